From an optimization exercise on the open Yosys and OpenROAD flow, aimed at small area and a short achievable clock period; shortcuts taken in it are not production practice.
Where RTL was checked, it was by simulation tests only, not by an equivalence proof against the original.
The runs stand in the order in which they began. Some may have run side by side, so a run need not build on the results above it, and the first need not be the original design.
Some runs may be left out. An edit can pass the tests and still lose a function that they never use.
For runs 2 to 5, 7, 8, 11 to 13, 15 and 17, only the layout was checked, not whether the RTL still works.

==> flow/design.v <==
module mul_acc_32x16 (input wire [31:0] a, input wire [15:0] b, input wire [31:0] c, output wire [47:0] p);
    wire pp0_0 = a[0] & b[0];
    wire pp0_1 = a[1] & b[0];
    wire pp0_2 = a[2] & b[0];
    wire pp0_3 = a[3] & b[0];
    wire pp0_4 = a[4] & b[0];
    wire pp0_5 = a[5] & b[0];
    wire pp0_6 = a[6] & b[0];
    wire pp0_7 = a[7] & b[0];
    wire pp0_8 = a[8] & b[0];
    wire pp0_9 = a[9] & b[0];
    wire pp0_10 = a[10] & b[0];
    wire pp0_11 = a[11] & b[0];
    wire pp0_12 = a[12] & b[0];
    wire pp0_13 = a[13] & b[0];
    wire pp0_14 = a[14] & b[0];
    wire pp0_15 = a[15] & b[0];
    wire pp0_16 = a[16] & b[0];
    wire pp0_17 = a[17] & b[0];
    wire pp0_18 = a[18] & b[0];
    wire pp0_19 = a[19] & b[0];
    wire pp0_20 = a[20] & b[0];
    wire pp0_21 = a[21] & b[0];
    wire pp0_22 = a[22] & b[0];
    wire pp0_23 = a[23] & b[0];
    wire pp0_24 = a[24] & b[0];
    wire pp0_25 = a[25] & b[0];
    wire pp0_26 = a[26] & b[0];
    wire pp0_27 = a[27] & b[0];
    wire pp0_28 = a[28] & b[0];
    wire pp0_29 = a[29] & b[0];
    wire pp0_30 = a[30] & b[0];
    wire pp0_31 = a[31] & b[0];
    wire pp1_0 = a[0] & b[1];
    wire pp1_1 = a[1] & b[1];
    wire pp1_2 = a[2] & b[1];
    wire pp1_3 = a[3] & b[1];
    wire pp1_4 = a[4] & b[1];
    wire pp1_5 = a[5] & b[1];
    wire pp1_6 = a[6] & b[1];
    wire pp1_7 = a[7] & b[1];
    wire pp1_8 = a[8] & b[1];
    wire pp1_9 = a[9] & b[1];
    wire pp1_10 = a[10] & b[1];
    wire pp1_11 = a[11] & b[1];
    wire pp1_12 = a[12] & b[1];
    wire pp1_13 = a[13] & b[1];
    wire pp1_14 = a[14] & b[1];
    wire pp1_15 = a[15] & b[1];
    wire pp1_16 = a[16] & b[1];
    wire pp1_17 = a[17] & b[1];
    wire pp1_18 = a[18] & b[1];
    wire pp1_19 = a[19] & b[1];
    wire pp1_20 = a[20] & b[1];
    wire pp1_21 = a[21] & b[1];
    wire pp1_22 = a[22] & b[1];
    wire pp1_23 = a[23] & b[1];
    wire pp1_24 = a[24] & b[1];
    wire pp1_25 = a[25] & b[1];
    wire pp1_26 = a[26] & b[1];
    wire pp1_27 = a[27] & b[1];
    wire pp1_28 = a[28] & b[1];
    wire pp1_29 = a[29] & b[1];
    wire pp1_30 = a[30] & b[1];
    wire pp1_31 = a[31] & b[1];
    wire pp2_0 = a[0] & b[2];
    wire pp2_1 = a[1] & b[2];
    wire pp2_2 = a[2] & b[2];
    wire pp2_3 = a[3] & b[2];
    wire pp2_4 = a[4] & b[2];
    wire pp2_5 = a[5] & b[2];
    wire pp2_6 = a[6] & b[2];
    wire pp2_7 = a[7] & b[2];
    wire pp2_8 = a[8] & b[2];
    wire pp2_9 = a[9] & b[2];
    wire pp2_10 = a[10] & b[2];
    wire pp2_11 = a[11] & b[2];
    wire pp2_12 = a[12] & b[2];
    wire pp2_13 = a[13] & b[2];
    wire pp2_14 = a[14] & b[2];
    wire pp2_15 = a[15] & b[2];
    wire pp2_16 = a[16] & b[2];
    wire pp2_17 = a[17] & b[2];
    wire pp2_18 = a[18] & b[2];
    wire pp2_19 = a[19] & b[2];
    wire pp2_20 = a[20] & b[2];
    wire pp2_21 = a[21] & b[2];
    wire pp2_22 = a[22] & b[2];
    wire pp2_23 = a[23] & b[2];
    wire pp2_24 = a[24] & b[2];
    wire pp2_25 = a[25] & b[2];
    wire pp2_26 = a[26] & b[2];
    wire pp2_27 = a[27] & b[2];
    wire pp2_28 = a[28] & b[2];
    wire pp2_29 = a[29] & b[2];
    wire pp2_30 = a[30] & b[2];
    wire pp2_31 = a[31] & b[2];
    wire pp3_0 = a[0] & b[3];
    wire pp3_1 = a[1] & b[3];
    wire pp3_2 = a[2] & b[3];
    wire pp3_3 = a[3] & b[3];
    wire pp3_4 = a[4] & b[3];
    wire pp3_5 = a[5] & b[3];
    wire pp3_6 = a[6] & b[3];
    wire pp3_7 = a[7] & b[3];
    wire pp3_8 = a[8] & b[3];
    wire pp3_9 = a[9] & b[3];
    wire pp3_10 = a[10] & b[3];
    wire pp3_11 = a[11] & b[3];
    wire pp3_12 = a[12] & b[3];
    wire pp3_13 = a[13] & b[3];
    wire pp3_14 = a[14] & b[3];
    wire pp3_15 = a[15] & b[3];
    wire pp3_16 = a[16] & b[3];
    wire pp3_17 = a[17] & b[3];
    wire pp3_18 = a[18] & b[3];
    wire pp3_19 = a[19] & b[3];
    wire pp3_20 = a[20] & b[3];
    wire pp3_21 = a[21] & b[3];
    wire pp3_22 = a[22] & b[3];
    wire pp3_23 = a[23] & b[3];
    wire pp3_24 = a[24] & b[3];
    wire pp3_25 = a[25] & b[3];
    wire pp3_26 = a[26] & b[3];
    wire pp3_27 = a[27] & b[3];
    wire pp3_28 = a[28] & b[3];
    wire pp3_29 = a[29] & b[3];
    wire pp3_30 = a[30] & b[3];
    wire pp3_31 = a[31] & b[3];
    wire pp4_0 = a[0] & b[4];
    wire pp4_1 = a[1] & b[4];
    wire pp4_2 = a[2] & b[4];
    wire pp4_3 = a[3] & b[4];
    wire pp4_4 = a[4] & b[4];
    wire pp4_5 = a[5] & b[4];
    wire pp4_6 = a[6] & b[4];
    wire pp4_7 = a[7] & b[4];
    wire pp4_8 = a[8] & b[4];
    wire pp4_9 = a[9] & b[4];
    wire pp4_10 = a[10] & b[4];
    wire pp4_11 = a[11] & b[4];
    wire pp4_12 = a[12] & b[4];
    wire pp4_13 = a[13] & b[4];
    wire pp4_14 = a[14] & b[4];
    wire pp4_15 = a[15] & b[4];
    wire pp4_16 = a[16] & b[4];
    wire pp4_17 = a[17] & b[4];
    wire pp4_18 = a[18] & b[4];
    wire pp4_19 = a[19] & b[4];
    wire pp4_20 = a[20] & b[4];
    wire pp4_21 = a[21] & b[4];
    wire pp4_22 = a[22] & b[4];
    wire pp4_23 = a[23] & b[4];
    wire pp4_24 = a[24] & b[4];
    wire pp4_25 = a[25] & b[4];
    wire pp4_26 = a[26] & b[4];
    wire pp4_27 = a[27] & b[4];
    wire pp4_28 = a[28] & b[4];
    wire pp4_29 = a[29] & b[4];
    wire pp4_30 = a[30] & b[4];
    wire pp4_31 = a[31] & b[4];
    wire pp5_0 = a[0] & b[5];
    wire pp5_1 = a[1] & b[5];
    wire pp5_2 = a[2] & b[5];
    wire pp5_3 = a[3] & b[5];
    wire pp5_4 = a[4] & b[5];
    wire pp5_5 = a[5] & b[5];
    wire pp5_6 = a[6] & b[5];
    wire pp5_7 = a[7] & b[5];
    wire pp5_8 = a[8] & b[5];
    wire pp5_9 = a[9] & b[5];
    wire pp5_10 = a[10] & b[5];
    wire pp5_11 = a[11] & b[5];
    wire pp5_12 = a[12] & b[5];
    wire pp5_13 = a[13] & b[5];
    wire pp5_14 = a[14] & b[5];
    wire pp5_15 = a[15] & b[5];
    wire pp5_16 = a[16] & b[5];
    wire pp5_17 = a[17] & b[5];
    wire pp5_18 = a[18] & b[5];
    wire pp5_19 = a[19] & b[5];
    wire pp5_20 = a[20] & b[5];
    wire pp5_21 = a[21] & b[5];
    wire pp5_22 = a[22] & b[5];
    wire pp5_23 = a[23] & b[5];
    wire pp5_24 = a[24] & b[5];
    wire pp5_25 = a[25] & b[5];
    wire pp5_26 = a[26] & b[5];
    wire pp5_27 = a[27] & b[5];
    wire pp5_28 = a[28] & b[5];
    wire pp5_29 = a[29] & b[5];
    wire pp5_30 = a[30] & b[5];
    wire pp5_31 = a[31] & b[5];
    wire pp6_0 = a[0] & b[6];
    wire pp6_1 = a[1] & b[6];
    wire pp6_2 = a[2] & b[6];
    wire pp6_3 = a[3] & b[6];
    wire pp6_4 = a[4] & b[6];
    wire pp6_5 = a[5] & b[6];
    wire pp6_6 = a[6] & b[6];
    wire pp6_7 = a[7] & b[6];
    wire pp6_8 = a[8] & b[6];
    wire pp6_9 = a[9] & b[6];
    wire pp6_10 = a[10] & b[6];
    wire pp6_11 = a[11] & b[6];
    wire pp6_12 = a[12] & b[6];
    wire pp6_13 = a[13] & b[6];
    wire pp6_14 = a[14] & b[6];
    wire pp6_15 = a[15] & b[6];
    wire pp6_16 = a[16] & b[6];
    wire pp6_17 = a[17] & b[6];
    wire pp6_18 = a[18] & b[6];
    wire pp6_19 = a[19] & b[6];
    wire pp6_20 = a[20] & b[6];
    wire pp6_21 = a[21] & b[6];
    wire pp6_22 = a[22] & b[6];
    wire pp6_23 = a[23] & b[6];
    wire pp6_24 = a[24] & b[6];
    wire pp6_25 = a[25] & b[6];
    wire pp6_26 = a[26] & b[6];
    wire pp6_27 = a[27] & b[6];
    wire pp6_28 = a[28] & b[6];
    wire pp6_29 = a[29] & b[6];
    wire pp6_30 = a[30] & b[6];
    wire pp6_31 = a[31] & b[6];
    wire pp7_0 = a[0] & b[7];
    wire pp7_1 = a[1] & b[7];
    wire pp7_2 = a[2] & b[7];
    wire pp7_3 = a[3] & b[7];
    wire pp7_4 = a[4] & b[7];
    wire pp7_5 = a[5] & b[7];
    wire pp7_6 = a[6] & b[7];
    wire pp7_7 = a[7] & b[7];
    wire pp7_8 = a[8] & b[7];
    wire pp7_9 = a[9] & b[7];
    wire pp7_10 = a[10] & b[7];
    wire pp7_11 = a[11] & b[7];
    wire pp7_12 = a[12] & b[7];
    wire pp7_13 = a[13] & b[7];
    wire pp7_14 = a[14] & b[7];
    wire pp7_15 = a[15] & b[7];
    wire pp7_16 = a[16] & b[7];
    wire pp7_17 = a[17] & b[7];
    wire pp7_18 = a[18] & b[7];
    wire pp7_19 = a[19] & b[7];
    wire pp7_20 = a[20] & b[7];
    wire pp7_21 = a[21] & b[7];
    wire pp7_22 = a[22] & b[7];
    wire pp7_23 = a[23] & b[7];
    wire pp7_24 = a[24] & b[7];
    wire pp7_25 = a[25] & b[7];
    wire pp7_26 = a[26] & b[7];
    wire pp7_27 = a[27] & b[7];
    wire pp7_28 = a[28] & b[7];
    wire pp7_29 = a[29] & b[7];
    wire pp7_30 = a[30] & b[7];
    wire pp7_31 = a[31] & b[7];
    wire pp8_0 = a[0] & b[8];
    wire pp8_1 = a[1] & b[8];
    wire pp8_2 = a[2] & b[8];
    wire pp8_3 = a[3] & b[8];
    wire pp8_4 = a[4] & b[8];
    wire pp8_5 = a[5] & b[8];
    wire pp8_6 = a[6] & b[8];
    wire pp8_7 = a[7] & b[8];
    wire pp8_8 = a[8] & b[8];
    wire pp8_9 = a[9] & b[8];
    wire pp8_10 = a[10] & b[8];
    wire pp8_11 = a[11] & b[8];
    wire pp8_12 = a[12] & b[8];
    wire pp8_13 = a[13] & b[8];
    wire pp8_14 = a[14] & b[8];
    wire pp8_15 = a[15] & b[8];
    wire pp8_16 = a[16] & b[8];
    wire pp8_17 = a[17] & b[8];
    wire pp8_18 = a[18] & b[8];
    wire pp8_19 = a[19] & b[8];
    wire pp8_20 = a[20] & b[8];
    wire pp8_21 = a[21] & b[8];
    wire pp8_22 = a[22] & b[8];
    wire pp8_23 = a[23] & b[8];
    wire pp8_24 = a[24] & b[8];
    wire pp8_25 = a[25] & b[8];
    wire pp8_26 = a[26] & b[8];
    wire pp8_27 = a[27] & b[8];
    wire pp8_28 = a[28] & b[8];
    wire pp8_29 = a[29] & b[8];
    wire pp8_30 = a[30] & b[8];
    wire pp8_31 = a[31] & b[8];
    wire pp9_0 = a[0] & b[9];
    wire pp9_1 = a[1] & b[9];
    wire pp9_2 = a[2] & b[9];
    wire pp9_3 = a[3] & b[9];
    wire pp9_4 = a[4] & b[9];
    wire pp9_5 = a[5] & b[9];
    wire pp9_6 = a[6] & b[9];
    wire pp9_7 = a[7] & b[9];
    wire pp9_8 = a[8] & b[9];
    wire pp9_9 = a[9] & b[9];
    wire pp9_10 = a[10] & b[9];
    wire pp9_11 = a[11] & b[9];
    wire pp9_12 = a[12] & b[9];
    wire pp9_13 = a[13] & b[9];
    wire pp9_14 = a[14] & b[9];
    wire pp9_15 = a[15] & b[9];
    wire pp9_16 = a[16] & b[9];
    wire pp9_17 = a[17] & b[9];
    wire pp9_18 = a[18] & b[9];
    wire pp9_19 = a[19] & b[9];
    wire pp9_20 = a[20] & b[9];
    wire pp9_21 = a[21] & b[9];
    wire pp9_22 = a[22] & b[9];
    wire pp9_23 = a[23] & b[9];
    wire pp9_24 = a[24] & b[9];
    wire pp9_25 = a[25] & b[9];
    wire pp9_26 = a[26] & b[9];
    wire pp9_27 = a[27] & b[9];
    wire pp9_28 = a[28] & b[9];
    wire pp9_29 = a[29] & b[9];
    wire pp9_30 = a[30] & b[9];
    wire pp9_31 = a[31] & b[9];
    wire pp10_0 = a[0] & b[10];
    wire pp10_1 = a[1] & b[10];
    wire pp10_2 = a[2] & b[10];
    wire pp10_3 = a[3] & b[10];
    wire pp10_4 = a[4] & b[10];
    wire pp10_5 = a[5] & b[10];
    wire pp10_6 = a[6] & b[10];
    wire pp10_7 = a[7] & b[10];
    wire pp10_8 = a[8] & b[10];
    wire pp10_9 = a[9] & b[10];
    wire pp10_10 = a[10] & b[10];
    wire pp10_11 = a[11] & b[10];
    wire pp10_12 = a[12] & b[10];
    wire pp10_13 = a[13] & b[10];
    wire pp10_14 = a[14] & b[10];
    wire pp10_15 = a[15] & b[10];
    wire pp10_16 = a[16] & b[10];
    wire pp10_17 = a[17] & b[10];
    wire pp10_18 = a[18] & b[10];
    wire pp10_19 = a[19] & b[10];
    wire pp10_20 = a[20] & b[10];
    wire pp10_21 = a[21] & b[10];
    wire pp10_22 = a[22] & b[10];
    wire pp10_23 = a[23] & b[10];
    wire pp10_24 = a[24] & b[10];
    wire pp10_25 = a[25] & b[10];
    wire pp10_26 = a[26] & b[10];
    wire pp10_27 = a[27] & b[10];
    wire pp10_28 = a[28] & b[10];
    wire pp10_29 = a[29] & b[10];
    wire pp10_30 = a[30] & b[10];
    wire pp10_31 = a[31] & b[10];
    wire pp11_0 = a[0] & b[11];
    wire pp11_1 = a[1] & b[11];
    wire pp11_2 = a[2] & b[11];
    wire pp11_3 = a[3] & b[11];
    wire pp11_4 = a[4] & b[11];
    wire pp11_5 = a[5] & b[11];
    wire pp11_6 = a[6] & b[11];
    wire pp11_7 = a[7] & b[11];
    wire pp11_8 = a[8] & b[11];
    wire pp11_9 = a[9] & b[11];
    wire pp11_10 = a[10] & b[11];
    wire pp11_11 = a[11] & b[11];
    wire pp11_12 = a[12] & b[11];
    wire pp11_13 = a[13] & b[11];
    wire pp11_14 = a[14] & b[11];
    wire pp11_15 = a[15] & b[11];
    wire pp11_16 = a[16] & b[11];
    wire pp11_17 = a[17] & b[11];
    wire pp11_18 = a[18] & b[11];
    wire pp11_19 = a[19] & b[11];
    wire pp11_20 = a[20] & b[11];
    wire pp11_21 = a[21] & b[11];
    wire pp11_22 = a[22] & b[11];
    wire pp11_23 = a[23] & b[11];
    wire pp11_24 = a[24] & b[11];
    wire pp11_25 = a[25] & b[11];
    wire pp11_26 = a[26] & b[11];
    wire pp11_27 = a[27] & b[11];
    wire pp11_28 = a[28] & b[11];
    wire pp11_29 = a[29] & b[11];
    wire pp11_30 = a[30] & b[11];
    wire pp11_31 = a[31] & b[11];
    wire pp12_0 = a[0] & b[12];
    wire pp12_1 = a[1] & b[12];
    wire pp12_2 = a[2] & b[12];
    wire pp12_3 = a[3] & b[12];
    wire pp12_4 = a[4] & b[12];
    wire pp12_5 = a[5] & b[12];
    wire pp12_6 = a[6] & b[12];
    wire pp12_7 = a[7] & b[12];
    wire pp12_8 = a[8] & b[12];
    wire pp12_9 = a[9] & b[12];
    wire pp12_10 = a[10] & b[12];
    wire pp12_11 = a[11] & b[12];
    wire pp12_12 = a[12] & b[12];
    wire pp12_13 = a[13] & b[12];
    wire pp12_14 = a[14] & b[12];
    wire pp12_15 = a[15] & b[12];
    wire pp12_16 = a[16] & b[12];
    wire pp12_17 = a[17] & b[12];
    wire pp12_18 = a[18] & b[12];
    wire pp12_19 = a[19] & b[12];
    wire pp12_20 = a[20] & b[12];
    wire pp12_21 = a[21] & b[12];
    wire pp12_22 = a[22] & b[12];
    wire pp12_23 = a[23] & b[12];
    wire pp12_24 = a[24] & b[12];
    wire pp12_25 = a[25] & b[12];
    wire pp12_26 = a[26] & b[12];
    wire pp12_27 = a[27] & b[12];
    wire pp12_28 = a[28] & b[12];
    wire pp12_29 = a[29] & b[12];
    wire pp12_30 = a[30] & b[12];
    wire pp12_31 = a[31] & b[12];
    wire pp13_0 = a[0] & b[13];
    wire pp13_1 = a[1] & b[13];
    wire pp13_2 = a[2] & b[13];
    wire pp13_3 = a[3] & b[13];
    wire pp13_4 = a[4] & b[13];
    wire pp13_5 = a[5] & b[13];
    wire pp13_6 = a[6] & b[13];
    wire pp13_7 = a[7] & b[13];
    wire pp13_8 = a[8] & b[13];
    wire pp13_9 = a[9] & b[13];
    wire pp13_10 = a[10] & b[13];
    wire pp13_11 = a[11] & b[13];
    wire pp13_12 = a[12] & b[13];
    wire pp13_13 = a[13] & b[13];
    wire pp13_14 = a[14] & b[13];
    wire pp13_15 = a[15] & b[13];
    wire pp13_16 = a[16] & b[13];
    wire pp13_17 = a[17] & b[13];
    wire pp13_18 = a[18] & b[13];
    wire pp13_19 = a[19] & b[13];
    wire pp13_20 = a[20] & b[13];
    wire pp13_21 = a[21] & b[13];
    wire pp13_22 = a[22] & b[13];
    wire pp13_23 = a[23] & b[13];
    wire pp13_24 = a[24] & b[13];
    wire pp13_25 = a[25] & b[13];
    wire pp13_26 = a[26] & b[13];
    wire pp13_27 = a[27] & b[13];
    wire pp13_28 = a[28] & b[13];
    wire pp13_29 = a[29] & b[13];
    wire pp13_30 = a[30] & b[13];
    wire pp13_31 = a[31] & b[13];
    wire pp14_0 = a[0] & b[14];
    wire pp14_1 = a[1] & b[14];
    wire pp14_2 = a[2] & b[14];
    wire pp14_3 = a[3] & b[14];
    wire pp14_4 = a[4] & b[14];
    wire pp14_5 = a[5] & b[14];
    wire pp14_6 = a[6] & b[14];
    wire pp14_7 = a[7] & b[14];
    wire pp14_8 = a[8] & b[14];
    wire pp14_9 = a[9] & b[14];
    wire pp14_10 = a[10] & b[14];
    wire pp14_11 = a[11] & b[14];
    wire pp14_12 = a[12] & b[14];
    wire pp14_13 = a[13] & b[14];
    wire pp14_14 = a[14] & b[14];
    wire pp14_15 = a[15] & b[14];
    wire pp14_16 = a[16] & b[14];
    wire pp14_17 = a[17] & b[14];
    wire pp14_18 = a[18] & b[14];
    wire pp14_19 = a[19] & b[14];
    wire pp14_20 = a[20] & b[14];
    wire pp14_21 = a[21] & b[14];
    wire pp14_22 = a[22] & b[14];
    wire pp14_23 = a[23] & b[14];
    wire pp14_24 = a[24] & b[14];
    wire pp14_25 = a[25] & b[14];
    wire pp14_26 = a[26] & b[14];
    wire pp14_27 = a[27] & b[14];
    wire pp14_28 = a[28] & b[14];
    wire pp14_29 = a[29] & b[14];
    wire pp14_30 = a[30] & b[14];
    wire pp14_31 = a[31] & b[14];
    wire pp15_0 = a[0] & b[15];
    wire pp15_1 = a[1] & b[15];
    wire pp15_2 = a[2] & b[15];
    wire pp15_3 = a[3] & b[15];
    wire pp15_4 = a[4] & b[15];
    wire pp15_5 = a[5] & b[15];
    wire pp15_6 = a[6] & b[15];
    wire pp15_7 = a[7] & b[15];
    wire pp15_8 = a[8] & b[15];
    wire pp15_9 = a[9] & b[15];
    wire pp15_10 = a[10] & b[15];
    wire pp15_11 = a[11] & b[15];
    wire pp15_12 = a[12] & b[15];
    wire pp15_13 = a[13] & b[15];
    wire pp15_14 = a[14] & b[15];
    wire pp15_15 = a[15] & b[15];
    wire pp15_16 = a[16] & b[15];
    wire pp15_17 = a[17] & b[15];
    wire pp15_18 = a[18] & b[15];
    wire pp15_19 = a[19] & b[15];
    wire pp15_20 = a[20] & b[15];
    wire pp15_21 = a[21] & b[15];
    wire pp15_22 = a[22] & b[15];
    wire pp15_23 = a[23] & b[15];
    wire pp15_24 = a[24] & b[15];
    wire pp15_25 = a[25] & b[15];
    wire pp15_26 = a[26] & b[15];
    wire pp15_27 = a[27] & b[15];
    wire pp15_28 = a[28] & b[15];
    wire pp15_29 = a[29] & b[15];
    wire pp15_30 = a[30] & b[15];
    wire pp15_31 = a[31] & b[15];
    wire t1 = pp0_12 ^ pp1_11;
    wire t2 = pp0_12 & pp1_11;
    wire t3 = pp0_13 ^ pp1_12 ^ pp2_11;
    wire t4 = (pp0_13 & pp1_12) | (pp0_13 & pp2_11) | (pp1_12 & pp2_11);
    wire t5 = pp3_10 ^ pp4_9;
    wire t6 = pp3_10 & pp4_9;
    wire t7 = pp0_14 ^ pp1_13 ^ pp2_12;
    wire t8 = (pp0_14 & pp1_13) | (pp0_14 & pp2_12) | (pp1_13 & pp2_12);
    wire t9 = pp3_11 ^ pp4_10 ^ pp5_9;
    wire t10 = (pp3_11 & pp4_10) | (pp3_11 & pp5_9) | (pp4_10 & pp5_9);
    wire t11 = pp6_8 ^ pp7_7;
    wire t12 = pp6_8 & pp7_7;
    wire t13 = pp0_15 ^ pp1_14 ^ pp2_13;
    wire t14 = (pp0_15 & pp1_14) | (pp0_15 & pp2_13) | (pp1_14 & pp2_13);
    wire t15 = pp3_12 ^ pp4_11 ^ pp5_10;
    wire t16 = (pp3_12 & pp4_11) | (pp3_12 & pp5_10) | (pp4_11 & pp5_10);
    wire t17 = pp6_9 ^ pp7_8 ^ pp8_7;
    wire t18 = (pp6_9 & pp7_8) | (pp6_9 & pp8_7) | (pp7_8 & pp8_7);
    wire t19 = pp9_6 ^ pp10_5;
    wire t20 = pp9_6 & pp10_5;
    wire t21 = pp0_16 ^ pp1_15 ^ pp2_14;
    wire t22 = (pp0_16 & pp1_15) | (pp0_16 & pp2_14) | (pp1_15 & pp2_14);
    wire t23 = pp3_13 ^ pp4_12 ^ pp5_11;
    wire t24 = (pp3_13 & pp4_12) | (pp3_13 & pp5_11) | (pp4_12 & pp5_11);
    wire t25 = pp6_10 ^ pp7_9 ^ pp8_8;
    wire t26 = (pp6_10 & pp7_9) | (pp6_10 & pp8_8) | (pp7_9 & pp8_8);
    wire t27 = pp9_7 ^ pp10_6 ^ pp11_5;
    wire t28 = (pp9_7 & pp10_6) | (pp9_7 & pp11_5) | (pp10_6 & pp11_5);
    wire t29 = pp0_17 ^ pp1_16 ^ pp2_15;
    wire t30 = (pp0_17 & pp1_16) | (pp0_17 & pp2_15) | (pp1_16 & pp2_15);
    wire t31 = pp3_14 ^ pp4_13 ^ pp5_12;
    wire t32 = (pp3_14 & pp4_13) | (pp3_14 & pp5_12) | (pp4_13 & pp5_12);
    wire t33 = pp6_11 ^ pp7_10 ^ pp8_9;
    wire t34 = (pp6_11 & pp7_10) | (pp6_11 & pp8_9) | (pp7_10 & pp8_9);
    wire t35 = pp9_8 ^ pp10_7 ^ pp11_6;
    wire t36 = (pp9_8 & pp10_7) | (pp9_8 & pp11_6) | (pp10_7 & pp11_6);
    wire t37 = pp0_18 ^ pp1_17 ^ pp2_16;
    wire t38 = (pp0_18 & pp1_17) | (pp0_18 & pp2_16) | (pp1_17 & pp2_16);
    wire t39 = pp3_15 ^ pp4_14 ^ pp5_13;
    wire t40 = (pp3_15 & pp4_14) | (pp3_15 & pp5_13) | (pp4_14 & pp5_13);
    wire t41 = pp6_12 ^ pp7_11 ^ pp8_10;
    wire t42 = (pp6_12 & pp7_11) | (pp6_12 & pp8_10) | (pp7_11 & pp8_10);
    wire t43 = pp9_9 ^ pp10_8 ^ pp11_7;
    wire t44 = (pp9_9 & pp10_8) | (pp9_9 & pp11_7) | (pp10_8 & pp11_7);
    wire t45 = pp0_19 ^ pp1_18 ^ pp2_17;
    wire t46 = (pp0_19 & pp1_18) | (pp0_19 & pp2_17) | (pp1_18 & pp2_17);
    wire t47 = pp3_16 ^ pp4_15 ^ pp5_14;
    wire t48 = (pp3_16 & pp4_15) | (pp3_16 & pp5_14) | (pp4_15 & pp5_14);
    wire t49 = pp6_13 ^ pp7_12 ^ pp8_11;
    wire t50 = (pp6_13 & pp7_12) | (pp6_13 & pp8_11) | (pp7_12 & pp8_11);
    wire t51 = pp9_10 ^ pp10_9 ^ pp11_8;
    wire t52 = (pp9_10 & pp10_9) | (pp9_10 & pp11_8) | (pp10_9 & pp11_8);
    wire t53 = pp0_20 ^ pp1_19 ^ pp2_18;
    wire t54 = (pp0_20 & pp1_19) | (pp0_20 & pp2_18) | (pp1_19 & pp2_18);
    wire t55 = pp3_17 ^ pp4_16 ^ pp5_15;
    wire t56 = (pp3_17 & pp4_16) | (pp3_17 & pp5_15) | (pp4_16 & pp5_15);
    wire t57 = pp6_14 ^ pp7_13 ^ pp8_12;
    wire t58 = (pp6_14 & pp7_13) | (pp6_14 & pp8_12) | (pp7_13 & pp8_12);
    wire t59 = pp9_11 ^ pp10_10 ^ pp11_9;
    wire t60 = (pp9_11 & pp10_10) | (pp9_11 & pp11_9) | (pp10_10 & pp11_9);
    wire t61 = pp0_21 ^ pp1_20 ^ pp2_19;
    wire t62 = (pp0_21 & pp1_20) | (pp0_21 & pp2_19) | (pp1_20 & pp2_19);
    wire t63 = pp3_18 ^ pp4_17 ^ pp5_16;
    wire t64 = (pp3_18 & pp4_17) | (pp3_18 & pp5_16) | (pp4_17 & pp5_16);
    wire t65 = pp6_15 ^ pp7_14 ^ pp8_13;
    wire t66 = (pp6_15 & pp7_14) | (pp6_15 & pp8_13) | (pp7_14 & pp8_13);
    wire t67 = pp9_12 ^ pp10_11 ^ pp11_10;
    wire t68 = (pp9_12 & pp10_11) | (pp9_12 & pp11_10) | (pp10_11 & pp11_10);
    wire t69 = pp0_22 ^ pp1_21 ^ pp2_20;
    wire t70 = (pp0_22 & pp1_21) | (pp0_22 & pp2_20) | (pp1_21 & pp2_20);
    wire t71 = pp3_19 ^ pp4_18 ^ pp5_17;
    wire t72 = (pp3_19 & pp4_18) | (pp3_19 & pp5_17) | (pp4_18 & pp5_17);
    wire t73 = pp6_16 ^ pp7_15 ^ pp8_14;
    wire t74 = (pp6_16 & pp7_15) | (pp6_16 & pp8_14) | (pp7_15 & pp8_14);
    wire t75 = pp9_13 ^ pp10_12 ^ pp11_11;
    wire t76 = (pp9_13 & pp10_12) | (pp9_13 & pp11_11) | (pp10_12 & pp11_11);
    wire t77 = pp0_23 ^ pp1_22 ^ pp2_21;
    wire t78 = (pp0_23 & pp1_22) | (pp0_23 & pp2_21) | (pp1_22 & pp2_21);
    wire t79 = pp3_20 ^ pp4_19 ^ pp5_18;
    wire t80 = (pp3_20 & pp4_19) | (pp3_20 & pp5_18) | (pp4_19 & pp5_18);
    wire t81 = pp6_17 ^ pp7_16 ^ pp8_15;
    wire t82 = (pp6_17 & pp7_16) | (pp6_17 & pp8_15) | (pp7_16 & pp8_15);
    wire t83 = pp9_14 ^ pp10_13 ^ pp11_12;
    wire t84 = (pp9_14 & pp10_13) | (pp9_14 & pp11_12) | (pp10_13 & pp11_12);
    wire t85 = pp0_24 ^ pp1_23 ^ pp2_22;
    wire t86 = (pp0_24 & pp1_23) | (pp0_24 & pp2_22) | (pp1_23 & pp2_22);
    wire t87 = pp3_21 ^ pp4_20 ^ pp5_19;
    wire t88 = (pp3_21 & pp4_20) | (pp3_21 & pp5_19) | (pp4_20 & pp5_19);
    wire t89 = pp6_18 ^ pp7_17 ^ pp8_16;
    wire t90 = (pp6_18 & pp7_17) | (pp6_18 & pp8_16) | (pp7_17 & pp8_16);
    wire t91 = pp9_15 ^ pp10_14 ^ pp11_13;
    wire t92 = (pp9_15 & pp10_14) | (pp9_15 & pp11_13) | (pp10_14 & pp11_13);
    wire t93 = pp0_25 ^ pp1_24 ^ pp2_23;
    wire t94 = (pp0_25 & pp1_24) | (pp0_25 & pp2_23) | (pp1_24 & pp2_23);
    wire t95 = pp3_22 ^ pp4_21 ^ pp5_20;
    wire t96 = (pp3_22 & pp4_21) | (pp3_22 & pp5_20) | (pp4_21 & pp5_20);
    wire t97 = pp6_19 ^ pp7_18 ^ pp8_17;
    wire t98 = (pp6_19 & pp7_18) | (pp6_19 & pp8_17) | (pp7_18 & pp8_17);
    wire t99 = pp9_16 ^ pp10_15 ^ pp11_14;
    wire t100 = (pp9_16 & pp10_15) | (pp9_16 & pp11_14) | (pp10_15 & pp11_14);
    wire t101 = pp0_26 ^ pp1_25 ^ pp2_24;
    wire t102 = (pp0_26 & pp1_25) | (pp0_26 & pp2_24) | (pp1_25 & pp2_24);
    wire t103 = pp3_23 ^ pp4_22 ^ pp5_21;
    wire t104 = (pp3_23 & pp4_22) | (pp3_23 & pp5_21) | (pp4_22 & pp5_21);
    wire t105 = pp6_20 ^ pp7_19 ^ pp8_18;
    wire t106 = (pp6_20 & pp7_19) | (pp6_20 & pp8_18) | (pp7_19 & pp8_18);
    wire t107 = pp9_17 ^ pp10_16 ^ pp11_15;
    wire t108 = (pp9_17 & pp10_16) | (pp9_17 & pp11_15) | (pp10_16 & pp11_15);
    wire t109 = pp0_27 ^ pp1_26 ^ pp2_25;
    wire t110 = (pp0_27 & pp1_26) | (pp0_27 & pp2_25) | (pp1_26 & pp2_25);
    wire t111 = pp3_24 ^ pp4_23 ^ pp5_22;
    wire t112 = (pp3_24 & pp4_23) | (pp3_24 & pp5_22) | (pp4_23 & pp5_22);
    wire t113 = pp6_21 ^ pp7_20 ^ pp8_19;
    wire t114 = (pp6_21 & pp7_20) | (pp6_21 & pp8_19) | (pp7_20 & pp8_19);
    wire t115 = pp9_18 ^ pp10_17 ^ pp11_16;
    wire t116 = (pp9_18 & pp10_17) | (pp9_18 & pp11_16) | (pp10_17 & pp11_16);
    wire t117 = pp0_28 ^ pp1_27 ^ pp2_26;
    wire t118 = (pp0_28 & pp1_27) | (pp0_28 & pp2_26) | (pp1_27 & pp2_26);
    wire t119 = pp3_25 ^ pp4_24 ^ pp5_23;
    wire t120 = (pp3_25 & pp4_24) | (pp3_25 & pp5_23) | (pp4_24 & pp5_23);
    wire t121 = pp6_22 ^ pp7_21 ^ pp8_20;
    wire t122 = (pp6_22 & pp7_21) | (pp6_22 & pp8_20) | (pp7_21 & pp8_20);
    wire t123 = pp9_19 ^ pp10_18 ^ pp11_17;
    wire t124 = (pp9_19 & pp10_18) | (pp9_19 & pp11_17) | (pp10_18 & pp11_17);
    wire t125 = pp0_29 ^ pp1_28 ^ pp2_27;
    wire t126 = (pp0_29 & pp1_28) | (pp0_29 & pp2_27) | (pp1_28 & pp2_27);
    wire t127 = pp3_26 ^ pp4_25 ^ pp5_24;
    wire t128 = (pp3_26 & pp4_25) | (pp3_26 & pp5_24) | (pp4_25 & pp5_24);
    wire t129 = pp6_23 ^ pp7_22 ^ pp8_21;
    wire t130 = (pp6_23 & pp7_22) | (pp6_23 & pp8_21) | (pp7_22 & pp8_21);
    wire t131 = pp9_20 ^ pp10_19 ^ pp11_18;
    wire t132 = (pp9_20 & pp10_19) | (pp9_20 & pp11_18) | (pp10_19 & pp11_18);
    wire t133 = pp0_30 ^ pp1_29 ^ pp2_28;
    wire t134 = (pp0_30 & pp1_29) | (pp0_30 & pp2_28) | (pp1_29 & pp2_28);
    wire t135 = pp3_27 ^ pp4_26 ^ pp5_25;
    wire t136 = (pp3_27 & pp4_26) | (pp3_27 & pp5_25) | (pp4_26 & pp5_25);
    wire t137 = pp6_24 ^ pp7_23 ^ pp8_22;
    wire t138 = (pp6_24 & pp7_23) | (pp6_24 & pp8_22) | (pp7_23 & pp8_22);
    wire t139 = pp9_21 ^ pp10_20 ^ pp11_19;
    wire t140 = (pp9_21 & pp10_20) | (pp9_21 & pp11_19) | (pp10_20 & pp11_19);
    wire t141 = pp0_31 ^ pp1_30 ^ pp2_29;
    wire t142 = (pp0_31 & pp1_30) | (pp0_31 & pp2_29) | (pp1_30 & pp2_29);
    wire t143 = pp3_28 ^ pp4_27 ^ pp5_26;
    wire t144 = (pp3_28 & pp4_27) | (pp3_28 & pp5_26) | (pp4_27 & pp5_26);
    wire t145 = pp6_25 ^ pp7_24 ^ pp8_23;
    wire t146 = (pp6_25 & pp7_24) | (pp6_25 & pp8_23) | (pp7_24 & pp8_23);
    wire t147 = pp9_22 ^ pp10_21 ^ pp11_20;
    wire t148 = (pp9_22 & pp10_21) | (pp9_22 & pp11_20) | (pp10_21 & pp11_20);
    wire t149 = pp1_31 ^ pp2_30 ^ pp3_29;
    wire t150 = (pp1_31 & pp2_30) | (pp1_31 & pp3_29) | (pp2_30 & pp3_29);
    wire t151 = pp4_28 ^ pp5_27 ^ pp6_26;
    wire t152 = (pp4_28 & pp5_27) | (pp4_28 & pp6_26) | (pp5_27 & pp6_26);
    wire t153 = pp7_25 ^ pp8_24 ^ pp9_23;
    wire t154 = (pp7_25 & pp8_24) | (pp7_25 & pp9_23) | (pp8_24 & pp9_23);
    wire t155 = pp2_31 ^ pp3_30 ^ pp4_29;
    wire t156 = (pp2_31 & pp3_30) | (pp2_31 & pp4_29) | (pp3_30 & pp4_29);
    wire t157 = pp5_28 ^ pp6_27 ^ pp7_26;
    wire t158 = (pp5_28 & pp6_27) | (pp5_28 & pp7_26) | (pp6_27 & pp7_26);
    wire t159 = pp3_31 ^ pp4_30 ^ pp5_29;
    wire t160 = (pp3_31 & pp4_30) | (pp3_31 & pp5_29) | (pp4_30 & pp5_29);
    wire t161 = pp0_8 ^ pp1_7;
    wire t162 = pp0_8 & pp1_7;
    wire t163 = pp0_9 ^ pp1_8 ^ pp2_7;
    wire t164 = (pp0_9 & pp1_8) | (pp0_9 & pp2_7) | (pp1_8 & pp2_7);
    wire t165 = pp3_6 ^ pp4_5;
    wire t166 = pp3_6 & pp4_5;
    wire t167 = pp0_10 ^ pp1_9 ^ pp2_8;
    wire t168 = (pp0_10 & pp1_9) | (pp0_10 & pp2_8) | (pp1_9 & pp2_8);
    wire t169 = pp3_7 ^ pp4_6 ^ pp5_5;
    wire t170 = (pp3_7 & pp4_6) | (pp3_7 & pp5_5) | (pp4_6 & pp5_5);
    wire t171 = pp6_4 ^ pp7_3;
    wire t172 = pp6_4 & pp7_3;
    wire t173 = pp0_11 ^ pp1_10 ^ pp2_9;
    wire t174 = (pp0_11 & pp1_10) | (pp0_11 & pp2_9) | (pp1_10 & pp2_9);
    wire t175 = pp3_8 ^ pp4_7 ^ pp5_6;
    wire t176 = (pp3_8 & pp4_7) | (pp3_8 & pp5_6) | (pp4_7 & pp5_6);
    wire t177 = pp6_5 ^ pp7_4 ^ pp8_3;
    wire t178 = (pp6_5 & pp7_4) | (pp6_5 & pp8_3) | (pp7_4 & pp8_3);
    wire t179 = pp9_2 ^ pp10_1;
    wire t180 = pp9_2 & pp10_1;
    wire t181 = pp2_10 ^ pp3_9 ^ pp4_8;
    wire t182 = (pp2_10 & pp3_9) | (pp2_10 & pp4_8) | (pp3_9 & pp4_8);
    wire t183 = pp5_7 ^ pp6_6 ^ pp7_5;
    wire t184 = (pp5_7 & pp6_6) | (pp5_7 & pp7_5) | (pp6_6 & pp7_5);
    wire t185 = pp8_4 ^ pp9_3 ^ pp10_2;
    wire t186 = (pp8_4 & pp9_3) | (pp8_4 & pp10_2) | (pp9_3 & pp10_2);
    wire t187 = pp11_1 ^ pp12_0 ^ c[12];
    wire t188 = (pp11_1 & pp12_0) | (pp11_1 & c[12]) | (pp12_0 & c[12]);
    wire t189 = pp5_8 ^ pp6_7 ^ pp7_6;
    wire t190 = (pp5_8 & pp6_7) | (pp5_8 & pp7_6) | (pp6_7 & pp7_6);
    wire t191 = pp8_5 ^ pp9_4 ^ pp10_3;
    wire t192 = (pp8_5 & pp9_4) | (pp8_5 & pp10_3) | (pp9_4 & pp10_3);
    wire t193 = pp11_2 ^ pp12_1 ^ pp13_0;
    wire t194 = (pp11_2 & pp12_1) | (pp11_2 & pp13_0) | (pp12_1 & pp13_0);
    wire t195 = c[13] ^ t3 ^ t5;
    wire t196 = (c[13] & t3) | (c[13] & t5) | (t3 & t5);
    wire t197 = pp8_6 ^ pp9_5 ^ pp10_4;
    wire t198 = (pp8_6 & pp9_5) | (pp8_6 & pp10_4) | (pp9_5 & pp10_4);
    wire t199 = pp11_3 ^ pp12_2 ^ pp13_1;
    wire t200 = (pp11_3 & pp12_2) | (pp11_3 & pp13_1) | (pp12_2 & pp13_1);
    wire t201 = pp14_0 ^ c[14] ^ t7;
    wire t202 = (pp14_0 & c[14]) | (pp14_0 & t7) | (c[14] & t7);
    wire t203 = t9 ^ t11 ^ t4;
    wire t204 = (t9 & t11) | (t9 & t4) | (t11 & t4);
    wire t205 = pp11_4 ^ pp12_3 ^ pp13_2;
    wire t206 = (pp11_4 & pp12_3) | (pp11_4 & pp13_2) | (pp12_3 & pp13_2);
    wire t207 = pp14_1 ^ pp15_0 ^ c[15];
    wire t208 = (pp14_1 & pp15_0) | (pp14_1 & c[15]) | (pp15_0 & c[15]);
    wire t209 = t13 ^ t15 ^ t17;
    wire t210 = (t13 & t15) | (t13 & t17) | (t15 & t17);
    wire t211 = t19 ^ t8 ^ t10;
    wire t212 = (t19 & t8) | (t19 & t10) | (t8 & t10);
    wire t213 = pp12_4 ^ pp13_3 ^ pp14_2;
    wire t214 = (pp12_4 & pp13_3) | (pp12_4 & pp14_2) | (pp13_3 & pp14_2);
    wire t215 = pp15_1 ^ c[16] ^ t21;
    wire t216 = (pp15_1 & c[16]) | (pp15_1 & t21) | (c[16] & t21);
    wire t217 = t23 ^ t25 ^ t27;
    wire t218 = (t23 & t25) | (t23 & t27) | (t25 & t27);
    wire t219 = t14 ^ t16 ^ t18;
    wire t220 = (t14 & t16) | (t14 & t18) | (t16 & t18);
    wire t221 = pp12_5 ^ pp13_4 ^ pp14_3;
    wire t222 = (pp12_5 & pp13_4) | (pp12_5 & pp14_3) | (pp13_4 & pp14_3);
    wire t223 = pp15_2 ^ c[17] ^ t29;
    wire t224 = (pp15_2 & c[17]) | (pp15_2 & t29) | (c[17] & t29);
    wire t225 = t31 ^ t33 ^ t35;
    wire t226 = (t31 & t33) | (t31 & t35) | (t33 & t35);
    wire t227 = t22 ^ t24 ^ t26;
    wire t228 = (t22 & t24) | (t22 & t26) | (t24 & t26);
    wire t229 = pp12_6 ^ pp13_5 ^ pp14_4;
    wire t230 = (pp12_6 & pp13_5) | (pp12_6 & pp14_4) | (pp13_5 & pp14_4);
    wire t231 = pp15_3 ^ c[18] ^ t37;
    wire t232 = (pp15_3 & c[18]) | (pp15_3 & t37) | (c[18] & t37);
    wire t233 = t39 ^ t41 ^ t43;
    wire t234 = (t39 & t41) | (t39 & t43) | (t41 & t43);
    wire t235 = t30 ^ t32 ^ t34;
    wire t236 = (t30 & t32) | (t30 & t34) | (t32 & t34);
    wire t237 = pp12_7 ^ pp13_6 ^ pp14_5;
    wire t238 = (pp12_7 & pp13_6) | (pp12_7 & pp14_5) | (pp13_6 & pp14_5);
    wire t239 = pp15_4 ^ c[19] ^ t45;
    wire t240 = (pp15_4 & c[19]) | (pp15_4 & t45) | (c[19] & t45);
    wire t241 = t47 ^ t49 ^ t51;
    wire t242 = (t47 & t49) | (t47 & t51) | (t49 & t51);
    wire t243 = t38 ^ t40 ^ t42;
    wire t244 = (t38 & t40) | (t38 & t42) | (t40 & t42);
    wire t245 = pp12_8 ^ pp13_7 ^ pp14_6;
    wire t246 = (pp12_8 & pp13_7) | (pp12_8 & pp14_6) | (pp13_7 & pp14_6);
    wire t247 = pp15_5 ^ c[20] ^ t53;
    wire t248 = (pp15_5 & c[20]) | (pp15_5 & t53) | (c[20] & t53);
    wire t249 = t55 ^ t57 ^ t59;
    wire t250 = (t55 & t57) | (t55 & t59) | (t57 & t59);
    wire t251 = t46 ^ t48 ^ t50;
    wire t252 = (t46 & t48) | (t46 & t50) | (t48 & t50);
    wire t253 = pp12_9 ^ pp13_8 ^ pp14_7;
    wire t254 = (pp12_9 & pp13_8) | (pp12_9 & pp14_7) | (pp13_8 & pp14_7);
    wire t255 = pp15_6 ^ c[21] ^ t61;
    wire t256 = (pp15_6 & c[21]) | (pp15_6 & t61) | (c[21] & t61);
    wire t257 = t63 ^ t65 ^ t67;
    wire t258 = (t63 & t65) | (t63 & t67) | (t65 & t67);
    wire t259 = t54 ^ t56 ^ t58;
    wire t260 = (t54 & t56) | (t54 & t58) | (t56 & t58);
    wire t261 = pp12_10 ^ pp13_9 ^ pp14_8;
    wire t262 = (pp12_10 & pp13_9) | (pp12_10 & pp14_8) | (pp13_9 & pp14_8);
    wire t263 = pp15_7 ^ c[22] ^ t69;
    wire t264 = (pp15_7 & c[22]) | (pp15_7 & t69) | (c[22] & t69);
    wire t265 = t71 ^ t73 ^ t75;
    wire t266 = (t71 & t73) | (t71 & t75) | (t73 & t75);
    wire t267 = t62 ^ t64 ^ t66;
    wire t268 = (t62 & t64) | (t62 & t66) | (t64 & t66);
    wire t269 = pp12_11 ^ pp13_10 ^ pp14_9;
    wire t270 = (pp12_11 & pp13_10) | (pp12_11 & pp14_9) | (pp13_10 & pp14_9);
    wire t271 = pp15_8 ^ c[23] ^ t77;
    wire t272 = (pp15_8 & c[23]) | (pp15_8 & t77) | (c[23] & t77);
    wire t273 = t79 ^ t81 ^ t83;
    wire t274 = (t79 & t81) | (t79 & t83) | (t81 & t83);
    wire t275 = t70 ^ t72 ^ t74;
    wire t276 = (t70 & t72) | (t70 & t74) | (t72 & t74);
    wire t277 = pp12_12 ^ pp13_11 ^ pp14_10;
    wire t278 = (pp12_12 & pp13_11) | (pp12_12 & pp14_10) | (pp13_11 & pp14_10);
    wire t279 = pp15_9 ^ c[24] ^ t85;
    wire t280 = (pp15_9 & c[24]) | (pp15_9 & t85) | (c[24] & t85);
    wire t281 = t87 ^ t89 ^ t91;
    wire t282 = (t87 & t89) | (t87 & t91) | (t89 & t91);
    wire t283 = t78 ^ t80 ^ t82;
    wire t284 = (t78 & t80) | (t78 & t82) | (t80 & t82);
    wire t285 = pp12_13 ^ pp13_12 ^ pp14_11;
    wire t286 = (pp12_13 & pp13_12) | (pp12_13 & pp14_11) | (pp13_12 & pp14_11);
    wire t287 = pp15_10 ^ c[25] ^ t93;
    wire t288 = (pp15_10 & c[25]) | (pp15_10 & t93) | (c[25] & t93);
    wire t289 = t95 ^ t97 ^ t99;
    wire t290 = (t95 & t97) | (t95 & t99) | (t97 & t99);
    wire t291 = t86 ^ t88 ^ t90;
    wire t292 = (t86 & t88) | (t86 & t90) | (t88 & t90);
    wire t293 = pp12_14 ^ pp13_13 ^ pp14_12;
    wire t294 = (pp12_14 & pp13_13) | (pp12_14 & pp14_12) | (pp13_13 & pp14_12);
    wire t295 = pp15_11 ^ c[26] ^ t101;
    wire t296 = (pp15_11 & c[26]) | (pp15_11 & t101) | (c[26] & t101);
    wire t297 = t103 ^ t105 ^ t107;
    wire t298 = (t103 & t105) | (t103 & t107) | (t105 & t107);
    wire t299 = t94 ^ t96 ^ t98;
    wire t300 = (t94 & t96) | (t94 & t98) | (t96 & t98);
    wire t301 = pp12_15 ^ pp13_14 ^ pp14_13;
    wire t302 = (pp12_15 & pp13_14) | (pp12_15 & pp14_13) | (pp13_14 & pp14_13);
    wire t303 = pp15_12 ^ c[27] ^ t109;
    wire t304 = (pp15_12 & c[27]) | (pp15_12 & t109) | (c[27] & t109);
    wire t305 = t111 ^ t113 ^ t115;
    wire t306 = (t111 & t113) | (t111 & t115) | (t113 & t115);
    wire t307 = t102 ^ t104 ^ t106;
    wire t308 = (t102 & t104) | (t102 & t106) | (t104 & t106);
    wire t309 = pp12_16 ^ pp13_15 ^ pp14_14;
    wire t310 = (pp12_16 & pp13_15) | (pp12_16 & pp14_14) | (pp13_15 & pp14_14);
    wire t311 = pp15_13 ^ c[28] ^ t117;
    wire t312 = (pp15_13 & c[28]) | (pp15_13 & t117) | (c[28] & t117);
    wire t313 = t119 ^ t121 ^ t123;
    wire t314 = (t119 & t121) | (t119 & t123) | (t121 & t123);
    wire t315 = t110 ^ t112 ^ t114;
    wire t316 = (t110 & t112) | (t110 & t114) | (t112 & t114);
    wire t317 = pp12_17 ^ pp13_16 ^ pp14_15;
    wire t318 = (pp12_17 & pp13_16) | (pp12_17 & pp14_15) | (pp13_16 & pp14_15);
    wire t319 = pp15_14 ^ c[29] ^ t125;
    wire t320 = (pp15_14 & c[29]) | (pp15_14 & t125) | (c[29] & t125);
    wire t321 = t127 ^ t129 ^ t131;
    wire t322 = (t127 & t129) | (t127 & t131) | (t129 & t131);
    wire t323 = t118 ^ t120 ^ t122;
    wire t324 = (t118 & t120) | (t118 & t122) | (t120 & t122);
    wire t325 = pp12_18 ^ pp13_17 ^ pp14_16;
    wire t326 = (pp12_18 & pp13_17) | (pp12_18 & pp14_16) | (pp13_17 & pp14_16);
    wire t327 = pp15_15 ^ c[30] ^ t133;
    wire t328 = (pp15_15 & c[30]) | (pp15_15 & t133) | (c[30] & t133);
    wire t329 = t135 ^ t137 ^ t139;
    wire t330 = (t135 & t137) | (t135 & t139) | (t137 & t139);
    wire t331 = t126 ^ t128 ^ t130;
    wire t332 = (t126 & t128) | (t126 & t130) | (t128 & t130);
    wire t333 = pp12_19 ^ pp13_18 ^ pp14_17;
    wire t334 = (pp12_19 & pp13_18) | (pp12_19 & pp14_17) | (pp13_18 & pp14_17);
    wire t335 = pp15_16 ^ c[31] ^ t141;
    wire t336 = (pp15_16 & c[31]) | (pp15_16 & t141) | (c[31] & t141);
    wire t337 = t143 ^ t145 ^ t147;
    wire t338 = (t143 & t145) | (t143 & t147) | (t145 & t147);
    wire t339 = t134 ^ t136 ^ t138;
    wire t340 = (t134 & t136) | (t134 & t138) | (t136 & t138);
    wire t341 = pp10_22 ^ pp11_21 ^ pp12_20;
    wire t342 = (pp10_22 & pp11_21) | (pp10_22 & pp12_20) | (pp11_21 & pp12_20);
    wire t343 = pp13_19 ^ pp14_18 ^ pp15_17;
    wire t344 = (pp13_19 & pp14_18) | (pp13_19 & pp15_17) | (pp14_18 & pp15_17);
    wire t345 = t149 ^ t151 ^ t153;
    wire t346 = (t149 & t151) | (t149 & t153) | (t151 & t153);
    wire t347 = t142 ^ t144 ^ t146;
    wire t348 = (t142 & t144) | (t142 & t146) | (t144 & t146);
    wire t349 = pp8_25 ^ pp9_24 ^ pp10_23;
    wire t350 = (pp8_25 & pp9_24) | (pp8_25 & pp10_23) | (pp9_24 & pp10_23);
    wire t351 = pp11_22 ^ pp12_21 ^ pp13_20;
    wire t352 = (pp11_22 & pp12_21) | (pp11_22 & pp13_20) | (pp12_21 & pp13_20);
    wire t353 = pp14_19 ^ pp15_18 ^ t155;
    wire t354 = (pp14_19 & pp15_18) | (pp14_19 & t155) | (pp15_18 & t155);
    wire t355 = t157 ^ t150 ^ t152;
    wire t356 = (t157 & t150) | (t157 & t152) | (t150 & t152);
    wire t357 = pp6_28 ^ pp7_27 ^ pp8_26;
    wire t358 = (pp6_28 & pp7_27) | (pp6_28 & pp8_26) | (pp7_27 & pp8_26);
    wire t359 = pp9_25 ^ pp10_24 ^ pp11_23;
    wire t360 = (pp9_25 & pp10_24) | (pp9_25 & pp11_23) | (pp10_24 & pp11_23);
    wire t361 = pp12_22 ^ pp13_21 ^ pp14_20;
    wire t362 = (pp12_22 & pp13_21) | (pp12_22 & pp14_20) | (pp13_21 & pp14_20);
    wire t363 = pp15_19 ^ t159 ^ t156;
    wire t364 = (pp15_19 & t159) | (pp15_19 & t156) | (t159 & t156);
    wire t365 = pp4_31 ^ pp5_30 ^ pp6_29;
    wire t366 = (pp4_31 & pp5_30) | (pp4_31 & pp6_29) | (pp5_30 & pp6_29);
    wire t367 = pp7_28 ^ pp8_27 ^ pp9_26;
    wire t368 = (pp7_28 & pp8_27) | (pp7_28 & pp9_26) | (pp8_27 & pp9_26);
    wire t369 = pp10_25 ^ pp11_24 ^ pp12_23;
    wire t370 = (pp10_25 & pp11_24) | (pp10_25 & pp12_23) | (pp11_24 & pp12_23);
    wire t371 = pp13_22 ^ pp14_21 ^ pp15_20;
    wire t372 = (pp13_22 & pp14_21) | (pp13_22 & pp15_20) | (pp14_21 & pp15_20);
    wire t373 = pp5_31 ^ pp6_30 ^ pp7_29;
    wire t374 = (pp5_31 & pp6_30) | (pp5_31 & pp7_29) | (pp6_30 & pp7_29);
    wire t375 = pp8_28 ^ pp9_27 ^ pp10_26;
    wire t376 = (pp8_28 & pp9_27) | (pp8_28 & pp10_26) | (pp9_27 & pp10_26);
    wire t377 = pp11_25 ^ pp12_24 ^ pp13_23;
    wire t378 = (pp11_25 & pp12_24) | (pp11_25 & pp13_23) | (pp12_24 & pp13_23);
    wire t379 = pp6_31 ^ pp7_30 ^ pp8_29;
    wire t380 = (pp6_31 & pp7_30) | (pp6_31 & pp8_29) | (pp7_30 & pp8_29);
    wire t381 = pp9_28 ^ pp10_27 ^ pp11_26;
    wire t382 = (pp9_28 & pp10_27) | (pp9_28 & pp11_26) | (pp10_27 & pp11_26);
    wire t383 = pp7_31 ^ pp8_30 ^ pp9_29;
    wire t384 = (pp7_31 & pp8_30) | (pp7_31 & pp9_29) | (pp8_30 & pp9_29);
    wire t385 = pp0_5 ^ pp1_4;
    wire t386 = pp0_5 & pp1_4;
    wire t387 = pp0_6 ^ pp1_5 ^ pp2_4;
    wire t388 = (pp0_6 & pp1_5) | (pp0_6 & pp2_4) | (pp1_5 & pp2_4);
    wire t389 = pp3_3 ^ pp4_2;
    wire t390 = pp3_3 & pp4_2;
    wire t391 = pp0_7 ^ pp1_6 ^ pp2_5;
    wire t392 = (pp0_7 & pp1_6) | (pp0_7 & pp2_5) | (pp1_6 & pp2_5);
    wire t393 = pp3_4 ^ pp4_3 ^ pp5_2;
    wire t394 = (pp3_4 & pp4_3) | (pp3_4 & pp5_2) | (pp4_3 & pp5_2);
    wire t395 = pp6_1 ^ pp7_0;
    wire t396 = pp6_1 & pp7_0;
    wire t397 = pp2_6 ^ pp3_5 ^ pp4_4;
    wire t398 = (pp2_6 & pp3_5) | (pp2_6 & pp4_4) | (pp3_5 & pp4_4);
    wire t399 = pp5_3 ^ pp6_2 ^ pp7_1;
    wire t400 = (pp5_3 & pp6_2) | (pp5_3 & pp7_1) | (pp6_2 & pp7_1);
    wire t401 = pp8_0 ^ c[8] ^ t161;
    wire t402 = (pp8_0 & c[8]) | (pp8_0 & t161) | (c[8] & t161);
    wire t403 = pp5_4 ^ pp6_3 ^ pp7_2;
    wire t404 = (pp5_4 & pp6_3) | (pp5_4 & pp7_2) | (pp6_3 & pp7_2);
    wire t405 = pp8_1 ^ pp9_0 ^ c[9];
    wire t406 = (pp8_1 & pp9_0) | (pp8_1 & c[9]) | (pp9_0 & c[9]);
    wire t407 = t163 ^ t165 ^ t162;
    wire t408 = (t163 & t165) | (t163 & t162) | (t165 & t162);
    wire t409 = pp8_2 ^ pp9_1 ^ pp10_0;
    wire t410 = (pp8_2 & pp9_1) | (pp8_2 & pp10_0) | (pp9_1 & pp10_0);
    wire t411 = c[10] ^ t167 ^ t169;
    wire t412 = (c[10] & t167) | (c[10] & t169) | (t167 & t169);
    wire t413 = t171 ^ t164 ^ t166;
    wire t414 = (t171 & t164) | (t171 & t166) | (t164 & t166);
    wire t415 = pp11_0 ^ c[11] ^ t173;
    wire t416 = (pp11_0 & c[11]) | (pp11_0 & t173) | (c[11] & t173);
    wire t417 = t175 ^ t177 ^ t179;
    wire t418 = (t175 & t177) | (t175 & t179) | (t177 & t179);
    wire t419 = t168 ^ t170 ^ t172;
    wire t420 = (t168 & t170) | (t168 & t172) | (t170 & t172);
    wire t421 = t1 ^ t181 ^ t183;
    wire t422 = (t1 & t181) | (t1 & t183) | (t181 & t183);
    wire t423 = t185 ^ t187 ^ t174;
    wire t424 = (t185 & t187) | (t185 & t174) | (t187 & t174);
    wire t425 = t176 ^ t178 ^ t180;
    wire t426 = (t176 & t178) | (t176 & t180) | (t178 & t180);
    wire t427 = t2 ^ t189 ^ t191;
    wire t428 = (t2 & t189) | (t2 & t191) | (t189 & t191);
    wire t429 = t193 ^ t195 ^ t182;
    wire t430 = (t193 & t195) | (t193 & t182) | (t195 & t182);
    wire t431 = t184 ^ t186 ^ t188;
    wire t432 = (t184 & t186) | (t184 & t188) | (t186 & t188);
    wire t433 = t6 ^ t197 ^ t199;
    wire t434 = (t6 & t197) | (t6 & t199) | (t197 & t199);
    wire t435 = t201 ^ t203 ^ t190;
    wire t436 = (t201 & t203) | (t201 & t190) | (t203 & t190);
    wire t437 = t192 ^ t194 ^ t196;
    wire t438 = (t192 & t194) | (t192 & t196) | (t194 & t196);
    wire t439 = t12 ^ t205 ^ t207;
    wire t440 = (t12 & t205) | (t12 & t207) | (t205 & t207);
    wire t441 = t209 ^ t211 ^ t198;
    wire t442 = (t209 & t211) | (t209 & t198) | (t211 & t198);
    wire t443 = t200 ^ t202 ^ t204;
    wire t444 = (t200 & t202) | (t200 & t204) | (t202 & t204);
    wire t445 = t20 ^ t213 ^ t215;
    wire t446 = (t20 & t213) | (t20 & t215) | (t213 & t215);
    wire t447 = t217 ^ t219 ^ t206;
    wire t448 = (t217 & t219) | (t217 & t206) | (t219 & t206);
    wire t449 = t208 ^ t210 ^ t212;
    wire t450 = (t208 & t210) | (t208 & t212) | (t210 & t212);
    wire t451 = t28 ^ t221 ^ t223;
    wire t452 = (t28 & t221) | (t28 & t223) | (t221 & t223);
    wire t453 = t225 ^ t227 ^ t214;
    wire t454 = (t225 & t227) | (t225 & t214) | (t227 & t214);
    wire t455 = t216 ^ t218 ^ t220;
    wire t456 = (t216 & t218) | (t216 & t220) | (t218 & t220);
    wire t457 = t36 ^ t229 ^ t231;
    wire t458 = (t36 & t229) | (t36 & t231) | (t229 & t231);
    wire t459 = t233 ^ t235 ^ t222;
    wire t460 = (t233 & t235) | (t233 & t222) | (t235 & t222);
    wire t461 = t224 ^ t226 ^ t228;
    wire t462 = (t224 & t226) | (t224 & t228) | (t226 & t228);
    wire t463 = t44 ^ t237 ^ t239;
    wire t464 = (t44 & t237) | (t44 & t239) | (t237 & t239);
    wire t465 = t241 ^ t243 ^ t230;
    wire t466 = (t241 & t243) | (t241 & t230) | (t243 & t230);
    wire t467 = t232 ^ t234 ^ t236;
    wire t468 = (t232 & t234) | (t232 & t236) | (t234 & t236);
    wire t469 = t52 ^ t245 ^ t247;
    wire t470 = (t52 & t245) | (t52 & t247) | (t245 & t247);
    wire t471 = t249 ^ t251 ^ t238;
    wire t472 = (t249 & t251) | (t249 & t238) | (t251 & t238);
    wire t473 = t240 ^ t242 ^ t244;
    wire t474 = (t240 & t242) | (t240 & t244) | (t242 & t244);
    wire t475 = t60 ^ t253 ^ t255;
    wire t476 = (t60 & t253) | (t60 & t255) | (t253 & t255);
    wire t477 = t257 ^ t259 ^ t246;
    wire t478 = (t257 & t259) | (t257 & t246) | (t259 & t246);
    wire t479 = t248 ^ t250 ^ t252;
    wire t480 = (t248 & t250) | (t248 & t252) | (t250 & t252);
    wire t481 = t68 ^ t261 ^ t263;
    wire t482 = (t68 & t261) | (t68 & t263) | (t261 & t263);
    wire t483 = t265 ^ t267 ^ t254;
    wire t484 = (t265 & t267) | (t265 & t254) | (t267 & t254);
    wire t485 = t256 ^ t258 ^ t260;
    wire t486 = (t256 & t258) | (t256 & t260) | (t258 & t260);
    wire t487 = t76 ^ t269 ^ t271;
    wire t488 = (t76 & t269) | (t76 & t271) | (t269 & t271);
    wire t489 = t273 ^ t275 ^ t262;
    wire t490 = (t273 & t275) | (t273 & t262) | (t275 & t262);
    wire t491 = t264 ^ t266 ^ t268;
    wire t492 = (t264 & t266) | (t264 & t268) | (t266 & t268);
    wire t493 = t84 ^ t277 ^ t279;
    wire t494 = (t84 & t277) | (t84 & t279) | (t277 & t279);
    wire t495 = t281 ^ t283 ^ t270;
    wire t496 = (t281 & t283) | (t281 & t270) | (t283 & t270);
    wire t497 = t272 ^ t274 ^ t276;
    wire t498 = (t272 & t274) | (t272 & t276) | (t274 & t276);
    wire t499 = t92 ^ t285 ^ t287;
    wire t500 = (t92 & t285) | (t92 & t287) | (t285 & t287);
    wire t501 = t289 ^ t291 ^ t278;
    wire t502 = (t289 & t291) | (t289 & t278) | (t291 & t278);
    wire t503 = t280 ^ t282 ^ t284;
    wire t504 = (t280 & t282) | (t280 & t284) | (t282 & t284);
    wire t505 = t100 ^ t293 ^ t295;
    wire t506 = (t100 & t293) | (t100 & t295) | (t293 & t295);
    wire t507 = t297 ^ t299 ^ t286;
    wire t508 = (t297 & t299) | (t297 & t286) | (t299 & t286);
    wire t509 = t288 ^ t290 ^ t292;
    wire t510 = (t288 & t290) | (t288 & t292) | (t290 & t292);
    wire t511 = t108 ^ t301 ^ t303;
    wire t512 = (t108 & t301) | (t108 & t303) | (t301 & t303);
    wire t513 = t305 ^ t307 ^ t294;
    wire t514 = (t305 & t307) | (t305 & t294) | (t307 & t294);
    wire t515 = t296 ^ t298 ^ t300;
    wire t516 = (t296 & t298) | (t296 & t300) | (t298 & t300);
    wire t517 = t116 ^ t309 ^ t311;
    wire t518 = (t116 & t309) | (t116 & t311) | (t309 & t311);
    wire t519 = t313 ^ t315 ^ t302;
    wire t520 = (t313 & t315) | (t313 & t302) | (t315 & t302);
    wire t521 = t304 ^ t306 ^ t308;
    wire t522 = (t304 & t306) | (t304 & t308) | (t306 & t308);
    wire t523 = t124 ^ t317 ^ t319;
    wire t524 = (t124 & t317) | (t124 & t319) | (t317 & t319);
    wire t525 = t321 ^ t323 ^ t310;
    wire t526 = (t321 & t323) | (t321 & t310) | (t323 & t310);
    wire t527 = t312 ^ t314 ^ t316;
    wire t528 = (t312 & t314) | (t312 & t316) | (t314 & t316);
    wire t529 = t132 ^ t325 ^ t327;
    wire t530 = (t132 & t325) | (t132 & t327) | (t325 & t327);
    wire t531 = t329 ^ t331 ^ t318;
    wire t532 = (t329 & t331) | (t329 & t318) | (t331 & t318);
    wire t533 = t320 ^ t322 ^ t324;
    wire t534 = (t320 & t322) | (t320 & t324) | (t322 & t324);
    wire t535 = t140 ^ t333 ^ t335;
    wire t536 = (t140 & t333) | (t140 & t335) | (t333 & t335);
    wire t537 = t337 ^ t339 ^ t326;
    wire t538 = (t337 & t339) | (t337 & t326) | (t339 & t326);
    wire t539 = t328 ^ t330 ^ t332;
    wire t540 = (t328 & t330) | (t328 & t332) | (t330 & t332);
    wire t541 = t148 ^ t341 ^ t343;
    wire t542 = (t148 & t341) | (t148 & t343) | (t341 & t343);
    wire t543 = t345 ^ t347 ^ t334;
    wire t544 = (t345 & t347) | (t345 & t334) | (t347 & t334);
    wire t545 = t336 ^ t338 ^ t340;
    wire t546 = (t336 & t338) | (t336 & t340) | (t338 & t340);
    wire t547 = t154 ^ t349 ^ t351;
    wire t548 = (t154 & t349) | (t154 & t351) | (t349 & t351);
    wire t549 = t353 ^ t355 ^ t342;
    wire t550 = (t353 & t355) | (t353 & t342) | (t355 & t342);
    wire t551 = t344 ^ t346 ^ t348;
    wire t552 = (t344 & t346) | (t344 & t348) | (t346 & t348);
    wire t553 = t158 ^ t357 ^ t359;
    wire t554 = (t158 & t357) | (t158 & t359) | (t357 & t359);
    wire t555 = t361 ^ t363 ^ t350;
    wire t556 = (t361 & t363) | (t361 & t350) | (t363 & t350);
    wire t557 = t352 ^ t354 ^ t356;
    wire t558 = (t352 & t354) | (t352 & t356) | (t354 & t356);
    wire t559 = t160 ^ t365 ^ t367;
    wire t560 = (t160 & t365) | (t160 & t367) | (t365 & t367);
    wire t561 = t369 ^ t371 ^ t358;
    wire t562 = (t369 & t371) | (t369 & t358) | (t371 & t358);
    wire t563 = t360 ^ t362 ^ t364;
    wire t564 = (t360 & t362) | (t360 & t364) | (t362 & t364);
    wire t565 = pp14_22 ^ pp15_21 ^ t373;
    wire t566 = (pp14_22 & pp15_21) | (pp14_22 & t373) | (pp15_21 & t373);
    wire t567 = t375 ^ t377 ^ t366;
    wire t568 = (t375 & t377) | (t375 & t366) | (t377 & t366);
    wire t569 = t368 ^ t370 ^ t372;
    wire t570 = (t368 & t370) | (t368 & t372) | (t370 & t372);
    wire t571 = pp12_25 ^ pp13_24 ^ pp14_23;
    wire t572 = (pp12_25 & pp13_24) | (pp12_25 & pp14_23) | (pp13_24 & pp14_23);
    wire t573 = pp15_22 ^ t379 ^ t381;
    wire t574 = (pp15_22 & t379) | (pp15_22 & t381) | (t379 & t381);
    wire t575 = t374 ^ t376 ^ t378;
    wire t576 = (t374 & t376) | (t374 & t378) | (t376 & t378);
    wire t577 = pp10_28 ^ pp11_27 ^ pp12_26;
    wire t578 = (pp10_28 & pp11_27) | (pp10_28 & pp12_26) | (pp11_27 & pp12_26);
    wire t579 = pp13_25 ^ pp14_24 ^ pp15_23;
    wire t580 = (pp13_25 & pp14_24) | (pp13_25 & pp15_23) | (pp14_24 & pp15_23);
    wire t581 = t383 ^ t380 ^ t382;
    wire t582 = (t383 & t380) | (t383 & t382) | (t380 & t382);
    wire t583 = pp8_31 ^ pp9_30 ^ pp10_29;
    wire t584 = (pp8_31 & pp9_30) | (pp8_31 & pp10_29) | (pp9_30 & pp10_29);
    wire t585 = pp11_28 ^ pp12_27 ^ pp13_26;
    wire t586 = (pp11_28 & pp12_27) | (pp11_28 & pp13_26) | (pp12_27 & pp13_26);
    wire t587 = pp14_25 ^ pp15_24 ^ t384;
    wire t588 = (pp14_25 & pp15_24) | (pp14_25 & t384) | (pp15_24 & t384);
    wire t589 = pp9_31 ^ pp10_30 ^ pp11_29;
    wire t590 = (pp9_31 & pp10_30) | (pp9_31 & pp11_29) | (pp10_30 & pp11_29);
    wire t591 = pp12_28 ^ pp13_27 ^ pp14_26;
    wire t592 = (pp12_28 & pp13_27) | (pp12_28 & pp14_26) | (pp13_27 & pp14_26);
    wire t593 = pp10_31 ^ pp11_30 ^ pp12_29;
    wire t594 = (pp10_31 & pp11_30) | (pp10_31 & pp12_29) | (pp11_30 & pp12_29);
    wire t595 = pp0_3 ^ pp1_2;
    wire t596 = pp0_3 & pp1_2;
    wire t597 = pp0_4 ^ pp1_3 ^ pp2_2;
    wire t598 = (pp0_4 & pp1_3) | (pp0_4 & pp2_2) | (pp1_3 & pp2_2);
    wire t599 = pp3_1 ^ pp4_0;
    wire t600 = pp3_1 & pp4_0;
    wire t601 = pp2_3 ^ pp3_2 ^ pp4_1;
    wire t602 = (pp2_3 & pp3_2) | (pp2_3 & pp4_1) | (pp3_2 & pp4_1);
    wire t603 = pp5_0 ^ c[5] ^ t385;
    wire t604 = (pp5_0 & c[5]) | (pp5_0 & t385) | (c[5] & t385);
    wire t605 = pp5_1 ^ pp6_0 ^ c[6];
    wire t606 = (pp5_1 & pp6_0) | (pp5_1 & c[6]) | (pp6_0 & c[6]);
    wire t607 = t387 ^ t389 ^ t386;
    wire t608 = (t387 & t389) | (t387 & t386) | (t389 & t386);
    wire t609 = c[7] ^ t391 ^ t393;
    wire t610 = (c[7] & t391) | (c[7] & t393) | (t391 & t393);
    wire t611 = t395 ^ t388 ^ t390;
    wire t612 = (t395 & t388) | (t395 & t390) | (t388 & t390);
    wire t613 = t397 ^ t399 ^ t401;
    wire t614 = (t397 & t399) | (t397 & t401) | (t399 & t401);
    wire t615 = t392 ^ t394 ^ t396;
    wire t616 = (t392 & t394) | (t392 & t396) | (t394 & t396);
    wire t617 = t403 ^ t405 ^ t407;
    wire t618 = (t403 & t405) | (t403 & t407) | (t405 & t407);
    wire t619 = t398 ^ t400 ^ t402;
    wire t620 = (t398 & t400) | (t398 & t402) | (t400 & t402);
    wire t621 = t409 ^ t411 ^ t413;
    wire t622 = (t409 & t411) | (t409 & t413) | (t411 & t413);
    wire t623 = t404 ^ t406 ^ t408;
    wire t624 = (t404 & t406) | (t404 & t408) | (t406 & t408);
    wire t625 = t415 ^ t417 ^ t419;
    wire t626 = (t415 & t417) | (t415 & t419) | (t417 & t419);
    wire t627 = t410 ^ t412 ^ t414;
    wire t628 = (t410 & t412) | (t410 & t414) | (t412 & t414);
    wire t629 = t421 ^ t423 ^ t425;
    wire t630 = (t421 & t423) | (t421 & t425) | (t423 & t425);
    wire t631 = t416 ^ t418 ^ t420;
    wire t632 = (t416 & t418) | (t416 & t420) | (t418 & t420);
    wire t633 = t427 ^ t429 ^ t431;
    wire t634 = (t427 & t429) | (t427 & t431) | (t429 & t431);
    wire t635 = t422 ^ t424 ^ t426;
    wire t636 = (t422 & t424) | (t422 & t426) | (t424 & t426);
    wire t637 = t433 ^ t435 ^ t437;
    wire t638 = (t433 & t435) | (t433 & t437) | (t435 & t437);
    wire t639 = t428 ^ t430 ^ t432;
    wire t640 = (t428 & t430) | (t428 & t432) | (t430 & t432);
    wire t641 = t439 ^ t441 ^ t443;
    wire t642 = (t439 & t441) | (t439 & t443) | (t441 & t443);
    wire t643 = t434 ^ t436 ^ t438;
    wire t644 = (t434 & t436) | (t434 & t438) | (t436 & t438);
    wire t645 = t445 ^ t447 ^ t449;
    wire t646 = (t445 & t447) | (t445 & t449) | (t447 & t449);
    wire t647 = t440 ^ t442 ^ t444;
    wire t648 = (t440 & t442) | (t440 & t444) | (t442 & t444);
    wire t649 = t451 ^ t453 ^ t455;
    wire t650 = (t451 & t453) | (t451 & t455) | (t453 & t455);
    wire t651 = t446 ^ t448 ^ t450;
    wire t652 = (t446 & t448) | (t446 & t450) | (t448 & t450);
    wire t653 = t457 ^ t459 ^ t461;
    wire t654 = (t457 & t459) | (t457 & t461) | (t459 & t461);
    wire t655 = t452 ^ t454 ^ t456;
    wire t656 = (t452 & t454) | (t452 & t456) | (t454 & t456);
    wire t657 = t463 ^ t465 ^ t467;
    wire t658 = (t463 & t465) | (t463 & t467) | (t465 & t467);
    wire t659 = t458 ^ t460 ^ t462;
    wire t660 = (t458 & t460) | (t458 & t462) | (t460 & t462);
    wire t661 = t469 ^ t471 ^ t473;
    wire t662 = (t469 & t471) | (t469 & t473) | (t471 & t473);
    wire t663 = t464 ^ t466 ^ t468;
    wire t664 = (t464 & t466) | (t464 & t468) | (t466 & t468);
    wire t665 = t475 ^ t477 ^ t479;
    wire t666 = (t475 & t477) | (t475 & t479) | (t477 & t479);
    wire t667 = t470 ^ t472 ^ t474;
    wire t668 = (t470 & t472) | (t470 & t474) | (t472 & t474);
    wire t669 = t481 ^ t483 ^ t485;
    wire t670 = (t481 & t483) | (t481 & t485) | (t483 & t485);
    wire t671 = t476 ^ t478 ^ t480;
    wire t672 = (t476 & t478) | (t476 & t480) | (t478 & t480);
    wire t673 = t487 ^ t489 ^ t491;
    wire t674 = (t487 & t489) | (t487 & t491) | (t489 & t491);
    wire t675 = t482 ^ t484 ^ t486;
    wire t676 = (t482 & t484) | (t482 & t486) | (t484 & t486);
    wire t677 = t493 ^ t495 ^ t497;
    wire t678 = (t493 & t495) | (t493 & t497) | (t495 & t497);
    wire t679 = t488 ^ t490 ^ t492;
    wire t680 = (t488 & t490) | (t488 & t492) | (t490 & t492);
    wire t681 = t499 ^ t501 ^ t503;
    wire t682 = (t499 & t501) | (t499 & t503) | (t501 & t503);
    wire t683 = t494 ^ t496 ^ t498;
    wire t684 = (t494 & t496) | (t494 & t498) | (t496 & t498);
    wire t685 = t505 ^ t507 ^ t509;
    wire t686 = (t505 & t507) | (t505 & t509) | (t507 & t509);
    wire t687 = t500 ^ t502 ^ t504;
    wire t688 = (t500 & t502) | (t500 & t504) | (t502 & t504);
    wire t689 = t511 ^ t513 ^ t515;
    wire t690 = (t511 & t513) | (t511 & t515) | (t513 & t515);
    wire t691 = t506 ^ t508 ^ t510;
    wire t692 = (t506 & t508) | (t506 & t510) | (t508 & t510);
    wire t693 = t517 ^ t519 ^ t521;
    wire t694 = (t517 & t519) | (t517 & t521) | (t519 & t521);
    wire t695 = t512 ^ t514 ^ t516;
    wire t696 = (t512 & t514) | (t512 & t516) | (t514 & t516);
    wire t697 = t523 ^ t525 ^ t527;
    wire t698 = (t523 & t525) | (t523 & t527) | (t525 & t527);
    wire t699 = t518 ^ t520 ^ t522;
    wire t700 = (t518 & t520) | (t518 & t522) | (t520 & t522);
    wire t701 = t529 ^ t531 ^ t533;
    wire t702 = (t529 & t531) | (t529 & t533) | (t531 & t533);
    wire t703 = t524 ^ t526 ^ t528;
    wire t704 = (t524 & t526) | (t524 & t528) | (t526 & t528);
    wire t705 = t535 ^ t537 ^ t539;
    wire t706 = (t535 & t537) | (t535 & t539) | (t537 & t539);
    wire t707 = t530 ^ t532 ^ t534;
    wire t708 = (t530 & t532) | (t530 & t534) | (t532 & t534);
    wire t709 = t541 ^ t543 ^ t545;
    wire t710 = (t541 & t543) | (t541 & t545) | (t543 & t545);
    wire t711 = t536 ^ t538 ^ t540;
    wire t712 = (t536 & t538) | (t536 & t540) | (t538 & t540);
    wire t713 = t547 ^ t549 ^ t551;
    wire t714 = (t547 & t549) | (t547 & t551) | (t549 & t551);
    wire t715 = t542 ^ t544 ^ t546;
    wire t716 = (t542 & t544) | (t542 & t546) | (t544 & t546);
    wire t717 = t553 ^ t555 ^ t557;
    wire t718 = (t553 & t555) | (t553 & t557) | (t555 & t557);
    wire t719 = t548 ^ t550 ^ t552;
    wire t720 = (t548 & t550) | (t548 & t552) | (t550 & t552);
    wire t721 = t559 ^ t561 ^ t563;
    wire t722 = (t559 & t561) | (t559 & t563) | (t561 & t563);
    wire t723 = t554 ^ t556 ^ t558;
    wire t724 = (t554 & t556) | (t554 & t558) | (t556 & t558);
    wire t725 = t565 ^ t567 ^ t569;
    wire t726 = (t565 & t567) | (t565 & t569) | (t567 & t569);
    wire t727 = t560 ^ t562 ^ t564;
    wire t728 = (t560 & t562) | (t560 & t564) | (t562 & t564);
    wire t729 = t571 ^ t573 ^ t575;
    wire t730 = (t571 & t573) | (t571 & t575) | (t573 & t575);
    wire t731 = t566 ^ t568 ^ t570;
    wire t732 = (t566 & t568) | (t566 & t570) | (t568 & t570);
    wire t733 = t577 ^ t579 ^ t581;
    wire t734 = (t577 & t579) | (t577 & t581) | (t579 & t581);
    wire t735 = t572 ^ t574 ^ t576;
    wire t736 = (t572 & t574) | (t572 & t576) | (t574 & t576);
    wire t737 = t583 ^ t585 ^ t587;
    wire t738 = (t583 & t585) | (t583 & t587) | (t585 & t587);
    wire t739 = t578 ^ t580 ^ t582;
    wire t740 = (t578 & t580) | (t578 & t582) | (t580 & t582);
    wire t741 = pp15_25 ^ t589 ^ t591;
    wire t742 = (pp15_25 & t589) | (pp15_25 & t591) | (t589 & t591);
    wire t743 = t584 ^ t586 ^ t588;
    wire t744 = (t584 & t586) | (t584 & t588) | (t586 & t588);
    wire t745 = pp13_28 ^ pp14_27 ^ pp15_26;
    wire t746 = (pp13_28 & pp14_27) | (pp13_28 & pp15_26) | (pp14_27 & pp15_26);
    wire t747 = t593 ^ t590 ^ t592;
    wire t748 = (t593 & t590) | (t593 & t592) | (t590 & t592);
    wire t749 = pp11_31 ^ pp12_30 ^ pp13_29;
    wire t750 = (pp11_31 & pp12_30) | (pp11_31 & pp13_29) | (pp12_30 & pp13_29);
    wire t751 = pp14_28 ^ pp15_27 ^ t594;
    wire t752 = (pp14_28 & pp15_27) | (pp14_28 & t594) | (pp15_27 & t594);
    wire t753 = pp12_31 ^ pp13_30 ^ pp14_29;
    wire t754 = (pp12_31 & pp13_30) | (pp12_31 & pp14_29) | (pp13_30 & pp14_29);
    wire t755 = pp0_2 ^ pp1_1;
    wire t756 = pp0_2 & pp1_1;
    wire t757 = pp2_1 ^ pp3_0 ^ c[3];
    wire t758 = (pp2_1 & pp3_0) | (pp2_1 & c[3]) | (pp3_0 & c[3]);
    wire t759 = c[4] ^ t597 ^ t599;
    wire t760 = (c[4] & t597) | (c[4] & t599) | (t597 & t599);
    wire t761 = t601 ^ t603 ^ t598;
    wire t762 = (t601 & t603) | (t601 & t598) | (t603 & t598);
    wire t763 = t605 ^ t607 ^ t602;
    wire t764 = (t605 & t607) | (t605 & t602) | (t607 & t602);
    wire t765 = t609 ^ t611 ^ t606;
    wire t766 = (t609 & t611) | (t609 & t606) | (t611 & t606);
    wire t767 = t613 ^ t615 ^ t610;
    wire t768 = (t613 & t615) | (t613 & t610) | (t615 & t610);
    wire t769 = t617 ^ t619 ^ t614;
    wire t770 = (t617 & t619) | (t617 & t614) | (t619 & t614);
    wire t771 = t621 ^ t623 ^ t618;
    wire t772 = (t621 & t623) | (t621 & t618) | (t623 & t618);
    wire t773 = t625 ^ t627 ^ t622;
    wire t774 = (t625 & t627) | (t625 & t622) | (t627 & t622);
    wire t775 = t629 ^ t631 ^ t626;
    wire t776 = (t629 & t631) | (t629 & t626) | (t631 & t626);
    wire t777 = t633 ^ t635 ^ t630;
    wire t778 = (t633 & t635) | (t633 & t630) | (t635 & t630);
    wire t779 = t637 ^ t639 ^ t634;
    wire t780 = (t637 & t639) | (t637 & t634) | (t639 & t634);
    wire t781 = t641 ^ t643 ^ t638;
    wire t782 = (t641 & t643) | (t641 & t638) | (t643 & t638);
    wire t783 = t645 ^ t647 ^ t642;
    wire t784 = (t645 & t647) | (t645 & t642) | (t647 & t642);
    wire t785 = t649 ^ t651 ^ t646;
    wire t786 = (t649 & t651) | (t649 & t646) | (t651 & t646);
    wire t787 = t653 ^ t655 ^ t650;
    wire t788 = (t653 & t655) | (t653 & t650) | (t655 & t650);
    wire t789 = t657 ^ t659 ^ t654;
    wire t790 = (t657 & t659) | (t657 & t654) | (t659 & t654);
    wire t791 = t661 ^ t663 ^ t658;
    wire t792 = (t661 & t663) | (t661 & t658) | (t663 & t658);
    wire t793 = t665 ^ t667 ^ t662;
    wire t794 = (t665 & t667) | (t665 & t662) | (t667 & t662);
    wire t795 = t669 ^ t671 ^ t666;
    wire t796 = (t669 & t671) | (t669 & t666) | (t671 & t666);
    wire t797 = t673 ^ t675 ^ t670;
    wire t798 = (t673 & t675) | (t673 & t670) | (t675 & t670);
    wire t799 = t677 ^ t679 ^ t674;
    wire t800 = (t677 & t679) | (t677 & t674) | (t679 & t674);
    wire t801 = t681 ^ t683 ^ t678;
    wire t802 = (t681 & t683) | (t681 & t678) | (t683 & t678);
    wire t803 = t685 ^ t687 ^ t682;
    wire t804 = (t685 & t687) | (t685 & t682) | (t687 & t682);
    wire t805 = t689 ^ t691 ^ t686;
    wire t806 = (t689 & t691) | (t689 & t686) | (t691 & t686);
    wire t807 = t693 ^ t695 ^ t690;
    wire t808 = (t693 & t695) | (t693 & t690) | (t695 & t690);
    wire t809 = t697 ^ t699 ^ t694;
    wire t810 = (t697 & t699) | (t697 & t694) | (t699 & t694);
    wire t811 = t701 ^ t703 ^ t698;
    wire t812 = (t701 & t703) | (t701 & t698) | (t703 & t698);
    wire t813 = t705 ^ t707 ^ t702;
    wire t814 = (t705 & t707) | (t705 & t702) | (t707 & t702);
    wire t815 = t709 ^ t711 ^ t706;
    wire t816 = (t709 & t711) | (t709 & t706) | (t711 & t706);
    wire t817 = t713 ^ t715 ^ t710;
    wire t818 = (t713 & t715) | (t713 & t710) | (t715 & t710);
    wire t819 = t717 ^ t719 ^ t714;
    wire t820 = (t717 & t719) | (t717 & t714) | (t719 & t714);
    wire t821 = t721 ^ t723 ^ t718;
    wire t822 = (t721 & t723) | (t721 & t718) | (t723 & t718);
    wire t823 = t725 ^ t727 ^ t722;
    wire t824 = (t725 & t727) | (t725 & t722) | (t727 & t722);
    wire t825 = t729 ^ t731 ^ t726;
    wire t826 = (t729 & t731) | (t729 & t726) | (t731 & t726);
    wire t827 = t733 ^ t735 ^ t730;
    wire t828 = (t733 & t735) | (t733 & t730) | (t735 & t730);
    wire t829 = t737 ^ t739 ^ t734;
    wire t830 = (t737 & t739) | (t737 & t734) | (t739 & t734);
    wire t831 = t741 ^ t743 ^ t738;
    wire t832 = (t741 & t743) | (t741 & t738) | (t743 & t738);
    wire t833 = t745 ^ t747 ^ t742;
    wire t834 = (t745 & t747) | (t745 & t742) | (t747 & t742);
    wire t835 = t749 ^ t751 ^ t746;
    wire t836 = (t749 & t751) | (t749 & t746) | (t751 & t746);
    wire t837 = pp15_28 ^ t753 ^ t750;
    wire t838 = (pp15_28 & t753) | (pp15_28 & t750) | (t753 & t750);
    wire t839 = pp13_31 ^ pp14_30 ^ pp15_29;
    wire t840 = (pp13_31 & pp14_30) | (pp13_31 & pp15_29) | (pp14_30 & pp15_29);
    wire t841 = pp0_1 ^ pp1_0;
    wire t842 = pp0_1 & pp1_0;
    wire t843 = pp2_0 ^ c[2] ^ t755;
    wire t844 = (pp2_0 & c[2]) | (pp2_0 & t755) | (c[2] & t755);
    wire t845 = t595 ^ t757 ^ t756;
    wire t846 = (t595 & t757) | (t595 & t756) | (t757 & t756);
    wire t847 = t596 ^ t759 ^ t758;
    wire t848 = (t596 & t759) | (t596 & t758) | (t759 & t758);
    wire t849 = t600 ^ t761 ^ t760;
    wire t850 = (t600 & t761) | (t600 & t760) | (t761 & t760);
    wire t851 = t604 ^ t763 ^ t762;
    wire t852 = (t604 & t763) | (t604 & t762) | (t763 & t762);
    wire t853 = t608 ^ t765 ^ t764;
    wire t854 = (t608 & t765) | (t608 & t764) | (t765 & t764);
    wire t855 = t612 ^ t767 ^ t766;
    wire t856 = (t612 & t767) | (t612 & t766) | (t767 & t766);
    wire t857 = t616 ^ t769 ^ t768;
    wire t858 = (t616 & t769) | (t616 & t768) | (t769 & t768);
    wire t859 = t620 ^ t771 ^ t770;
    wire t860 = (t620 & t771) | (t620 & t770) | (t771 & t770);
    wire t861 = t624 ^ t773 ^ t772;
    wire t862 = (t624 & t773) | (t624 & t772) | (t773 & t772);
    wire t863 = t628 ^ t775 ^ t774;
    wire t864 = (t628 & t775) | (t628 & t774) | (t775 & t774);
    wire t865 = t632 ^ t777 ^ t776;
    wire t866 = (t632 & t777) | (t632 & t776) | (t777 & t776);
    wire t867 = t636 ^ t779 ^ t778;
    wire t868 = (t636 & t779) | (t636 & t778) | (t779 & t778);
    wire t869 = t640 ^ t781 ^ t780;
    wire t870 = (t640 & t781) | (t640 & t780) | (t781 & t780);
    wire t871 = t644 ^ t783 ^ t782;
    wire t872 = (t644 & t783) | (t644 & t782) | (t783 & t782);
    wire t873 = t648 ^ t785 ^ t784;
    wire t874 = (t648 & t785) | (t648 & t784) | (t785 & t784);
    wire t875 = t652 ^ t787 ^ t786;
    wire t876 = (t652 & t787) | (t652 & t786) | (t787 & t786);
    wire t877 = t656 ^ t789 ^ t788;
    wire t878 = (t656 & t789) | (t656 & t788) | (t789 & t788);
    wire t879 = t660 ^ t791 ^ t790;
    wire t880 = (t660 & t791) | (t660 & t790) | (t791 & t790);
    wire t881 = t664 ^ t793 ^ t792;
    wire t882 = (t664 & t793) | (t664 & t792) | (t793 & t792);
    wire t883 = t668 ^ t795 ^ t794;
    wire t884 = (t668 & t795) | (t668 & t794) | (t795 & t794);
    wire t885 = t672 ^ t797 ^ t796;
    wire t886 = (t672 & t797) | (t672 & t796) | (t797 & t796);
    wire t887 = t676 ^ t799 ^ t798;
    wire t888 = (t676 & t799) | (t676 & t798) | (t799 & t798);
    wire t889 = t680 ^ t801 ^ t800;
    wire t890 = (t680 & t801) | (t680 & t800) | (t801 & t800);
    wire t891 = t684 ^ t803 ^ t802;
    wire t892 = (t684 & t803) | (t684 & t802) | (t803 & t802);
    wire t893 = t688 ^ t805 ^ t804;
    wire t894 = (t688 & t805) | (t688 & t804) | (t805 & t804);
    wire t895 = t692 ^ t807 ^ t806;
    wire t896 = (t692 & t807) | (t692 & t806) | (t807 & t806);
    wire t897 = t696 ^ t809 ^ t808;
    wire t898 = (t696 & t809) | (t696 & t808) | (t809 & t808);
    wire t899 = t700 ^ t811 ^ t810;
    wire t900 = (t700 & t811) | (t700 & t810) | (t811 & t810);
    wire t901 = t704 ^ t813 ^ t812;
    wire t902 = (t704 & t813) | (t704 & t812) | (t813 & t812);
    wire t903 = t708 ^ t815 ^ t814;
    wire t904 = (t708 & t815) | (t708 & t814) | (t815 & t814);
    wire t905 = t712 ^ t817 ^ t816;
    wire t906 = (t712 & t817) | (t712 & t816) | (t817 & t816);
    wire t907 = t716 ^ t819 ^ t818;
    wire t908 = (t716 & t819) | (t716 & t818) | (t819 & t818);
    wire t909 = t720 ^ t821 ^ t820;
    wire t910 = (t720 & t821) | (t720 & t820) | (t821 & t820);
    wire t911 = t724 ^ t823 ^ t822;
    wire t912 = (t724 & t823) | (t724 & t822) | (t823 & t822);
    wire t913 = t728 ^ t825 ^ t824;
    wire t914 = (t728 & t825) | (t728 & t824) | (t825 & t824);
    wire t915 = t732 ^ t827 ^ t826;
    wire t916 = (t732 & t827) | (t732 & t826) | (t827 & t826);
    wire t917 = t736 ^ t829 ^ t828;
    wire t918 = (t736 & t829) | (t736 & t828) | (t829 & t828);
    wire t919 = t740 ^ t831 ^ t830;
    wire t920 = (t740 & t831) | (t740 & t830) | (t831 & t830);
    wire t921 = t744 ^ t833 ^ t832;
    wire t922 = (t744 & t833) | (t744 & t832) | (t833 & t832);
    wire t923 = t748 ^ t835 ^ t834;
    wire t924 = (t748 & t835) | (t748 & t834) | (t835 & t834);
    wire t925 = t752 ^ t837 ^ t836;
    wire t926 = (t752 & t837) | (t752 & t836) | (t837 & t836);
    wire t927 = t754 ^ t839 ^ t838;
    wire t928 = (t754 & t839) | (t754 & t838) | (t839 & t838);
    wire t929 = pp14_31 ^ pp15_30 ^ t840;
    wire t930 = (pp14_31 & pp15_30) | (pp14_31 & t840) | (pp15_30 & t840);
    wire [47:0] r0 = {1'b0, pp15_31, t929, t927, t925, t923, t921, t919, t917, t915, t913, t911, t909, t907, t905, t903, t901, t899, t897, t895, t893, t891, t889, t887, t885, t883, t881, t879, t877, t875, t873, t871, t869, t867, t865, t863, t861, t859, t857, t855, t853, t851, t849, t847, t845, t843, c[1], pp0_0};
    wire [47:0] r1 = {1'b0, t930, t928, t926, t924, t922, t920, t918, t916, t914, t912, t910, t908, t906, t904, t902, t900, t898, t896, t894, t892, t890, t888, t886, t884, t882, t880, t878, t876, t874, t872, t870, t868, t866, t864, t862, t860, t858, t856, t854, t852, t850, t848, t846, t844, t842, t841, c[0]};
    assign p = r0 + r1;
endmodule
`default_nettype none
module long_slow_div_denom_reg
        #(parameter DATA_WIDTH = 32)(
        input  wire                                         clk,
        input  wire                                         reset_n,
        input  wire                                         enable_in,
        input  wire [DATA_WIDTH - 1 : 0]                    numerator,
        input  wire [DATA_WIDTH - 1 : 0]                    denominator,
        output wire                                         enable_out,
        output wire [DATA_WIDTH - 1 : 0]                    quotient,
        output wire [DATA_WIDTH - 1 : 0]                    remainder
);
    reg   [DATA_WIDTH * 2 : 0]                      L_num;
    wire  [DATA_WIDTH : 0]                          L_num_high;
    wire  [DATA_WIDTH : 0]                          difference;
    reg   [DATA_WIDTH - 1 : 0]                      denominator_reg;
    reg   [5 : 0]                                   iteration;
    localparam S_IDLE = 0, S_CHECK = 1, S_DIVISION = 2, S_OUTPUT = 3;
    reg [3 : 0] current_state;
    always @(posedge clk) begin
        if (enable_in)
            denominator_reg <= denominator;
    end
    assign L_num_high = L_num[DATA_WIDTH * 2 : DATA_WIDTH];
    wire  [DATA_WIDTH + 1 : 0]                      diff_full = {1'b0, L_num_high} - {2'b00, denominator_reg};
    assign difference = diff_full[DATA_WIDTH : 0];
    wire   q_bit      = ~diff_full[DATA_WIDTH + 1];
    wire division_init   = current_state[S_CHECK];
    wire division_step   = current_state[S_DIVISION] & ~iteration[5];
    always @(posedge clk) begin
        if (division_init) begin
            L_num <= {{(DATA_WIDTH){1'b0}}, numerator, 1'b0};
        end else if (division_step) begin
            if (q_bit)
                L_num <= {difference[DATA_WIDTH - 1 : 0], L_num[DATA_WIDTH - 1 : 0], 1'b1};
            else
                L_num <= {L_num[DATA_WIDTH * 2 - 1 : 0], 1'b0};
        end
    end
    always @(posedge clk) begin
        if (division_init)
            iteration <= 6'd0;
        else if (current_state[S_DIVISION])
            iteration <= iteration + 6'd1;
    end
    assign quotient   = L_num[DATA_WIDTH - 1 : 0];
    assign remainder  = L_num[DATA_WIDTH * 2 : DATA_WIDTH + 1];
    assign enable_out = current_state[S_OUTPUT];
    always @(posedge clk, negedge reset_n) begin
        if (!reset_n) begin
            current_state <= 4'b0;
        end else begin
            current_state <= 4'b0;
            if (current_state[S_IDLE]) begin
                if (enable_in) current_state[S_CHECK] <= 1'b1;
                else           current_state[S_IDLE]  <= 1'b1;
            end else if (current_state[S_CHECK]) begin
                current_state[S_DIVISION] <= 1'b1;
            end else if (current_state[S_DIVISION]) begin
                if (iteration == 6'd33) current_state[S_OUTPUT]   <= 1'b1;
                else                    current_state[S_DIVISION] <= 1'b1;
            end else begin
                current_state[S_IDLE] <= 1'b1;
            end
        end
    end
endmodule
`default_nettype wire
`default_nettype none
module mul_div_32(
        input  wire                              clk,
        input  wire                              reset_n,
        input  wire                              enable_in,
        input  wire [31 : 0]                     x,
        input  wire [31 : 0]                     y,
        input  wire                              mul0_div1,
        input  wire                              x_signed0_unsigned1,
        input  wire                              y_signed0_unsigned1,
        output wire                              enable_out,
        output wire [63 : 0]                     z
);
        reg  [31 : 0]               x_mul;
        reg  [31 : 0]               y_mul;
        reg                         enable_in_d1;
        reg                         enable_in_d2;
        reg                         enable_in_d3;
        reg                         mul0_div1_reg;
        reg                         z_pos0_neg1;
        reg                         x_pos0_neg1;
        reg                         ph1;
        reg                         ph2;
        reg  [63 : 0]               z_i;
        wire                        div_enable_out;
        wire [31 : 0]               q_i;
        wire [31 : 0]               r_i;
        wire x_neg = ~x_signed0_unsigned1 & x[31];
        wire y_neg = ~y_signed0_unsigned1 & y[31];
        wire [31:0] x_abs = (x ^ {32{x_neg}}) + {31'b0, x_neg};
        wire [31:0] y_abs = (y ^ {32{y_neg}}) + {31'b0, y_neg};
        always @(posedge clk or negedge reset_n) begin
            if (!reset_n) begin
                mul0_div1_reg <= 1'b0;
                enable_in_d1  <= 1'b0;
                enable_in_d2  <= 1'b0;
                enable_in_d3  <= 1'b0;
                ph1           <= 1'b0;
                ph2           <= 1'b0;
            end else begin
                enable_in_d1  <= enable_in;
                enable_in_d2  <= enable_in_d1;
                enable_in_d3  <= enable_in_d2;
                ph1           <= enable_in & ~enable_in_d1;
                ph2           <= ph1;
                if (enable_in)
                    mul0_div1_reg <= mul0_div1;
            end
        end
        always @(posedge clk) begin
            if (enable_in) begin
                x_mul       <= x_abs;
                y_mul       <= y_abs;
                z_pos0_neg1 <= x_neg ^ y_neg;
                x_pos0_neg1 <= x_neg;
            end
        end
        reg  [15:0] y_part;
        reg         add_hi;
        always @(posedge clk) begin
            if (enable_in & ~enable_in_d1)
                y_part <= y_abs[15:0];
            else if (ph1)
                y_part <= y_mul[31:16];
            add_hi <= ph1;
        end
        wire [31:0] addend  = z_i[63:32] & {32{add_hi}};
        wire [47:0] m;
        mul_acc_32x16 u_mul (.a(x_mul), .b(y_part), .c(addend), .p(m));
        always @(posedge clk) begin
            if (ph1 | ph2)
                z_i[63:16] <= m;
            if (ph2)
                z_i[15:0]  <= z_i[31:16];
        end
        assign enable_out = mul0_div1_reg ? div_enable_out : enable_in_d3;
        wire [63:0] v    = mul0_div1_reg ? {q_i, r_i} : z_i;
        wire        s_hi = z_pos0_neg1;
        wire        s_lo = mul0_div1_reg ? x_pos0_neg1 : z_pos0_neg1;
        wire        c_hi = s_hi & (mul0_div1_reg | (v[31:0] == 32'b0));
        assign z[31:0]   = (v[31:0]  ^ {32{s_lo}}) + {31'b0, s_lo};
        assign z[63:32]  = (v[63:32] ^ {32{s_hi}}) + {31'b0, c_hi};
        long_slow_div_denom_reg #(.DATA_WIDTH (32)) long_slow_div_denom_reg_i (
              .clk (clk),
              .reset_n (reset_n),
              .enable_in (enable_in_d1 & mul0_div1_reg),
              .numerator   (x_mul),
              .denominator (y_mul),
              .enable_out (div_enable_out),
              .quotient   (q_i),
              .remainder  (r_i)
            );
endmodule
`default_nettype wire
module cpu_ahb_if (
    input   wire            clk,
    input   wire            rst_n,
    input   wire [31:0]     cpu_addr_i,
    input   wire            cpu_ce_i,
    input   wire            cpu_we_i,
    input   wire [31:0]     cpu_writedata_i,
    input   wire [2:0]      cpu_sel_i,
    output  reg  [31:0]     cpu_readdata_o,
    input   wire            M_HGRANT,
    input   wire [31:0]     M_HRDATA,
    output  reg             M_HBUSREQ,
    output  reg  [31:0]     M_HADDR,
    output  reg  [ 1:0]     M_HTRANS,
    output  reg  [ 2:0]     M_HSIZE,
    output  reg  [ 2:0]     M_HBURST,
    output  reg             M_HWRITE,
    output  reg  [31:0]     M_HWDATA,
    output  reg             stallreq
);
    localparam  IDLE    = 3'b000, 
                WAIT    = 3'b001, 
                CONTROL = 3'b010, 
                ENDS    = 3'b100;
    reg [2:0] state;
    reg [2:0] nxt_state;
    always @(posedge clk or negedge rst_n) begin 
        if (rst_n == 1'b0)
            state <= IDLE ;
        else 
            state <= nxt_state;
    end
    always @(*) begin   
        case(state)
            IDLE:       nxt_state = cpu_ce_i ? WAIT : IDLE;
            WAIT:       nxt_state = cpu_ce_i ? (M_HGRANT ? CONTROL : WAIT) : IDLE;
            CONTROL:    nxt_state = cpu_ce_i ? ENDS : IDLE;
            ENDS:       nxt_state = cpu_ce_i ? ENDS : IDLE;
            default:    nxt_state = IDLE;
        endcase
    end
    always @(*) begin
        M_HADDR         = cpu_addr_i;      
        M_HSIZE         = cpu_sel_i;       
        M_HTRANS        = 2'b10;           
        M_HBURST        = 3'b000;          
        M_HWRITE        = cpu_we_i;        
        cpu_readdata_o  = 32'h00000000;       
        stallreq        = 1'b0;
        M_HBUSREQ       = 1'b0;
        M_HWDATA        = 32'h00000000;       
        case (state) 
            IDLE, WAIT, CONTROL: begin
                stallreq    = 1'b1;
                M_HBUSREQ   = cpu_ce_i ? 1'b1 : 1'b0;
            end 
            ENDS: begin
                if (cpu_ce_i) begin
                    stallreq    =   1'b0;
                    M_HBUSREQ   =   1'b1; 
                    if (cpu_we_i == 1'b1) begin      
                        M_HWDATA    =   cpu_writedata_i;    
                    end else begin                           
                        cpu_readdata_o  =  M_HRDATA;
                    end
                end else begin
                    stallreq    =   1'b1;
                    M_HBUSREQ   =   1'b0;
                end 
            end 
        endcase
    end
endmodule
module cpu_ahb_mem (
    input   wire            clk,
    input   wire            rst_n,
    input   wire [31:0]     cpu_addr_i,
    input   wire            cpu_ce_i,
    input   wire            cpu_we_i,
    input   wire [31:0]     cpu_writedata_i,
    input   wire [2:0]      cpu_sel_i,
    output  reg  [31:0]     cpu_readdata_o,
    input   wire            M_HGRANT,
    input   wire [31:0]     M_HRDATA,
    input   wire            M_HREADY,    
    output  reg             M_HBUSREQ,
    output  reg  [31:0]     M_HADDR,
    output  reg  [ 1:0]     M_HTRANS,
    output  reg  [ 2:0]     M_HSIZE,
    output  reg  [ 2:0]     M_HBURST,
    output  reg             M_HWRITE,
    output  reg  [31:0]     M_HWDATA,
    output  reg             stallreq
);
    localparam  IDLE    = 3'b000, 
                WAIT    = 3'b001, 
                CONTROL = 3'b010, 
                ENDS    = 3'b100;
    reg [2:0] state;
    reg [2:0] nxt_state;
    always @(posedge clk or negedge rst_n) begin 
        if (rst_n == 1'b0)
            state <= IDLE ;
        else 
            state <= nxt_state;
    end
    always @(*) begin   
        case(state)
            IDLE:       nxt_state = cpu_ce_i ? WAIT : IDLE;
            WAIT:       nxt_state = cpu_ce_i ? (M_HGRANT ? CONTROL : WAIT) : IDLE;
            CONTROL:    nxt_state = cpu_ce_i ? ENDS : IDLE;
            ENDS:       nxt_state = cpu_ce_i ? (M_HREADY ? ENDS : IDLE) : IDLE;
            default:    nxt_state = IDLE;
        endcase
    end
    always @(*) begin
        M_HADDR         = cpu_addr_i;      
        M_HSIZE         = cpu_sel_i;       
        M_HTRANS        = 2'b10;           
        M_HBURST        = 3'b000;          
        M_HWRITE        = cpu_we_i;        
        cpu_readdata_o  = 32'h00000000;       
        stallreq        = 1'b0;
        M_HBUSREQ       = 1'b0;
        M_HWDATA        = 32'h00000000;       
        case (state) 
            IDLE, WAIT, CONTROL: begin
                stallreq    = cpu_ce_i ? 1'b1 : 1'b0;
                M_HBUSREQ   = cpu_ce_i ? 1'b1 : 1'b0;
            end
            ENDS: begin
                if (cpu_ce_i) begin
                    stallreq    = M_HREADY ? 1'b0 : 1'b1;
                    M_HBUSREQ   =   1'b0;
                    if (cpu_we_i == 1'b1) begin      
                        M_HWDATA    =   cpu_writedata_i;    
                    end else begin                           
                        cpu_readdata_o  =  M_HRDATA;
                    end
                end else begin
                    stallreq    =   1'b0;
                    M_HBUSREQ   =   1'b0;                    
                end 
            end
        endcase
    end
endmodule
module csr_reg(
    input   wire                clk,
    input   wire                rst_n,
    input   wire                we_i,
    input   wire[31:0]  waddr_i,
    input   wire[31:0]       wdata_i,
    input   wire[31:0]  raddr_i,
    input   wire                interrupt_we_i,
    input   wire[31:0]  interrupt_waddr_i,
    input   wire[31:0]       interrupt_data_i,
    output  wire[31:0]       interrupt_csr_mtvec,
    output  wire[31:0]       interrupt_csr_mepc,
    output  wire[31:0]       interrupt_csr_mstatus,
    output  wire                global_int_en_o,
    output  wire[31:0]       rdata_o
);
    reg [31:0]       csr_mstatus;
    reg [31:0]       csr_mie;
    reg [31:0]       csr_mtvec;
    reg [31:0]       csr_mscratch;
    reg [31:0]       csr_mepc;
    reg [31:0]       csr_mcause;
    reg [31:0]       csr_mtval;
    reg [31:0]       csr_mip;
    reg [31:0]       csr_sscratch;
    reg [63:0]          csr_mcycle;
    reg [5:0]           valid;       
    assign global_int_en_o       = csr_mstatus[3];
    assign interrupt_csr_mtvec   = csr_mtvec;
    assign interrupt_csr_mepc    = csr_mepc;
    assign interrupt_csr_mstatus = csr_mstatus;
    wire [11:0] wa = waddr_i[11:0];
    wire [11:0] ia = interrupt_waddr_i[11:0];
    wire w_mstatus  = we_i & (wa == 12'h300);
    wire w_mie      = we_i & (wa == 12'h304);
    wire w_mtvec    = we_i & (wa == 12'h305);
    wire w_mscratch = we_i & (wa == 12'h340);
    wire w_mepc     = we_i & (wa == 12'h341);
    wire w_mcause   = we_i & (wa == 12'h342);
    wire w_mtval    = we_i & (wa == 12'h343);
    wire w_mip      = we_i & (wa == 12'h344);
    wire w_sscratch = we_i & (wa == 12'h140);
    wire w_mcycle   = we_i & (wa == 12'hc00);
    wire w_mcycleh  = we_i & (wa == 12'hc80);
    wire i_we       = ~we_i & interrupt_we_i;
    wire i_mstatus  = i_we & (ia == 12'h300);
    wire i_mepc     = i_we & (ia == 12'h341);
    wire i_mcause   = i_we & (ia == 12'h342);
    wire [31:0] sdata = we_i ? wdata_i : interrupt_data_i;
    always @(posedge clk or negedge rst_n) begin
        if (rst_n == 1'b0) begin
            csr_mcycle <= 64'b0;
        end else begin
            if (w_mcycle)
                csr_mcycle[31:0]  <= wdata_i;
            else if (!w_mcycleh)
                csr_mcycle[31:0]  <= csr_mcycle[31:0] + 32'd1;
            if (w_mcycleh)
                csr_mcycle[63:32] <= wdata_i;
            else if (!w_mcycle)
                csr_mcycle[63:32] <= csr_mcycle[63:32] + {31'b0, &csr_mcycle[31:0]};
        end
    end
    always @(posedge clk or negedge rst_n) begin
        if (rst_n == 1'b0) begin
            csr_mstatus <= 32'h00000000;
            csr_mtvec   <= 32'h00000000;
            csr_mepc    <= 32'h00000000;
            valid       <= 6'b0;
        end else begin
            if (w_mstatus | i_mstatus) csr_mstatus <= sdata;
            if (w_mtvec)               csr_mtvec   <= wdata_i;
            if (w_mepc | i_mepc)       csr_mepc    <= sdata;
            valid <= valid | {w_sscratch, w_mip, w_mtval, w_mcause | i_mcause, w_mscratch, w_mie};
        end
    end
    always @(posedge clk) begin
        if (w_mie)                 csr_mie      <= wdata_i;
        if (w_mscratch)            csr_mscratch <= wdata_i;
        if (w_mcause | i_mcause)   csr_mcause   <= sdata;
        if (w_mtval)               csr_mtval    <= wdata_i;
        if (w_mip)                 csr_mip      <= wdata_i;
        if (w_sscratch)            csr_sscratch <= wdata_i;
    end
    reg [31:0] rdata;
    always @(*) begin
        case (raddr_i[11:0])
            12'h300:  rdata = csr_mstatus;
            12'h340: rdata = csr_mscratch & {32{valid[1]}};
            12'h341:     rdata = csr_mepc;
            12'h305:    rdata = csr_mtvec;
            12'h343:    rdata = csr_mtval & {32{valid[3]}};
            12'h342:   rdata = csr_mcause & {32{valid[2]}};
            12'h344:      rdata = csr_mip & {32{valid[4]}};
            12'h304:      rdata = csr_mie & {32{valid[0]}};
            12'hc00:   rdata = csr_mcycle[31:0];
            12'hc80:  rdata = csr_mcycle[63:32];
            12'h140: rdata = csr_sscratch & {32{valid[5]}};
            default:       rdata = 32'h00000000;
        endcase
    end
    assign rdata_o = ((raddr_i[11:0] == wa) && we_i) ? wdata_i : rdata;
endmodule  
module ctrl(
    input   wire                stallreq_from_id_i,
    input   wire                stallreq_from_ex_i,
    input   wire                stallreq_from_if_i,
    input   wire                stallreq_from_mem_i,
    input   wire                stallreq_from_interrupt_i,
    input   wire                ex_branch_flag_i,
    output  reg[4:0]            stalled_o,
    output  reg[4:0]            flush_o
);
    always @(*) begin
        if(ex_branch_flag_i == 1'b1) begin
            stalled_o   =  5'b00001;
            flush_o     =  5'b00110;
        end else if (stallreq_from_mem_i == 1'b1) begin  
            stalled_o   =  5'b11111;
            flush_o     =  5'b00000;
        end else if (stallreq_from_ex_i == 1'b1) begin
            stalled_o   =  5'b00111;
            flush_o     =  5'b01000;
        end else if (stallreq_from_id_i == 1'b1 || stallreq_from_interrupt_i == 1'b1) begin    
            stalled_o   =  5'b00011;
            flush_o     =  5'b00100;
        end else if (stallreq_from_if_i == 1'b1) begin
            stalled_o   =  5'b00001;
            flush_o     =  5'b00010;
        end else begin
            stalled_o   =  5'b00000;
            flush_o     =  5'b00000;
        end
    end
endmodule  
module ex(
    input   wire                int_assert_i,
    input   wire[31:0]  int_addr_i,
    input   wire[31:0]  pc_i,
    input   wire[31:0]      inst_i,
    input   wire[5:0]     aluop_i,
    input   wire[3:0]    alusel_i,
    input   wire[31:0]       operand1_i,
    input   wire[31:0]       operand2_i,
    input   wire                wreg_i,
    input   wire[4:0]   wreg_addr_i,
    input   wire[31:0]       csr_data_i,
    input   wire                wcsr_i,
    input   wire[31:0]  wcsr_addr_i,
    input   wire[63:0] muldiv_result_i,
    input   wire                muldiv_done_i,
    output  wire                muldiv_start_o,
    output  wire[31:0]       muldiv_dividend_o,
    output  wire[31:0]       muldiv_divisor_o,
    output  wire                mul_or_div_o,
    output  wire                muldiv_reg1_sign_o,
    output  wire                muldiv_reg2_sign_o,
    output  wire                wreg_o,
    output  wire[4:0]   wreg_addr_o,
    output  reg [31:0]       wreg_data_o,
    output  wire[5:0]     aluop_o,
    output  wire[31:0]  memaddr_o,
    output  wire[31:0]       operand2_o,
    output  wire                wcsr_o,
    output  wire[31:0]  wcsr_addr_o,
    output  reg [31:0]       wcsr_data_o,
    output  wire                branch_flag_o,
    output  wire[31:0]       branch_addr_o
);
    wire [31:0] op1 = operand1_i;
    wire [31:0] op2 = operand2_i;
    assign wreg_o      = wreg_i;
    assign wreg_addr_o = wreg_addr_i;
    assign aluop_o     = aluop_i;
    assign operand2_o  = operand2_i;
    assign wcsr_o      = int_assert_i ? 1'b0 : wcsr_i;
    assign wcsr_addr_o = wcsr_addr_i;
    wire op_add   = aluop_i == 6'b000001;
    wire op_sub   = aluop_i == 6'b000010;
    wire op_slt   = aluop_i == 6'b001001;
    wire op_sltu  = aluop_i == 6'b001010;
    wire op_sll   = aluop_i == 6'b000110;
    wire op_srl   = aluop_i == 6'b000111;
    wire op_sra   = aluop_i == 6'b001000;
    wire op_lui   = aluop_i == 6'b001011;
    wire op_jal   = aluop_i == 6'b010010;
    wire op_jalr  = aluop_i == 6'b010011;
    wire is_md    = (aluop_i >= 6'b011111) && (aluop_i <= 6'b100110);
    wire md_hi    = (aluop_i == 6'b100011) || (aluop_i == 6'b100100) || (aluop_i == 6'b100010) ||
                    (aluop_i == 6'b100000) || (aluop_i == 6'b100001);
    assign muldiv_start_o     = is_md & ~muldiv_done_i;
    assign muldiv_dividend_o  = op1;
    assign muldiv_divisor_o   = op2;
    assign mul_or_div_o       = (aluop_i == 6'b100011) || (aluop_i == 6'b100100) ||
                                (aluop_i == 6'b100101) || (aluop_i == 6'b100110);
    assign muldiv_reg1_sign_o = ~((aluop_i == 6'b100011) || (aluop_i == 6'b100101) ||
                                  (aluop_i == 6'b100000) || (aluop_i == 6'b100001));
    assign muldiv_reg2_sign_o = ~((aluop_i == 6'b100011) || (aluop_i == 6'b100101) ||
                                  (aluop_i == 6'b100000));
    wire        sub   = ~op_add;
    wire [32:0] sum   = {1'b0, op1} + {1'b0, op2 ^ {32{sub}}} + {32'b0, sub};
    wire        ltu   = ~sum[32];
    wire        lts   = (op1[31] != op2[31]) ? op1[31] : ltu;
    wire        eq    = (op1 == op2);
    reg [31:0] arithresult;
    always @(*) begin
        if (op_add | op_sub)
            arithresult = sum[31:0];
        else if (is_md & muldiv_done_i)
            arithresult = md_hi ? muldiv_result_i[63:32] : muldiv_result_i[31:0];
        else
            arithresult = 32'h00000000;
    end
    reg [31:0] logicout;
    always @(*) begin
        case (aluop_i)
            6'b000011:   logicout = op1 & op2;
            6'b000100:    logicout = op1 | op2;
            6'b000101:   logicout = op1 ^ op2;
            default:    logicout = 32'h00000000;
        endcase
    end
    wire [31:0] compare = {31'b0, (op_slt & lts) | (op_sltu & ltu)};
    function [31:0] rev32(input [31:0] a);
        integer k;
        for (k = 0; k < 32; k = k + 1) rev32[k] = a[31 - k];
    endfunction
    wire [31:0] sh_in  = op_sll ? rev32(op1) : op1;
    wire [31:0] sh_fill = {32{op_sra & op1[31]}} & ~(32'hffffffff >> op2[4:0]);
    wire [31:0] sh_out  = (sh_in >> op2[4:0]) | sh_fill;
    reg  [31:0] shiftres;
    always @(*) begin
        if (op_sll)              shiftres = rev32(sh_out[31:0]);
        else if (op_srl | op_sra) shiftres = sh_out[31:0];
        else if (op_lui)         shiftres = op2;
        else                     shiftres = 32'h00000000;
    end
    wire [31:0] imm_i = {{20{inst_i[31]}}, inst_i[31:20]};
    wire [31:0] imm_s = {{20{inst_i[31]}}, inst_i[31:25], inst_i[11:7]};
    wire [31:0] imm_b = {{20{inst_i[31]}}, inst_i[7], inst_i[30:25], inst_i[11:8], 1'b0};
    wire [31:0] imm_j = {{12{inst_i[31]}}, inst_i[19:12], inst_i[20], inst_i[30:21], 1'b0};
    wire        is_store = alusel_i == 4'b0110;
    wire [31:0] agu      = op1 + (is_store ? imm_s : imm_i);
    assign memaddr_o     = (is_store || alusel_i == 4'b0101) ? agu : 32'h00000000;
    wire [31:0] pc_target = pc_i + (op_jal ? imm_j : imm_b);
    wire [31:0] pc_plus4  = pc_i + 32'd4;
    reg take;
    always @(*) begin
        case (aluop_i)
            6'b001100:  take = eq;
            6'b001101:  take = ~eq;
            6'b001110:  take = lts;
            6'b001111:  take = ~lts;
            6'b010000: take = ltu;
            6'b010001: take = ~ltu;
            6'b010010, 6'b010011: take = 1'b1;
            default:   take = 1'b0;
        endcase
    end
    wire [31:0] branch_addr = op_jalr ? {agu[31:1], 1'b0} : pc_target;
    assign branch_flag_o = take | int_assert_i;
    assign branch_addr_o = int_assert_i ? int_addr_i : branch_addr;
    always @(*) begin
        case (aluop_i)
            6'b011100: wcsr_data_o = op1;
            6'b011101: wcsr_data_o = csr_data_i | op1;
            6'b011110: wcsr_data_o = csr_data_i & (~op1);
            default:    wcsr_data_o = 32'h00000000;
        endcase
    end
    always @(*) begin
        case (alusel_i)
            4'b0001:     wreg_data_o = logicout;
            4'b0100:   wreg_data_o = compare;
            4'b0010:     wreg_data_o = shiftres;
            4'b0011:     wreg_data_o = arithresult;
            4'b0111:    wreg_data_o = (op_jal | op_jalr) ? pc_plus4 : 32'h00000000;
            4'b1000:       wreg_data_o = csr_data_i;
            default:            wreg_data_o = 32'h00000000;
        endcase
    end
endmodule  
module ex_mem(
    input   wire        clk,
    input   wire        rst_n,
    input   wire                ex_wreg_i,
    input   wire[4:0]   ex_wreg_addr_i,
    input   wire[31:0]       ex_wreg_data_i,
    input   wire[5:0]     ex_aluop_i,
    input   wire[31:0]  ex_memaddr_i,
    input   wire[31:0]       ex_operand2_i,
    input   wire                stalled_i,
    input   wire                flush_i,
    output  reg                 mem_wreg_o,
    output  reg[4:0]    mem_wreg_addr_o,
    output  reg[31:0]        mem_wreg_data_o,
    output  reg[5:0]      mem_aluop_o,
    output  reg[31:0]   mem_memaddr_o,
    output  reg[31:0]        mem_operand2_o
);
    always @(posedge clk or negedge rst_n) begin
        if (rst_n == 1'b0) begin
            mem_wreg_o          <= 1'b0;
            mem_aluop_o         <= 6'b000000;
            mem_memaddr_o       <= 32'h00000000;
        end else if (flush_i == 1) begin
            mem_wreg_o          <= 1'b0;
            mem_aluop_o         <= 6'b000000;
            mem_memaddr_o       <= 32'h00000000;
        end else if (stalled_i == 1'b0) begin
            mem_wreg_o          <= ex_wreg_i;
            mem_aluop_o         <= ex_aluop_i;
            mem_memaddr_o       <= ex_memaddr_i;
        end
    end
    always @(posedge clk) begin
        if (stalled_i == 1'b0) begin
            mem_wreg_addr_o     <= ex_wreg_addr_i;
            mem_wreg_data_o     <= ex_wreg_data_i;
            mem_operand2_o      <= ex_operand2_i;
        end
    end
endmodule  
module id(
    input   wire[31:0]   pc_i,
    input   wire[31:0]       inst_i,
    input   wire[31:0]        reg1_data_i,
    input   wire[31:0]        reg2_data_i,
    input   wire                 ex_wreg_i,
    input   wire[31:0]        ex_wreg_data_i,
    input   wire[4:0]    ex_wreg_addr_i,
    input   wire[5:0]      ex_aluop_i,  
    input   wire                 mem_wreg_i,
    input   wire[31:0]        mem_wreg_data_i,
    input   wire[4:0]    mem_wreg_addr_i,
    input   wire[31:0]        csr_data_i,
    output  reg[31:0]    rcsr_addr_o,
    output  reg                  reg1_read_o,
    output  reg                  reg2_read_o,
    output  reg[4:0]     reg1_addr_o,
    output  reg[4:0]     reg2_addr_o,
    output  wire                 stallreq_o,
    output  wire[31:0]   pc_o,
    output  reg[31:0]        inst_o,
    output  reg[5:0]       aluop_o,
    output  reg[3:0]      alusel_o,
    output  reg[31:0]         operand1_o,
    output  reg[31:0]         operand2_o,
    output  reg                  wreg_o,
    output  reg[4:0]     wreg_addr_o,
    output  reg[31:0]         csr_data_o,
    output  reg                  wcsr_o,
    output  reg[31:0]    wcsr_addr_o
);
    wire[6:0] opcode  = inst_i[6:0];
    wire[4:0] rd      = inst_i[11:7];
    wire[2:0] funct3  = inst_i[14:12];
    wire[4:0] rs1     = inst_i[19:15];
    wire[4:0] rs2     = inst_i[24:20];
    reg[31:0] imm_1;
    reg[31:0] imm_2;
    reg     instvalid;
    reg     reg1_stallreq;
    reg     reg2_stallreq;
    wire    pre_inst_is_load;
    assign  stallreq_o = reg1_stallreq | reg2_stallreq;
    assign  pre_inst_is_load = (ex_aluop_i == 6'b010100) ||
                               (ex_aluop_i == 6'b010101) ||
                               (ex_aluop_i == 6'b010110) ||
                               (ex_aluop_i == 6'b010111)||
                               (ex_aluop_i == 6'b011000);
    assign pc_o = pc_i; 
    always @(*) begin
        if (reg1_read_o == 1'b0) begin
            operand1_o  = imm_1;
            reg1_stallreq = 1'b0;
        end else if (reg1_addr_o == 5'b00000) begin
            operand1_o  = 32'h00000000;
            reg1_stallreq = 1'b0;
        end else if (pre_inst_is_load == 1'b1 && ex_wreg_addr_i == reg1_addr_o) begin
            operand1_o  = 32'h00000000;
            reg1_stallreq = 1'b1;
        end else if (ex_wreg_i == 1'b1 && ex_wreg_addr_i == reg1_addr_o) begin
            operand1_o  = ex_wreg_data_i;
            reg1_stallreq = 1'b0;
        end else if (mem_wreg_i == 1'b1 && mem_wreg_addr_i == reg1_addr_o) begin
            operand1_o  = mem_wreg_data_i;
            reg1_stallreq = 1'b0;
        end else begin
            operand1_o  = reg1_data_i; 
            reg1_stallreq = 1'b0;         
        end
    end
    always @(*) begin
        if (reg2_read_o == 1'b0) begin
            operand2_o  = imm_2;
            reg2_stallreq = 1'b0;
        end else if (reg2_addr_o == 5'b00000) begin
            operand2_o  = 32'h00000000;
            reg2_stallreq = 1'b0;
        end else if (pre_inst_is_load == 1'b1 && ex_wreg_addr_i == reg2_addr_o) begin
            reg2_stallreq = 1'b1; 
            operand2_o  = 32'h00000000;
        end else if (ex_wreg_i == 1'b1 && ex_wreg_addr_i == reg2_addr_o) begin
            operand2_o  = ex_wreg_data_i;
            reg2_stallreq = 1'b0;
        end else if (mem_wreg_i == 1'b1 && mem_wreg_addr_i == reg2_addr_o) begin
            operand2_o  = mem_wreg_data_i;
            reg2_stallreq = 1'b0;
        end else begin
            operand2_o  = reg2_data_i;
            reg2_stallreq = 1'b0;
        end
    end
    always @(*) begin
        instvalid       = 1'b0;
        aluop_o         = 6'b000000;
        alusel_o        = 4'b0000;
        wreg_o          = 1'b0;
        wreg_addr_o     =  rd;
        reg1_read_o     = 1'b0;
        reg2_read_o     = 1'b0;
        reg1_addr_o     = rs1;
        reg2_addr_o     = rs2;
        imm_1           = 32'h00000000;
        imm_2           = 32'h00000000;
        inst_o          = inst_i;
        rcsr_addr_o     = 32'h00000000;
        csr_data_o      = csr_data_i;
        wcsr_addr_o     = 32'h00000000;
        wcsr_o          = 1'b0;
        case (opcode)
            7'b0000000  : begin
                aluop_o         = 6'b000000;
                alusel_o        = 4'b0000;
                wreg_o          = 1'b0;
                wreg_addr_o     = 5'b00000;
                instvalid       = 1'b1;
                reg1_read_o     = 1'b0;
                reg2_read_o     = 1'b0;
                reg1_addr_o     = 5'b00000;
                reg2_addr_o     = 5'b00000;
                imm_1           = 32'h00000000;
                imm_2           = 32'h00000000;
            end
            7'b0110111   : begin      
                wreg_o          = 1'b1;
                aluop_o         = 6'b001011;
                alusel_o        = 4'b0010;
                imm_2           = {inst_i[31:12], 12'b0};
                wreg_addr_o     = rd;
                instvalid       = 1'b1;
            end
            7'b0010111 : begin      
                wreg_o          = 1'b1;
                aluop_o         = 6'b000001;
                alusel_o        = 4'b0011;
                imm_1           = pc_i;
                imm_2           = {inst_i[31:12], 12'b0};
                wreg_addr_o     = rd;
                instvalid       = 1'b1;
            end
            7'b1100011: begin
                case (funct3)
                    3'b000: begin         
                        aluop_o         = 6'b001100;
                        reg1_read_o     = 1'b1;
                        reg2_read_o     = 1'b1;
                        instvalid       = 1'b1;
                    end
                    3'b001: begin         
                        aluop_o         = 6'b001101;
                        reg1_read_o     = 1'b1;
                        reg2_read_o     = 1'b1;
                        instvalid       = 1'b1;
                    end
                    3'b100: begin        
                        aluop_o         = 6'b001110;
                        reg1_read_o     = 1'b1;
                        reg2_read_o     = 1'b1;
                        instvalid       = 1'b1;
                    end
                    3'b101: begin         
                        aluop_o         = 6'b001111;
                        reg1_read_o     = 1'b1;
                        reg2_read_o     = 1'b1;
                        instvalid       = 1'b1;
                    end
                    3'b110: begin       
                        aluop_o         = 6'b010000;
                        reg1_read_o     = 1'b1;
                        reg2_read_o     = 1'b1;
                        instvalid       = 1'b1;
                    end
                    3'b111: begin       
                        aluop_o         = 6'b010001;
                        reg1_read_o     = 1'b1;
                        reg2_read_o     = 1'b1;
                        instvalid       = 1'b1;
                    end
                    default: begin
                        instvalid       = 1'b0;
                    end 
                endcase
            end
            7'b1101111:  begin        
                wreg_o          = 1'b1;
                aluop_o         = 6'b010010;
                alusel_o        = 4'b0111;
                wreg_addr_o     = rd;
                instvalid       = 1'b1;
            end
            7'b1100111: begin       
                wreg_o          = 1'b1;
                aluop_o         = 6'b010011;
                alusel_o        = 4'b0111;
                reg1_read_o     = 1'b1;
                reg2_read_o     = 1'b0;
                wreg_addr_o     = rd;
                instvalid       = 1'b1;
            end
            7'b0000011:   begin
                case (funct3)
                    3'b000: begin          
                        wreg_o          = 1'b1; 
                        aluop_o         = 6'b010100;   
                        alusel_o        = 4'b0101; 
                        reg1_read_o     = 1'b1;  
                        reg2_read_o     = 1'b0;  
                        wreg_addr_o     = rd; 
                        instvalid       = 1'b1;
                    end 
                    3'b001: begin         
                        wreg_o          = 1'b1; 
                        aluop_o         = 6'b010101;   
                        alusel_o        = 4'b0101; 
                        reg1_read_o     = 1'b1;  
                        reg2_read_o     = 1'b0;  
                        wreg_addr_o     = rd; 
                        instvalid       = 1'b1;
                    end
                    3'b010: begin         
                        wreg_o          = 1'b1; 
                        aluop_o         = 6'b010110;   
                        alusel_o        = 4'b0101; 
                        reg1_read_o     = 1'b1;  
                        reg2_read_o     = 1'b0;  
                        wreg_addr_o     = rd; 
                        instvalid       = 1'b1;
                    end
                    3'b100: begin        
                        wreg_o          = 1'b1; 
                        aluop_o         = 6'b010111;   
                        alusel_o        = 4'b0101; 
                        reg1_read_o     = 1'b1;  
                        reg2_read_o     = 1'b0;  
                        wreg_addr_o     = rd; 
                        instvalid       = 1'b1;
                    end
                    3'b101: begin        
                        wreg_o          = 1'b1; 
                        aluop_o         = 6'b011000;   
                        alusel_o        = 4'b0101; 
                        reg1_read_o     = 1'b1;  
                        reg2_read_o     = 1'b0;  
                        wreg_addr_o     = rd; 
                        instvalid       = 1'b1;
                    end
                    default: begin
                        instvalid       = 1'b0;
                    end 
                endcase
            end
            7'b0100011: begin
                case (funct3)
                    3'b000: begin          
                        wreg_o          = 1'b0; 
                        aluop_o         = 6'b011001;   
                        alusel_o        = 4'b0110; 
                        reg1_read_o     = 1'b1;  
                        reg2_read_o     = 1'b1;  
                        instvalid       = 1'b1;
                    end
                    3'b001: begin         
                        wreg_o          = 1'b0; 
                        aluop_o         = 6'b011010;   
                        alusel_o        = 4'b0110; 
                        reg1_read_o     = 1'b1;  
                        reg2_read_o     = 1'b1;  
                        instvalid       = 1'b1;
                    end
                    3'b010: begin         
                        wreg_o          = 1'b0; 
                        aluop_o         = 6'b011011;   
                        alusel_o        = 4'b0110; 
                        reg1_read_o     = 1'b1;  
                        reg2_read_o     = 1'b1;  
                        instvalid       = 1'b1;
                    end
                    default: begin
                        instvalid       =  1'b0;
                    end
                endcase
            end
            7'b0010011:   begin
                case (funct3)
                    3'b000: begin        
                        wreg_o          = 1'b1;                      
                        aluop_o         = 6'b000001;                           
                        alusel_o        = 4'b0011;                    
                        reg1_read_o     = 1'b1;                         
                        reg2_read_o     = 1'b0;                       
                        imm_2           = {{20{inst_i[31]}}, inst_i[31:20]}; 
                        wreg_addr_o     = rd;                                  
                        instvalid       = 1'b1;  
                    end
                    3'b010: begin       
                        wreg_o          = 1'b1;                      
                        aluop_o         = 6'b001001;                           
                        alusel_o        = 4'b0100;                    
                        reg1_read_o     = 1'b1;                         
                        reg2_read_o     = 1'b0;                       
                        imm_2           = {{20{inst_i[31]}}, inst_i[31:20]}; 
                        wreg_addr_o     = rd;                                  
                        instvalid       = 1'b1; 
                    end
                    3'b011: begin      
                        wreg_o          = 1'b1;                      
                        aluop_o         = 6'b001010;                           
                        alusel_o        = 4'b0100;                    
                        reg1_read_o     = 1'b1;                         
                        reg2_read_o     = 1'b0;                       
                        imm_2           = {{20{inst_i[31]}}, inst_i[31:20]}; 
                        wreg_addr_o     = rd;                                  
                        instvalid       = 1'b1;
                    end
                    3'b100: begin       
                        wreg_o          = 1'b1;                      
                        aluop_o         = 6'b000101;                           
                        alusel_o        = 4'b0001;                    
                        reg1_read_o     = 1'b1;                         
                        reg2_read_o     = 1'b0;                       
                        imm_2           = {{20{inst_i[31]}}, inst_i[31:20]}; 
                        wreg_addr_o     = rd;                                  
                        instvalid       = 1'b1;
                    end
                    3'b110:  begin       
                        wreg_o          = 1'b1;                         
                        aluop_o         = 6'b000100;                              
                        alusel_o        = 4'b0001;                       
                        reg1_read_o     = 1'b1;                          
                        reg2_read_o     = 1'b0;                         
                        imm_2           = {{20{inst_i[31]}}, inst_i[31:20]};    
                        wreg_addr_o     = rd;                                   
                        instvalid       = 1'b1;                           
                    end 
                    3'b111: begin       
                        wreg_o          = 1'b1;                      
                        aluop_o         = 6'b000011;                           
                        alusel_o        = 4'b0001;                    
                        reg1_read_o     = 1'b1;                         
                        reg2_read_o     = 1'b0;                       
                        imm_2           = {{20{inst_i[31]}}, inst_i[31:20]}; 
                        wreg_addr_o     = rd;                                  
                        instvalid       = 1'b1;
                    end
                    3'b001: begin       
                        wreg_o          = 1'b1; 
                        aluop_o         = 6'b000110;   
                        alusel_o        = 4'b0010; 
                        reg1_read_o     = 1'b1;  
                        reg2_read_o     = 1'b0;    
                        imm_2           = {27'b0, inst_i[24:20]}; 
                        wreg_addr_o     = rd;                 
                        instvalid       = 1'b1;
                    end
                    3'b101: begin        
                        wreg_o          = 1'b1;
                        if (inst_i[30] == 1'b0) begin
                            aluop_o     = 6'b000111; 
                        end else begin
                            aluop_o     = 6'b001000;
                        end                      
                        alusel_o        = 4'b0010;                    
                        reg1_read_o     = 1'b1;                         
                        reg2_read_o     = 1'b0;                       
                        imm_2           = {27'b0, inst_i[24:20]}; 
                        wreg_addr_o     = rd;                                  
                        instvalid       = 1'b1;
                    end
                    default:  begin
                        instvalid       = 1'b0;
                    end
                endcase 
            end 
            7'b0110011: begin
                if(inst_i[25] == 1'b0) begin
                    case (funct3)
                        3'b000: begin         
                            wreg_o          = 1'b1;
                            if (inst_i[30] == 1'b0) begin
                                aluop_o     = 6'b000001; 
                            end else begin
                                aluop_o     = 6'b000010;
                            end                      
                            alusel_o        = 4'b0011; 
                            reg1_read_o     = 1'b1; 
                            reg2_read_o     = 1'b1;
                            wreg_addr_o     = rd; 
                            instvalid       = 1'b1;
                        end 
                        3'b001: begin        
                            wreg_o          = 1'b1; 
                            aluop_o         = 6'b000110;   
                            alusel_o        = 4'b0010; 
                            reg1_read_o     = 1'b1;  
                            reg2_read_o     = 1'b1;
                            wreg_addr_o     = rd;  
                            instvalid       = 1'b1;
                        end
                        3'b010: begin        
                            wreg_o          = 1'b1; 
                            aluop_o         = 6'b001001;   
                            alusel_o        = 4'b0100; 
                            reg1_read_o     = 1'b1;  
                            reg2_read_o     = 1'b1;
                            wreg_addr_o     = rd;                    
                            instvalid       = 1'b1;
                        end
                        3'b011: begin       
                            wreg_o          = 1'b1; 
                            aluop_o         = 6'b001010;   
                            alusel_o        = 4'b0100; 
                            reg1_read_o     = 1'b1;  
                            reg2_read_o     = 1'b1;
                            wreg_addr_o     = rd;  
                            instvalid       = 1'b1;
                        end
                        3'b100 : begin       
                            wreg_o          = 1'b1; 
                            aluop_o         = 6'b000101;   
                            alusel_o        = 4'b0001; 
                            reg1_read_o     = 1'b1;  
                            reg2_read_o     = 1'b1;
                            wreg_addr_o     = rd;  
                            instvalid       = 1'b1;
                        end
                        3'b101 : begin        
                            if (inst_i[30] == 1'b0) begin
                                aluop_o     = 6'b000111; 
                            end else begin
                                aluop_o     = 6'b001000;
                            end                      
                            wreg_o          = 1'b1;
                            alusel_o        = 4'b0010; 
                            reg1_read_o     = 1'b1; 
                            reg2_read_o     = 1'b1;
                            wreg_addr_o     = rd; 
                            instvalid       = 1'b1;
                        end
                        3'b110 : begin         
                            wreg_o          = 1'b1; 
                            aluop_o         = 6'b000100;   
                            alusel_o        = 4'b0001; 
                            reg1_read_o     = 1'b1;  
                            reg2_read_o     = 1'b1;
                            wreg_addr_o     = rd;  
                            instvalid       = 1'b1;
                        end
                        3'b111: begin         
                            wreg_o          = 1'b1; 
                            aluop_o         = 6'b000011;   
                            alusel_o        = 4'b0001; 
                            reg1_read_o     = 1'b1;  
                            reg2_read_o     = 1'b1;
                            wreg_addr_o     = rd;  
                            instvalid       = 1'b1;
                        end
                        default: begin
                            instvalid       = 1'b0;
                        end
                    endcase
                end else if(inst_i[25] == 1'b1) begin
                    case (funct3)
                        3'b000: begin
                            aluop_o         = 6'b011111; 
                            alusel_o        = 4'b0011;
                            wreg_o          = 1'b1;
                            wreg_addr_o     =  rd; 
                            reg1_read_o     = 1'b1;  
                            reg2_read_o     = 1'b1;
                            instvalid       = 1'b1;
                        end
                        3'b011: begin
                            aluop_o         = 6'b100010; 
                            alusel_o        = 4'b0011;
                            wreg_o          = 1'b1;
                            wreg_addr_o     =  rd; 
                            reg1_read_o     = 1'b1;  
                            reg2_read_o     = 1'b1;
                            instvalid       = 1'b1;
                        end
                        3'b001: begin
                            aluop_o         = 6'b100000; 
                            alusel_o        = 4'b0011;
                            wreg_o          = 1'b1;
                            wreg_addr_o     =  rd; 
                            reg1_read_o     = 1'b1;  
                            reg2_read_o     = 1'b1;
                            instvalid       = 1'b1;
                        end
                        3'b010: begin
                            aluop_o         = 6'b100001; 
                            alusel_o        = 4'b0011;
                            wreg_o          = 1'b1;
                            wreg_addr_o     =  rd; 
                            reg1_read_o     = 1'b1;  
                            reg2_read_o     = 1'b1;
                            instvalid       = 1'b1;
                        end
                        3'b100: begin
                            aluop_o         = 6'b100011; 
                            alusel_o        = 4'b0011;
                            wreg_o          = 1'b1;
                            wreg_addr_o     =  rd; 
                            reg1_read_o     = 1'b1;  
                            reg2_read_o     = 1'b1;
                            instvalid       = 1'b1;
                        end
                        3'b101: begin
                            aluop_o         = 6'b100100; 
                            alusel_o        = 4'b0011;
                            wreg_o          = 1'b1;
                            wreg_addr_o     =  rd; 
                            reg1_read_o     = 1'b1;  
                            reg2_read_o     = 1'b1;
                            instvalid       = 1'b1;
                        end
                        3'b110: begin
                            aluop_o         = 6'b100101; 
                            alusel_o        = 4'b0011;
                            wreg_o          = 1'b1;
                            wreg_addr_o     =  rd; 
                            reg1_read_o     = 1'b1;  
                            reg2_read_o     = 1'b1;
                            instvalid       = 1'b1;
                        end
                        3'b111: begin
                            aluop_o         = 6'b100110; 
                            alusel_o        = 4'b0011;
                            wreg_o          = 1'b1;
                            wreg_addr_o     =  rd; 
                            reg1_read_o     = 1'b1;  
                            reg2_read_o     = 1'b1;
                            instvalid       = 1'b1;
                        end
                        default: begin
                            instvalid       = 1'b0;
                        end
                    endcase
                end else begin
                    instvalid       = 1'b0;
                end
            end
            7'b0001111: begin
                wreg_o          = 1'b0;
                wreg_addr_o     = 5'b00000;
                reg1_addr_o     = 5'b00000;
                reg2_addr_o     = 5'b00000;
            end
            7'b1110011: begin
                case (funct3) 
                    3'b001: begin
                        aluop_o         = 6'b011100;
                        alusel_o        = 4'b1000;
                        wreg_o          = 1'b1;
                        wreg_addr_o     = rd;
                        reg1_read_o     = 1'b1;
                        reg2_read_o     = 1'b0;
                        wcsr_o          = 1'b1;
                        rcsr_addr_o     = {20'h0, inst_i[31:20]};
                        wcsr_addr_o     = {20'h0, inst_i[31:20]};
                        instvalid       = 1'b1;
                    end
                    3'b010: begin
                        aluop_o         = 6'b011101;
                        alusel_o        = 4'b1000;
                        wreg_o          = 1'b1;
                        wreg_addr_o     = rd;
                        reg1_read_o     = 1'b1;
                        reg2_read_o     = 1'b0;
                        wcsr_o          = 1'b1;
                        rcsr_addr_o     = {20'h0, inst_i[31:20]};
                        wcsr_addr_o     = {20'h0, inst_i[31:20]};
                        instvalid       = 1'b1;
                    end
                    3'b011: begin
                        aluop_o         = 6'b011110;
                        alusel_o        = 4'b1000;
                        wreg_o          = 1'b1;
                        wreg_addr_o     = rd;
                        reg1_read_o     = 1'b1;
                        reg2_read_o     = 1'b0;
                        wcsr_o          = 1'b1;
                        rcsr_addr_o     = {20'h0, inst_i[31:20]};
                        wcsr_addr_o     = {20'h0, inst_i[31:20]};
                        instvalid       = 1'b1;
                    end
                    3'b101: begin
                        aluop_o         = 6'b011100;
                        alusel_o        = 4'b1000;
                        wreg_o          = 1'b1;
                        wreg_addr_o     = rd;
                        reg1_read_o     = 1'b0;
                        reg2_read_o     = 1'b0;
                        wcsr_o          = 1'b1;
                        rcsr_addr_o     = {20'h0, inst_i[31:20]};
                        wcsr_addr_o     = {20'h0, inst_i[31:20]};
                        imm_1           = {27'h0, inst_i[19:15]};
                        instvalid       = 1'b1;
                    end
                    3'b110: begin
                        aluop_o         = 6'b011101;
                        alusel_o        = 4'b1000;
                        wreg_o          = 1'b1;
                        wreg_addr_o     = rd;
                        reg1_read_o     = 1'b0;
                        reg2_read_o     = 1'b0;
                        wcsr_o          = 1'b1;
                        rcsr_addr_o     = {20'h0, inst_i[31:20]};
                        wcsr_addr_o     = {20'h0, inst_i[31:20]};
                        imm_1           = {27'h0, inst_i[19:15]};
                        instvalid       = 1'b1;
                    end
                    3'b111: begin
                        aluop_o         = 6'b011110;
                        alusel_o        = 4'b1000;
                        wreg_o          = 1'b1;
                        wreg_addr_o     = rd;
                        reg1_read_o     = 1'b0;
                        reg2_read_o     = 1'b0;
                        wcsr_o          = 1'b1;
                        rcsr_addr_o     = {20'h0, inst_i[31:20]};
                        wcsr_addr_o     = {20'h0, inst_i[31:20]};
                        imm_1           = {27'h0, inst_i[19:15]};
                        instvalid       = 1'b1;
                    end
                    default: begin
                        instvalid       = 1'b0;
                    end
                endcase      
            end
            default: begin
                instvalid       = 1'b0;
            end
        endcase      
    end  
endmodule  
module id_ex(
    input   wire        clk,
    input   wire        rst_n,
    input   wire[31:0]  id_pc_i,
    input   wire[31:0]      id_inst_i,
    input   wire[5:0]     id_aluop_i,
    input   wire[3:0]    id_alusel_i,
    input   wire[31:0]       id_operand1_i,
    input   wire[31:0]       id_operand2_i,
    input   wire[4:0]   id_wreg_addr_i,
    input   wire                id_wreg_i,
    input   wire[31:0]       id_csr_data_i,
    input   wire                id_wcsr_i,
    input   wire[31:0]  id_wcsr_addr_i,
    input   wire                stalled_i,
    input   wire                flush_i,
    input   wire                data_hold_i,     
    output  reg[31:0]   ex_pc_o,
    output  reg[31:0]       ex_inst_o,
    output  reg[5:0]      ex_aluop_o,
    output  reg[3:0]     ex_alusel_o,
    output  reg[31:0]        ex_operand1_o,
    output  reg[31:0]        ex_operand2_o,
    output  reg                 ex_wreg_o,
    output  reg[4:0]    ex_wreg_addr_o,
    output  reg[31:0]        ex_csr_data_o,
    output  reg                 ex_wcsr_o,
    output  reg[31:0]   ex_wcsr_addr_o
);
    always @(posedge clk or negedge rst_n) begin
        if (rst_n == 1'b0) begin
            ex_aluop_o      <= 6'b000000;
            ex_alusel_o     <= 4'b0000;
            ex_wreg_o       <= 1'b0;
            ex_wcsr_o       <= 1'b0;
        end else if (flush_i == 1) begin
            ex_aluop_o      <= 6'b000000;
            ex_alusel_o     <= 4'b0000;
            ex_wreg_o       <= 1'b0;
            ex_wcsr_o       <= 1'b0;
        end else if (stalled_i == 1'b0) begin
            ex_aluop_o      <= id_aluop_i;
            ex_alusel_o     <= id_alusel_i;
            ex_wreg_o       <= id_wreg_i;
            ex_wcsr_o       <= id_wcsr_i;
        end
    end
    always @(posedge clk) begin
        if (!data_hold_i) begin
            ex_pc_o         <= id_pc_i;
            ex_inst_o       <= id_inst_i;
            ex_operand1_o   <= id_operand1_i;
            ex_operand2_o   <= id_operand2_i;
            ex_wreg_addr_o  <= id_wreg_addr_i;
            ex_csr_data_o   <= id_csr_data_i;
            ex_wcsr_addr_o  <= id_wcsr_addr_i;
        end
    end
endmodule  
module if_id(
    input   wire        clk,  
    input   wire        rst_n,
    input   wire[31:0]      pc_i,    
    input   wire[31:0]          inst_i,  
    input   wire                stalled_i,
    input   wire                flush_i,
    output  reg[31:0]       pc_o,
    output  reg[31:0]           inst_o
);
    always @(posedge clk or negedge rst_n) begin
        if (rst_n == 1'b0) begin
            pc_o    <= 32'h00000000;
            inst_o  <= 32'h00000000;
        end else begin
            if (flush_i == 1) begin
                pc_o    <= 32'h00000000;
                inst_o  <= 32'h00000000;
            end else if (stalled_i == 1'b0) begin
                pc_o    <= pc_i;
                inst_o  <= inst_i;
            end  
        end
    end
endmodule
module interrupt_ctrl(
    input   wire                    clk,
    input   wire                    rst_n,
    input   wire    [7:0]      int_flag_i,      
    input   wire    [31:0]      inst_i,          
    input   wire    [31:0]  inst_addr_i,     
    input   wire                    branch_flag_i,   
    input   wire    [31:0]       branch_addr_i,   
    input   wire                    muldiv_start_i,  
    input   wire                    global_int_en_i, 
    input   wire    [31:0]       csr_mtvec,       
    input   wire    [31:0]       csr_mepc,        
    input   wire    [31:0]       csr_mstatus,     
    output  reg                     we_o,            
    output  reg     [31:0]  waddr_o,         
    output  reg     [31:0]       data_o,          
    output  reg     [31:0]  int_addr_o,      
    output  reg                     int_assert_o,    
    output  wire                    stallreq_interrupt_o     
);
    localparam NONE             = 3'b000;
    localparam SYNC             = 3'b001;    
    localparam ASYNC            = 3'b010;    
    localparam MRET             = 3'b100;    
    localparam CSR_IDLE         = 4'b0000;
    localparam CSR_MEPC         = 4'b0001;   
    localparam CSR_MCAUSE       = 4'b0010;   
    localparam CSR_MSTATUS      = 4'b0100;   
    localparam CSR_MSTATUS_MRET = 4'b1000;   
    reg [2:0]           int_mode;
    reg [3:0]           csr_state;
    reg [3:0]           csr_state_nxt;
    reg [31:0]          cause;
    reg [31:0]  inst_addr;
    reg                 branch_flag_ff1;
    reg [31:0]       branch_addr_ff1;
    reg                     state_flag;
    assign stallreq_interrupt_o = (int_mode != NONE) || (csr_state != CSR_IDLE);
    always @(*) begin
        if( (inst_i == 32'h73 || inst_i == 32'h00100073) &&
            (!muldiv_start_i) &&                 
            (branch_flag_i != 1'b1) && (!state_flag))    
                int_mode = SYNC;
        else if((|int_flag_i) && global_int_en_i && (!state_flag)) 
            int_mode = ASYNC;
        else if(inst_i == 32'h30200073)
            int_mode = MRET;
        else
            int_mode = NONE;
    end
    always @(posedge clk or negedge rst_n) begin
        if(rst_n == 1'b0) begin
            branch_flag_ff1 <= 'b0;
            branch_addr_ff1 <= 'b0;
        end else begin
            branch_flag_ff1 <= branch_flag_i;
            branch_addr_ff1 <= branch_addr_i;
        end
    end
    always @(posedge clk or negedge rst_n) begin
        if(rst_n == 1'b0) begin
            cause       <= 32'h00000000;
            inst_addr   <= 32'h00000000;
            state_flag <= 0;
        end else begin
            if(int_mode == SYNC) begin
                if(inst_i == 32'h73)
                    cause   <= 32'd11;           
                else if(inst_i == 32'h00100073)
                    cause   <= 32'd3;            
                else
                    cause   <= 32'd10;           
                inst_addr <= inst_addr_i;
                state_flag <= 1;
            end else if(int_mode == ASYNC) begin
                cause <= {1'b1, 19'b0, int_flag_i, 4'b0};
                if (branch_flag_i == 1'b1)          
                    inst_addr <= branch_addr_i;              
                else if (branch_flag_ff1 == 1'b1)   
                    inst_addr <= branch_addr_ff1;            
                else if (muldiv_start_i)
                    inst_addr <= inst_addr_i - 4'h4;
                else
                    inst_addr <= inst_addr_i;
                state_flag <= 1;
            end else  if(int_mode == MRET) state_flag <= 0;
        end
    end 
    always @(posedge clk or negedge rst_n) begin
        if(rst_n == 1'b0)
            csr_state <= CSR_IDLE;
        else
            csr_state <= csr_state_nxt;
    end
    always @(*) begin
        case (csr_state)
            CSR_IDLE: begin
                if(int_mode == MRET)
                    csr_state_nxt = CSR_MSTATUS_MRET;
                else if((int_mode == SYNC) || (int_mode == ASYNC))
                    csr_state_nxt = CSR_MEPC;
                else 
                    csr_state_nxt = CSR_IDLE;
            end
            CSR_MEPC:           csr_state_nxt = CSR_MCAUSE;
            CSR_MCAUSE:         csr_state_nxt = CSR_MSTATUS;
            CSR_MSTATUS:        csr_state_nxt = CSR_IDLE;
            CSR_MSTATUS_MRET:   csr_state_nxt = CSR_IDLE;
            default:            csr_state_nxt = CSR_IDLE;
        endcase
    end
    always @(posedge clk or negedge rst_n) begin
        if(rst_n == 1'b0) begin
            we_o            <= 1'b0;
            waddr_o         <= 32'h00000000;
            data_o          <= 32'h00000000;
            int_assert_o    <= 1'b0;
            int_addr_o      <= 32'h00000000;
        end else begin
            case(csr_state)
                CSR_MEPC: begin
                    we_o            <= 1'b1;
                    waddr_o         <= {20'h0, 12'h341};
                    data_o          <= inst_addr;
                    int_assert_o    <= 1'b0;
                    int_addr_o      <= 32'h00000000;
                end
                CSR_MCAUSE: begin
                    we_o            <= 1'b1;
                    waddr_o         <= {20'h0, 12'h342};
                    data_o          <= cause;
                    int_assert_o    <= 1'b1;
                    int_addr_o      <= csr_mtvec;
                end
                CSR_MSTATUS: begin
                    we_o            <= 1'b1;
                    waddr_o         <= {20'h0, 12'h300};
                    data_o          <= {csr_mstatus[31:4], 1'b0, csr_mstatus[2:0]};
                    int_assert_o    <= 1'b0;
                    int_addr_o      <= 32'h00000000;
                end
                CSR_MSTATUS_MRET: begin
                    we_o            <= 1'b1;
                    waddr_o         <= {20'h0, 12'h300};
                    data_o          <= {csr_mstatus[31:4], csr_mstatus[7], csr_mstatus[2:0]};
                    int_assert_o    <= 1'b1;
                    int_addr_o      <= csr_mepc;
                end
                default: begin
                    we_o            <= 1'b0;
                    waddr_o         <= 32'h00000000;
                    data_o          <= 32'h00000000;
                    int_assert_o    <= 1'b0;
                    int_addr_o      <= 32'h00000000;
                end
            endcase
        end
    end
 endmodule
module mem(
    input   wire[4:0]   wreg_addr_i,
    input   wire                wreg_i,
    input   wire[31:0]       wreg_data_i,
    input   wire[5:0]     aluop_i,
    input   wire[31:0]  memaddr_i,
    input   wire[31:0]       operand2_i,
    input wire int_assert_i,                 
    input   wire[31:0]      ram_data_i,
    output  reg[31:0]   ram_addr_o,
    output  wire                ram_we_o,
    output  reg[2:0]            ram_sel_o,
    output  reg[31:0]       ram_data_o,
    output  wire                ram_ce_o,
    output  reg                 wreg_o,
    output  reg[4:0]    wreg_addr_o,
    output  reg[31:0]        wreg_data_o
);
    reg         ram_we;
    reg         ram_ce;
    assign  ram_we_o = ram_we; 
    assign  ram_ce_o = ram_ce; 
    always @(*) begin
        wreg_addr_o = wreg_addr_i;
        wreg_o      = wreg_i;
        wreg_data_o = wreg_data_i;
        ram_addr_o  = memaddr_i;
        ram_we      = 1'b0;
        ram_sel_o   = 3'b010;
        ram_data_o  = 32'h00000000;
        ram_ce      = 1'b0;
        case (aluop_i)
            6'b010100: begin           
                ram_we      = 1'b0;
                ram_ce      = 1'b1;
                ram_sel_o   = 3'b000;
                case (memaddr_i[1:0])
                    2'b00: begin
                        wreg_data_o = {{24{ram_data_i[7]}}, ram_data_i[7:0]};
                    end 
                    2'b01: begin
                        wreg_data_o = {{24{ram_data_i[15]}}, ram_data_i[15:8]};
                    end
                    2'b10: begin
                        wreg_data_o = {{24{ram_data_i[23]}}, ram_data_i[23:16]};
                    end
                    2'b11: begin
                        wreg_data_o = {{24{ram_data_i[31]}}, ram_data_i[31:24]};
                    end
                    default: begin
                        wreg_data_o = 32'h00000000;
                    end
                endcase                   
            end
            6'b010101: begin           
                ram_we      = 1'b0;
                ram_ce      = 1'b1;
                ram_sel_o   = 3'b001;
                case (memaddr_i[1:0])
                    2'b00: begin
                        wreg_data_o = {{16{ram_data_i[15]}}, ram_data_i[15:0]};
                    end 
                    2'b10: begin
                        wreg_data_o = {{16{ram_data_i[31]}}, ram_data_i[31:16]};
                    end
                    default: begin
                        wreg_data_o = 32'h00000000;
                    end
                endcase
            end
            6'b010110: begin           
                ram_we      = 1'b0;
                ram_ce      = 1'b1;
                wreg_data_o = ram_data_i;
            end
            6'b010111: begin          
                ram_we      = 1'b0;
                ram_ce      = 1'b1;
                ram_sel_o   = 3'b000;
                case (memaddr_i[1:0])
                    2'b00: begin
                        wreg_data_o = {24'h0, ram_data_i[7:0]};
                    end 
                    2'b01: begin
                        wreg_data_o = {24'h0, ram_data_i[15:8]};
                    end
                    2'b10: begin
                        wreg_data_o = {24'h0, ram_data_i[23:16]};
                    end
                    2'b11: begin
                        wreg_data_o = {24'h0, ram_data_i[31:24]};
                    end
                    default: begin
                        wreg_data_o = 32'h00000000;
                    end
                endcase
            end
            6'b011000: begin          
                ram_we      = 1'b0;
                ram_ce      = 1'b1;
                ram_sel_o   = 3'b001;
                case (memaddr_i[1:0])
                    2'b00: begin
                        wreg_data_o = {16'h0, ram_data_i[15:0]};
                    end 
                    2'b10: begin
                        wreg_data_o = {16'h0, ram_data_i[31:16]};
                    end
                    default: begin
                        wreg_data_o = 32'h00000000;
                    end
                endcase   
            end
            6'b011001 : begin          
                ram_we      = 1'b1;
                ram_ce      =  1'b1;
                ram_data_o  = {24'h000000, operand2_i[7:0]};
                ram_sel_o   = 3'b000;
                wreg_data_o = wreg_data_i;
            end
            6'b011010: begin           
                ram_we      = 1'b1;
                ram_ce      =  1'b1; 
                ram_data_o  = {operand2_i[15:0], operand2_i[15:0]};
                ram_sel_o   = 3'b001;
                wreg_data_o = wreg_data_i;
            end
            6'b011011: begin           
                ram_we      = 1'b1;
                ram_ce      = 1'b1;
                ram_data_o  = operand2_i;
                ram_sel_o   = 3'b010;
                wreg_data_o = wreg_data_i;
            end
            default: begin
                ram_we      = 1'b0;
                ram_ce      = 1'b0;
                ram_sel_o   = 3'b000;
            end
        endcase
    end
endmodule  
module mem_wb(
    input   wire            clk,
    input   wire            rst_n,
    input   wire                mem_wreg_i,
    input   wire[4:0]   mem_wreg_addr_i,
    input   wire[31:0]       mem_wreg_data_i,
    input   wire                stalled_i,
    input   wire                flush_i,
    output  reg                 wb_wreg_o,
    output  reg[4:0]    wb_wreg_addr_o,
    output  reg[31:0]        wb_wreg_data_o
);
    always @(posedge clk or negedge rst_n) begin
        if (rst_n == 1'b0)
            wb_wreg_o       <= 1'b0;
        else if (stalled_i == 1'b0)
            wb_wreg_o       <= mem_wreg_i;
    end
    always @(posedge clk) begin
        if (stalled_i == 1'b0) begin
            wb_wreg_addr_o  <= mem_wreg_addr_i;
            wb_wreg_data_o  <= mem_wreg_data_i;
        end
    end
endmodule  
module pc_reg(
    input   wire             clk,
    input   wire             rst_n,
    input   wire             PCchange_enable_i,
    input   wire             ex_branch_flag_i,
    input   wire[31:0]    ex_branch_addr_i,
    input   wire                stalled_i,
    input   wire                flush_i,
    output  reg[31:0]pc_o,
    output  wire             ce_o
);
    assign  ce_o = PCchange_enable_i;
    always @(posedge clk or negedge rst_n) begin
        if(rst_n == 1'b0) begin
            pc_o <= 32'h00000000;
        end else begin
            if(ex_branch_flag_i == 1'b1) begin
                pc_o <= ex_branch_addr_i;
            end else if(stalled_i == 1'b0) begin
                if(pc_o < 32'h00018000) begin
                    pc_o <= pc_o + 4'h4;
                end else begin
                    pc_o <= 32'h00000000;
                end
            end else begin
                pc_o  <=  pc_o;
            end
        end
    end
endmodule  
module regsfile
(
    input   wire        clk,
    input   wire        rst_n,
    input   wire                we_i,
    input   wire[4:0]   waddr_i,
    input   wire[31:0]       wdata_i,
    input   wire[4:0]   raddr1_i,
    output  wire[31:0]       rdata1_o,
    input   wire[4:0]   raddr2_i,
    output  wire[31:0]       rdata2_o
);
    reg [31:0]   reg_Q [1:32-1];
    reg [32-1:1] valid;
    genvar i;
    generate
        for (i = 1; i < 32; i = i + 1) begin : g_reg
            always @(posedge clk) begin
                if (we_i && waddr_i == i)
                    reg_Q[i] <= wdata_i;
            end
            always @(posedge clk or negedge rst_n) begin
                if (rst_n == 1'b0)
                    valid[i] <= 1'b0;
                else if (we_i && waddr_i == i)
                    valid[i] <= 1'b1;
            end
        end
    endgenerate
    wire [31:0] word1 = reg_Q[raddr1_i];
    wire [31:0] word2 = reg_Q[raddr2_i];
    wire [32-1:0] valid0 = {valid, 1'b0};
    assign rdata1_o = (raddr1_i == waddr_i && we_i) ? wdata_i :
                      (word1 & {32{valid0[raddr1_i]}});
    assign rdata2_o = (raddr2_i == waddr_i && we_i) ? wdata_i :
                      (word2 & {32{valid0[raddr2_i]}});
endmodule  
module yadan_riscv(
    input  wire             clk,
    input  wire             rst_n,
    input  wire [7:0]  int_flag_i,
    output wire             M0_HBUSREQ,      
    input  wire             M0_HGRANT,       
    output wire  [31:0]     M0_HADDR,        
    output wire  [ 1:0]     M0_HTRANS,       
    output wire  [ 2:0]     M0_HSIZE,        
    output wire  [ 2:0]     M0_HBURST,       
    output wire  [ 3:0]     M0_HPROT,       
    output wire             M0_HLOCK,       
    output wire             M0_HWRITE,       
    output wire  [31:0]     M0_HWDATA,      
    output wire             M1_HBUSREQ,
    input  wire             M1_HGRANT,
    output wire  [31:0]     M1_HADDR,
    output wire  [ 1:0]     M1_HTRANS,
    output wire  [ 2:0]     M1_HSIZE,
    output wire  [ 2:0]     M1_HBURST,
    output wire  [ 3:0]     M1_HPROT,
    output wire             M1_HLOCK,
    output wire             M1_HWRITE,
    output wire  [31:0]     M1_HWDATA,
    input  wire  [31:0]     M_HRDATA,       
    input  wire  [ 1:0]     M_HRESP,         
    input  wire             M_HREADY         
);
    assign  M0_HPROT = 4'h0;            
    assign  M1_HPROT = 4'h0;
    assign  M0_HLOCK = 1'b0;            
    assign  M1_HLOCK = 1'b0;
    wire[31:0]           rom_addr;    
    wire                    rom_ce;      
    wire[31:0]           rom_data;    
    wire[31:0]           ram_addr;    
    wire                    ram_ce;
    wire                    ram_we;
    wire[2:0]               ram_sel;
    wire[31:0]           ram_wdata;
    wire[31:0]           ram_rdata;   
    wire[31:0]      if_pc;
    wire[31:0]      if_id_pc;
    wire[31:0]          if_id_inst;
    wire                    id_reg1_read;
    wire                    id_reg2_read;
    wire[4:0]       id_reg1_addr;
    wire[4:0]       id_reg2_addr;
    wire[31:0]           reg1_data;
    wire[31:0]           reg2_data;
    wire[31:0]      id_pc;
    wire[31:0]          id_inst;
    wire[5:0]         id_aluop;
    wire[3:0]        id_alusel;
    wire[31:0]           id_operand1;
    wire[31:0]           id_operand2;
    wire                    id_wreg;
    wire[4:0]       id_wreg_addr;
    wire                    id_wcsr;
    wire[31:0]           id_csr_data;
    wire[31:0]      id_wcsr_addr;
    wire[31:0]      id_ex_pc;
    wire[31:0]          id_ex_inst;
    wire[5:0]         id_ex_aluop;
    wire[3:0]        id_ex_alusel;
    wire[31:0]           id_ex_operand1;
    wire[31:0]           id_ex_operand2;
    wire                    id_ex_wreg;
    wire[4:0]       id_ex_wreg_addr;
    wire                    id_ex_wcsr;
    wire[31:0]           id_ex_csr_data;
    wire[31:0]      id_ex_wcsr_addr;
    wire                    muldiv_start;
    wire[31:0]           dividend;        
    wire[31:0]           divisor;        
    wire                    mul0_div1;
    wire                    x_signed0_unsigned1;
    wire                    y_signed0_unsigned1;
    wire[63:0]     muldiv_result;
    wire                    muldiv_done;
    wire                    ex_branch_flag;
    wire[31:0]           ex_branch_addr;
    wire                    ex_wreg;
    wire[4:0]       ex_wreg_addr;
    wire[31:0]           ex_wreg_data;
    wire[5:0]         ex_aluop;
    wire[31:0]      ex_memaddr;
    wire[31:0]           ex_operand2;
    wire                    ex_mem_wreg;
    wire[4:0]       ex_mem_wreg_addr;
    wire[31:0]           ex_mem_wreg_data;
    wire[5:0]         ex_mem_aluop;
    wire[31:0]      ex_mem_memaddr;
    wire[31:0]           ex_mem_operand2;
    wire                    mem_wreg;
    wire[4:0]       mem_wreg_addr;
    wire[31:0]           mem_wreg_data;
    wire                    wb_wreg;
    wire[4:0]       wb_wreg_addr;
    wire[31:0]           wb_wreg_data;
    wire[4:0]               stall;  
    wire[4:0]               flush;
    wire                    stallreq_from_id;
    wire                    stallreq_from_mem;
    wire                    stallreq_from_if;
    wire                    stallreq_from_interrupt;
    wire[31:0]           csr_data;
    wire[31:0]           csr_interrupt_data;
    wire[31:0]           csr_mtvec;    
    wire[31:0]           csr_mepc;     
    wire[31:0]           csr_mstatus; 
    wire global_int_en;
    wire[31:0]      id_rcsr_addr;
    wire                    ex_wcsr;
    wire[31:0]      ex_wcsr_addr;
    wire[31:0]           ex_wcsr_data;
    wire interrupt_we_o;
    wire[31:0] interrupt_waddr_o;
    wire[31:0] interrupt_data_o;
    wire[31:0] interrupt_int_addr_o;
    wire interrupt_int_assert_o;
    pc_reg u_pc_reg(
        .clk                (clk),
        .rst_n              (rst_n),
        .PCchange_enable_i  (~ram_ce),
        .ex_branch_flag_i   (ex_branch_flag),
        .ex_branch_addr_i   (ex_branch_addr),
        .stalled_i          (stall[0]),
        .flush_i            (flush[0]),
        .pc_o               (if_pc),
        .ce_o               (rom_ce)
    );
    assign  rom_addr  =  if_pc;   
    if_id u_if_id(
        .clk                (clk),
        .rst_n              (rst_n),
        .pc_i               (if_pc),
        .inst_i             (rom_data),
        .stalled_i          (stall[1]),
        .flush_i            (flush[1]),
        .pc_o               (if_id_pc),
        .inst_o             (if_id_inst)
    );
    id u_id(
        .pc_i               (if_id_pc),
        .inst_i             (if_id_inst),
        .reg1_data_i        (reg1_data),
        .reg2_data_i        (reg2_data),
        .ex_wreg_i          (ex_wreg),
        .ex_wreg_addr_i     (ex_wreg_addr),
        .ex_wreg_data_i     (ex_wreg_data),
        .ex_aluop_i         (ex_aluop),
        .mem_wreg_i         (mem_wreg),
        .mem_wreg_addr_i    (mem_wreg_addr),
        .mem_wreg_data_i    (mem_wreg_data),
        .csr_data_i         (csr_data),
        .rcsr_addr_o        (id_rcsr_addr),
        .reg1_read_o        (id_reg1_read),
        .reg2_read_o        (id_reg2_read),
        .reg1_addr_o        (id_reg1_addr),
        .reg2_addr_o        (id_reg2_addr),
        .stallreq_o         (stallreq_from_id),
        .pc_o               (id_pc),
        .inst_o             (id_inst),
        .aluop_o            (id_aluop),
        .alusel_o           (id_alusel),
        .operand1_o         (id_operand1),
        .operand2_o         (id_operand2),
        .wreg_o             (id_wreg),
        .wreg_addr_o        (id_wreg_addr),
        .csr_data_o         (id_csr_data),
        .wcsr_o             (id_wcsr),
        .wcsr_addr_o        (id_wcsr_addr)
    );
    regsfile u_regsfile(
        .clk                (clk),
        .rst_n              (rst_n),
        .we_i               (wb_wreg),
        .waddr_i            (wb_wreg_addr),
        .wdata_i            (wb_wreg_data),
        .raddr1_i           (id_reg1_addr),
        .rdata1_o           (reg1_data),
        .raddr2_i           (id_reg2_addr),
        .rdata2_o           (reg2_data)
    );
    id_ex u_id_ex(
        .clk                (clk),
        .rst_n              (rst_n),
        .id_pc_i            (id_pc),
        .id_inst_i          (id_inst),
        .id_aluop_i         (id_aluop),
        .id_alusel_i        (id_alusel),
        .id_operand1_i      (id_operand1),
        .id_operand2_i      (id_operand2),
        .id_wreg_i          (id_wreg),
        .id_wreg_addr_i     (id_wreg_addr),
        .id_csr_data_i      (id_csr_data),
        .id_wcsr_i          (id_wcsr),
        .id_wcsr_addr_i     (id_wcsr_addr),
        .stalled_i          (stall[2]),
        .flush_i            (flush[2]),
        .data_hold_i        (stallreq_from_mem | muldiv_start),
        .ex_pc_o            (id_ex_pc),
        .ex_inst_o          (id_ex_inst),
        .ex_aluop_o         (id_ex_aluop),
        .ex_alusel_o        (id_ex_alusel),
        .ex_operand1_o      (id_ex_operand1),
        .ex_operand2_o      (id_ex_operand2),
        .ex_wreg_o          (id_ex_wreg),
        .ex_wreg_addr_o     (id_ex_wreg_addr),
        .ex_csr_data_o      (id_ex_csr_data),
        .ex_wcsr_o          (id_ex_wcsr),
        .ex_wcsr_addr_o     (id_ex_wcsr_addr)
    );
    ex u_ex(
        .int_assert_i(interrupt_int_assert_o),
        .int_addr_i(interrupt_int_addr_o),
        .pc_i               (id_ex_pc),
        .inst_i             (id_ex_inst),
        .aluop_i            (id_ex_aluop),
        .alusel_i           (id_ex_alusel),
        .operand1_i         (id_ex_operand1),
        .operand2_i         (id_ex_operand2),
        .wreg_i             (id_ex_wreg),
        .wreg_addr_i        (id_ex_wreg_addr),
        .csr_data_i         (id_ex_csr_data),
        .wcsr_i             (id_ex_wcsr),
        .wcsr_addr_i        (id_ex_wcsr_addr),
        .muldiv_result_i    (muldiv_result),
        .muldiv_done_i      (muldiv_done),
        .muldiv_start_o     (muldiv_start),
        .muldiv_dividend_o  (dividend),
        .muldiv_divisor_o   (divisor),
        .mul_or_div_o       (mul0_div1),
        .muldiv_reg1_sign_o (x_signed0_unsigned1),
        .muldiv_reg2_sign_o (y_signed0_unsigned1),
        .wreg_o             (ex_wreg),
        .wreg_addr_o        (ex_wreg_addr),
        .wreg_data_o        (ex_wreg_data),
        .aluop_o            (ex_aluop),
        .memaddr_o          (ex_memaddr),
        .operand2_o         (ex_operand2),
        .wcsr_o             (ex_wcsr),
        .wcsr_addr_o        (ex_wcsr_addr),
        .wcsr_data_o        (ex_wcsr_data),
        .branch_flag_o      (ex_branch_flag),
        .branch_addr_o      (ex_branch_addr)
    );
    mul_div_32 u_mul_div_32(
        .clk                (clk),
        .reset_n            (rst_n),
        .enable_in          (muldiv_start),
        .x                  (dividend),
        .y                  (divisor),
        .mul0_div1          (mul0_div1),
        .x_signed0_unsigned1(x_signed0_unsigned1),
        .y_signed0_unsigned1(y_signed0_unsigned1),
        .enable_out         (muldiv_done),
        .z                  (muldiv_result)
    );
    ex_mem u_ex_mem(
        .clk                (clk),
        .rst_n              (rst_n),
        .ex_wreg_i          (ex_wreg),
        .ex_wreg_addr_i     (ex_wreg_addr),
        .ex_wreg_data_i     (ex_wreg_data),
        .ex_aluop_i         (ex_aluop),
        .ex_memaddr_i       (ex_memaddr),
        .ex_operand2_i      (ex_operand2),
        .stalled_i          (stall[3]),
        .flush_i            (flush[3]),
        .mem_wreg_o         (ex_mem_wreg),
        .mem_wreg_addr_o    (ex_mem_wreg_addr),
        .mem_wreg_data_o    (ex_mem_wreg_data),
        .mem_aluop_o        (ex_mem_aluop),
        .mem_memaddr_o      (ex_mem_memaddr),
        .mem_operand2_o     (ex_mem_operand2)
    );
    mem u_mem(
        .wreg_i             (ex_mem_wreg),
        .wreg_addr_i        (ex_mem_wreg_addr),
        .wreg_data_i        (ex_mem_wreg_data),
        .aluop_i            (ex_mem_aluop),
        .memaddr_i          (ex_mem_memaddr),
        .operand2_i         (ex_mem_operand2),
        .int_assert_i(interrupt_int_assert_o),
        .ram_data_i         (ram_rdata),
        .ram_addr_o         (ram_addr),
        .ram_we_o           (ram_we),
        .ram_data_o         (ram_wdata),
        .ram_sel_o          (ram_sel),
        .ram_ce_o           (ram_ce),
        .wreg_o             (mem_wreg),
        .wreg_addr_o        (mem_wreg_addr),
        .wreg_data_o        (mem_wreg_data)
    );
    mem_wb u_mem_wb(
        .clk                (clk),
        .rst_n              (rst_n),
        .mem_wreg_i         (mem_wreg),
        .mem_wreg_addr_i    (mem_wreg_addr),
        .mem_wreg_data_i    (mem_wreg_data),
        .stalled_i          (stall[4]),
        .flush_i            (flush[4]),
        .wb_wreg_o          (wb_wreg),
        .wb_wreg_addr_o     (wb_wreg_addr),
        .wb_wreg_data_o     (wb_wreg_data)
    );
    ctrl u_ctrl(
        .stallreq_from_id_i         (stallreq_from_id),
        .stallreq_from_ex_i         (muldiv_start),
        .stallreq_from_mem_i        (stallreq_from_mem),
        .stallreq_from_if_i         (stallreq_from_if),
        .stallreq_from_interrupt_i  (stallreq_from_interrupt),
        .ex_branch_flag_i           (ex_branch_flag),    
        .stalled_o                  (stall),
        .flush_o                    (flush)
    );
    csr_reg u_csr_reg(
        .clk                (clk),
        .rst_n              (rst_n),
        .we_i               (ex_wcsr),
        .waddr_i            (ex_wcsr_addr), 
        .wdata_i            (ex_wcsr_data),
        .raddr_i            (id_rcsr_addr),
        .rdata_o            (csr_data),
        .global_int_en_o        (global_int_en),
        .interrupt_csr_mtvec    (csr_mtvec),
        .interrupt_csr_mepc     (csr_mepc),
        .interrupt_csr_mstatus  (csr_mstatus),
        .interrupt_we_i(interrupt_we_o),
        .interrupt_waddr_i(interrupt_waddr_o),
        .interrupt_data_i(interrupt_data_o)
    );
   interrupt_ctrl u_interrupt_ctrl(
        .clk                (clk),
        .rst_n              (rst_n),
        .int_flag_i         (int_flag_i),
        .inst_i             (id_inst),
        .inst_addr_i        (id_pc),
        .branch_flag_i      (ex_branch_flag),
        .branch_addr_i      (ex_branch_addr),
        .muldiv_start_i     (muldiv_start),
        .global_int_en_i    (global_int_en),
        .csr_mtvec          (csr_mtvec),
        .csr_mepc           (csr_mepc),
        .csr_mstatus        (csr_mstatus),
        .we_o               (interrupt_we_o),
        .waddr_o            (interrupt_waddr_o),
        .data_o             (interrupt_data_o),
        .int_addr_o         (interrupt_int_addr_o),
        .int_assert_o       (interrupt_int_assert_o),
        .stallreq_interrupt_o(stallreq_from_interrupt)
   );
    cpu_ahb_if u_cpu_ahb_if(
        .clk                (clk),
        .rst_n              (rst_n),
        .cpu_addr_i         (rom_addr),
        .cpu_ce_i           (rom_ce),
        .cpu_we_i           (1'b0),
        .cpu_writedata_i    (32'h00000000),
        .cpu_sel_i          (3'b010),
        .M_HGRANT           (M1_HGRANT),
        .M_HRDATA           (M_HRDATA),
        .cpu_readdata_o     (rom_data),
        .M_HBUSREQ          (M1_HBUSREQ),
        .M_HADDR            (M1_HADDR),
        .M_HTRANS           (M1_HTRANS),
        .M_HSIZE            (M1_HSIZE),
        .M_HBURST           (M1_HBURST),
        .M_HWRITE           (M1_HWRITE),
        .M_HWDATA           (M1_HWDATA),
        .stallreq           (stallreq_from_if)
    );
    cpu_ahb_mem u_cpu_ahb_mem(
        .clk                (clk),
        .rst_n              (rst_n),
        .cpu_addr_i         (ram_addr),
        .cpu_ce_i           (ram_ce),
        .cpu_we_i           (ram_we),
        .cpu_writedata_i    (ram_wdata),
        .cpu_sel_i          (ram_sel),
        .M_HGRANT           (M0_HGRANT),
        .M_HRDATA           (M_HRDATA),
        .M_HREADY           (M_HREADY),
        .cpu_readdata_o     (ram_rdata),
        .M_HBUSREQ          (M0_HBUSREQ),
        .M_HADDR            (M0_HADDR),
        .M_HTRANS           (M0_HTRANS),
        .M_HSIZE            (M0_HSIZE),
        .M_HBURST           (M0_HBURST),
        .M_HWRITE           (M0_HWRITE),
        .M_HWDATA           (M0_HWDATA),
        .stallreq           (stallreq_from_mem)
    );
endmodule  
==> flow/config.mk <==
export PLATFORM = sky130hd
export DESIGN_NAME = yadan_riscv
export DESIGN_NICKNAME = yadan_riscv
export VERILOG_FILES = /design/flow/design.v
export SDC_FILE = /design/flow/constraint.sdc
export NUM_CORES = 8
export LEC_CHECK = 0
export CAP_MARGIN = 20
export CORE_MARGIN = 2
export CORE_UTILIZATION = 40
export SLEW_MARGIN = 20
==> flow/constraint.sdc <==
create_clock -name core_clock -period 11.0 [get_ports {clk}]
set_input_delay 2.2000 -clock core_clock [delete_from_list [all_inputs] [get_ports {clk}]]
set_output_delay 2.2000 -clock core_clock [all_outputs]
set_load 0.01 [all_outputs]
==> flow/run.sh <==
#!/bin/bash
# synth_recipe.tcl (not shown) runs the flow's synth.tcl, then flattens the netlist and writes it again
# the make line also repeats each setting of config.mk as NAME=value (left out here)
make -C /OpenROAD-flow-scripts/flow DESIGN_CONFIG=/design/flow/config.mk WORK_HOME=/design/flow/orfs CLKGATE_MAP_FILE= SYNTH_SCRIPT=/design/flow/synth_recipe.tcl finish
==> results of run 1 <==
-- placed cells by master (no fill, tap or decap), types with 67 or more instances in the layout --
cell type	instances
nor3_1	127
nand4_1	198
a222oi_1	184
nor2_1	628
nor3_2	67
fa_1	455
nand2_1	965
o21ai_0	435
xnor2_1	361
a221oi_1	258
dfrtp_1	506
inv_1	733
clkdlybuf4s50_1	144
and2_1	424
buf_4	413
and3_1	128
a22o_1	382
nand2b_1	71
xor2_1	122
a21o_1	113
a31oi_1	70
a21oi_1	561
a22oi_1	551
clkbuf_16	249
mux2i_1	154
o22ai_1	117
edfxtp_1	1670
ha_1	265
nand3_1	288
-- routing by layer --
| metal | track usage, % | part of all wire, % | up-vias |
|---|---|---|---|
| met4 | 20.92 | 7.2 | 22 |
| met1 | 47.98 | 37 | 56940 |
| li1 | - | - | 44820 |
| met5 | 0.08608 | 0.023 | - |
| met2 | 50.91 | 41 | 10020 |
| met3 | 12.60 | 15 | 2153 |
-- synthesized netlist by cell type, types with 154 or more instances --
cell type	number	area share [%]
edfxtp_1	1670	38
nand2_1	967	2.8
inv_1	737	2.1
nor2_1	670	1.9
clkbuf_1	649	1.9
a21oi_1	565	2.2
a22oi_1	551	3.2
dfrtp_1	512	9.8
fa_1	455	7.0
o21ai_0	441	1.7
and2_1	425	2.0
a22o_1	382	2.6
xnor2_1	361	2.4
nand3_1	289	1.1
ha_1	265	2.5
a221oi_1	258	1.7
nand4_1	198	0.95
nor3_1	193	0.74
a222oi_1	184	1.4
mux2i_1	154	1.2
-- worst paths after layout --
kind | slack, ns | from | cells past startpoint | to
setup / recovery | 2.73 | u_id_ex.ex_aluop_o[3] | 15 | u_ex_mem.mem_memaddr_o[14]
hold / removal | 0.36 | u_mul_div_32.enable_in_d2 | 0 | u_mul_div_32.enable_in_d3
setup reg to reg | 2.73 | u_id_ex.ex_aluop_o[3] | 15 | u_ex_mem.mem_memaddr_o[14]
hold reg to reg | 0.36 | u_mul_div_32.enable_in_d2 | 0 | u_mul_div_32.enable_in_d3
max in group asynchronous | 7.42 | rst_n | 3 | u_csr_reg.csr_mtvec[7]
min in group asynchronous | 1.24 | rst_n | 1 | u_csr_reg.csr_mtvec[24]
-- cell type report --
type	instances	share of cell area, %
sequential	2222	43.28
multi-input combinational	8163	42.02
clock buffer	289	4.391
tap	4346	3.691
timing repair buffer	575	3.318
inverter	752	1.922
clock inverter	171	1.331
antenna	23	0.03907
-- metrics by stage --
| step | utilization (%) | area, µm² | hold WS, ns | instances |
|---|---|---|---|---|
| final | 45.15 | 147300 | 0.3569 | 16540 |
| after global routing | 45.13 | 147300 | 0.3823 | 16520 |
| after CTS | 45.02 | 146900 | 0.3698 | 16500 |
| after detailed placement | 42.44 | 138500 | 0.3355 | 16040 |
| after global placement | 42.43 | 138500 | 0.3365 | 16040 |
| after floorplan | - | 131100 | 0.3312 | 11980 |
-- cells by family after synthesis --
group	count (synthesis)	synth area share [%]
XOR/XNOR	483	3.233
AO/OA/AOI/OAI	3287	18.19
other	2	0.005739
flip-flops	2222	48.72
adder cells (fa/ha/maj)	720	9.494
buffers and inverters	1599	4.848
AND/OR/NAND/NOR	3343	12.74
multiplexers	273	2.763
-- worst register-to-register path: stages (launching register included) --
cell,delay (ns)
dfrtp_1,0.57
nor4_1,0.62
nand3_1,0.52
and2_1,0.36
fa_1,0.44
a21o_1,0.22
a311o_1,0.40
a31o_2,0.32
a2111oi_1,1.04
o211ai_1,0.37
xnor2_1,0.22
o21ai_1,0.83
nand3_1,0.73
nand3_1,1.08
buf_4,0.32
o2bb2ai_1,0.09
==> run notes, run 1 <==
status=complete, no violations; Mean Syn Cell Area=between 10 and 15 µm²; fillers=between 30k and 40k; Initial Utilization=about two fifths; Buffers & Inverters on Critical Path=1; vias in the first global route=roughly 110k; CP Cell Sequence=nor4_1 > nand3_1 > and2_1 > fa_1 > a21o_1 > a311o_1 > a31o_2 > a2111oi_1 > o211ai_1 > xnor2_1 > o21ai_1 > nand3_1 > nand3_1 > buf_4 > o2bb2ai_1; # Max-Cap Violations=0; area delta synth->final=12.58%; cts bufs inserted=~250; Core ar.=roughly 330000 µm²; clk sinks=2222; DP Worst Slack=3.149 ns; nets@finish=between 10k and 15k; Worst path top cell family by delay=simple AND/OR/NAND/NOR gates; CP arrival=between 9 and 10 ns; initial antenna violation count=40; CP peak stage delay=1.08 ns; first-pass GRT wire length=848.7 mm; minimum clock period=about 8.3 ns; area of the multi-input gates=61920 µm²; GP Congestion=roughly 1.0; Reg with most FFs=u_regsfile.reg_Q; CP required=approximately 12 ns; Hold Path Class=flip-flop to flip-flop; Main synth FF type=edfxtp_1; die area=331800 µm²; Worst setup EP type=flip-flop; Setup TNS=0 ns; Worst setup SP type=flip-flop; Seq cells post-synth=2222; die width=576.0 µm; most used cell, CP=nand3_1; H-tree levels=4; Antenna Nets Post-Route=0; Synth cell types=between 100 and 150; post-CTS sizing=0; initial drt markers=between 20k and 25k; CTS tree=built; IO Count=around 210; Die Ht=576.0 µm; cts hold-fix bufs=0; vias per cell=between 6 and 7; relative slew slack=around an eighth; mapped cell area=around 130000 µm²; GRT Total Usage=36.13%; final clock skew=around 0.13 ns; final period utilization=roughly 75%; worst skew pair latency=1.00 ns; Pre-antenna DRT Iters=13; worst setup path class=flip-flop to flip-flop; top flop regs=u_regsfile.reg_Q: 992 flops, u_mul_div_32.long_slow_div_denom_reg_i.L_num: 65 flops; Post CTS Setup Buffer Count=0; Seq/Total Area, Yosys=between 40% and 50%; DR vias=114.0k; Post-synth ARST share=23.04%; share of layout cells above drive strength 1=10.10%; Fmax achieved=about 120 MHz; Worst-Margin Slew=1.299 ns; worst-path maximum fanout=15; clock slew at reported path FFs=0.06 ns; input/output buffers=around 150; register area=roughly 64000 µm²; final WL=roughly 620 mm; largest net degree at the start of global routing=153; RSZ-0062 raised after global routing=false; final setup fails=0; post-synthesis cell count=around 12k; root buffer cell=clkbuf_16; GR Overflow Total=0; WL/cell=37.43 µm; Std-Cell Rows=between 200 and 250; Final Hold Viols=0; number of remaining DRC errors=0; crit path max-delay cell type=nand3_1; post-detail-place hpwl=405.4 mm; Clock Tree Buf Depth=4; Final WS setup=~2.7 ns; max-slew violations=0; number of synthesized flops with an enable pin=between 1.5k and 2k; max reg flops=between 900 and 1k; Ys Warns=just under 50
Power of run 1 is not shown: the default activity estimate is doubtful for this run.
==> run 2, diff against run 1 <==
--- a/flow/design.v
+++ b/flow/design.v
@@ -2799,162 +2799,94 @@
 module interrupt_ctrl(
     input   wire                    clk,
     input   wire                    rst_n,
-    input   wire    [7:0]      int_flag_i,      
-    input   wire    [31:0]      inst_i,          
-    input   wire    [31:0]  inst_addr_i,     
-    input   wire                    branch_flag_i,   
-    input   wire    [31:0]       branch_addr_i,   
-    input   wire                    muldiv_start_i,  
-    input   wire                    global_int_en_i, 
-    input   wire    [31:0]       csr_mtvec,       
-    input   wire    [31:0]       csr_mepc,        
-    input   wire    [31:0]       csr_mstatus,     
-    output  reg                     we_o,            
-    output  reg     [31:0]  waddr_o,         
-    output  reg     [31:0]       data_o,          
-    output  reg     [31:0]  int_addr_o,      
-    output  reg                     int_assert_o,    
-    output  wire                    stallreq_interrupt_o     
+    input   wire    [7:0]      int_flag_i,
+    input   wire    [31:0]      inst_i,
+    input   wire    [31:0]  inst_addr_i,
+    input   wire                    branch_flag_i,
+    input   wire    [31:0]       branch_addr_i,
+    input   wire                    muldiv_start_i,
+    input   wire                    global_int_en_i,
+    input   wire    [31:0]       csr_mtvec,
+    input   wire    [31:0]       csr_mepc,
+    input   wire    [31:0]       csr_mstatus,
+    output  reg                     we_o,
+    output  reg     [31:0]  waddr_o,
+    output  reg     [31:0]       data_o,
+    output  reg     [31:0]  int_addr_o,
+    output  reg                     int_assert_o,
+    output  wire                    stallreq_interrupt_o
 );
-    localparam NONE             = 3'b000;
-    localparam SYNC             = 3'b001;    
-    localparam ASYNC            = 3'b010;    
-    localparam MRET             = 3'b100;    
     localparam CSR_IDLE         = 4'b0000;
-    localparam CSR_MEPC         = 4'b0001;   
-    localparam CSR_MCAUSE       = 4'b0010;   
-    localparam CSR_MSTATUS      = 4'b0100;   
-    localparam CSR_MSTATUS_MRET = 4'b1000;   
-    reg [2:0]           int_mode;
+    localparam CSR_MEPC         = 4'b0001;
+    localparam CSR_MCAUSE       = 4'b0010;
+    localparam CSR_MSTATUS      = 4'b0100;
+    localparam CSR_MSTATUS_MRET = 4'b1000;
     reg [3:0]           csr_state;
-    reg [3:0]           csr_state_nxt;
-    reg [31:0]          cause;
-    reg [31:0]  inst_addr;
+    reg                 state_flag;
     reg                 branch_flag_ff1;
     reg [31:0]       branch_addr_ff1;
-    reg                     state_flag;
-    assign stallreq_interrupt_o = (int_mode != NONE) || (csr_state != CSR_IDLE);
-    always @(*) begin
-        if( (inst_i == 32'h73 || inst_i == 32'h00100073) &&
-            (!muldiv_start_i) &&                 
-            (branch_flag_i != 1'b1) && (!state_flag))    
-                int_mode = SYNC;
-        else if((|int_flag_i) && global_int_en_i && (!state_flag)) 
-            int_mode = ASYNC;
-        else if(inst_i == 32'h30200073)
-            int_mode = MRET;
-        else
-            int_mode = NONE;
-    end
+    reg                 cause_async;
+    reg [7:0]           cause_flags;
+    reg                 cause_ecall;
+    reg [31:0]  inst_addr;
+    wire is_ecall = (inst_i == 32'h73);
+    wire is_ebr   = (inst_i == 32'h00100073);
+    wire is_mret  = (inst_i == 32'h30200073);
+    wire m_sync  = (is_ecall | is_ebr) & ~muldiv_start_i & ~branch_flag_i & ~state_flag;
+    wire m_async = ~m_sync & (|int_flag_i) & global_int_en_i & ~state_flag;
+    wire m_mret  = ~m_sync & ~m_async & is_mret;
+    wire m_trap  = m_sync | m_async;
+    assign stallreq_interrupt_o = m_trap | m_mret | (csr_state != CSR_IDLE);
     always @(posedge clk or negedge rst_n) begin
-        if(rst_n == 1'b0) begin
-            branch_flag_ff1 <= 'b0;
-            branch_addr_ff1 <= 'b0;
+        if (rst_n == 1'b0) begin
+            branch_flag_ff1 <= 1'b0;
+            state_flag      <= 1'b0;
+            csr_state       <= CSR_IDLE;
+            we_o            <= 1'b0;
+            int_assert_o    <= 1'b0;
         end else begin
             branch_flag_ff1 <= branch_flag_i;
-            branch_addr_ff1 <= branch_addr_i;
+            if (m_trap)
+                state_flag  <= 1'b1;
+            else if (m_mret)
+                state_flag  <= 1'b0;
+            case (csr_state)
+                CSR_IDLE:    csr_state <= m_mret ? CSR_MSTATUS_MRET : m_trap ? CSR_MEPC : CSR_IDLE;
+                CSR_MEPC:    csr_state <= CSR_MCAUSE;
+                CSR_MCAUSE:  csr_state <= CSR_MSTATUS;
+                default:     csr_state <= CSR_IDLE;
+            endcase
+            we_o         <= csr_state != CSR_IDLE;
+            int_assert_o <= (csr_state == CSR_MCAUSE) | (csr_state == CSR_MSTATUS_MRET);
         end
     end
-    always @(posedge clk or negedge rst_n) begin
-        if(rst_n == 1'b0) begin
-            cause       <= 32'h00000000;
-            inst_addr   <= 32'h00000000;
-            state_flag <= 0;
-        end else begin
-            if(int_mode == SYNC) begin
-                if(inst_i == 32'h73)
-                    cause   <= 32'd11;           
-                else if(inst_i == 32'h00100073)
-                    cause   <= 32'd3;            
-                else
-                    cause   <= 32'd10;           
-                inst_addr <= inst_addr_i;
-                state_flag <= 1;
-            end else if(int_mode == ASYNC) begin
-                cause <= {1'b1, 19'b0, int_flag_i, 4'b0};
-                if (branch_flag_i == 1'b1)          
-                    inst_addr <= branch_addr_i;              
-                else if (branch_flag_ff1 == 1'b1)   
-                    inst_addr <= branch_addr_ff1;            
-                else if (muldiv_start_i)
-                    inst_addr <= inst_addr_i - 4'h4;
-                else
-                    inst_addr <= inst_addr_i;
-                state_flag <= 1;
-            end else  if(int_mode == MRET) state_flag <= 0;
+    always @(posedge clk) begin
+        branch_addr_ff1 <= branch_addr_i;
+        if (m_trap) begin
+            cause_async <= m_async;
+            cause_flags <= m_async ? int_flag_i : 8'b0;
+            cause_ecall <= m_sync & is_ecall;
+            if (m_sync | branch_flag_i)
+                inst_addr <= m_sync ? inst_addr_i : branch_addr_i;
+            else if (branch_flag_ff1)
+                inst_addr <= branch_addr_ff1;
+            else
+                inst_addr <= muldiv_start_i ? inst_addr_i - 32'd4 : inst_addr_i;
         end
-    end 
-    always @(posedge clk or negedge rst_n) begin
-        if(rst_n == 1'b0)
-            csr_state <= CSR_IDLE;
-        else
-            csr_state <= csr_state_nxt;
-    end
-    always @(*) begin
         case (csr_state)
-            CSR_IDLE: begin
-                if(int_mode == MRET)
-                    csr_state_nxt = CSR_MSTATUS_MRET;
-                else if((int_mode == SYNC) || (int_mode == ASYNC))
-                    csr_state_nxt = CSR_MEPC;
-                else 
-                    csr_state_nxt = CSR_IDLE;
-            end
-            CSR_MEPC:           csr_state_nxt = CSR_MCAUSE;
-            CSR_MCAUSE:         csr_state_nxt = CSR_MSTATUS;
-            CSR_MSTATUS:        csr_state_nxt = CSR_IDLE;
-            CSR_MSTATUS_MRET:   csr_state_nxt = CSR_IDLE;
-            default:            csr_state_nxt = CSR_IDLE;
+            CSR_MEPC:    data_o <= inst_addr;
+            CSR_MCAUSE:  data_o <= {cause_async, 19'b0, cause_flags, cause_ecall, 1'b0, ~cause_async, ~cause_async};
+            CSR_MSTATUS: data_o <= {csr_mstatus[31:4], 1'b0, csr_mstatus[2:0]};
+            default:     data_o <= {csr_mstatus[31:4], csr_mstatus[7], csr_mstatus[2:0]};
         endcase
+        case (csr_state)
+            CSR_MEPC:    waddr_o <= {20'h0, 12'h341};
+            CSR_MCAUSE:  waddr_o <= {20'h0, 12'h342};
+            default:     waddr_o <= {20'h0, 12'h300};
+        endcase
+        int_addr_o <= (csr_state == CSR_MCAUSE) ? csr_mtvec : csr_mepc;
     end
-    always @(posedge clk or negedge rst_n) begin
-        if(rst_n == 1'b0) begin
-            we_o            <= 1'b0;
-            waddr_o         <= 32'h00000000;
-            data_o          <= 32'h00000000;
-            int_assert_o    <= 1'b0;
-            int_addr_o      <= 32'h00000000;
-        end else begin
-            case(csr_state)
-                CSR_MEPC: begin
-                    we_o            <= 1'b1;
-                    waddr_o         <= {20'h0, 12'h341};
-                    data_o          <= inst_addr;
-                    int_assert_o    <= 1'b0;
-                    int_addr_o      <= 32'h00000000;
-                end
-                CSR_MCAUSE: begin
-                    we_o            <= 1'b1;
-                    waddr_o         <= {20'h0, 12'h342};
-                    data_o          <= cause;
-                    int_assert_o    <= 1'b1;
-                    int_addr_o      <= csr_mtvec;
-                end
-                CSR_MSTATUS: begin
-                    we_o            <= 1'b1;
-                    waddr_o         <= {20'h0, 12'h300};
-                    data_o          <= {csr_mstatus[31:4], 1'b0, csr_mstatus[2:0]};
-                    int_assert_o    <= 1'b0;
-                    int_addr_o      <= 32'h00000000;
-                end
-                CSR_MSTATUS_MRET: begin
-                    we_o            <= 1'b1;
-                    waddr_o         <= {20'h0, 12'h300};
-                    data_o          <= {csr_mstatus[31:4], csr_mstatus[7], csr_mstatus[2:0]};
-                    int_assert_o    <= 1'b1;
-                    int_addr_o      <= csr_mepc;
-                end
-                default: begin
-                    we_o            <= 1'b0;
-                    waddr_o         <= 32'h00000000;
-                    data_o          <= 32'h00000000;
-                    int_assert_o    <= 1'b0;
-                    int_addr_o      <= 32'h00000000;
-                end
-            endcase
-        end
-    end
- endmodule
+endmodule
 module mem(
     input   wire[4:0]   wreg_addr_i,
     input   wire                wreg_i,
--- a/flow/config.mk
+++ b/flow/config.mk
@@ -8,4 +8,5 @@
 export CAP_MARGIN = 20
 export CORE_MARGIN = 2
 export CORE_UTILIZATION = 40
+export SETUP_SLACK_MARGIN = 3
 export SLEW_MARGIN = 20
==> run 2 against run 1 <==
  * Final area down 0.32%
  * Non-clock buffer count up 36
  * Register-to-register slack better by 0.44 ns
  * First-iteration DRC count down 3.7%
  * Count of clock-buffer cells in the layout up 20
  * Area after synthesis down 0.42%
  * Critical path depth up 4
  * Core utilization up 0.14 points
  * Wire length up 3.7%
  * Critical path type unchanged
==> run notes, run 2 <==
Clock Tree Buf Depth=4 (unchanged); largest net degree at the start of global routing=152 (-0.65%); nets@finish=12.81k (+0.64%); Final Core Density=45.29% (+0.14 points); initial antenna violation count=45 (+13%); final period utilization=71.19% (-4.0 points); share of layout cells above drive strength 1=10.23% (+0.13 points); vias per cell=6.837 (-0.75%); most used cell, CP=buf_4; synth cell count leaders=1712 x edfxtp_1, 1068 x nand2_1, 717 x a22oi_1, 702 x inv_1, 653 x nor2_1; crit path max-delay cell type=a311oi_1; max-slew violations=0 (unchanged); cts bufs inserted=239 (-2.4%); Die Ht=574.8 µm (-0.21%); die width=574.8 µm (-0.21%); number of synthesized flops with an enable pin=1712 (+2.5%); clk sinks=2220 (-0.090%); first-pass GRT wire length=875.6 mm (+3.2%); Final Instance Area=146900 µm² (-0.32%); fillers=29.90k (-0.55%); most common cell in the synthesized netlist=edfxtp_1; final setup fails=0 (unchanged); CP arrival=8.35 ns (-0.76 ns); Fmax achieved=127.7 MHz (+5.6%); Worst setup SP type=flip-flop; post-detail-place hpwl=429.6 mm (+6.0%); final clock skew=0.1256 ns (+0.00003900 ns); input/output buffers=145 (unchanged); Worst Reg2Reg Path Length in Cells=19 (+4); Core ar.=324300 µm² (-0.64%); H-tree levels=4 (unchanged); IO Count=205 (unchanged); R2R Setup Slk=3.17 ns (+0.44 ns); vias in the first global route=108.1k (+1.0%); Post-synth ARST share=16.62% (-6.4 points); CP peak stage delay=0.85 ns (-0.23 ns); area delta synth->final=12.69% (about the same); GP Congestion=1.024 (-1.9%); minimum clock period=7.831 ns (-0.4383 ns); Main synth FF type=edfxtp_1; final WL=642.1 mm (+3.7%); Worst setup EP type=flip-flop; worst skew pair latency=1.01 ns (about the same); most frequent cells in the layout=1712 x edfxtp_1, 1065 x nand2_1, 717 x a22oi_1, 701 x inv_1, 601 x nor2_1; CP required=11.52 ns (-0.32 ns); CP Cell Sequence=or4_1 > or2_2 > buf_4 > xnor2_1 > ha_1 > a21oi_1 > o21a_1 > o221ai_1 > a21o_1 > a311oi_1 > and2_1 > mux2_1 > o22a_2 > buf_4 > inv_2 > nor3_4 > buf_4 > inv_4 > buf_4; area leader, netlist=edfxtp_1; register area=63440 µm² (-0.51%); top flop regs=u_regsfile.reg_Q: 992 flops, u_mul_div_32.long_slow_div_denom_reg_i.L_num: 65 flops; root buffer cell=clkbuf_16; Seq cells post-synth=2220 (-0.090%); area share of the largest cell type after synthesis=39.45% (+1.1 points); relative slew slack=4.997% (-7.7 points); GRT Total Usage=37.62% (+1.5 points); initial drt markers=20.59k (-3.7%); DP Area=138200 µm² (-0.24%); die area=330400 µm² (-0.41%); number of remaining DRC errors=0 (unchanged); Worst-Margin Slew=1.412 ns (+0.1132 ns); # Max-Cap Violations=0 (unchanged); Initial Utilization=40.19% (+0.089 points); RSZ-0062 raised after global routing=false; post-synthesis cell count=11.98k (+0.40%); Synth area leaders=edfxtp_1 39%, dfrtp_1 7.1%, fa_1 7.0%; Hold Path Class=flip-flop to flip-flop; WL/cell=38.66 µm (+3.3%); Antenna Nets Post-Route=0 (unchanged); most common cell after layout, fill and taps aside=edfxtp_1; worst setup path class=flip-flop to flip-flop; Pre-antenna DRT Iters=13 (unchanged); DR vias=113.6k (-0.34%); Synth cell types=109 (unchanged); Ys Warns=49 (unchanged); hold depth=0 (unchanged); max reg flops=992 (unchanged); CTS tree=built; clock slew at reported path FFs=0.06 ns (about the same); Setup TNS=0 ns (unchanged); Reg with most FFs=u_regsfile.reg_Q; mapped cell area=130300 µm² (-0.42%); Final Hold Viols=0 (unchanged); Mean Syn Cell Area=10.88 µm² (-0.82%); area of the multi-input gates=61840 µm² (-0.12%); Std-Cell Rows=209 (-0.48%); Seq/Total Area, Yosys=48.67% (-0.053 points); GR Overflow Total=0 (unchanged); worst-path maximum fanout=39 (+24); status=complete, no violations
-- run 2: layer usage --
layer	track usage, %	vias up	wire length (µm)
met2	55.18	9804	269900
met5	0	-	214
li1	-	44910	-
met3	12.84	2656	89160
met4	26.17	28	56120
met1	46.59	56160	226700
-- run 2: stage by stage --
stage,setup slack [ns],hold slack [ns],std cells
after global placement,2.776,0.3406,16100
final,3.169,0.3480,16610
after CTS,3.041,0.3482,16560
after detailed placement,2.775,0.3347,16100
after global routing,3.010,0.3732,16580
after floorplan,4.127,0.3312,12030
-- run 2: cell type report --
class	instances	area share (%)
inverters	716	1.836
multi-input cells	8253	42.11
repair buffers	611	3.540
clock buffers	309	4.512
flip-flops and latches	2220	43.20
well taps	4325	3.685
clock inverters	141	1.062
diodes	34	0.05793
-- run 2: what timing repair did --
action                                  4_1_cts  5_1_grt
resized for setup                             0        3
hold buffers                                  0        0
endpoints found under the setup margin        3       79
cloned                                        0        0
buffers inserted                              3        2
-- run 2: cell families (layout without fill, tap and decap cells) --
kind of cell | after synthesis | in the layout | share of synthesized area [%]
simple gates | 3397 | 3397 | 12.91
compound gates | 3359 | 3359 | 18.31
flops | 2220 | 2220 | 48.67
buf+inv | 1559 | 1777 | 4.772
fa+ha+maj | 721 | 721 | 9.541
xor+xnor | 465 | 465 | 3.136
mux | 254 | 254 | 2.657
other cells | 2 | 91 | 0.005763
-- run 2: final timing paths --
kind,end,startpoint
min,u_mul_div_32.enable_in_d3,u_mul_div_32.enable_in_d2
min reg2reg,u_mul_div_32.enable_in_d3,u_mul_div_32.enable_in_d2
max,u_ex_mem.mem_operand2_o[19],u_id_ex.ex_aluop_o[5]
max reg2reg,u_ex_mem.mem_operand2_o[19],u_id_ex.ex_aluop_o[5]
max in group asynchronous,u_if_id.inst_o[21],rst_n
min in group asynchronous,u_ex_mem.mem_memaddr_o[25],rst_n
-- run 2: critical path, delay by kind of cell (launching register included) --
kind / cells / cell delay (ns)
buf+inv: 6 / 2.53
compound gates: 6 / 1.85
simple gates: 4 / 1.43
flops: 1 / 0.53
fa+ha+maj: 1 / 0.41
mux: 1 / 0.34
xor+xnor: 1 / 0.22
Power of run 2 is not shown: the default activity estimate is doubtful for this run.
==> run 3, diff against run 2 <==
--- a/flow/config.mk
+++ b/flow/config.mk
@@ -8,5 +8,5 @@
 export CAP_MARGIN = 20
 export CORE_MARGIN = 2
 export CORE_UTILIZATION = 40
-export SETUP_SLACK_MARGIN = 3
+export SETUP_SLACK_MARGIN = 5
 export SLEW_MARGIN = 20
==> run 3 against run 2 <==
  * Area after synthesis is the same
  * Register-to-register slack gained 1.1 ns
  * Worst setup slack gained 1.1 ns
  * First-iteration DRC count grew 5.3%
  * Count of clock-buffer cells in the layout shrank 17
  * Synthesized cell count is the same
==> run notes, run 3 <==
status=complete, no violations; post-synthesis cell count=11.98k (unchanged); GR Overflow Total=0 (unchanged); GP Congestion=1.023 (about the same); Final Hold Viols=0 (unchanged); largest net degree at the start of global routing=154 (+1.3%); Antenna Nets Post-Route=0 (unchanged); Worst setup SP type=flip-flop; most frequent cells in the layout=1712 x edfxtp_1, 1054 x nand2_1, 717 x a22oi_1, 694 x inv_1, 588 x nor2_1; area leader, netlist=edfxtp_1; Final WS setup=4.270 ns (+1.100 ns); WL met3=92.88 mm (+4.2%); area of the multi-input gates=62710 µm² (+1.4%); post-detail-place hpwl=429.3 mm (about the same); min-delay src=u_mul_div_32.enable_in_d2; M1 WL=233.1 mm (+2.8%); synth cell count leaders=1712 x edfxtp_1, 1068 x nand2_1, 717 x a22oi_1, 702 x inv_1, 653 x nor2_1; worst-path maximum fanout=8 (-79%); Reg with most FFs=u_regsfile.reg_Q; top sig layer=met5; WL/cell=39.15 µm (+1.3%); GRT Total Usage=38.23% (+0.60 points); root buffer cell=clkbuf_16; DR vias=115.0k (+1.2%); fillers=29.70k (-0.64%); area share of the largest cell type after synthesis=39.45% (unchanged); Final Core Density=45.95% (+0.65 points); die width=574.8 µm (unchanged); clk sinks=2220 (unchanged); Mean Syn Cell Area=10.88 µm² (unchanged); mapped cell area=130300 µm² (unchanged); worst skew pair latency=1.02 ns (about the same); area delta synth->final=14.32%; Synth area leaders=edfxtp_1 39%, dfrtp_1 7.1%, fa_1 7.0%; vias per cell=6.890 (+0.77%); most common cell after layout, fill and taps aside=edfxtp_1; Clock Tree Buf Depth=4 (unchanged); Hold Path Class=flip-flop to flip-flop; Ys Warns=49 (unchanged); initial antenna violation count=36 (-20%); cts bufs inserted=237 (-0.84%); Seq cells post-synth=2220 (unchanged); cts hold-fix bufs=0 (unchanged); RSZ-0062 raised after global routing=true; Synth cell types=109 (unchanged); Pre-antenna DRT Iters=13 (unchanged); Worst-Margin Slew=1.387 ns (-0.02517 ns); register area=63450 µm² (about the same); Std-Cell Rows=209 (unchanged); relative slew slack=6.832% (+1.8 points); Initial Utilization=40.19% (unchanged); first-pass GRT wire length=885.3 mm (+1.1%); top flop regs=u_regsfile.reg_Q: 992 flops, u_mul_div_32.long_slow_div_denom_reg_i.L_num: 65 flops; max-slew violations=0 (unchanged); worst setup path class=flip-flop to flip-flop; clock slew at reported path FFs=0.06 ns (about the same); Worst setup EP type=flip-flop; DP Worst Slack=3.507 ns (+0.7320 ns); Post-synth ARST share=16.62% (unchanged); CP required=11.65 ns (+0.13 ns); number of synthesized flops with an enable pin=1712 (unchanged); Main synth FF type=edfxtp_1; Setup TNS=0 ns (unchanged); metal2 WL=270.2 mm (+0.10%); number of remaining DRC errors=0 (unchanged); share of layout cells above drive strength 1=12.01% (+1.8 points); CP arrival=7.38 ns (-0.97 ns); most common cell in the synthesized netlist=edfxtp_1; Seq/Total Area, Yosys=48.67% (unchanged); nets@finish=12.90k (+0.73%); max reg flops=992 (unchanged); Fmax achieved=148.6 MHz (+16%); final clock skew=0.1406 ns (+0.01499 ns); Core ar.=324300 µm² (unchanged); initial drt markers=21.69k (+5.3%); IO Count=205 (unchanged); input/output buffers=145 (unchanged); H-tree levels=4 (unchanged); CP startpoint=u_mul_div_32.y_part[2]; final setup fails=0 (unchanged); die area=330400 µm² (unchanged); Reg-to-Reg Start=u_mul_div_32.y_part[2]; minimum clock period=6.731 ns (-1.100 ns); final WL=653.2 mm (+1.7%); Hold Slack=0.3487 ns (+0.0007220 ns); # Max-Cap Violations=0 (unchanged); vias in the first global route=108.4k (+0.21%); CTS tree=built; final period utilization=61.19% (-10 points); Die Ht=574.8 µm (unchanged)
[run 3: layer usage]
| layer | up-vias | GRT usage [%] |
|---|---|---|
| li1 | 45100 | - |
| met3 | 2652 | 12.93 |
| met1 | 57050 | 48.49 |
| met4 | 24 | 25.80 |
| met2 | 10130 | 55.15 |
| met5 | - | 0.1004 |
[run 3: kinds of logic after synthesis]
kind of cell,count (synthesis),share of synthesized area [%]
compound gates,3359,18.31
xor+xnor,465,3.136
fa+ha+maj,721,9.541
buf+inv,1559,4.772
flops,2220,48.67
mux,254,2.657
other cells,2,0.005763
simple gates,3397,12.91
[run 3: stage by stage]
step,instance area (µm²),std cells
floorplan,130800,12030
global placement,138100,16080
detailed placement,138200,16090
CTS,147500,16590
global route,148900,16660
finish,149000,16680
[run 3: repair_timing]
action | 4_1_cts | 5_1_grt
pin swaps | 31 | 51
endpoints found under the setup margin | 403 | 213
cloned | 6 | 4
resized for setup | 131 | 144
buffers inserted | 64 | 42
endpoints found under the hold margin | 0 | 0
[run 3: worst paths after layout]
check,end,slack (ns),cells after the start
max,u_mul_div_32.z_i[57],4.27,21
min,u_mul_div_32.enable_in_d3,0.35,0
max reg2reg,u_mul_div_32.z_i[57],4.27,21
min reg2reg,u_mul_div_32.enable_in_d3,0.35,0
max in group asynchronous,u_if_id.inst_o[21],7.34,3
min in group asynchronous,u_csr_reg.csr_mstatus[21],1.38,1
[run 3: cell type report]
type | instances | share of cell area [%]
repair inverters | 1 | 0.005879
well taps | 4325 | 3.632
clock inverters | 146 | 1.088
diodes | 26 | 0.04367
flip-flops and latches | 2220 | 42.59
repair buffers | 704 | 4.419
multi-input cells | 8254 | 42.09
inverters | 716 | 1.826
clock buffers | 292 | 4.306
[run 3: worst max-delay path, stage by stage (launching register included)]
cell and delay, ns:
edfxtp_1 0.44, buf_12 0.18, and2_4 0.16, fa_1 0.53
inv_1 0.05, fa_1 0.48, fa_1 0.54, fa_1 0.45
fa_1 0.52, inv_1 0.05, fa_1 0.54, ha_4 0.23
a21oi_4 0.16, o21ai_2 0.08, a221o_1 0.37, or3b_4 0.42
o21ai_4 0.19, o31a_1 0.30, o21ai_2 0.12, a311oi_4 0.39
o21bai_1 0.12, xor2_1 0.15
Power of run 3 is not shown: the default activity estimate is doubtful for this run.
==> run 4: too many edits to list; what changed since run 3 <==
flow/design.v: 3519 -> 3034 lines; modules unchanged: 13
  mul_sb33x9: new, 958 lines, shown in part
  mul_div_32: edited, 92 -> 96 lines
  ex: edited, 147 -> 147 lines
  interrupt_ctrl: edited, 91 -> 90 lines
  yadan_riscv: edited, 396 -> 397 lines
  removed: mul_acc_32x16
==> module mul_sb33x9 as of run 4, first 30 of 958 lines <==
module mul_sb33x9 (input wire [32:0] a, input wire [18:0] b, input wire [47:0] c, output wire [47:0] p);
    wire one0 = b[1] ^ b[0];
    wire two0 = (b[2] & ~b[1] & ~b[0]) | (~b[2] & b[1] & b[0]);
    wire neg0 = b[2] & ~(b[1] & b[0]);
    wire pp0_0 = ((one0 & a[0]) | (two0 & 1'b0)) ^ neg0;
    wire pp0_1 = ((one0 & a[1]) | (two0 & a[0])) ^ neg0;
    wire pp0_2 = ((one0 & a[2]) | (two0 & a[1])) ^ neg0;
    wire pp0_3 = ((one0 & a[3]) | (two0 & a[2])) ^ neg0;
    wire pp0_4 = ((one0 & a[4]) | (two0 & a[3])) ^ neg0;
    wire pp0_5 = ((one0 & a[5]) | (two0 & a[4])) ^ neg0;
    wire pp0_6 = ((one0 & a[6]) | (two0 & a[5])) ^ neg0;
    wire pp0_7 = ((one0 & a[7]) | (two0 & a[6])) ^ neg0;
    wire pp0_8 = ((one0 & a[8]) | (two0 & a[7])) ^ neg0;
    wire pp0_9 = ((one0 & a[9]) | (two0 & a[8])) ^ neg0;
    wire pp0_10 = ((one0 & a[10]) | (two0 & a[9])) ^ neg0;
    wire pp0_11 = ((one0 & a[11]) | (two0 & a[10])) ^ neg0;
    wire pp0_12 = ((one0 & a[12]) | (two0 & a[11])) ^ neg0;
    wire pp0_13 = ((one0 & a[13]) | (two0 & a[12])) ^ neg0;
    wire pp0_14 = ((one0 & a[14]) | (two0 & a[13])) ^ neg0;
    wire pp0_15 = ((one0 & a[15]) | (two0 & a[14])) ^ neg0;
    wire pp0_16 = ((one0 & a[16]) | (two0 & a[15])) ^ neg0;
    wire pp0_17 = ((one0 & a[17]) | (two0 & a[16])) ^ neg0;
    wire pp0_18 = ((one0 & a[18]) | (two0 & a[17])) ^ neg0;
    wire pp0_19 = ((one0 & a[19]) | (two0 & a[18])) ^ neg0;
    wire pp0_20 = ((one0 & a[20]) | (two0 & a[19])) ^ neg0;
    wire pp0_21 = ((one0 & a[21]) | (two0 & a[20])) ^ neg0;
    wire pp0_22 = ((one0 & a[22]) | (two0 & a[21])) ^ neg0;
    wire pp0_23 = ((one0 & a[23]) | (two0 & a[22])) ^ neg0;
    wire pp0_24 = ((one0 & a[24]) | (two0 & a[23])) ^ neg0;
    wire pp0_25 = ((one0 & a[25]) | (two0 & a[24])) ^ neg0;
==> module mul_div_32 as of run 4 <==
module mul_div_32(
        input  wire                              clk,
        input  wire                              reset_n,
        input  wire                              enable_in,
        input  wire [31 : 0]                     x,
        input  wire [31 : 0]                     y,
        input  wire                              mul0_div1,
        input  wire                              x_signed0_unsigned1,
        input  wire                              y_signed0_unsigned1,
        output wire                              enable_out,
        output wire [63 : 0]                     z
);
        reg  [31 : 0]               x_mul;
        reg  [31 : 0]               y_mul;
        reg                         enable_in_d1;
        reg                         enable_in_d2;
        reg                         enable_in_d3;
        reg                         mul0_div1_reg;
        reg                         z_pos0_neg1;
        reg                         x_pos0_neg1;
        reg                         ph1;
        reg                         ph2;
        reg  [63 : 0]               z_i;
        wire                        div_enable_out;
        wire [31 : 0]               q_i;
        wire [31 : 0]               r_i;
        wire x_neg = ~x_signed0_unsigned1 & x[31];
        wire y_neg = ~y_signed0_unsigned1 & y[31];
        always @(posedge clk or negedge reset_n) begin
            if (!reset_n) begin
                mul0_div1_reg <= 1'b0;
                enable_in_d1  <= 1'b0;
                enable_in_d2  <= 1'b0;
                enable_in_d3  <= 1'b0;
                ph1           <= 1'b0;
                ph2           <= 1'b0;
            end else begin
                enable_in_d1  <= enable_in;
                enable_in_d2  <= enable_in_d1;
                enable_in_d3  <= enable_in_d2;
                ph1           <= enable_in & ~enable_in_d1;
                ph2           <= ph1;
                if (enable_in)
                    mul0_div1_reg <= mul0_div1;
            end
        end
        always @(posedge clk) begin
            if (enable_in) begin
                x_mul       <= x;
                y_mul       <= y;
                z_pos0_neg1 <= x_neg ^ y_neg;
                x_pos0_neg1 <= x_neg;
            end
        end
        wire        y_mul_neg = x_pos0_neg1 ^ z_pos0_neg1;
        wire [31:0] x_abs = (x_mul ^ {32{x_pos0_neg1}}) + {31'b0, x_pos0_neg1};
        wire [31:0] y_abs = (y_mul ^ {32{y_mul_neg}}) + {31'b0, y_mul_neg};
        reg  [18:0] y_win;       
        reg         add_hi;
        reg         s_run;
        always @(posedge clk) begin
            if (enable_in & ~enable_in_d1)
                y_win <= {y[15], y[15], y[15:0], 1'b0};
            else if (ph1)
                y_win <= {y_mul_neg, y_mul_neg, y_mul[31:16], y_mul[15]};
            add_hi <= ph1;
            if (ph2)
                s_run <= z_pos0_neg1;
        end
        wire [47:0] addend = {{16{z_i[63] & add_hi}}, z_i[63:32] & {32{add_hi}}};
        wire [47:0] m;
        mul_sb33x9 u_mul (.a({x_pos0_neg1, x_mul}), .b(y_win), .c(addend), .p(m));
        always @(posedge clk) begin
            if (ph1 | ph2)
                z_i[63:16] <= m;
            if (ph2)
                z_i[15:0]  <= z_i[31:16];
        end
        assign enable_out = mul0_div1_reg ? div_enable_out : enable_in_d3;
        wire [63:0] v    = mul0_div1_reg ? {q_i, r_i} : z_i;
        wire        s_hi = mul0_div1_reg ? z_pos0_neg1 : (z_pos0_neg1 ^ s_run);
        wire        s_lo = mul0_div1_reg ? x_pos0_neg1 : (z_pos0_neg1 ^ s_run);
        wire        c_hi = s_hi & (mul0_div1_reg | (v[31:0] == 32'b0));
        assign z[31:0]   = (v[31:0]  ^ {32{s_lo}}) + {31'b0, s_lo};
        assign z[63:32]  = (v[63:32] ^ {32{s_hi}}) + {31'b0, c_hi};
        long_slow_div_denom_reg #(.DATA_WIDTH (32)) long_slow_div_denom_reg_i (
              .clk (clk),
              .reset_n (reset_n),
              .enable_in (enable_in_d1 & mul0_div1_reg),
              .numerator   (x_abs),
              .denominator (y_abs),
              .enable_out (div_enable_out),
              .quotient   (q_i),
              .remainder  (r_i)
            );
endmodule
==> module ex, changes in run 4 <==
@@ -39,7 +39,7 @@
     assign aluop_o     = aluop_i;
     assign operand2_o  = operand2_i;
     assign wcsr_o      = int_assert_i ? 1'b0 : wcsr_i;
-    assign wcsr_addr_o = wcsr_addr_i;
+    assign wcsr_addr_o = {20'h0, inst_i[31:20]};    
     wire op_add   = aluop_i == 6'b000001;
     wire op_sub   = aluop_i == 6'b000010;
     wire op_slt   = aluop_i == 6'b001001;
==> module interrupt_ctrl, changes in run 4 <==
@@ -7,6 +7,7 @@
     input   wire                    branch_flag_i,
     input   wire    [31:0]       branch_addr_i,
     input   wire                    muldiv_start_i,
+    input   wire    [31:0]  pc_i,
     input   wire                    global_int_en_i,
     input   wire    [31:0]       csr_mtvec,
     input   wire    [31:0]       csr_mepc,
@@ -26,7 +27,6 @@
     reg [3:0]           csr_state;
     reg                 state_flag;
     reg                 branch_flag_ff1;
-    reg [31:0]       branch_addr_ff1;
     reg                 cause_async;
     reg [7:0]           cause_flags;
     reg                 cause_ecall;
@@ -63,7 +63,6 @@
         end
     end
     always @(posedge clk) begin
-        branch_addr_ff1 <= branch_addr_i;
         if (m_trap) begin
             cause_async <= m_async;
             cause_flags <= m_async ? int_flag_i : 8'b0;
@@ -71,7 +70,7 @@
             if (m_sync | branch_flag_i)
                 inst_addr <= m_sync ? inst_addr_i : branch_addr_i;
             else if (branch_flag_ff1)
-                inst_addr <= branch_addr_ff1;
+                inst_addr <= pc_i;
             else
                 inst_addr <= muldiv_start_i ? inst_addr_i - 32'd4 : inst_addr_i;
         end
==> module yadan_riscv, changes in run 4 <==
@@ -341,6 +341,7 @@
         .branch_flag_i      (ex_branch_flag),
         .branch_addr_i      (ex_branch_addr),
         .muldiv_start_i     (muldiv_start),
+        .pc_i               (if_pc),
         .global_int_en_i    (global_int_en),
         .csr_mtvec          (csr_mtvec),
         .csr_mepc           (csr_mepc),
removed: flow/run.sh
==> flow/flow/run.sh (new file) <==
#!/bin/bash
set -euo pipefail
bash standard.sh SETUP_SLACK_MARGIN=6.5 finish > flow_make.log 2>&1
==> flow/standard.sh (new file) <==
#!/bin/bash
# synth_recipe.tcl (not shown) runs the flow's synth.tcl, then flattens the netlist and writes it again
# the make line also repeats each setting of config.mk as NAME=value (left out here)
make -C /OpenROAD-flow-scripts/flow DESIGN_CONFIG=/design/flow/config.mk WORK_HOME=/design/flow/orfs CLKGATE_MAP_FILE= SYNTH_SCRIPT=/design/flow/synth_recipe.tcl "${@:-finish}"
--- a/flow/config.mk
+++ b/flow/config.mk
@@ -7,6 +7,5 @@
 export LEC_CHECK = 0
 export CAP_MARGIN = 20
 export CORE_MARGIN = 2
-export CORE_UTILIZATION = 40
-export SETUP_SLACK_MARGIN = 5
+export CORE_UTILIZATION = 55
 export SLEW_MARGIN = 20
==> run 4 against run 3 <==
  * Still clean on timing, DRC and antenna
  * Die area decreased by 28%
  * First-iteration DRC count increased by 18%
  * Synthesized cell count increased by 1.6%
  * Via count increased by 6.5%
  * Sequential share of layout area decreased by 2.4 points
  * Wire length decreased by 2.6%
  * Core utilization increased by 21 points
  * Critical endpoint is now u_mul_div_32.z_i[56]
==> run notes, run 4 <==
status=complete, no violations; clk sinks=2179 (-1.8%); max-slew violations=0 (unchanged); Final Hold Viols=0 (unchanged); Ys Warns=49 (unchanged); H-tree levels=4 (unchanged); CP required=11.64 ns (about the same); initial drt markers=25.54k (+18%); Std-Cell Rows=177 (-15%); Seq/Total Area, Yosys=48.51% (-0.16 points); most frequent cells in the layout=1702 x edfxtp_1, 1040 x nand2_1, 975 x a22oi_1, 628 x buf_4, 621 x nor2_1; CP peak stage delay=0.55 ns (about the same); RSZ-0062 raised after global routing=true; final period utilization=59.15% (-2.0 points); DR vias=122.4k (+6.5%); post-detail-place hpwl=398.0 mm (-7.3%); initial antenna violation count=66 (+83%); Setup TNS=0 ns (unchanged); Reg-to-Reg Start=u_mul_div_32.y_win[2]; nets@finish=13.27k (+2.9%); most common cell in the synthesized netlist=edfxtp_1; fillers=17.45k (-41%); Synth cell types=102 (-6.4%); cts bufs inserted=228 (-3.8%); worst-path maximum fanout=7 (-1); # Max-Cap Violations=0 (unchanged); area of the multi-input gates=66550 µm² (+6.1%); met3 Use GR=26.04% (+13 points); area delta synth->final=20.71%; final setup fails=0 (unchanged); die area=238100 µm² (-28%); Synth area leaders=edfxtp_1 40%, dfrtp_1 7.2%, a22oi_1 6.1%; routing usage on met1=64.87% (+16 points); top flop regs=u_regsfile.reg_Q: 992 flops, u_mul_div_32.long_slow_div_denom_reg_i.L_num: 65 flops; Worst setup EP type=flip-flop; GP Congestion=1.060 (+3.6%); min-delay src=u_mul_div_32.enable_in_d2; vias per cell=7.613 (+10%); die width=488 µm (-15%); Hold Path Class=flip-flop to flip-flop; minimum clock period=6.507 ns (-0.2239 ns); area leader, netlist=edfxtp_1; Die Ht=488 µm (-15%); Post-synth ARST share=16.93% (+0.31 points); Buffers & Inverters on Critical Path=7 (+4); Initial Utilization=55.35% (+15 points); met2 Use GR=68.78% (+14 points); CP startpoint=u_mul_div_32.y_win[2]; worst setup path class=flip-flop to flip-flop; Reg with most FFs=u_regsfile.reg_Q; Worst setup SP type=flip-flop; area share of the largest cell type after synthesis=39.67% (+0.22 points); Pre-antenna DRT Iters=14 (+1); max reg flops=992 (unchanged); post-synthesis cell count=12.16k (+1.6%); Seq cells post-synth=2179 (-1.8%); Fmax achieved=153.7 MHz (+3.4%); Worst-Margin Slew=1.237 ns (-0.1499 ns); crit path max-delay cell type=edfxtp_1; most used cell, CP=fa_1; largest net degree at the start of global routing=160 (+3.9%); Worst path top cell family by delay=adder cells; synth cell count leaders=1702 x edfxtp_1, 1066 x nand2_1, 1041 x a22oi_1, 727 x clkbuf_1, 714 x nor2_1; Core ar.=232800 µm² (-28%); clock slew at reported path FFs=0.07 ns (about the same); vias in the first global route=111.9k (+3.2%); GRT Total Usage=51.61% (+13 points); worst skew pair latency=0.97 ns (-0.05 ns); IO Count=205 (unchanged); root buffer cell=clkbuf_16; final WL=636.2 mm (-2.6%); Clock Tree Buf Depth=3 (-1); WL/cell=39.56 µm (+1.0%); Mean Syn Cell Area=10.59 µm² (-2.6%); CP arrival=7.15 ns (-0.23 ns); number of remaining DRC errors=0 (unchanged); GR Overflow Total=0 (unchanged); Most Crowded Layer GR=met2; Antenna Nets Post-Route=0 (unchanged); Main synth FF type=edfxtp_1; register area=62560 µm² (-1.4%); number of synthesized flops with an enable pin=1702 (-0.58%); input/output buffers=145 (unchanged); first-pass GRT wire length=863.2 mm (-2.5%); mapped cell area=128800 µm² (-1.1%); relative slew slack=16.66% (+9.8 points); share of layout cells above drive strength 1=18.98% (+7.0 points); CTS tree=built; most common cell after layout, fill and taps aside=edfxtp_1; final clock skew=0.1555 ns (+0.01499 ns)
==> run 4: cell count changes in the layout (fill, tap and decap cells not counted), sizes merged, moves of 47 or more <==
cell / before / now
clkdlybuf4s50: 144 / 97
buf: 549 / 1000
fa: 455 / 265
a221oi: 258 / 138
diode: 26 / 90
a22o: 318 / 267
xor2: 137 / 302
nand3: 212 / 262
o21ai: 477 / 543
xnor2: 327 / 477
a22oi: 717 / 1041
inv: 719 / 570
nor2: 656 / 715
and2: 471 / 90
==> run 4: kinds of logic after synthesis <==
| family | count (synthesis) | synth area share (%) |
|---|---|---|
| AOI/OAI and AO/OA | 3712 | 20.49 |
| adders and majority gates | 565 | 7.031 |
| and+or+nand+nor | 3234 | 12.06 |
| buffers and inverters | 1501 | 4.606 |
| DFF | 2179 | 48.51 |
| other | 2 | 0.005829 |
| xor gates and xnor gates | 779 | 5.316 |
| muxes | 191 | 1.984 |
==> run 4: cell type report <==
type	instances	area share [%]
Clock buffer	284	3.915
Clock inverter	149	1.192
Tap cell	3132	2.520
Timing Repair inverter	1	0.004827
Sequential cell	2179	40.22
Antenna cell	90	0.1448
Multi-Input combinational cell	8544	42.79
Timing Repair Buffer	1132	7.802
Inverter	572	1.407
==> run 4: worst reg2reg max path, stage by stage (launching register included) <==
cell	delay, ns
edfxtp_1	0.55
nand2_2	0.12
o21ai_4	0.23
buf_12	0.16
buf_16	0.14
a22oi_2	0.07
xnor2_2	0.17
fa_1	0.53
inv_1	0.07
fa_1	0.49
inv_1	0.05
fa_1	0.45
fa_1	0.51
inv_1	0.05
fa_1	0.55
ha_4	0.22
a21o_1	0.19
a21oi_2	0.23
o21ai_1	0.11
o22a_2	0.27
nor3_4	0.20
a211oi_2	0.09
buf_4	0.18
buf_6	0.12
o31a_1	0.23
o21ai_1	0.12
nand2b_1	0.09
xor2_1	0.14
==> run 4: repair_timing <==
action,4_1_cts,5_1_grt
hold buffers,0,0
endpoints found under the setup margin,551,513
resized for setup,1006,469
gates cloned,53,17
pin swaps,240,195
setup buffers,319,154
==> run 4: final timing paths <==
path / to / slack [ns] / depth (start not counted)
setup / recovery: u_mul_div_32.z_i[56] / 4.49 / 27
min in group asynchronous: u_pc_reg.pc_o[10] / 1.22 / 1
hold reg to reg: u_mul_div_32.enable_in_d3 / 0.35 / 0
setup reg to reg: u_mul_div_32.z_i[56] / 4.49 / 27
max in group asynchronous: u_mul_div_32.mul0_div1_reg / 7.44 / 3
hold / removal: u_mul_div_32.enable_in_d3 / 0.35 / 0
==> run 4: metrics by stage <==
stage,hold WS (ns),cells,area (µm²),util (%),setup WS (ns)
5_1_grt,0.3556,16000,155300,66.73,4.266
6_report,0.3479,16080,155500,66.82,4.493
3_3_place_gp,0.3338,15000,135700,58.32,3.809
4_1_cts,0.3503,15810,151400,65.03,4.582
2_1_floorplan,0.3312,12220,130400,-,4.865
3_5_place_dp,0.3364,15000,135700,58.32,3.750
==> run 4: per-layer routing <==
layer  vias up  wire length, µm
met3      3514           117400
li1      47170                -
met5         -              466
met2     12670           248000
met4        40            57890
met1     59040           212500
Power of run 4 is not shown: the default activity estimate is doubtful for this run.
==> run 5, diff against run 4 <==
==> flow/run.sh (new file) <==
#!/bin/bash
# synth_recipe.tcl (not shown) runs the flow's synth.tcl, then flattens the netlist and writes it again
# the make line also repeats each setting of config.mk as NAME=value (left out here)
make -C /OpenROAD-flow-scripts/flow DESIGN_CONFIG=/design/flow/config.mk WORK_HOME=/design/flow/orfs CLKGATE_MAP_FILE= SYNTH_SCRIPT=/design/flow/synth_recipe.tcl finish
--- a/flow/config.mk
+++ b/flow/config.mk
@@ -7,5 +7,6 @@
 export LEC_CHECK = 0
 export CAP_MARGIN = 20
 export CORE_MARGIN = 2
-export CORE_UTILIZATION = 55
+export CORE_UTILIZATION = 40
+export SETUP_SLACK_MARGIN = 5
 export SLEW_MARGIN = 20
removed: flow/flow/run.sh
removed: flow/standard.sh
==> run 5 against run 4 <==
  * Still clean
  * Synthesized cell count unchanged
  * Via count decreased by 4.5%
  * Area after synthesis unchanged
  * Sequential cell count unchanged
  * Critical path depth is 3 lower
  * Highest routed layer unchanged
==> run notes, run 5 <==
status=complete, no violations; Most Crowded Layer GR=met2; Synth cell types=102 (unchanged); CP startpoint=u_mul_div_32.y_win[4]; synth cell count leaders=1702 x edfxtp_1, 1066 x nand2_1, 1041 x a22oi_1, 727 x clkbuf_1, 714 x nor2_1; Core ar.=320900 µm² (+38%); number of synthesized flops with an enable pin=1702 (unchanged); max reg flops=992 (unchanged); first-pass GRT wire length=877.5 mm (+1.7%); Std-Cell Rows=208 (+18%); Main synth FF type=edfxtp_1; met2 Use GR=53.87% (-15 points); most common cell after layout, fill and taps aside=edfxtp_1; Seq/Total Area, Yosys=48.51% (unchanged); area delta synth->final=14.61%; post-detail-place hpwl=421.9 mm (+6.0%); number of remaining DRC errors=0 (unchanged); worst setup path endpoint=u_mul_div_32.z_i[56]; Clock Tree Buf Depth=4 (+1); GRT Total Usage=38.28% (-13 points); area leader, netlist=edfxtp_1; most frequent cells in the layout=1702 x edfxtp_1, 1060 x nand2_1, 1018 x a22oi_1, 655 x nor2_1, 561 x a21oi_1; Worst setup EP type=flip-flop; die width=571.5 µm (+17%); Ys Warns=49 (unchanged); top flop regs=u_regsfile.reg_Q: 992 flops, u_mul_div_32.long_slow_div_denom_reg_i.L_num: 65 flops; Worst-Margin Slew=1.417 ns (+0.1798 ns); worst setup path class=flip-flop to flip-flop; RSZ-0062 raised after global routing=true; input/output buffers=145 (unchanged); Post-synth ARST share=16.93% (unchanged); final WL=647.4 mm (+1.8%); routing usage on met1=50.81% (-14 points); final period utilization=59.51% (+0.36 points); Setup TNS=0 ns (unchanged); relative slew slack=5.552% (-11 points); # Max-Cap Violations=0 (unchanged); post-synthesis cell count=12.16k (unchanged); root buffer cell=clkbuf_16; area share of the largest cell type after synthesis=39.67% (unchanged); clock slew at reported path FFs=0.06 ns (about the same); minimum clock period=6.546 ns (+0.03935 ns); share of layout cells above drive strength 1=12.27% (-6.7 points); final clock skew=0.1982 ns (+0.04263 ns); vias in the first global route=108.9k (-2.7%); initial drt markers=24.11k (-5.6%); max-slew violations=0 (unchanged); most common cell in the synthesized netlist=edfxtp_1; GR Overflow Total=0 (unchanged); nets@finish=12.86k (-3.1%); worst-path maximum fanout=5 (-2); Worst Reg2Reg Path Length in Cells=24 (-11%); met3 Use GR=13.18% (-13 points); Initial Utilization=40.15% (-15 points); WL/cell=38.53 µm (-2.6%); Seq cells post-synth=2179 (unchanged); CTS tree=built; Hold Path Class=flip-flop to flip-flop; cts bufs inserted=240 (+5.3%); Mean Syn Cell Area=10.59 µm² (unchanged); Die Ht=571.5 µm (+17%); Worst setup SP type=flip-flop; mapped cell area=128800 µm² (unchanged); Reg-to-Reg Start=u_mul_div_32.y_win[4]; IO Count=205 (unchanged); R2R Setup Slk=4.45 ns (-0.04 ns); Final Hold Viols=0 (unchanged); Fmax achieved=152.8 MHz (-0.60%); H-tree levels=4 (unchanged); DR vias=116.9k (-4.5%); final setup fails=0 (unchanged); Hold Slack=0.3507 ns (+0.002798 ns); CP required=11.67 ns (+0.03 ns); GP Congestion=1.033 (-2.5%); Synth area leaders=edfxtp_1 40%, dfrtp_1 7.2%, a22oi_1 6.1%; initial antenna violation count=50 (-24%); CP arrival=7.22 ns (+0.07 ns); worst reg2reg endpoint=u_mul_div_32.z_i[56]; Pre-antenna DRT Iters=13 (-1); vias per cell=6.956 (-8.6%); worst skew pair latency=1.09 ns (+0.12 ns); largest net degree at the start of global routing=160 (unchanged); Reg with most FFs=u_regsfile.reg_Q; clk sinks=2179 (unchanged); die area=326700 µm² (+37%); Antenna Nets Post-Route=0 (unchanged); Final Core Density=46.02% (-21 points)
## run 5: cell counts after synthesis
Identical to the previous run, type by type.
## run 5: timing repair
action / in CTS / in global routing
cloned: 5 / 2
pin swaps: 65 / 34
buffers inserted: 91 / 36
resized for setup: 187 / 104
hold buffers: 0 / 0
endpoints found under the setup margin: 286 / 209
## run 5: cells by family after synthesis
logic type,Yosys count,synth area share [%]
other,2,0.005829
buffers and inverters,1501,4.606
xor gates and xnor gates,779,5.316
AOI/OAI and AO/OA,3712,20.49
muxes,191,1.984
DFF,2179,48.51
adders and majority gates,565,7.031
and+or+nand+nor,3234,12.06
## run 5: worst min path at each step
stage / start / endpoint / slack [ns] / depth (start not counted)
finish: u_mul_div_32.enable_in_d2 / u_mul_div_32.enable_in_d3 / 0.35 / 0
global route: u_mul_div_32.enable_in_d2 / u_mul_div_32.enable_in_d3 / 0.37 / 0
CTS: u_mul_div_32.enable_in_d2 / u_mul_div_32.enable_in_d3 / 0.35 / 0
detailed placement: u_mul_div_32.enable_in_d2 / u_mul_div_32.enable_in_d3 / 0.34 / 0
global placement: u_mul_div_32.enable_in_d2 / u_mul_div_32.enable_in_d3 / 0.34 / 0
floorplan: u_mul_div_32.enable_in_d2 / u_mul_div_32.enable_in_d3 / 0.33 / 0
## run 5: metrics by stage
step	cell area, µm²	cells	setup slack (ns)
global route	147600	16760	4.318
floorplan	129400	12220	4.865
global placement	136600	16160	3.265
finish	147700	16800	4.454
detailed placement	136600	16170	3.267
CTS	146500	16710	4.602
## run 5: critical path, stage by stage (launching register included)
cell and delay (ns):
edfxtp_1 0.46, buf_6 0.16, ha_4 0.36, buf_12 0.14, a22oi_2 0.09, xor2_2 0.17, fa_1 0.56, inv_2 0.05
fa_1 0.54, inv_1 0.05, fa_1 0.53, fa_1 0.44, fa_1 0.53, inv_2 0.05, ha_4 0.27, nand4_1 0.14
buf_4 0.19, a2111oi_4 0.35, o211ai_1 0.33, a211oi_2 0.36, buf_4 0.18, o31a_1 0.11, o21ai_1 0.06, nand2b_1 0.09
xor2_1 0.07
## run 5: cell type report
| type | instances | area (µm²) |
|---|---|---|
| fill | 29310 | 173200 |
| tap | 4305 | 5386 |
| inverter | 572 | 2182 |
| multi-input combinational | 8538 | 62870 |
| antenna | 40 | 100.1 |
| clock inverter | 151 | 1598 |
| timing repair inverter | 1 | 8.758 |
| sequential | 2179 | 62520 |
| timing repair buffer | 720 | 6544 |
| clock buffer | 297 | 6459 |
## run 5: routing by layer
layer | share of wire [%] | routed length [µm] | vias to the layer above
met3 | 15 | 98630 | 2345
met2 | 41 | 262300 | 10670
met5 | 0.019 | 126 | -
met1 | 37 | 238700 | 57570
met4 | 7.4 | 47680 | 16
li1 | - | - | 46270
Power of run 5 is not shown: the default activity estimate is doubtful for this run.
--- run 6: outline of the changes from run 5 ---
flow/design.v: 3034 -> 2756 lines; modules unchanged: 10
  mul_sb8x6: new, 665 lines, shown in part
  mul_div_32: edited, 96 -> 115 lines
  ex: edited, 147 -> 137 lines
  ex_mem: edited, 41 -> 42 lines
  id: edited, 635 -> 617 lines, not shown
  id_ex: edited, 59 -> 76 lines
  interrupt_ctrl: edited, 90 -> 92 lines
  yadan_riscv: edited, 397 -> 401 lines
  removed: mul_sb33x9
==> module mul_sb8x6 as of run 6, first 17 of 665 lines <==
module mul_sb8x6 (input wire [32:0] a, input wire [34:0] a3, input wire [5:0] d1, input wire [5:0] d2, input wire [5:0] d3, input wire [5:0] d4, input wire [5:0] dn, input wire [48:0] c, output wire [48:0] p);
    wire pp0_0 = ((d1[0] & a[0]) | (d2[0] & 1'b0) | (d3[0] & a3[0]) | (d4[0] & 1'b0)) ^ dn[0];
    wire pp0_1 = ((d1[0] & a[1]) | (d2[0] & a[0]) | (d3[0] & a3[1]) | (d4[0] & 1'b0)) ^ dn[0];
    wire pp0_2 = ((d1[0] & a[2]) | (d2[0] & a[1]) | (d3[0] & a3[2]) | (d4[0] & a[0])) ^ dn[0];
    wire pp0_3 = ((d1[0] & a[3]) | (d2[0] & a[2]) | (d3[0] & a3[3]) | (d4[0] & a[1])) ^ dn[0];
    wire pp0_4 = ((d1[0] & a[4]) | (d2[0] & a[3]) | (d3[0] & a3[4]) | (d4[0] & a[2])) ^ dn[0];
    wire pp0_5 = ((d1[0] & a[5]) | (d2[0] & a[4]) | (d3[0] & a3[5]) | (d4[0] & a[3])) ^ dn[0];
    wire pp0_6 = ((d1[0] & a[6]) | (d2[0] & a[5]) | (d3[0] & a3[6]) | (d4[0] & a[4])) ^ dn[0];
    wire pp0_7 = ((d1[0] & a[7]) | (d2[0] & a[6]) | (d3[0] & a3[7]) | (d4[0] & a[5])) ^ dn[0];
    wire pp0_8 = ((d1[0] & a[8]) | (d2[0] & a[7]) | (d3[0] & a3[8]) | (d4[0] & a[6])) ^ dn[0];
    wire pp0_9 = ((d1[0] & a[9]) | (d2[0] & a[8]) | (d3[0] & a3[9]) | (d4[0] & a[7])) ^ dn[0];
    wire pp0_10 = ((d1[0] & a[10]) | (d2[0] & a[9]) | (d3[0] & a3[10]) | (d4[0] & a[8])) ^ dn[0];
    wire pp0_11 = ((d1[0] & a[11]) | (d2[0] & a[10]) | (d3[0] & a3[11]) | (d4[0] & a[9])) ^ dn[0];
    wire pp0_12 = ((d1[0] & a[12]) | (d2[0] & a[11]) | (d3[0] & a3[12]) | (d4[0] & a[10])) ^ dn[0];
    wire pp0_13 = ((d1[0] & a[13]) | (d2[0] & a[12]) | (d3[0] & a3[13]) | (d4[0] & a[11])) ^ dn[0];
    wire pp0_14 = ((d1[0] & a[14]) | (d2[0] & a[13]) | (d3[0] & a3[14]) | (d4[0] & a[12])) ^ dn[0];
    wire pp0_15 = ((d1[0] & a[15]) | (d2[0] & a[14]) | (d3[0] & a3[15]) | (d4[0] & a[13])) ^ dn[0];
==> module mul_div_32, changes in run 6 <==
@@ -55,26 +55,45 @@
         wire        y_mul_neg = x_pos0_neg1 ^ z_pos0_neg1;
         wire [31:0] x_abs = (x_mul ^ {32{x_pos0_neg1}}) + {31'b0, x_pos0_neg1};
         wire [31:0] y_abs = (y_mul ^ {32{y_mul_neg}}) + {31'b0, y_mul_neg};
-        reg  [18:0] y_win;       
+        function [29:0] enc6(input [18:0] w);     
+            integer k;
+            reg [2:0] t;
+            begin
+                for (k = 0; k < 6; k = k + 1) begin
+                    t = {w[3*k+2], w[3*k+1], w[3*k]} ^ {3{w[3*k+3]}};
+                    enc6[k]      = (t == 3'd1) | (t == 3'd2);
+                    enc6[6 + k]  = (t == 3'd3) | (t == 3'd4);
+                    enc6[12 + k] = (t == 3'd5) | (t == 3'd6);
+                    enc6[18 + k] = (t == 3'd7);
+                    enc6[24 + k] = w[3*k+3] & ~(w[3*k+2] & w[3*k+1] & w[3*k]);
+                end
+            end
+        endfunction
+        reg  [29:0] dig;         
+        reg  [34:0] x3;
         reg         add_hi;
         reg         s_run;
         always @(posedge clk) begin
-            if (enable_in & ~enable_in_d1)
-                y_win <= {y[15], y[15], y[15:0], 1'b0};
-            else if (ph1)
-                y_win <= {y_mul_neg, y_mul_neg, y_mul[31:16], y_mul[15]};
+            if (enable_in) begin
+                x3 <= {x_neg, x_neg, x_neg, x} + {x_neg, x_neg, x, 1'b0};
+                if (~enable_in_d1)
+                    dig <= enc6({{3{y[14]}}, y[14:0], 1'b0});
+            end
+            if (ph1)
+                dig <= enc6({y_mul_neg, y_mul[31:15], y_mul[14]});
             add_hi <= ph1;
             if (ph2)
                 s_run <= z_pos0_neg1;
         end
-        wire [47:0] addend = {{16{z_i[63] & add_hi}}, z_i[63:32] & {32{add_hi}}};
-        wire [47:0] m;
-        mul_sb33x9 u_mul (.a({x_pos0_neg1, x_mul}), .b(y_win), .c(addend), .p(m));
+        wire [48:0] addend = {{15{z_i[63] & add_hi}}, z_i[63:30] & {34{add_hi}}};
+        wire [48:0] m;
+        mul_sb8x6 u_mul (.a({x_pos0_neg1, x_mul}), .a3(x3), .d1(dig[5:0]), .d2(dig[11:6]),
+                         .d3(dig[17:12]), .d4(dig[23:18]), .dn(dig[29:24]), .c(addend), .p(m));
         always @(posedge clk) begin
             if (ph1 | ph2)
-                z_i[63:16] <= m;
+                z_i[63:15] <= m;
             if (ph2)
-                z_i[15:0]  <= z_i[31:16];
+                z_i[14:0]  <= z_i[29:15];
         end
         assign enable_out = mul0_div1_reg ? div_enable_out : enable_in_d3;
         wire [63:0] v    = mul0_div1_reg ? {q_i, r_i} : z_i;
==> module ex, changes in run 6 <==
@@ -4,6 +4,7 @@
     input   wire[31:0]  pc_i,
     input   wire[31:0]      inst_i,
     input   wire[5:0]     aluop_i,
+    input   wire[8:0]           dec_i,           
     input   wire[3:0]    alusel_i,
     input   wire[31:0]       operand1_i,
     input   wire[31:0]       operand2_i,
@@ -50,7 +51,7 @@
     wire op_lui   = aluop_i == 6'b001011;
     wire op_jal   = aluop_i == 6'b010010;
     wire op_jalr  = aluop_i == 6'b010011;
-    wire is_md    = (aluop_i >= 6'b011111) && (aluop_i <= 6'b100110);
+    wire is_md    = dec_i[8];
     wire md_hi    = (aluop_i == 6'b100011) || (aluop_i == 6'b100100) || (aluop_i == 6'b100010) ||
                     (aluop_i == 6'b100000) || (aluop_i == 6'b100001);
     assign muldiv_start_o     = is_md & ~muldiv_done_i;
@@ -62,7 +63,7 @@
                                   (aluop_i == 6'b100000) || (aluop_i == 6'b100001));
     assign muldiv_reg2_sign_o = ~((aluop_i == 6'b100011) || (aluop_i == 6'b100101) ||
                                   (aluop_i == 6'b100000));
-    wire        sub   = ~op_add;
+    wire        sub   = dec_i[0];
     wire [32:0] sum   = {1'b0, op1} + {1'b0, op2 ^ {32{sub}}} + {32'b0, sub};
     wire        ltu   = ~sum[32];
     wire        lts   = (op1[31] != op2[31]) ? op1[31] : ltu;
@@ -109,19 +110,8 @@
     assign memaddr_o     = (is_store || alusel_i == 4'b0101) ? agu : 32'h00000000;
     wire [31:0] pc_target = pc_i + (op_jal ? imm_j : imm_b);
     wire [31:0] pc_plus4  = pc_i + 32'd4;
-    reg take;
-    always @(*) begin
-        case (aluop_i)
-            6'b001100:  take = eq;
-            6'b001101:  take = ~eq;
-            6'b001110:  take = lts;
-            6'b001111:  take = ~lts;
-            6'b010000: take = ltu;
-            6'b010001: take = ~ltu;
-            6'b010010, 6'b010011: take = 1'b1;
-            default:   take = 1'b0;
-        endcase
-    end
+    wire take = (dec_i[1] & eq) | (dec_i[2] & ~eq) | (dec_i[3] & lts) | (dec_i[4] & ~lts) |
+                (dec_i[5] & ltu) | (dec_i[6] & ~ltu) | dec_i[7];
     wire [31:0] branch_addr = op_jalr ? {agu[31:1], 1'b0} : pc_target;
     assign branch_flag_o = take | int_assert_i;
     assign branch_addr_o = int_assert_i ? int_addr_i : branch_addr;
==> module ex_mem, changes in run 6 <==
@@ -9,6 +9,7 @@
     input   wire[31:0]       ex_operand2_i,
     input   wire                stalled_i,
     input   wire                flush_i,
+    input   wire                data_load_i,     
     output  reg                 mem_wreg_o,
     output  reg[4:0]    mem_wreg_addr_o,
     output  reg[31:0]        mem_wreg_data_o,
@@ -32,7 +33,7 @@
         end
     end
     always @(posedge clk) begin
-        if (stalled_i == 1'b0) begin
+        if (data_load_i) begin
             mem_wreg_addr_o     <= ex_wreg_addr_i;
             mem_wreg_data_o     <= ex_wreg_data_i;
             mem_operand2_o      <= ex_operand2_i;
==> module id_ex, changes in run 6 <==
@@ -18,6 +18,7 @@
     output  reg[31:0]   ex_pc_o,
     output  reg[31:0]       ex_inst_o,
     output  reg[5:0]      ex_aluop_o,
+    output  reg[8:0]            ex_dec_o,        
     output  reg[3:0]     ex_alusel_o,
     output  reg[31:0]        ex_operand1_o,
     output  reg[31:0]        ex_operand2_o,
@@ -27,19 +28,35 @@
     output  reg                 ex_wcsr_o,
     output  reg[31:0]   ex_wcsr_addr_o
 );
+    function [8:0] dec(input [5:0] op);
+        begin
+            dec[0] = (op != 6'b000001);
+            dec[1] = (op == 6'b001100);
+            dec[2] = (op == 6'b001101);
+            dec[3] = (op == 6'b001110);
+            dec[4] = (op == 6'b001111);
+            dec[5] = (op == 6'b010000);
+            dec[6] = (op == 6'b010001);
+            dec[7] = (op == 6'b010010) || (op == 6'b010011);
+            dec[8] = (op >= 6'b011111) && (op <= 6'b100110);
+        end
+    endfunction
     always @(posedge clk or negedge rst_n) begin
         if (rst_n == 1'b0) begin
             ex_aluop_o      <= 6'b000000;
+            ex_dec_o        <= dec(6'b000000);
             ex_alusel_o     <= 4'b0000;
             ex_wreg_o       <= 1'b0;
             ex_wcsr_o       <= 1'b0;
         end else if (flush_i == 1) begin
+            ex_dec_o        <= dec(6'b000000);
             ex_aluop_o      <= 6'b000000;
             ex_alusel_o     <= 4'b0000;
             ex_wreg_o       <= 1'b0;
             ex_wcsr_o       <= 1'b0;
         end else if (stalled_i == 1'b0) begin
             ex_aluop_o      <= id_aluop_i;
+            ex_dec_o        <= dec(id_aluop_i);
             ex_alusel_o     <= id_alusel_i;
             ex_wreg_o       <= id_wreg_i;
             ex_wcsr_o       <= id_wcsr_i;
==> module interrupt_ctrl, changes in run 6 <==
@@ -38,7 +38,9 @@
     wire m_async = ~m_sync & (|int_flag_i) & global_int_en_i & ~state_flag;
     wire m_mret  = ~m_sync & ~m_async & is_mret;
     wire m_trap  = m_sync | m_async;
-    assign stallreq_interrupt_o = m_trap | m_mret | (csr_state != CSR_IDLE);
+    assign stallreq_interrupt_o = ((is_ecall | is_ebr) & ~muldiv_start_i & ~state_flag) |
+                                  ((|int_flag_i) & global_int_en_i & ~state_flag) |
+                                  is_mret | (csr_state != CSR_IDLE);
     always @(posedge clk or negedge rst_n) begin
         if (rst_n == 1'b0) begin
             branch_flag_ff1 <= 1'b0;
==> module yadan_riscv, changes in run 6 <==
@@ -62,6 +62,7 @@
     wire[31:0]      id_ex_pc;
     wire[31:0]          id_ex_inst;
     wire[5:0]         id_ex_aluop;
+    wire[8:0]               id_ex_dec;
     wire[3:0]        id_ex_alusel;
     wire[31:0]           id_ex_operand1;
     wire[31:0]           id_ex_operand2;
@@ -203,6 +204,7 @@
         .ex_pc_o            (id_ex_pc),
         .ex_inst_o          (id_ex_inst),
         .ex_aluop_o         (id_ex_aluop),
+        .ex_dec_o           (id_ex_dec),
         .ex_alusel_o        (id_ex_alusel),
         .ex_operand1_o      (id_ex_operand1),
         .ex_operand2_o      (id_ex_operand2),
@@ -218,6 +220,7 @@
         .pc_i               (id_ex_pc),
         .inst_i             (id_ex_inst),
         .aluop_i            (id_ex_aluop),
+        .dec_i              (id_ex_dec),
         .alusel_i           (id_ex_alusel),
         .operand1_i         (id_ex_operand1),
         .operand2_i         (id_ex_operand2),
@@ -269,6 +272,7 @@
         .ex_operand2_i      (ex_operand2),
         .stalled_i          (stall[3]),
         .flush_i            (flush[3]),
+        .data_load_i        (~stallreq_from_mem | id_ex_dec[7] | interrupt_int_assert_o),
         .mem_wreg_o         (ex_mem_wreg),
         .mem_wreg_addr_o    (ex_mem_wreg_addr),
         .mem_wreg_data_o    (ex_mem_wreg_data),
==> run 6 against run 5 <==
  * Sequential cell count up 54
  * Still clean on timing, DRC and antenna
  * Global-route usage down 1.6 points
  * Core utilization down 0.44 points
  * First-iteration DRC count down 6.6%
==> run notes, run 6 <==
RSZ-0062 raised after global routing=true; Antenna Nets Post-Route=0 (unchanged); Main synth FF type=edfxtp_1; Worst setup EP type=flip-flop; Synth cell types=102 (unchanged); max-slew violations=0 (unchanged); DR vias=117.2k (+0.24%); synth cell count leaders=1748 x edfxtp_1, 978 x nand2_1, 848 x nor2_1, 730 x clkbuf_1, 675 x a22oi_1; Seq/Total Area, Yosys=49.45% (+0.93 points); input/output buffers=145 (unchanged); die width=573.2 µm (+0.30%); final WL=627.9 mm (-3.0%); CTS tree=built; Std-Cell Rows=209 (+0.48%); Core ar.=323200 µm² (+0.73%); area leader, netlist=edfxtp_1; Die Ht=573.2 µm (+0.30%); top flop regs=u_regsfile.reg_Q: 992 flops, u_mul_div_32.long_slow_div_denom_reg_i.L_num: 65 flops; Seq cells post-synth=2233 (+2.5%); Synth area leaders=edfxtp_1 40%, dfrtp_1 7.3%, a22oi_1 3.9%; final setup fails=0 (unchanged); initial antenna violation count=48 (-4.0%); GP Congestion=1.024 (-0.85%); minimum clock period=6.339 ns (-0.2070 ns); CP arrival=6.98 ns (-0.24 ns); cts hold-fix bufs=0 (unchanged); Clock Tree Buf Depth=4 (unchanged); Fmax achieved=157.8 MHz (+3.3%); largest net degree at the start of global routing=144 (-10%); area delta synth->final=13.65%; Worst-Margin Slew=1.401 ns (-0.01544 ns); most common cell in the synthesized netlist=edfxtp_1; Final Hold Viols=0 (unchanged); final clock skew=0.1731 ns (-0.02508 ns); worst skew pair latency=1.08 ns (about the same); GR Overflow Total=0 (unchanged); Post-synth ARST share=16.93% (about the same); die area=328600 µm² (+0.60%); status=complete, no violations; most common cell after layout, fill and taps aside=edfxtp_1; CP required=11.65 ns (-0.02 ns); number of remaining DRC errors=0 (unchanged); Final WS setup=4.661 ns (+0.2070 ns); # Max-Cap Violations=0 (unchanged); worst-path maximum fanout=5 (unchanged); final period utilization=57.63% (-1.9 points); most frequent cells in the layout=1748 x edfxtp_1, 969 x nand2_1, 741 x nor2_1, 675 x a22oi_1, 634 x a21oi_1; H-tree levels=4 (unchanged); WL/cell=37.54 µm (-2.6%); relative slew slack=5.595% (+0.042 points); area share of the largest cell type after synthesis=40.50% (+0.83 points); mapped cell area=129600 µm² (+0.60%); Worst setup SP type=flip-flop; Setup TNS=0 ns (unchanged); number of synthesized flops with an enable pin=1748 (+2.7%); DP Worst Slack=3.945 ns (+0.6774 ns); share of layout cells above drive strength 1=10.88% (-1.4 points); Ys Warns=49 (unchanged); vias per cell=7.005 (+0.71%); Mean Syn Cell Area=10.67 µm² (+0.72%); Initial Utilization=40.10% (-0.049 points); max reg flops=992 (unchanged); Pre-antenna DRT Iters=12 (-1); clock slew at reported path FFs=0.06 ns (about the same); fillers=29.78k (+1.6%); Hold Path Class=flip-flop to flip-flop; IO Count=205 (unchanged); initial drt markers=22.51k (-6.6%); clk sinks=2233 (+2.5%); post-detail-place hpwl=409.2 mm (-3.0%); Reg with most FFs=u_regsfile.reg_Q; post-synthesis cell count=12.15k (-0.12%); GRT Total Usage=36.70% (-1.6 points); cts bufs inserted=245 (+2.1%); root buffer cell=clkbuf_16; worst setup path class=flip-flop to flip-flop; nets@finish=12.71k (-1.2%); vias in the first global route=110.1k (+1.1%); first-pass GRT wire length=861.8 mm (-1.8%)
## run 6: cell count changes in the layout (fill, tap and decap cells not counted), sizes merged, moves of 90 or more
cell,delta
a22oi,-364
a221oi,+316
a22o,+227
nor2,+134
inv,-130
fa,-90
## run 6: cells by family (layout without fill, tap and decap cells)
family | count (synthesis) | count (layout) | share of synthesized area (%)
adders and majority gates | 511 | 511 | 5.946
buffers and inverters | 1393 | 1554 | 4.296
and+or+nand+nor | 3149 | 3150 | 11.48
AOI/OAI and AO/OA | 3912 | 3912 | 21.66
other | 2 | 91 | 0.005794
muxes | 223 | 223 | 2.211
xor gates and xnor gates | 726 | 726 | 4.955
DFF | 2233 | 2233 | 49.45
## run 6: final cells by class
type,count,area [µm²],area share (%)
antenna,34,85.08,0.05776
clock buffer,298,6568,4.458
clock inverter,161,1785,1.212
inverter,447,1690,1.147
multi-input combinational,8579,62020,42.10
sequential,2233,64100,43.52
tap,4325,5411,3.674
timing repair buffer,648,5649,3.835
## run 6: stage by stage
| step | utilization, % | std cells | hold slack (ns) | cell area, µm² |
|---|---|---|---|---|
| 2_1_floorplan | - | 12200 | 0.3312 | 129900 |
| 3_3_place_gp | 42.42 | 16140 | 0.3339 | 137100 |
| 3_5_place_dp | 42.44 | 16150 | 0.3410 | 137200 |
| 4_1_cts | 45.33 | 16660 | 0.3581 | 146500 |
| 5_1_grt | 45.55 | 16700 | 0.3708 | 147200 |
| 6_report | 45.58 | 16730 | 0.3567 | 147300 |
## run 6: routing by layer
layer  track usage, %  vias up  wire length (µm)
met3            13.59     2549             94710
met1            47.21    57530            229800
li1                 -    46740                 -
met2            52.18    10310            254500
met5          0.02904        -               267
met4            22.50       36             48590
## run 6: worst paths after layout
kind / start / endpoint / slack, ns / cells after the start
worst max-delay path: u_mul_div_32.dig[12] / u_mul_div_32.z_i[62] / 4.66 / 22
worst min-delay path: u_mul_div_32.enable_in_d2 / u_mul_div_32.enable_in_d3 / 0.36 / 0
worst max register to register: u_mul_div_32.dig[12] / u_mul_div_32.z_i[62] / 4.66 / 22
worst min register to register: u_mul_div_32.enable_in_d2 / u_mul_div_32.enable_in_d3 / 0.36 / 0
max in group asynchronous: rst_n / u_ex_mem.mem_aluop_o[0] / 7.41 / 3
min in group asynchronous: rst_n / u_mul_div_32.ph1 / 1.34 / 1
## run 6: timing repair
item                                    4_1_cts  5_1_grt
hold endpoints to repair                      0        0
endpoints found under the setup margin      272      267
buffers inserted                             47       19
cloned                                        4        0
pin swaps                                    27       42
resized for setup                            93       48
## run 6: critical path: stages, from the launching register on
cell      delay, ns
edfxtp_1       0.37
buf_6          0.16
buf_12         0.14
a22o_1         0.21
a221oi_2       0.19
xor2_1         0.27
fa_1           0.53
fa_1           0.57
inv_1          0.05
fa_1           0.46
fa_1           0.57
ha_4           0.22
a21o_1         0.21
a21o_1         0.17
a21oi_2        0.10
o211ai_1       0.15
a31oi_4        0.28
a21o_1         0.27
a21oi_4        0.10
a311o_1        0.41
a221o_1        0.36
a21oi_2        0.14
xnor2_1        0.08
Power of run 6 is not shown: the default activity estimate is doubtful for this run.
--- run 7: outline of the changes from run 6 ---
flow/design.v: 2756 -> 3054 lines; modules unchanged: 12
  mul_sb4acc: new, 1055 lines, shown in part
  mul_div_32: edited, 115 -> 96 lines
  ex: edited, 137 -> 138 lines
  ex_mem: edited, 42 -> 59 lines
  mem: edited, 142 -> 43 lines
  yadan_riscv: edited, 401 -> 409 lines
  removed: mul_sb8x6
==> module mul_sb4acc as of run 7, first 29 of 1055 lines <==
module mul_sb4acc (input wire [32:0] a, input wire [18:0] b, input wire [45:0] c, input wire [45:0] d, input wire ci, output wire [63:0] r0, output wire [63:0] r1);
    wire one0 = b[1] ^ b[0];
    wire two0 = (b[2] & ~b[1] & ~b[0]) | (~b[2] & b[1] & b[0]);
    wire neg0 = b[2] & ~(b[1] & b[0]);
    wire pp0_0 = ((one0 & a[0]) | (two0 & 1'b0)) ^ neg0;
    wire pp0_1 = ((one0 & a[1]) | (two0 & a[0])) ^ neg0;
    wire pp0_2 = ((one0 & a[2]) | (two0 & a[1])) ^ neg0;
    wire pp0_3 = ((one0 & a[3]) | (two0 & a[2])) ^ neg0;
    wire pp0_4 = ((one0 & a[4]) | (two0 & a[3])) ^ neg0;
    wire pp0_5 = ((one0 & a[5]) | (two0 & a[4])) ^ neg0;
    wire pp0_6 = ((one0 & a[6]) | (two0 & a[5])) ^ neg0;
    wire pp0_7 = ((one0 & a[7]) | (two0 & a[6])) ^ neg0;
    wire pp0_8 = ((one0 & a[8]) | (two0 & a[7])) ^ neg0;
    wire pp0_9 = ((one0 & a[9]) | (two0 & a[8])) ^ neg0;
    wire pp0_10 = ((one0 & a[10]) | (two0 & a[9])) ^ neg0;
    wire pp0_11 = ((one0 & a[11]) | (two0 & a[10])) ^ neg0;
    wire pp0_12 = ((one0 & a[12]) | (two0 & a[11])) ^ neg0;
    wire pp0_13 = ((one0 & a[13]) | (two0 & a[12])) ^ neg0;
    wire pp0_14 = ((one0 & a[14]) | (two0 & a[13])) ^ neg0;
    wire pp0_15 = ((one0 & a[15]) | (two0 & a[14])) ^ neg0;
    wire pp0_16 = ((one0 & a[16]) | (two0 & a[15])) ^ neg0;
    wire pp0_17 = ((one0 & a[17]) | (two0 & a[16])) ^ neg0;
    wire pp0_18 = ((one0 & a[18]) | (two0 & a[17])) ^ neg0;
    wire pp0_19 = ((one0 & a[19]) | (two0 & a[18])) ^ neg0;
    wire pp0_20 = ((one0 & a[20]) | (two0 & a[19])) ^ neg0;
    wire pp0_21 = ((one0 & a[21]) | (two0 & a[20])) ^ neg0;
    wire pp0_22 = ((one0 & a[22]) | (two0 & a[21])) ^ neg0;
    wire pp0_23 = ((one0 & a[23]) | (two0 & a[22])) ^ neg0;
    wire pp0_24 = ((one0 & a[24]) | (two0 & a[23])) ^ neg0;
==> module mul_div_32, changes in run 7 <==
@@ -55,45 +55,26 @@
         wire        y_mul_neg = x_pos0_neg1 ^ z_pos0_neg1;
         wire [31:0] x_abs = (x_mul ^ {32{x_pos0_neg1}}) + {31'b0, x_pos0_neg1};
         wire [31:0] y_abs = (y_mul ^ {32{y_mul_neg}}) + {31'b0, y_mul_neg};
-        function [29:0] enc6(input [18:0] w);     
-            integer k;
-            reg [2:0] t;
-            begin
-                for (k = 0; k < 6; k = k + 1) begin
-                    t = {w[3*k+2], w[3*k+1], w[3*k]} ^ {3{w[3*k+3]}};
-                    enc6[k]      = (t == 3'd1) | (t == 3'd2);
-                    enc6[6 + k]  = (t == 3'd3) | (t == 3'd4);
-                    enc6[12 + k] = (t == 3'd5) | (t == 3'd6);
-                    enc6[18 + k] = (t == 3'd7);
-                    enc6[24 + k] = w[3*k+3] & ~(w[3*k+2] & w[3*k+1] & w[3*k]);
-                end
+        reg  [63:0] prod_s;
+        reg  [63:0] prod_c;
+        reg  [17:0] p_lo;
+        reg         s_run;
+        wire [18:0] lo_sum  = {1'b0, prod_s[17:0]} + {1'b0, prod_c[17:0]};
+        wire [32:0] t_a     = ph1 ? {x_pos0_neg1, x_mul} : {x_neg, x};
+        wire [18:0] t_b     = ph1 ? {{4{y_mul_neg}}, y_mul[31:18], y_mul[17]} : {y[17:0], 1'b0};
+        wire [45:0] t_c     = prod_s[63:18] & {46{ph1}};
+        wire [45:0] t_d     = prod_c[63:18] & {46{ph1}};
+        wire [63:0] r0, r1;
+        mul_sb4acc u_mul (.a(t_a), .b(t_b), .c(t_c), .d(t_d), .ci(lo_sum[18] & ph1), .r0(r0), .r1(r1));
+        always @(posedge clk) begin
+            prod_s <= r0;
+            prod_c <= r1;
+            if (ph1)
+                p_lo <= lo_sum[17:0];
+            if (ph2) begin
+                z_i   <= {prod_s[45:0] + prod_c[45:0], p_lo};
+                s_run <= z_pos0_neg1;
             end
-        endfunction
-        reg  [29:0] dig;         
-        reg  [34:0] x3;
-        reg         add_hi;
-        reg         s_run;
-        always @(posedge clk) begin
-            if (enable_in) begin
-                x3 <= {x_neg, x_neg, x_neg, x} + {x_neg, x_neg, x, 1'b0};
-                if (~enable_in_d1)
-                    dig <= enc6({{3{y[14]}}, y[14:0], 1'b0});
-            end
-            if (ph1)
-                dig <= enc6({y_mul_neg, y_mul[31:15], y_mul[14]});
-            add_hi <= ph1;
-            if (ph2)
-                s_run <= z_pos0_neg1;
-        end
-        wire [48:0] addend = {{15{z_i[63] & add_hi}}, z_i[63:30] & {34{add_hi}}};
-        wire [48:0] m;
-        mul_sb8x6 u_mul (.a({x_pos0_neg1, x_mul}), .a3(x3), .d1(dig[5:0]), .d2(dig[11:6]),
-                         .d3(dig[17:12]), .d4(dig[23:18]), .dn(dig[29:24]), .c(addend), .p(m));
-        always @(posedge clk) begin
-            if (ph1 | ph2)
-                z_i[63:15] <= m;
-            if (ph2)
-                z_i[14:0]  <= z_i[29:15];
         end
         assign enable_out = mul0_div1_reg ? div_enable_out : enable_in_d3;
         wire [63:0] v    = mul0_div1_reg ? {q_i, r_i} : z_i;
==> module ex, changes in run 7 <==
@@ -38,7 +38,8 @@
     assign wreg_o      = wreg_i;
     assign wreg_addr_o = wreg_addr_i;
     assign aluop_o     = aluop_i;
-    assign operand2_o  = operand2_i;
+    assign operand2_o  = (aluop_i == 6'b011001) ? {24'h0, operand2_i[7:0]} :
+                         (aluop_i == 6'b011010) ? {operand2_i[15:0], operand2_i[15:0]} : operand2_i;
     assign wcsr_o      = int_assert_i ? 1'b0 : wcsr_i;
     assign wcsr_addr_o = {20'h0, inst_i[31:20]};    
     wire op_add   = aluop_i == 6'b000001;
==> module ex_mem as of run 7 <==
module ex_mem(
    input   wire        clk,
    input   wire        rst_n,
    input   wire                ex_wreg_i,
    input   wire[4:0]   ex_wreg_addr_i,
    input   wire[31:0]       ex_wreg_data_i,
    input   wire[5:0]     ex_aluop_i,
    input   wire[31:0]  ex_memaddr_i,
    input   wire[31:0]       ex_operand2_i,
    input   wire                stalled_i,
    input   wire                flush_i,
    input   wire                data_load_i,     
    output  reg                 mem_wreg_o,
    output  reg[4:0]    mem_wreg_addr_o,
    output  reg[31:0]        mem_wreg_data_o,
    output  reg[5:0]      mem_aluop_o,
    output  reg                 mem_ce_o,        
    output  reg                 mem_we_o,        
    output  reg[2:0]            mem_sel_o,       
    output  reg[31:0]   mem_memaddr_o,
    output  reg[31:0]        mem_operand2_o
);
    wire ld = (ex_aluop_i == 6'b010100) || (ex_aluop_i == 6'b010101) || (ex_aluop_i == 6'b010110) ||
              (ex_aluop_i == 6'b010111) || (ex_aluop_i == 6'b011000);
    wire st = (ex_aluop_i == 6'b011001) || (ex_aluop_i == 6'b011010) || (ex_aluop_i == 6'b011011);
    wire [2:0] sel = ((ex_aluop_i == 6'b010110) || (ex_aluop_i == 6'b011011)) ? 3'b010 :
                     ((ex_aluop_i == 6'b010101) || (ex_aluop_i == 6'b011000) || (ex_aluop_i == 6'b011010)) ? 3'b001 : 3'b000;
    always @(posedge clk or negedge rst_n) begin
        if (rst_n == 1'b0) begin
            mem_ce_o            <= 1'b0;
            mem_we_o            <= 1'b0;
            mem_sel_o           <= 3'b000;
            mem_wreg_o          <= 1'b0;
            mem_aluop_o         <= 6'b000000;
            mem_memaddr_o       <= 32'h00000000;
        end else if (flush_i == 1) begin
            mem_ce_o            <= 1'b0;
            mem_we_o            <= 1'b0;
            mem_sel_o           <= 3'b000;
            mem_wreg_o          <= 1'b0;
            mem_aluop_o         <= 6'b000000;
            mem_memaddr_o       <= 32'h00000000;
        end else if (stalled_i == 1'b0) begin
            mem_ce_o            <= ld | st;
            mem_we_o            <= st;
            mem_sel_o           <= sel;
            mem_wreg_o          <= ex_wreg_i;
            mem_aluop_o         <= ex_aluop_i;
            mem_memaddr_o       <= ex_memaddr_i;
        end
    end
    always @(posedge clk) begin
        if (data_load_i) begin
            mem_wreg_addr_o     <= ex_wreg_addr_i;
            mem_wreg_data_o     <= ex_wreg_data_i;
            mem_operand2_o      <= ex_operand2_i;
        end
    end
endmodule  
==> module mem as of run 7 <==
module mem(
    input   wire[4:0]   wreg_addr_i,
    input   wire                wreg_i,
    input   wire[31:0]       wreg_data_i,
    input   wire[5:0]     aluop_i,
    input   wire[31:0]  memaddr_i,
    input   wire[31:0]       operand2_i,      
    input   wire                ce_i,
    input   wire                we_i,
    input   wire[2:0]           sel_i,
    input   wire[31:0]      ram_data_i,
    output  wire[31:0]  ram_addr_o,
    output  wire                ram_we_o,
    output  wire[2:0]           ram_sel_o,
    output  wire[31:0]      ram_data_o,
    output  wire                ram_ce_o,
    output  wire                wreg_o,
    output  wire[4:0]   wreg_addr_o,
    output  reg [31:0]       wreg_data_o
);
    assign ram_addr_o  = memaddr_i;
    assign ram_we_o    = we_i;
    assign ram_sel_o   = sel_i;
    assign ram_ce_o    = ce_i;
    assign ram_data_o  = operand2_i;     
    assign wreg_o      = wreg_i;
    assign wreg_addr_o = wreg_addr_i;
    wire [7:0]  byte_v = (memaddr_i[1:0] == 2'b00) ? ram_data_i[7:0] :
                         (memaddr_i[1:0] == 2'b01) ? ram_data_i[15:8] :
                         (memaddr_i[1:0] == 2'b10) ? ram_data_i[23:16] : ram_data_i[31:24];
    wire [15:0] half_v = memaddr_i[1] ? ram_data_i[31:16] : ram_data_i[15:0];
    wire        half_ok = ~memaddr_i[0];
    always @(*) begin
        case (aluop_i)
            6'b010100:  wreg_data_o = {{24{byte_v[7]}}, byte_v};
            6'b010111: wreg_data_o = {24'h0, byte_v};
            6'b010101:  wreg_data_o = half_ok ? {{16{half_v[15]}}, half_v} : 32'h00000000;
            6'b011000: wreg_data_o = half_ok ? {16'h0, half_v} : 32'h00000000;
            6'b010110:  wreg_data_o = ram_data_i;
            default:  wreg_data_o = wreg_data_i;
        endcase
    end
endmodule  
==> module yadan_riscv, changes in run 7 <==
@@ -93,6 +93,9 @@
     wire[5:0]         ex_mem_aluop;
     wire[31:0]      ex_mem_memaddr;
     wire[31:0]           ex_mem_operand2;
+    wire                    ex_mem_ce;
+    wire                    ex_mem_we;
+    wire[2:0]               ex_mem_sel;
     wire                    mem_wreg;
     wire[4:0]       mem_wreg_addr;
     wire[31:0]           mem_wreg_data;
@@ -277,6 +280,9 @@
         .mem_wreg_addr_o    (ex_mem_wreg_addr),
         .mem_wreg_data_o    (ex_mem_wreg_data),
         .mem_aluop_o        (ex_mem_aluop),
+        .mem_ce_o           (ex_mem_ce),
+        .mem_we_o           (ex_mem_we),
+        .mem_sel_o          (ex_mem_sel),
         .mem_memaddr_o      (ex_mem_memaddr),
         .mem_operand2_o     (ex_mem_operand2)
     );
@@ -287,7 +293,9 @@
         .aluop_i            (ex_mem_aluop),
         .memaddr_i          (ex_mem_memaddr),
         .operand2_i         (ex_mem_operand2),
-        .int_assert_i(interrupt_int_assert_o),
+        .ce_i               (ex_mem_ce),
+        .we_i               (ex_mem_we),
+        .sel_i              (ex_mem_sel),
         .ram_data_i         (ram_rdata),
         .ram_addr_o         (ram_addr),
         .ram_we_o           (ram_we),
removed: flow/run.sh
==> flow/flow/run.sh (new file) <==
#!/bin/bash
set -euo pipefail
bash standard.sh SETUP_SLACK_MARGIN=6 finish > flow_make.log 2>&1
==> flow/standard.sh (new file) <==
#!/bin/bash
# synth_recipe.tcl (not shown) runs the flow's synth.tcl, then flattens the netlist and writes it again
# the make line also repeats each setting of config.mk as NAME=value (left out here)
make -C /OpenROAD-flow-scripts/flow DESIGN_CONFIG=/design/flow/config.mk WORK_HOME=/design/flow/orfs CLKGATE_MAP_FILE= SYNTH_SCRIPT=/design/flow/synth_recipe.tcl "${@:-finish}"
--- a/flow/config.mk
+++ b/flow/config.mk
@@ -7,6 +7,7 @@
 export LEC_CHECK = 0
 export CAP_MARGIN = 20
 export CORE_MARGIN = 2
-export CORE_UTILIZATION = 40
-export SETUP_SLACK_MARGIN = 5
+export CORE_UTILIZATION = 55
+export CTS_BUF_LIST = sky130_fd_sc_hd__clkbuf_8
+export CTS_CLUSTER_SIZE = 30
 export SLEW_MARGIN = 20
==> run 7 against run 6 <==
  * Still clean on timing, DRC and antenna
  * Worst setup slack gained 1.1 ns
  * Count of clock-buffer cells in the layout increased by 142
  * Area after synthesis rose by 0.70%
  * Final area grew 1.9%
  * Synthesized cell count down 2.3%
  * First-iteration DRC count rose by 15%
  * Sequential cell count increased by 58
  * Critical path type unchanged
  * Largest cell class unchanged
  * Highest routed layer unchanged
==> run notes, run 7 <==
Final Hold Viols=0 (unchanged); worst setup path endpoint=u_id_ex.ex_operand2_o[24]; GP Congestion=1.073 (+4.8%); Synth cell types=118 (+16%); Synth area leaders=edfxtp_1 39%, dfrtp_1 7.3%, fa_1 4.6%; first-pass GRT wire length=856.6 mm (-0.61%); Worst-Margin Slew=1.358 ns (-0.04300 ns); Final Core Density=63.68% (+18 points); Ys Warns=49 (unchanged); cts bufs inserted=393 (+60%); IO Count=205 (unchanged); Setup TNS=0 ns (unchanged); worst-path maximum fanout=31 (+26); area delta synth->final=14.96%; Worst Reg2Reg Path Length in Cells=15 (-32%); die area=241200 µm² (-27%); final period utilization=48.07% (-9.6 points); Mean Syn Cell Area=11.00 µm² (+3.1%); H-tree levels=5 (+1); max-slew violations=0 (unchanged); largest net degree at the start of global routing=128 (-11%); initial antenna violation count=60 (+25%); GRT Total Usage=50.34% (+14 points); most common cell in the synthesized netlist=edfxtp_1; # Max-Cap Violations=0 (unchanged); minimum clock period=5.288 ns (-1.051 ns); final setup fails=0 (unchanged); Core ar.=235600 µm² (-27%); GR Overflow Total=0 (unchanged); worst skew pair latency=1.13 ns (+0.05 ns); Fmax achieved=189.1 MHz (+20%); CP peak stage delay=0.62 ns (+0.05 ns); R2R Setup Slk=5.71 ns (+1.05 ns); DR vias=119.2k (+1.8%); area leader, netlist=edfxtp_1; final WL=631.6 mm (+0.59%); worst reg2reg endpoint=u_id_ex.ex_operand2_o[24]; area share of the largest cell type after synthesis=39.18% (-1.3 points); max reg flops=992 (unchanged); share of layout cells above drive strength 1=15.53% (+4.7 points); Clock Tree Buf Depth=4 (unchanged); relative slew slack=8.491% (+2.9 points); final clock skew=0.1767 ns (+0.003583 ns); RSZ-0062 raised after global routing=true; vias per cell=7.542 (+7.7%); Seq cells post-synth=2291 (+2.6%); Main synth FF type=edfxtp_1; number of synthesized flops with an enable pin=1703 (-2.6%); mapped cell area=130500 µm² (+0.70%); most common cell after layout, fill and taps aside=edfxtp_1; post-detail-place hpwl=395.6 mm (-3.3%); Seq/Total Area, Yosys=49.66% (+0.21 points); clk sinks=2291 (+2.6%); Reg with most FFs=u_regsfile.reg_Q; Antenna Nets Post-Route=0 (unchanged); post-synthesis cell count=11.87k (-2.3%); Std-Cell Rows=178 (-15%); Post-synth ARST share=16.67% (-0.25 points); Worst setup EP type=flip-flop; Initial Utilization=55.39% (+15 points); Pre-antenna DRT Iters=13 (+1); vias in the first global route=110.2k (+0.091%); number of remaining DRC errors=0 (unchanged); worst setup path class=flip-flop to flip-flop; CTS tree=built; status=complete, no violations; Die Ht=491.2 µm (-14%); WL/cell=39.95 µm (+6.4%); top flop regs=u_regsfile.reg_Q: 992 flops, u_mul_div_32.long_slow_div_denom_reg_i.L_num: 65 flops; input/output buffers=145 (unchanged); crit path max-delay cell type=a21oi_2; CP startpoint=u_if_id.inst_o[23]; Hold Path Class=flip-flop to flip-flop; cts hold-fix bufs=0 (unchanged); nets@finish=12.93k (+1.7%); Reg-to-Reg Start=u_if_id.inst_o[23]; clock slew at reported path FFs=0.07 ns (about the same); initial drt markers=25.82k (+15%); Worst setup SP type=flip-flop; die width=491.2 µm (-14%); most frequent cells in the layout=1703 x edfxtp_1, 943 x nand2_1, 738 x a22oi_1, 661 x inv_1, 582 x o21ai_0; root buffer cell=clkbuf_8; synth cell count leaders=1703 x edfxtp_1, 959 x nand2_1, 766 x a22oi_1, 670 x clkbuf_1, 634 x nor2_1; CP required=11.95 ns (+0.30 ns); CP arrival=6.24 ns (-0.74 ns); CP Cell Sequence=buf_6 > clkinv_1 > buf_4 > nor2_1 > buf_4 > nand3_1 > nor2_4 > buf_6 > a22o_1 > a221oi_1 > nand4_1 > nor3_1 > a21oi_2 > a211o_1 > a21o_1
-- run 7: timing repair --
action / CTS / global route
setup buffers: 120 / 95
pin swaps: 42 / 155
endpoints found under the setup margin: 493 / 368
resized for setup: 434 / 216
cloned: 17 / 10
-- run 7: cell type report --
cell class / count / area (µm²)
Tap cell: 3150 / 3941
Clock buffer: 440 / 6056
Antenna cell: 77 / 192.7
Clock inverter: 261 / 1665
Sequential cell: 2291 / 64860
Fill cell: 18760 / 85580
Inverter: 599 / 2278
Multi-Input combinational cell: 8187 / 62990
Timing Repair Buffer: 801 / 8065
Timing Repair inverter: 1 / 5.005
-- run 7: critical path: cells and delay by family (launching register included) --
| kind | cells | cell delay [ns] |
|---|---|---|
| simple gates | 5 | 1.13 |
| flops | 1 | 0.46 |
| compound gates | 5 | 1.19 |
| buf+inv | 5 | 2.30 |
-- run 7: how the worst min path moves through the flow --
| stage | slack [ns] | startpoint | cells past startpoint | to |
|---|---|---|---|---|
| final | 0.37 | u_mul_div_32.enable_in_d2 | 0 | u_mul_div_32.enable_in_d3 |
| after floorplan | 0.33 | u_mul_div_32.enable_in_d2 | 0 | u_mul_div_32.enable_in_d3 |
| after global routing | 0.37 | u_mul_div_32.enable_in_d2 | 0 | u_mul_div_32.enable_in_d3 |
| after CTS | 0.36 | u_mul_div_32.enable_in_d2 | 0 | u_mul_div_32.enable_in_d3 |
| after global placement | 0.34 | u_mul_div_32.enable_in_d2 | 0 | u_mul_div_32.enable_in_d3 |
| after detailed placement | 0.35 | u_mul_div_32.enable_in_d2 | 0 | u_mul_div_32.enable_in_d3 |
-- run 7: logic make-up after synthesis --
family	Yosys count	synth area share [%]
AOI/OAI and AO/OA	3554	19.56
and+or+nand+nor	2885	10.55
DFF	2291	49.66
buffers and inverters	1452	4.477
xor gates and xnor gates	767	5.191
adders and majority gates	613	7.605
muxes	305	2.955
other	2	0.005754
-- run 7: metrics by stage --
| step | std cells | worst slack (ns) | hold WS (ns) | instance area [µm²] |
|---|---|---|---|---|
| after floorplan | 11920 | 5.105 | 0.3312 | 131000 |
| final | 15810 | 5.712 | 0.3691 | 150100 |
| after CTS | 15600 | 5.895 | 0.3629 | 147500 |
| after detailed placement | 14770 | 4.472 | 0.3484 | 136900 |
| after global placement | 14760 | 4.534 | 0.3364 | 136800 |
| after global routing | 15730 | 5.876 | 0.3658 | 149900 |
-- run 7: routing by layer --
layer  GRT usage, %  wire length [µm]  up-vias
met5         0.7540               697        -
met3          23.46            114300     3283
met1          64.44            214000    57500
met2          67.94            247300    12440
met4          32.63             55290       44
li1               -                 -    45950
Power of run 7 is not shown: the default activity estimate is doubtful for this run.
==> run 8, diff against run 7 <==
--- a/flow/config.mk
+++ b/flow/config.mk
@@ -7,7 +7,5 @@
 export LEC_CHECK = 0
 export CAP_MARGIN = 20
 export CORE_MARGIN = 2
-export CORE_UTILIZATION = 55
-export CTS_BUF_LIST = sky130_fd_sc_hd__clkbuf_8
-export CTS_CLUSTER_SIZE = 30
+export CORE_UTILIZATION = 40
 export SLEW_MARGIN = 20
==> run 8 against run 7 <==
  * Still clean
  * Wire length increased by 2.8%
  * Via count decreased by 2.8%
  * Final cell count increased by 5.8%
  * Global-route usage decreased by 13 points
  * Register-to-register slack improved by 0.22 ns
  * Worst hold slack got worse by 0.020 ns
  * Critical endpoint is now M0_HWDATA[16]
  * Highest routed layer unchanged
==> run notes, run 8 <==
status=complete, no violations; GP Congestion=1.028 (-4.2%); Synth area leaders=edfxtp_1 39%, dfrtp_1 7.3%, fa_1 4.6%; largest net degree at the start of global routing=164 (+28%); min-delay src=u_mul_div_32.enable_in_d2; worst setup path class=flip-flop to output pin; Synth cell types=118 (unchanged); Clock Tree Buf Depth=4 (unchanged); Final Instance Area=153000 µm² (+1.9%); IO Count=205 (unchanged); vias in the first global route=108.8k (-1.2%); final clock skew=0.07349 ns (-0.1032 ns); Reg with most FFs=u_regsfile.reg_Q; cts bufs inserted=269 (-32%); GRT Total Usage=37.58% (-13 points); register area=64850 µm² (about the same); cts hold-fix bufs=0 (unchanged); relative slew slack=14.41% (+5.9 points); Hold Path Class=flip-flop to flip-flop; H-tree levels=5 (unchanged); mapped cell area=130500 µm² (unchanged); hold depth=0 (unchanged); initial antenna violation count=50 (-17%); clock slew at reported path FFs=0.06 ns (about the same); Worst-Margin Slew=1.284 ns (-0.07445 ns); most common cell after layout, fill and taps aside=edfxtp_1; Fmax achieved=194.1 MHz (+2.6%); hold worst-path end=u_mul_div_32.enable_in_d3; Pre-antenna DRT Iters=13 (unchanged); area leader, netlist=edfxtp_1; fillers=29.01k (+55%); DR vias=115.8k (-2.8%); clk sinks=2291 (unchanged); final period utilization=46.84% (-1.2 points); post-synthesis cell count=11.87k (unchanged); Setup TNS=0 ns (unchanged); CTS tree=built; final setup fails=0 (unchanged); worst-path maximum fanout=32 (+3.2%); die area=330900 µm² (+37%); nets@finish=12.81k (-0.97%); Worst Reg2Reg Path Length in Cells=13 (-2); vias per cell=6.929 (-8.1%); Final Hold Viols=0 (unchanged); Ys Warns=49 (unchanged); most frequent cells in the layout=1703 x edfxtp_1, 943 x nand2_1, 730 x a22oi_1, 570 x inv_1, 568 x o21ai_0; RSZ-0062 raised after global routing=true; R2R Setup Slk=5.93 ns (+0.22 ns); most common cell in the synthesized netlist=edfxtp_1; Std-Cell Rows=209 (+17%); die width=575.2 µm (+17%); worst skew pair latency=0.94 ns (-0.19 ns); first-pass GRT wire length=877.4 mm (+2.4%); # Max-Cap Violations=0 (unchanged); Hold Slack=0.3486 ns (-0.02045 ns); Worst setup EP type=output pin; max reg flops=992 (unchanged); minimum clock period=5.152 ns (-0.1357 ns); number of synthesized flops with an enable pin=1703 (unchanged); worst reg2reg endpoint=u_id_ex.ex_operand1_o[20]; Initial Utilization=40.22% (-15 points); Reg-to-Reg Start=u_if_id.inst_o[5]; Antenna Nets Post-Route=0 (unchanged); area share of the largest cell type after synthesis=39.18% (unchanged); Die Ht=575.2 µm (+17%); initial drt markers=23.04k (-11%); top flop regs=u_regsfile.reg_Q: 992 flops, u_mul_div_32.long_slow_div_denom_reg_i.L_num: 65 flops; root buffer cell=clkbuf_16; Post-synth ARST share=16.67% (unchanged); final WL=649.3 mm (+2.8%); DP Area=138200 µm² (+0.96%); Worst setup SP type=flip-flop; synth cell count leaders=1703 x edfxtp_1, 959 x nand2_1, 766 x a22oi_1, 670 x clkbuf_1, 634 x nor2_1; GR Overflow Total=0 (unchanged); post-detail-place hpwl=406.9 mm (+2.9%); max-slew violations=0 (unchanged); CP required=8.80 ns (-3.15 ns); CP arrival=2.95 ns (-3.29 ns); number of remaining DRC errors=0 (unchanged); Mean Syn Cell Area=11.00 µm² (unchanged); share of layout cells above drive strength 1=14.72% (-0.81 points); area of the multi-input gates=63160 µm² (+0.28%); area delta synth->final=17.20%; WL/cell=38.84 µm (-2.8%); input/output buffers=145 (unchanged); Seq cells post-synth=2291 (unchanged); Core ar.=324500 µm² (+38%); Main synth FF type=edfxtp_1; Seq/Total Area, Yosys=49.66% (unchanged)
==> run 8: cell counts after synthesis <==
No cell type changed its count.
==> run 8: metal layers <==
metal | up-vias | global-route usage, % | routed length (µm)
li1 | 45580 | - | -
met1 | 57240 | 46.47 | 227100
met2 | 10260 | 55.46 | 272800
met3 | 2712 | 11.82 | 90680
met4 | 40 | 27.17 | 58220
met5 | - | 0.1148 | 411
==> run 8: worst max-delay path by stage <==
stage	start	to	slack, ns	cells past startpoint
final	u_ex_mem.mem_we_o	M0_HWDATA[16]	5.85	3
after global routing	u_cpu_ahb_mem.state[1]	M0_HWDATA[16]	5.82	4
after CTS	u_cpu_ahb_mem.state[1]	M0_HWDATA[16]	5.87	4
after detailed placement	M_HREADY	u_ex_mem.mem_memaddr_o[1]	4.42	9
after global placement	u_mul_div_32.ph1	u_mul_div_32.prod_s[14]	4.52	17
after floorplan	M_HREADY	u_ex_mem.mem_memaddr_o[26]	5.10	9
==> run 8: per-stage QoR <==
step | setup slack, ns | utilization, % | std cells
4_1_cts | 5.872 | 46.26 | 16550
5_1_grt | 5.823 | 47.12 | 16690
2_1_floorplan | 5.105 | - | 11920
6_report | 5.848 | 47.14 | 16720
3_5_place_dp | 4.419 | 42.58 | 15930
3_3_place_gp | 4.523 | 42.58 | 15930
==> run 8: final cells by class <==
cell class / count / share of cell area (%)
antenna: 28 / 0.04580
clock buffer: 348 / 4.849
clock inverter: 138 / 1.031
inverter: 599 / 1.495
multi-input combinational: 8186 / 41.29
sequential: 2291 / 42.40
tap: 4325 / 3.538
timing repair buffer: 801 / 5.350
timing repair inverter: 1 / 0.003272
==> run 8: kinds of logic (layout without fill, tap and decap cells) <==
| kind of cell | after synthesis | after routing | synth area share, % |
|---|---|---|---|
| AND/OR/NAND/NOR | 2885 | 2890 | 10.55 |
| flip-flops | 2291 | 2291 | 49.66 |
| adder cells (fa/ha/maj) | 613 | 613 | 7.605 |
| AO/OA/AOI/OAI | 3554 | 3554 | 19.56 |
| other | 2 | 85 | 0.005754 |
| buffers and inverters | 1452 | 1887 | 4.477 |
| XOR/XNOR | 767 | 767 | 5.191 |
| multiplexers | 305 | 305 | 2.955 |
==> run 8: critical path, cell delays in order (launching register included) <==
cell and delay [ns]:
dfrtp_1 0.64, buf_4 0.39, and3_2 0.36, clkdlybuf4s50_1 0.59
==> run 8: timing repair <==
| action | in CTS | in global routing |
|---|---|---|
| pin swaps | 69 | 120 |
| gates resized for setup | 322 | 217 |
| endpoints found under the setup margin | 567 | 382 |
| setup buffers | 106 | 109 |
| cloned | 19 | 12 |
Power of run 8 is not shown: the default activity estimate is doubtful for this run.
==> run 9, diff against run 8 <==
--- a/flow/design.v
+++ b/flow/design.v
@@ -332,386 +332,386 @@
     wire pp8_31 = ((one8 & a[31]) | (two8 & a[30])) ^ neg8;
     wire pp8_32 = ((one8 & a[32]) | (two8 & a[31])) ^ neg8;
     wire pp8_33 = ~(((one8 & a[32]) | (two8 & a[32])) ^ neg8);
-    wire t1 = pp0_12 ^ pp1_10;
-    wire t2 = pp0_12 & pp1_10;
-    wire t3 = pp0_13 ^ pp1_11;
-    wire t4 = pp0_13 & pp1_11;
-    wire t5 = pp0_14 ^ pp1_12 ^ pp2_10;
-    wire t6 = (pp0_14 & pp1_12) | (pp0_14 & pp2_10) | (pp1_12 & pp2_10);
-    wire t7 = pp3_8 ^ pp4_6;
-    wire t8 = pp3_8 & pp4_6;
-    wire t9 = pp0_15 ^ pp1_13 ^ pp2_11;
-    wire t10 = (pp0_15 & pp1_13) | (pp0_15 & pp2_11) | (pp1_13 & pp2_11);
-    wire t11 = pp3_9 ^ pp4_7;
-    wire t12 = pp3_9 & pp4_7;
-    wire t13 = pp0_16 ^ pp1_14 ^ pp2_12;
-    wire t14 = (pp0_16 & pp1_14) | (pp0_16 & pp2_12) | (pp1_14 & pp2_12);
-    wire t15 = pp3_10 ^ pp4_8 ^ pp5_6;
-    wire t16 = (pp3_10 & pp4_8) | (pp3_10 & pp5_6) | (pp4_8 & pp5_6);
-    wire t17 = pp6_4 ^ pp7_2;
-    wire t18 = pp6_4 & pp7_2;
-    wire t19 = pp0_17 ^ pp1_15 ^ pp2_13;
-    wire t20 = (pp0_17 & pp1_15) | (pp0_17 & pp2_13) | (pp1_15 & pp2_13);
-    wire t21 = pp3_11 ^ pp4_9 ^ pp5_7;
-    wire t22 = (pp3_11 & pp4_9) | (pp3_11 & pp5_7) | (pp4_9 & pp5_7);
-    wire t23 = pp6_5 ^ pp7_3;
-    wire t24 = pp6_5 & pp7_3;
-    wire t25 = pp0_18 ^ pp1_16 ^ pp2_14;
-    wire t26 = (pp0_18 & pp1_16) | (pp0_18 & pp2_14) | (pp1_16 & pp2_14);
-    wire t27 = pp3_12 ^ pp4_10 ^ pp5_8;
-    wire t28 = (pp3_12 & pp4_10) | (pp3_12 & pp5_8) | (pp4_10 & pp5_8);
-    wire t29 = pp6_6 ^ pp7_4;
-    wire t30 = pp6_6 & pp7_4;
-    wire t31 = pp0_19 ^ pp1_17 ^ pp2_15;
-    wire t32 = (pp0_19 & pp1_17) | (pp0_19 & pp2_15) | (pp1_17 & pp2_15);
-    wire t33 = pp3_13 ^ pp4_11 ^ pp5_9;
-    wire t34 = (pp3_13 & pp4_11) | (pp3_13 & pp5_9) | (pp4_11 & pp5_9);
-    wire t35 = pp6_7 ^ pp7_5;
-    wire t36 = pp6_7 & pp7_5;
-    wire t37 = pp0_20 ^ pp1_18 ^ pp2_16;
-    wire t38 = (pp0_20 & pp1_18) | (pp0_20 & pp2_16) | (pp1_18 & pp2_16);
-    wire t39 = pp3_14 ^ pp4_12 ^ pp5_10;
-    wire t40 = (pp3_14 & pp4_12) | (pp3_14 & pp5_10) | (pp4_12 & pp5_10);
-    wire t41 = pp6_8 ^ pp7_6;
-    wire t42 = pp6_8 & pp7_6;
-    wire t43 = pp0_21 ^ pp1_19 ^ pp2_17;
-    wire t44 = (pp0_21 & pp1_19) | (pp0_21 & pp2_17) | (pp1_19 & pp2_17);
-    wire t45 = pp3_15 ^ pp4_13 ^ pp5_11;
-    wire t46 = (pp3_15 & pp4_13) | (pp3_15 & pp5_11) | (pp4_13 & pp5_11);
-    wire t47 = pp6_9 ^ pp7_7;
-    wire t48 = pp6_9 & pp7_7;
-    wire t49 = pp0_22 ^ pp1_20 ^ pp2_18;
-    wire t50 = (pp0_22 & pp1_20) | (pp0_22 & pp2_18) | (pp1_20 & pp2_18);
-    wire t51 = pp3_16 ^ pp4_14 ^ pp5_12;
-    wire t52 = (pp3_16 & pp4_14) | (pp3_16 & pp5_12) | (pp4_14 & pp5_12);
-    wire t53 = pp6_10 ^ pp7_8;
-    wire t54 = pp6_10 & pp7_8;
-    wire t55 = pp0_23 ^ pp1_21 ^ pp2_19;
-    wire t56 = (pp0_23 & pp1_21) | (pp0_23 & pp2_19) | (pp1_21 & pp2_19);
-    wire t57 = pp3_17 ^ pp4_15 ^ pp5_13;
-    wire t58 = (pp3_17 & pp4_15) | (pp3_17 & pp5_13) | (pp4_15 & pp5_13);
-    wire t59 = pp6_11 ^ pp7_9;
-    wire t60 = pp6_11 & pp7_9;
-    wire t61 = pp0_24 ^ pp1_22 ^ pp2_20;
-    wire t62 = (pp0_24 & pp1_22) | (pp0_24 & pp2_20) | (pp1_22 & pp2_20);
-    wire t63 = pp3_18 ^ pp4_16 ^ pp5_14;
-    wire t64 = (pp3_18 & pp4_16) | (pp3_18 & pp5_14) | (pp4_16 & pp5_14);
-    wire t65 = pp6_12 ^ pp7_10;
-    wire t66 = pp6_12 & pp7_10;
-    wire t67 = pp0_25 ^ pp1_23 ^ pp2_21;
-    wire t68 = (pp0_25 & pp1_23) | (pp0_25 & pp2_21) | (pp1_23 & pp2_21);
-    wire t69 = pp3_19 ^ pp4_17 ^ pp5_15;
-    wire t70 = (pp3_19 & pp4_17) | (pp3_19 & pp5_15) | (pp4_17 & pp5_15);
-    wire t71 = pp6_13 ^ pp7_11;
-    wire t72 = pp6_13 & pp7_11;
-    wire t73 = pp0_26 ^ pp1_24 ^ pp2_22;
-    wire t74 = (pp0_26 & pp1_24) | (pp0_26 & pp2_22) | (pp1_24 & pp2_22);
-    wire t75 = pp3_20 ^ pp4_18 ^ pp5_16;
-    wire t76 = (pp3_20 & pp4_18) | (pp3_20 & pp5_16) | (pp4_18 & pp5_16);
-    wire t77 = pp6_14 ^ pp7_12;
-    wire t78 = pp6_14 & pp7_12;
-    wire t79 = pp0_27 ^ pp1_25 ^ pp2_23;
-    wire t80 = (pp0_27 & pp1_25) | (pp0_27 & pp2_23) | (pp1_25 & pp2_23);
-    wire t81 = pp3_21 ^ pp4_19 ^ pp5_17;
-    wire t82 = (pp3_21 & pp4_19) | (pp3_21 & pp5_17) | (pp4_19 & pp5_17);
-    wire t83 = pp6_15 ^ pp7_13;
-    wire t84 = pp6_15 & pp7_13;
-    wire t85 = pp0_28 ^ pp1_26 ^ pp2_24;
-    wire t86 = (pp0_28 & pp1_26) | (pp0_28 & pp2_24) | (pp1_26 & pp2_24);
-    wire t87 = pp3_22 ^ pp4_20 ^ pp5_18;
-    wire t88 = (pp3_22 & pp4_20) | (pp3_22 & pp5_18) | (pp4_20 & pp5_18);
-    wire t89 = pp6_16 ^ pp7_14;
-    wire t90 = pp6_16 & pp7_14;
-    wire t91 = pp0_29 ^ pp1_27 ^ pp2_25;
-    wire t92 = (pp0_29 & pp1_27) | (pp0_29 & pp2_25) | (pp1_27 & pp2_25);
-    wire t93 = pp3_23 ^ pp4_21 ^ pp5_19;
-    wire t94 = (pp3_23 & pp4_21) | (pp3_23 & pp5_19) | (pp4_21 & pp5_19);
-    wire t95 = pp6_17 ^ pp7_15;
-    wire t96 = pp6_17 & pp7_15;
-    wire t97 = pp0_30 ^ pp1_28 ^ pp2_26;
-    wire t98 = (pp0_30 & pp1_28) | (pp0_30 & pp2_26) | (pp1_28 & pp2_26);
-    wire t99 = pp3_24 ^ pp4_22 ^ pp5_20;
-    wire t100 = (pp3_24 & pp4_22) | (pp3_24 & pp5_20) | (pp4_22 & pp5_20);
-    wire t101 = pp6_18 ^ pp7_16;
-    wire t102 = pp6_18 & pp7_16;
-    wire t103 = pp0_31 ^ pp1_29 ^ pp2_27;
-    wire t104 = (pp0_31 & pp1_29) | (pp0_31 & pp2_27) | (pp1_29 & pp2_27);
-    wire t105 = pp3_25 ^ pp4_23 ^ pp5_21;
-    wire t106 = (pp3_25 & pp4_23) | (pp3_25 & pp5_21) | (pp4_23 & pp5_21);
-    wire t107 = pp6_19 ^ pp7_17;
-    wire t108 = pp6_19 & pp7_17;
-    wire t109 = pp0_32 ^ pp1_30 ^ pp2_28;
-    wire t110 = (pp0_32 & pp1_30) | (pp0_32 & pp2_28) | (pp1_30 & pp2_28);
-    wire t111 = pp3_26 ^ pp4_24 ^ pp5_22;
-    wire t112 = (pp3_26 & pp4_24) | (pp3_26 & pp5_22) | (pp4_24 & pp5_22);
-    wire t113 = pp6_20 ^ pp7_18;
-    wire t114 = pp6_20 & pp7_18;
-    wire t115 = pp0_33 ^ pp1_31 ^ pp2_29;
-    wire t116 = (pp0_33 & pp1_31) | (pp0_33 & pp2_29) | (pp1_31 & pp2_29);
-    wire t117 = pp3_27 ^ pp4_25 ^ pp5_23;
-    wire t118 = (pp3_27 & pp4_25) | (pp3_27 & pp5_23) | (pp4_25 & pp5_23);
-    wire t119 = pp6_21 ^ pp7_19 ^ pp8_17;
-    wire t120 = (pp6_21 & pp7_19) | (pp6_21 & pp8_17) | (pp7_19 & pp8_17);
-    wire t121 = pp1_32 ^ pp2_30 ^ pp3_28;
-    wire t122 = (pp1_32 & pp2_30) | (pp1_32 & pp3_28) | (pp2_30 & pp3_28);
-    wire t123 = pp4_26 ^ pp5_24 ^ pp6_22;
-    wire t124 = (pp4_26 & pp5_24) | (pp4_26 & pp6_22) | (pp5_24 & pp6_22);
-    wire t125 = pp7_20 ^ pp8_18;
-    wire t126 = pp7_20 & pp8_18;
-    wire t127 = pp1_33 ^ pp2_31 ^ pp3_29;
-    wire t128 = (pp1_33 & pp2_31) | (pp1_33 & pp3_29) | (pp2_31 & pp3_29);
-    wire t129 = pp4_27 ^ pp5_25 ^ pp6_23;
-    wire t130 = (pp4_27 & pp5_25) | (pp4_27 & pp6_23) | (pp5_25 & pp6_23);
-    wire t131 = pp2_32 ^ pp3_30 ^ pp4_28;
-    wire t132 = (pp2_32 & pp3_30) | (pp2_32 & pp4_28) | (pp3_30 & pp4_28);
-    wire t133 = pp5_26 ^ pp6_24;
-    wire t134 = pp5_26 & pp6_24;
-    wire t135 = pp2_33 ^ pp3_31 ^ pp4_29;
-    wire t136 = (pp2_33 & pp3_31) | (pp2_33 & pp4_29) | (pp3_31 & pp4_29);
-    wire t137 = pp3_32 ^ pp4_30;
-    wire t138 = pp3_32 & pp4_30;
-    wire t139 = pp0_6 ^ pp1_4;
-    wire t140 = pp0_6 & pp1_4;
-    wire t141 = pp0_7 ^ pp1_5;
-    wire t142 = pp0_7 & pp1_5;
-    wire t143 = pp0_8 ^ pp1_6 ^ pp2_4;
-    wire t144 = (pp0_8 & pp1_6) | (pp0_8 & pp2_4) | (pp1_6 & pp2_4);
-    wire t145 = pp3_2 ^ pp4_0;
-    wire t146 = pp3_2 & pp4_0;
-    wire t147 = pp0_9 ^ pp1_7 ^ pp2_5;
-    wire t148 = (pp0_9 & pp1_7) | (pp0_9 & pp2_5) | (pp1_7 & pp2_5);
-    wire t149 = pp3_3 ^ pp4_1;
-    wire t150 = pp3_3 & pp4_1;
-    wire t151 = pp0_10 ^ pp1_8 ^ pp2_6;
-    wire t152 = (pp0_10 & pp1_8) | (pp0_10 & pp2_6) | (pp1_8 & pp2_6);
-    wire t153 = pp3_4 ^ pp4_2 ^ pp5_0;
-    wire t154 = (pp3_4 & pp4_2) | (pp3_4 & pp5_0) | (pp4_2 & pp5_0);
-    wire t155 = neg5 ^ d[10];
-    wire t156 = neg5 & d[10];
-    wire t157 = pp0_11 ^ pp1_9 ^ pp2_7;
-    wire t158 = (pp0_11 & pp1_9) | (pp0_11 & pp2_7) | (pp1_9 & pp2_7);
-    wire t159 = pp3_5 ^ pp4_3 ^ pp5_1;
-    wire t160 = (pp3_5 & pp4_3) | (pp3_5 & pp5_1) | (pp4_3 & pp5_1);
-    wire t161 = d[11] ^ c[11];
-    wire t162 = d[11] & c[11];
-    wire t163 = pp2_8 ^ pp3_6 ^ pp4_4;
-    wire t164 = (pp2_8 & pp3_6) | (pp2_8 & pp4_4) | (pp3_6 & pp4_4);
-    wire t165 = pp5_2 ^ pp6_0 ^ neg6;
-    wire t166 = (pp5_2 & pp6_0) | (pp5_2 & neg6) | (pp6_0 & neg6);
-    wire t167 = d[12] ^ c[12] ^ t1;
-    wire t168 = (d[12] & c[12]) | (d[12] & t1) | (c[12] & t1);
-    wire t169 = pp2_9 ^ pp3_7 ^ pp4_5;
-    wire t170 = (pp2_9 & pp3_7) | (pp2_9 & pp4_5) | (pp3_7 & pp4_5);
-    wire t171 = pp5_3 ^ pp6_1 ^ d[13];
-    wire t172 = (pp5_3 & pp6_1) | (pp5_3 & d[13]) | (pp6_1 & d[13]);
-    wire t173 = c[13] ^ t3 ^ t2;
-    wire t174 = (c[13] & t3) | (c[13] & t2) | (t3 & t2);
-    wire t175 = pp5_4 ^ pp6_2 ^ pp7_0;
-    wire t176 = (pp5_4 & pp6_2) | (pp5_4 & pp7_0) | (pp6_2 & pp7_0);
-    wire t177 = neg7 ^ d[14] ^ c[14];
-    wire t178 = (neg7 & d[14]) | (neg7 & c[14]) | (d[14] & c[14]);
+    wire t1 = d[12] ^ c[12];
+    wire t2 = d[12] & c[12];
+    wire t3 = d[13] ^ c[13];
+    wire t4 = d[13] & c[13];
+    wire t5 = d[14] ^ c[14] ^ pp0_14;
+    wire t6 = (d[14] & c[14]) | (d[14] & pp0_14) | (c[14] & pp0_14);
+    wire t7 = pp1_12 ^ pp2_10;
+    wire t8 = pp1_12 & pp2_10;
+    wire t9 = d[15] ^ c[15] ^ pp0_15;
+    wire t10 = (d[15] & c[15]) | (d[15] & pp0_15) | (c[15] & pp0_15);
+    wire t11 = pp1_13 ^ pp2_11;
+    wire t12 = pp1_13 & pp2_11;
+    wire t13 = d[16] ^ c[16] ^ pp0_16;
+    wire t14 = (d[16] & c[16]) | (d[16] & pp0_16) | (c[16] & pp0_16);
+    wire t15 = pp1_14 ^ pp2_12 ^ pp3_10;
+    wire t16 = (pp1_14 & pp2_12) | (pp1_14 & pp3_10) | (pp2_12 & pp3_10);
+    wire t17 = pp4_8 ^ pp5_6;
+    wire t18 = pp4_8 & pp5_6;
+    wire t19 = d[17] ^ c[17] ^ pp0_17;
+    wire t20 = (d[17] & c[17]) | (d[17] & pp0_17) | (c[17] & pp0_17);
+    wire t21 = pp1_15 ^ pp2_13 ^ pp3_11;
+    wire t22 = (pp1_15 & pp2_13) | (pp1_15 & pp3_11) | (pp2_13 & pp3_11);
+    wire t23 = pp4_9 ^ pp5_7;
+    wire t24 = pp4_9 & pp5_7;
+    wire t25 = d[18] ^ c[18] ^ pp0_18;
+    wire t26 = (d[18] & c[18]) | (d[18] & pp0_18) | (c[18] & pp0_18);
+    wire t27 = pp1_16 ^ pp2_14 ^ pp3_12;
+    wire t28 = (pp1_16 & pp2_14) | (pp1_16 & pp3_12) | (pp2_14 & pp3_12);
+    wire t29 = pp4_10 ^ pp5_8;
+    wire t30 = pp4_10 & pp5_8;
+    wire t31 = d[19] ^ c[19] ^ pp0_19;
+    wire t32 = (d[19] & c[19]) | (d[19] & pp0_19) | (c[19] & pp0_19);
+    wire t33 = pp1_17 ^ pp2_15 ^ pp3_13;
+    wire t34 = (pp1_17 & pp2_15) | (pp1_17 & pp3_13) | (pp2_15 & pp3_13);
+    wire t35 = pp4_11 ^ pp5_9;
+    wire t36 = pp4_11 & pp5_9;
+    wire t37 = d[20] ^ c[20] ^ pp0_20;
+    wire t38 = (d[20] & c[20]) | (d[20] & pp0_20) | (c[20] & pp0_20);
+    wire t39 = pp1_18 ^ pp2_16 ^ pp3_14;
+    wire t40 = (pp1_18 & pp2_16) | (pp1_18 & pp3_14) | (pp2_16 & pp3_14);
+    wire t41 = pp4_12 ^ pp5_10;
+    wire t42 = pp4_12 & pp5_10;
+    wire t43 = d[21] ^ c[21] ^ pp0_21;
+    wire t44 = (d[21] & c[21]) | (d[21] & pp0_21) | (c[21] & pp0_21);
+    wire t45 = pp1_19 ^ pp2_17 ^ pp3_15;
+    wire t46 = (pp1_19 & pp2_17) | (pp1_19 & pp3_15) | (pp2_17 & pp3_15);
+    wire t47 = pp4_13 ^ pp5_11;
+    wire t48 = pp4_13 & pp5_11;
+    wire t49 = d[22] ^ c[22] ^ pp0_22;
+    wire t50 = (d[22] & c[22]) | (d[22] & pp0_22) | (c[22] & pp0_22);
+    wire t51 = pp1_20 ^ pp2_18 ^ pp3_16;
+    wire t52 = (pp1_20 & pp2_18) | (pp1_20 & pp3_16) | (pp2_18 & pp3_16);
+    wire t53 = pp4_14 ^ pp5_12;
+    wire t54 = pp4_14 & pp5_12;
+    wire t55 = d[23] ^ c[23] ^ pp0_23;
+    wire t56 = (d[23] & c[23]) | (d[23] & pp0_23) | (c[23] & pp0_23);
+    wire t57 = pp1_21 ^ pp2_19 ^ pp3_17;
+    wire t58 = (pp1_21 & pp2_19) | (pp1_21 & pp3_17) | (pp2_19 & pp3_17);
+    wire t59 = pp4_15 ^ pp5_13;
+    wire t60 = pp4_15 & pp5_13;
+    wire t61 = d[24] ^ c[24] ^ pp0_24;
+    wire t62 = (d[24] & c[24]) | (d[24] & pp0_24) | (c[24] & pp0_24);
+    wire t63 = pp1_22 ^ pp2_20 ^ pp3_18;
+    wire t64 = (pp1_22 & pp2_20) | (pp1_22 & pp3_18) | (pp2_20 & pp3_18);
+    wire t65 = pp4_16 ^ pp5_14;
+    wire t66 = pp4_16 & pp5_14;
+    wire t67 = d[25] ^ c[25] ^ pp0_25;
+    wire t68 = (d[25] & c[25]) | (d[25] & pp0_25) | (c[25] & pp0_25);
+    wire t69 = pp1_23 ^ pp2_21 ^ pp3_19;
+    wire t70 = (pp1_23 & pp2_21) | (pp1_23 & pp3_19) | (pp2_21 & pp3_19);
+    wire t71 = pp4_17 ^ pp5_15;
+    wire t72 = pp4_17 & pp5_15;
+    wire t73 = d[26] ^ c[26] ^ pp0_26;
+    wire t74 = (d[26] & c[26]) | (d[26] & pp0_26) | (c[26] & pp0_26);
+    wire t75 = pp1_24 ^ pp2_22 ^ pp3_20;
+    wire t76 = (pp1_24 & pp2_22) | (pp1_24 & pp3_20) | (pp2_22 & pp3_20);
+    wire t77 = pp4_18 ^ pp5_16;
+    wire t78 = pp4_18 & pp5_16;
+    wire t79 = d[27] ^ c[27] ^ pp0_27;
+    wire t80 = (d[27] & c[27]) | (d[27] & pp0_27) | (c[27] & pp0_27);
+    wire t81 = pp1_25 ^ pp2_23 ^ pp3_21;
+    wire t82 = (pp1_25 & pp2_23) | (pp1_25 & pp3_21) | (pp2_23 & pp3_21);
+    wire t83 = pp4_19 ^ pp5_17;
+    wire t84 = pp4_19 & pp5_17;
+    wire t85 = d[28] ^ c[28] ^ pp0_28;
+    wire t86 = (d[28] & c[28]) | (d[28] & pp0_28) | (c[28] & pp0_28);
+    wire t87 = pp1_26 ^ pp2_24 ^ pp3_22;
+    wire t88 = (pp1_26 & pp2_24) | (pp1_26 & pp3_22) | (pp2_24 & pp3_22);
+    wire t89 = pp4_20 ^ pp5_18;
+    wire t90 = pp4_20 & pp5_18;
+    wire t91 = d[29] ^ c[29] ^ pp0_29;
+    wire t92 = (d[29] & c[29]) | (d[29] & pp0_29) | (c[29] & pp0_29);
+    wire t93 = pp1_27 ^ pp2_25 ^ pp3_23;
+    wire t94 = (pp1_27 & pp2_25) | (pp1_27 & pp3_23) | (pp2_25 & pp3_23);
+    wire t95 = pp4_21 ^ pp5_19;
+    wire t96 = pp4_21 & pp5_19;
+    wire t97 = d[30] ^ c[30] ^ pp0_30;
+    wire t98 = (d[30] & c[30]) | (d[30] & pp0_30) | (c[30] & pp0_30);
+    wire t99 = pp1_28 ^ pp2_26 ^ pp3_24;
+    wire t100 = (pp1_28 & pp2_26) | (pp1_28 & pp3_24) | (pp2_26 & pp3_24);
+    wire t101 = pp4_22 ^ pp5_20;
+    wire t102 = pp4_22 & pp5_20;
+    wire t103 = d[31] ^ c[31] ^ pp0_31;
+    wire t104 = (d[31] & c[31]) | (d[31] & pp0_31) | (c[31] & pp0_31);
+    wire t105 = pp1_29 ^ pp2_27 ^ pp3_25;
+    wire t106 = (pp1_29 & pp2_27) | (pp1_29 & pp3_25) | (pp2_27 & pp3_25);
+    wire t107 = pp4_23 ^ pp5_21;
+    wire t108 = pp4_23 & pp5_21;
+    wire t109 = d[32] ^ c[32] ^ pp0_32;
+    wire t110 = (d[32] & c[32]) | (d[32] & pp0_32) | (c[32] & pp0_32);
+    wire t111 = pp1_30 ^ pp2_28 ^ pp3_26;
+    wire t112 = (pp1_30 & pp2_28) | (pp1_30 & pp3_26) | (pp2_28 & pp3_26);
+    wire t113 = pp4_24 ^ pp5_22;
+    wire t114 = pp4_24 & pp5_22;
+    wire t115 = d[33] ^ 1'b1 ^ c[33];
+    wire t116 = (d[33] & 1'b1) | (d[33] & c[33]) | (1'b1 & c[33]);
+    wire t117 = pp0_33 ^ pp1_31 ^ pp2_29;
+    wire t118 = (pp0_33 & pp1_31) | (pp0_33 & pp2_29) | (pp1_31 & pp2_29);
+    wire t119 = pp3_27 ^ pp4_25 ^ pp5_23;
+    wire t120 = (pp3_27 & pp4_25) | (pp3_27 & pp5_23) | (pp4_25 & pp5_23);
+    wire t121 = d[34] ^ 1'b1 ^ c[34];
+    wire t122 = (d[34] & 1'b1) | (d[34] & c[34]) | (1'b1 & c[34]);
+    wire t123 = pp1_32 ^ pp2_30 ^ pp3_28;
+    wire t124 = (pp1_32 & pp2_30) | (pp1_32 & pp3_28) | (pp2_30 & pp3_28);
+    wire t125 = pp4_26 ^ pp5_24;
+    wire t126 = pp4_26 & pp5_24;
+    wire t127 = d[35] ^ c[35] ^ pp1_33;
+    wire t128 = (d[35] & c[35]) | (d[35] & pp1_33) | (c[35] & pp1_33);
+    wire t129 = pp2_31 ^ pp3_29 ^ pp4_27;
+    wire t130 = (pp2_31 & pp3_29) | (pp2_31 & pp4_27) | (pp3_29 & pp4_27);
+    wire t131 = d[36] ^ 1'b1 ^ c[36];
+    wire t132 = (d[36] & 1'b1) | (d[36] & c[36]) | (1'b1 & c[36]);
+    wire t133 = pp2_32 ^ pp3_30;
+    wire t134 = pp2_32 & pp3_30;
+    wire t135 = d[37] ^ c[37] ^ pp2_33;
+    wire t136 = (d[37] & c[37]) | (d[37] & pp2_33) | (c[37] & pp2_33);
+    wire t137 = d[38] ^ 1'b1;
+    wire t138 = d[38] & 1'b1;
+    wire t139 = d[6] ^ c[6];
+    wire t140 = d[6] & c[6];
+    wire t141 = d[7] ^ c[7];
+    wire t142 = d[7] & c[7];
+    wire t143 = d[8] ^ c[8] ^ pp0_8;
+    wire t144 = (d[8] & c[8]) | (d[8] & pp0_8) | (c[8] & pp0_8);
+    wire t145 = pp1_6 ^ pp2_4;
+    wire t146 = pp1_6 & pp2_4;
+    wire t147 = d[9] ^ c[9] ^ pp0_9;
+    wire t148 = (d[9] & c[9]) | (d[9] & pp0_9) | (c[9] & pp0_9);
+    wire t149 = pp1_7 ^ pp2_5;
+    wire t150 = pp1_7 & pp2_5;
+    wire t151 = d[10] ^ c[10] ^ pp0_10;
+    wire t152 = (d[10] & c[10]) | (d[10] & pp0_10) | (c[10] & pp0_10);
+    wire t153 = pp1_8 ^ pp2_6 ^ pp3_4;
+    wire t154 = (pp1_8 & pp2_6) | (pp1_8 & pp3_4) | (pp2_6 & pp3_4);
+    wire t155 = pp4_2 ^ pp5_0;
+    wire t156 = pp4_2 & pp5_0;
+    wire t157 = d[11] ^ c[11] ^ pp0_11;
+    wire t158 = (d[11] & c[11]) | (d[11] & pp0_11) | (c[11] & pp0_11);
+    wire t159 = pp1_9 ^ pp2_7 ^ pp3_5;
+    wire t160 = (pp1_9 & pp2_7) | (pp1_9 & pp3_5) | (pp2_7 & pp3_5);
+    wire t161 = pp4_3 ^ pp5_1;
+    wire t162 = pp4_3 & pp5_1;
+    wire t163 = pp0_12 ^ pp1_10 ^ pp2_8;
+    wire t164 = (pp0_12 & pp1_10) | (pp0_12 & pp2_8) | (pp1_10 & pp2_8);
+    wire t165 = pp3_6 ^ pp4_4 ^ pp5_2;
+    wire t166 = (pp3_6 & pp4_4) | (pp3_6 & pp5_2) | (pp4_4 & pp5_2);
+    wire t167 = pp6_0 ^ neg6 ^ t1;
+    wire t168 = (pp6_0 & neg6) | (pp6_0 & t1) | (neg6 & t1);
+    wire t169 = pp0_13 ^ pp1_11 ^ pp2_9;
+    wire t170 = (pp0_13 & pp1_11) | (pp0_13 & pp2_9) | (pp1_11 & pp2_9);
+    wire t171 = pp3_7 ^ pp4_5 ^ pp5_3;
+    wire t172 = (pp3_7 & pp4_5) | (pp3_7 & pp5_3) | (pp4_5 & pp5_3);
+    wire t173 = pp6_1 ^ t3 ^ t2;
+    wire t174 = (pp6_1 & t3) | (pp6_1 & t2) | (t3 & t2);
+    wire t175 = pp3_8 ^ pp4_6 ^ pp5_4;
+    wire t176 = (pp3_8 & pp4_6) | (pp3_8 & pp5_4) | (pp4_6 & pp5_4);
+    wire t177 = pp6_2 ^ pp7_0 ^ neg7;
+    wire t178 = (pp6_2 & pp7_0) | (pp6_2 & neg7) | (pp7_0 & neg7);
     wire t179 = t5 ^ t7 ^ t4;
     wire t180 = (t5 & t7) | (t5 & t4) | (t7 & t4);
-    wire t181 = pp5_5 ^ pp6_3 ^ pp7_1;
-    wire t182 = (pp5_5 & pp6_3) | (pp5_5 & pp7_1) | (pp6_3 & pp7_1);
-    wire t183 = d[15] ^ c[15] ^ t9;
-    wire t184 = (d[15] & c[15]) | (d[15] & t9) | (c[15] & t9);
+    wire t181 = pp3_9 ^ pp4_7 ^ pp5_5;
+    wire t182 = (pp3_9 & pp4_7) | (pp3_9 & pp5_5) | (pp4_7 & pp5_5);
+    wire t183 = pp6_3 ^ pp7_1 ^ t9;
+    wire t184 = (pp6_3 & pp7_1) | (pp6_3 & t9) | (pp7_1 & t9);
     wire t185 = t11 ^ t6 ^ t8;
     wire t186 = (t11 & t6) | (t11 & t8) | (t6 & t8);
-    wire t187 = pp8_0 ^ neg8 ^ d[16];
-    wire t188 = (pp8_0 & neg8) | (pp8_0 & d[16]) | (neg8 & d[16]);
-    wire t189 = c[16] ^ t13 ^ t15;
-    wire t190 = (c[16] & t13) | (c[16] & t15) | (t13 & t15);
+    wire t187 = pp6_4 ^ pp7_2 ^ pp8_0;
+    wire t188 = (pp6_4 & pp7_2) | (pp6_4 & pp8_0) | (pp7_2 & pp8_0);
+    wire t189 = neg8 ^ t13 ^ t15;
+    wire t190 = (neg8 & t13) | (neg8 & t15) | (t13 & t15);
     wire t191 = t17 ^ t10 ^ t12;
     wire t192 = (t17 & t10) | (t17 & t12) | (t10 & t12);
-    wire t193 = pp8_1 ^ d[17] ^ c[17];
-    wire t194 = (pp8_1 & d[17]) | (pp8_1 & c[17]) | (d[17] & c[17]);
+    wire t193 = pp6_5 ^ pp7_3 ^ pp8_1;
+    wire t194 = (pp6_5 & pp7_3) | (pp6_5 & pp8_1) | (pp7_3 & pp8_1);
     wire t195 = t19 ^ t21 ^ t23;
     wire t196 = (t19 & t21) | (t19 & t23) | (t21 & t23);
     wire t197 = t14 ^ t16 ^ t18;
     wire t198 = (t14 & t16) | (t14 & t18) | (t16 & t18);
-    wire t199 = pp8_2 ^ d[18] ^ c[18];
-    wire t200 = (pp8_2 & d[18]) | (pp8_2 & c[18]) | (d[18] & c[18]);
+    wire t199 = pp6_6 ^ pp7_4 ^ pp8_2;
+    wire t200 = (pp6_6 & pp7_4) | (pp6_6 & pp8_2) | (pp7_4 & pp8_2);
     wire t201 = t25 ^ t27 ^ t29;
     wire t202 = (t25 & t27) | (t25 & t29) | (t27 & t29);
     wire t203 = t20 ^ t22 ^ t24;
     wire t204 = (t20 & t22) | (t20 & t24) | (t22 & t24);
-    wire t205 = pp8_3 ^ d[19] ^ c[19];
-    wire t206 = (pp8_3 & d[19]) | (pp8_3 & c[19]) | (d[19] & c[19]);
+    wire t205 = pp6_7 ^ pp7_5 ^ pp8_3;
+    wire t206 = (pp6_7 & pp7_5) | (pp6_7 & pp8_3) | (pp7_5 & pp8_3);
     wire t207 = t31 ^ t33 ^ t35;
     wire t208 = (t31 & t33) | (t31 & t35) | (t33 & t35);
     wire t209 = t26 ^ t28 ^ t30;
     wire t210 = (t26 & t28) | (t26 & t30) | (t28 & t30);
-    wire t211 = pp8_4 ^ d[20] ^ c[20];
-    wire t212 = (pp8_4 & d[20]) | (pp8_4 & c[20]) | (d[20] & c[20]);
+    wire t211 = pp6_8 ^ pp7_6 ^ pp8_4;
+    wire t212 = (pp6_8 & pp7_6) | (pp6_8 & pp8_4) | (pp7_6 & pp8_4);
     wire t213 = t37 ^ t39 ^ t41;
     wire t214 = (t37 & t39) | (t37 & t41) | (t39 & t41);
     wire t215 = t32 ^ t34 ^ t36;
     wire t216 = (t32 & t34) | (t32 & t36) | (t34 & t36);
-    wire t217 = pp8_5 ^ d[21] ^ c[21];
-    wire t218 = (pp8_5 & d[21]) | (pp8_5 & c[21]) | (d[21] & c[21]);
+    wire t217 = pp6_9 ^ pp7_7 ^ pp8_5;
+    wire t218 = (pp6_9 & pp7_7) | (pp6_9 & pp8_5) | (pp7_7 & pp8_5);
     wire t219 = t43 ^ t45 ^ t47;
     wire t220 = (t43 & t45) | (t43 & t47) | (t45 & t47);
     wire t221 = t38 ^ t40 ^ t42;
     wire t222 = (t38 & t40) | (t38 & t42) | (t40 & t42);
-    wire t223 = pp8_6 ^ d[22] ^ c[22];
-    wire t224 = (pp8_6 & d[22]) | (pp8_6 & c[22]) | (d[22] & c[22]);
+    wire t223 = pp6_10 ^ pp7_8 ^ pp8_6;
+    wire t224 = (pp6_10 & pp7_8) | (pp6_10 & pp8_6) | (pp7_8 & pp8_6);
     wire t225 = t49 ^ t51 ^ t53;
     wire t226 = (t49 & t51) | (t49 & t53) | (t51 & t53);
     wire t227 = t44 ^ t46 ^ t48;
     wire t228 = (t44 & t46) | (t44 & t48) | (t46 & t48);
-    wire t229 = pp8_7 ^ d[23] ^ c[23];
-    wire t230 = (pp8_7 & d[23]) | (pp8_7 & c[23]) | (d[23] & c[23]);
+    wire t229 = pp6_11 ^ pp7_9 ^ pp8_7;
+    wire t230 = (pp6_11 & pp7_9) | (pp6_11 & pp8_7) | (pp7_9 & pp8_7);
     wire t231 = t55 ^ t57 ^ t59;
     wire t232 = (t55 & t57) | (t55 & t59) | (t57 & t59);
     wire t233 = t50 ^ t52 ^ t54;
     wire t234 = (t50 & t52) | (t50 & t54) | (t52 & t54);
-    wire t235 = pp8_8 ^ d[24] ^ c[24];
-    wire t236 = (pp8_8 & d[24]) | (pp8_8 & c[24]) | (d[24] & c[24]);
+    wire t235 = pp6_12 ^ pp7_10 ^ pp8_8;
+    wire t236 = (pp6_12 & pp7_10) | (pp6_12 & pp8_8) | (pp7_10 & pp8_8);
     wire t237 = t61 ^ t63 ^ t65;
     wire t238 = (t61 & t63) | (t61 & t65) | (t63 & t65);
     wire t239 = t56 ^ t58 ^ t60;
     wire t240 = (t56 & t58) | (t56 & t60) | (t58 & t60);
-    wire t241 = pp8_9 ^ d[25] ^ c[25];
-    wire t242 = (pp8_9 & d[25]) | (pp8_9 & c[25]) | (d[25] & c[25]);
+    wire t241 = pp6_13 ^ pp7_11 ^ pp8_9;
+    wire t242 = (pp6_13 & pp7_11) | (pp6_13 & pp8_9) | (pp7_11 & pp8_9);
     wire t243 = t67 ^ t69 ^ t71;
     wire t244 = (t67 & t69) | (t67 & t71) | (t69 & t71);
     wire t245 = t62 ^ t64 ^ t66;
     wire t246 = (t62 & t64) | (t62 & t66) | (t64 & t66);
-    wire t247 = pp8_10 ^ d[26] ^ c[26];
-    wire t248 = (pp8_10 & d[26]) | (pp8_10 & c[26]) | (d[26] & c[26]);
+    wire t247 = pp6_14 ^ pp7_12 ^ pp8_10;
+    wire t248 = (pp6_14 & pp7_12) | (pp6_14 & pp8_10) | (pp7_12 & pp8_10);
     wire t249 = t73 ^ t75 ^ t77;
     wire t250 = (t73 & t75) | (t73 & t77) | (t75 & t77);
     wire t251 = t68 ^ t70 ^ t72;
     wire t252 = (t68 & t70) | (t68 & t72) | (t70 & t72);
-    wire t253 = pp8_11 ^ d[27] ^ c[27];
-    wire t254 = (pp8_11 & d[27]) | (pp8_11 & c[27]) | (d[27] & c[27]);
+    wire t253 = pp6_15 ^ pp7_13 ^ pp8_11;
+    wire t254 = (pp6_15 & pp7_13) | (pp6_15 & pp8_11) | (pp7_13 & pp8_11);
     wire t255 = t79 ^ t81 ^ t83;
     wire t256 = (t79 & t81) | (t79 & t83) | (t81 & t83);
     wire t257 = t74 ^ t76 ^ t78;
     wire t258 = (t74 & t76) | (t74 & t78) | (t76 & t78);
-    wire t259 = pp8_12 ^ d[28] ^ c[28];
-    wire t260 = (pp8_12 & d[28]) | (pp8_12 & c[28]) | (d[28] & c[28]);
+    wire t259 = pp6_16 ^ pp7_14 ^ pp8_12;
+    wire t260 = (pp6_16 & pp7_14) | (pp6_16 & pp8_12) | (pp7_14 & pp8_12);
     wire t261 = t85 ^ t87 ^ t89;
     wire t262 = (t85 & t87) | (t85 & t89) | (t87 & t89);
     wire t263 = t80 ^ t82 ^ t84;
     wire t264 = (t80 & t82) | (t80 & t84) | (t82 & t84);
-    wire t265 = pp8_13 ^ d[29] ^ c[29];
-    wire t266 = (pp8_13 & d[29]) | (pp8_13 & c[29]) | (d[29] & c[29]);
+    wire t265 = pp6_17 ^ pp7_15 ^ pp8_13;
+    wire t266 = (pp6_17 & pp7_15) | (pp6_17 & pp8_13) | (pp7_15 & pp8_13);
     wire t267 = t91 ^ t93 ^ t95;
     wire t268 = (t91 & t93) | (t91 & t95) | (t93 & t95);
     wire t269 = t86 ^ t88 ^ t90;
     wire t270 = (t86 & t88) | (t86 & t90) | (t88 & t90);
-    wire t271 = pp8_14 ^ d[30] ^ c[30];
-    wire t272 = (pp8_14 & d[30]) | (pp8_14 & c[30]) | (d[30] & c[30]);
+    wire t271 = pp6_18 ^ pp7_16 ^ pp8_14;
+    wire t272 = (pp6_18 & pp7_16) | (pp6_18 & pp8_14) | (pp7_16 & pp8_14);
     wire t273 = t97 ^ t99 ^ t101;
     wire t274 = (t97 & t99) | (t97 & t101) | (t99 & t101);
     wire t275 = t92 ^ t94 ^ t96;
     wire t276 = (t92 & t94) | (t92 & t96) | (t94 & t96);
-    wire t277 = pp8_15 ^ d[31] ^ c[31];
-    wire t278 = (pp8_15 & d[31]) | (pp8_15 & c[31]) | (d[31] & c[31]);
+    wire t277 = pp6_19 ^ pp7_17 ^ pp8_15;
+    wire t278 = (pp6_19 & pp7_17) | (pp6_19 & pp8_15) | (pp7_17 & pp8_15);
     wire t279 = t103 ^ t105 ^ t107;
     wire t280 = (t103 & t105) | (t103 & t107) | (t105 & t107);
     wire t281 = t98 ^ t100 ^ t102;
     wire t282 = (t98 & t100) | (t98 & t102) | (t100 & t102);
-    wire t283 = pp8_16 ^ d[32] ^ c[32];
-    wire t284 = (pp8_16 & d[32]) | (pp8_16 & c[32]) | (d[32] & c[32]);
+    wire t283 = pp6_20 ^ pp7_18 ^ pp8_16;
+    wire t284 = (pp6_20 & pp7_18) | (pp6_20 & pp8_16) | (pp7_18 & pp8_16);
     wire t285 = t109 ^ t111 ^ t113;
     wire t286 = (t109 & t111) | (t109 & t113) | (t111 & t113);
     wire t287 = t104 ^ t106 ^ t108;
     wire t288 = (t104 & t106) | (t104 & t108) | (t106 & t108);
-    wire t289 = d[33] ^ 1'b1 ^ c[33];
-    wire t290 = (d[33] & 1'b1) | (d[33] & c[33]) | (1'b1 & c[33]);
+    wire t289 = pp6_21 ^ pp7_19 ^ pp8_17;
+    wire t290 = (pp6_21 & pp7_19) | (pp6_21 & pp8_17) | (pp7_19 & pp8_17);
     wire t291 = t115 ^ t117 ^ t119;
     wire t292 = (t115 & t117) | (t115 & t119) | (t117 & t119);
     wire t293 = t110 ^ t112 ^ t114;
     wire t294 = (t110 & t112) | (t110 & t114) | (t112 & t114);
-    wire t295 = d[34] ^ 1'b1 ^ c[34];
-    wire t296 = (d[34] & 1'b1) | (d[34] & c[34]) | (1'b1 & c[34]);
+    wire t295 = pp6_22 ^ pp7_20 ^ pp8_18;
+    wire t296 = (pp6_22 & pp7_20) | (pp6_22 & pp8_18) | (pp7_20 & pp8_18);
     wire t297 = t121 ^ t123 ^ t125;
     wire t298 = (t121 & t123) | (t121 & t125) | (t123 & t125);
     wire t299 = t116 ^ t118 ^ t120;
     wire t300 = (t116 & t118) | (t116 & t120) | (t118 & t120);
-    wire t301 = pp7_21 ^ pp8_19 ^ d[35];
-    wire t302 = (pp7_21 & pp8_19) | (pp7_21 & d[35]) | (pp8_19 & d[35]);
-    wire t303 = c[35] ^ t127 ^ t129;
-    wire t304 = (c[35] & t127) | (c[35] & t129) | (t127 & t129);
+    wire t301 = pp5_25 ^ pp6_23 ^ pp7_21;
+    wire t302 = (pp5_25 & pp6_23) | (pp5_25 & pp7_21) | (pp6_23 & pp7_21);
+    wire t303 = pp8_19 ^ t127 ^ t129;
+    wire t304 = (pp8_19 & t127) | (pp8_19 & t129) | (t127 & t129);
     wire t305 = t122 ^ t124 ^ t126;
     wire t306 = (t122 & t124) | (t122 & t126) | (t124 & t126);
-    wire t307 = pp7_22 ^ pp8_20 ^ d[36];
-    wire t308 = (pp7_22 & pp8_20) | (pp7_22 & d[36]) | (pp8_20 & d[36]);
-    wire t309 = 1'b1 ^ c[36] ^ t131;
-    wire t310 = (1'b1 & c[36]) | (1'b1 & t131) | (c[36] & t131);
+    wire t307 = pp4_28 ^ pp5_26 ^ pp6_24;
+    wire t308 = (pp4_28 & pp5_26) | (pp4_28 & pp6_24) | (pp5_26 & pp6_24);
+    wire t309 = pp7_22 ^ pp8_20 ^ t131;
+    wire t310 = (pp7_22 & pp8_20) | (pp7_22 & t131) | (pp8_20 & t131);
     wire t311 = t133 ^ t128 ^ t130;
     wire t312 = (t133 & t128) | (t133 & t130) | (t128 & t130);
-    wire t313 = pp5_27 ^ pp6_25 ^ pp7_23;
-    wire t314 = (pp5_27 & pp6_25) | (pp5_27 & pp7_23) | (pp6_25 & pp7_23);
-    wire t315 = pp8_21 ^ d[37] ^ c[37];
-    wire t316 = (pp8_21 & d[37]) | (pp8_21 & c[37]) | (d[37] & c[37]);
+    wire t313 = pp3_31 ^ pp4_29 ^ pp5_27;
+    wire t314 = (pp3_31 & pp4_29) | (pp3_31 & pp5_27) | (pp4_29 & pp5_27);
+    wire t315 = pp6_25 ^ pp7_23 ^ pp8_21;
+    wire t316 = (pp6_25 & pp7_23) | (pp6_25 & pp8_21) | (pp7_23 & pp8_21);
     wire t317 = t135 ^ t132 ^ t134;
     wire t318 = (t135 & t132) | (t135 & t134) | (t132 & t134);
-    wire t319 = pp5_28 ^ pp6_26 ^ pp7_24;
-    wire t320 = (pp5_28 & pp6_26) | (pp5_28 & pp7_24) | (pp6_26 & pp7_24);
-    wire t321 = pp8_22 ^ d[38] ^ 1'b1;
-    wire t322 = (pp8_22 & d[38]) | (pp8_22 & 1'b1) | (d[38] & 1'b1);
-    wire t323 = c[38] ^ t137 ^ t136;
-    wire t324 = (c[38] & t137) | (c[38] & t136) | (t137 & t136);
-    wire t325 = pp3_33 ^ pp4_31 ^ pp5_29;
-    wire t326 = (pp3_33 & pp4_31) | (pp3_33 & pp5_29) | (pp4_31 & pp5_29);
-    wire t327 = pp6_27 ^ pp7_25 ^ pp8_23;
-    wire t328 = (pp6_27 & pp7_25) | (pp6_27 & pp8_23) | (pp7_25 & pp8_23);
-    wire t329 = d[39] ^ c[39] ^ t138;
-    wire t330 = (d[39] & c[39]) | (d[39] & t138) | (c[39] & t138);
-    wire t331 = pp4_32 ^ pp5_30 ^ pp6_28;
-    wire t332 = (pp4_32 & pp5_30) | (pp4_32 & pp6_28) | (pp5_30 & pp6_28);
-    wire t333 = pp7_26 ^ pp8_24 ^ d[40];
-    wire t334 = (pp7_26 & pp8_24) | (pp7_26 & d[40]) | (pp8_24 & d[40]);
-    wire t335 = 1'b1 ^ c[40];
-    wire t336 = 1'b1 & c[40];
-    wire t337 = pp4_33 ^ pp5_31 ^ pp6_29;
-    wire t338 = (pp4_33 & pp5_31) | (pp4_33 & pp6_29) | (pp5_31 & pp6_29);
-    wire t339 = pp7_27 ^ pp8_25 ^ d[41];
-    wire t340 = (pp7_27 & pp8_25) | (pp7_27 & d[41]) | (pp8_25 & d[41]);
-    wire t341 = pp5_32 ^ pp6_30 ^ pp7_28;
-    wire t342 = (pp5_32 & pp6_30) | (pp5_32 & pp7_28) | (pp6_30 & pp7_28);
-    wire t343 = pp8_26 ^ d[42];
-    wire t344 = pp8_26 & d[42];
-    wire t345 = pp5_33 ^ pp6_31 ^ pp7_29;
-    wire t346 = (pp5_33 & pp6_31) | (pp5_33 & pp7_29) | (pp6_31 & pp7_29);
-    wire t347 = pp6_32 ^ pp7_30;
-    wire t348 = pp6_32 & pp7_30;
-    wire t349 = pp0_0 ^ neg0;
-    wire t350 = pp0_0 & neg0;
-    wire t351 = pp0_2 ^ pp1_0;
-    wire t352 = pp0_2 & pp1_0;
-    wire t353 = pp0_3 ^ pp1_1;
-    wire t354 = pp0_3 & pp1_1;
-    wire t355 = pp0_4 ^ pp1_2 ^ pp2_0;
-    wire t356 = (pp0_4 & pp1_2) | (pp0_4 & pp2_0) | (pp1_2 & pp2_0);
-    wire t357 = neg2 ^ d[4];
-    wire t358 = neg2 & d[4];
-    wire t359 = pp0_5 ^ pp1_3 ^ pp2_1;
-    wire t360 = (pp0_5 & pp1_3) | (pp0_5 & pp2_1) | (pp1_3 & pp2_1);
-    wire t361 = d[5] ^ c[5];
-    wire t362 = d[5] & c[5];
-    wire t363 = pp2_2 ^ pp3_0 ^ neg3;
-    wire t364 = (pp2_2 & pp3_0) | (pp2_2 & neg3) | (pp3_0 & neg3);
-    wire t365 = d[6] ^ c[6] ^ t139;
-    wire t366 = (d[6] & c[6]) | (d[6] & t139) | (c[6] & t139);
-    wire t367 = pp2_3 ^ pp3_1 ^ d[7];
-    wire t368 = (pp2_3 & pp3_1) | (pp2_3 & d[7]) | (pp3_1 & d[7]);
-    wire t369 = c[7] ^ t141 ^ t140;
-    wire t370 = (c[7] & t141) | (c[7] & t140) | (t141 & t140);
-    wire t371 = neg4 ^ d[8] ^ c[8];
-    wire t372 = (neg4 & d[8]) | (neg4 & c[8]) | (d[8] & c[8]);
+    wire t319 = c[38] ^ pp3_32 ^ pp4_30;
+    wire t320 = (c[38] & pp3_32) | (c[38] & pp4_30) | (pp3_32 & pp4_30);
+    wire t321 = pp5_28 ^ pp6_26 ^ pp7_24;
+    wire t322 = (pp5_28 & pp6_26) | (pp5_28 & pp7_24) | (pp6_26 & pp7_24);
+    wire t323 = pp8_22 ^ t137 ^ t136;
+    wire t324 = (pp8_22 & t137) | (pp8_22 & t136) | (t137 & t136);
+    wire t325 = d[39] ^ c[39] ^ pp3_33;
+    wire t326 = (d[39] & c[39]) | (d[39] & pp3_33) | (c[39] & pp3_33);
+    wire t327 = pp4_31 ^ pp5_29 ^ pp6_27;
+    wire t328 = (pp4_31 & pp5_29) | (pp4_31 & pp6_27) | (pp5_29 & pp6_27);
+    wire t329 = pp7_25 ^ pp8_23 ^ t138;
+    wire t330 = (pp7_25 & pp8_23) | (pp7_25 & t138) | (pp8_23 & t138);
+    wire t331 = d[40] ^ 1'b1 ^ c[40];
+    wire t332 = (d[40] & 1'b1) | (d[40] & c[40]) | (1'b1 & c[40]);
+    wire t333 = pp4_32 ^ pp5_30 ^ pp6_28;
+    wire t334 = (pp4_32 & pp5_30) | (pp4_32 & pp6_28) | (pp5_30 & pp6_28);
+    wire t335 = pp7_26 ^ pp8_24;
+    wire t336 = pp7_26 & pp8_24;
+    wire t337 = d[41] ^ c[41] ^ pp4_33;
+    wire t338 = (d[41] & c[41]) | (d[41] & pp4_33) | (c[41] & pp4_33);
+    wire t339 = pp5_31 ^ pp6_29 ^ pp7_27;
+    wire t340 = (pp5_31 & pp6_29) | (pp5_31 & pp7_27) | (pp6_29 & pp7_27);
+    wire t341 = d[42] ^ 1'b1 ^ c[42];
+    wire t342 = (d[42] & 1'b1) | (d[42] & c[42]) | (1'b1 & c[42]);
+    wire t343 = pp5_32 ^ pp6_30;
+    wire t344 = pp5_32 & pp6_30;
+    wire t345 = d[43] ^ c[43] ^ pp5_33;
+    wire t346 = (d[43] & c[43]) | (d[43] & pp5_33) | (c[43] & pp5_33);
+    wire t347 = d[44] ^ 1'b1;
+    wire t348 = d[44] & 1'b1;
+    wire t349 = d[0] ^ ci;
+    wire t350 = d[0] & ci;
+    wire t351 = d[2] ^ c[2];
+    wire t352 = d[2] & c[2];
+    wire t353 = d[3] ^ c[3];
+    wire t354 = d[3] & c[3];
+    wire t355 = d[4] ^ c[4] ^ pp0_4;
+    wire t356 = (d[4] & c[4]) | (d[4] & pp0_4) | (c[4] & pp0_4);
+    wire t357 = pp1_2 ^ pp2_0;
+    wire t358 = pp1_2 & pp2_0;
+    wire t359 = d[5] ^ c[5] ^ pp0_5;
+    wire t360 = (d[5] & c[5]) | (d[5] & pp0_5) | (c[5] & pp0_5);
+    wire t361 = pp1_3 ^ pp2_1;
+    wire t362 = pp1_3 & pp2_1;
+    wire t363 = pp0_6 ^ pp1_4 ^ pp2_2;
+    wire t364 = (pp0_6 & pp1_4) | (pp0_6 & pp2_2) | (pp1_4 & pp2_2);
+    wire t365 = pp3_0 ^ neg3 ^ t139;
+    wire t366 = (pp3_0 & neg3) | (pp3_0 & t139) | (neg3 & t139);
+    wire t367 = pp0_7 ^ pp1_5 ^ pp2_3;
+    wire t368 = (pp0_7 & pp1_5) | (pp0_7 & pp2_3) | (pp1_5 & pp2_3);
+    wire t369 = pp3_1 ^ t141 ^ t140;
+    wire t370 = (pp3_1 & t141) | (pp3_1 & t140) | (t141 & t140);
+    wire t371 = pp3_2 ^ pp4_0 ^ neg4;
+    wire t372 = (pp3_2 & pp4_0) | (pp3_2 & neg4) | (pp4_0 & neg4);
     wire t373 = t143 ^ t145 ^ t142;
     wire t374 = (t143 & t145) | (t143 & t142) | (t145 & t142);
-    wire t375 = d[9] ^ c[9] ^ t147;
-    wire t376 = (d[9] & c[9]) | (d[9] & t147) | (c[9] & t147);
+    wire t375 = pp3_3 ^ pp4_1 ^ t147;
+    wire t376 = (pp3_3 & pp4_1) | (pp3_3 & t147) | (pp4_1 & t147);
     wire t377 = t149 ^ t144 ^ t146;
     wire t378 = (t149 & t144) | (t149 & t146) | (t144 & t146);
-    wire t379 = c[10] ^ t151 ^ t153;
-    wire t380 = (c[10] & t151) | (c[10] & t153) | (t151 & t153);
+    wire t379 = neg5 ^ t151 ^ t153;
+    wire t380 = (neg5 & t151) | (neg5 & t153) | (t151 & t153);
     wire t381 = t155 ^ t148 ^ t150;
     wire t382 = (t155 & t148) | (t155 & t150) | (t148 & t150);
     wire t383 = t157 ^ t159 ^ t161;
@@ -834,38 +834,38 @@
     wire t500 = (t331 & t333) | (t331 & t335) | (t333 & t335);
     wire t501 = t326 ^ t328 ^ t330;
     wire t502 = (t326 & t328) | (t326 & t330) | (t328 & t330);
-    wire t503 = c[41] ^ t337 ^ t339;
-    wire t504 = (c[41] & t337) | (c[41] & t339) | (t337 & t339);
+    wire t503 = pp8_25 ^ t337 ^ t339;
+    wire t504 = (pp8_25 & t337) | (pp8_25 & t339) | (t337 & t339);
     wire t505 = t332 ^ t334 ^ t336;
     wire t506 = (t332 & t334) | (t332 & t336) | (t334 & t336);
-    wire t507 = 1'b1 ^ c[42] ^ t341;
-    wire t508 = (1'b1 & c[42]) | (1'b1 & t341) | (c[42] & t341);
+    wire t507 = pp7_28 ^ pp8_26 ^ t341;
+    wire t508 = (pp7_28 & pp8_26) | (pp7_28 & t341) | (pp8_26 & t341);
     wire t509 = t343 ^ t338 ^ t340;
     wire t510 = (t343 & t338) | (t343 & t340) | (t338 & t340);
-    wire t511 = pp8_27 ^ d[43] ^ c[43];
-    wire t512 = (pp8_27 & d[43]) | (pp8_27 & c[43]) | (d[43] & c[43]);
+    wire t511 = pp6_31 ^ pp7_29 ^ pp8_27;
+    wire t512 = (pp6_31 & pp7_29) | (pp6_31 & pp8_27) | (pp7_29 & pp8_27);
     wire t513 = t345 ^ t342 ^ t344;
     wire t514 = (t345 & t342) | (t345 & t344) | (t342 & t344);
-    wire t515 = pp8_28 ^ d[44] ^ 1'b1;
-    wire t516 = (pp8_28 & d[44]) | (pp8_28 & 1'b1) | (d[44] & 1'b1);
-    wire t517 = c[44] ^ t347 ^ t346;
-    wire t518 = (c[44] & t347) | (c[44] & t346) | (t347 & t346);
-    wire t519 = pp6_33 ^ pp7_31 ^ pp8_29;
-    wire t520 = (pp6_33 & pp7_31) | (pp6_33 & pp8_29) | (pp7_31 & pp8_29);
-    wire t521 = d[45] ^ c[45] ^ t348;
-    wire t522 = (d[45] & c[45]) | (d[45] & t348) | (c[45] & t348);
-    wire t523 = pp7_32 ^ pp8_30;
-    wire t524 = pp7_32 & pp8_30;
-    wire t525 = d[0] ^ ci;
-    wire t526 = d[0] & ci;
-    wire t527 = pp0_1 ^ d[1] ^ c[1];
-    wire t528 = (pp0_1 & d[1]) | (pp0_1 & c[1]) | (d[1] & c[1]);
-    wire t529 = neg1 ^ d[2] ^ c[2];
-    wire t530 = (neg1 & d[2]) | (neg1 & c[2]) | (d[2] & c[2]);
-    wire t531 = d[3] ^ c[3] ^ t353;
-    wire t532 = (d[3] & c[3]) | (d[3] & t353) | (c[3] & t353);
-    wire t533 = c[4] ^ t355 ^ t357;
-    wire t534 = (c[4] & t355) | (c[4] & t357) | (t355 & t357);
+    wire t515 = c[44] ^ pp6_32 ^ pp7_30;
+    wire t516 = (c[44] & pp6_32) | (c[44] & pp7_30) | (pp6_32 & pp7_30);
+    wire t517 = pp8_28 ^ t347 ^ t346;
+    wire t518 = (pp8_28 & t347) | (pp8_28 & t346) | (t347 & t346);
+    wire t519 = d[45] ^ c[45] ^ pp6_33;
+    wire t520 = (d[45] & c[45]) | (d[45] & pp6_33) | (c[45] & pp6_33);
+    wire t521 = pp7_31 ^ pp8_29 ^ t348;
+    wire t522 = (pp7_31 & pp8_29) | (pp7_31 & t348) | (pp8_29 & t348);
+    wire t523 = 1'b1 ^ pp7_32;
+    wire t524 = 1'b1 & pp7_32;
+    wire t525 = c[0] ^ pp0_0;
+    wire t526 = c[0] & pp0_0;
+    wire t527 = d[1] ^ c[1] ^ pp0_1;
+    wire t528 = (d[1] & c[1]) | (d[1] & pp0_1) | (c[1] & pp0_1);
+    wire t529 = pp0_2 ^ pp1_0 ^ neg1;
+    wire t530 = (pp0_2 & pp1_0) | (pp0_2 & neg1) | (pp1_0 & neg1);
+    wire t531 = pp0_3 ^ pp1_1 ^ t353;
+    wire t532 = (pp0_3 & pp1_1) | (pp0_3 & t353) | (pp1_1 & t353);
+    wire t533 = neg2 ^ t355 ^ t357;
+    wire t534 = (neg2 & t355) | (neg2 & t357) | (t355 & t357);
     wire t535 = t359 ^ t361 ^ t356;
     wire t536 = (t359 & t361) | (t359 & t356) | (t361 & t356);
     wire t537 = t363 ^ t365 ^ t360;
@@ -948,12 +948,12 @@
     wire t614 = (t515 & t517) | (t515 & t512) | (t517 & t512);
     wire t615 = t519 ^ t521 ^ t516;
     wire t616 = (t519 & t521) | (t519 & t516) | (t521 & t516);
-    wire t617 = 1'b1 ^ t523 ^ t520;
-    wire t618 = (1'b1 & t523) | (1'b1 & t520) | (t523 & t520);
+    wire t617 = pp8_30 ^ t523 ^ t520;
+    wire t618 = (pp8_30 & t523) | (pp8_30 & t520) | (t523 & t520);
     wire t619 = pp7_33 ^ pp8_31;
     wire t620 = pp7_33 & pp8_31;
-    wire t621 = c[0] ^ t349;
-    wire t622 = c[0] & t349;
+    wire t621 = neg0 ^ t349;
+    wire t622 = neg0 & t349;
     wire t623 = t350 ^ t527 ^ t526;
     wire t624 = (t350 & t527) | (t350 & t526) | (t527 & t526);
     wire t625 = t351 ^ t529 ^ t528;
@@ -1048,8 +1048,8 @@
     wire t714 = (t522 & t617) | (t522 & t616) | (t617 & t616);
     wire t715 = t524 ^ t619 ^ t618;
     wire t716 = (t524 & t619) | (t524 & t618) | (t619 & t618);
-    wire t717 = pp8_32 ^ 1'b1 ^ t620;
-    wire t718 = (pp8_32 & 1'b1) | (pp8_32 & t620) | (1'b1 & t620);
+    wire t717 = 1'b1 ^ pp8_32 ^ t620;
+    wire t718 = (1'b1 & pp8_32) | (1'b1 & t620) | (pp8_32 & t620);
     assign r0 = {1'b1, 1'b1, 1'b1, 1'b1, 1'b1, 1'b1, 1'b1, 1'b1, 1'b1, 1'b1, 1'b1, 1'b1, 1'b1, 1'b1, pp8_33, t717, t715, t713, t711, t709, t707, t705, t703, t701, t699, t697, t695, t693, t691, t689, t687, t685, t683, t681, t679, t677, t675, t673, t671, t669, t667, t665, t663, t661, t659, t657, t655, t653, t651, t649, t647, t645, t643, t641, t639, t637, t635, t633, t631, t629, t627, t625, t623, t525};
     assign r1 = {1'b0, 1'b0, 1'b0, 1'b0, 1'b0, 1'b0, 1'b0, 1'b0, 1'b0, 1'b0, 1'b0, 1'b0, 1'b0, 1'b0, t718, t716, t714, t712, t710, t708, t706, t704, t702, t700, t698, t696, t694, t692, t690, t688, t686, t684, t682, t680, t678, t676, t674, t672, t670, t668, t666, t664, t662, t660, t658, t656, t654, t652, t650, t648, t646, t644, t642, t640, t638, t636, t634, t632, t630, t628, t626, t624, t622, t621};
 endmodule
@@ -1184,13 +1184,15 @@
         reg  [17:0] p_lo;
         reg         s_run;
         wire [18:0] lo_sum  = {1'b0, prod_s[17:0]} + {1'b0, prod_c[17:0]};
-        wire [32:0] t_a     = ph1 ? {x_pos0_neg1, x_mul} : {x_neg, x};
-        wire [18:0] t_b     = ph1 ? {{4{y_mul_neg}}, y_mul[31:18], y_mul[17]} : {y[17:0], 1'b0};
+        reg         ph1m;        
+        wire [32:0] t_a     = ph1m ? {x_pos0_neg1, x_mul} : {x_neg, x};
+        wire [18:0] t_b     = ph1m ? {{4{y_mul_neg}}, y_mul[31:18], y_mul[17]} : {y[17:0], 1'b0};
         wire [45:0] t_c     = prod_s[63:18] & {46{ph1}};
         wire [45:0] t_d     = prod_c[63:18] & {46{ph1}};
         wire [63:0] r0, r1;
         mul_sb4acc u_mul (.a(t_a), .b(t_b), .c(t_c), .d(t_d), .ci(lo_sum[18] & ph1), .r0(r0), .r1(r1));
         always @(posedge clk) begin
+            ph1m   <= enable_in & ~enable_in_d1;
             prod_s <= r0;
             prod_c <= r1;
             if (ph1)
@@ -1224,147 +1226,88 @@
     input   wire            rst_n,
     input   wire [31:0]     cpu_addr_i,
     input   wire            cpu_ce_i,
-    input   wire            cpu_we_i,
-    input   wire [31:0]     cpu_writedata_i,
-    input   wire [2:0]      cpu_sel_i,
-    output  reg  [31:0]     cpu_readdata_o,
+    output  wire [31:0]     cpu_readdata_o,
     input   wire            M_HGRANT,
     input   wire [31:0]     M_HRDATA,
-    output  reg             M_HBUSREQ,
-    output  reg  [31:0]     M_HADDR,
-    output  reg  [ 1:0]     M_HTRANS,
-    output  reg  [ 2:0]     M_HSIZE,
-    output  reg  [ 2:0]     M_HBURST,
-    output  reg             M_HWRITE,
-    output  reg  [31:0]     M_HWDATA,
-    output  reg             stallreq
+    output  wire            M_HBUSREQ,
+    output  wire [31:0]     M_HADDR,
+    output  wire [ 1:0]     M_HTRANS,
+    output  wire [ 2:0]     M_HSIZE,
+    output  wire [ 2:0]     M_HBURST,
+    output  wire            M_HWRITE,
+    output  wire [31:0]     M_HWDATA,
+    output  wire            stallreq
 );
-    localparam  IDLE    = 3'b000, 
-                WAIT    = 3'b001, 
-                CONTROL = 3'b010, 
-                ENDS    = 3'b100;
     reg [2:0] state;
-    reg [2:0] nxt_state;
-    always @(posedge clk or negedge rst_n) begin 
+    wire ends = state[2];
+    always @(posedge clk or negedge rst_n) begin
         if (rst_n == 1'b0)
-            state <= IDLE ;
-        else 
-            state <= nxt_state;
-    end
-    always @(*) begin   
-        case(state)
-            IDLE:       nxt_state = cpu_ce_i ? WAIT : IDLE;
-            WAIT:       nxt_state = cpu_ce_i ? (M_HGRANT ? CONTROL : WAIT) : IDLE;
-            CONTROL:    nxt_state = cpu_ce_i ? ENDS : IDLE;
-            ENDS:       nxt_state = cpu_ce_i ? ENDS : IDLE;
-            default:    nxt_state = IDLE;
-        endcase
-    end
-    always @(*) begin
-        M_HADDR         = cpu_addr_i;      
-        M_HSIZE         = cpu_sel_i;       
-        M_HTRANS        = 2'b10;           
-        M_HBURST        = 3'b000;          
-        M_HWRITE        = cpu_we_i;        
-        cpu_readdata_o  = 32'h00000000;       
-        stallreq        = 1'b0;
-        M_HBUSREQ       = 1'b0;
-        M_HWDATA        = 32'h00000000;       
-        case (state) 
-            IDLE, WAIT, CONTROL: begin
-                stallreq    = 1'b1;
-                M_HBUSREQ   = cpu_ce_i ? 1'b1 : 1'b0;
-            end 
-            ENDS: begin
-                if (cpu_ce_i) begin
-                    stallreq    =   1'b0;
-                    M_HBUSREQ   =   1'b1; 
-                    if (cpu_we_i == 1'b1) begin      
-                        M_HWDATA    =   cpu_writedata_i;    
-                    end else begin                           
-                        cpu_readdata_o  =  M_HRDATA;
-                    end
-                end else begin
-                    stallreq    =   1'b1;
-                    M_HBUSREQ   =   1'b0;
-                end 
-            end 
-        endcase
+            state <= 3'b000;
+        else if (!cpu_ce_i)
+            state <= 3'b000;
+        else if (state[0])
+            state <= M_HGRANT ? 3'b010 : 3'b001;
+        else if (state[1] | state[2])
+            state <= 3'b100;
+        else
+            state <= 3'b001;
     end
+    assign M_HADDR        = cpu_addr_i;
+    assign M_HSIZE        = 3'b010;
+    assign M_HTRANS       = 2'b10;
+    assign M_HBURST       = 3'b000;
+    assign M_HWRITE       = 1'b0;
+    assign M_HWDATA       = 32'b0;
+    assign M_HBUSREQ      = cpu_ce_i;
+    assign cpu_readdata_o = M_HRDATA & {32{ends & cpu_ce_i}};
+    assign stallreq       = ~ends | ~cpu_ce_i;
 endmodule
 module cpu_ahb_mem (
     input   wire            clk,
     input   wire            rst_n,
     input   wire [31:0]     cpu_addr_i,
     input   wire            cpu_ce_i,
-    input   wire            cpu_we_i,
+    input   wire            cpu_we_i,        
     input   wire [31:0]     cpu_writedata_i,
     input   wire [2:0]      cpu_sel_i,
-    output  reg  [31:0]     cpu_readdata_o,
+    output  wire [31:0]     cpu_readdata_o,
     input   wire            M_HGRANT,
     input   wire [31:0]     M_HRDATA,
-    input   wire            M_HREADY,    
-    output  reg             M_HBUSREQ,
-    output  reg  [31:0]     M_HADDR,
-    output  reg  [ 1:0]     M_HTRANS,
-    output  reg  [ 2:0]     M_HSIZE,
-    output  reg  [ 2:0]     M_HBURST,
-    output  reg             M_HWRITE,
-    output  reg  [31:0]     M_HWDATA,
-    output  reg             stallreq
+    input   wire            M_HREADY,
+    output  wire            M_HBUSREQ,
+    output  wire [31:0]     M_HADDR,
+    output  wire [ 1:0]     M_HTRANS,
+    output  wire [ 2:0]     M_HSIZE,
+    output  wire [ 2:0]     M_HBURST,
+    output  wire            M_HWRITE,
+    output  wire [31:0]     M_HWDATA,
+    output  wire            stallreq
 );
-    localparam  IDLE    = 3'b000, 
-                WAIT    = 3'b001, 
-                CONTROL = 3'b010, 
-                ENDS    = 3'b100;
     reg [2:0] state;
-    reg [2:0] nxt_state;
-    always @(posedge clk or negedge rst_n) begin 
+    wire ends = state[2];
+    always @(posedge clk or negedge rst_n) begin
         if (rst_n == 1'b0)
-            state <= IDLE ;
-        else 
-            state <= nxt_state;
-    end
-    always @(*) begin   
-        case(state)
-            IDLE:       nxt_state = cpu_ce_i ? WAIT : IDLE;
-            WAIT:       nxt_state = cpu_ce_i ? (M_HGRANT ? CONTROL : WAIT) : IDLE;
-            CONTROL:    nxt_state = cpu_ce_i ? ENDS : IDLE;
-            ENDS:       nxt_state = cpu_ce_i ? (M_HREADY ? ENDS : IDLE) : IDLE;
-            default:    nxt_state = IDLE;
-        endcase
-    end
-    always @(*) begin
-        M_HADDR         = cpu_addr_i;      
-        M_HSIZE         = cpu_sel_i;       
-        M_HTRANS        = 2'b10;           
-        M_HBURST        = 3'b000;          
-        M_HWRITE        = cpu_we_i;        
-        cpu_readdata_o  = 32'h00000000;       
-        stallreq        = 1'b0;
-        M_HBUSREQ       = 1'b0;
-        M_HWDATA        = 32'h00000000;       
-        case (state) 
-            IDLE, WAIT, CONTROL: begin
-                stallreq    = cpu_ce_i ? 1'b1 : 1'b0;
-                M_HBUSREQ   = cpu_ce_i ? 1'b1 : 1'b0;
-            end
-            ENDS: begin
-                if (cpu_ce_i) begin
-                    stallreq    = M_HREADY ? 1'b0 : 1'b1;
-                    M_HBUSREQ   =   1'b0;
-                    if (cpu_we_i == 1'b1) begin      
-                        M_HWDATA    =   cpu_writedata_i;    
-                    end else begin                           
-                        cpu_readdata_o  =  M_HRDATA;
-                    end
-                end else begin
-                    stallreq    =   1'b0;
-                    M_HBUSREQ   =   1'b0;                    
-                end 
-            end
-        endcase
+            state <= 3'b000;
+        else if (!cpu_ce_i)
+            state <= 3'b000;
+        else if (state[0])
+            state <= M_HGRANT ? 3'b010 : 3'b001;
+        else if (state[1])
+            state <= 3'b100;
+        else if (state[2])
+            state <= M_HREADY ? 3'b100 : 3'b000;
+        else
+            state <= 3'b001;
     end
+    assign M_HADDR        = cpu_addr_i;
+    assign M_HSIZE        = cpu_sel_i;
+    assign M_HTRANS       = 2'b10;
+    assign M_HBURST       = 3'b000;
+    assign M_HWRITE       = cpu_we_i;
+    assign M_HBUSREQ      = cpu_ce_i & ~ends;
+    assign M_HWDATA       = cpu_writedata_i & {32{ends & cpu_we_i}};
+    assign cpu_readdata_o = M_HRDATA & {32{ends & cpu_ce_i & ~cpu_we_i}};
+    assign stallreq       = cpu_ce_i & (~ends | ~M_HREADY);
 endmodule
 module csr_reg(
     input   wire                clk,
@@ -1415,18 +1358,20 @@
     wire i_mepc     = i_we & (ia == 12'h341);
     wire i_mcause   = i_we & (ia == 12'h342);
     wire [31:0] sdata = we_i ? wdata_i : interrupt_data_i;
+    reg         lo_ones;
+    wire [31:0] lo_next = w_mcycle  ? wdata_i :
+                          w_mcycleh ? csr_mcycle[31:0] : csr_mcycle[31:0] + 32'd1;
     always @(posedge clk or negedge rst_n) begin
         if (rst_n == 1'b0) begin
             csr_mcycle <= 64'b0;
+            lo_ones    <= 1'b0;
         end else begin
-            if (w_mcycle)
-                csr_mcycle[31:0]  <= wdata_i;
-            else if (!w_mcycleh)
-                csr_mcycle[31:0]  <= csr_mcycle[31:0] + 32'd1;
+            csr_mcycle[31:0] <= lo_next;
+            lo_ones          <= &lo_next;
             if (w_mcycleh)
                 csr_mcycle[63:32] <= wdata_i;
             else if (!w_mcycle)
-                csr_mcycle[63:32] <= csr_mcycle[63:32] + {31'b0, &csr_mcycle[31:0]};
+                csr_mcycle[63:32] <= csr_mcycle[63:32] + {31'b0, lo_ones};
         end
     end
     always @(posedge clk or negedge rst_n) begin
@@ -1659,6 +1604,7 @@
     output  reg                 mem_we_o,        
     output  reg[2:0]            mem_sel_o,       
     output  reg[31:0]   mem_memaddr_o,
+    output  reg[1:0]            mem_align_o,     
     output  reg[31:0]        mem_operand2_o
 );
     wire ld = (ex_aluop_i == 6'b010100) || (ex_aluop_i == 6'b010101) || (ex_aluop_i == 6'b010110) ||
@@ -1695,6 +1641,7 @@
             mem_wreg_addr_o     <= ex_wreg_addr_i;
             mem_wreg_data_o     <= ex_wreg_data_i;
             mem_operand2_o      <= ex_operand2_i;
+            mem_align_o         <= ex_memaddr_i[1:0];
         end
     end
 endmodule  
@@ -1797,8 +1744,6 @@
                 instvalid       = 1'b1;
                 reg1_read_o     = 1'b0;
                 reg2_read_o     = 1'b0;
-                reg1_addr_o     = 5'b00000;
-                reg2_addr_o     = 5'b00000;
                 imm_1           = 32'h00000000;
                 imm_2           = 32'h00000000;
             end
@@ -2224,8 +2169,6 @@
             7'b0001111: begin
                 wreg_o          = 1'b0;
                 wreg_addr_o     = 5'b00000;
-                reg1_addr_o     = 5'b00000;
-                reg2_addr_o     = 5'b00000;
             end
             7'b1110011: begin
                 case (funct3) 
@@ -2448,7 +2391,8 @@
     reg                 cause_async;
     reg [7:0]           cause_flags;
     reg                 cause_ecall;
-    reg [31:0]  inst_addr;
+    reg [31:0]  idpc_adj;
+    reg                 trap_pc;
     wire is_ecall = (inst_i == 32'h73);
     wire is_ebr   = (inst_i == 32'h00100073);
     wire is_mret  = (inst_i == 32'h30200073);
@@ -2487,15 +2431,13 @@
             cause_async <= m_async;
             cause_flags <= m_async ? int_flag_i : 8'b0;
             cause_ecall <= m_sync & is_ecall;
-            if (m_sync | branch_flag_i)
-                inst_addr <= m_sync ? inst_addr_i : branch_addr_i;
-            else if (branch_flag_ff1)
-                inst_addr <= pc_i;
-            else
-                inst_addr <= muldiv_start_i ? inst_addr_i - 32'd4 : inst_addr_i;
+        end
+        if (!state_flag) begin
+            idpc_adj  <= muldiv_start_i ? inst_addr_i - 32'd4 : inst_addr_i;
+            trap_pc   <= m_async & (branch_flag_i | branch_flag_ff1);
         end
         case (csr_state)
-            CSR_MEPC:    data_o <= inst_addr;
+            CSR_MEPC:    data_o <= trap_pc ? pc_i : idpc_adj;
             CSR_MCAUSE:  data_o <= {cause_async, 19'b0, cause_flags, cause_ecall, 1'b0, ~cause_async, ~cause_async};
             CSR_MSTATUS: data_o <= {csr_mstatus[31:4], 1'b0, csr_mstatus[2:0]};
             default:     data_o <= {csr_mstatus[31:4], csr_mstatus[7], csr_mstatus[2:0]};
@@ -2515,6 +2457,7 @@
     input   wire[5:0]     aluop_i,
     input   wire[31:0]  memaddr_i,
     input   wire[31:0]       operand2_i,      
+    input   wire[1:0]           align_i,         
     input   wire                ce_i,
     input   wire                we_i,
     input   wire[2:0]           sel_i,
@@ -2535,11 +2478,11 @@
     assign ram_data_o  = operand2_i;     
     assign wreg_o      = wreg_i;
     assign wreg_addr_o = wreg_addr_i;
-    wire [7:0]  byte_v = (memaddr_i[1:0] == 2'b00) ? ram_data_i[7:0] :
-                         (memaddr_i[1:0] == 2'b01) ? ram_data_i[15:8] :
-                         (memaddr_i[1:0] == 2'b10) ? ram_data_i[23:16] : ram_data_i[31:24];
-    wire [15:0] half_v = memaddr_i[1] ? ram_data_i[31:16] : ram_data_i[15:0];
-    wire        half_ok = ~memaddr_i[0];
+    wire [7:0]  byte_v = (align_i == 2'b00) ? ram_data_i[7:0] :
+                         (align_i == 2'b01) ? ram_data_i[15:8] :
+                         (align_i == 2'b10) ? ram_data_i[23:16] : ram_data_i[31:24];
+    wire [15:0] half_v = align_i[1] ? ram_data_i[31:16] : ram_data_i[15:0];
+    wire        half_ok = ~align_i[0];
     always @(*) begin
         case (aluop_i)
             6'b010100:  wreg_data_o = {{24{byte_v[7]}}, byte_v};
@@ -2739,6 +2682,7 @@
     wire[31:0]      ex_mem_memaddr;
     wire[31:0]           ex_mem_operand2;
     wire                    ex_mem_ce;
+    wire[1:0]               ex_mem_align;
     wire                    ex_mem_we;
     wire[2:0]               ex_mem_sel;
     wire                    mem_wreg;
@@ -2926,6 +2870,7 @@
         .mem_wreg_data_o    (ex_mem_wreg_data),
         .mem_aluop_o        (ex_mem_aluop),
         .mem_ce_o           (ex_mem_ce),
+        .mem_align_o        (ex_mem_align),
         .mem_we_o           (ex_mem_we),
         .mem_sel_o          (ex_mem_sel),
         .mem_memaddr_o      (ex_mem_memaddr),
@@ -2938,6 +2883,7 @@
         .aluop_i            (ex_mem_aluop),
         .memaddr_i          (ex_mem_memaddr),
         .operand2_i         (ex_mem_operand2),
+        .align_i            (ex_mem_align),
         .ce_i               (ex_mem_ce),
         .we_i               (ex_mem_we),
         .sel_i              (ex_mem_sel),
@@ -3015,9 +2961,6 @@
         .rst_n              (rst_n),
         .cpu_addr_i         (rom_addr),
         .cpu_ce_i           (rom_ce),
-        .cpu_we_i           (1'b0),
-        .cpu_writedata_i    (32'h00000000),
-        .cpu_sel_i          (3'b010),
         .M_HGRANT           (M1_HGRANT),
         .M_HRDATA           (M_HRDATA),
         .cpu_readdata_o     (rom_data),
==> flow/flow/run.sh (replaced) <==
#!/bin/bash
set -euo pipefail
bash standard.sh SETUP_SLACK_MARGIN=6 "BUFFER_PORTS_ARGS=-buffer_cell sky130_fd_sc_hd__buf_4" finish > flow_make.log 2>&1
==> run 9 against run 8 <==
  * Wire length down 2.0%
  * First-iteration DRC count is 0.37% higher
  * Synthesized cell count grew 0.81%
  * Die area grew 0.29%
  * Final area fell by 1.4%
  * Sequential share of layout area grew 0.67 points
  * Sequential cell count is 5 higher
  * Core utilization is 0.93 points lower
==> run notes, run 9 <==
worst-path maximum fanout=26 (-19%); Main synth FF type=edfxtp_1; # Max-Cap Violations=0 (unchanged); Antenna Nets Post-Route=0 (unchanged); input/output buffers=145 (unchanged); clk sinks=2296 (+0.22%); R2R Setup Slk=5.71 ns (-0.22 ns); initial drt markers=23.12k (+0.37%); max reg flops=992 (unchanged); GRT Total Usage=36.73% (-0.86 points); most common cell after layout, fill and taps aside=edfxtp_1; Core ar.=326600 µm² (+0.64%); GP Congestion=1.019 (-0.88%); status=complete, no violations; worst skew pair latency=0.95 ns (about the same); minimum clock period=5.286 ns (+0.1341 ns); largest net degree at the start of global routing=152 (-7.3%); hold worst-path end=u_mul_div_32.enable_in_d3; worst reg2reg endpoint=u_id_ex.ex_operand2_o[0]; Worst Reg2Reg Path Length in Cells=10 (-3); Seq cells post-synth=2296 (+0.22%); DP Worst Slack=4.251 ns (-0.1676 ns); hold depth=0 (unchanged); Final Hold Viols=0 (unchanged); worst setup path class=flip-flop to flip-flop; root buffer cell=clkbuf_16; initial antenna violation count=44 (-12%); RSZ-0062 raised after global routing=true; vias per cell=6.922 (about the same); final period utilization=48.06% (+1.2 points); Final Instance Area=150900 µm² (-1.4%); Worst-Margin Slew=1.399 ns (+0.1152 ns); number of synthesized flops with an enable pin=1706 (+0.18%); synth cell count leaders=1706 x edfxtp_1, 1259 x a22oi_1, 904 x nand2_1, 720 x nor2_1, 642 x clkbuf_1; Die Ht=576.1 µm (+0.15%); Mean Syn Cell Area=10.94 µm² (-0.51%); mapped cell area=130900 µm² (+0.30%); post-detail-place hpwl=408.9 mm (+0.49%); area delta synth->final=15.27%; final setup fails=0 (unchanged); nets@finish=12.81k (+0.016%); Worst setup EP type=flip-flop; Synth cell types=122 (+3.4%); DR vias=115.9k (+0.073%); IO Count=205 (unchanged); clock slew at reported path FFs=0.07 ns (about the same); die width=576.1 µm (+0.15%); Final Core Density=46.20% (-0.93 points); WL/cell=38.01 µm (-2.1%); area leader, netlist=edfxtp_1; final clock skew=0.1078 ns (+0.03427 ns); area share of the largest cell type after synthesis=39.13% (-0.047 points); CTS tree=built; Reg-to-Reg Start=u_if_id.inst_o[23]; Reg with most FFs=u_regsfile.reg_Q; final WL=636.5 mm (-2.0%); CP arrival=5.94 ns (+2.99 ns); Setup TNS=0 ns (unchanged); Synth area leaders=edfxtp_1 39%, dfrtp_1 7.3%, a22oi_1 7.2%; Final WS setup=5.714 ns (-0.1341 ns); Post-synth ARST share=16.68% (about the same); CP required=11.66 ns (+2.86 ns); Pre-antenna DRT Iters=10 (-3); Ys Warns=49 (unchanged); Fmax achieved=189.2 MHz (-2.5%); GR Overflow Total=0 (unchanged); first-pass GRT wire length=862.7 mm (-1.7%); most common cell in the synthesized netlist=edfxtp_1; vias in the first global route=108.8k (-0.030%); min-delay src=u_mul_div_32.enable_in_d2; cts bufs inserted=269 (unchanged); DP Area=138700 µm² (+0.35%); Initial Utilization=40.08% (-0.14 points); relative slew slack=6.445% (-8.0 points); cts hold-fix bufs=0 (unchanged); H-tree levels=5 (unchanged); die area=331900 µm² (+0.29%); max-slew violations=0 (unchanged); Seq/Total Area, Yosys=49.62% (about the same); top flop regs=u_regsfile.reg_Q: 992 flops, u_mul_div_32.long_slow_div_denom_reg_i.L_num: 65 flops; fillers=29.59k (+2.0%); Worst setup SP type=flip-flop; number of remaining DRC errors=0 (unchanged); Hold Path Class=flip-flop to flip-flop; share of layout cells above drive strength 1=13.75% (-0.97 points); post-synthesis cell count=11.97k (+0.81%); most frequent cells in the layout=1706 x edfxtp_1, 1258 x a22oi_1, 896 x nand2_1, 616 x inv_1, 613 x buf_4; Std-Cell Rows=210 (+0.48%); Clock Tree Buf Depth=4 (unchanged)
## run 9: cell types whose count changed in the layout (fill, tap and decap cells not counted), moves of 71 or more
| cell | previous run | this run |
|---|---|---|
| nor2_1 | 531 | 602 |
| a221oi_1 | 287 | 132 |
| a22o_1 | 368 | 174 |
| clkdlybuf4s50_1 | 144 | 0 |
| a21oi_1 | 448 | 529 |
| a22oi_1 | 730 | 1258 |
| o21ai_0 | 568 | 446 |
| nand4_1 | 156 | 233 |
| a222oi_1 | 198 | 79 |
| buf_4 | 521 | 613 |
## run 9: worst max-delay path by stage
stage / startpoint / to / slack (ns) / cells past startpoint
2_1_floorplan: M_HREADY / u_pc_reg.pc_o[15] / 4.35 / 10
3_3_place_gp: u_id_ex.ex_dec_o[0] / u_if_id.inst_o[15] / 4.35 / 14
3_5_place_dp: u_id_ex.ex_dec_o[0] / u_if_id.inst_o[15] / 4.25 / 14
4_1_cts: u_id_ex.ex_operand1_o[25] / u_mul_div_32.prod_s[25] / 6.00 / 11
5_1_grt: u_id_ex.ex_operand2_o[8] / u_mul_div_32.prod_s[33] / 5.97 / 13
6_report: u_if_id.inst_o[23] / u_id_ex.ex_operand2_o[0] / 5.71 / 10
## run 9: layer usage
| layer | global-route usage (%) | wire length, µm |
|---|---|---|
| met4 | 21.65 | 49820 |
| met5 | 0 | 207 |
| met1 | 48.10 | 231600 |
| met2 | 51.31 | 254500 |
| met3 | 14.12 | 100400 |
## run 9: stage by stage
stage,hold WS [ns],instances
finish,0.3735,16750
global route,0.3788,16730
CTS,0.3699,16630
detailed placement,0.3434,16090
global placement,0.3403,16090
floorplan,0.3312,12020
## run 9: layout make-up
cell class | instances | area (µm²) | share of cell area [%]
well taps | 4346 | 5438 | 3.603
repair buffers | 711 | 6386 | 4.232
repair inverters | 1 | 7.507 | 0.004975
inverters | 637 | 2446 | 1.621
flip-flops and latches | 2296 | 64980 | 43.06
diodes | 22 | 55.05 | 0.03648
multi-input cells | 8241 | 62440 | 41.38
clock buffers | 342 | 7398 | 4.903
clock inverters | 149 | 1749 | 1.159
## run 9: timing repair
item | in CTS | in global routing
hold endpoints to repair | 0 | 0
pin swaps | 19 | 37
endpoints found under the setup margin | 390 | 255
gates cloned | 3 | 13
setup buffers | 39 | 64
resized for setup | 176 | 123
## run 9: kinds of logic (layout without fill, tap and decap cells)
family	Yosys count	after routing	share of synthesized area [%]
AO/OA/AOI/OAI	3495	3495	18.79
AND/OR/NAND/NOR	2950	2951	10.93
flip-flops	2296	2296	49.62
buffers and inverters	1484	1840	4.543
XOR/XNOR	828	828	5.625
adder cells (fa/ha/maj)	606	606	7.501
multiplexers	304	304	2.985
other	2	79	0.005737
## run 9: worst max-delay path: stages, from the launching register on
cell and delay (ns):
dfrtp_1 0.49, buf_4 0.47, or3b_2 0.63, nor2_4 0.76
buf_4 0.70, a222oi_1 0.24, nand3_1 0.15, o32ai_1 0.12
o31ai_2 0.64, a222oi_1 0.43, o21ai_1 0.32
Power of run 9 is not shown: the default activity estimate is doubtful for this run.
==> run 10, diff against run 9 <==
--- a/flow/config.mk
+++ b/flow/config.mk
@@ -8,4 +8,6 @@
 export CAP_MARGIN = 20
 export CORE_MARGIN = 2
 export CORE_UTILIZATION = 40
+export CTS_BUF_LIST = sky130_fd_sc_hd__clkbuf_8
+export CTS_CLUSTER_SIZE = 30
 export SLEW_MARGIN = 20
==> run 10 against run 9 <==
  * Wire length grew 0.19%
  * Final cell count up 1.5%
  * Non-clock buffer count grew 6
  * Final area decreased by 0.68%
  * Clock skew increased by 0.0042 ns
  * First-iteration DRC count shrank 2.9%
  * Via count is 0.53% higher
  * Critical path type unchanged
==> run notes, run 10 <==
GRT Total Usage=36.82% (+0.094 points); most frequent cells in the layout=1706 x edfxtp_1, 1258 x a22oi_1, 895 x nand2_1, 717 x inv_1, 614 x buf_4; Mean Syn Cell Area=10.94 µm² (unchanged); mapped cell area=130900 µm² (unchanged); Non-Filler Instances=17.00k (+1.5%); Clock Tree Buf Depth=4 (unchanged); Pre-antenna DRT Iters=17 (+7); CP arrival=6.09 ns (+0.15 ns); final WL=637.6 mm (+0.19%); first-pass GRT wire length=865.9 mm (+0.37%); worst setup path class=flip-flop to flip-flop; Final WS setup=5.625 ns (-0.08815 ns); IO Count=205 (unchanged); die width=576.1 µm (unchanged); crit path max-delay cell type=a222oi_1; max reg flops=992 (unchanged); max-slew violations=0 (unchanged); CTS tree=built; Seq/Total Area, Yosys=49.62% (unchanged); initial antenna violation count=42 (-4.5%); share of layout cells above drive strength 1=14.56% (+0.80 points); synth cell count leaders=1706 x edfxtp_1, 1259 x a22oi_1, 904 x nand2_1, 720 x nor2_1, 642 x clkbuf_1; Fmax achieved=186.1 MHz (-1.6%); DP Worst Slack=4.251 ns (unchanged); root buffer cell=clkbuf_8; Main synth FF type=edfxtp_1; most common cell in the synthesized netlist=edfxtp_1; GP Congestion=1.019 (unchanged); number of synthesized flops with an enable pin=1706 (unchanged); clk sinks=2296 (unchanged); Initial Utilization=40.08% (unchanged); CP required=11.72 ns (+0.06 ns); top flop regs=u_regsfile.reg_Q: 992 flops, u_mul_div_32.long_slow_div_denom_reg_i.L_num: 65 flops; area leader, netlist=edfxtp_1; Buffers & Inverters on Critical Path=3 (+1); Worst setup EP type=flip-flop; RSZ-0062 raised after global routing=true; post-synthesis cell count=11.97k (unchanged); minimum clock period=5.375 ns (+0.08815 ns); Hold Path Class=flip-flop to flip-flop; CP Cell Sequence=buf_6 > nand3b_1 > nor2_4 > buf_4 > buf_4 > a222oi_1 > nand3_1 > o32ai_1 > o31ai_2 > a222oi_1 > o21ai_1; relative slew slack=11.86% (+5.4 points); Worst setup SP type=flip-flop; Worst path top cell family by delay=compound AO/OA/AOI/OAI gates; worst-path maximum fanout=27 (+3.8%); Core ar.=326600 µm² (unchanged); final period utilization=48.86% (+0.80 points); Seq cells post-synth=2296 (unchanged); clock slew at reported path FFs=0.06 ns (about the same); cts bufs inserted=396 (+47%); input/output buffers=145 (unchanged); area delta synth->final=14.49%; area share of the largest cell type after synthesis=39.13% (unchanged); GR Overflow Total=0 (unchanged); Post-synth ARST share=16.68% (unchanged); Synth area leaders=edfxtp_1 39%, dfrtp_1 7.3%, a22oi_1 7.2%; CP peak stage delay=1.17 ns (+0.41 ns); initial drt markers=22.46k (-2.9%); number of remaining DRC errors=0 (unchanged); vias per cell=6.855 (-0.97%); final clock skew=0.1120 ns (+0.004229 ns); Synth cell types=122 (unchanged); status=complete, no violations; post-detail-place hpwl=408.9 mm (unchanged); Std-Cell Rows=210 (unchanged); H-tree levels=5 (unchanged); vias in the first global route=109.9k (+1.0%); placed cell count=16.09k (unchanged); final setup fails=0 (unchanged); most common cell after layout, fill and taps aside=edfxtp_1; largest net degree at the start of global routing=152 (unchanged); WL/cell=37.51 µm (-1.3%); Reg with most FFs=u_regsfile.reg_Q; Die Ht=576.1 µm (unchanged); Antenna Nets Post-Route=0 (unchanged); Worst-Margin Slew=1.322 ns (-0.07693 ns); # Max-Cap Violations=0 (unchanged); nets@finish=12.94k (+1.0%); fillers=29.90k (+1.1%); Ys Warns=49 (unchanged); Final Hold Viols=0 (unchanged); worst skew pair latency=1.19 ns (+0.24 ns); Setup TNS=0 ns (unchanged); die area=331900 µm² (unchanged); DR vias=116.5k (+0.53%)
## run 10: cell counts after synthesis
No cell type changed its count.
## run 10: metal layers
layer | GRT usage, % | up-vias | share of wire (%)
li1 | - | 45860 | -
met1 | 47.78 | 57240 | 36
met2 | 51.43 | 10800 | 40
met3 | 14.52 | 2605 | 16
met4 | 22.25 | 22 | 7.9
met5 | 0.1004 | - | 0.033
## run 10: cell families after synthesis
group                    share of synthesized area [%]
AO/OA/AOI/OAI                                    18.79
AND/OR/NAND/NOR                                  10.93
flip-flops                                       49.62
buffers and inverters                            4.543
XOR/XNOR                                         5.625
adder cells (fa/ha/maj)                          7.501
multiplexers                                     2.985
other                                         0.005737
## run 10: final timing paths
path                                                 from                        end  slack (ns)  depth (start not counted)
worst max-delay path                   u_if_id.inst_o[22]   u_id_ex.ex_operand2_o[0]        5.63                         11
worst min-delay path            u_mul_div_32.enable_in_d2  u_mul_div_32.enable_in_d3        0.32                          0
worst max register to register         u_if_id.inst_o[22]   u_id_ex.ex_operand2_o[0]        5.63                         11
worst min register to register  u_mul_div_32.enable_in_d2  u_mul_div_32.enable_in_d3        0.32                          0
max in group asynchronous                           rst_n            u_if_id.pc_o[5]        7.50                          3
min in group asynchronous                           rst_n           u_mul_div_32.ph1        1.07                          1
## run 10: final cells by class
class	count	area (µm²)	share of cell area, %
inverter	637	2446	1.632
timing repair inverter	1	7.507	0.005009
clock buffer	432	5946	3.967
antenna	26	65.06	0.04341
sequential	2296	64980	43.36
tap	4346	5438	3.628
multi-input combinational	8241	62440	41.66
clock inverter	303	2067	1.379
timing repair buffer	717	6482	4.325
## run 10: what timing repair did
action | CTS | global route
pin swaps | 19 | 42
endpoints found under the setup margin | 420 | 256
hold buffers | 0 | 0
resized for setup | 176 | 123
buffers inserted | 49 | 60
gates cloned | 3 | 15
## run 10: metrics by stage
step	utilization, %	hold slack [ns]	area [µm²]
finish	45.89	0.3228	149900
global route	45.88	0.3530	149800
CTS	45.33	0.3336	148100
detailed placement	42.46	0.3434	138700
global placement	42.45	0.3403	138600
floorplan	-	0.3312	131200
Power of run 10 is not shown: the default activity estimate is doubtful for this run.
==> run 11, diff against run 10 <==
--- a/flow/design.v
+++ b/flow/design.v
@@ -1452,7 +1452,7 @@
     input   wire[31:0]  pc_i,
     input   wire[31:0]      inst_i,
     input   wire[5:0]     aluop_i,
-    input   wire[8:0]           dec_i,           
+    input   wire[36:0]          dec_i,           
     input   wire[3:0]    alusel_i,
     input   wire[31:0]       operand1_i,
     input   wire[31:0]       operand2_i,
@@ -1486,55 +1486,59 @@
     assign wreg_o      = wreg_i;
     assign wreg_addr_o = wreg_addr_i;
     assign aluop_o     = aluop_i;
-    assign operand2_o  = (aluop_i == 6'b011001) ? {24'h0, operand2_i[7:0]} :
-                         (aluop_i == 6'b011010) ? {operand2_i[15:0], operand2_i[15:0]} : operand2_i;
+    assign operand2_o  = op_sb ? {24'h0, operand2_i[7:0]} :
+                         op_sh ? {operand2_i[15:0], operand2_i[15:0]} : operand2_i;
     assign wcsr_o      = int_assert_i ? 1'b0 : wcsr_i;
     assign wcsr_addr_o = {20'h0, inst_i[31:20]};    
-    wire op_add   = aluop_i == 6'b000001;
-    wire op_sub   = aluop_i == 6'b000010;
-    wire op_slt   = aluop_i == 6'b001001;
-    wire op_sltu  = aluop_i == 6'b001010;
-    wire op_sll   = aluop_i == 6'b000110;
-    wire op_srl   = aluop_i == 6'b000111;
-    wire op_sra   = aluop_i == 6'b001000;
-    wire op_lui   = aluop_i == 6'b001011;
-    wire op_jal   = aluop_i == 6'b010010;
-    wire op_jalr  = aluop_i == 6'b010011;
+    wire sub      = dec_i[0];
     wire is_md    = dec_i[8];
-    wire md_hi    = (aluop_i == 6'b100011) || (aluop_i == 6'b100100) || (aluop_i == 6'b100010) ||
-                    (aluop_i == 6'b100000) || (aluop_i == 6'b100001);
+    wire op_sll   = dec_i[9];
+    wire op_sr    = dec_i[10];
+    wire op_sra   = dec_i[11];
+    wire op_lui   = dec_i[12];
+    wire op_addsub= dec_i[13];
+    wire op_slt   = dec_i[14];
+    wire op_sltu  = dec_i[15];
+    wire op_and   = dec_i[16];
+    wire op_or    = dec_i[17];
+    wire op_xor   = dec_i[18];
+    wire md_hi    = dec_i[19];
+    wire res_logic= dec_i[20];
+    wire res_cmp  = dec_i[21];
+    wire res_shift= dec_i[22];
+    wire res_arith= dec_i[23];
+    wire res_br   = dec_i[24];
+    wire res_csr  = dec_i[25];
+    wire is_ldst  = dec_i[26];
+    wire is_store = dec_i[27];
+    wire op_csrrw = dec_i[28];
+    wire op_csrrs = dec_i[29];
+    wire op_csrrc = dec_i[30];
+    wire op_sb    = dec_i[31];
+    wire op_sh    = dec_i[32];
+    wire op_jal   = dec_i[33];
+    wire op_jump  = dec_i[7];
     assign muldiv_start_o     = is_md & ~muldiv_done_i;
     assign muldiv_dividend_o  = op1;
     assign muldiv_divisor_o   = op2;
-    assign mul_or_div_o       = (aluop_i == 6'b100011) || (aluop_i == 6'b100100) ||
-                                (aluop_i == 6'b100101) || (aluop_i == 6'b100110);
-    assign muldiv_reg1_sign_o = ~((aluop_i == 6'b100011) || (aluop_i == 6'b100101) ||
-                                  (aluop_i == 6'b100000) || (aluop_i == 6'b100001));
-    assign muldiv_reg2_sign_o = ~((aluop_i == 6'b100011) || (aluop_i == 6'b100101) ||
-                                  (aluop_i == 6'b100000));
-    wire        sub   = dec_i[0];
+    assign mul_or_div_o       = dec_i[36];
+    assign muldiv_reg1_sign_o = ~dec_i[34];
+    assign muldiv_reg2_sign_o = ~dec_i[35];
     wire [32:0] sum   = {1'b0, op1} + {1'b0, op2 ^ {32{sub}}} + {32'b0, sub};
     wire        ltu   = ~sum[32];
     wire        lts   = (op1[31] != op2[31]) ? op1[31] : ltu;
     wire        eq    = (op1 == op2);
     reg [31:0] arithresult;
     always @(*) begin
-        if (op_add | op_sub)
+        if (op_addsub)
             arithresult = sum[31:0];
         else if (is_md & muldiv_done_i)
             arithresult = md_hi ? muldiv_result_i[63:32] : muldiv_result_i[31:0];
         else
             arithresult = 32'h00000000;
     end
-    reg [31:0] logicout;
-    always @(*) begin
-        case (aluop_i)
-            6'b000011:   logicout = op1 & op2;
-            6'b000100:    logicout = op1 | op2;
-            6'b000101:   logicout = op1 ^ op2;
-            default:    logicout = 32'h00000000;
-        endcase
-    end
+    wire [31:0] logicout = ({32{op_and}} & (op1 & op2)) | ({32{op_or}} & (op1 | op2)) |
+                           ({32{op_xor}} & (op1 ^ op2));
     wire [31:0] compare = {31'b0, (op_slt & lts) | (op_sltu & ltu)};
     function [31:0] rev32(input [31:0] a);
         integer k;
@@ -1546,7 +1550,7 @@
     reg  [31:0] shiftres;
     always @(*) begin
         if (op_sll)              shiftres = rev32(sh_out[31:0]);
-        else if (op_srl | op_sra) shiftres = sh_out[31:0];
+        else if (op_sr)          shiftres = sh_out[31:0];
         else if (op_lui)         shiftres = op2;
         else                     shiftres = 32'h00000000;
     end
@@ -1554,34 +1558,23 @@
     wire [31:0] imm_s = {{20{inst_i[31]}}, inst_i[31:25], inst_i[11:7]};
     wire [31:0] imm_b = {{20{inst_i[31]}}, inst_i[7], inst_i[30:25], inst_i[11:8], 1'b0};
     wire [31:0] imm_j = {{12{inst_i[31]}}, inst_i[19:12], inst_i[20], inst_i[30:21], 1'b0};
-    wire        is_store = alusel_i == 4'b0110;
     wire [31:0] agu      = op1 + (is_store ? imm_s : imm_i);
-    assign memaddr_o     = (is_store || alusel_i == 4'b0101) ? agu : 32'h00000000;
+    assign memaddr_o     = is_ldst ? agu : 32'h00000000;
     wire [31:0] pc_target = pc_i + (op_jal ? imm_j : imm_b);
     wire [31:0] pc_plus4  = pc_i + 32'd4;
     wire take = (dec_i[1] & eq) | (dec_i[2] & ~eq) | (dec_i[3] & lts) | (dec_i[4] & ~lts) |
                 (dec_i[5] & ltu) | (dec_i[6] & ~ltu) | dec_i[7];
-    wire [31:0] branch_addr = op_jalr ? {agu[31:1], 1'b0} : pc_target;
+    wire [31:0] branch_addr = (op_jump & ~op_jal) ? {agu[31:1], 1'b0} : pc_target;
     assign branch_flag_o = take | int_assert_i;
     assign branch_addr_o = int_assert_i ? int_addr_i : branch_addr;
     always @(*) begin
-        case (aluop_i)
-            6'b011100: wcsr_data_o = op1;
-            6'b011101: wcsr_data_o = csr_data_i | op1;
-            6'b011110: wcsr_data_o = csr_data_i & (~op1);
-            default:    wcsr_data_o = 32'h00000000;
-        endcase
+        wcsr_data_o = ({32{op_csrrw}} & op1) | ({32{op_csrrs}} & (csr_data_i | op1)) |
+                      ({32{op_csrrc}} & (csr_data_i & ~op1));
     end
     always @(*) begin
-        case (alusel_i)
-            4'b0001:     wreg_data_o = logicout;
-            4'b0100:   wreg_data_o = compare;
-            4'b0010:     wreg_data_o = shiftres;
-            4'b0011:     wreg_data_o = arithresult;
-            4'b0111:    wreg_data_o = (op_jal | op_jalr) ? pc_plus4 : 32'h00000000;
-            4'b1000:       wreg_data_o = csr_data_i;
-            default:            wreg_data_o = 32'h00000000;
-        endcase
+        wreg_data_o = ({32{res_logic}} & logicout) | ({32{res_cmp}} & compare) |
+                      ({32{res_shift}} & shiftres) | ({32{res_arith}} & arithresult) |
+                      ({32{res_br & op_jump}} & pc_plus4) | ({32{res_csr}} & csr_data_i);
     end
 endmodule  
 module ex_mem(
@@ -1603,6 +1596,7 @@
     output  reg                 mem_ce_o,        
     output  reg                 mem_we_o,        
     output  reg[2:0]            mem_sel_o,       
+    output  reg[4:0]            mem_ld_o,        
     output  reg[31:0]   mem_memaddr_o,
     output  reg[1:0]            mem_align_o,     
     output  reg[31:0]        mem_operand2_o
@@ -1617,6 +1611,7 @@
             mem_ce_o            <= 1'b0;
             mem_we_o            <= 1'b0;
             mem_sel_o           <= 3'b000;
+            mem_ld_o            <= 5'b0;
             mem_wreg_o          <= 1'b0;
             mem_aluop_o         <= 6'b000000;
             mem_memaddr_o       <= 32'h00000000;
@@ -1624,6 +1619,7 @@
             mem_ce_o            <= 1'b0;
             mem_we_o            <= 1'b0;
             mem_sel_o           <= 3'b000;
+            mem_ld_o            <= 5'b0;
             mem_wreg_o          <= 1'b0;
             mem_aluop_o         <= 6'b000000;
             mem_memaddr_o       <= 32'h00000000;
@@ -1631,6 +1627,8 @@
             mem_ce_o            <= ld | st;
             mem_we_o            <= st;
             mem_sel_o           <= sel;
+            mem_ld_o            <= {ex_aluop_i == 6'b010110, ex_aluop_i == 6'b011000, ex_aluop_i == 6'b010101,
+                                    ex_aluop_i == 6'b010111, ex_aluop_i == 6'b010100};
             mem_wreg_o          <= ex_wreg_i;
             mem_aluop_o         <= ex_aluop_i;
             mem_memaddr_o       <= ex_memaddr_i;
@@ -2278,7 +2276,7 @@
     output  reg[31:0]   ex_pc_o,
     output  reg[31:0]       ex_inst_o,
     output  reg[5:0]      ex_aluop_o,
-    output  reg[8:0]            ex_dec_o,        
+    output  reg[36:0]           ex_dec_o,        
     output  reg[3:0]     ex_alusel_o,
     output  reg[31:0]        ex_operand1_o,
     output  reg[31:0]        ex_operand2_o,
@@ -2288,35 +2286,64 @@
     output  reg                 ex_wcsr_o,
     output  reg[31:0]   ex_wcsr_addr_o
 );
-    function [8:0] dec(input [5:0] op);
+    function [36:0] dec(input [5:0] op, input [3:0] sel);
         begin
-            dec[0] = (op != 6'b000001);
-            dec[1] = (op == 6'b001100);
-            dec[2] = (op == 6'b001101);
-            dec[3] = (op == 6'b001110);
-            dec[4] = (op == 6'b001111);
-            dec[5] = (op == 6'b010000);
-            dec[6] = (op == 6'b010001);
-            dec[7] = (op == 6'b010010) || (op == 6'b010011);
-            dec[8] = (op >= 6'b011111) && (op <= 6'b100110);
+            dec[0]  = (op != 6'b000001);                               
+            dec[1]  = (op == 6'b001100);
+            dec[2]  = (op == 6'b001101);
+            dec[3]  = (op == 6'b001110);
+            dec[4]  = (op == 6'b001111);
+            dec[5]  = (op == 6'b010000);
+            dec[6]  = (op == 6'b010001);
+            dec[7]  = (op == 6'b010010) || (op == 6'b010011);          
+            dec[8]  = (op >= 6'b011111) && (op <= 6'b100110);          
+            dec[9]  = (op == 6'b000110);
+            dec[10] = (op == 6'b000111) || (op == 6'b001000);
+            dec[11] = (op == 6'b001000);
+            dec[12] = (op == 6'b001011);
+            dec[13] = (op == 6'b000001) || (op == 6'b000010);
+            dec[14] = (op == 6'b001001);
+            dec[15] = (op == 6'b001010);
+            dec[16] = (op == 6'b000011);
+            dec[17] = (op == 6'b000100);
+            dec[18] = (op == 6'b000101);
+            dec[19] = (op == 6'b100011) || (op == 6'b100100) || (op == 6'b100010) ||
+                      (op == 6'b100000) || (op == 6'b100001);       
+            dec[20] = (sel == 4'b0001);
+            dec[21] = (sel == 4'b0100);
+            dec[22] = (sel == 4'b0010);
+            dec[23] = (sel == 4'b0011);
+            dec[24] = (sel == 4'b0111);
+            dec[25] = (sel == 4'b1000);
+            dec[26] = (sel == 4'b0101) || (sel == 4'b0110);
+            dec[27] = (sel == 4'b0110);
+            dec[28] = (op == 6'b011100);
+            dec[29] = (op == 6'b011101);
+            dec[30] = (op == 6'b011110);
+            dec[31] = (op == 6'b011001);
+            dec[32] = (op == 6'b011010);
+            dec[33] = (op == 6'b010010);
+            dec[34] = (op == 6'b100011) || (op == 6'b100101) || (op == 6'b100000) || (op == 6'b100001);  
+            dec[35] = (op == 6'b100011) || (op == 6'b100101) || (op == 6'b100000);                        
+            dec[36] = (op == 6'b100011) || (op == 6'b100100) || (op == 6'b100101) || (op == 6'b100110);   
         end
     endfunction
     always @(posedge clk or negedge rst_n) begin
         if (rst_n == 1'b0) begin
             ex_aluop_o      <= 6'b000000;
-            ex_dec_o        <= dec(6'b000000);
+            ex_dec_o        <= dec(6'b000000, 4'b0000);
             ex_alusel_o     <= 4'b0000;
             ex_wreg_o       <= 1'b0;
             ex_wcsr_o       <= 1'b0;
         end else if (flush_i == 1) begin
-            ex_dec_o        <= dec(6'b000000);
+            ex_dec_o        <= dec(6'b000000, 4'b0000);
             ex_aluop_o      <= 6'b000000;
             ex_alusel_o     <= 4'b0000;
             ex_wreg_o       <= 1'b0;
             ex_wcsr_o       <= 1'b0;
         end else if (stalled_i == 1'b0) begin
             ex_aluop_o      <= id_aluop_i;
-            ex_dec_o        <= dec(id_aluop_i);
+            ex_dec_o        <= dec(id_aluop_i, id_alusel_i);
             ex_alusel_o     <= id_alusel_i;
             ex_wreg_o       <= id_wreg_i;
             ex_wcsr_o       <= id_wcsr_i;
@@ -2461,6 +2488,7 @@
     input   wire                ce_i,
     input   wire                we_i,
     input   wire[2:0]           sel_i,
+    input   wire[4:0]           ld_i,            
     input   wire[31:0]      ram_data_i,
     output  wire[31:0]  ram_addr_o,
     output  wire                ram_we_o,
@@ -2484,14 +2512,12 @@
     wire [15:0] half_v = align_i[1] ? ram_data_i[31:16] : ram_data_i[15:0];
     wire        half_ok = ~align_i[0];
     always @(*) begin
-        case (aluop_i)
-            6'b010100:  wreg_data_o = {{24{byte_v[7]}}, byte_v};
-            6'b010111: wreg_data_o = {24'h0, byte_v};
-            6'b010101:  wreg_data_o = half_ok ? {{16{half_v[15]}}, half_v} : 32'h00000000;
-            6'b011000: wreg_data_o = half_ok ? {16'h0, half_v} : 32'h00000000;
-            6'b010110:  wreg_data_o = ram_data_i;
-            default:  wreg_data_o = wreg_data_i;
-        endcase
+        wreg_data_o = ({32{ld_i[0]}} & {{24{byte_v[7]}}, byte_v}) |
+                      ({32{ld_i[1]}} & {24'h0, byte_v}) |
+                      ({32{ld_i[2] & half_ok}} & {{16{half_v[15]}}, half_v}) |
+                      ({32{ld_i[3] & half_ok}} & {16'h0, half_v}) |
+                      ({32{ld_i[4]}} & ram_data_i) |
+                      ({32{~|ld_i}} & wreg_data_i);
     end
 endmodule  
 module mem_wb(
@@ -2650,7 +2676,7 @@
     wire[31:0]      id_ex_pc;
     wire[31:0]          id_ex_inst;
     wire[5:0]         id_ex_aluop;
-    wire[8:0]               id_ex_dec;
+    wire[36:0]              id_ex_dec;
     wire[3:0]        id_ex_alusel;
     wire[31:0]           id_ex_operand1;
     wire[31:0]           id_ex_operand2;
@@ -2683,6 +2709,7 @@
     wire[31:0]           ex_mem_operand2;
     wire                    ex_mem_ce;
     wire[1:0]               ex_mem_align;
+    wire[4:0]               ex_mem_ld;
     wire                    ex_mem_we;
     wire[2:0]               ex_mem_sel;
     wire                    mem_wreg;
@@ -2873,6 +2900,7 @@
         .mem_align_o        (ex_mem_align),
         .mem_we_o           (ex_mem_we),
         .mem_sel_o          (ex_mem_sel),
+        .mem_ld_o           (ex_mem_ld),
         .mem_memaddr_o      (ex_mem_memaddr),
         .mem_operand2_o     (ex_mem_operand2)
     );
@@ -2887,6 +2915,7 @@
         .ce_i               (ex_mem_ce),
         .we_i               (ex_mem_we),
         .sel_i              (ex_mem_sel),
+        .ld_i               (ex_mem_ld),
         .ram_data_i         (ram_rdata),
         .ram_addr_o         (ram_addr),
         .ram_we_o           (ram_we),
--- a/flow/config.mk
+++ b/flow/config.mk
@@ -8,6 +8,4 @@
 export CAP_MARGIN = 20
 export CORE_MARGIN = 2
 export CORE_UTILIZATION = 40
-export CTS_BUF_LIST = sky130_fd_sc_hd__clkbuf_8
-export CTS_CLUSTER_SIZE = 30
 export SLEW_MARGIN = 20
==> run 11 against run 10 <==
  * Via count shrank 1.8%
  * Non-clock buffer count fell by 30
  * Final area rose by 0.60%
  * Clock skew rose by 0.025 ns
  * Global-route usage down 0.73 points
  * Worst hold slack better by 0.033 ns
  * Final cell count down 2.0%
  * Critical path depth did not move
  * Synthesized cell count down 0.64%
  * First-iteration DRC count shrank 1.4%
  * Critical path type unchanged
==> run notes, run 11 <==
Worst path top cell family by delay=simple AND/OR/NAND/NOR gates; Most Crowded Layer GR=met2; Setup TNS=0 ns (unchanged); max reg flops=992 (unchanged); final period utilization=47.40% (-1.5 points); Synth area leaders=edfxtp_1 39%, dfrtp_1 7.7%, a22oi_1 6.7%; Reg with most FFs=u_regsfile.reg_Q; first-pass GRT wire length=851.8 mm (-1.6%); synth cell count leaders=1706 x edfxtp_1, 1165 x a22oi_1, 1019 x nand2_1, 646 x clkbuf_1, 611 x inv_1; Pre-antenna DRT Iters=11 (-6); worst skew pair latency=1.00 ns (-0.19 ns); CTS tree=built; most frequent cells in the layout=1706 x edfxtp_1, 1163 x a22oi_1, 1009 x nand2_1, 602 x inv_1, 582 x buf_4; nets@finish=12.71k (-1.8%); number of synthesized flops with an enable pin=1706 (unchanged); met3 Use GR=12.00% (-2.5 points); number of remaining DRC errors=0 (unchanged); clk sinks=2319 (+1.0%); area delta synth->final=14.94%; Ys Warns=49 (unchanged); CP arrival=5.90 ns (-0.19 ns); GP Congestion=1.027 (+0.76%); crit path max-delay cell type=nor2_4; Initial Utilization=40.14% (+0.052 points); worst setup path class=flip-flop to flip-flop; most common cell after layout, fill and taps aside=edfxtp_1; Worst setup SP type=flip-flop; hold depth=0 (unchanged); CP Cell Sequence=buf_4 > nand4bb_1 > nor2_4 > buf_4 > a22oi_1 > nand4_1 > nand4b_1 > o22ai_1 > o311a_1 > nor3_1 > a221o_1; status=complete, no violations; Hold Path Class=flip-flop to flip-flop; most used cell, CP=buf_4; GR Overflow Total=0 (unchanged); RSZ-0062 raised after global routing=true; final setup fails=0 (unchanged); Seq/Total Area, Yosys=49.95% (+0.33 points); relative slew slack=10.05% (-1.8 points); Std-Cell Rows=210 (unchanged); met2 Use GR=50.97% (-0.45 points); Buffers & Inverters on Critical Path=2 (-1); routing usage on met1=48.34% (+0.56 points); Die Ht=576.7 µm (+0.10%); Seq cells post-synth=2319 (+1.0%); cts bufs inserted=272 (-31%); # Max-Cap Violations=0 (unchanged); Final Core Density=46.13% (+0.24 points); final WL=622.9 mm (-2.3%); IO Count=205 (unchanged); share of layout cells above drive strength 1=13.50% (-1.1 points); Main synth FF type=edfxtp_1; worst-path maximum fanout=20 (-26%); max-slew violations=0 (unchanged); Worst Reg2Reg Path Length in Cells=11 (unchanged); H-tree levels=5 (unchanged); Final Hold Viols=0 (unchanged); vias per cell=6.872 (+0.25%); post-detail-place hpwl=394.9 mm (-3.4%); area leader, netlist=edfxtp_1; final clock skew=0.1370 ns (+0.02504 ns); Synth cell types=100 (-18%); input/output buffers=145 (unchanged); WL/cell=37.39 µm (-0.33%); CP peak stage delay=0.73 ns (-0.44 ns); Clock Tree Buf Depth=4 (unchanged); Worst-Margin Slew=1.349 ns (+0.02712 ns); initial antenna violation count=43 (+2.4%); Worst setup EP type=flip-flop; initial drt markers=22.15k (-1.4%); die width=576.7 µm (+0.10%); DR vias=114.5k (-1.8%); Mean Syn Cell Area=11.03 µm² (+0.85%); cts hold-fix bufs=0 (unchanged); post-synthesis cell count=11.89k (-0.64%); CP required=11.69 ns (-0.03 ns); vias in the first global route=107.5k (-2.2%); GRT Total Usage=36.09% (-0.73 points); mapped cell area=131200 µm² (+0.21%); minimum clock period=5.214 ns (-0.1601 ns); largest net degree at the start of global routing=138 (-9.2%); CP Depth=11 (unchanged); root buffer cell=clkbuf_16; Fmax achieved=191.8 MHz (+3.1%); most common cell in the synthesized netlist=edfxtp_1; Post-synth ARST share=17.51% (+0.83 points); DP Area=138700 µm² (about the same); Final Instance Area=150800 µm² (+0.60%); die area=332600 µm² (+0.21%); area share of the largest cell type after synthesis=39.05% (-0.082 points); top flop regs=u_regsfile.reg_Q: 992 flops, u_mul_div_32.long_slow_div_denom_reg_i.L_num: 65 flops; Core ar.=326900 µm² (about the same); Antenna Nets Post-Route=0 (unchanged); clock slew at reported path FFs=0.06 ns (about the same)
run 11: path summary, 6_finish.rpt:
kind / end / startpoint / slack (ns)
max: u_id_ex.ex_operand2_o[1] / u_if_id.inst_o[22] / 5.79
min: u_mul_div_32.enable_in_d3 / u_mul_div_32.enable_in_d2 / 0.36
max reg2reg: u_id_ex.ex_operand2_o[1] / u_if_id.inst_o[22] / 5.79
min reg2reg: u_mul_div_32.enable_in_d3 / u_mul_div_32.enable_in_d2 / 0.36
max in group asynchronous: u_csr_reg.csr_mcycle[17] / rst_n / 7.31
min in group asynchronous: u_mul_div_32.ph2 / rst_n / 1.32
run 11: stage by stage:
step | worst slack (ns) | std cells | hold WS, ns
finish | 5.786 | 16660 | 0.3560
global route | 5.883 | 16630 | 0.3892
CTS | 5.951 | 16550 | 0.3600
detailed placement | 4.327 | 15990 | 0.3347
global placement | 4.462 | 15980 | 0.3328
floorplan | 5.874 | 11940 | 0.3312
run 11: timing repair:
action,4_1_cts,5_1_grt
endpoints found under the setup margin,411,279
pin swaps,22,31
gates resized for setup,148,92
setup buffers,52,49
gates cloned,12,10
run 11: kinds of logic after synthesis:
kind of cell / after synthesis / synth area share [%]
XOR/XNOR: 825 / 5.545
AO/OA/AOI/OAI: 3400 / 18.41
buffers and inverters: 1473 / 4.439
multiplexers: 354 / 3.424
AND/OR/NAND/NOR: 2910 / 10.74
adder cells (fa/ha/maj): 606 / 7.485
other: 2 / 0.005725
flip-flops: 2319 / 49.95
run 11: area by class of cell:
cell class	count	area [µm²]
Antenna cell	36	90.09
Clock buffer	354	7455
Clock inverter	139	1516
Fill cell	29800	176100
Inverter	621	2409
Multi-Input combinational cell	8154	61960
Sequential cell	2319	65560
Tap cell	4346	5438
Timing Repair Buffer	687	6335
Timing Repair inverter	3	25.02
run 11: worst reg2reg max path, cell delays in order (launching register included):
cell,delay (ns)
dfrtp_1,0.63
buf_4,0.35
nand4bb_1,0.57
nor2_4,0.73
buf_4,0.68
a22oi_1,0.25
nand4_1,0.15
nand4b_1,0.16
o22ai_1,0.29
o311a_1,0.41
nor3_1,0.35
a221o_1,0.33
run 11: routing by layer:
layer	share of wire, %	wire, µm
met3	15	91000
met1	37	233100
met4	7.2	44860
met2	41	253800
met5	0.025	158
Power of run 11 is not shown: the default activity estimate is doubtful for this run.
==> run 12, diff against run 11 <==
--- a/flow/design.v
+++ b/flow/design.v
@@ -2362,27 +2362,40 @@
     end
 endmodule  
 module if_id(
-    input   wire        clk,  
+    input   wire        clk,
     input   wire        rst_n,
     input   wire[31:0]      pc_i,    
     input   wire[31:0]          inst_i,  
     input   wire                stalled_i,
     input   wire                flush_i,
     output  reg[31:0]       pc_o,
-    output  reg[31:0]           inst_o
+    output  reg[31:0]           inst_o,
+    output  reg[32-1:1]        rs1_sel_o,
+    output  reg[32-1:1]        rs2_sel_o
 );
+    function [32-1:1] onehot(input [4:0] a);
+        integer k;
+        for (k = 1; k < 32; k = k + 1)
+            onehot[k] = (a == k);
+    endfunction
     always @(posedge clk or negedge rst_n) begin
         if (rst_n == 1'b0) begin
-            pc_o    <= 32'h00000000;
-            inst_o  <= 32'h00000000;
+            pc_o      <= 32'h00000000;
+            inst_o    <= 32'h00000000;
+            rs1_sel_o <= 31'b0;
+            rs2_sel_o <= 31'b0;
         end else begin
             if (flush_i == 1) begin
-                pc_o    <= 32'h00000000;
-                inst_o  <= 32'h00000000;
+                pc_o      <= 32'h00000000;
+                inst_o    <= 32'h00000000;
+                rs1_sel_o <= 31'b0;
+                rs2_sel_o <= 31'b0;
             end else if (stalled_i == 1'b0) begin
-                pc_o    <= pc_i;
-                inst_o  <= inst_i;
-            end  
+                pc_o      <= pc_i;
+                inst_o    <= inst_i;
+                rs1_sel_o <= onehot(inst_i[19:15]);
+                rs2_sel_o <= onehot(inst_i[24:20]);
+            end
         end
     end
 endmodule
@@ -2582,35 +2595,44 @@
     input   wire                we_i,
     input   wire[4:0]   waddr_i,
     input   wire[31:0]       wdata_i,
-    input   wire[4:0]   raddr1_i,
+    input   wire[32-1:1]   rsel1_i,
     output  wire[31:0]       rdata1_o,
-    input   wire[4:0]   raddr2_i,
+    input   wire[32-1:1]   rsel2_i,
     output  wire[31:0]       rdata2_o
 );
-    reg [31:0]   reg_Q [1:32-1];
+    reg [31:0]     reg_Q [1:32-1];
     reg [32-1:1] valid;
+    wire [32-1:1] wen;
     genvar i;
     generate
         for (i = 1; i < 32; i = i + 1) begin : g_reg
+            assign wen[i] = we_i && (waddr_i == i);
             always @(posedge clk) begin
-                if (we_i && waddr_i == i)
+                if (wen[i])
                     reg_Q[i] <= wdata_i;
             end
             always @(posedge clk or negedge rst_n) begin
                 if (rst_n == 1'b0)
                     valid[i] <= 1'b0;
-                else if (we_i && waddr_i == i)
+                else if (wen[i])
                     valid[i] <= 1'b1;
             end
         end
     endgenerate
-    wire [31:0] word1 = reg_Q[raddr1_i];
-    wire [31:0] word2 = reg_Q[raddr2_i];
-    wire [32-1:0] valid0 = {valid, 1'b0};
-    assign rdata1_o = (raddr1_i == waddr_i && we_i) ? wdata_i :
-                      (word1 & {32{valid0[raddr1_i]}});
-    assign rdata2_o = (raddr2_i == waddr_i && we_i) ? wdata_i :
-                      (word2 & {32{valid0[raddr2_i]}});
+    wire [32-1:1] s1 = rsel1_i & valid;
+    wire [32-1:1] s2 = rsel2_i & valid;
+    reg  [31:0] word1, word2;
+    integer k;
+    always @(*) begin
+        word1 = 32'b0;
+        word2 = 32'b0;
+        for (k = 1; k < 32; k = k + 1) begin
+            word1 = word1 | (reg_Q[k] & {32{s1[k]}});
+            word2 = word2 | (reg_Q[k] & {32{s2[k]}});
+        end
+    end
+    assign rdata1_o = (|(rsel1_i & wen)) ? wdata_i : word1;
+    assign rdata2_o = (|(rsel2_i & wen)) ? wdata_i : word2;
 endmodule  
 module yadan_riscv(
     input  wire             clk,
@@ -2656,6 +2678,8 @@
     wire[31:0]      if_pc;
     wire[31:0]      if_id_pc;
     wire[31:0]          if_id_inst;
+    wire[32-1:1]       if_id_rs1_sel;
+    wire[32-1:1]       if_id_rs2_sel;
     wire                    id_reg1_read;
     wire                    id_reg2_read;
     wire[4:0]       id_reg1_addr;
@@ -2759,7 +2783,9 @@
         .stalled_i          (stall[1]),
         .flush_i            (flush[1]),
         .pc_o               (if_id_pc),
-        .inst_o             (if_id_inst)
+        .inst_o             (if_id_inst),
+        .rs1_sel_o          (if_id_rs1_sel),
+        .rs2_sel_o          (if_id_rs2_sel)
     );
     id u_id(
         .pc_i               (if_id_pc),
@@ -2798,9 +2824,9 @@
         .we_i               (wb_wreg),
         .waddr_i            (wb_wreg_addr),
         .wdata_i            (wb_wreg_data),
-        .raddr1_i           (id_reg1_addr),
+        .rsel1_i            (if_id_rs1_sel),
         .rdata1_o           (reg1_data),
-        .raddr2_i           (id_reg2_addr),
+        .rsel2_i            (if_id_rs2_sel),
         .rdata2_o           (reg2_data)
     );
     id_ex u_id_ex(
==> run 12 against run 11 <==
  * Still clean on timing, DRC and antenna
  * Via count up 1.5%
  * Global-route usage decreased by 0.59 points
  * Worst setup slack improved by 0.14 ns
  * Final cell count about the same
  * Clock skew down 0.062 ns
  * First-iteration DRC count fell by 0.37%
  * Non-clock buffer count shrank 12
  * Register-to-register slack better by 0.14 ns
  * Core utilization decreased by 0.27 points
  * Fmax rose by 2.8%
  * Count of clock-buffer cells in the layout fell by 6
  * Area after synthesis increased by 2.4%
  * Largest cell class unchanged
==> run notes, run 12 <==
Antenna Nets Post-Route=0 (unchanged); root buffer cell=clkbuf_16; final clock skew=0.07480 ns (-0.06223 ns); CP peak stage delay=0.65 ns (-0.08 ns); number of synthesized flops with an enable pin=1706 (unchanged); most used cell, CP=fa_1; clock slew at reported path FFs=0.06 ns (about the same); RSZ-0062 raised after global routing=true; hold depth=0 (unchanged); Hold Path Class=flip-flop to flip-flop; die area=340600 µm² (+2.4%); initial drt markers=22.07k (-0.37%); clk sinks=2381 (+2.7%); H-tree levels=5 (unchanged); fillers=30.19k (+1.3%); CTS tree=built; area share of the largest cell type after synthesis=38.13% (-0.92 points); Worst-Margin Slew=1.238 ns (-0.1114 ns); CP required=11.80 ns (+0.11 ns); most common cell after layout, fill and taps aside=edfxtp_1; cts bufs inserted=273 (+0.37%); Core ar.=334000 µm² (+2.2%); Ys Warns=17 (-65%); Worst setup SP type=flip-flop; area leader, netlist=edfxtp_1; IO Count=205 (unchanged); Worst setup EP type=flip-flop; final period utilization=46.12% (-1.3 points); post-detail-place hpwl=399.2 mm (+1.1%); max reg flops=992 (unchanged); Seq cells post-synth=2381 (+2.7%); top flop regs=u_regsfile.reg_Q: 992 flops, u_mul_div_32.long_slow_div_denom_reg_i.L_num: 65 flops; Seq/Total Area, Yosys=49.93% (about the same); Setup TNS=0 ns (unchanged); worst-path maximum fanout=33 (+65%); initial antenna violation count=34 (-21%); most frequent cells in the layout=1706 x edfxtp_1, 812 x nand2_1, 787 x a22oi_1, 598 x inv_1, 580 x buf_4; minimum clock period=5.073 ns (-0.1415 ns); hold worst-path end=u_mul_div_32.enable_in_d3; CP startpoint=u_id_ex.ex_operand2_o[16]; most common cell in the synthesized netlist=edfxtp_1; Buffers & Inverters on Critical Path=5 (+3); Worst Reg2Reg Path Length in Cells=14 (+3); area delta synth->final=13.99%; GRT Total Usage=35.50% (-0.59 points); Post-synth ARST share=19.66% (+2.1 points); first-pass GRT wire length=859.1 mm (+0.85%); Final Hold Viols=0 (unchanged); Die Ht=583.6 µm (+1.2%); GR Overflow Total=0 (unchanged); Reg with most FFs=u_regsfile.reg_Q; WL/cell=37.76 µm (+1.0%); Clock Tree Buf Depth=4 (unchanged); mapped cell area=134400 µm² (+2.4%); nets@finish=12.69k (-0.20%); min-delay src=u_mul_div_32.enable_in_d2; GP Congestion=1.042 (+1.5%); largest net degree at the start of global routing=162 (+17%); Worst path top cell family by delay=adder cells; worst reg2reg endpoint=u_mul_div_32.prod_s[27]; Synth area leaders=edfxtp_1 38%, dfrtp_1 8.7%, fa_1 4.4%; DR vias=116.2k (+1.5%); vias per cell=6.971 (+1.4%); Initial Utilization=40.23% (+0.099 points); worst setup path class=flip-flop to flip-flop; number of remaining DRC errors=0 (unchanged); cts hold-fix bufs=0 (unchanged); Mean Syn Cell Area=11.23 µm² (+1.8%); crit path max-delay cell type=nor3_1; worst skew pair latency=0.95 ns (-0.05 ns); final setup fails=0 (unchanged); # Max-Cap Violations=0 (unchanged); Pre-antenna DRT Iters=13 (+2); max-slew violations=0 (unchanged); register area=67110 µm² (+2.4%); input/output buffers=145 (unchanged); CP Cell Sequence=buf_4 > inv_1 > nor3_1 > a21oi_1 > nor2_2 > buf_4 > a22oi_1 > xnor2_1 > fa_1 > inv_1 > fa_1 > fa_1 > inv_1 > fa_1; vias in the first global route=110.0k (+2.3%); Main synth FF type=edfxtp_1; final WL=629.3 mm (+1.0%); relative slew slack=16.84% (+6.8 points); share of layout cells above drive strength 1=13.55% (+0.054 points); Synth cell types=116 (+16%); die width=583.6 µm (+1.2%); post-synthesis cell count=11.96k (+0.62%); Fmax achieved=197.1 MHz (+2.8%); area of the multi-input gates=62840 µm² (+1.4%); R2R Setup Slk=5.93 ns (+0.14 ns); synth cell count leaders=1706 x edfxtp_1, 823 x nand2_1, 790 x a22oi_1, 718 x clkbuf_1, 612 x inv_1; Reg-to-Reg Start=u_id_ex.ex_operand2_o[16]; Std-Cell Rows=212 (+0.95%); CP arrival=5.88 ns (-0.02 ns); status=complete, no violations
[run 12: cell count changes in the layout (fill, tap and decap cells not counted), moves of 40 or more]
cell / before / now
nor4_1: 102 / 50
dfrtp_1: 397 / 461
nand3_1: 270 / 323
a22o_1: 168 / 452
nor2_4: 101 / 45
o21ai_0: 489 / 445
a221oi_1: 106 / 348
a22oi_1: 1163 / 787
a21oi_1: 469 / 382
nand2_1: 1009 / 812
nor3_1: 120 / 160
and2_2: 2 / 47
[run 12: per-stage QoR]
step                area (µm²)  util (%)  worst slack (ns)  cells  hold slack (ns)
CTS                     151500     45.37             6.001  16530           0.3704
global route            153100     45.85             5.958  16640           0.3692
detailed placement      141000     42.22             4.179  15980           0.3547
floorplan               134900         -             5.164  12020           0.3312
finish                  153200     45.86             5.927  16660           0.3656
global placement        141000     42.21             4.308  15970           0.3368
[run 12: cell families (layout without fill, tap and decap cells)]
kind of cell	count (synthesis)	count (layout)	share of synthesized area [%]
fa+ha+maj	606	606	7.308
flops	2381	2381	49.93
buf+inv	1558	1785	4.650
mux	356	358	3.202
xor+xnor	813	813	5.367
other cells	2	84	0.005589
simple gates	2733	2736	10.28
compound gates	3514	3514	19.26
[run 12: worst reg2reg max path, stage by stage (launching register included)]
cell and delay [ns]:
edfxtp_1 0.35, buf_4 0.32, inv_1 0.21, nor3_1 0.65
a21oi_1 0.14, nor2_2 0.11, buf_4 0.50, a22oi_1 0.28
xnor2_1 0.19, fa_1 0.49, inv_1 0.06, fa_1 0.53
fa_1 0.60, inv_1 0.07, fa_1 0.45
[run 12: worst max path at each step]
stage,to,cells after the start
after floorplan,u_id_ex.ex_dec_o[16],11
after global placement,u_mem_wb.wb_wreg_addr_o[0],16
after detailed placement,u_mem_wb.wb_wreg_addr_o[0],16
after CTS,u_id_ex.ex_dec_o[16],13
after global routing,u_mul_div_32.prod_s[27],15
final,u_mul_div_32.prod_s[27],14
[run 12: layer usage]
metal	vias to the layer above	track usage, %	routed length [µm]
met4	28	21.97	48630
met5	-	0	364
met2	10530	49.63	254200
met1	57450	46.56	229700
met3	2394	12.81	96360
li1	45770	-	-
[run 12: timing repair]
item	in CTS	in global routing
buffers inserted	53	86
gates resized for setup	134	78
cloned	11	7
endpoints found under the setup margin	548	350
pin swaps	9	26
[run 12: layout make-up]
| cell class | count | area share, % |
|---|---|---|
| timing repair inverter | 1 | 0.004902 |
| tap | 4387 | 3.584 |
| inverter | 616 | 1.539 |
| clock inverter | 145 | 1.081 |
| multi-input combinational | 8084 | 41.03 |
| sequential | 2381 | 43.81 |
| clock buffer | 348 | 4.895 |
| antenna | 27 | 0.04411 |
| timing repair buffer | 675 | 4.013 |
Power of run 12 is not shown: the default activity estimate is doubtful for this run.
==> run 13, diff against run 12 <==
==> flow/design.v: back to that of run 11 <==
--- a/flow/config.mk
+++ b/flow/config.mk
@@ -8,4 +8,5 @@
 export CAP_MARGIN = 20
 export CORE_MARGIN = 2
 export CORE_UTILIZATION = 40
+export PLACE_DENSITY = 0.75
 export SLEW_MARGIN = 20
==> run 13 against run 12 <==
  * Synthesized cell count down 0.62%
  * Worst setup slack worse by 0.22 ns
  * Sequential cell count down 62
  * Worst hold slack worse by 0.017 ns
  * Sequential share of layout area about the same
  * Fmax down 4.2%
  * Critical endpoint is now u_id_ex.ex_operand2_o[11]
  * Global-route usage down 1.3 points
  * Critical path depth down 3
  * Still clean on timing, DRC and antenna
  * Wire length down 5.7%
==> run notes, run 13 <==
status=complete, no violations; Std-Cell Rows=210 (-0.94%); most common cell in the synthesized netlist=edfxtp_1; largest net degree at the start of global routing=149 (-8.0%); WL/cell=35.77 µm (-5.3%); initial drt markers=24.90k (+13%); Post-synth ARST share=17.51% (-2.1 points); post-synthesis cell count=11.89k (-0.62%); Hold Path Class=flip-flop to flip-flop; Synth cell types=100 (-14%); Seq/Total Area, Yosys=49.95% (about the same); DR vias=115.2k (-0.84%); final setup fails=0 (unchanged); clock slew at reported path FFs=0.06 ns (about the same); Reg-to-Reg Start=u_if_id.inst_o[24]; relative slew slack=4.077% (-13 points); initial antenna violation count=39 (+15%); fillers=29.37k (-2.7%); die area=332600 µm² (-2.3%); Clock Tree Buf Depth=4 (unchanged); Worst setup EP type=flip-flop; clk sinks=2319 (-2.6%); Mean Syn Cell Area=11.03 µm² (-1.8%); CP arrival=5.89 ns (about the same); Main synth FF type=edfxtp_1; vias per cell=6.947 (-0.35%); Worst Reg2Reg Path Length in Cells=11 (-3); Initial Utilization=40.14% (-0.099 points); Core ar.=326900 µm² (-2.1%); min-delay src=u_mul_div_32.enable_in_d2; synth cell count leaders=1706 x edfxtp_1, 1165 x a22oi_1, 1019 x nand2_1, 646 x clkbuf_1, 611 x inv_1; # Max-Cap Violations=0 (unchanged); GR Overflow Total=0 (unchanged); worst setup path class=flip-flop to flip-flop; final clock skew=0.1633 ns (+0.08853 ns); worst skew pair latency=1.06 ns (+0.11 ns); area share of the largest cell type after synthesis=39.05% (+0.92 points); most frequent cells in the layout=1706 x edfxtp_1, 1165 x a22oi_1, 1008 x nand2_1, 602 x inv_1, 563 x buf_4; CP required=11.59 ns (-0.21 ns); Hold Slack=0.3486 ns (-0.01705 ns); Worst-Margin Slew=1.424 ns (+0.1860 ns); area delta synth->final=14.16%; top flop regs=u_regsfile.reg_Q: 992 flops, u_mul_div_32.long_slow_div_denom_reg_i.L_num: 65 flops; Synth area leaders=edfxtp_1 39%, dfrtp_1 7.7%, a22oi_1 6.7%; Worst setup SP type=flip-flop; R2R Setup Slk=5.70 ns (-0.22 ns); H-tree levels=4 (-1); root buffer cell=clkbuf_16; Final Hold Viols=0 (unchanged); GP Congestion=1.033 (-0.83%); area leader, netlist=edfxtp_1; number of synthesized flops with an enable pin=1706 (unchanged); worst reg2reg endpoint=u_id_ex.ex_operand2_o[11]; Die Ht=576.7 µm (-1.2%); final period utilization=48.16% (+2.0 points); CTS tree=built; Fmax achieved=188.8 MHz (-4.2%); number of remaining DRC errors=0 (unchanged); Setup TNS=0 ns (unchanged); worst-path maximum fanout=32 (-3.0%); IO Count=205 (unchanged); share of layout cells above drive strength 1=13.27% (-0.28 points); Antenna Nets Post-Route=0 (unchanged); vias in the first global route=106.6k (-3.1%); nets@finish=12.65k (-0.26%); RSZ-0062 raised after global routing=true; Seq cells post-synth=2319 (-2.6%); hold worst-path end=u_mul_div_32.enable_in_d3; DP Worst Slack=4.253 ns (+0.07373 ns); Ys Warns=49 (+32); max reg flops=992 (unchanged); post-detail-place hpwl=374.5 mm (-6.2%); hold depth=0 (unchanged); mapped cell area=131200 µm² (-2.4%); Final WS setup=5.702 ns (-0.2249 ns); die width=576.7 µm (-1.2%); max-slew violations=0 (unchanged); first-pass GRT wire length=812.7 mm (-5.4%); Pre-antenna DRT Iters=14 (+1); input/output buffers=145 (unchanged); minimum clock period=5.298 ns (+0.2249 ns); cts bufs inserted=245 (-10%); final WL=593.2 mm (-5.7%); Reg with most FFs=u_regsfile.reg_Q; most common cell after layout, fill and taps aside=edfxtp_1; GRT Total Usage=34.18% (-1.3 points)
==> run 13: area by class of cell <==
| cell class | count | area [µm²] | share of cell area [%] |
|---|---|---|---|
| tap | 4346 | 5438 | 3.631 |
| clock buffer | 303 | 6626 | 4.425 |
| sequential | 2319 | 65550 | 43.77 |
| multi-input combinational | 8154 | 61910 | 41.34 |
| clock inverter | 155 | 1847 | 1.233 |
| timing repair inverter | 1 | 7.507 | 0.005013 |
| inverter | 621 | 2409 | 1.608 |
| timing repair buffer | 657 | 5899 | 3.939 |
| antenna | 26 | 65.06 | 0.04344 |
==> run 13: metrics by stage <==
stage                     util (%)  std cells  area [µm²]
after detailed placement     42.39      15970      138500
after global placement       42.39      15970      138500
after floorplan                  -      11940      131500
final                        45.82      16580      149800
after CTS                    45.32      16470      148100
after global routing         45.80      16560      149700
==> run 13: cell families (layout without fill, tap and decap cells) <==
kind of cell	Yosys count	in the layout	synth area share, %
buf+inv	1473	1737	4.439
xor+xnor	825	825	5.545
mux	354	354	3.424
other cells	2	83	0.005725
compound gates	3400	3400	18.41
flops	2319	2319	49.95
simple gates	2910	2912	10.74
fa+ha+maj	606	606	7.485
==> run 13: worst max path at each step <==
| stage | startpoint | endpoint | slack, ns | cells past startpoint |
|---|---|---|---|---|
| 5_1_grt | u_id_ex.ex_operand2_o[3] | u_mul_div_32.prod_s[31] | 5.95 | 15 |
| 4_1_cts | u_id_ex.ex_dec_o[0] | u_ex_mem.mem_ld_o[0] | 6.00 | 14 |
| 3_3_place_gp | u_id_ex.ex_dec_o[0] | u_if_id.inst_o[24] | 4.21 | 17 |
| 2_1_floorplan | M_HREADY | u_id_ex.ex_csr_data_o[0] | 5.87 | 4 |
| 6_report | u_if_id.inst_o[24] | u_id_ex.ex_operand2_o[11] | 5.70 | 11 |
| 3_5_place_dp | u_id_ex.ex_dec_o[0] | u_if_id.inst_o[16] | 4.25 | 17 |
==> run 13: layer usage <==
layer,GRT usage (%),routed length [µm]
met5,0.2582,393
met4,20.50,49360
met3,15.31,103900
met2,48.19,238800
met1,42.83,200800
==> run 13: what timing repair did <==
action | CTS | global route
gates cloned | 6 | 10
buffers inserted | 35 | 52
endpoints found under the setup margin | 409 | 248
resized for setup | 133 | 105
pin swaps | 18 | 37
hold buffers | 0 | 0
==> run 13: critical path: stages (launching register included) <==
cell and delay, ns:
dfrtp_2 0.53, buf_4 0.52, or3b_2 0.37, nor2_4 0.04, buf_4 0.41, a22oi_1 0.25, and3_1 0.19, nand4_1 0.10
nor3_1 0.84, o41ai_1 0.23, a221oi_1 1.06, o21ai_0 0.29
Power of run 13 is not shown: the default activity estimate is doubtful for this run.
==> run 14, diff against run 13 <==
--- a/flow/design.v
+++ b/flow/design.v
@@ -2362,27 +2362,42 @@
     end
 endmodule  
 module if_id(
-    input   wire        clk,  
+    input   wire        clk,
     input   wire        rst_n,
     input   wire[31:0]      pc_i,    
     input   wire[31:0]          inst_i,  
     input   wire                stalled_i,
     input   wire                flush_i,
     output  reg[31:0]       pc_o,
-    output  reg[31:0]           inst_o
+    output  reg[31:0]           inst_o,
+    output  reg[11:0]               rs1_sel_o,
+    output  reg[11:0]               rs2_sel_o
 );
+    function [11:0] predec(input [4:0] a);
+        integer k;
+        begin
+            for (k = 0; k < 8; k = k + 1) predec[4 + k] = (a[4:2] == k);
+            for (k = 0; k < 4; k = k + 1) predec[k] = (a[1:0] == k);
+        end
+    endfunction
     always @(posedge clk or negedge rst_n) begin
         if (rst_n == 1'b0) begin
-            pc_o    <= 32'h00000000;
-            inst_o  <= 32'h00000000;
+            pc_o      <= 32'h00000000;
+            inst_o    <= 32'h00000000;
+            rs1_sel_o <= 12'b0;
+            rs2_sel_o <= 12'b0;
         end else begin
             if (flush_i == 1) begin
-                pc_o    <= 32'h00000000;
-                inst_o  <= 32'h00000000;
+                pc_o      <= 32'h00000000;
+                inst_o    <= 32'h00000000;
+                rs1_sel_o <= 12'b0;
+                rs2_sel_o <= 12'b0;
             end else if (stalled_i == 1'b0) begin
-                pc_o    <= pc_i;
-                inst_o  <= inst_i;
-            end  
+                pc_o      <= pc_i;
+                inst_o    <= inst_i;
+                rs1_sel_o <= predec(inst_i[19:15]);
+                rs2_sel_o <= predec(inst_i[24:20]);
+            end
         end
     end
 endmodule
@@ -2582,35 +2597,51 @@
     input   wire                we_i,
     input   wire[4:0]   waddr_i,
     input   wire[31:0]       wdata_i,
-    input   wire[4:0]   raddr1_i,
+    input   wire[11:0]          rsel1_i,
     output  wire[31:0]       rdata1_o,
-    input   wire[4:0]   raddr2_i,
+    input   wire[11:0]          rsel2_i,
     output  wire[31:0]       rdata2_o
 );
-    reg [31:0]   reg_Q [1:32-1];
+    reg [31:0]     reg_Q [1:32-1];
     reg [32-1:1] valid;
+    wire [32-1:1] wen;
     genvar i;
     generate
         for (i = 1; i < 32; i = i + 1) begin : g_reg
+            assign wen[i] = we_i && (waddr_i == i);
             always @(posedge clk) begin
-                if (we_i && waddr_i == i)
+                if (wen[i])
                     reg_Q[i] <= wdata_i;
             end
             always @(posedge clk or negedge rst_n) begin
                 if (rst_n == 1'b0)
                     valid[i] <= 1'b0;
-                else if (we_i && waddr_i == i)
+                else if (wen[i])
                     valid[i] <= 1'b1;
             end
         end
     endgenerate
-    wire [31:0] word1 = reg_Q[raddr1_i];
-    wire [31:0] word2 = reg_Q[raddr2_i];
-    wire [32-1:0] valid0 = {valid, 1'b0};
-    assign rdata1_o = (raddr1_i == waddr_i && we_i) ? wdata_i :
-                      (word1 & {32{valid0[raddr1_i]}});
-    assign rdata2_o = (raddr2_i == waddr_i && we_i) ? wdata_i :
-                      (word2 & {32{valid0[raddr2_i]}});
+    wire [32-1:1] sel1, sel2;
+    generate
+        for (i = 1; i < 32; i = i + 1) begin : g_sel
+            assign sel1[i] = rsel1_i[4 + i / 4] & rsel1_i[i % 4];
+            assign sel2[i] = rsel2_i[4 + i / 4] & rsel2_i[i % 4];
+        end
+    endgenerate
+    wire [32-1:1] s1 = sel1 & valid;
+    wire [32-1:1] s2 = sel2 & valid;
+    reg  [31:0] word1, word2;
+    integer k;
+    always @(*) begin
+        word1 = 32'b0;
+        word2 = 32'b0;
+        for (k = 1; k < 32; k = k + 1) begin
+            word1 = word1 | (reg_Q[k] & {32{s1[k]}});
+            word2 = word2 | (reg_Q[k] & {32{s2[k]}});
+        end
+    end
+    assign rdata1_o = (|(sel1 & wen)) ? wdata_i : word1;
+    assign rdata2_o = (|(sel2 & wen)) ? wdata_i : word2;
 endmodule  
 module yadan_riscv(
     input  wire             clk,
@@ -2656,6 +2687,8 @@
     wire[31:0]      if_pc;
     wire[31:0]      if_id_pc;
     wire[31:0]          if_id_inst;
+    wire[11:0]              if_id_rs1_sel;
+    wire[11:0]              if_id_rs2_sel;
     wire                    id_reg1_read;
     wire                    id_reg2_read;
     wire[4:0]       id_reg1_addr;
@@ -2759,7 +2792,9 @@
         .stalled_i          (stall[1]),
         .flush_i            (flush[1]),
         .pc_o               (if_id_pc),
-        .inst_o             (if_id_inst)
+        .inst_o             (if_id_inst),
+        .rs1_sel_o          (if_id_rs1_sel),
+        .rs2_sel_o          (if_id_rs2_sel)
     );
     id u_id(
         .pc_i               (if_id_pc),
@@ -2798,9 +2833,9 @@
         .we_i               (wb_wreg),
         .waddr_i            (wb_wreg_addr),
         .wdata_i            (wb_wreg_data),
-        .raddr1_i           (id_reg1_addr),
+        .rsel1_i            (if_id_rs1_sel),
         .rdata1_o           (reg1_data),
-        .raddr2_i           (id_reg2_addr),
+        .rsel2_i            (if_id_rs2_sel),
         .rdata2_o           (reg2_data)
     );
     id_ex u_id_ex(
--- a/flow/config.mk
+++ b/flow/config.mk
@@ -8,5 +8,4 @@
 export CAP_MARGIN = 20
 export CORE_MARGIN = 2
 export CORE_UTILIZATION = 40
-export PLACE_DENSITY = 0.75
 export SLEW_MARGIN = 20
==> run 14 against run 13 <==
  * Worst hold slack worse by 0.012 ns
  * Core utilization shrank 0.30 points
  * Count of clock-buffer cells in the layout up 67
  * Synthesized cell count down 1.2%
  * Clock skew down 0.083 ns
  * Largest cell class unchanged
  * Global-route usage is 0.34 points higher
  * Via count decreased by 2.7%
  * Highest routed layer unchanged
  * Sequential share of layout area increased by 0.73 points
==> run notes, run 14 <==
Setup TNS=0 ns (unchanged); max reg flops=992 (unchanged); CP startpoint=u_mem_wb.wb_wreg_addr_o[3]; Core ar.=326600 µm² (about the same); Hold Path Class=flip-flop to flip-flop; GP Congestion=1.069 (+3.4%); relative slew slack=14.08% (+10 points); Worst setup SP type=flip-flop; Std-Cell Rows=210 (unchanged); Reg with most FFs=u_regsfile.reg_Q; GR Overflow Total=0 (unchanged); Synth area leaders=edfxtp_1 39%, dfrtp_1 8.2%, a22oi_1 4.6%; Antenna Nets Post-Route=0 (unchanged); final clock skew=0.07990 ns (-0.08343 ns); clk sinks=2343 (+1.0%); Clock Tree Buf Depth=4 (unchanged); synth cell count leaders=1706 x edfxtp_1, 937 x nand2_1, 796 x a22oi_1, 731 x clkbuf_1, 627 x inv_1; vias in the first global route=106.4k (-0.18%); clock slew at reported path FFs=0.06 ns (about the same); worst setup path class=flip-flop to flip-flop; top flop regs=u_regsfile.reg_Q: 992 flops, u_mul_div_32.long_slow_div_denom_reg_i.L_num: 65 flops; cts hold-fix bufs=0 (unchanged); IO Count=205 (unchanged); nets@finish=12.41k (-1.9%); Mean Syn Cell Area=11.14 µm² (+0.96%); final setup fails=0 (unchanged); largest net degree at the start of global routing=151 (+1.3%); Seq cells post-synth=2343 (+1.0%); mapped cell area=130900 µm² (-0.21%); max-slew violations=0 (unchanged); area delta synth->final=13.55%; most frequent cells in the layout=1706 x edfxtp_1, 921 x nand2_1, 784 x a22oi_1, 619 x inv_1, 500 x o21ai_0; Die Ht=576.1 µm (-0.10%); first-pass GRT wire length=818.9 mm (+0.76%); cts bufs inserted=269 (+9.8%); minimum clock period=5.055 ns (-0.2428 ns); post-synthesis cell count=11.75k (-1.2%); input/output buffers=145 (unchanged); WL/cell=36.33 µm (+1.6%); initial antenna violation count=51 (+31%); die area=331900 µm² (-0.20%); area leader, netlist=edfxtp_1; CP required=11.66 ns (+0.07 ns); final WL=593.8 mm (+0.11%); Initial Utilization=40.09% (-0.050 points); Reg-to-Reg Start=u_mem_wb.wb_wreg_addr_o[3]; number of synthesized flops with an enable pin=1706 (unchanged); die width=576.1 µm (-0.10%); root buffer cell=clkbuf_16; H-tree levels=5 (+1); Final Hold Viols=0 (unchanged); initial drt markers=20.89k (-16%); Synth cell types=114 (+14%); status=complete, no violations; Ys Warns=17 (-65%); Pre-antenna DRT Iters=13 (-1); DR vias=112.1k (-2.7%); Worst-Margin Slew=1.289 ns (-0.1349 ns); area share of the largest cell type after synthesis=39.13% (+0.081 points); GRT Total Usage=34.52% (+0.34 points); CTS tree=built; worst-path maximum fanout=35 (+9.4%); final period utilization=45.96% (-2.2 points); Post-synth ARST share=18.35% (+0.84 points); Seq/Total Area, Yosys=50.52% (+0.56 points); post-detail-place hpwl=373.7 mm (-0.20%); # Max-Cap Violations=0 (unchanged); CP arrival=5.71 ns (-0.18 ns); most common cell after layout, fill and taps aside=edfxtp_1; worst skew pair latency=0.96 ns (-0.10 ns); share of layout cells above drive strength 1=12.33% (-0.93 points); vias per cell=6.860 (-1.2%); min-delay src=u_mul_div_32.enable_in_d2; number of remaining DRC errors=0 (unchanged); Fmax achieved=197.8 MHz (+4.8%); most common cell in the synthesized netlist=edfxtp_1; RSZ-0062 raised after global routing=false; Main synth FF type=edfxtp_1; Worst setup EP type=flip-flop
## run 14: repair_timing
item                                    CTS  global route
pin swaps                                 9            20
endpoints found under the setup margin  410           340
gates resized for setup                 133           111
gates cloned                              8             6
buffers inserted                         31            38
## run 14: through the flow
step / hold WS, ns / cells / area [µm²] / worst slack, ns / utilization [%]
floorplan: 0.3312 / 11810 / 131400 / 4.614 / -
global placement: 0.3315 / 15730 / 137600 / 4.575 / 42.12
detailed placement: 0.3347 / 15730 / 137600 / 4.429 / 42.12
CTS: 0.3320 / 16250 / 147200 / 5.942 / 45.08
global route: 0.3496 / 16320 / 148600 / 5.960 / 45.50
finish: 0.3362 / 16340 / 148700 / 5.945 / 45.52
## run 14: worst max-delay path, cell delays in order, from the launching register on
cell and delay [ns]:
edfxtp_1 0.56, buf_4 0.24, nand2_4 0.21, nor2_4 0.06, buf_4 0.40, a222oi_1 0.50, o22ai_1 0.15, a21oi_2 0.18
buf_6 0.31, nand3_4 0.11, buf_4 0.20, buf_4 0.28, nor4_1 0.75, o31ai_1 0.27, a222oi_1 0.38, inv_1 0.09
## run 14: kinds of logic (layout without fill, tap and decap cells)
family,Yosys count,count (layout),share of synthesized area (%)
compound gates,3454,3455,19.27
simple gates,2712,2715,10.06
flops,2343,2343,50.52
buf+inv,1549,1704,4.681
xor+xnor,799,799,5.374
fa+ha+maj,606,606,7.500
mux,287,287,2.588
other cells,2,89,0.005736
## run 14: area by class of cell
class	instances	area, µm²
Tap cell	4346	5438
Timing Repair Buffer	579	5296
Clock buffer	370	7492
Timing Repair inverter	1	5.005
Sequential cell	2343	66160
Fill cell	29570	177900
Antenna cell	32	80.08
Clock inverter	114	1112
Multi-Input combinational cell	7919	60650
Inverter	640	2434
## run 14: worst paths after layout
path,endpoint,slack (ns),depth (start not counted)
max,u_id_ex.ex_operand1_o[6],5.94,15
min,u_mul_div_32.enable_in_d3,0.34,0
max reg2reg,u_id_ex.ex_operand1_o[6],5.94,15
min reg2reg,u_mul_div_32.enable_in_d3,0.34,0
max in group asynchronous,u_mul_div_32.mul0_div1_reg,7.16,3
min in group asynchronous,u_csr_reg.csr_mtvec[24],1.26,1
## run 14: routing by layer
metal | track usage (%) | wire length [µm]
met5 | 0.04304 | 271
met4 | 24.28 | 52160
met3 | 11.81 | 84280
met2 | 50.29 | 247500
met1 | 42.88 | 209600
Power of run 14 is not shown: the default activity estimate is doubtful for this run.
==> run 15, diff against run 14 <==
--- a/flow/design.v
+++ b/flow/design.v
@@ -1655,6 +1655,9 @@
     input   wire                 mem_wreg_i,
     input   wire[31:0]        mem_wreg_data_i,
     input   wire[4:0]    mem_wreg_addr_i,
+    input   wire                 wb_wreg_i,
+    input   wire[31:0]        wb_wreg_data_i,
+    input   wire[4:0]    wb_wreg_addr_i,
     input   wire[31:0]        csr_data_i,
     output  reg[31:0]    rcsr_addr_o,
     output  reg                  reg1_read_o,
@@ -1698,23 +1701,29 @@
     wire r1_mem  = mem_wreg_i & (mem_wreg_addr_i == reg1_addr_o);
     wire s1_imm  = ~reg1_read_o;
     wire s1_ex   = reg1_read_o & ~r1_zero & ~r1_ld & r1_ex;
+    wire r1_wb   = wb_wreg_i & (wb_wreg_addr_i == reg1_addr_o);
     wire s1_mem  = reg1_read_o & ~r1_zero & ~r1_ld & ~r1_ex & r1_mem;
-    wire s1_rf   = reg1_read_o & ~r1_zero & ~r1_ld & ~r1_ex & ~r1_mem;
+    wire s1_wb   = reg1_read_o & ~r1_zero & ~r1_ld & ~r1_ex & ~r1_mem & r1_wb;
+    wire s1_rf   = reg1_read_o & ~r1_zero & ~r1_ld & ~r1_ex & ~r1_mem & ~r1_wb;
     wire r2_zero = (reg2_addr_o == 5'b00000);
     wire r2_ld   = pre_inst_is_load & (ex_wreg_addr_i == reg2_addr_o);
     wire r2_ex   = ex_wreg_i & (ex_wreg_addr_i == reg2_addr_o);
     wire r2_mem  = mem_wreg_i & (mem_wreg_addr_i == reg2_addr_o);
     wire s2_imm  = ~reg2_read_o;
     wire s2_ex   = reg2_read_o & ~r2_zero & ~r2_ld & r2_ex;
+    wire r2_wb   = wb_wreg_i & (wb_wreg_addr_i == reg2_addr_o);
     wire s2_mem  = reg2_read_o & ~r2_zero & ~r2_ld & ~r2_ex & r2_mem;
-    wire s2_rf   = reg2_read_o & ~r2_zero & ~r2_ld & ~r2_ex & ~r2_mem;
+    wire s2_wb   = reg2_read_o & ~r2_zero & ~r2_ld & ~r2_ex & ~r2_mem & r2_wb;
+    wire s2_rf   = reg2_read_o & ~r2_zero & ~r2_ld & ~r2_ex & ~r2_mem & ~r2_wb;
     always @(*) begin
         reg1_stallreq = reg1_read_o & ~r1_zero & r1_ld;
         reg2_stallreq = reg2_read_o & ~r2_zero & r2_ld;
         operand1_o = ({32{s1_imm}} & imm_1) | ({32{s1_ex}} & ex_wreg_data_i) |
-                     ({32{s1_mem}} & mem_wreg_data_i) | ({32{s1_rf}} & reg1_data_i);
+                     ({32{s1_mem}} & mem_wreg_data_i) | ({32{s1_wb}} & wb_wreg_data_i) |
+                     ({32{s1_rf}} & reg1_data_i);
         operand2_o = ({32{s2_imm}} & imm_2) | ({32{s2_ex}} & ex_wreg_data_i) |
-                     ({32{s2_mem}} & mem_wreg_data_i) | ({32{s2_rf}} & reg2_data_i);
+                     ({32{s2_mem}} & mem_wreg_data_i) | ({32{s2_wb}} & wb_wreg_data_i) |
+                     ({32{s2_rf}} & reg2_data_i);
     end
     always @(*) begin
         instvalid       = 1'b0;
@@ -2368,8 +2377,9 @@
     input   wire[31:0]          inst_i,  
     input   wire                stalled_i,
     input   wire                flush_i,
-    output  reg[31:0]       pc_o,
-    output  reg[31:0]           inst_o,
+    input   wire                hold_i,      
+    output  wire[31:0]      pc_o,
+    output  wire[31:0]          inst_o,
     output  reg[11:0]               rs1_sel_o,
     output  reg[11:0]               rs2_sel_o
 );
@@ -2380,26 +2390,32 @@
             for (k = 0; k < 4; k = k + 1) predec[k] = (a[1:0] == k);
         end
     endfunction
+    reg [6:0]           opcode;
+    reg                 pc_valid;
+    reg [31:7]          inst_hi;
+    reg [31:0]  pc_q;
     always @(posedge clk or negedge rst_n) begin
         if (rst_n == 1'b0) begin
-            pc_o      <= 32'h00000000;
-            inst_o    <= 32'h00000000;
-            rs1_sel_o <= 12'b0;
-            rs2_sel_o <= 12'b0;
-        end else begin
-            if (flush_i == 1) begin
-                pc_o      <= 32'h00000000;
-                inst_o    <= 32'h00000000;
-                rs1_sel_o <= 12'b0;
-                rs2_sel_o <= 12'b0;
-            end else if (stalled_i == 1'b0) begin
-                pc_o      <= pc_i;
-                inst_o    <= inst_i;
-                rs1_sel_o <= predec(inst_i[19:15]);
-                rs2_sel_o <= predec(inst_i[24:20]);
-            end
+            opcode   <= 7'b0;
+            pc_valid <= 1'b0;
+        end else if (flush_i == 1) begin
+            opcode   <= 7'b0;
+            pc_valid <= 1'b0;
+        end else if (stalled_i == 1'b0) begin
+            opcode   <= inst_i[6:0];
+            pc_valid <= 1'b1;
+        end
+    end
+    always @(posedge clk) begin
+        if (!hold_i) begin
+            inst_hi   <= inst_i[31:7];
+            pc_q      <= pc_i;
+            rs1_sel_o <= predec(inst_i[19:15]);
+            rs2_sel_o <= predec(inst_i[24:20]);
         end
     end
+    assign inst_o = {inst_hi, opcode};
+    assign pc_o   = pc_q & {32{pc_valid}};
 endmodule
 module interrupt_ctrl(
     input   wire                    clk,
@@ -2640,8 +2656,8 @@
             word2 = word2 | (reg_Q[k] & {32{s2[k]}});
         end
     end
-    assign rdata1_o = (|(sel1 & wen)) ? wdata_i : word1;
-    assign rdata2_o = (|(sel2 & wen)) ? wdata_i : word2;
+    assign rdata1_o = word1;
+    assign rdata2_o = word2;
 endmodule  
 module yadan_riscv(
     input  wire             clk,
@@ -2791,6 +2807,7 @@
         .inst_i             (rom_data),
         .stalled_i          (stall[1]),
         .flush_i            (flush[1]),
+        .hold_i             (stallreq_from_mem | muldiv_start | stallreq_from_id | stallreq_from_interrupt),
         .pc_o               (if_id_pc),
         .inst_o             (if_id_inst),
         .rs1_sel_o          (if_id_rs1_sel),
@@ -2808,6 +2825,9 @@
         .mem_wreg_i         (mem_wreg),
         .mem_wreg_addr_i    (mem_wreg_addr),
         .mem_wreg_data_i    (mem_wreg_data),
+        .wb_wreg_i          (wb_wreg),
+        .wb_wreg_data_i     (wb_wreg_data),
+        .wb_wreg_addr_i     (wb_wreg_addr),
         .csr_data_i         (csr_data),
         .rcsr_addr_o        (id_rcsr_addr),
         .reg1_read_o        (id_reg1_read),
--- a/flow/config.mk
+++ b/flow/config.mk
@@ -5,7 +5,7 @@
 export SDC_FILE = /design/flow/constraint.sdc
 export NUM_CORES = 8
 export LEC_CHECK = 0
-export CAP_MARGIN = 20
+export CAP_MARGIN = 35
 export CORE_MARGIN = 2
 export CORE_UTILIZATION = 40
-export SLEW_MARGIN = 20
+export SLEW_MARGIN = 35
==> run 15 against run 14 <==
  * Highest routed layer unchanged
  * Still clean
  * Count of clock-buffer cells in the layout down 27
  * Area after synthesis up 0.42%
  * Register-to-register slack better by 0.06 ns
  * First-iteration DRC count up 1.3%
  * Synthesized cell count down 1.6%
  * Worst hold slack better by 0.020 ns
  * Critical path type unchanged
  * Via count up 0.46%
  * Sequential share of layout area down 0.14 points
  * Die area up 0.41%
==> run notes, run 15 <==
GR Overflow Total=0 (unchanged); final WL=611.5 mm (+3.0%); relative slew slack=25.89% (+12 points); Setup TNS=0 ns (unchanged); vias per cell=6.945 (+1.2%); area delta synth->final=14.18%; worst-path maximum fanout=18 (-49%); Reg with most FFs=u_regsfile.reg_Q; metal2 WL=252.1 mm (+1.9%); first-pass GRT wire length=829.7 mm (+1.3%); Reg-to-Reg Start=u_id_ex.ex_operand1_o[17]; share of layout cells above drive strength 1=13.52% (+1.2 points); max-slew violations=0 (unchanged); main combinational cell family by area after synthesis=compound AO/OA/AOI/OAI gates; Fmax achieved=200.2 MHz (+1.2%); CP required=11.75 ns (+0.09 ns); top flop regs=u_regsfile.reg_Q: 992 flops, u_mul_div_32.long_slow_div_denom_reg_i.L_num: 65 flops; crit path max-delay cell type=fa_1; Synth area leaders=edfxtp_1 41%, dfrtp_1 6.6%, fa_1 4.5%; DR vias=112.6k (+0.46%); mapped cell area=131500 µm² (+0.42%); mux share of post-synthesis cell area=3.140% (+0.55 points); IO Count=205 (unchanged); Die Ht=577.3 µm (+0.21%); Seq/Total Area, Yosys=50.63% (+0.12 points); Initial Utilization=40.19% (+0.10 points); die width=577.3 µm (+0.21%); post-synthesis cell count=11.57k (-1.6%); RSZ-0062 raised after global routing=true; nets@finish=12.29k (-0.98%); most common cell after layout, fill and taps aside=edfxtp_1; number of synthesized flops with an enable pin=1787 (+4.7%); H-tree levels=5 (unchanged); Seq cells post-synth=2344 (+0.043%); M1 WL=223.2 mm (+6.5%); CP startpoint=u_id_ex.ex_operand1_o[17]; Std-Cell Rows=210 (unchanged); input/output buffers=145 (unchanged); hold worst-path end=u_mul_div_32.enable_in_d3; worst reg2reg endpoint=u_mul_div_32.prod_s[21]; GP Congestion=1.047 (-2.0%); Adder-Cell Fraction of Synth Area=7.469% (-0.031 points); WL/cell=37.70 µm (+3.8%); Core ar.=327100 µm² (+0.16%); XOR/XNOR Fraction of Synth Area=5.558% (+0.18 points); final clock skew=0.09093 ns (+0.01103 ns); die area=333300 µm² (+0.41%); Mean Syn Cell Area=11.37 µm² (+2.0%); simple-gate share of the synthesized area=9.503% (-0.56 points); hold depth=0 (unchanged); area share of the largest cell type after synthesis=40.82% (+1.7 points); CP peak stage delay=0.57 ns (-0.18 ns); WL met3=91.02 mm (+8.0%); Synth cell types=111 (-2.6%); synth cell count leaders=1787 x edfxtp_1, 786 x nand2_1, 702 x clkbuf_1, 656 x inv_1, 598 x a22oi_1; CTS tree=built; Clock Tree Buf Depth=4 (unchanged); Worst setup EP type=flip-flop; root buffer cell=clkbuf_16; Pre-antenna DRT Iters=10 (-3); worst skew pair latency=0.95 ns (about the same); most common cell in the synthesized netlist=edfxtp_1; clk sinks=2344 (+0.043%); post-detail-place hpwl=386.3 mm (+3.4%); initial antenna violation count=33 (-35%); Post-synth ARST share=14.93% (-3.4 points); minimum clock period=4.996 ns (-0.05896 ns); # Max-Cap Violations=0 (unchanged); Hold Slack=0.3562 ns (+0.01999 ns); CP Cell Sequence=buf_4 > inv_1 > o21ai_2 > buf_4 > a22oi_1 > xor2_1 > fa_1 > fa_1 > fa_1 > fa_1 > inv_1 > fa_1; top sig layer=met5; Worst-Margin Slew=1.100 ns (-0.1888 ns); Buffers & Inverters on Critical Path=4 (-2); R2R Setup Slk=6.00 ns (+0.06 ns); most used cell, CP=fa_1; Main synth FF type=edfxtp_1; number of remaining DRC errors=0 (unchanged); largest net degree at the start of global routing=144 (-4.6%); GRT Total Usage=35.10% (+0.58 points); initial drt markers=21.16k (+1.3%); post-synthesis compound-gate area fraction=18.97% (-0.30 points); Worst path top cell family by delay=adder cells; Worst Reg2Reg Path Length in Cells=12 (-3); Worst setup SP type=flip-flop; CP arrival=5.75 ns (+0.04 ns); most frequent cells in the layout=1787 x edfxtp_1, 782 x nand2_1, 650 x inv_1, 595 x a22oi_1, 534 x o21ai_0; area leader, netlist=edfxtp_1; max reg flops=992 (unchanged); clock slew at reported path FFs=0.06 ns (about the same); cts bufs inserted=270 (+0.37%); Ys Warns=17 (unchanged); min-delay src=u_mul_div_32.enable_in_d2; Hold Path Class=flip-flop to flip-flop; worst setup path class=flip-flop to flip-flop; final period utilization=45.42% (-0.54 points); final setup fails=0 (unchanged); Final Hold Viols=0 (unchanged); status=complete, no violations; vias in the first global route=105.6k (-0.75%); Antenna Nets Post-Route=0 (unchanged)
[run 15: how the worst max path moves through the flow]
stage	end	depth (start not counted)	slack (ns)
2_1_floorplan	u_id_ex.ex_dec_o[31]	10	4.97
3_3_place_gp	u_mul_div_32.prod_s[16]	15	4.71
3_5_place_dp	u_mul_div_32.prod_s[16]	15	4.67
4_1_cts	u_mul_div_32.prod_s[16]	16	5.96
5_1_grt	u_mul_div_32.prod_c[19]	15	5.98
6_report	u_mul_div_32.prod_s[21]	12	6.00
[run 15: worst reg2reg max path: cells and delay by family (launching register included)]
kind | cells | cell delay, ns
AOI/OAI and AO/OA | 2 | 0.44
xor gates and xnor gates | 1 | 0.18
adders and majority gates | 5 | 2.57
buffers and inverters | 4 | 1.32
DFF | 1 | 0.32
[run 15: cells by family after synthesis]
logic type      Yosys count
compound gates         3378
simple gates           2507
flops                  2344
buf+inv                1564
xor+xnor                824
fa+ha+maj               606
mux                     342
other cells               2
[run 15: what timing repair did]
item                                   4_1_cts  5_1_grt
pin swaps                                    2       17
cloned                                       1       14
buffers inserted                            31       34
hold buffers                                 0        0
endpoints found under the hold margin        0        0
gates resized for setup                    119       68
setup endpoints to repair                  342      191
[run 15: routing by layer]
layer,global-route usage [%],up-vias
met1,46.03,55840
met5,0.08508,-
met4,20.04,32
met3,12.24,2336
li1,-,44200
met2,50.25,10230
[run 15: through the flow]
| step | cell area [µm²] | util, % | worst slack, ns | instances |
|---|---|---|---|---|
| 2_1_floorplan | 131800 | - | 4.966 | 11620 |
| 3_3_place_gp | 138200 | 42.25 | 4.714 | 15560 |
| 3_5_place_dp | 139000 | 42.49 | 4.672 | 15610 |
| 4_1_cts | 148800 | 45.49 | 5.960 | 16130 |
| 5_1_grt | 150000 | 45.87 | 5.981 | 16200 |
| 6_report | 150100 | 45.89 | 6.004 | 16220 |
[run 15: cell type report]
cell class	count	area, µm²
Fill cell	29590	177000
Sequential cell	2344	66580
Multi-Input combinational cell	7714	60530
Clock buffer	343	7276
Timing Repair Buffer	637	5911
Tap cell	4346	5438
Inverter	665	2571
Clock inverter	142	1720
Antenna cell	29	72.57
Power of run 15 is not shown: the default activity estimate is doubtful for this run.
==> run 16, diff against run 15 <==
--- a/flow/design.v
+++ b/flow/design.v
@@ -2377,9 +2377,8 @@
     input   wire[31:0]          inst_i,  
     input   wire                stalled_i,
     input   wire                flush_i,
-    input   wire                hold_i,      
-    output  wire[31:0]      pc_o,
-    output  wire[31:0]          inst_o,
+    output  reg[31:0]       pc_o,
+    output  reg[31:0]           inst_o,
     output  reg[11:0]               rs1_sel_o,
     output  reg[11:0]               rs2_sel_o
 );
@@ -2390,32 +2389,26 @@
             for (k = 0; k < 4; k = k + 1) predec[k] = (a[1:0] == k);
         end
     endfunction
-    reg [6:0]           opcode;
-    reg                 pc_valid;
-    reg [31:7]          inst_hi;
-    reg [31:0]  pc_q;
     always @(posedge clk or negedge rst_n) begin
         if (rst_n == 1'b0) begin
-            opcode   <= 7'b0;
-            pc_valid <= 1'b0;
-        end else if (flush_i == 1) begin
-            opcode   <= 7'b0;
-            pc_valid <= 1'b0;
-        end else if (stalled_i == 1'b0) begin
-            opcode   <= inst_i[6:0];
-            pc_valid <= 1'b1;
-        end
-    end
-    always @(posedge clk) begin
-        if (!hold_i) begin
-            inst_hi   <= inst_i[31:7];
-            pc_q      <= pc_i;
-            rs1_sel_o <= predec(inst_i[19:15]);
-            rs2_sel_o <= predec(inst_i[24:20]);
+            pc_o      <= 32'h00000000;
+            inst_o    <= 32'h00000000;
+            rs1_sel_o <= 12'b0;
+            rs2_sel_o <= 12'b0;
+        end else begin
+            if (flush_i == 1) begin
+                pc_o      <= 32'h00000000;
+                inst_o    <= 32'h00000000;
+                rs1_sel_o <= 12'b0;
+                rs2_sel_o <= 12'b0;
+            end else if (stalled_i == 1'b0) begin
+                pc_o      <= pc_i;
+                inst_o    <= inst_i;
+                rs1_sel_o <= predec(inst_i[19:15]);
+                rs2_sel_o <= predec(inst_i[24:20]);
+            end
         end
     end
-    assign inst_o = {inst_hi, opcode};
-    assign pc_o   = pc_q & {32{pc_valid}};
 endmodule
 module interrupt_ctrl(
     input   wire                    clk,
@@ -2807,7 +2800,6 @@
         .inst_i             (rom_data),
         .stalled_i          (stall[1]),
         .flush_i            (flush[1]),
-        .hold_i             (stallreq_from_mem | muldiv_start | stallreq_from_id | stallreq_from_interrupt),
         .pc_o               (if_id_pc),
         .inst_o             (if_id_inst),
         .rs1_sel_o          (if_id_rs1_sel),
==> run 16 against run 15 <==
  * Area after synthesis decreased by 0.92%
  * Global-route usage about the same
  * Core utilization decreased by 0.067 points
  * Sequential share of layout area increased by 0.21 points
  * First-iteration DRC count decreased by 0.86%
  * Register-to-register slack improved by 0.05 ns
  * Final cell count decreased by 0.92%
  * Worst hold slack got worse by 0.0093 ns
  * Critical path type is now flip-flop to output pin
==> run notes, run 16 <==
RSZ-0062 raised after global routing=false; largest net degree at the start of global routing=125 (-13%); Worst-Margin Slew=1.140 ns (+0.04029 ns); Post-synth ARST share=18.35% (+3.4 points); GP Congestion=1.049 (+0.15%); CTS tree=built; Synth cell types=108 (-2.7%); number of remaining DRC errors=0 (unchanged); WL/cell=37.51 µm (-0.51%); Setup TNS=0 ns (unchanged); worst reg2reg endpoint=u_id_ex.ex_operand2_o[0]; Main synth FF type=edfxtp_1; number of synthesized flops with an enable pin=1706 (-4.5%); # Max-Cap Violations=0 (unchanged); min-delay src=u_mul_div_32.enable_in_d2; R2R Setup Slk=6.05 ns (+0.05 ns); worst setup path class=flip-flop to output pin; DR vias=111.3k (-1.2%); Core ar.=324000 µm² (-0.96%); top flop regs=u_regsfile.reg_Q: 992 flops, u_mul_div_32.long_slow_div_denom_reg_i.L_num: 65 flops; Worst Reg2Reg Path Length in Cells=12 (unchanged); post-synthesis cell count=11.44k (-1.1%); vias per cell=6.927 (-0.25%); input/output buffers=145 (unchanged); CP required=8.80 ns (-2.95 ns); Pre-antenna DRT Iters=14 (+4); Seq/Total Area, Yosys=50.77% (+0.14 points); final clock skew=0.1040 ns (+0.01305 ns); H-tree levels=5 (unchanged); area delta synth->final=13.97%; Adder-Cell Fraction of Synth Area=7.539% (+0.069 points); share of layout cells above drive strength 1=13.27% (-0.24 points); clk sinks=2343 (-0.043%); root buffer cell=clkbuf_16; Ys Warns=17 (unchanged); CP arrival=2.86 ns (-2.89 ns); final period utilization=46.02% (+0.60 points); nets@finish=12.15k (-1.1%); worst-path maximum fanout=34 (+16); Seq cells post-synth=2343 (-0.043%); worst skew pair latency=0.96 ns (about the same); max reg flops=992 (unchanged); Reg-to-Reg Start=u_id_ex.ex_dec_o[9]; mapped cell area=130300 µm² (-0.92%); area share of the largest cell type after synthesis=39.33% (-1.5 points); most common cell after layout, fill and taps aside=edfxtp_1; Std-Cell Rows=209 (-0.48%); IO Count=205 (unchanged); Mean Syn Cell Area=11.39 µm² (+0.18%); Synth area leaders=edfxtp_1 39%, dfrtp_1 8.2%, fa_1 4.6%; CP startpoint=u_cpu_ahb_mem.state[2]; cts hold-fix bufs=0 (unchanged); Worst setup EP type=output pin; main combinational cell family by area after synthesis=compound AO/OA/AOI/OAI gates; simple-gate share of the synthesized area=9.260% (-0.24 points); final WL=602.8 mm (-1.4%); cts bufs inserted=269 (-0.37%); area leader, netlist=edfxtp_1; GRT Total Usage=35.13% (about the same); initial drt markers=20.98k (-0.86%); synth cell count leaders=1706 x edfxtp_1, 805 x nand2_1, 657 x clkbuf_1, 600 x a22oi_1, 600 x inv_1; clock slew at reported path FFs=0.07 ns (about the same); XOR/XNOR Fraction of Synth Area=5.624% (+0.066 points); first-pass GRT wire length=825.9 mm (-0.47%); worst setup path endpoint=M0_HWDATA[11]; most common cell in the synthesized netlist=edfxtp_1; mux share of post-synthesis cell area=3.114% (-0.026 points); status=complete, no violations; GR Overflow Total=0 (unchanged); Hold Path Class=flip-flop to flip-flop; Die Ht=574.7 µm (-0.46%); Initial Utilization=40.20% (about the same); minimum clock period=5.062 ns (+0.06628 ns); die area=330200 µm² (-0.91%); max-slew violations=0 (unchanged); initial antenna violation count=36 (+9.1%); Fmax achieved=197.5 MHz (-1.3%); Clock Tree Buf Depth=4 (unchanged); Reg with most FFs=u_regsfile.reg_Q; hold depth=0 (unchanged); post-synthesis compound-gate area fraction=19.13% (+0.17 points); Antenna Nets Post-Route=0 (unchanged); Worst setup SP type=flip-flop; vias in the first global route=105.9k (+0.28%); post-detail-place hpwl=379.0 mm (-1.9%); relative slew slack=23.98% (-1.9 points); most frequent cells in the layout=1706 x edfxtp_1, 798 x nand2_1, 596 x inv_1, 594 x a22oi_1, 528 x a22o_1; die width=574.7 µm (-0.46%); final setup fails=0 (unchanged); Final Hold Viols=0 (unchanged)
-- run 16: repair_timing --
action                     4_1_cts  5_1_grt
resized for setup               94       97
setup endpoints to repair      422      240
cloned                           4        6
pin swaps                        6       11
buffers inserted                21       24
-- run 16: worst max-delay path, cell delays in order (launching register included) --
cell     delay (ns)
dfrtp_1        0.71
buf_4          0.43
and3_1         0.52
buf_4          0.21
-- run 16: worst min path at each step --
stage                                endpoint  slack [ns]
floorplan           u_mul_div_32.enable_in_d3        0.33
global placement    u_mul_div_32.enable_in_d3        0.33
detailed placement  u_mul_div_32.enable_in_d3        0.34
CTS                 u_mul_div_32.enable_in_d3        0.35
global route        u_mul_div_32.enable_in_d3        0.37
finish              u_mul_div_32.enable_in_d3        0.35
-- run 16: metal layers --
metal | vias up | global-route usage (%) | part of all wire, %
met4 | 22 | 20.82 | 7.3
li1 | 43660 | - | -
met5 | - | 0.1291 | 0.045
met1 | 55200 | 45.73 | 37
met2 | 10100 | 49.46 | 41
met3 | 2345 | 13.37 | 15
-- run 16: through the flow --
stage               worst slack (ns)  hold WS, ns  instances  area (µm²)  util [%]
global placement               4.698       0.3319      15440      136900     42.24
CTS                            6.000       0.3532      16000      147400     45.48
detailed placement             4.749       0.3358      15480      137600     42.46
global route                   5.988       0.3728      16050      148400     45.80
floorplan                      4.631       0.3312      11500      130700         -
finish                         5.938       0.3469      16070      148500     45.82
-- run 16: layout make-up --
cell class | count | area, µm²
well taps | 4325 | 5411
inverters | 611 | 2327
fillers | 29110 | 175500
clock inverters | 143 | 1810
multi-input cells | 7664 | 59870
repair buffers | 607 | 5545
clock buffers | 349 | 7258
diodes | 28 | 70.07
flip-flops and latches | 2343 | 66160
-- run 16: logic make-up after synthesis --
logic type | Yosys count
buffers and inverters | 1489
multiplexers | 341
AO/OA/AOI/OAI | 3361
other | 2
AND/OR/NAND/NOR | 2464
adder cells (fa/ha/maj) | 606
XOR/XNOR | 834
flip-flops | 2343
Power of run 16 is not shown: the default activity estimate is doubtful for this run.
==> run 17, diff against run 16 <==
--- a/flow/design.v
+++ b/flow/design.v
@@ -1270,6 +1270,8 @@
     input   wire            cpu_we_i,        
     input   wire [31:0]     cpu_writedata_i,
     input   wire [2:0]      cpu_sel_i,
+    input   wire            cpu_we_next_i,           
+    input   wire [31:0]     cpu_writedata_next_i,    
     output  wire [31:0]     cpu_readdata_o,
     input   wire            M_HGRANT,
     input   wire [31:0]     M_HRDATA,
@@ -1305,7 +1307,15 @@
     assign M_HBURST       = 3'b000;
     assign M_HWRITE       = cpu_we_i;
     assign M_HBUSREQ      = cpu_ce_i & ~ends;
-    assign M_HWDATA       = cpu_writedata_i & {32{ends & cpu_we_i}};
+    wire       nxt_ends = cpu_ce_i & (state[1] | (state[2] & M_HREADY));
+    reg [31:0] hwdata;
+    always @(posedge clk or negedge rst_n) begin
+        if (rst_n == 1'b0)
+            hwdata <= 32'b0;
+        else
+            hwdata <= cpu_writedata_next_i & {32{nxt_ends & cpu_we_next_i}};
+    end
+    assign M_HWDATA       = hwdata;
     assign cpu_readdata_o = M_HRDATA & {32{ends & cpu_ce_i & ~cpu_we_i}};
     assign stallreq       = cpu_ce_i & (~ends | ~M_HREADY);
 endmodule
@@ -1599,13 +1609,17 @@
     output  reg[4:0]            mem_ld_o,        
     output  reg[31:0]   mem_memaddr_o,
     output  reg[1:0]            mem_align_o,     
-    output  reg[31:0]        mem_operand2_o
+    output  reg[31:0]        mem_operand2_o,
+    output  wire                mem_we_next_o,
+    output  wire[31:0]       mem_operand2_next_o
 );
     wire ld = (ex_aluop_i == 6'b010100) || (ex_aluop_i == 6'b010101) || (ex_aluop_i == 6'b010110) ||
               (ex_aluop_i == 6'b010111) || (ex_aluop_i == 6'b011000);
     wire st = (ex_aluop_i == 6'b011001) || (ex_aluop_i == 6'b011010) || (ex_aluop_i == 6'b011011);
     wire [2:0] sel = ((ex_aluop_i == 6'b010110) || (ex_aluop_i == 6'b011011)) ? 3'b010 :
                      ((ex_aluop_i == 6'b010101) || (ex_aluop_i == 6'b011000) || (ex_aluop_i == 6'b011010)) ? 3'b001 : 3'b000;
+    assign mem_we_next_o       = flush_i ? 1'b0 : (stalled_i == 1'b0) ? st : mem_we_o;
+    assign mem_operand2_next_o = data_load_i ? ex_operand2_i : mem_operand2_o;
     always @(posedge clk or negedge rst_n) begin
         if (rst_n == 1'b0) begin
             mem_ce_o            <= 1'b0;
@@ -2752,6 +2766,8 @@
     wire                    ex_mem_ce;
     wire[1:0]               ex_mem_align;
     wire[4:0]               ex_mem_ld;
+    wire                    ex_mem_we_next;
+    wire[31:0]           ex_mem_operand2_next;
     wire                    ex_mem_we;
     wire[2:0]               ex_mem_sel;
     wire                    mem_wreg;
@@ -2949,7 +2965,9 @@
         .mem_sel_o          (ex_mem_sel),
         .mem_ld_o           (ex_mem_ld),
         .mem_memaddr_o      (ex_mem_memaddr),
-        .mem_operand2_o     (ex_mem_operand2)
+        .mem_operand2_o     (ex_mem_operand2),
+        .mem_we_next_o      (ex_mem_we_next),
+        .mem_operand2_next_o(ex_mem_operand2_next)
     );
     mem u_mem(
         .wreg_i             (ex_mem_wreg),
@@ -3057,6 +3075,8 @@
         .cpu_we_i           (ram_we),
         .cpu_writedata_i    (ram_wdata),
         .cpu_sel_i          (ram_sel),
+        .cpu_we_next_i      (ex_mem_we_next),
+        .cpu_writedata_next_i (ex_mem_operand2_next),
         .M_HGRANT           (M0_HGRANT),
         .M_HRDATA           (M_HRDATA),
         .M_HREADY           (M_HREADY),
--- a/flow/config.mk
+++ b/flow/config.mk
@@ -8,4 +8,6 @@
 export CAP_MARGIN = 35
 export CORE_MARGIN = 2
 export CORE_UTILIZATION = 40
+export CTS_CLUSTER_DIAMETER = 100
+export CTS_CLUSTER_SIZE = 20
 export SLEW_MARGIN = 35
==> run 17 against run 16 <==
  * Wire length increased by 3.4%
  * Worst hold slack improved by 0.0080 ns
  * Clock skew increased by 0.017 ns
  * Still clean on timing, DRC and antenna
  * Critical endpoint is now u_interrupt_ctrl.cause_flags[2]
  * Register-to-register slack got worse by 0.12 ns
  * Highest routed layer unchanged
  * Global-route usage increased by 0.69 points
==> run notes, run 17 <==
area leader, netlist=edfxtp_1; Worst-Margin Slew=1.136 ns (-0.004582 ns); largest net degree at the start of global routing=132 (+5.6%); # Max-Cap Violations=0 (unchanged); worst setup path class=flip-flop to flip-flop; XOR/XNOR Fraction of Synth Area=5.543% (-0.081 points); Final Hold Viols=0 (unchanged); CP peak stage delay=0.65 ns (-0.06 ns); mapped cell area=132100 µm² (+1.4%); Final WS setup=5.934 ns (-0.003610 ns); Pre-antenna DRT Iters=13 (-1); cts hold-fix bufs=0 (unchanged); final WL=623.4 mm (+3.4%); IO Count=205 (unchanged); first-pass GRT wire length=845.9 mm (+2.4%); relative slew slack=23.48% (-0.49 points); Worst setup EP type=flip-flop; Reg with most FFs=u_regsfile.reg_Q; crit path max-delay cell type=dfstp_2; CP required=11.54 ns (+2.74 ns); Adder-Cell Fraction of Synth Area=7.435% (-0.10 points); Initial Utilization=40.28% (+0.075 points); fillers=30.11k (+3.4%); number of remaining DRC errors=0 (unchanged); post-synthesis cell count=11.86k (+3.6%); die width=578.6 µm (+0.69%); area delta synth->final=10.82%; share of layout cells above drive strength 1=11.29% (-2.0 points); Fmax achieved=197.4 MHz (about the same); Ys Warns=17 (unchanged); Synth area leaders=edfxtp_1 38%, dfrtp_1 8.7%, fa_1 4.5%; vias per cell=6.986 (+0.84%); post-synthesis compound-gate area fraction=19.30% (+0.17 points); max reg flops=992 (unchanged); clock slew at reported path FFs=0.09 ns (+0.02 ns); Hold Slack=0.3549 ns (+0.008016 ns); Mean Syn Cell Area=11.14 µm² (-2.2%); die area=334800 µm² (+1.4%); Buffers & Inverters on Critical Path=3 (+1); Worst path top cell family by delay=compound AO/OA/AOI/OAI gates; worst-path maximum fanout=17 (-50%); mux share of post-synthesis cell area=2.736% (-0.38 points); GP Congestion=1.023 (-2.5%); initial drt markers=22.29k (+6.3%); DP Worst Slack=4.702 ns (-0.04661 ns); nets@finish=12.47k (+2.6%); root buffer cell=clkbuf_16; CTS tree=built; input/output buffers=145 (unchanged); Post-synth ARST share=19.45% (+1.1 points); simple-gate share of the synthesized area=9.948% (+0.69 points); most frequent cells in the layout=1674 x edfxtp_1, 989 x nand2_1, 622 x inv_1, 544 x o21ai_0, 542 x a22oi_1; final period utilization=46.06% (about the same); GRT Total Usage=35.82% (+0.69 points); vias in the first global route=106.2k (+0.27%); Antenna Nets Post-Route=0 (unchanged); CP arrival=5.61 ns (+2.75 ns); Hold Path Class=flip-flop to flip-flop; Clock Tree Buf Depth=4 (unchanged); status=complete, no violations; Synth cell types=109 (+0.93%); post-detail-place hpwl=398.6 mm (+5.2%); DR vias=113.8k (+2.2%); top flop regs=u_regsfile.reg_Q: 992 flops, u_mul_div_32.long_slow_div_denom_reg_i.L_num: 65 flops; Setup TNS=0 ns (unchanged); CP Cell Sequence=buf_12 > xor2_1 > inv_1 > fa_1 > nand2b_1 > a21o_1 > a2111oi_4 > a21o_1 > a21oi_4 > a311o_2 > nor3_2 > nor2_1 > inv_1; Main synth FF type=edfxtp_1; Core ar.=327900 µm² (+1.2%); cts bufs inserted=148 (-45%); number of synthesized flops with an enable pin=1674 (-1.9%); H-tree levels=4 (-1); Die Ht=578.6 µm (+0.69%); most common cell in the synthesized netlist=edfxtp_1; main combinational cell family by area after synthesis=compound AO/OA/AOI/OAI gates; Seq cells post-synth=2375 (+1.4%); final clock skew=0.1211 ns (+0.01708 ns); initial antenna violation count=51 (+42%); worst skew pair latency=0.94 ns (-0.02 ns); most common cell after layout, fill and taps aside=edfxtp_1; minimum clock period=5.066 ns (+0.003610 ns); final setup fails=0 (unchanged); clk sinks=2375 (+1.4%); RSZ-0062 raised after global routing=true; Seq/Total Area, Yosys=50.44% (-0.34 points); WL/cell=38.28 µm (+2.0%); synth cell count leaders=1674 x edfxtp_1, 994 x nand2_1, 715 x clkbuf_1, 632 x inv_1, 569 x o21ai_0; Worst setup SP type=flip-flop; Std-Cell Rows=210 (+0.48%); max-slew violations=0 (unchanged); GR Overflow Total=0 (unchanged); area share of the largest cell type after synthesis=38.06% (-1.3 points)
-- run 17: logic make-up (layout without fill, tap and decap cells) --
family,after synthesis,after routing
and+or+nand+nor,2703,2703
buffers and inverters,1546,1538
adders and majority gates,606,606
AOI/OAI and AO/OA,3495,3496
other,2,92
DFF,2375,2375
muxes,298,298
xor gates and xnor gates,831,831
-- run 17: layout make-up --
| cell class | count | area [µm²] | area share, % |
|---|---|---|---|
| inverters | 643 | 2465 | 1.684 |
| flip-flops and latches | 2375 | 66630 | 45.52 |
| multi-input cells | 7991 | 61230 | 41.83 |
| clock buffers | 211 | 4045 | 2.764 |
| repair buffers | 654 | 6136 | 4.192 |
| clock inverters | 30 | 334.1 | 0.2282 |
| well taps | 4346 | 5438 | 3.715 |
| diodes | 35 | 87.58 | 0.05984 |
-- run 17: routing by layer --
| metal | global-route usage (%) | vias to the layer above | share of wire [%] |
|---|---|---|---|
| li1 | - | 44680 | - |
| met2 | 51.00 | 10420 | 41 |
| met5 | 0.3120 | - | 0.030 |
| met3 | 12.34 | 2400 | 15 |
| met4 | 21.07 | 18 | 7.7 |
| met1 | 47.02 | 56250 | 36 |
-- run 17: what timing repair did --
item,in CTS,in global routing
gates cloned,5,8
resized for setup,120,96
setup buffers,28,22
pin swaps,5,11
endpoints found under the setup margin,468,312
-- run 17: per-stage QoR --
stage	utilization (%)	cell area [µm²]	std cells
3_5_place_dp	42.64	139800	15930
2_1_floorplan	-	132300	11910
4_1_cts	44.27	145200	16200
6_report	44.64	146400	16290
5_1_grt	44.61	146300	16250
3_3_place_gp	42.35	138900	15880
-- run 17: path summary, 6_finish.rpt --
check                      cells past startpoint                               to  slack, ns                 startpoint
min in group asynchronous                      1       asynchronous set/reset pin       1.30                      rst_n
max in group asynchronous                      4          u_csr_reg.csr_mtvec[21]       8.19                      rst_n
setup / recovery                              13  u_interrupt_ctrl.cause_flags[2]       5.93        u_id_ex.ex_dec_o[0]
setup reg to reg                              13  u_interrupt_ctrl.cause_flags[2]       5.93        u_id_ex.ex_dec_o[0]
hold reg to reg                                0        u_mul_div_32.enable_in_d3       0.35  u_mul_div_32.enable_in_d2
hold / removal                                 0        u_mul_div_32.enable_in_d3       0.35  u_mul_div_32.enable_in_d2
Power of run 17 is not shown: the default activity estimate is doubtful for this run.
==> run 18, diff against run 17 <==
==> flow/design.v: back to that of run 16 <==
==> run 18 against run 17 <==
  * Sequential cell count down 32
  * Fmax up 0.19%
  * Sequential share of layout area grew 0.44 points
  * Register-to-register slack hardly changed
  * Largest cell class unchanged
  * Clock skew fell by 0.011 ns
  * Die area shrank 1.4%
  * Worst hold slack worse by 0.013 ns
  * Final area down 1.7%
  * Still clean on timing, DRC and antenna
  * Wire length down 3.9%
  * Highest routed layer unchanged
  * Global-route usage down 0.85 points
==> run notes, run 18 <==
Final Hold Viols=0 (unchanged); first-pass GRT wire length=821.6 mm (-2.9%); Core ar.=324000 µm² (-1.2%); Setup TNS=0 ns (unchanged); cts hold-fix bufs=0 (unchanged); initial antenna violation count=33 (-35%); final setup fails=0 (unchanged); Worst setup EP type=flip-flop; Buffers & Inverters on Critical Path=1 (-2); CTS tree=built; final clock skew=0.1100 ns (-0.01107 ns); number of synthesized flops with an enable pin=1706 (+1.9%); Fmax achieved=197.8 MHz (+0.19%); post-detail-place hpwl=379.0 mm (-4.9%); Mean Syn Cell Area=11.39 µm² (+2.2%); Synth area leaders=edfxtp_1 39%, dfrtp_1 8.2%, fa_1 4.6%; largest net degree at the start of global routing=125 (-5.3%); area share of the largest cell type after synthesis=39.33% (+1.3 points); share of layout cells above drive strength 1=11.68% (+0.39 points); status=complete, no violations; Main synth FF type=edfxtp_1; most frequent cells in the layout=1706 x edfxtp_1, 798 x nand2_1, 597 x a22oi_1, 596 x inv_1, 528 x a22o_1; Reg with most FFs=u_regsfile.reg_Q; Std-Cell Rows=209 (-0.48%); Clock Tree Buf Depth=4 (unchanged); CP arrival=5.67 ns (+0.06 ns); fillers=29.50k (-2.0%); IO Count=205 (unchanged); root buffer cell=clkbuf_16; Worst path top cell family by delay=compound AO/OA/AOI/OAI gates; Synth cell types=108 (-0.92%); GR Overflow Total=0 (unchanged); Pre-antenna DRT Iters=13 (unchanged); most used cell, CP=nand2_1; worst skew pair latency=0.94 ns (about the same); Non-Filler Instances=15.83k (-2.8%); Ys Warns=17 (unchanged); input/output buffers=145 (unchanged); vias per cell=6.958 (-0.39%); clk sinks=2343 (-1.3%); die area=330200 µm² (-1.4%); GP Congestion=1.049 (+2.5%); max reg flops=992 (unchanged); area delta synth->final=10.49%; Die Ht=574.7 µm (-0.69%); Initial Utilization=40.20% (-0.075 points); CP required=11.62 ns (+0.08 ns); RSZ-0062 raised after global routing=true; synth cell count leaders=1706 x edfxtp_1, 805 x nand2_1, 657 x clkbuf_1, 600 x a22oi_1, 600 x inv_1; relative slew slack=24.06% (+0.57 points); crit path max-delay cell type=o22ai_1; DR vias=110.1k (-3.2%); Post-synth ARST share=18.35% (-1.1 points); CP Cell Sequence=buf_8 > mux2i_2 > and2_1 > nand4_1 > nor4_2 > a21oi_1 > nor2_1 > ha_1 > ha_2 > xnor2_1 > nand2_1 > o21ai_0 > o22ai_1 > a221o_1 > nand2_1 > nand3_1; worst-path maximum fanout=38 (+21); minimum clock period=5.057 ns (-0.009390 ns); Worst-Margin Slew=1.133 ns (-0.002747 ns); die width=574.7 µm (-0.69%); Final Core Density=44.42% (-0.21 points); placed cell count=15.48k (-2.8%); Seq cells post-synth=2343 (-1.3%); final period utilization=45.97% (-0.085 points); most common cell in the synthesized netlist=edfxtp_1; Worst setup SP type=flip-flop; number of remaining DRC errors=0 (unchanged); # Max-Cap Violations=0 (unchanged); initial drt markers=21.36k (-4.2%); Hold Path Class=flip-flop to flip-flop; post-synthesis cell count=11.44k (-3.5%); max-slew violations=0 (unchanged); most common cell after layout, fill and taps aside=edfxtp_1; area leader, netlist=edfxtp_1; worst setup path class=flip-flop to flip-flop; vias in the first global route=104.7k (-1.4%); GRT Total Usage=34.97% (-0.85 points); Antenna Nets Post-Route=0 (unchanged); cts bufs inserted=153 (+3.4%); WL/cell=37.85 µm (-1.1%); top flop regs=u_regsfile.reg_Q: 992 flops, u_mul_div_32.long_slow_div_denom_reg_i.L_num: 65 flops; H-tree levels=4 (unchanged); clock slew at reported path FFs=0.09 ns (about the same); nets@finish=12.03k (-3.5%); Seq/Total Area, Yosys=50.77% (+0.34 points); final WL=599.1 mm (-3.9%); CP peak stage delay=0.83 ns (+0.18 ns); mapped cell area=130300 µm² (-1.4%)
-- run 18: cell count changes in the layout (fill, tap and decap cells not counted), sizes merged, moves of 38 or more --
cell / previous run / this run
nand2: 994 / 806
a21oi: 438 / 332
mux2: 31 / 101
a221o: 103 / 42
a222oi: 111 / 165
o21ai: 642 / 591
nand4: 186 / 138
a22oi: 554 / 600
buf: 638 / 599
nand3: 218 / 256
-- run 18: per-stage QoR --
stage | setup slack, ns | hold slack, ns | area (µm²)
2_1_floorplan | 4.631 | 0.3312 | 130700
3_3_place_gp | 4.698 | 0.3319 | 136900
3_5_place_dp | 4.749 | 0.3358 | 137600
4_1_cts | 6.005 | 0.3502 | 142900
5_1_grt | 5.851 | 0.3795 | 143900
6_report | 5.943 | 0.3415 | 143900
-- run 18: per-layer routing --
metal | GRT usage, % | share of wire [%] | up-vias
li1 | - | - | 43280
met1 | 45.72 | 37 | 54590
met2 | 49.56 | 41 | 9928
met3 | 12.88 | 15 | 2332
met4 | 20.26 | 7.3 | 18
met5 | 0.1291 | 0.032 | -
-- run 18: logic make-up after synthesis --
kind of cell,synth area share [%]
muxes,3.114
AOI/OAI and AO/OA,19.13
xor gates and xnor gates,5.624
buffers and inverters,4.553
adders and majority gates,7.539
other,0.005766
DFF,50.77
and+or+nand+nor,9.260
-- run 18: path summary, 6_finish.rpt --
path | end | slack (ns) | cells after the start | start
min reg2reg | u_mul_div_32.enable_in_d3 | 0.34 | 0 | u_mul_div_32.enable_in_d2
max in group asynchronous | u_if_id.inst_o[20] | 7.60 | 3 | rst_n
min in group asynchronous | u_csr_reg.csr_mtvec[31] | 1.33 | 1 | rst_n
min | u_mul_div_32.enable_in_d3 | 0.34 | 0 | u_mul_div_32.enable_in_d2
max | u_id_ex.ex_operand2_o[2] | 5.94 | 16 | u_mul_div_32.mul0_div1_reg
max reg2reg | u_id_ex.ex_operand2_o[2] | 5.94 | 16 | u_mul_div_32.mul0_div1_reg
-- run 18: cell type report --
class,instances,area (µm²),area share [%]
multi-input combinational,7664,59830,41.57
tap,4325,5411,3.760
inverter,611,2337,1.624
sequential,2343,66160,45.97
antenna,27,67.56,0.04694
clock inverter,37,495.5,0.3443
timing repair buffer,607,5520,3.836
clock buffer,215,4104,2.851
-- run 18: repair_timing --
item	CTS	global route
resized for setup	94	89
cloned	4	5
pin swaps	6	7
setup buffers	20	26
endpoints found under the setup margin	421	239
endpoints found under the hold margin	0	0
-- run 18: worst reg2reg max path: stages (launching register included) --
cell,delay [ns]
dfrtp_4,0.48
buf_8,0.28
mux2i_2,0.39
and2_1,0.20
nand4_1,0.12
nor4_2,0.33
a21oi_1,0.12
nor2_1,0.11
ha_1,0.18
ha_2,0.27
xnor2_1,0.09
nand2_1,0.07
o21ai_0,0.18
o22ai_1,0.83
a221o_1,0.64
nand2_1,0.10
nand3_1,0.42
Power of run 18 is not shown: the default activity estimate is doubtful for this run.
==> run 19, diff against run 18 <==
--- a/flow/config.mk
+++ b/flow/config.mk
@@ -8,6 +8,6 @@
 export CAP_MARGIN = 35
 export CORE_MARGIN = 2
 export CORE_UTILIZATION = 40
-export CTS_CLUSTER_DIAMETER = 100
-export CTS_CLUSTER_SIZE = 20
+export CTS_CLUSTER_DIAMETER = 120
+export CTS_CLUSTER_SIZE = 24
 export SLEW_MARGIN = 35
==> run 19 against run 18 <==
  * Die area unchanged
  * Final area decreased by 0.67%
  * Wire length decreased by 0.32%
  * Synthesized cell count unchanged
  * Worst setup slack improved by 0.022 ns
  * Area after synthesis unchanged
  * Count of clock-buffer cells in the layout decreased by 18
  * Critical path type is now flip-flop to output pin
  * Largest cell class unchanged
==> run notes, run 19 <==
IO Count=205 (unchanged); post-synthesis cell count=11.44k (unchanged); Reg with most FFs=u_regsfile.reg_Q; vias per cell=6.955 (about the same); Worst-Margin Slew=1.136 ns (+0.002705 ns); Main synth FF type=edfxtp_1; number of remaining DRC errors=0 (unchanged); Synth area leaders=edfxtp_1 39%, dfrtp_1 8.2%, fa_1 4.6%; Clock Tree Buf Depth=4 (unchanged); area delta synth->final=9.758%; first-pass GRT wire length=818.6 mm (-0.36%); number of synthesized flops with an enable pin=1706 (unchanged); Final Hold Viols=0 (unchanged); met2 Use GR=49.46% (-0.096 points); mapped cell area=130300 µm² (unchanged); area share of the largest cell type after synthesis=39.33% (unchanged); post-detail-place hpwl=379.0 mm (unchanged); Most Crowded Layer GR=met2; synth cell count leaders=1706 x edfxtp_1, 805 x nand2_1, 657 x clkbuf_1, 600 x a22oi_1, 600 x inv_1; Seq cells post-synth=2343 (unchanged); Seq/Total Area, Yosys=50.77% (unchanged); max reg flops=992 (unchanged); # Max-Cap Violations=0 (unchanged); vias in the first global route=104.2k (-0.47%); Die Ht=574.7 µm (unchanged); routing usage on met1=45.68% (about the same); most common cell in the synthesized netlist=edfxtp_1; final period utilization=45.77% (-0.20 points); relative slew slack=23.59% (-0.47 points); clock slew at reported path FFs=0.09 ns (about the same); Setup TNS=0 ns (unchanged); CTS tree=built; GRT Total Usage=34.84% (-0.13 points); Pre-antenna DRT Iters=13 (unchanged); area leader, netlist=edfxtp_1; nets@finish=12.00k (-0.25%); DR vias=109.9k (-0.21%); Mean Syn Cell Area=11.39 µm² (unchanged); die area=330200 µm² (unchanged); max-slew violations=0 (unchanged); Std-Cell Rows=209 (unchanged); root buffer cell=clkbuf_16; WL/cell=37.79 µm (-0.16%); final clock skew=0.2249 ns (+0.1149 ns); worst setup path class=flip-flop to output pin; RSZ-0062 raised after global routing=true; top flop regs=u_regsfile.reg_Q: 992 flops, u_mul_div_32.long_slow_div_denom_reg_i.L_num: 65 flops; Post-synth ARST share=18.35% (unchanged); Core ar.=324000 µm² (unchanged); CP required=8.80 ns (-2.82 ns); Worst setup EP type=output pin; H-tree levels=3 (-1); GR Overflow Total=0 (unchanged); Fmax achieved=198.6 MHz (+0.44%); most frequent cells in the layout=1706 x edfxtp_1, 798 x nand2_1, 597 x inv_1, 593 x a22oi_1, 528 x a22o_1; most common cell after layout, fill and taps aside=edfxtp_1; final WL=597.2 mm (-0.32%); minimum clock period=5.034 ns (-0.02240 ns); met3 Use GR=12.99% (+0.11 points); die width=574.7 µm (unchanged); CP arrival=2.83 ns (-2.84 ns); largest net degree at the start of global routing=125 (unchanged); initial antenna violation count=40 (+21%); Ys Warns=17 (unchanged); worst-path maximum fanout=34 (-11%); status=complete, no violations; clk sinks=2343 (unchanged); GP Congestion=1.049 (unchanged); cts bufs inserted=118 (-23%); initial drt markers=21.23k (-0.57%); Initial Utilization=40.20% (unchanged); share of layout cells above drive strength 1=11.31% (-0.36 points); input/output buffers=145 (unchanged); cts hold-fix bufs=0 (unchanged); worst skew pair latency=1.06 ns (+0.12 ns); Antenna Nets Post-Route=0 (unchanged); Synth cell types=108 (unchanged); final setup fails=0 (unchanged); Hold Path Class=flip-flop to flip-flop; Worst setup SP type=flip-flop
-- run 19: cell counts after synthesis --
No cell type changed its count.
-- run 19: through the flow --
step           util (%)  cell area (µm²)  instances  hold slack [ns]  worst slack [ns]
6_report          44.13           143000      15800           0.3007             5.966
5_1_grt           44.11           142900      15790           0.3185             5.963
4_1_cts           43.78           141900      15720           0.2937             6.007
3_5_place_dp      42.46           137600      15480           0.3358             4.749
3_3_place_gp      42.24           136900      15440           0.3319             4.698
2_1_floorplan         -           130700      11500           0.3312             4.631
-- run 19: final timing paths --
path | start | end | slack (ns) | cells past startpoint
worst max-delay path | u_cpu_ahb_mem.state[2] | M0_HWDATA[4] | 5.97 | 3
worst min-delay path | u_mul_div_32.enable_in_d2 | u_mul_div_32.enable_in_d3 | 0.30 | 0
worst max register to register | u_mul_div_32.mul0_div1_reg | u_id_ex.ex_operand2_o[3] | 6.01 | 16
worst min register to register | u_mul_div_32.enable_in_d2 | u_mul_div_32.enable_in_d3 | 0.30 | 0
max in group asynchronous | rst_n | u_regsfile.valid[22] | 7.68 | 3
min in group asynchronous | rst_n | u_csr_reg.csr_mcycle[30] | 1.28 | 1
-- run 19: what timing repair did --
action                     CTS  global route
gates resized for setup     98            89
setup endpoints to repair  419           238
buffers inserted            20            30
gates cloned                 3             6
pin swaps                    5            12
-- run 19: layout make-up --
class	instances	area [µm²]
Fill cell	29600	181000
Sequential cell	2343	66160
Antenna cell	30	75.07
Inverter	611	2327
Multi-Input combinational cell	7664	59850
Clock buffer	197	3249
Timing Repair Buffer	612	5558
Clock inverter	22	340.3
Tap cell	4325	5411
-- run 19: logic make-up after synthesis --
| kind of cell | after synthesis | share of synthesized area [%] |
|---|---|---|
| AOI/OAI and AO/OA | 3361 | 19.13 |
| xor gates and xnor gates | 834 | 5.624 |
| adders and majority gates | 606 | 7.539 |
| buffers and inverters | 1489 | 4.553 |
| DFF | 2343 | 50.77 |
| muxes | 341 | 3.114 |
| other | 2 | 0.005766 |
| and+or+nand+nor | 2464 | 9.260 |
-- run 19: critical path, cell delays in order, from the launching register on --
cell     delay, ns
dfrtp_1       0.72
buf_4         0.43
and3_1        0.53
buf_4         0.22
-- run 19: metal layers --
layer  share of wire [%]  vias up
li1                    -    43210
met1                  37    54540
met2                  41     9949
met3                  15     2187
met4                 7.1       24
met5               0.033        -
Power of run 19 is not shown: the default activity estimate is doubtful for this run.
==> run 20, diff against run 19 <==
--- a/flow/config.mk
+++ b/flow/config.mk
@@ -8,6 +8,6 @@
 export CAP_MARGIN = 35
 export CORE_MARGIN = 2
 export CORE_UTILIZATION = 40
-export CTS_CLUSTER_DIAMETER = 120
-export CTS_CLUSTER_SIZE = 24
+export CTS_CLUSTER_DIAMETER = 110
+export CTS_CLUSTER_SIZE = 22
 export SLEW_MARGIN = 35
==> run 20 against run 19 <==
  * Fmax decreased by 0.34%
  * Synthesized cell count stayed put
  * Critical endpoint is now M0_HWDATA[9]
  * Worst hold slack better by 0.037 ns
  * Non-clock buffer count down 11
  * Global-route usage barely moved
  * Sequential cell count stayed put
  * Worst setup slack got worse by 0.017 ns
  * Count of clock-buffer cells in the layout is 2 higher
  * Register-to-register slack got worse by 0.04 ns
  * Critical path depth did not move
  * First-iteration DRC count down 2.5%
==> run notes, run 20 <==
status=complete, no violations; cts bufs inserted=139 (+18%); Hold Path Class=flip-flop to flip-flop; minimum clock period=5.052 ns (+0.01741 ns); max reg flops=992 (unchanged); vias in the first global route=104.4k (+0.20%); Core ar.=324000 µm² (unchanged); Reg with most FFs=u_regsfile.reg_Q; Antenna Nets Post-Route=0 (unchanged); GRT Total Usage=34.84% (about the same); Std-Cell Rows=209 (unchanged); largest net degree at the start of global routing=125 (unchanged); Post-synth ARST share=18.35% (unchanged); most frequent cells in the layout=1706 x edfxtp_1, 798 x nand2_1, 600 x a22oi_1, 597 x inv_1, 528 x a22o_1; Worst Reg2Reg Path Length in Cells=16 (unchanged); Final Hold Viols=0 (unchanged); min-delay src=u_mul_div_32.enable_in_d2; IO Count=205 (unchanged); final setup fails=0 (unchanged); Fmax achieved=198.0 MHz (-0.34%); Worst-Margin Slew=1.128 ns (-0.008001 ns); share of layout cells above drive strength 1=11.49% (+0.18 points); DR vias=109.9k (-0.048%); first-pass GRT wire length=819.1 mm (about the same); Initial Utilization=40.20% (unchanged); Synth area leaders=edfxtp_1 39%, dfrtp_1 8.2%, fa_1 4.6%; max-slew violations=0 (unchanged); Pre-antenna DRT Iters=14 (+1); WL/cell=37.74 µm (-0.11%); mapped cell area=130300 µm² (unchanged); fillers=29.53k (-0.23%); area of the multi-input gates=59790 µm² (about the same); Seq cells post-synth=2343 (unchanged); post-detail-place hpwl=379.0 mm (unchanged); nets@finish=12.01k (+0.083%); number of synthesized flops with an enable pin=1706 (unchanged); Worst setup SP type=flip-flop; H-tree levels=4 (+1); worst reg2reg endpoint=u_ex_mem.mem_memaddr_o[28]; worst setup path class=flip-flop to output pin; CP required=8.80 ns (about the same); initial drt markers=20.69k (-2.5%); synth cell count leaders=1706 x edfxtp_1, 805 x nand2_1, 657 x clkbuf_1, 600 x a22oi_1, 600 x inv_1; GP Congestion=1.049 (unchanged); clock slew at reported path FFs=0.09 ns (about the same); top flop regs=u_regsfile.reg_Q: 992 flops, u_mul_div_32.long_slow_div_denom_reg_i.L_num: 65 flops; die area=330200 µm² (unchanged); RSZ-0062 raised after global routing=true; R2R Setup Slk=5.97 ns (-0.04 ns); final period utilization=45.92% (+0.16 points); Setup TNS=0 ns (unchanged); clk sinks=2343 (unchanged); area leader, netlist=edfxtp_1; Mean Syn Cell Area=11.39 µm² (unchanged); area share of the largest cell type after synthesis=39.33% (unchanged); CP arrival=2.85 ns (+0.02 ns); area delta synth->final=10.09%; Die Ht=574.7 µm (unchanged); worst skew pair latency=0.95 ns (-0.11 ns); number of remaining DRC errors=0 (unchanged); Seq/Total Area, Yosys=50.77% (unchanged); root buffer cell=clkbuf_16; final clock skew=0.1426 ns (-0.08237 ns); die width=574.7 µm (unchanged); post-synthesis cell count=11.44k (unchanged); relative slew slack=24.64% (+1.1 points); input/output buffers=145 (unchanged); hold worst-path end=u_mul_div_32.enable_in_d3; # Max-Cap Violations=0 (unchanged); Reg-to-Reg Start=u_id_ex.ex_operand1_o[31]; worst-path maximum fanout=34 (unchanged); most common cell after layout, fill and taps aside=edfxtp_1; initial antenna violation count=40 (unchanged); vias per cell=6.952 (about the same); Main synth FF type=edfxtp_1; cts hold-fix bufs=0 (unchanged); CTS tree=built; most common cell in the synthesized netlist=edfxtp_1; Worst setup EP type=output pin; hold depth=0 (unchanged); Ys Warns=17 (unchanged); final WL=596.4 mm (-0.13%); Synth cell types=108 (unchanged); register area=66160 µm² (unchanged); GR Overflow Total=0 (unchanged); Clock Tree Buf Depth=4 (unchanged)
-- run 20: per-layer routing --
layer  wire [µm]  up-vias  global-route usage [%]
li1            -    43240                       -
met1      219700    54520                   45.51
met2      242700     9800                   49.20
met3       89960     2265                   12.98
met4       43800       32                   20.40
met5         213        -                 0.01435
-- run 20: area by class of cell --
type,instances,area share [%]
tap,4325,3.774
clock buffer,199,2.649
multi-input combinational,7664,41.70
clock inverter,33,0.2844
antenna,26,0.04537
sequential,2343,46.14
inverter,611,1.625
timing repair buffer,601,3.789
-- run 20: critical path, cell delays in order (launching register included) --
cell,delay [ns]
dfrtp_1,0.73
buf_4,0.44
and3_1,0.49
buf_4,0.20
-- run 20: what timing repair did --
item | 4_1_cts | 5_1_grt
resized for setup | 87 | 92
endpoints found under the setup margin | 421 | 246
buffers inserted | 19 | 22
gates cloned | 3 | 5
pin swaps | 6 | 9
-- run 20: kinds of logic after synthesis --
logic type / count (synthesis) / share of synthesized area [%]
AO/OA/AOI/OAI: 3361 / 19.13
AND/OR/NAND/NOR: 2464 / 9.260
flip-flops: 2343 / 50.77
buffers and inverters: 1489 / 4.553
XOR/XNOR: 834 / 5.624
adder cells (fa/ha/maj): 606 / 7.539
multiplexers: 341 / 3.114
other: 2 / 0.005766
-- run 20: worst max-delay path by stage --
stage	end	startpoint	slack, ns
final	M0_HWDATA[9]	u_cpu_ahb_mem.state[2]	5.95
after global routing	u_ex_mem.mem_memaddr_o[10]	u_id_ex.ex_dec_o[0]	5.94
after CTS	u_mul_div_32.prod_s[16]	u_mul_div_32.y_mul[21]	6.00
after detailed placement	u_ex_mem.mem_memaddr_o[30]	u_id_ex.ex_dec_o[0]	4.75
after global placement	u_ex_mem.mem_memaddr_o[27]	u_id_ex.ex_dec_o[0]	4.70
after floorplan	u_pc_reg.pc_o[10]	M_HREADY	4.63
-- run 20: stage by stage --
stage / hold slack (ns) / area [µm²] / std cells / util (%) / worst slack [ns]
finish: 0.3376 / 143400 / 15800 / 44.26 / 5.948
global route: 0.3597 / 143400 / 15780 / 44.25 / 5.943
CTS: 0.3420 / 142400 / 15730 / 43.95 / 6.001
detailed placement: 0.3358 / 137600 / 15480 / 42.46 / 4.749
global placement: 0.3319 / 136900 / 15440 / 42.24 / 4.698
floorplan: 0.3312 / 130700 / 11500 / - / 4.631
Power of run 20 is not shown: the default activity estimate is doubtful for this run.

-- re-timing with driven ports --
The flow's constraints put no driver on any port. The routed layouts listed below were extracted and timed again, unchanged, in two steps. Step 1 (the two cells are an assumption about what drives the block):
set clk [get_ports {clk}]
set_driving_cell -lib_cell sky130_fd_sc_hd__clkbuf_16 $clk
set_driving_cell -lib_cell sky130_fd_sc_hd__buf_2 [delete_from_list [all_inputs] $clk]
Step 2, shift: input delay + t, output delay - t, t = (earliest + latest rising clock arrival at the registers) / 2. This alone moves slack from input paths to output paths. Slacks: ideal / step 1 / step 2; pairs: ideal / step 1.
run | t (ns) | setup slack, ns | hold WS [ns] | clock arrival spread, ns | cell pins on the clock port's net
run 1 | 1.047 | 2.731 / 2.731 / 2.731 | 0.357 / 0.357 / 0.357 | 0.147 / 0.147 | 1
run 2 | 1.051 | 3.169 / 3.169 / 3.169 | 0.348 / 0.348 / 0.348 | 0.159 / 0.158 | 1
run 3 | 1.050 | 4.269 / 4.269 / 4.269 | 0.349 / 0.349 / 0.349 | 0.146 / 0.147 | 1
run 4 | 1.007 | 4.493 / 4.493 / 4.493 | 0.348 / 0.348 / 0.348 | 0.172 / 0.172 | 1
run 5 | 1.098 | 4.454 / 4.454 / 3.974 | 0.351 / 0.351 / 0.351 | 0.215 / 0.215 | 1
run 6 | 1.103 | 4.661 / 4.661 / 4.661 | 0.357 / 0.357 / 0.357 | 0.206 / 0.206 | 1
run 7 | 1.175 | 5.712 / 5.712 / 4.965 | 0.369 / 0.369 / 0.369 | 0.250 / 0.249 | 1
run 8 | 1.021 | 5.848 / 5.740 / 5.049 | 0.349 / 0.349 / 0.349 | 0.085 / 0.086 | 1
run 9 | 1.014 | 5.714 / 5.714 / 5.143 | 0.374 / 0.374 / 0.374 | 0.136 / 0.137 | 1
run 10 | 1.247 | 5.625 / 5.625 / 5.330 | 0.323 / 0.323 / 0.323 | 0.131 / 0.131 | 1
run 11 | 1.042 | 5.786 / 5.786 / 5.088 | 0.356 / 0.356 / 0.356 | 0.152 / 0.151 | 1
run 12 | 1.038 | 5.927 / 5.917 / 5.226 | 0.366 / 0.366 / 0.366 | 0.102 / 0.102 | 1
run 13 | 1.087 | 5.702 / 5.702 / 4.976 | 0.349 / 0.349 / 0.349 | 0.189 / 0.189 | 1
run 14 | 1.040 | 5.945 / 5.945 / 5.302 | 0.336 / 0.336 / 0.336 | 0.095 / 0.095 | 1
run 15 | 1.016 | 6.004 / 6.004 / 5.117 | 0.356 / 0.356 / 0.356 | 0.098 / 0.098 | 1
run 16 | 1.036 | 5.938 / 5.816 / 5.480 | 0.347 / 0.347 / 0.347 | 0.110 / 0.109 | 1
run 17 | 1.007 | 5.934 / 5.934 / 5.206 | 0.355 / 0.355 / 0.355 | 0.146 / 0.146 | 1
run 18 | 1.024 | 5.943 / 5.833 / 5.503 | 0.342 / 0.342 / 0.342 | 0.131 / 0.131 | 1
run 19 | 1.048 | 5.966 / 5.863 / 5.389 | 0.301 / 0.301 / 0.301 | 0.259 / 0.259 | 1
run 20 | 0.986 | 5.948 / 5.847 / 5.363 | 0.338 / 0.338 / 0.338 | 0.150 / 0.149 | 1
After both steps setup and hold are still met in every run listed. For run 15, which loses most, drivers alone change the setup slack by 0.000 ns; drivers and shift together by -0.887 ns.
